What follows belongs to an exercise in optimizing a design on an open flow for small area and a short achievable clock period; a production flow would make more cautious choices. Where RTL was checked, it was by simulation tests only, not by an equivalence proof against the original. The runs stand in the order in which they began. Some may have run side by side, so a run need not build on the results above it, and the first need not be the original design. Some runs may be left out. An edit can pass the tests and still lose a function that they never use. The RTL of runs 4 to 7 was laid out without a check of its function.

==> design/flow/design.v <==
module EntryBox(Ai, Bi, Pi, Gi);
  input Ai, Bi;
  output Pi, Gi;
  wire Pi, Gi;
  xor(Pi, Ai, Bi);
  and(Gi, Ai, Bi);
endmodule
module GenerateBox(Pi, Gi, Gki, G);
  input Pi, Gi, Gki;
  output G;
  wire G;
  wire w1, w2;
  and(w1, Pi, Gki);
  or(G, w1, Gi);
endmodule
module PropagateBox(Pi, Gi, Pki, Gki, P, G);
  input Pi, Gi, Pki, Gki;
  output P, G;
  wire P, G;
  and(P, Pi, Pki);  
  GenerateBox gbox(.Pi(Pi), .Gi(Gi), .Gki(Gki), .G(G));
endmodule
module SumBlock(Pi, Gki, Si);
  input Pi, Gki;
  output Si;
  wire Si;
  xor(Si, Pi, Gki);
endmodule
`timescale 1ns / 1ns
module KoggeStoneAdder8bit(A, B, Ci, S, Co);
  input Ci;
  input [7:0] A, B;
  output [7:0] S;
  output Co;
  wire [7:0] S;
  wire Co;
  wire P00, P01, P02, P03, P04, P05, P06, P07;
  wire G00, G01, G02, G03, G04, G05, G06, G07;
  wire P11, P12, P13, P14, P15, P16, P17;
  wire G10, G11, G12, G13, G14, G15, G16, G17;
  wire P23, P24, P25, P26, P27;
  wire G21, G22, G23, G24, G25, G26, G27;
  wire P37;
  wire G33, G34, G35, G36;
  EntryBox E0(.Ai(A[0]), .Bi(B[0]), .Pi(P00), .Gi(G00));
  EntryBox E1(.Ai(A[1]), .Bi(B[1]), .Pi(P01), .Gi(G01));
  EntryBox E2(.Ai(A[2]), .Bi(B[2]), .Pi(P02), .Gi(G02));
  EntryBox E3(.Ai(A[3]), .Bi(B[3]), .Pi(P03), .Gi(G03));
  EntryBox E4(.Ai(A[4]), .Bi(B[4]), .Pi(P04), .Gi(G04));
  EntryBox E5(.Ai(A[5]), .Bi(B[5]), .Pi(P05), .Gi(G05));
  EntryBox E6(.Ai(A[6]), .Bi(B[6]), .Pi(P06), .Gi(G06));
  EntryBox E7(.Ai(A[7]), .Bi(B[7]), .Pi(P07), .Gi(G07));
  GenerateBox  GB10 (.Pi(P00), .Gi(G00), .Gki(Ci),  .G(G10));
  PropagateBox PB11 (.Pi(P01), .Gi(G01), .Pki(P00), .Gki(G00), .P(P11), .G(G11));
  PropagateBox PB12 (.Pi(P02), .Gi(G02), .Pki(P01), .Gki(G01), .P(P12), .G(G12));
  PropagateBox PB13 (.Pi(P03), .Gi(G03), .Pki(P02), .Gki(G02), .P(P13), .G(G13));
  PropagateBox PB14 (.Pi(P04), .Gi(G04), .Pki(P03), .Gki(G03), .P(P14), .G(G14));
  PropagateBox PB15 (.Pi(P05), .Gi(G05), .Pki(P04), .Gki(G04), .P(P15), .G(G15));
  PropagateBox PB16 (.Pi(P06), .Gi(G06), .Pki(P05), .Gki(G05), .P(P16), .G(G16));
  PropagateBox PB17 (.Pi(P07), .Gi(G07), .Pki(P06), .Gki(G06), .P(P17), .G(G17));
  GenerateBox  GB21 (.Pi(P11), .Gi(G11), .Gki(Ci),  .G(G21));
  GenerateBox  GB22 (.Pi(P12), .Gi(G12), .Gki(G10), .G(G22));
  PropagateBox PB23 (.Pi(P13), .Gi(G13), .Pki(P11), .Gki(G11), .P(P23), .G(G23));
  PropagateBox PB24 (.Pi(P14), .Gi(G14), .Pki(P12), .Gki(G12), .P(P24), .G(G24));
  PropagateBox PB25 (.Pi(P15), .Gi(G15), .Pki(P13), .Gki(G13), .P(P25), .G(G25));
  PropagateBox PB26 (.Pi(P16), .Gi(G16), .Pki(P14), .Gki(G14), .P(P26), .G(G26));
  PropagateBox PB27 (.Pi(P17), .Gi(G17), .Pki(P15), .Gki(G15), .P(P27), .G(G27));
  GenerateBox  GB33 (.Pi(P23), .Gi(G23), .Gki(Ci),  .G(G33));
  GenerateBox  GB34 (.Pi(P24), .Gi(G24), .Gki(G10), .G(G34));
  GenerateBox  GB35 (.Pi(P25), .Gi(G25), .Gki(G21), .G(G35));
  GenerateBox  GB36 (.Pi(P26), .Gi(G26), .Gki(G22), .G(G36));
  PropagateBox PB37 (.Pi(P27), .Gi(G27), .Pki(P23), .Gki(G23), .P(P37), .G(G37));
  GenerateBox  GB47 (.Pi(P37), .Gi(G37), .Gki(Ci), .G(Co)); 
  SumBlock S0(.Pi(P00), .Gki(Ci),  .Si(S[0]));
  SumBlock S1(.Pi(P01), .Gki(G10), .Si(S[1]));
  SumBlock S2(.Pi(P02), .Gki(G21), .Si(S[2]));
  SumBlock S3(.Pi(P03), .Gki(G22), .Si(S[3]));
  SumBlock S4(.Pi(P04), .Gki(G33), .Si(S[4]));
  SumBlock S5(.Pi(P05), .Gki(G34), .Si(S[5]));
  SumBlock S6(.Pi(P06), .Gki(G35), .Si(S[6]));
  SumBlock S7(.Pi(P07), .Gki(G36), .Si(S[7]));
endmodule
`timescale 1ns / 1ns
module KSA_24bit(Ci, A, B, S, Co);
	input Ci;						 
	input [23:0] A, B;			 
	output wire [23:0] S;		 
	output wire Co;				 
	wire W1, W2;
	KoggeStoneAdder8bit KSA0(.A(A[7:0]),   .B(B[7:0]),   .Ci(Ci), .S(S[7:0]),   .Co(W1));
	KoggeStoneAdder8bit KSA1(.A(A[15:8]),  .B(B[15:8]),  .Ci(W1), .S(S[15:8]),  .Co(W2));
	KoggeStoneAdder8bit KSA2(.A(A[23:16]), .B(B[23:16]), .Ci(W2), .S(S[23:16]), .Co(Co));
endmodule
`timescale 1ns / 1ns
module KSA_48bit(Ci, A, B, S, Co);
	input Ci;						 
	input [47:0] A, B;			 
	output wire [47:0] S;		 
	output wire Co;				 
	wire W1, W2, W3, W4, W5;
	KoggeStoneAdder8bit KSA0(.A(A[7:0]),   .B(B[7:0]),   .Ci(Ci), .S(S[7:0]),   .Co(W1));
	KoggeStoneAdder8bit KSA1(.A(A[15:8]),  .B(B[15:8]),  .Ci(W1), .S(S[15:8]),  .Co(W2));
	KoggeStoneAdder8bit KSA2(.A(A[23:16]), .B(B[23:16]), .Ci(W2), .S(S[23:16]), .Co(W3));
	KoggeStoneAdder8bit KSA3(.A(A[31:24]), .B(B[31:24]), .Ci(W3), .S(S[31:24]), .Co(W4));
	KoggeStoneAdder8bit KSA4(.A(A[39:32]), .B(B[39:32]), .Ci(W4), .S(S[39:32]), .Co(W5));
	KoggeStoneAdder8bit KSA5(.A(A[47:40]), .B(B[47:40]), .Ci(W5), .S(S[47:40]), .Co(Co));
endmodule
module Mux(sel,in0,in1,out);
input wire sel;
input wire [23:0] in0,in1;
output wire [23:0] out;
assign out=(sel)? in1:in0;
endmodule
`timescale 1ns / 1ps
module FSA_24bit_u(Multiplicand, Multiplier, Result);
	input wire [23:0] Multiplicand;
	input wire [23:0] Multiplier;
	output wire [47:0] Result;
	wire [47:0] W0,	 W1,  W2,  W3,  W4,  W5,  W6,  W7,  W8,  W9,  W10, W11;
	wire [47:0] W12, W13, W14, W15, W16, W17, W18, W19, W20, W21;
	wire [23:0] WAND0,	WAND1,	WAND2,	WAND3,	WAND4,	WAND5,	WAND6,	WAND7; 
	wire [23:0] WAND8,	WAND9,	WAND10, WAND11, WAND12, WAND13, WAND14, WAND15; 
	wire [23:0] WAND16, WAND17, WAND18, WAND19, WAND20, WAND21, WAND22, WAND23;
	and(WAND0[0], Multiplicand[0], Multiplier[0]);
	and(WAND0[1], Multiplicand[1], Multiplier[0]);
	and(WAND0[2], Multiplicand[2], Multiplier[0]);
	and(WAND0[3], Multiplicand[3], Multiplier[0]);
	and(WAND0[4], Multiplicand[4], Multiplier[0]);
	and(WAND0[5], Multiplicand[5], Multiplier[0]);
	and(WAND0[6], Multiplicand[6], Multiplier[0]);
	and(WAND0[7], Multiplicand[7], Multiplier[0]);
	and(WAND0[8], Multiplicand[8], Multiplier[0]);
	and(WAND0[9], Multiplicand[9], Multiplier[0]);
	and(WAND0[10], Multiplicand[10], Multiplier[0]);
	and(WAND0[11], Multiplicand[11], Multiplier[0]);
	and(WAND0[12], Multiplicand[12], Multiplier[0]);
	and(WAND0[13], Multiplicand[13], Multiplier[0]);
	and(WAND0[14], Multiplicand[14], Multiplier[0]);
	and(WAND0[15], Multiplicand[15], Multiplier[0]);
	and(WAND0[16], Multiplicand[16], Multiplier[0]);
	and(WAND0[17], Multiplicand[17], Multiplier[0]);
	and(WAND0[18], Multiplicand[18], Multiplier[0]);
	and(WAND0[19], Multiplicand[19], Multiplier[0]);
	and(WAND0[20], Multiplicand[20], Multiplier[0]);
	and(WAND0[21], Multiplicand[21], Multiplier[0]);
	and(WAND0[22], Multiplicand[22], Multiplier[0]);
	and(WAND0[23], Multiplicand[23], Multiplier[0]);
	and(WAND1[0], Multiplicand[0], Multiplier[1]);
	and(WAND1[1], Multiplicand[1], Multiplier[1]);
	and(WAND1[2], Multiplicand[2], Multiplier[1]);
	and(WAND1[3], Multiplicand[3], Multiplier[1]);
	and(WAND1[4], Multiplicand[4], Multiplier[1]);
	and(WAND1[5], Multiplicand[5], Multiplier[1]);
	and(WAND1[6], Multiplicand[6], Multiplier[1]);
	and(WAND1[7], Multiplicand[7], Multiplier[1]);
	and(WAND1[8], Multiplicand[8], Multiplier[1]);
	and(WAND1[9], Multiplicand[9], Multiplier[1]);
	and(WAND1[10], Multiplicand[10], Multiplier[1]);
	and(WAND1[11], Multiplicand[11], Multiplier[1]);
	and(WAND1[12], Multiplicand[12], Multiplier[1]);
	and(WAND1[13], Multiplicand[13], Multiplier[1]);
	and(WAND1[14], Multiplicand[14], Multiplier[1]);
	and(WAND1[15], Multiplicand[15], Multiplier[1]);
	and(WAND1[16], Multiplicand[16], Multiplier[1]);
	and(WAND1[17], Multiplicand[17], Multiplier[1]);
	and(WAND1[18], Multiplicand[18], Multiplier[1]);
	and(WAND1[19], Multiplicand[19], Multiplier[1]);
	and(WAND1[20], Multiplicand[20], Multiplier[1]);
	and(WAND1[21], Multiplicand[21], Multiplier[1]);
	and(WAND1[22], Multiplicand[22], Multiplier[1]);
	and(WAND1[23], Multiplicand[23], Multiplier[1]);
	and(WAND2[0], Multiplicand[0], Multiplier[2]);
	and(WAND2[1], Multiplicand[1], Multiplier[2]);
	and(WAND2[2], Multiplicand[2], Multiplier[2]);
	and(WAND2[3], Multiplicand[3], Multiplier[2]);
	and(WAND2[4], Multiplicand[4], Multiplier[2]);
	and(WAND2[5], Multiplicand[5], Multiplier[2]);
	and(WAND2[6], Multiplicand[6], Multiplier[2]);
	and(WAND2[7], Multiplicand[7], Multiplier[2]);
	and(WAND2[8], Multiplicand[8], Multiplier[2]);
	and(WAND2[9], Multiplicand[9], Multiplier[2]);
	and(WAND2[10], Multiplicand[10], Multiplier[2]);
	and(WAND2[11], Multiplicand[11], Multiplier[2]);
	and(WAND2[12], Multiplicand[12], Multiplier[2]);
	and(WAND2[13], Multiplicand[13], Multiplier[2]);
	and(WAND2[14], Multiplicand[14], Multiplier[2]);
	and(WAND2[15], Multiplicand[15], Multiplier[2]);
	and(WAND2[16], Multiplicand[16], Multiplier[2]);
	and(WAND2[17], Multiplicand[17], Multiplier[2]);
	and(WAND2[18], Multiplicand[18], Multiplier[2]);
	and(WAND2[19], Multiplicand[19], Multiplier[2]);
	and(WAND2[20], Multiplicand[20], Multiplier[2]);
	and(WAND2[21], Multiplicand[21], Multiplier[2]);
	and(WAND2[22], Multiplicand[22], Multiplier[2]);
	and(WAND2[23], Multiplicand[23], Multiplier[2]);
	and(WAND3[0], Multiplicand[0], Multiplier[3]);
	and(WAND3[1], Multiplicand[1], Multiplier[3]);
	and(WAND3[2], Multiplicand[2], Multiplier[3]);
	and(WAND3[3], Multiplicand[3], Multiplier[3]);
	and(WAND3[4], Multiplicand[4], Multiplier[3]);
	and(WAND3[5], Multiplicand[5], Multiplier[3]);
	and(WAND3[6], Multiplicand[6], Multiplier[3]);
	and(WAND3[7], Multiplicand[7], Multiplier[3]);
	and(WAND3[8], Multiplicand[8], Multiplier[3]);
	and(WAND3[9], Multiplicand[9], Multiplier[3]);
	and(WAND3[10], Multiplicand[10], Multiplier[3]);
	and(WAND3[11], Multiplicand[11], Multiplier[3]);
	and(WAND3[12], Multiplicand[12], Multiplier[3]);
	and(WAND3[13], Multiplicand[13], Multiplier[3]);
	and(WAND3[14], Multiplicand[14], Multiplier[3]);
	and(WAND3[15], Multiplicand[15], Multiplier[3]);
	and(WAND3[16], Multiplicand[16], Multiplier[3]);
	and(WAND3[17], Multiplicand[17], Multiplier[3]);
	and(WAND3[18], Multiplicand[18], Multiplier[3]);
	and(WAND3[19], Multiplicand[19], Multiplier[3]);
	and(WAND3[20], Multiplicand[20], Multiplier[3]);
	and(WAND3[21], Multiplicand[21], Multiplier[3]);
	and(WAND3[22], Multiplicand[22], Multiplier[3]);
	and(WAND3[23], Multiplicand[23], Multiplier[3]);
	and(WAND4[0], Multiplicand[0], Multiplier[4]);
	and(WAND4[1], Multiplicand[1], Multiplier[4]);
	and(WAND4[2], Multiplicand[2], Multiplier[4]);
	and(WAND4[3], Multiplicand[3], Multiplier[4]);
	and(WAND4[4], Multiplicand[4], Multiplier[4]);
	and(WAND4[5], Multiplicand[5], Multiplier[4]);
	and(WAND4[6], Multiplicand[6], Multiplier[4]);
	and(WAND4[7], Multiplicand[7], Multiplier[4]);
	and(WAND4[8], Multiplicand[8], Multiplier[4]);
	and(WAND4[9], Multiplicand[9], Multiplier[4]);
	and(WAND4[10], Multiplicand[10], Multiplier[4]);
	and(WAND4[11], Multiplicand[11], Multiplier[4]);
	and(WAND4[12], Multiplicand[12], Multiplier[4]);
	and(WAND4[13], Multiplicand[13], Multiplier[4]);
	and(WAND4[14], Multiplicand[14], Multiplier[4]);
	and(WAND4[15], Multiplicand[15], Multiplier[4]);
	and(WAND4[16], Multiplicand[16], Multiplier[4]);
	and(WAND4[17], Multiplicand[17], Multiplier[4]);
	and(WAND4[18], Multiplicand[18], Multiplier[4]);
	and(WAND4[19], Multiplicand[19], Multiplier[4]);
	and(WAND4[20], Multiplicand[20], Multiplier[4]);
	and(WAND4[21], Multiplicand[21], Multiplier[4]);
	and(WAND4[22], Multiplicand[22], Multiplier[4]);
	and(WAND4[23], Multiplicand[23], Multiplier[4]);
	and(WAND5[0], Multiplicand[0], Multiplier[5]);
	and(WAND5[1], Multiplicand[1], Multiplier[5]);
	and(WAND5[2], Multiplicand[2], Multiplier[5]);
	and(WAND5[3], Multiplicand[3], Multiplier[5]);
	and(WAND5[4], Multiplicand[4], Multiplier[5]);
	and(WAND5[5], Multiplicand[5], Multiplier[5]);
	and(WAND5[6], Multiplicand[6], Multiplier[5]);
	and(WAND5[7], Multiplicand[7], Multiplier[5]);
	and(WAND5[8], Multiplicand[8], Multiplier[5]);
	and(WAND5[9], Multiplicand[9], Multiplier[5]);
	and(WAND5[10], Multiplicand[10], Multiplier[5]);
	and(WAND5[11], Multiplicand[11], Multiplier[5]);
	and(WAND5[12], Multiplicand[12], Multiplier[5]);
	and(WAND5[13], Multiplicand[13], Multiplier[5]);
	and(WAND5[14], Multiplicand[14], Multiplier[5]);
	and(WAND5[15], Multiplicand[15], Multiplier[5]);
	and(WAND5[16], Multiplicand[16], Multiplier[5]);
	and(WAND5[17], Multiplicand[17], Multiplier[5]);
	and(WAND5[18], Multiplicand[18], Multiplier[5]);
	and(WAND5[19], Multiplicand[19], Multiplier[5]);
	and(WAND5[20], Multiplicand[20], Multiplier[5]);
	and(WAND5[21], Multiplicand[21], Multiplier[5]);
	and(WAND5[22], Multiplicand[22], Multiplier[5]);
	and(WAND5[23], Multiplicand[23], Multiplier[5]);
	and(WAND6[0], Multiplicand[0], Multiplier[6]);
	and(WAND6[1], Multiplicand[1], Multiplier[6]);
	and(WAND6[2], Multiplicand[2], Multiplier[6]);
	and(WAND6[3], Multiplicand[3], Multiplier[6]);
	and(WAND6[4], Multiplicand[4], Multiplier[6]);
	and(WAND6[5], Multiplicand[5], Multiplier[6]);
	and(WAND6[6], Multiplicand[6], Multiplier[6]);
	and(WAND6[7], Multiplicand[7], Multiplier[6]);
	and(WAND6[8], Multiplicand[8], Multiplier[6]);
	and(WAND6[9], Multiplicand[9], Multiplier[6]);
	and(WAND6[10], Multiplicand[10], Multiplier[6]);
	and(WAND6[11], Multiplicand[11], Multiplier[6]);
	and(WAND6[12], Multiplicand[12], Multiplier[6]);
	and(WAND6[13], Multiplicand[13], Multiplier[6]);
	and(WAND6[14], Multiplicand[14], Multiplier[6]);
	and(WAND6[15], Multiplicand[15], Multiplier[6]);
	and(WAND6[16], Multiplicand[16], Multiplier[6]);
	and(WAND6[17], Multiplicand[17], Multiplier[6]);
	and(WAND6[18], Multiplicand[18], Multiplier[6]);
	and(WAND6[19], Multiplicand[19], Multiplier[6]);
	and(WAND6[20], Multiplicand[20], Multiplier[6]);
	and(WAND6[21], Multiplicand[21], Multiplier[6]);
	and(WAND6[22], Multiplicand[22], Multiplier[6]);
	and(WAND6[23], Multiplicand[23], Multiplier[6]);
	and(WAND7[0], Multiplicand[0], Multiplier[7]);
	and(WAND7[1], Multiplicand[1], Multiplier[7]);
	and(WAND7[2], Multiplicand[2], Multiplier[7]);
	and(WAND7[3], Multiplicand[3], Multiplier[7]);
	and(WAND7[4], Multiplicand[4], Multiplier[7]);
	and(WAND7[5], Multiplicand[5], Multiplier[7]);
	and(WAND7[6], Multiplicand[6], Multiplier[7]);
	and(WAND7[7], Multiplicand[7], Multiplier[7]);
	and(WAND7[8], Multiplicand[8], Multiplier[7]);
	and(WAND7[9], Multiplicand[9], Multiplier[7]);
	and(WAND7[10], Multiplicand[10], Multiplier[7]);
	and(WAND7[11], Multiplicand[11], Multiplier[7]);
	and(WAND7[12], Multiplicand[12], Multiplier[7]);
	and(WAND7[13], Multiplicand[13], Multiplier[7]);
	and(WAND7[14], Multiplicand[14], Multiplier[7]);
	and(WAND7[15], Multiplicand[15], Multiplier[7]);
	and(WAND7[16], Multiplicand[16], Multiplier[7]);
	and(WAND7[17], Multiplicand[17], Multiplier[7]);
	and(WAND7[18], Multiplicand[18], Multiplier[7]);
	and(WAND7[19], Multiplicand[19], Multiplier[7]);
	and(WAND7[20], Multiplicand[20], Multiplier[7]);
	and(WAND7[21], Multiplicand[21], Multiplier[7]);
	and(WAND7[22], Multiplicand[22], Multiplier[7]);
	and(WAND7[23], Multiplicand[23], Multiplier[7]);
	and(WAND8[0], Multiplicand[0], Multiplier[8]);
	and(WAND8[1], Multiplicand[1], Multiplier[8]);
	and(WAND8[2], Multiplicand[2], Multiplier[8]);
	and(WAND8[3], Multiplicand[3], Multiplier[8]);
	and(WAND8[4], Multiplicand[4], Multiplier[8]);
	and(WAND8[5], Multiplicand[5], Multiplier[8]);
	and(WAND8[6], Multiplicand[6], Multiplier[8]);
	and(WAND8[7], Multiplicand[7], Multiplier[8]);
	and(WAND8[8], Multiplicand[8], Multiplier[8]);
	and(WAND8[9], Multiplicand[9], Multiplier[8]);
	and(WAND8[10], Multiplicand[10], Multiplier[8]);
	and(WAND8[11], Multiplicand[11], Multiplier[8]);
	and(WAND8[12], Multiplicand[12], Multiplier[8]);
	and(WAND8[13], Multiplicand[13], Multiplier[8]);
	and(WAND8[14], Multiplicand[14], Multiplier[8]);
	and(WAND8[15], Multiplicand[15], Multiplier[8]);
	and(WAND8[16], Multiplicand[16], Multiplier[8]);
	and(WAND8[17], Multiplicand[17], Multiplier[8]);
	and(WAND8[18], Multiplicand[18], Multiplier[8]);
	and(WAND8[19], Multiplicand[19], Multiplier[8]);
	and(WAND8[20], Multiplicand[20], Multiplier[8]);
	and(WAND8[21], Multiplicand[21], Multiplier[8]);
	and(WAND8[22], Multiplicand[22], Multiplier[8]);
	and(WAND8[23], Multiplicand[23], Multiplier[8]);
	and(WAND9[0], Multiplicand[0], Multiplier[9]);
	and(WAND9[1], Multiplicand[1], Multiplier[9]);
	and(WAND9[2], Multiplicand[2], Multiplier[9]);
	and(WAND9[3], Multiplicand[3], Multiplier[9]);
	and(WAND9[4], Multiplicand[4], Multiplier[9]);
	and(WAND9[5], Multiplicand[5], Multiplier[9]);
	and(WAND9[6], Multiplicand[6], Multiplier[9]);
	and(WAND9[7], Multiplicand[7], Multiplier[9]);
	and(WAND9[8], Multiplicand[8], Multiplier[9]);
	and(WAND9[9], Multiplicand[9], Multiplier[9]);
	and(WAND9[10], Multiplicand[10], Multiplier[9]);
	and(WAND9[11], Multiplicand[11], Multiplier[9]);
	and(WAND9[12], Multiplicand[12], Multiplier[9]);
	and(WAND9[13], Multiplicand[13], Multiplier[9]);
	and(WAND9[14], Multiplicand[14], Multiplier[9]);
	and(WAND9[15], Multiplicand[15], Multiplier[9]);
	and(WAND9[16], Multiplicand[16], Multiplier[9]);
	and(WAND9[17], Multiplicand[17], Multiplier[9]);
	and(WAND9[18], Multiplicand[18], Multiplier[9]);
	and(WAND9[19], Multiplicand[19], Multiplier[9]);
	and(WAND9[20], Multiplicand[20], Multiplier[9]);
	and(WAND9[21], Multiplicand[21], Multiplier[9]);
	and(WAND9[22], Multiplicand[22], Multiplier[9]);
	and(WAND9[23], Multiplicand[23], Multiplier[9]);
	and(WAND10[0], Multiplicand[0], Multiplier[10]);
	and(WAND10[1], Multiplicand[1], Multiplier[10]);
	and(WAND10[2], Multiplicand[2], Multiplier[10]);
	and(WAND10[3], Multiplicand[3], Multiplier[10]);
	and(WAND10[4], Multiplicand[4], Multiplier[10]);
	and(WAND10[5], Multiplicand[5], Multiplier[10]);
	and(WAND10[6], Multiplicand[6], Multiplier[10]);
	and(WAND10[7], Multiplicand[7], Multiplier[10]);
	and(WAND10[8], Multiplicand[8], Multiplier[10]);
	and(WAND10[9], Multiplicand[9], Multiplier[10]);
	and(WAND10[10], Multiplicand[10], Multiplier[10]);
	and(WAND10[11], Multiplicand[11], Multiplier[10]);
	and(WAND10[12], Multiplicand[12], Multiplier[10]);
	and(WAND10[13], Multiplicand[13], Multiplier[10]);
	and(WAND10[14], Multiplicand[14], Multiplier[10]);
	and(WAND10[15], Multiplicand[15], Multiplier[10]);
	and(WAND10[16], Multiplicand[16], Multiplier[10]);
	and(WAND10[17], Multiplicand[17], Multiplier[10]);
	and(WAND10[18], Multiplicand[18], Multiplier[10]);
	and(WAND10[19], Multiplicand[19], Multiplier[10]);
	and(WAND10[20], Multiplicand[20], Multiplier[10]);
	and(WAND10[21], Multiplicand[21], Multiplier[10]);
	and(WAND10[22], Multiplicand[22], Multiplier[10]);
	and(WAND10[23], Multiplicand[23], Multiplier[10]);
	and(WAND11[0], Multiplicand[0], Multiplier[11]);
	and(WAND11[1], Multiplicand[1], Multiplier[11]);
	and(WAND11[2], Multiplicand[2], Multiplier[11]);
	and(WAND11[3], Multiplicand[3], Multiplier[11]);
	and(WAND11[4], Multiplicand[4], Multiplier[11]);
	and(WAND11[5], Multiplicand[5], Multiplier[11]);
	and(WAND11[6], Multiplicand[6], Multiplier[11]);
	and(WAND11[7], Multiplicand[7], Multiplier[11]);
	and(WAND11[8], Multiplicand[8], Multiplier[11]);
	and(WAND11[9], Multiplicand[9], Multiplier[11]);
	and(WAND11[10], Multiplicand[10], Multiplier[11]);
	and(WAND11[11], Multiplicand[11], Multiplier[11]);
	and(WAND11[12], Multiplicand[12], Multiplier[11]);
	and(WAND11[13], Multiplicand[13], Multiplier[11]);
	and(WAND11[14], Multiplicand[14], Multiplier[11]);
	and(WAND11[15], Multiplicand[15], Multiplier[11]);
	and(WAND11[16], Multiplicand[16], Multiplier[11]);
	and(WAND11[17], Multiplicand[17], Multiplier[11]);
	and(WAND11[18], Multiplicand[18], Multiplier[11]);
	and(WAND11[19], Multiplicand[19], Multiplier[11]);
	and(WAND11[20], Multiplicand[20], Multiplier[11]);
	and(WAND11[21], Multiplicand[21], Multiplier[11]);
	and(WAND11[22], Multiplicand[22], Multiplier[11]);
	and(WAND11[23], Multiplicand[23], Multiplier[11]);
	and(WAND12[0], Multiplicand[0], Multiplier[12]);
	and(WAND12[1], Multiplicand[1], Multiplier[12]);
	and(WAND12[2], Multiplicand[2], Multiplier[12]);
	and(WAND12[3], Multiplicand[3], Multiplier[12]);
	and(WAND12[4], Multiplicand[4], Multiplier[12]);
	and(WAND12[5], Multiplicand[5], Multiplier[12]);
	and(WAND12[6], Multiplicand[6], Multiplier[12]);
	and(WAND12[7], Multiplicand[7], Multiplier[12]);
	and(WAND12[8], Multiplicand[8], Multiplier[12]);
	and(WAND12[9], Multiplicand[9], Multiplier[12]);
	and(WAND12[10], Multiplicand[10], Multiplier[12]);
	and(WAND12[11], Multiplicand[11], Multiplier[12]);
	and(WAND12[12], Multiplicand[12], Multiplier[12]);
	and(WAND12[13], Multiplicand[13], Multiplier[12]);
	and(WAND12[14], Multiplicand[14], Multiplier[12]);
	and(WAND12[15], Multiplicand[15], Multiplier[12]);
	and(WAND12[16], Multiplicand[16], Multiplier[12]);
	and(WAND12[17], Multiplicand[17], Multiplier[12]);
	and(WAND12[18], Multiplicand[18], Multiplier[12]);
	and(WAND12[19], Multiplicand[19], Multiplier[12]);
	and(WAND12[20], Multiplicand[20], Multiplier[12]);
	and(WAND12[21], Multiplicand[21], Multiplier[12]);
	and(WAND12[22], Multiplicand[22], Multiplier[12]);
	and(WAND12[23], Multiplicand[23], Multiplier[12]);
	and(WAND13[0], Multiplicand[0], Multiplier[13]);
	and(WAND13[1], Multiplicand[1], Multiplier[13]);
	and(WAND13[2], Multiplicand[2], Multiplier[13]);
	and(WAND13[3], Multiplicand[3], Multiplier[13]);
	and(WAND13[4], Multiplicand[4], Multiplier[13]);
	and(WAND13[5], Multiplicand[5], Multiplier[13]);
	and(WAND13[6], Multiplicand[6], Multiplier[13]);
	and(WAND13[7], Multiplicand[7], Multiplier[13]);
	and(WAND13[8], Multiplicand[8], Multiplier[13]);
	and(WAND13[9], Multiplicand[9], Multiplier[13]);
	and(WAND13[10], Multiplicand[10], Multiplier[13]);
	and(WAND13[11], Multiplicand[11], Multiplier[13]);
	and(WAND13[12], Multiplicand[12], Multiplier[13]);
	and(WAND13[13], Multiplicand[13], Multiplier[13]);
	and(WAND13[14], Multiplicand[14], Multiplier[13]);
	and(WAND13[15], Multiplicand[15], Multiplier[13]);
	and(WAND13[16], Multiplicand[16], Multiplier[13]);
	and(WAND13[17], Multiplicand[17], Multiplier[13]);
	and(WAND13[18], Multiplicand[18], Multiplier[13]);
	and(WAND13[19], Multiplicand[19], Multiplier[13]);
	and(WAND13[20], Multiplicand[20], Multiplier[13]);
	and(WAND13[21], Multiplicand[21], Multiplier[13]);
	and(WAND13[22], Multiplicand[22], Multiplier[13]);
	and(WAND13[23], Multiplicand[23], Multiplier[13]);
	and(WAND14[0], Multiplicand[0], Multiplier[14]);
	and(WAND14[1], Multiplicand[1], Multiplier[14]);
	and(WAND14[2], Multiplicand[2], Multiplier[14]);
	and(WAND14[3], Multiplicand[3], Multiplier[14]);
	and(WAND14[4], Multiplicand[4], Multiplier[14]);
	and(WAND14[5], Multiplicand[5], Multiplier[14]);
	and(WAND14[6], Multiplicand[6], Multiplier[14]);
	and(WAND14[7], Multiplicand[7], Multiplier[14]);
	and(WAND14[8], Multiplicand[8], Multiplier[14]);
	and(WAND14[9], Multiplicand[9], Multiplier[14]);
	and(WAND14[10], Multiplicand[10], Multiplier[14]);
	and(WAND14[11], Multiplicand[11], Multiplier[14]);
	and(WAND14[12], Multiplicand[12], Multiplier[14]);
	and(WAND14[13], Multiplicand[13], Multiplier[14]);
	and(WAND14[14], Multiplicand[14], Multiplier[14]);
	and(WAND14[15], Multiplicand[15], Multiplier[14]);
	and(WAND14[16], Multiplicand[16], Multiplier[14]);
	and(WAND14[17], Multiplicand[17], Multiplier[14]);
	and(WAND14[18], Multiplicand[18], Multiplier[14]);
	and(WAND14[19], Multiplicand[19], Multiplier[14]);
	and(WAND14[20], Multiplicand[20], Multiplier[14]);
	and(WAND14[21], Multiplicand[21], Multiplier[14]);
	and(WAND14[22], Multiplicand[22], Multiplier[14]);
	and(WAND14[23], Multiplicand[23], Multiplier[14]);
	and(WAND15[0], Multiplicand[0], Multiplier[15]);
	and(WAND15[1], Multiplicand[1], Multiplier[15]);
	and(WAND15[2], Multiplicand[2], Multiplier[15]);
	and(WAND15[3], Multiplicand[3], Multiplier[15]);
	and(WAND15[4], Multiplicand[4], Multiplier[15]);
	and(WAND15[5], Multiplicand[5], Multiplier[15]);
	and(WAND15[6], Multiplicand[6], Multiplier[15]);
	and(WAND15[7], Multiplicand[7], Multiplier[15]);
	and(WAND15[8], Multiplicand[8], Multiplier[15]);
	and(WAND15[9], Multiplicand[9], Multiplier[15]);
	and(WAND15[10], Multiplicand[10], Multiplier[15]);
	and(WAND15[11], Multiplicand[11], Multiplier[15]);
	and(WAND15[12], Multiplicand[12], Multiplier[15]);
	and(WAND15[13], Multiplicand[13], Multiplier[15]);
	and(WAND15[14], Multiplicand[14], Multiplier[15]);
	and(WAND15[15], Multiplicand[15], Multiplier[15]);
	and(WAND15[16], Multiplicand[16], Multiplier[15]);
	and(WAND15[17], Multiplicand[17], Multiplier[15]);
	and(WAND15[18], Multiplicand[18], Multiplier[15]);
	and(WAND15[19], Multiplicand[19], Multiplier[15]);
	and(WAND15[20], Multiplicand[20], Multiplier[15]);
	and(WAND15[21], Multiplicand[21], Multiplier[15]);
	and(WAND15[22], Multiplicand[22], Multiplier[15]);
	and(WAND15[23], Multiplicand[23], Multiplier[15]);
	and(WAND16[0], Multiplicand[0], Multiplier[16]);
	and(WAND16[1], Multiplicand[1], Multiplier[16]);
	and(WAND16[2], Multiplicand[2], Multiplier[16]);
	and(WAND16[3], Multiplicand[3], Multiplier[16]);
	and(WAND16[4], Multiplicand[4], Multiplier[16]);
	and(WAND16[5], Multiplicand[5], Multiplier[16]);
	and(WAND16[6], Multiplicand[6], Multiplier[16]);
	and(WAND16[7], Multiplicand[7], Multiplier[16]);
	and(WAND16[8], Multiplicand[8], Multiplier[16]);
	and(WAND16[9], Multiplicand[9], Multiplier[16]);
	and(WAND16[10], Multiplicand[10], Multiplier[16]);
	and(WAND16[11], Multiplicand[11], Multiplier[16]);
	and(WAND16[12], Multiplicand[12], Multiplier[16]);
	and(WAND16[13], Multiplicand[13], Multiplier[16]);
	and(WAND16[14], Multiplicand[14], Multiplier[16]);
	and(WAND16[15], Multiplicand[15], Multiplier[16]);
	and(WAND16[16], Multiplicand[16], Multiplier[16]);
	and(WAND16[17], Multiplicand[17], Multiplier[16]);
	and(WAND16[18], Multiplicand[18], Multiplier[16]);
	and(WAND16[19], Multiplicand[19], Multiplier[16]);
	and(WAND16[20], Multiplicand[20], Multiplier[16]);
	and(WAND16[21], Multiplicand[21], Multiplier[16]);
	and(WAND16[22], Multiplicand[22], Multiplier[16]);
	and(WAND16[23], Multiplicand[23], Multiplier[16]);
	and(WAND17[0], Multiplicand[0], Multiplier[17]);
	and(WAND17[1], Multiplicand[1], Multiplier[17]);
	and(WAND17[2], Multiplicand[2], Multiplier[17]);
	and(WAND17[3], Multiplicand[3], Multiplier[17]);
	and(WAND17[4], Multiplicand[4], Multiplier[17]);
	and(WAND17[5], Multiplicand[5], Multiplier[17]);
	and(WAND17[6], Multiplicand[6], Multiplier[17]);
	and(WAND17[7], Multiplicand[7], Multiplier[17]);
	and(WAND17[8], Multiplicand[8], Multiplier[17]);
	and(WAND17[9], Multiplicand[9], Multiplier[17]);
	and(WAND17[10], Multiplicand[10], Multiplier[17]);
	and(WAND17[11], Multiplicand[11], Multiplier[17]);
	and(WAND17[12], Multiplicand[12], Multiplier[17]);
	and(WAND17[13], Multiplicand[13], Multiplier[17]);
	and(WAND17[14], Multiplicand[14], Multiplier[17]);
	and(WAND17[15], Multiplicand[15], Multiplier[17]);
	and(WAND17[16], Multiplicand[16], Multiplier[17]);
	and(WAND17[17], Multiplicand[17], Multiplier[17]);
	and(WAND17[18], Multiplicand[18], Multiplier[17]);
	and(WAND17[19], Multiplicand[19], Multiplier[17]);
	and(WAND17[20], Multiplicand[20], Multiplier[17]);
	and(WAND17[21], Multiplicand[21], Multiplier[17]);
	and(WAND17[22], Multiplicand[22], Multiplier[17]);
	and(WAND17[23], Multiplicand[23], Multiplier[17]);
	and(WAND18[0], Multiplicand[0], Multiplier[18]);
	and(WAND18[1], Multiplicand[1], Multiplier[18]);
	and(WAND18[2], Multiplicand[2], Multiplier[18]);
	and(WAND18[3], Multiplicand[3], Multiplier[18]);
	and(WAND18[4], Multiplicand[4], Multiplier[18]);
	and(WAND18[5], Multiplicand[5], Multiplier[18]);
	and(WAND18[6], Multiplicand[6], Multiplier[18]);
	and(WAND18[7], Multiplicand[7], Multiplier[18]);
	and(WAND18[8], Multiplicand[8], Multiplier[18]);
	and(WAND18[9], Multiplicand[9], Multiplier[18]);
	and(WAND18[10], Multiplicand[10], Multiplier[18]);
	and(WAND18[11], Multiplicand[11], Multiplier[18]);
	and(WAND18[12], Multiplicand[12], Multiplier[18]);
	and(WAND18[13], Multiplicand[13], Multiplier[18]);
	and(WAND18[14], Multiplicand[14], Multiplier[18]);
	and(WAND18[15], Multiplicand[15], Multiplier[18]);
	and(WAND18[16], Multiplicand[16], Multiplier[18]);
	and(WAND18[17], Multiplicand[17], Multiplier[18]);
	and(WAND18[18], Multiplicand[18], Multiplier[18]);
	and(WAND18[19], Multiplicand[19], Multiplier[18]);
	and(WAND18[20], Multiplicand[20], Multiplier[18]);
	and(WAND18[21], Multiplicand[21], Multiplier[18]);
	and(WAND18[22], Multiplicand[22], Multiplier[18]);
	and(WAND18[23], Multiplicand[23], Multiplier[18]);
	and(WAND19[0], Multiplicand[0], Multiplier[19]);
	and(WAND19[1], Multiplicand[1], Multiplier[19]);
	and(WAND19[2], Multiplicand[2], Multiplier[19]);
	and(WAND19[3], Multiplicand[3], Multiplier[19]);
	and(WAND19[4], Multiplicand[4], Multiplier[19]);
	and(WAND19[5], Multiplicand[5], Multiplier[19]);
	and(WAND19[6], Multiplicand[6], Multiplier[19]);
	and(WAND19[7], Multiplicand[7], Multiplier[19]);
	and(WAND19[8], Multiplicand[8], Multiplier[19]);
	and(WAND19[9], Multiplicand[9], Multiplier[19]);
	and(WAND19[10], Multiplicand[10], Multiplier[19]);
	and(WAND19[11], Multiplicand[11], Multiplier[19]);
	and(WAND19[12], Multiplicand[12], Multiplier[19]);
	and(WAND19[13], Multiplicand[13], Multiplier[19]);
	and(WAND19[14], Multiplicand[14], Multiplier[19]);
	and(WAND19[15], Multiplicand[15], Multiplier[19]);
	and(WAND19[16], Multiplicand[16], Multiplier[19]);
	and(WAND19[17], Multiplicand[17], Multiplier[19]);
	and(WAND19[18], Multiplicand[18], Multiplier[19]);
	and(WAND19[19], Multiplicand[19], Multiplier[19]);
	and(WAND19[20], Multiplicand[20], Multiplier[19]);
	and(WAND19[21], Multiplicand[21], Multiplier[19]);
	and(WAND19[22], Multiplicand[22], Multiplier[19]);
	and(WAND19[23], Multiplicand[23], Multiplier[19]);
	and(WAND20[0], Multiplicand[0], Multiplier[20]);
	and(WAND20[1], Multiplicand[1], Multiplier[20]);
	and(WAND20[2], Multiplicand[2], Multiplier[20]);
	and(WAND20[3], Multiplicand[3], Multiplier[20]);
	and(WAND20[4], Multiplicand[4], Multiplier[20]);
	and(WAND20[5], Multiplicand[5], Multiplier[20]);
	and(WAND20[6], Multiplicand[6], Multiplier[20]);
	and(WAND20[7], Multiplicand[7], Multiplier[20]);
	and(WAND20[8], Multiplicand[8], Multiplier[20]);
	and(WAND20[9], Multiplicand[9], Multiplier[20]);
	and(WAND20[10], Multiplicand[10], Multiplier[20]);
	and(WAND20[11], Multiplicand[11], Multiplier[20]);
	and(WAND20[12], Multiplicand[12], Multiplier[20]);
	and(WAND20[13], Multiplicand[13], Multiplier[20]);
	and(WAND20[14], Multiplicand[14], Multiplier[20]);
	and(WAND20[15], Multiplicand[15], Multiplier[20]);
	and(WAND20[16], Multiplicand[16], Multiplier[20]);
	and(WAND20[17], Multiplicand[17], Multiplier[20]);
	and(WAND20[18], Multiplicand[18], Multiplier[20]);
	and(WAND20[19], Multiplicand[19], Multiplier[20]);
	and(WAND20[20], Multiplicand[20], Multiplier[20]);
	and(WAND20[21], Multiplicand[21], Multiplier[20]);
	and(WAND20[22], Multiplicand[22], Multiplier[20]);
	and(WAND20[23], Multiplicand[23], Multiplier[20]);
	and(WAND21[0], Multiplicand[0], Multiplier[21]);
	and(WAND21[1], Multiplicand[1], Multiplier[21]);
	and(WAND21[2], Multiplicand[2], Multiplier[21]);
	and(WAND21[3], Multiplicand[3], Multiplier[21]);
	and(WAND21[4], Multiplicand[4], Multiplier[21]);
	and(WAND21[5], Multiplicand[5], Multiplier[21]);
	and(WAND21[6], Multiplicand[6], Multiplier[21]);
	and(WAND21[7], Multiplicand[7], Multiplier[21]);
	and(WAND21[8], Multiplicand[8], Multiplier[21]);
	and(WAND21[9], Multiplicand[9], Multiplier[21]);
	and(WAND21[10], Multiplicand[10], Multiplier[21]);
	and(WAND21[11], Multiplicand[11], Multiplier[21]);
	and(WAND21[12], Multiplicand[12], Multiplier[21]);
	and(WAND21[13], Multiplicand[13], Multiplier[21]);
	and(WAND21[14], Multiplicand[14], Multiplier[21]);
	and(WAND21[15], Multiplicand[15], Multiplier[21]);
	and(WAND21[16], Multiplicand[16], Multiplier[21]);
	and(WAND21[17], Multiplicand[17], Multiplier[21]);
	and(WAND21[18], Multiplicand[18], Multiplier[21]);
	and(WAND21[19], Multiplicand[19], Multiplier[21]);
	and(WAND21[20], Multiplicand[20], Multiplier[21]);
	and(WAND21[21], Multiplicand[21], Multiplier[21]);
	and(WAND21[22], Multiplicand[22], Multiplier[21]);
	and(WAND21[23], Multiplicand[23], Multiplier[21]);
	and(WAND22[0], Multiplicand[0], Multiplier[22]);
	and(WAND22[1], Multiplicand[1], Multiplier[22]);
	and(WAND22[2], Multiplicand[2], Multiplier[22]);
	and(WAND22[3], Multiplicand[3], Multiplier[22]);
	and(WAND22[4], Multiplicand[4], Multiplier[22]);
	and(WAND22[5], Multiplicand[5], Multiplier[22]);
	and(WAND22[6], Multiplicand[6], Multiplier[22]);
	and(WAND22[7], Multiplicand[7], Multiplier[22]);
	and(WAND22[8], Multiplicand[8], Multiplier[22]);
	and(WAND22[9], Multiplicand[9], Multiplier[22]);
	and(WAND22[10], Multiplicand[10], Multiplier[22]);
	and(WAND22[11], Multiplicand[11], Multiplier[22]);
	and(WAND22[12], Multiplicand[12], Multiplier[22]);
	and(WAND22[13], Multiplicand[13], Multiplier[22]);
	and(WAND22[14], Multiplicand[14], Multiplier[22]);
	and(WAND22[15], Multiplicand[15], Multiplier[22]);
	and(WAND22[16], Multiplicand[16], Multiplier[22]);
	and(WAND22[17], Multiplicand[17], Multiplier[22]);
	and(WAND22[18], Multiplicand[18], Multiplier[22]);
	and(WAND22[19], Multiplicand[19], Multiplier[22]);
	and(WAND22[20], Multiplicand[20], Multiplier[22]);
	and(WAND22[21], Multiplicand[21], Multiplier[22]);
	and(WAND22[22], Multiplicand[22], Multiplier[22]);
	and(WAND22[23], Multiplicand[23], Multiplier[22]);
	and(WAND23[0], Multiplicand[0], Multiplier[23]);
	and(WAND23[1], Multiplicand[1], Multiplier[23]);
	and(WAND23[2], Multiplicand[2], Multiplier[23]);
	and(WAND23[3], Multiplicand[3], Multiplier[23]);
	and(WAND23[4], Multiplicand[4], Multiplier[23]);
	and(WAND23[5], Multiplicand[5], Multiplier[23]);
	and(WAND23[6], Multiplicand[6], Multiplier[23]);
	and(WAND23[7], Multiplicand[7], Multiplier[23]);
	and(WAND23[8], Multiplicand[8], Multiplier[23]);
	and(WAND23[9], Multiplicand[9], Multiplier[23]);
	and(WAND23[10], Multiplicand[10], Multiplier[23]);
	and(WAND23[11], Multiplicand[11], Multiplier[23]);
	and(WAND23[12], Multiplicand[12], Multiplier[23]);
	and(WAND23[13], Multiplicand[13], Multiplier[23]);
	and(WAND23[14], Multiplicand[14], Multiplier[23]);
	and(WAND23[15], Multiplicand[15], Multiplier[23]);
	and(WAND23[16], Multiplicand[16], Multiplier[23]);
	and(WAND23[17], Multiplicand[17], Multiplier[23]);
	and(WAND23[18], Multiplicand[18], Multiplier[23]);
	and(WAND23[19], Multiplicand[19], Multiplier[23]);
	and(WAND23[20], Multiplicand[20], Multiplier[23]);
	and(WAND23[21], Multiplicand[21], Multiplier[23]);
	and(WAND23[22], Multiplicand[22], Multiplier[23]);
	and(WAND23[23], Multiplicand[23], Multiplier[23]);
	KSA_48bit KSA0  (.Ci(1'b0), .A({24'b0, WAND0}),         .B({23'b0, WAND1, 1'b0}),   .S(W0),  .Co());
	KSA_48bit KSA1  (.Ci(1'b0), .A({22'b0, WAND2, 2'b0}),   .B({21'b0, WAND3, 3'b0}),   .S(W1),  .Co());
	KSA_48bit KSA2  (.Ci(1'b0), .A({20'b0, WAND4, 4'b0}),   .B({19'b0, WAND5, 5'b0}),   .S(W2),  .Co());
	KSA_48bit KSA3  (.Ci(1'b0), .A({18'b0, WAND6, 6'b0}),   .B({17'b0, WAND7, 7'b0}),   .S(W3),  .Co());
	KSA_48bit KSA4  (.Ci(1'b0), .A({16'b0, WAND8, 8'b0}),   .B({15'b0, WAND9, 9'b0}),   .S(W4),  .Co());
	KSA_48bit KSA5  (.Ci(1'b0), .A({14'b0, WAND10, 10'b0}), .B({13'b0, WAND11, 11'b0}), .S(W5),  .Co());
	KSA_48bit KSA6  (.Ci(1'b0), .A({12'b0, WAND12, 12'b0}), .B({11'b0, WAND13, 13'b0}), .S(W6),  .Co());
	KSA_48bit KSA7  (.Ci(1'b0), .A({10'b0, WAND14, 14'b0}), .B({9'b0, WAND15, 15'b0}),  .S(W7),  .Co());
	KSA_48bit KSA8  (.Ci(1'b0), .A({8'b0, WAND16, 16'b0}),  .B({7'b0, WAND17, 17'b0}),  .S(W8),  .Co());
	KSA_48bit KSA9  (.Ci(1'b0), .A({6'b0, WAND18, 18'b0}),  .B({5'b0, WAND19, 19'b0}),  .S(W9),  .Co());
	KSA_48bit KSA10 (.Ci(1'b0), .A({4'b0, WAND20, 20'b0}),  .B({3'b0, WAND21, 21'b0}),  .S(W10), .Co());
	KSA_48bit KSA11 (.Ci(1'b0), .A({2'b0, WAND22, 22'b0}),  .B({1'b0, WAND23, 23'b0}),  .S(W11), .Co());
	KSA_48bit KSA12 (.Ci(1'b0), .A(W0),    .B(W1),    .S(W12),   .Co());
	KSA_48bit KSA13 (.Ci(1'b0), .A(W2),    .B(W3),    .S(W13),   .Co());
	KSA_48bit KSA14 (.Ci(1'b0), .A(W4),    .B(W5),    .S(W14),   .Co());
	KSA_48bit KSA15 (.Ci(1'b0), .A(W6),    .B(W7),    .S(W15),   .Co());
	KSA_48bit KSA16 (.Ci(1'b0), .A(W8),    .B(W9),    .S(W16),   .Co());
	KSA_48bit KSA17 (.Ci(1'b0), .A(W10),   .B(W11),   .S(W17),   .Co());
	KSA_48bit KSA18 (.Ci(1'b0), .A(W12),   .B(W13),   .S(W18),   .Co());
	KSA_48bit KSA19 (.Ci(1'b0), .A(W14),   .B(W15),   .S(W19),   .Co());
	KSA_48bit KSA20 (.Ci(1'b0), .A(W16),   .B(W17),   .S(W20),   .Co());
	KSA_48bit KSA21 (.Ci(1'b0), .A(W18),   .B(W19),   .S(W21),   .Co());
	KSA_48bit KSA22 (.Ci(1'b0), .A(W20),   .B(W21),   .S(Result),   .Co());
endmodule
`timescale 1ns / 1ps
module FloatMultiplier_rounding(Multiplicand, Multiplier, Result);
	input wire [31:0] Multiplicand;
	input wire [31:0] Multiplier;
	output wire [31:0] Result;
	wire [47:0] Wmult;
	wire [23:0] Wmux, Wround;
	wire [7:0] WE1;
	FSA_24bit_u Mult( .Multiplicand({1'b1,Multiplicand[22:0]}), .Multiplier({1'b1,Multiplier[22:0]}), .Result(Wmult));
	Mux m2to1( .sel(Wmult[47]), .in0(Wmult[45:22]), .in1(Wmult[46:23]), .out(Wmux));
	KSA_24bit addr( .Ci(Wmux[0]), .A({1'b0,Wmux[23:1]}), .B(24'b0), .S(Wround), .Co());
	assign Result[22:0] = Wround[22:0];
	KoggeStoneAdder8bit Add1( .A(Multiplicand[30:23]), .B(8'b10000001), .Ci(Wmult[47]), .S(WE1), .Co());
	KoggeStoneAdder8bit Add2( .A(WE1), .B(Multiplier[30:23]), .Ci(Wround[23]), .S(Result[30:23]), .Co());
	xor x1(Result[31],Multiplicand[31],Multiplier[31]);
endmodule
module Circle_Area_Calculator(clk, rst, radius, area);
  input wire clk, rst;
  input wire [31:0] radius;
  output reg [31:0] area;
  wire [31:0] Square_radius, Result;
  parameter Pi = 32'b01000000010010010000111111010000;
  FloatMultiplier_rounding FM0(.Multiplicand(radius), .Multiplier(radius), .Result(Square_radius));
  FloatMultiplier_rounding FM1(.Multiplicand(Square_radius), .Multiplier(Pi), .Result(Result));
  always @(posedge clk) begin
	if(rst) begin
		area[31:0] <= 1'b0;
	end else begin
		area[31:0] <= Result[31:0];
	end
  end
endmodule
==> design/flow/run.sh <==
#!/bin/bash
# synth_recipe.tcl (not shown) runs the flow's synth.tcl, then flattens the netlist and writes it again
# the make line also repeats each setting of config.mk as NAME=value (left out here)
make -C /OpenROAD-flow-scripts/flow DESIGN_CONFIG=/design/flow/config.mk WORK_HOME=/design/flow/orfs CLKGATE_MAP_FILE= SYNTH_SCRIPT=/design/flow/synth_recipe.tcl finish
==> design/flow/config.mk <==
export PLATFORM = sky130hd
export DESIGN_NAME = Circle_Area_Calculator
export DESIGN_NICKNAME = Circle_Area_Calculator
export VERILOG_FILES = /design/flow/design.v
export SDC_FILE = /design/flow/constraint.sdc
export NUM_CORES = 4
export LEC_CHECK = 0
export CAP_MARGIN = 20
export CORE_MARGIN = 2
export CORE_UTILIZATION = 40
export SLEW_MARGIN = 20
==> design/flow/constraint.sdc <==
create_clock -name core_clock -period 30.0 [get_ports {clk}]
set_input_delay 6.0000 -clock core_clock [delete_from_list [all_inputs] [get_ports {clk}]]
set_output_delay 6.0000 -clock core_clock [all_outputs]
set_load 0.01 [all_outputs]
==> results of run 1 <==
layer usage:
layer / vias up / part of all wire / wire [um] / track usage
li1: 15700 / - / - / -
met4: 0 / 0.019 / 1640 / 0.0407
met1: 14100 / 0.48 / 41600 / 0.273
met3: 73 / 0.019 / 1650 / 0.00285
met5: - / 0 / 0 / 0
met2: 330 / 0.48 / 41500 / 0.372
cells by family after synthesis:
kind of cell | Yosys count
flops | 31
buf+inv | 448
simple gates | 1194
mux | 18
xor+xnor | 601
fa+ha+maj | 738
compound gates | 1265
other cells | 2
critical path: cells and delay by family:
kind	cells	cell delay, ns
xor+xnor	6	0.82
compound gates	53	8.41
buf+inv	12	1.46
simple gates	39	5.02
fa+ha+maj	23	7.18
cells in the mapped netlist (16+ instances only):
| cell | n | share of area |
|---|---|---|
| a31o_2 | 21 | 0.0057 |
| clkbuf_1 | 79 | 0.0092 |
| nand4_1 | 19 | 0.0037 |
| inv_1 | 339 | 0.039 |
| a211oi_1 | 22 | 0.0051 |
| or3_1 | 19 | 0.0037 |
| ha_1 | 630 | 0.24 |
| nand2_1 | 179 | 0.021 |
| o21bai_1 | 110 | 0.026 |
| nand2b_1 | 98 | 0.019 |
| a31oi_1 | 18 | 0.0035 |
| o21a_1 | 117 | 0.027 |
| nand3_1 | 53 | 0.0082 |
| nor2_1 | 310 | 0.036 |
| xnor2_1 | 416 | 0.11 |
| o211ai_1 | 21 | 0.0049 |
| a21oi_1 | 406 | 0.063 |
| xor2_1 | 181 | 0.049 |
| or2_2 | 16 | 0.0031 |
| fa_1 | 104 | 0.065 |
| dfxtp_1 | 31 | 0.019 |
| and2_1 | 198 | 0.038 |
| o21ai_0 | 224 | 0.035 |
| nor2b_1 | 124 | 0.024 |
| and3_1 | 30 | 0.0058 |
| a21o_1 | 185 | 0.043 |
| nor3_1 | 93 | 0.014 |
per-stage QoR:
| stage | setup slack, ns | setup TNS, ns | hold WS (ns) | cell area (um2) |
|---|---|---|---|---|
| finish | 1.31 | 0 | 6.52 | 36800 |
| global route | -0.115 | -0.213 | 6.59 | 36800 |
| CTS | 0.0150 | 0 | 6.53 | 36300 |
| detailed placement | -0.651 | -1.89 | 6.73 | 36100 |
| global placement | -0.460 | -0.920 | 6.73 | 36100 |
| floorplan | 0.421 | 0 | 6.20 | 32300 |
repair_timing:
item                       CTS  global route
buffers inserted             2            12
setup endpoints to repair    3            31
cloned                       0             1
resized for setup            7           113
pin swaps                    1            32
path summary, 6_finish.rpt:
path,start,end,slack (ns),cells after the start
hold / removal,rst,area[30],6.52,3
setup / recovery,radius[2],area[28],1.31,133
cell type report:
cell class	instances	area, um2	area share
Sequential cell	31	621	0.0169
Inverter	352	1320	0.0359
Tap cell	1060	1330	0.0361
Multi-Input combinational cell	3820	30200	0.822
Clock buffer	8	156	0.00425
Timing Repair Buffer	382	3120	0.0848
==> impl_metrics.toml, run 1 <==
[run_status]
status = "no timing/DRC/antenna violations"

[synthesis]
synth_flop_cell = "dfxtp_1"
ys_seq_area_frac = 0.0192
synth-adder-area-share = 0.310
synth.distinct_cells = 106
yosys.area_share.simple = 0.192
synth_xor_area_frac = 0.164
yosysWarnings = 2
syn_area_per_cell_um2 = 7.51
ys_ff_latch = 31
synthCells = 4297
synth_top_family_by_area = "adder cells"
synthMuxAreaShare = 0.00609
synth_edf_count = 0
ys_async_sr_fraction = 0
syn_area_um2 = 32300
synth_compound_gate_area_share = 0.255

[worst_setup_path]
path_class = "in2reg"
cp.arrival_ns = 28.89
required_ns = 30.20
cp-start-kind = "input port"
crit_slowest_cell = "fa_1"
crit_fanout = 6
end_kind = "flop"
slowest_delay_ns = 0.51

[sta]
fmax_ghz = 0.0349
setup_viol = 0
finalHoldViolCount = 0
worst_slew_pin_slew_ns = 0.982
period_needed_ns = 28.69
slew_headroom = 0.346
period_share = 0.956
finalMaxSlewViolations = 0

[floorplan]
coreArea_um2 = 80200
rows = 104
die_h_um = 288
pin_count = 66
die-area_um2 = 82900
start_util = 0.402
die_width_um = 288

[global_route]
grt_pass1_wl_um = 143000
grt_max_degree = 34
grt_usage = 0.205
grt_pass1_vias = 29600
antenna_found_initial = 0
grt_overflow = 0

[job]
drv_cap = 0

[final_layout]
final_cell_mix = "ha_1, xnor2_1, a21oi_1, inv_1, buf_4"
area_growth_pct = 14.1
fin_nets = 5360
fin_cells = 5653
largest_register_ffs = 31
reg.largest.list = "area x31"
drive_above_1_share = 0.105
top_register = "area"
postLayoutCoreUtil = 0.459
final_common_cell = "ha_1"
n_antenna_cell = 0
fillers = 8254

[drt]
drc = 0
detail-route-antenna-nets = 0
drtPass1Iterations = 5
num_vias = 30200
drt_first_iter_violations = 1288
vias_per_cell = 5.34
routed_wl_um = 86400
wire_per_inst_um = 15.3

[clocking]
cts_sinks = 31
htree_levels = 2
clockRootBuffer = "clkbuf_16"
path_clk_slew_ns = 0.05
clock_path_buffers = 2
cts_tree = "yes"
cts_buffers = 5
hold_buffers = 0

[placement]
dp_cells = 5630
gp_congestion = 0.885
dp_hpwl_um = 75100
portBuffers = 62

[hold_path]
hold_class = "in2reg"
Power of run 1 is not shown: default switching activity piles up to over one toggle a cycle in this logic, so the estimate is an artifact.
==> inputs of run 2 (changes only) <==
==> design/flow/design.v (replaced) <==
module Circle_Area_Calculator(clk, rst, radius, area);
  input wire clk, rst;
  input wire [31:0] radius;
  output reg [31:0] area;
  wire [22:0] r = radius[22:0];
  wire p47 = r >= 23'h3504f4;
  wire np47 = ~p47;
  wire ge_a = r >= 23'h106ebf;
  wire ge_b = r >= 23'h4c422f;
  wire ge_c = r >= 23'h4c4230;
  wire q47 = (ge_a & ~p47) | ge_c;
  wire nq47 = ~q47;
  wire [7:0] expo = {radius[29:23], 1'b0} + 8'd130 + {7'd0, ge_a} + {7'd0, ge_b};
  wire [22:0] nm1;
  wire pp1 = r[0] & r[1];
  wire pp2 = r[0] & r[2];
  wire pp3 = r[0] & r[3];
  wire pp4 = r[0] & r[4];
  wire pp5 = r[0] & r[5];
  wire pp6 = r[0] & r[6];
  wire pp7 = r[0] & r[7];
  wire pp8 = r[0] & r[8];
  wire pp9 = r[0] & r[9];
  wire pp10 = r[0] & r[10];
  wire pp11 = r[0] & r[11];
  wire pp12 = r[0] & r[12];
  wire pp13 = r[0] & r[13];
  wire pp14 = r[0] & r[14];
  wire pp15 = r[0] & r[15];
  wire pp16 = r[0] & r[16];
  wire pp17 = r[0] & r[17];
  wire pp18 = r[0] & r[18];
  wire pp19 = r[0] & r[19];
  wire pp20 = r[0] & r[20];
  wire pp21 = r[0] & r[21];
  wire pp22 = r[0] & r[22];
  wire pp23 = r[1] & r[2];
  wire pp24 = r[1] & r[3];
  wire pp25 = r[1] & r[4];
  wire pp26 = r[1] & r[5];
  wire pp27 = r[1] & r[6];
  wire pp28 = r[1] & r[7];
  wire pp29 = r[1] & r[8];
  wire pp30 = r[1] & r[9];
  wire pp31 = r[1] & r[10];
  wire pp32 = r[1] & r[11];
  wire pp33 = r[1] & r[12];
  wire pp34 = r[1] & r[13];
  wire pp35 = r[1] & r[14];
  wire pp36 = r[1] & r[15];
  wire pp37 = r[1] & r[16];
  wire pp38 = r[1] & r[17];
  wire pp39 = r[1] & r[18];
  wire pp40 = r[1] & r[19];
  wire pp41 = r[1] & r[20];
  wire pp42 = r[1] & r[21];
  wire pp43 = r[1] & r[22];
  wire pp44 = r[2] & r[3];
  wire pp45 = r[2] & r[4];
  wire pp46 = r[2] & r[5];
  wire pp47 = r[2] & r[6];
  wire pp48 = r[2] & r[7];
  wire pp49 = r[2] & r[8];
  wire pp50 = r[2] & r[9];
  wire pp51 = r[2] & r[10];
  wire pp52 = r[2] & r[11];
  wire pp53 = r[2] & r[12];
  wire pp54 = r[2] & r[13];
  wire pp55 = r[2] & r[14];
  wire pp56 = r[2] & r[15];
  wire pp57 = r[2] & r[16];
  wire pp58 = r[2] & r[17];
  wire pp59 = r[2] & r[18];
  wire pp60 = r[2] & r[19];
  wire pp61 = r[2] & r[20];
  wire pp62 = r[2] & r[21];
  wire pp63 = r[2] & r[22];
  wire pp64 = r[3] & r[4];
  wire pp65 = r[3] & r[5];
  wire pp66 = r[3] & r[6];
  wire pp67 = r[3] & r[7];
  wire pp68 = r[3] & r[8];
  wire pp69 = r[3] & r[9];
  wire pp70 = r[3] & r[10];
  wire pp71 = r[3] & r[11];
  wire pp72 = r[3] & r[12];
  wire pp73 = r[3] & r[13];
  wire pp74 = r[3] & r[14];
  wire pp75 = r[3] & r[15];
  wire pp76 = r[3] & r[16];
  wire pp77 = r[3] & r[17];
  wire pp78 = r[3] & r[18];
  wire pp79 = r[3] & r[19];
  wire pp80 = r[3] & r[20];
  wire pp81 = r[3] & r[21];
  wire pp82 = r[3] & r[22];
  wire pp83 = r[4] & r[5];
  wire pp84 = r[4] & r[6];
  wire pp85 = r[4] & r[7];
  wire pp86 = r[4] & r[8];
  wire pp87 = r[4] & r[9];
  wire pp88 = r[4] & r[10];
  wire pp89 = r[4] & r[11];
  wire pp90 = r[4] & r[12];
  wire pp91 = r[4] & r[13];
  wire pp92 = r[4] & r[14];
  wire pp93 = r[4] & r[15];
  wire pp94 = r[4] & r[16];
  wire pp95 = r[4] & r[17];
  wire pp96 = r[4] & r[18];
  wire pp97 = r[4] & r[19];
  wire pp98 = r[4] & r[20];
  wire pp99 = r[4] & r[21];
  wire pp100 = r[4] & r[22];
  wire pp101 = r[5] & r[6];
  wire pp102 = r[5] & r[7];
  wire pp103 = r[5] & r[8];
  wire pp104 = r[5] & r[9];
  wire pp105 = r[5] & r[10];
  wire pp106 = r[5] & r[11];
  wire pp107 = r[5] & r[12];
  wire pp108 = r[5] & r[13];
  wire pp109 = r[5] & r[14];
  wire pp110 = r[5] & r[15];
  wire pp111 = r[5] & r[16];
  wire pp112 = r[5] & r[17];
  wire pp113 = r[5] & r[18];
  wire pp114 = r[5] & r[19];
  wire pp115 = r[5] & r[20];
  wire pp116 = r[5] & r[21];
  wire pp117 = r[5] & r[22];
  wire pp118 = r[6] & r[7];
  wire pp119 = r[6] & r[8];
  wire pp120 = r[6] & r[9];
  wire pp121 = r[6] & r[10];
  wire pp122 = r[6] & r[11];
  wire pp123 = r[6] & r[12];
  wire pp124 = r[6] & r[13];
  wire pp125 = r[6] & r[14];
  wire pp126 = r[6] & r[15];
  wire pp127 = r[6] & r[16];
  wire pp128 = r[6] & r[17];
  wire pp129 = r[6] & r[18];
  wire pp130 = r[6] & r[19];
  wire pp131 = r[6] & r[20];
  wire pp132 = r[6] & r[21];
  wire pp133 = r[6] & r[22];
  wire pp134 = r[7] & r[8];
  wire pp135 = r[7] & r[9];
  wire pp136 = r[7] & r[10];
  wire pp137 = r[7] & r[11];
  wire pp138 = r[7] & r[12];
  wire pp139 = r[7] & r[13];
  wire pp140 = r[7] & r[14];
  wire pp141 = r[7] & r[15];
  wire pp142 = r[7] & r[16];
  wire pp143 = r[7] & r[17];
  wire pp144 = r[7] & r[18];
  wire pp145 = r[7] & r[19];
  wire pp146 = r[7] & r[20];
  wire pp147 = r[7] & r[21];
  wire pp148 = r[7] & r[22];
  wire pp149 = r[8] & r[9];
  wire pp150 = r[8] & r[10];
  wire pp151 = r[8] & r[11];
  wire pp152 = r[8] & r[12];
  wire pp153 = r[8] & r[13];
  wire pp154 = r[8] & r[14];
  wire pp155 = r[8] & r[15];
  wire pp156 = r[8] & r[16];
  wire pp157 = r[8] & r[17];
  wire pp158 = r[8] & r[18];
  wire pp159 = r[8] & r[19];
  wire pp160 = r[8] & r[20];
  wire pp161 = r[8] & r[21];
  wire pp162 = r[8] & r[22];
  wire pp163 = r[9] & r[10];
  wire pp164 = r[9] & r[11];
  wire pp165 = r[9] & r[12];
  wire pp166 = r[9] & r[13];
  wire pp167 = r[9] & r[14];
  wire pp168 = r[9] & r[15];
  wire pp169 = r[9] & r[16];
  wire pp170 = r[9] & r[17];
  wire pp171 = r[9] & r[18];
  wire pp172 = r[9] & r[19];
  wire pp173 = r[9] & r[20];
  wire pp174 = r[9] & r[21];
  wire pp175 = r[9] & r[22];
  wire pp176 = r[10] & r[11];
  wire pp177 = r[10] & r[12];
  wire pp178 = r[10] & r[13];
  wire pp179 = r[10] & r[14];
  wire pp180 = r[10] & r[15];
  wire pp181 = r[10] & r[16];
  wire pp182 = r[10] & r[17];
  wire pp183 = r[10] & r[18];
  wire pp184 = r[10] & r[19];
  wire pp185 = r[10] & r[20];
  wire pp186 = r[10] & r[21];
  wire pp187 = r[10] & r[22];
  wire pp188 = r[11] & r[12];
  wire pp189 = r[11] & r[13];
  wire pp190 = r[11] & r[14];
  wire pp191 = r[11] & r[15];
  wire pp192 = r[11] & r[16];
  wire pp193 = r[11] & r[17];
  wire pp194 = r[11] & r[18];
  wire pp195 = r[11] & r[19];
  wire pp196 = r[11] & r[20];
  wire pp197 = r[11] & r[21];
  wire pp198 = r[11] & r[22];
  wire pp199 = r[12] & r[13];
  wire pp200 = r[12] & r[14];
  wire pp201 = r[12] & r[15];
  wire pp202 = r[12] & r[16];
  wire pp203 = r[12] & r[17];
  wire pp204 = r[12] & r[18];
  wire pp205 = r[12] & r[19];
  wire pp206 = r[12] & r[20];
  wire pp207 = r[12] & r[21];
  wire pp208 = r[12] & r[22];
  wire pp209 = r[13] & r[14];
  wire pp210 = r[13] & r[15];
  wire pp211 = r[13] & r[16];
  wire pp212 = r[13] & r[17];
  wire pp213 = r[13] & r[18];
  wire pp214 = r[13] & r[19];
  wire pp215 = r[13] & r[20];
  wire pp216 = r[13] & r[21];
  wire pp217 = r[13] & r[22];
  wire pp218 = r[14] & r[15];
  wire pp219 = r[14] & r[16];
  wire pp220 = r[14] & r[17];
  wire pp221 = r[14] & r[18];
  wire pp222 = r[14] & r[19];
  wire pp223 = r[14] & r[20];
  wire pp224 = r[14] & r[21];
  wire pp225 = r[14] & r[22];
  wire pp226 = r[15] & r[16];
  wire pp227 = r[15] & r[17];
  wire pp228 = r[15] & r[18];
  wire pp229 = r[15] & r[19];
  wire pp230 = r[15] & r[20];
  wire pp231 = r[15] & r[21];
  wire pp232 = r[15] & r[22];
  wire pp233 = r[16] & r[17];
  wire pp234 = r[16] & r[18];
  wire pp235 = r[16] & r[19];
  wire pp236 = r[16] & r[20];
  wire pp237 = r[16] & r[21];
  wire pp238 = r[16] & r[22];
  wire pp239 = r[17] & r[18];
  wire pp240 = r[17] & r[19];
  wire pp241 = r[17] & r[20];
  wire pp242 = r[17] & r[21];
  wire pp243 = r[17] & r[22];
  wire pp244 = r[18] & r[19];
  wire pp245 = r[18] & r[20];
  wire pp246 = r[18] & r[21];
  wire pp247 = r[18] & r[22];
  wire pp248 = r[19] & r[20];
  wire pp249 = r[19] & r[21];
  wire pp250 = r[19] & r[22];
  wire pp251 = r[20] & r[21];
  wire pp252 = r[20] & r[22];
  wire pp253 = r[21] & r[22];
  wire fs254, fc254;
  assign {fc254, fs254} = r[2] + pp3 + pp23;
  wire fs255, fc255;
  assign {fc255, fs255} = pp4 + pp24;
  wire fs256, fc256;
  assign {fc256, fs256} = r[3] + pp5 + pp25;
  wire fs257, fc257;
  assign {fc257, fs257} = pp44 + fc255;
  wire fs258, fc258;
  assign {fc258, fs258} = pp6 + pp26 + pp45;
  wire fs259, fc259;
  assign {fc259, fs259} = fc256 + fs258;
  wire fs260, fc260;
  assign {fc260, fs260} = r[4] + pp7 + pp27;
  wire fs261, fc261;
  assign {fc261, fs261} = pp46 + pp64 + fc258;
  wire fs262, fc262;
  assign {fc262, fs262} = fs260 + fc259;
  wire fs263, fc263;
  assign {fc263, fs263} = pp8 + pp28 + pp47;
  wire fs264, fc264;
  assign {fc264, fs264} = pp65 + fc260 + fs263;
  wire fs265, fc265;
  assign {fc265, fs265} = fc261 + fs264;
  wire fs266, fc266;
  assign {fc266, fs266} = r[5] + pp9 + pp29;
  wire fs267, fc267;
  assign {fc267, fs267} = pp48 + pp66 + pp83;
  wire fs268, fc268;
  assign {fc268, fs268} = fc263 + fs266 + fs267;
  wire fs269, fc269;
  assign {fc269, fs269} = fc264 + fs268;
  wire fs270, fc270;
  assign {fc270, fs270} = pp10 + pp30 + pp49;
  wire fs271, fc271;
  assign {fc271, fs271} = pp67 + pp84 + fc266;
  wire fs272, fc272;
  assign {fc272, fs272} = fc267 + fs270 + fc268;
  wire fs273, fc273;
  assign {fc273, fs273} = fs271 + fc269 + fs272;
  wire fs274, fc274;
  assign {fc274, fs274} = r[6] + pp11 + pp31;
  wire fs275, fc275;
  assign {fc275, fs275} = pp50 + pp68 + pp85;
  wire fs276, fc276;
  assign {fc276, fs276} = pp101 + fc270 + fs274;
  wire fs277, fc277;
  assign {fc277, fs277} = fs275 + fc271 + fs276;
  wire fs278, fc278;
  assign {fc278, fs278} = fc272 + fs277;
  wire fs279, fc279;
  assign {fc279, fs279} = pp12 + pp32 + pp51;
  wire fs280, fc280;
  assign {fc280, fs280} = pp69 + pp86 + pp102;
  wire fs281, fc281;
  assign {fc281, fs281} = fc274 + fc275 + fs279;
  wire fs282, fc282;
  assign {fc282, fs282} = fs280 + fc276 + fs281;
  wire fs283, fc283;
  assign {fc283, fs283} = fc277 + fs282;
  wire fs284, fc284;
  assign {fc284, fs284} = r[7] + pp13 + pp33;
  wire fs285, fc285;
  assign {fc285, fs285} = pp52 + pp70 + pp87;
  wire fs286, fc286;
  assign {fc286, fs286} = pp103 + pp118 + fc279;
  wire fs287, fc287;
  assign {fc287, fs287} = fc280 + fs284 + fs285;
  wire fs288, fc288;
  assign {fc288, fs288} = fc281 + fs286 + fs287;
  wire fs289, fc289;
  assign {fc289, fs289} = fc282 + fs288;
  wire fs290, fc290;
  assign {fc290, fs290} = pp14 + pp34 + pp53;
  wire fs291, fc291;
  assign {fc291, fs291} = pp71 + pp88 + pp104;
  wire fs292, fc292;
  assign {fc292, fs292} = pp119 + fc284 + fc285;
  wire fs293, fc293;
  assign {fc293, fs293} = fs290 + fs291 + fc286;
  wire fs294, fc294;
  assign {fc294, fs294} = fc287 + fs292 + fs293;
  wire fs295, fc295;
  assign {fc295, fs295} = fc288 + fc289 + fs294;
  wire fs296, fc296;
  assign {fc296, fs296} = r[8] + pp15 + pp35;
  wire fs297, fc297;
  assign {fc297, fs297} = pp54 + pp72 + pp89;
  wire fs298, fc298;
  assign {fc298, fs298} = pp105 + pp120 + pp134;
  wire fs299, fc299;
  assign {fc299, fs299} = fc290 + fc291 + fs296;
  wire fs300, fc300;
  assign {fc300, fs300} = fs297 + fs298 + fc292;
  wire fs301, fc301;
  assign {fc301, fs301} = fs299 + fc293 + fs300;
  wire fs302, fc302;
  assign {fc302, fs302} = fc294 + fs301;
  wire fs303, fc303;
  assign {fc303, fs303} = pp16 + pp36 + pp55;
  wire fs304, fc304;
  assign {fc304, fs304} = pp73 + pp90 + pp106;
  wire fs305, fc305;
  assign {fc305, fs305} = pp121 + pp135 + fc296;
  wire fs306, fc306;
  assign {fc306, fs306} = fc297 + fc298 + fs303;
  wire fs307, fc307;
  assign {fc307, fs307} = fs304 + fc299 + fs305;
  wire fs308, fc308;
  assign {fc308, fs308} = fs306 + fc300 + fs307;
  wire fs309, fc309;
  assign {fc309, fs309} = fc301 + fs308;
  wire fs310, fc310;
  assign {fc310, fs310} = r[9] + pp17 + pp37;
  wire fs311, fc311;
  assign {fc311, fs311} = pp56 + pp74 + pp91;
  wire fs312, fc312;
  assign {fc312, fs312} = pp107 + pp122 + pp136;
  wire fs313, fc313;
  assign {fc313, fs313} = pp149 + fc303 + fc304;
  wire fs314, fc314;
  assign {fc314, fs314} = fs310 + fs311 + fs312;
  wire fs315, fc315;
  assign {fc315, fs315} = fc305 + fc306 + fs313;
  wire fs316, fc316;
  assign {fc316, fs316} = fs314 + fc307 + fs315;
  wire fs317, fc317;
  assign {fc317, fs317} = fc308 + fs316;
  wire fs318, fc318;
  assign {fc318, fs318} = pp18 + pp38 + pp57;
  wire fs319, fc319;
  assign {fc319, fs319} = pp75 + pp92 + pp108;
  wire fs320, fc320;
  assign {fc320, fs320} = pp123 + pp137 + pp150;
  wire fs321, fc321;
  assign {fc321, fs321} = fc310 + fc311 + fc312;
  wire fs322, fc322;
  assign {fc322, fs322} = fs318 + fs319 + fs320;
  wire fs323, fc323;
  assign {fc323, fs323} = fc313 + fc314 + fs321;
  wire fs324, fc324;
  assign {fc324, fs324} = fs322 + fc315 + fs323;
  wire fs325, fc325;
  assign {fc325, fs325} = fc316 + fs324;
  wire fs326, fc326;
  assign {fc326, fs326} = r[10] + pp19 + pp39;
  wire fs327, fc327;
  assign {fc327, fs327} = pp58 + pp76 + pp93;
  wire fs328, fc328;
  assign {fc328, fs328} = pp109 + pp124 + pp138;
  wire fs329, fc329;
  assign {fc329, fs329} = pp151 + pp163 + fc318;
  wire fs330, fc330;
  assign {fc330, fs330} = fc319 + fc320 + fs326;
  wire fs331, fc331;
  assign {fc331, fs331} = fs327 + fs328 + fc321;
  wire fs332, fc332;
  assign {fc332, fs332} = fc322 + fs329 + fs330;
  wire fs333, fc333;
  assign {fc333, fs333} = fc323 + fs331 + fs332;
  wire fs334, fc334;
  assign {fc334, fs334} = fc324 + fs333;
  wire fs335, fc335;
  assign {fc335, fs335} = pp20 + pp40 + pp59;
  wire fs336, fc336;
  assign {fc336, fs336} = pp77 + pp94 + pp110;
  wire fs337, fc337;
  assign {fc337, fs337} = pp125 + pp139 + pp152;
  wire fs338, fc338;
  assign {fc338, fs338} = pp164 + fc326 + fc327;
  wire fs339, fc339;
  assign {fc339, fs339} = fc328 + fs335 + fs336;
  wire fs340, fc340;
  assign {fc340, fs340} = fs337 + fc329 + fc330;
  wire fs341, fc341;
  assign {fc341, fs341} = fs338 + fs339 + fc331;
  wire fs342, fc342;
  assign {fc342, fs342} = fs340 + fc332 + fs341;
  wire fs343, fc343;
  assign {fc343, fs343} = fc333 + fc334 + fs342;
  wire fs344, fc344;
  assign {fc344, fs344} = r[11] + pp21 + pp41;
  wire fs345, fc345;
  assign {fc345, fs345} = pp60 + pp78 + pp95;
  wire fs346, fc346;
  assign {fc346, fs346} = pp111 + pp126 + pp140;
  wire fs347, fc347;
  assign {fc347, fs347} = pp153 + pp165 + pp176;
  wire fs348, fc348;
  assign {fc348, fs348} = fc335 + fc336 + fc337;
  wire fs349, fc349;
  assign {fc349, fs349} = np47 + fs344 + fs345;
  wire fs350, fc350;
  assign {fc350, fs350} = fs346 + fs347 + fc338;
  wire fs351, fc351;
  assign {fc351, fs351} = fc339 + fs348 + fs349;
  wire fs352, fc352;
  assign {fc352, fs352} = fc340 + fs350 + fs351;
  wire fs353, fc353;
  assign {fc353, fs353} = fc341 + fs352 + fc342;
  wire fs354, fc354;
  assign {fc354, fs354} = pp22 + pp42 + pp61;
  wire fs355, fc355;
  assign {fc355, fs355} = pp79 + pp96 + pp112;
  wire fs356, fc356;
  assign {fc356, fs356} = pp127 + pp141 + pp154;
  wire fs357, fc357;
  assign {fc357, fs357} = pp166 + pp177 + fc344;
  wire fs358, fc358;
  assign {fc358, fs358} = fc345 + fc346 + fc347;
  wire fs359, fc359;
  assign {fc359, fs359} = p47 + fs354 + fs355;
  wire fs360, fc360;
  assign {fc360, fs360} = fs356 + fc348 + fc349;
  wire fs361, fc361;
  assign {fc361, fs361} = fs357 + fs358 + fs359;
  wire fs362, fc362;
  assign {fc362, fs362} = fc350 + fs360 + fc351;
  wire fs363, fc363;
  assign {fc363, fs363} = fs361 + fc352 + fs362;
  wire fs364, fc364;
  assign {fc364, fs364} = r[0] + r[12] + pp43;
  wire fs365, fc365;
  assign {fc365, fs365} = pp62 + pp80 + pp97;
  wire fs366, fc366;
  assign {fc366, fs366} = pp113 + pp128 + pp142;
  wire fs367, fc367;
  assign {fc367, fs367} = pp155 + pp167 + pp178;
  wire fs368, fc368;
  assign {fc368, fs368} = pp188 + fc354 + fc355;
  wire fs369, fc369;
  assign {fc369, fs369} = fc356 + fs364 + fs365;
  wire fs370, fc370;
  assign {fc370, fs370} = fs366 + fs367 + fc357;
  wire fs371, fc371;
  assign {fc371, fs371} = fc358 + fc359 + fs368;
  wire fs372, fc372;
  assign {fc372, fs372} = fs369 + fc360 + fs370;
  wire fs373, fc373;
  assign {fc373, fs373} = fs371 + fc361 + fc362;
  wire fs374, fc374;
  assign {fc374, fs374} = fs372 + fc363 + fs373;
  wire fs375, fc375;
  assign {fc375, fs375} = r[1] + pp63 + pp81;
  wire fs376, fc376;
  assign {fc376, fs376} = pp98 + pp114 + pp129;
  wire fs377, fc377;
  assign {fc377, fs377} = pp143 + pp156 + pp168;
  wire fs378, fc378;
  assign {fc378, fs378} = pp179 + pp189 + fc364;
  wire fs379, fc379;
  assign {fc379, fs379} = fc365 + fc366 + fc367;
  wire fs380, fc380;
  assign {fc380, fs380} = fs375 + fs376 + fs377;
  wire fs381, fc381;
  assign {fc381, fs381} = fc368 + fc369 + fs378;
  wire fs382, fc382;
  assign {fc382, fs382} = fs379 + fs380 + fc370;
  wire fs383, fc383;
  assign {fc383, fs383} = fc371 + fs381 + fs382;
  wire fs384, fc384;
  assign {fc384, fs384} = fc372 + fc373 + fs383;
  wire fs385, fc385;
  assign {fc385, fs385} = r[2] + r[13] + pp82;
  wire fs386, fc386;
  assign {fc386, fs386} = pp99 + pp115 + pp130;
  wire fs387, fc387;
  assign {fc387, fs387} = pp144 + pp157 + pp169;
  wire fs388, fc388;
  assign {fc388, fs388} = pp180 + pp190 + pp199;
  wire fs389, fc389;
  assign {fc389, fs389} = fc375 + fc376 + fc377;
  wire fs390, fc390;
  assign {fc390, fs390} = fs385 + fs386 + fs387;
  wire fs391, fc391;
  assign {fc391, fs391} = fs388 + fc378 + fc379;
  wire fs392, fc392;
  assign {fc392, fs392} = fc380 + fs389 + fs390;
  wire fs393, fc393;
  assign {fc393, fs393} = fc381 + fs391 + fs392;
  wire fs394, fc394;
  assign {fc394, fs394} = fc382 + fs393 + fc383;
  wire fs395, fc395;
  assign {fc395, fs395} = r[3] + pp100 + pp116;
  wire fs396, fc396;
  assign {fc396, fs396} = pp131 + pp145 + pp158;
  wire fs397, fc397;
  assign {fc397, fs397} = pp170 + pp181 + pp191;
  wire fs398, fc398;
  assign {fc398, fs398} = pp200 + fc385 + fc386;
  wire fs399, fc399;
  assign {fc399, fs399} = fc387 + fc388 + fs395;
  wire fs400, fc400;
  assign {fc400, fs400} = fs396 + fs397 + fc389;
  wire fs401, fc401;
  assign {fc401, fs401} = fc390 + fs398 + fs399;
  wire fs402, fc402;
  assign {fc402, fs402} = fc391 + fs400 + fc392;
  wire fs403, fc403;
  assign {fc403, fs403} = fs401 + fc393 + fs402;
  wire fs404, fc404;
  assign {fc404, fs404} = r[4] + r[14] + pp117;
  wire fs405, fc405;
  assign {fc405, fs405} = pp132 + pp146 + pp159;
  wire fs406, fc406;
  assign {fc406, fs406} = pp171 + pp182 + pp192;
  wire fs407, fc407;
  assign {fc407, fs407} = pp201 + pp209 + fc395;
  wire fs408, fc408;
  assign {fc408, fs408} = fc396 + fc397 + fs404;
  wire fs409, fc409;
  assign {fc409, fs409} = fs405 + fs406 + fc398;
  wire fs410, fc410;
  assign {fc410, fs410} = fc399 + fs407 + fs408;
  wire fs411, fc411;
  assign {fc411, fs411} = fc400 + fs409 + fc401;
  wire fs412, fc412;
  assign {fc412, fs412} = fs410 + fc402 + fs411;
  wire fs413, fc413;
  assign {fc413, fs413} = r[5] + pp133 + pp147;
  wire fs414, fc414;
  assign {fc414, fs414} = pp160 + pp172 + pp183;
  wire fs415, fc415;
  assign {fc415, fs415} = pp193 + pp202 + pp210;
  wire fs416, fc416;
  assign {fc416, fs416} = fc404 + fc405 + fc406;
  wire fs417, fc417;
  assign {fc417, fs417} = fs413 + fs414 + fs415;
  wire fs418, fc418;
  assign {fc418, fs418} = fc407 + fc408 + fs416;
  wire fs419, fc419;
  assign {fc419, fs419} = fs417 + fc409 + fs418;
  wire fs420, fc420;
  assign {fc420, fs420} = fc410 + fc411 + fs419;
  wire fs421, fc421;
  assign {fc421, fs421} = r[6] + r[15] + pp148;
  wire fs422, fc422;
  assign {fc422, fs422} = pp161 + pp173 + pp184;
  wire fs423, fc423;
  assign {fc423, fs423} = pp194 + pp203 + pp211;
  wire fs424, fc424;
  assign {fc424, fs424} = pp218 + fc413 + fc414;
  wire fs425, fc425;
  assign {fc425, fs425} = fc415 + fs421 + fs422;
  wire fs426, fc426;
  assign {fc426, fs426} = fs423 + fc416 + fc417;
  wire fs427, fc427;
  assign {fc427, fs427} = fs424 + fs425 + fc418;
  wire fs428, fc428;
  assign {fc428, fs428} = fs426 + fs427 + fc419;
  wire fs429, fc429;
  assign {fc429, fs429} = r[7] + pp162 + pp174;
  wire fs430, fc430;
  assign {fc430, fs430} = pp185 + pp195 + pp204;
  wire fs431, fc431;
  assign {fc431, fs431} = pp212 + pp219 + fc421;
  wire fs432, fc432;
  assign {fc432, fs432} = fc422 + fc423 + fs429;
  wire fs433, fc433;
  assign {fc433, fs433} = fs430 + fc424 + fc425;
  wire fs434, fc434;
  assign {fc434, fs434} = fs431 + fs432 + fc426;
  wire fs435, fc435;
  assign {fc435, fs435} = fs433 + fc427 + fs434;
  wire fs436, fc436;
  assign {fc436, fs436} = r[8] + r[16] + pp175;
  wire fs437, fc437;
  assign {fc437, fs437} = pp186 + pp196 + pp205;
  wire fs438, fc438;
  assign {fc438, fs438} = pp213 + pp220 + pp226;
  wire fs439, fc439;
  assign {fc439, fs439} = fc429 + fc430 + fs436;
  wire fs440, fc440;
  assign {fc440, fs440} = fs437 + fs438 + fc431;
  wire fs441, fc441;
  assign {fc441, fs441} = fc432 + fs439 + fc433;
  wire fs442, fc442;
  assign {fc442, fs442} = fs440 + fc434 + fs441;
  wire fs443, fc443;
  assign {fc443, fs443} = r[9] + pp187 + pp197;
  wire fs444, fc444;
  assign {fc444, fs444} = pp206 + pp214 + pp221;
  wire fs445, fc445;
  assign {fc445, fs445} = pp227 + fc436 + fc437;
  wire fs446, fc446;
  assign {fc446, fs446} = fc438 + fs443 + fs444;
  wire fs447, fc447;
  assign {fc447, fs447} = fc439 + fs445 + fs446;
  wire fs448, fc448;
  assign {fc448, fs448} = fc440 + fs447 + fc441;
  wire fs449, fc449;
  assign {fc449, fs449} = r[10] + r[17] + pp198;
  wire fs450, fc450;
  assign {fc450, fs450} = pp207 + pp215 + pp222;
  wire fs451, fc451;
  assign {fc451, fs451} = pp228 + pp233 + fc443;
  wire fs452, fc452;
  assign {fc452, fs452} = fc444 + fs449 + fs450;
  wire fs453, fc453;
  assign {fc453, fs453} = fc445 + fc446 + fs451;
  wire fs454, fc454;
  assign {fc454, fs454} = fs452 + fs453 + fc447;
  wire fs455, fc455;
  assign {fc455, fs455} = r[11] + pp208 + pp216;
  wire fs456, fc456;
  assign {fc456, fs456} = pp223 + pp229 + pp234;
  wire fs457, fc457;
  assign {fc457, fs457} = fc449 + fc450 + fs455;
  wire fs458, fc458;
  assign {fc458, fs458} = fs456 + fc451 + fc452;
  wire fs459, fc459;
  assign {fc459, fs459} = fs457 + fc453 + fs458;
  wire fs460, fc460;
  assign {fc460, fs460} = r[12] + r[18] + pp217;
  wire fs461, fc461;
  assign {fc461, fs461} = pp224 + pp230 + pp235;
  wire fs462, fc462;
  assign {fc462, fs462} = pp239 + fc455 + fc456;
  wire fs463, fc463;
  assign {fc463, fs463} = fs460 + fs461 + fc457;
  wire fs464, fc464;
  assign {fc464, fs464} = fs462 + fc458 + fs463;
  wire fs465, fc465;
  assign {fc465, fs465} = r[13] + pp225 + pp231;
  wire fs466, fc466;
  assign {fc466, fs466} = pp236 + pp240 + fc460;
  wire fs467, fc467;
  assign {fc467, fs467} = fc461 + fs465 + fc462;
  wire fs468, fc468;
  assign {fc468, fs468} = fs466 + fc463 + fs467;
  wire fs469, fc469;
  assign {fc469, fs469} = r[14] + r[19] + pp232;
  wire fs470, fc470;
  assign {fc470, fs470} = pp237 + pp241 + pp244;
  wire fs471, fc471;
  assign {fc471, fs471} = fc465 + fs469 + fs470;
  wire fs472, fc472;
  assign {fc472, fs472} = fc466 + fs471 + fc467;
  wire fs473, fc473;
  assign {fc473, fs473} = r[15] + pp238 + pp242;
  wire fs474, fc474;
  assign {fc474, fs474} = pp245 + fc469 + fc470;
  wire fs475, fc475;
  assign {fc475, fs475} = fs473 + fc471 + fs474;
  wire fs476, fc476;
  assign {fc476, fs476} = r[16] + r[20] + pp243;
  wire fs477, fc477;
  assign {fc477, fs477} = pp246 + pp248 + fc473;
  wire fs478, fc478;
  assign {fc478, fs478} = fs476 + fc474 + fs477;
  wire fs479, fc479;
  assign {fc479, fs479} = r[17] + pp247 + pp249;
  wire fs480, fc480;
  assign {fc480, fs480} = fc476 + fs479 + fc477;
  wire fs481, fc481;
  assign {fc481, fs481} = r[18] + r[21] + pp250;
  wire fs482, fc482;
  assign {fc482, fs482} = pp251 + fc479 + fs481;
  wire fs483, fc483;
  assign {fc483, fs483} = r[19] + pp252 + fc481;
  wire fs484, fc484;
  assign {fc484, fs484} = r[20] + r[22] + pp253;
  wire [47:0] s1a = {1'b0, r[22], r[21], fc483, fc482, fc480, fc478, fc475, fc472, fc468, fc464, fc459, fc454, fc448, fc442, fc435, fc428, fc420, fc412, fc403, fc394, fc384, fc374, fs374, fc353, fc343, fs343, fc325, fc317, fc309, fc302, fc295, fs295, fc283, fc278, fc273, fs273, fc265, fc262, fs261, fc257, fs256, fc254, fs254, pp2, pp1, 1'b0, r[0]};
  wire [47:0] s1b = {1'b0, 1'b1, fc484, fs484, fs483, fs482, fs480, fs478, fs475, fs472, fs468, fs464, fs459, fs454, fs448, fs442, fs435, fs428, fs420, fs412, fs403, fs394, fs384, 1'b0, fs363, fs353, 1'b0, fs334, fs325, fs317, fs309, fs302, 1'b0, fs289, fs283, fs278, 1'b0, fs269, fs265, fs262, fs259, fs257, fs255, 1'b0, 1'b0, r[1], 1'b0, 1'b0};
  wire [47:0] p1 = s1a + s1b;
  wire [22:0] m1 = p47 ? p1[46:24] : p1[45:23];
  wire fs485, fc485;
  assign {fc485, fs485} = 1'b1 + m1[2] + nm1[0];
  wire fs486, fc486;
  assign {fc486, fs486} = m1[3] + nm1[1];
  wire fs487, fc487;
  assign {fc487, fs487} = m1[4] + nm1[2];
  wire fs488, fc488;
  assign {fc488, fs488} = m1[5] + nm1[3];
  wire fs489, fc489;
  assign {fc489, fs489} = m1[6] + nm1[4];
  wire fs490, fc490;
  assign {fc490, fs490} = m1[7] + nm1[5];
  wire fs491, fc491;
  assign {fc491, fs491} = m1[0] + m1[8] + nm1[6];
  wire fs492, fc492;
  assign {fc492, fs492} = m1[1] + m1[9] + nm1[7];
  wire fs493, fc493;
  assign {fc493, fs493} = m1[2] + m1[10] + nm1[8];
  wire fs494, fc494;
  assign {fc494, fs494} = m1[3] + m1[11] + nm1[9];
  wire fs495, fc495;
  assign {fc495, fs495} = m1[0] + m1[4] + m1[12];
  wire fs496, fc496;
  assign {fc496, fs496} = nm1[10] + fc494 + fs495;
  wire fs497, fc497;
  assign {fc497, fs497} = m1[1] + m1[5] + m1[13];
  wire fs498, fc498;
  assign {fc498, fs498} = nm1[11] + fc495 + fs497;
  wire fs499, fc499;
  assign {fc499, fs499} = m1[2] + m1[6] + m1[14];
  wire fs500, fc500;
  assign {fc500, fs500} = nm1[12] + fc497 + fs499;
  wire fs501, fc501;
  assign {fc501, fs501} = m1[0] + m1[3] + m1[7];
  wire fs502, fc502;
  assign {fc502, fs502} = m1[15] + nm1[13] + fc499;
  wire fs503, fc503;
  assign {fc503, fs503} = fs501 + fc500 + fs502;
  wire fs504, fc504;
  assign {fc504, fs504} = m1[1] + m1[4] + m1[8];
  wire fs505, fc505;
  assign {fc505, fs505} = m1[16] + nm1[14] + fc501;
  wire fs506, fc506;
  assign {fc506, fs506} = fs504 + fc502 + fs505;
  wire fs507, fc507;
  assign {fc507, fs507} = m1[2] + m1[5] + m1[9];
  wire fs508, fc508;
  assign {fc508, fs508} = m1[17] + nm1[15] + fc504;
  wire fs509, fc509;
  assign {fc509, fs509} = fs507 + fc505 + fs508;
  wire fs510, fc510;
  assign {fc510, fs510} = 1'b1 + m1[3] + m1[6];
  wire fs511, fc511;
  assign {fc511, fs511} = m1[10] + m1[18] + nq47;
  wire fs512, fc512;
  assign {fc512, fs512} = nm1[0] + nm1[16] + fc507;
  wire fs513, fc513;
  assign {fc513, fs513} = fs510 + fs511 + fc508;
  wire fs514, fc514;
  assign {fc514, fs514} = fs512 + fc509 + fs513;
  wire fs515, fc515;
  assign {fc515, fs515} = m1[4] + m1[7] + m1[11];
  wire fs516, fc516;
  assign {fc516, fs516} = m1[19] + q47 + nm1[1];
  wire fs517, fc517;
  assign {fc517, fs517} = nm1[17] + fc510 + fc511;
  wire fs518, fc518;
  assign {fc518, fs518} = fs515 + fs516 + fc512;
  wire fs519, fc519;
  assign {fc519, fs519} = fs517 + fc513 + fs518;
  wire fs520, fc520;
  assign {fc520, fs520} = m1[0] + m1[5] + m1[8];
  wire fs521, fc521;
  assign {fc521, fs521} = m1[12] + m1[20] + nm1[2];
  wire fs522, fc522;
  assign {fc522, fs522} = nm1[18] + fc515 + fc516;
  wire fs523, fc523;
  assign {fc523, fs523} = fs520 + fs521 + fc517;
  wire fs524, fc524;
  assign {fc524, fs524} = fs522 + fc518 + fs523;
  wire fs525, fc525;
  assign {fc525, fs525} = m1[1] + m1[6] + m1[9];
  wire fs526, fc526;
  assign {fc526, fs526} = m1[13] + m1[21] + nm1[3];
  wire fs527, fc527;
  assign {fc527, fs527} = nm1[19] + fc520 + fc521;
  wire fs528, fc528;
  assign {fc528, fs528} = fs525 + fs526 + fc522;
  wire fs529, fc529;
  assign {fc529, fs529} = fs527 + fc523 + fs528;
  wire fs530, fc530;
  assign {fc530, fs530} = m1[2] + m1[7] + m1[10];
  wire fs531, fc531;
  assign {fc531, fs531} = m1[14] + m1[22] + nm1[4];
  wire fs532, fc532;
  assign {fc532, fs532} = nm1[20] + fc525 + fc526;
  wire fs533, fc533;
  assign {fc533, fs533} = fs530 + fs531 + fc527;
  wire fs534, fc534;
  assign {fc534, fs534} = fs532 + fc528 + fs533;
  wire fs535, fc535;
  assign {fc535, fs535} = 1'b1 + m1[3] + m1[8];
  wire fs536, fc536;
  assign {fc536, fs536} = m1[11] + m1[15] + nm1[5];
  wire fs537, fc537;
  assign {fc537, fs537} = nm1[21] + fc530 + fc531;
  wire fs538, fc538;
  assign {fc538, fs538} = fs535 + fs536 + fc532;
  wire fs539, fc539;
  assign {fc539, fs539} = fs537 + fc533 + fs538;
  wire fs540, fc540;
  assign {fc540, fs540} = m1[4] + m1[9] + m1[12];
  wire fs541, fc541;
  assign {fc541, fs541} = m1[16] + nm1[6] + nm1[22];
  wire fs542, fc542;
  assign {fc542, fs542} = fc535 + fc536 + fs540;
  wire fs543, fc543;
  assign {fc543, fs543} = fs541 + fc537 + fs542;
  wire fs544, fc544;
  assign {fc544, fs544} = fc538 + fs543;
  wire fs545, fc545;
  assign {fc545, fs545} = m1[5] + m1[10] + m1[13];
  wire fs546, fc546;
  assign {fc546, fs546} = m1[17] + nm1[7] + fc540;
  wire fs547, fc547;
  assign {fc547, fs547} = fc541 + fs545 + fc542;
  wire fs548, fc548;
  assign {fc548, fs548} = fs546 + fc543 + fs547;
  wire fs549, fc549;
  assign {fc549, fs549} = 1'b1 + m1[6] + m1[11];
  wire fs550, fc550;
  assign {fc550, fs550} = m1[14] + m1[18] + nm1[8];
  wire fs551, fc551;
  assign {fc551, fs551} = fc545 + fs549 + fs550;
  wire fs552, fc552;
  assign {fc552, fs552} = fc546 + fs551 + fc547;
  wire fs553, fc553;
  assign {fc553, fs553} = 1'b1 + m1[7] + m1[12];
  wire fs554, fc554;
  assign {fc554, fs554} = m1[15] + m1[19] + nm1[9];
  wire fs555, fc555;
  assign {fc555, fs555} = fc549 + fc550 + fs553;
  wire fs556, fc556;
  assign {fc556, fs556} = fs554 + fc551 + fs555;
  wire fs557, fc557;
  assign {fc557, fs557} = 1'b1 + m1[8] + m1[13];
  wire fs558, fc558;
  assign {fc558, fs558} = m1[16] + m1[20] + nm1[10];
  wire fs559, fc559;
  assign {fc559, fs559} = fc553 + fc554 + fs557;
  wire fs560, fc560;
  assign {fc560, fs560} = fs558 + fc555 + fs559;
  wire fs561, fc561;
  assign {fc561, fs561} = 1'b1 + m1[9] + m1[14];
  wire fs562, fc562;
  assign {fc562, fs562} = m1[17] + m1[21] + nm1[11];
  wire fs563, fc563;
  assign {fc563, fs563} = fc557 + fc558 + fs561;
  wire fs564, fc564;
  assign {fc564, fs564} = fs562 + fc559 + fs563;
  wire fs565, fc565;
  assign {fc565, fs565} = 1'b1 + m1[10] + m1[15];
  wire fs566, fc566;
  assign {fc566, fs566} = m1[18] + m1[22] + nm1[12];
  wire fs567, fc567;
  assign {fc567, fs567} = fc561 + fc562 + fs565;
  wire fs568, fc568;
  assign {fc568, fs568} = fs566 + fc563 + fs567;
  wire fs569, fc569;
  assign {fc569, fs569} = m1[11] + m1[16] + m1[19];
  wire fs570, fc570;
  assign {fc570, fs570} = nm1[13] + fc565 + fc566;
  wire fs571, fc571;
  assign {fc571, fs571} = fs569 + fc567 + fs570;
  wire fs572, fc572;
  assign {fc572, fs572} = m1[12] + m1[17] + m1[20];
  wire fs573, fc573;
  assign {fc573, fs573} = nm1[14] + fc569 + fs572;
  wire fs574, fc574;
  assign {fc574, fs574} = fc570 + fs573;
  wire fs575, fc575;
  assign {fc575, fs575} = m1[13] + m1[18] + m1[21];
  wire fs576, fc576;
  assign {fc576, fs576} = nm1[15] + fc572 + fs575;
  wire fs577, fc577;
  assign {fc577, fs577} = fc573 + fs576;
  wire fs578, fc578;
  assign {fc578, fs578} = m1[14] + m1[19] + m1[22];
  wire fs579, fc579;
  assign {fc579, fs579} = nm1[16] + fc575 + fs578;
  wire fs580, fc580;
  assign {fc580, fs580} = fc576 + fs579;
  wire fs581, fc581;
  assign {fc581, fs581} = 1'b1 + m1[15] + m1[20];
  wire fs582, fc582;
  assign {fc582, fs582} = nm1[17] + fc578 + fs581;
  wire fs583, fc583;
  assign {fc583, fs583} = fc579 + fs582;
  wire fs584, fc584;
  assign {fc584, fs584} = m1[16] + m1[21] + nm1[18];
  wire fs585, fc585;
  assign {fc585, fs585} = fc581 + fs584 + fc582;
  wire fs586, fc586;
  assign {fc586, fs586} = m1[17] + m1[22] + nm1[19];
  wire fs587, fc587;
  assign {fc587, fs587} = fc584 + fs586;
  wire fs588, fc588;
  assign {fc588, fs588} = 1'b1 + m1[18] + nm1[20];
  wire fs589, fc589;
  assign {fc589, fs589} = fc586 + fs588;
  wire fs590, fc590;
  assign {fc590, fs590} = m1[19] + nm1[21] + fc588;
  wire fs591, fc591;
  assign {fc591, fs591} = m1[20] + nm1[22];
  wire [47:0] s2a = {1'b0, m1[22], m1[21], fc590, fc589, fc587, fc585, fc583, fc580, fc577, fc574, fc571, fc568, fc564, fc560, fc556, fc552, fc548, fc544, fc539, fc534, fc529, fc524, fc519, fc514, fs514, fc506, fc503, fs503, fc498, fc496, fs496, fc493, fc492, fc491, fc490, fc489, fc488, fc487, fc486, fc485, fs485, m1[1], m1[0], 1'b0, 1'b0, 1'b0, 1'b0};
  wire [47:0] s2b = {1'b0, 1'b1, fc591, fs591, fs590, fs589, fs587, fs585, fs583, fs580, fs577, fs574, fs571, fs568, fs564, fs560, fs556, fs552, fs548, fs544, fs539, fs534, fs529, fs524, fs519, 1'b0, fs509, fs506, 1'b0, fs500, fs498, 1'b0, fs494, fs493, fs492, fs491, fs490, fs489, fs488, fs487, fs486, 1'b0, 1'b0, 1'b0, 1'b0, 1'b0, 1'b0, 1'b0};
  wire [47:0] q1 = s2a + s2b;
  wire [22:0] mant = q47 ? q1[46:24] : q1[45:23];
  assign nm1 = ~m1;
  always @(posedge clk) begin
    if (rst)
      area <= 32'd0;
    else
      area <= {1'b0, expo, mant};
  end
endmodule
==> run 2 against run 1 <==
Net effect: still clean; sequential share of layout area grew 2.2 points; final cell count shrank 62%; utilization shrank 1.5 points; clock-buffer cell count shrank 2.
==> impl_metrics.toml, run 2 <==
[run_status]
status = "no timing/DRC/antenna violations"

[final_layout]
reg.largest.list = "area x31"
drive_above_1_share = 0.0406
largest_register_ffs = 31
design_area_um2 = 15800
n_antenna_cell = 0
fin_cells = 2159
fin_nets = 2143
final_common_cell = "inv_1"
top_register = "area"
area_growth_pct = 9.08
final_cell_mix = "inv_1, fa_1, and2_1, ha_1, nand2_1"

[hold_path]
hold_class = "in2reg"
whs_endpoint = "area[30]"
min_path_cells = 3
hp-start = "radius[29]"

[synthesis]
synth_common_cells = "inv_1, fa_1, and2_1"
yosysWarnings = 1
yosysMostFrequentCell = "inv_1"
synth_top_area_cell = "fa_1"
synth.distinct_cells = 79
ys_async_sr_fraction = 0
ys_ff_latch = 31
synth.area.top_cells = "fa_1, ha_1, inv_1, and2_1, dfxtp_1"
syn_area_um2 = 14500
synth_edf_count = 0
syn_area_per_cell_um2 = 8.71
ys_seq_area_frac = 0.0428
synthCells = 1665
synth_top_area_share = 0.414
synth_flop_cell = "dfxtp_1"

[floorplan]
coreArea_um2 = 35700
pin_count = 66
start_util = 0.407
die-area_um2 = 37800
die_h_um = 194
rows = 69
die_width_um = 194

[worst_setup_path]
crit_fanout = 39
worst-path-buf-inv = 7
end_kind = "flop"
cp_common_cell = "fa_1"
crit_family = "compound AO/OA/AOI/OAI gates"
cp-start-kind = "input port"
required_ns = 30.18
slowest_delay_ns = 0.85
crit_slowest_cell = "a221oi_1"
path_class = "in2reg"
cp.arrival_ns = 19.59

[drt]
wl_met3_um = 1360
drtPass1Iterations = 17
drt-met1-wl_um = 17400
detail-route-antenna-nets = 0
drc = 0
wl_met2_um = 17400
num_vias = 11000
vias_per_cell = 5.12
routed_wl_um = 36600
dr.max_layer_used = "met4"
wire_per_inst_um = 17.0
drt_first_iter_violations = 574

[sta]
rsz0062_at_grt = "false"
period_needed_ns = 19.41
tns_ns = 0
setup_viol = 0
fmax_ghz = 0.0515
finalMaxSlewViolations = 0
worst_slew_pin_slew_ns = 1.08
finalHoldViolCount = 0
slew_headroom = 0.281
period_share = 0.647
setup_slack_ns = 10.59

[placement]
portBuffers = 62
dp_hpwl_um = 28500
gp_congestion = 0.866
dpl_cell_area_um2 = 15700
dp_cells = 2152
place_ws_ns = 10.31

[clocking]
clock_path_buffers = 2
path_clk_slew_ns = 0.05
htree_levels = 2
cts_tree = "yes"
postCtsSetupBuffers = 0
clockRootBuffer = "clkbuf_16"
cts_sinks = 31
cts_resized = 0
cts_buffers = 5
hold_buffers = 0

[global_route]
grt_usage = 0.202
grt_pass1_vias = 11900
antenna_found_initial = 0
grt_max_degree = 40
grt_overflow = 0
grt_pass1_wl_um = 61500

[job]
drv_cap = 0
## run 2: kinds of logic (layout without fill, tap and decap cells)
kind of cell,Yosys count,count (layout),synth area share
compound gates,231,231,0.113
xor+xnor,36,36,0.0217
fa+ha+maj,411,411,0.510
buf+inv,427,460,0.111
flops,31,31,0.0428
mux,14,14,0.00992
other cells,1,1,0.000259
simple gates,514,514,0.191
## run 2: worst max-delay path by stage
stage / from / endpoint / cells after the start
finish: radius[4] / area[22] / 47
CTS: radius[4] / area[22] / 45
floorplan: radius[7] / area[22] / 44
global route: radius[4] / area[22] / 45
detailed placement: radius[4] / area[22] / 45
global placement: radius[4] / area[22] / 47
## run 2: area by class of cell
| type | instances | area (um2) |
|---|---|---|
| clock buffers | 6 | 139 |
| repair buffers | 94 | 861 |
| inverters | 359 | 1350 |
| fillers | 3570 | 19800 |
| clock inverters | 1 | 5.00 |
| flip-flops and latches | 31 | 621 |
| multi-input cells | 1207 | 12300 |
| well taps | 461 | 577 |
## run 2: routing by layer
layer	up-vias	GRT usage
li1	5239	-
met1	5551	0.283
met2	220	0.344
met3	37	0.0201
met4	0	0.0339
met5	-	0
## run 2: metrics by stage
| step | util | hold slack, ns |
|---|---|---|
| after floorplan | - | 6.14 |
| after global placement | 0.440 | 6.65 |
| after detailed placement | 0.440 | 6.66 |
| after CTS | 0.444 | 6.37 |
| after global routing | 0.444 | 6.38 |
| final | 0.444 | 6.37 |
## run 2: worst min-delay path: stages
cell and delay [ns]:
clkdlybuf4s50_1 0.41, xnor2_1 0.15, nor2_1 0.04
Power of run 2 is left out for the same reason.
==> inputs of run 3 (changes only) <==
==> design/flow/design.v (replaced) <==
module Circle_Area_Calculator(clk, rst, radius, area);
  input wire clk, rst;
  input wire [31:0] radius;
  output reg [31:0] area;
  wire [22:0] r = radius[22:0];
  wire p47 = r >= 23'h3504f4;
  wire np47 = ~p47;
  wire ge_a = r >= 23'h106ebf;
  wire ge_b = r >= 23'h4c422f;
  wire ge_c = r >= 23'h4c4230;
  wire q47 = (ge_a & ~p47) | ge_c;
  wire nq47 = ~q47;
  wire [7:0] expo = {radius[29:23], 1'b0} + 8'd130 + {7'd0, ge_a} + {7'd0, ge_b};
  wire [22:0] nm1;
  wire pp1 = r[0] & r[1];
  wire pp2 = r[0] & r[2];
  wire pp3 = r[0] & r[3];
  wire pp4 = r[0] & r[4];
  wire pp5 = r[0] & r[5];
  wire pp6 = r[0] & r[6];
  wire pp7 = r[0] & r[7];
  wire pp8 = r[0] & r[8];
  wire pp9 = r[0] & r[9];
  wire pp10 = r[0] & r[10];
  wire pp11 = r[0] & r[11];
  wire pp12 = r[0] & r[12];
  wire pp13 = r[0] & r[13];
  wire pp14 = r[0] & r[14];
  wire pp15 = r[0] & r[15];
  wire pp16 = r[0] & r[16];
  wire pp17 = r[0] & r[17];
  wire pp18 = r[0] & r[18];
  wire pp19 = r[0] & r[19];
  wire pp20 = r[0] & r[20];
  wire pp21 = r[0] & r[21];
  wire pp22 = r[0] & r[22];
  wire pp23 = r[1] & r[2];
  wire pp24 = r[1] & r[3];
  wire pp25 = r[1] & r[4];
  wire pp26 = r[1] & r[5];
  wire pp27 = r[1] & r[6];
  wire pp28 = r[1] & r[7];
  wire pp29 = r[1] & r[8];
  wire pp30 = r[1] & r[9];
  wire pp31 = r[1] & r[10];
  wire pp32 = r[1] & r[11];
  wire pp33 = r[1] & r[12];
  wire pp34 = r[1] & r[13];
  wire pp35 = r[1] & r[14];
  wire pp36 = r[1] & r[15];
  wire pp37 = r[1] & r[16];
  wire pp38 = r[1] & r[17];
  wire pp39 = r[1] & r[18];
  wire pp40 = r[1] & r[19];
  wire pp41 = r[1] & r[20];
  wire pp42 = r[1] & r[21];
  wire pp43 = r[1] & r[22];
  wire pp44 = r[2] & r[3];
  wire pp45 = r[2] & r[4];
  wire pp46 = r[2] & r[5];
  wire pp47 = r[2] & r[6];
  wire pp48 = r[2] & r[7];
  wire pp49 = r[2] & r[8];
  wire pp50 = r[2] & r[9];
  wire pp51 = r[2] & r[10];
  wire pp52 = r[2] & r[11];
  wire pp53 = r[2] & r[12];
  wire pp54 = r[2] & r[13];
  wire pp55 = r[2] & r[14];
  wire pp56 = r[2] & r[15];
  wire pp57 = r[2] & r[16];
  wire pp58 = r[2] & r[17];
  wire pp59 = r[2] & r[18];
  wire pp60 = r[2] & r[19];
  wire pp61 = r[2] & r[20];
  wire pp62 = r[2] & r[21];
  wire pp63 = r[2] & r[22];
  wire pp64 = r[3] & r[4];
  wire pp65 = r[3] & r[5];
  wire pp66 = r[3] & r[6];
  wire pp67 = r[3] & r[7];
  wire pp68 = r[3] & r[8];
  wire pp69 = r[3] & r[9];
  wire pp70 = r[3] & r[10];
  wire pp71 = r[3] & r[11];
  wire pp72 = r[3] & r[12];
  wire pp73 = r[3] & r[13];
  wire pp74 = r[3] & r[14];
  wire pp75 = r[3] & r[15];
  wire pp76 = r[3] & r[16];
  wire pp77 = r[3] & r[17];
  wire pp78 = r[3] & r[18];
  wire pp79 = r[3] & r[19];
  wire pp80 = r[3] & r[20];
  wire pp81 = r[3] & r[21];
  wire pp82 = r[3] & r[22];
  wire pp83 = r[4] & r[5];
  wire pp84 = r[4] & r[6];
  wire pp85 = r[4] & r[7];
  wire pp86 = r[4] & r[8];
  wire pp87 = r[4] & r[9];
  wire pp88 = r[4] & r[10];
  wire pp89 = r[4] & r[11];
  wire pp90 = r[4] & r[12];
  wire pp91 = r[4] & r[13];
  wire pp92 = r[4] & r[14];
  wire pp93 = r[4] & r[15];
  wire pp94 = r[4] & r[16];
  wire pp95 = r[4] & r[17];
  wire pp96 = r[4] & r[18];
  wire pp97 = r[4] & r[19];
  wire pp98 = r[4] & r[20];
  wire pp99 = r[4] & r[21];
  wire pp100 = r[4] & r[22];
  wire pp101 = r[5] & r[6];
  wire pp102 = r[5] & r[7];
  wire pp103 = r[5] & r[8];
  wire pp104 = r[5] & r[9];
  wire pp105 = r[5] & r[10];
  wire pp106 = r[5] & r[11];
  wire pp107 = r[5] & r[12];
  wire pp108 = r[5] & r[13];
  wire pp109 = r[5] & r[14];
  wire pp110 = r[5] & r[15];
  wire pp111 = r[5] & r[16];
  wire pp112 = r[5] & r[17];
  wire pp113 = r[5] & r[18];
  wire pp114 = r[5] & r[19];
  wire pp115 = r[5] & r[20];
  wire pp116 = r[5] & r[21];
  wire pp117 = r[5] & r[22];
  wire pp118 = r[6] & r[7];
  wire pp119 = r[6] & r[8];
  wire pp120 = r[6] & r[9];
  wire pp121 = r[6] & r[10];
  wire pp122 = r[6] & r[11];
  wire pp123 = r[6] & r[12];
  wire pp124 = r[6] & r[13];
  wire pp125 = r[6] & r[14];
  wire pp126 = r[6] & r[15];
  wire pp127 = r[6] & r[16];
  wire pp128 = r[6] & r[17];
  wire pp129 = r[6] & r[18];
  wire pp130 = r[6] & r[19];
  wire pp131 = r[6] & r[20];
  wire pp132 = r[6] & r[21];
  wire pp133 = r[6] & r[22];
  wire pp134 = r[7] & r[8];
  wire pp135 = r[7] & r[9];
  wire pp136 = r[7] & r[10];
  wire pp137 = r[7] & r[11];
  wire pp138 = r[7] & r[12];
  wire pp139 = r[7] & r[13];
  wire pp140 = r[7] & r[14];
  wire pp141 = r[7] & r[15];
  wire pp142 = r[7] & r[16];
  wire pp143 = r[7] & r[17];
  wire pp144 = r[7] & r[18];
  wire pp145 = r[7] & r[19];
  wire pp146 = r[7] & r[20];
  wire pp147 = r[7] & r[21];
  wire pp148 = r[7] & r[22];
  wire pp149 = r[8] & r[9];
  wire pp150 = r[8] & r[10];
  wire pp151 = r[8] & r[11];
  wire pp152 = r[8] & r[12];
  wire pp153 = r[8] & r[13];
  wire pp154 = r[8] & r[14];
  wire pp155 = r[8] & r[15];
  wire pp156 = r[8] & r[16];
  wire pp157 = r[8] & r[17];
  wire pp158 = r[8] & r[18];
  wire pp159 = r[8] & r[19];
  wire pp160 = r[8] & r[20];
  wire pp161 = r[8] & r[21];
  wire pp162 = r[8] & r[22];
  wire pp163 = r[9] & r[10];
  wire pp164 = r[9] & r[11];
  wire pp165 = r[9] & r[12];
  wire pp166 = r[9] & r[13];
  wire pp167 = r[9] & r[14];
  wire pp168 = r[9] & r[15];
  wire pp169 = r[9] & r[16];
  wire pp170 = r[9] & r[17];
  wire pp171 = r[9] & r[18];
  wire pp172 = r[9] & r[19];
  wire pp173 = r[9] & r[20];
  wire pp174 = r[9] & r[21];
  wire pp175 = r[9] & r[22];
  wire pp176 = r[10] & r[11];
  wire pp177 = r[10] & r[12];
  wire pp178 = r[10] & r[13];
  wire pp179 = r[10] & r[14];
  wire pp180 = r[10] & r[15];
  wire pp181 = r[10] & r[16];
  wire pp182 = r[10] & r[17];
  wire pp183 = r[10] & r[18];
  wire pp184 = r[10] & r[19];
  wire pp185 = r[10] & r[20];
  wire pp186 = r[10] & r[21];
  wire pp187 = r[10] & r[22];
  wire pp188 = r[11] & r[12];
  wire pp189 = r[11] & r[13];
  wire pp190 = r[11] & r[14];
  wire pp191 = r[11] & r[15];
  wire pp192 = r[11] & r[16];
  wire pp193 = r[11] & r[17];
  wire pp194 = r[11] & r[18];
  wire pp195 = r[11] & r[19];
  wire pp196 = r[11] & r[20];
  wire pp197 = r[11] & r[21];
  wire pp198 = r[11] & r[22];
  wire pp199 = r[12] & r[13];
  wire pp200 = r[12] & r[14];
  wire pp201 = r[12] & r[15];
  wire pp202 = r[12] & r[16];
  wire pp203 = r[12] & r[17];
  wire pp204 = r[12] & r[18];
  wire pp205 = r[12] & r[19];
  wire pp206 = r[12] & r[20];
  wire pp207 = r[12] & r[21];
  wire pp208 = r[12] & r[22];
  wire pp209 = r[13] & r[14];
  wire pp210 = r[13] & r[15];
  wire pp211 = r[13] & r[16];
  wire pp212 = r[13] & r[17];
  wire pp213 = r[13] & r[18];
  wire pp214 = r[13] & r[19];
  wire pp215 = r[13] & r[20];
  wire pp216 = r[13] & r[21];
  wire pp217 = r[13] & r[22];
  wire pp218 = r[14] & r[15];
  wire pp219 = r[14] & r[16];
  wire pp220 = r[14] & r[17];
  wire pp221 = r[14] & r[18];
  wire pp222 = r[14] & r[19];
  wire pp223 = r[14] & r[20];
  wire pp224 = r[14] & r[21];
  wire pp225 = r[14] & r[22];
  wire pp226 = r[15] & r[16];
  wire pp227 = r[15] & r[17];
  wire pp228 = r[15] & r[18];
  wire pp229 = r[15] & r[19];
  wire pp230 = r[15] & r[20];
  wire pp231 = r[15] & r[21];
  wire pp232 = r[15] & r[22];
  wire pp233 = r[16] & r[17];
  wire pp234 = r[16] & r[18];
  wire pp235 = r[16] & r[19];
  wire pp236 = r[16] & r[20];
  wire pp237 = r[16] & r[21];
  wire pp238 = r[16] & r[22];
  wire pp239 = r[17] & r[18];
  wire pp240 = r[17] & r[19];
  wire pp241 = r[17] & r[20];
  wire pp242 = r[17] & r[21];
  wire pp243 = r[17] & r[22];
  wire pp244 = r[18] & r[19];
  wire pp245 = r[18] & r[20];
  wire pp246 = r[18] & r[21];
  wire pp247 = r[18] & r[22];
  wire pp248 = r[19] & r[20];
  wire pp249 = r[19] & r[21];
  wire pp250 = r[19] & r[22];
  wire pp251 = r[20] & r[21];
  wire pp252 = r[20] & r[22];
  wire pp253 = r[21] & r[22];
  wire fs254, fc254;
  FA u254 (r[2], pp3, pp23, fs254, fc254);
  wire fs255, fc255;
  HA u255 (pp4, pp24, fs255, fc255);
  wire fs256, fc256;
  FA u256 (r[3], pp5, pp25, fs256, fc256);
  wire fs257, fc257;
  HA u257 (pp44, fc255, fs257, fc257);
  wire fs258, fc258;
  FA u258 (pp6, pp26, pp45, fs258, fc258);
  wire fs259, fc259;
  HA u259 (fc256, fs258, fs259, fc259);
  wire fs260, fc260;
  FA u260 (r[4], pp7, pp27, fs260, fc260);
  wire fs261, fc261;
  FA u261 (pp46, pp64, fc258, fs261, fc261);
  wire fs262, fc262;
  HA u262 (fs260, fc259, fs262, fc262);
  wire fs263, fc263;
  FA u263 (pp8, pp28, pp47, fs263, fc263);
  wire fs264, fc264;
  FA u264 (pp65, fc260, fs263, fs264, fc264);
  wire fs265, fc265;
  HA u265 (fc261, fs264, fs265, fc265);
  wire fs266, fc266;
  FA u266 (r[5], pp9, pp29, fs266, fc266);
  wire fs267, fc267;
  FA u267 (pp48, pp66, pp83, fs267, fc267);
  wire fs268, fc268;
  FA u268 (fc263, fs266, fs267, fs268, fc268);
  wire fs269, fc269;
  HA u269 (fc264, fs268, fs269, fc269);
  wire fs270, fc270;
  FA u270 (pp10, pp30, pp49, fs270, fc270);
  wire fs271, fc271;
  FA u271 (pp67, pp84, fc266, fs271, fc271);
  wire fs272, fc272;
  FA u272 (fc267, fs270, fc268, fs272, fc272);
  wire fs273, fc273;
  FA u273 (fs271, fc269, fs272, fs273, fc273);
  wire fs274, fc274;
  FA u274 (r[6], pp11, pp31, fs274, fc274);
  wire fs275, fc275;
  FA u275 (pp50, pp68, pp85, fs275, fc275);
  wire fs276, fc276;
  FA u276 (pp101, fc270, fs274, fs276, fc276);
  wire fs277, fc277;
  FA u277 (fs275, fc271, fs276, fs277, fc277);
  wire fs278, fc278;
  HA u278 (fc272, fs277, fs278, fc278);
  wire fs279, fc279;
  FA u279 (pp12, pp32, pp51, fs279, fc279);
  wire fs280, fc280;
  FA u280 (pp69, pp86, pp102, fs280, fc280);
  wire fs281, fc281;
  FA u281 (fc274, fc275, fs279, fs281, fc281);
  wire fs282, fc282;
  FA u282 (fs280, fc276, fs281, fs282, fc282);
  wire fs283, fc283;
  HA u283 (fc277, fs282, fs283, fc283);
  wire fs284, fc284;
  FA u284 (r[7], pp13, pp33, fs284, fc284);
  wire fs285, fc285;
  FA u285 (pp52, pp70, pp87, fs285, fc285);
  wire fs286, fc286;
  FA u286 (pp103, pp118, fc279, fs286, fc286);
  wire fs287, fc287;
  FA u287 (fc280, fs284, fs285, fs287, fc287);
  wire fs288, fc288;
  FA u288 (fc281, fs286, fs287, fs288, fc288);
  wire fs289, fc289;
  HA u289 (fc282, fs288, fs289, fc289);
  wire fs290, fc290;
  FA u290 (pp14, pp34, pp53, fs290, fc290);
  wire fs291, fc291;
  FA u291 (pp71, pp88, pp104, fs291, fc291);
  wire fs292, fc292;
  FA u292 (pp119, fc284, fc285, fs292, fc292);
  wire fs293, fc293;
  FA u293 (fs290, fs291, fc286, fs293, fc293);
  wire fs294, fc294;
  FA u294 (fc287, fs292, fs293, fs294, fc294);
  wire fs295, fc295;
  FA u295 (fc288, fc289, fs294, fs295, fc295);
  wire fs296, fc296;
  FA u296 (r[8], pp15, pp35, fs296, fc296);
  wire fs297, fc297;
  FA u297 (pp54, pp72, pp89, fs297, fc297);
  wire fs298, fc298;
  FA u298 (pp105, pp120, pp134, fs298, fc298);
  wire fs299, fc299;
  FA u299 (fc290, fc291, fs296, fs299, fc299);
  wire fs300, fc300;
  FA u300 (fs297, fs298, fc292, fs300, fc300);
  wire fs301, fc301;
  FA u301 (fs299, fc293, fs300, fs301, fc301);
  wire fs302, fc302;
  HA u302 (fc294, fs301, fs302, fc302);
  wire fs303, fc303;
  FA u303 (pp16, pp36, pp55, fs303, fc303);
  wire fs304, fc304;
  FA u304 (pp73, pp90, pp106, fs304, fc304);
  wire fs305, fc305;
  FA u305 (pp121, pp135, fc296, fs305, fc305);
  wire fs306, fc306;
  FA u306 (fc297, fc298, fs303, fs306, fc306);
  wire fs307, fc307;
  FA u307 (fs304, fc299, fs305, fs307, fc307);
  wire fs308, fc308;
  FA u308 (fs306, fc300, fs307, fs308, fc308);
  wire fs309, fc309;
  HA u309 (fc301, fs308, fs309, fc309);
  wire fs310, fc310;
  FA u310 (r[9], pp17, pp37, fs310, fc310);
  wire fs311, fc311;
  FA u311 (pp56, pp74, pp91, fs311, fc311);
  wire fs312, fc312;
  FA u312 (pp107, pp122, pp136, fs312, fc312);
  wire fs313, fc313;
  FA u313 (pp149, fc303, fc304, fs313, fc313);
  wire fs314, fc314;
  FA u314 (fs310, fs311, fs312, fs314, fc314);
  wire fs315, fc315;
  FA u315 (fc305, fc306, fs313, fs315, fc315);
  wire fs316, fc316;
  FA u316 (fs314, fc307, fs315, fs316, fc316);
  wire fs317, fc317;
  HA u317 (fc308, fs316, fs317, fc317);
  wire fs318, fc318;
  FA u318 (pp18, pp38, pp57, fs318, fc318);
  wire fs319, fc319;
  FA u319 (pp75, pp92, pp108, fs319, fc319);
  wire fs320, fc320;
  FA u320 (pp123, pp137, pp150, fs320, fc320);
  wire fs321, fc321;
  FA u321 (fc310, fc311, fc312, fs321, fc321);
  wire fs322, fc322;
  FA u322 (fs318, fs319, fs320, fs322, fc322);
  wire fs323, fc323;
  FA u323 (fc313, fc314, fs321, fs323, fc323);
  wire fs324, fc324;
  FA u324 (fs322, fc315, fs323, fs324, fc324);
  wire fs325, fc325;
  HA u325 (fc316, fs324, fs325, fc325);
  wire fs326, fc326;
  FA u326 (r[10], pp19, pp39, fs326, fc326);
  wire fs327, fc327;
  FA u327 (pp58, pp76, pp93, fs327, fc327);
  wire fs328, fc328;
  FA u328 (pp109, pp124, pp138, fs328, fc328);
  wire fs329, fc329;
  FA u329 (pp151, pp163, fc318, fs329, fc329);
  wire fs330, fc330;
  FA u330 (fc319, fc320, fs326, fs330, fc330);
  wire fs331, fc331;
  FA u331 (fs327, fs328, fc321, fs331, fc331);
  wire fs332, fc332;
  FA u332 (fc322, fs329, fs330, fs332, fc332);
  wire fs333, fc333;
  FA u333 (fc323, fs331, fs332, fs333, fc333);
  wire fs334, fc334;
  HA u334 (fc324, fs333, fs334, fc334);
  wire fs335, fc335;
  FA u335 (pp20, pp40, pp59, fs335, fc335);
  wire fs336, fc336;
  FA u336 (pp77, pp94, pp110, fs336, fc336);
  wire fs337, fc337;
  FA u337 (pp125, pp139, pp152, fs337, fc337);
  wire fs338, fc338;
  FA u338 (pp164, fc326, fc327, fs338, fc338);
  wire fs339, fc339;
  FA u339 (fc328, fs335, fs336, fs339, fc339);
  wire fs340, fc340;
  FA u340 (fs337, fc329, fc330, fs340, fc340);
  wire fs341, fc341;
  FA u341 (fs338, fs339, fc331, fs341, fc341);
  wire fs342, fc342;
  FA u342 (fs340, fc332, fs341, fs342, fc342);
  wire fs343, fc343;
  FA u343 (fc333, fc334, fs342, fs343, fc343);
  wire fs344 = ~(r[11] ^ pp21);
  wire fc344 = r[11] | pp21;
  wire fs345, fc345;
  FA u345 (pp41, pp60, pp78, fs345, fc345);
  wire fs346, fc346;
  FA u346 (pp95, pp111, pp126, fs346, fc346);
  wire fs347, fc347;
  FA u347 (pp140, pp153, pp165, fs347, fc347);
  wire fs348, fc348;
  FA u348 (pp176, fs344, fc335, fs348, fc348);
  wire fs349, fc349;
  FA u349 (fc336, fc337, fs345, fs349, fc349);
  wire fs350, fc350;
  FA u350 (fs346, fs347, fc338, fs350, fc350);
  wire fs351, fc351;
  FA u351 (fc339, fs348, fs349, fs351, fc351);
  wire fs352, fc352;
  FA u352 (fc340, fs350, p47, fs352, fc352);
  wire fs353, fc353;
  FA u353 (fs351, fc341, fs352, fs353, fc353);
  wire fs354, fc354;
  HA u354 (fc342, fs353, fs354, fc354);
  wire fs355, fc355;
  FA u355 (pp22, pp42, pp61, fs355, fc355);
  wire fs356, fc356;
  FA u356 (pp79, pp96, pp112, fs356, fc356);
  wire fs357, fc357;
  FA u357 (pp127, pp141, pp154, fs357, fc357);
  wire fs358, fc358;
  FA u358 (pp166, pp177, fc344, fs358, fc358);
  wire fs359, fc359;
  FA u359 (fc345, fc346, fc347, fs359, fc359);
  wire fs360, fc360;
  FA u360 (fs355, fs356, fs357, fs360, fc360);
  wire fs361, fc361;
  FA u361 (fs358, fc348, fc349, fs361, fc361);
  wire fs362, fc362;
  FA u362 (fs359, fs360, fc350, fs362, fc362);
  wire fs363, fc363;
  FA u363 (fs361, fc351, fs362, fs363, fc363);
  wire fs364, fc364;
  FA u364 (fc352, fs363, fc353, fs364, fc364);
  wire fs365, fc365;
  FA u365 (r[0], r[12], pp43, fs365, fc365);
  wire fs366, fc366;
  FA u366 (pp62, pp80, pp97, fs366, fc366);
  wire fs367, fc367;
  FA u367 (pp113, pp128, pp142, fs367, fc367);
  wire fs368, fc368;
  FA u368 (pp155, pp167, pp178, fs368, fc368);
  wire fs369, fc369;
  FA u369 (pp188, fc355, fc356, fs369, fc369);
  wire fs370, fc370;
  FA u370 (fc357, fs365, fs366, fs370, fc370);
  wire fs371, fc371;
  FA u371 (fs367, fs368, fc358, fs371, fc371);
  wire fs372, fc372;
  FA u372 (fc359, fc360, fs369, fs372, fc372);
  wire fs373, fc373;
  FA u373 (fs370, fs371, fc361, fs373, fc373);
  wire fs374, fc374;
  FA u374 (fs372, fc362, fs373, fs374, fc374);
  wire fs375, fc375;
  HA u375 (fc363, fs374, fs375, fc375);
  wire fs376, fc376;
  FA u376 (r[1], pp63, pp81, fs376, fc376);
  wire fs377, fc377;
  FA u377 (pp98, pp114, pp129, fs377, fc377);
  wire fs378, fc378;
  FA u378 (pp143, pp156, pp168, fs378, fc378);
  wire fs379, fc379;
  FA u379 (pp179, pp189, fc365, fs379, fc379);
  wire fs380, fc380;
  FA u380 (fc366, fc367, fc368, fs380, fc380);
  wire fs381, fc381;
  FA u381 (fs376, fs377, fs378, fs381, fc381);
  wire fs382, fc382;
  FA u382 (fc369, fc370, fs379, fs382, fc382);
  wire fs383, fc383;
  FA u383 (fs380, fs381, fc371, fs383, fc383);
  wire fs384, fc384;
  FA u384 (fc372, fs382, fs383, fs384, fc384);
  wire fs385, fc385;
  FA u385 (fc373, fs384, fc374, fs385, fc385);
  wire fs386, fc386;
  FA u386 (r[2], r[13], pp82, fs386, fc386);
  wire fs387, fc387;
  FA u387 (pp99, pp115, pp130, fs387, fc387);
  wire fs388, fc388;
  FA u388 (pp144, pp157, pp169, fs388, fc388);
  wire fs389, fc389;
  FA u389 (pp180, pp190, pp199, fs389, fc389);
  wire fs390, fc390;
  FA u390 (fc376, fc377, fc378, fs390, fc390);
  wire fs391, fc391;
  FA u391 (fs386, fs387, fs388, fs391, fc391);
  wire fs392, fc392;
  FA u392 (fs389, fc379, fc380, fs392, fc392);
  wire fs393, fc393;
  FA u393 (fc381, fs390, fs391, fs393, fc393);
  wire fs394, fc394;
  FA u394 (fc382, fs392, fs393, fs394, fc394);
  wire fs395, fc395;
  FA u395 (fc383, fs394, fc384, fs395, fc395);
  wire fs396, fc396;
  FA u396 (r[3], pp100, pp116, fs396, fc396);
  wire fs397, fc397;
  FA u397 (pp131, pp145, pp158, fs397, fc397);
  wire fs398, fc398;
  FA u398 (pp170, pp181, pp191, fs398, fc398);
  wire fs399, fc399;
  FA u399 (pp200, fc386, fc387, fs399, fc399);
  wire fs400, fc400;
  FA u400 (fc388, fc389, fs396, fs400, fc400);
  wire fs401, fc401;
  FA u401 (fs397, fs398, fc390, fs401, fc401);
  wire fs402, fc402;
  FA u402 (fc391, fs399, fs400, fs402, fc402);
  wire fs403, fc403;
  FA u403 (fc392, fs401, fc393, fs403, fc403);
  wire fs404, fc404;
  FA u404 (fs402, fc394, fs403, fs404, fc404);
  wire fs405, fc405;
  FA u405 (r[4], r[14], pp117, fs405, fc405);
  wire fs406, fc406;
  FA u406 (pp132, pp146, pp159, fs406, fc406);
  wire fs407, fc407;
  FA u407 (pp171, pp182, pp192, fs407, fc407);
  wire fs408, fc408;
  FA u408 (pp201, pp209, fc396, fs408, fc408);
  wire fs409, fc409;
  FA u409 (fc397, fc398, fs405, fs409, fc409);
  wire fs410, fc410;
  FA u410 (fs406, fs407, fc399, fs410, fc410);
  wire fs411, fc411;
  FA u411 (fc400, fs408, fs409, fs411, fc411);
  wire fs412, fc412;
  FA u412 (fc401, fs410, fc402, fs412, fc412);
  wire fs413, fc413;
  FA u413 (fs411, fc403, fs412, fs413, fc413);
  wire fs414, fc414;
  FA u414 (r[5], pp133, pp147, fs414, fc414);
  wire fs415, fc415;
  FA u415 (pp160, pp172, pp183, fs415, fc415);
  wire fs416, fc416;
  FA u416 (pp193, pp202, pp210, fs416, fc416);
  wire fs417, fc417;
  FA u417 (fc405, fc406, fc407, fs417, fc417);
  wire fs418, fc418;
  FA u418 (fs414, fs415, fs416, fs418, fc418);
  wire fs419, fc419;
  FA u419 (fc408, fc409, fs417, fs419, fc419);
  wire fs420, fc420;
  FA u420 (fs418, fc410, fs419, fs420, fc420);
  wire fs421, fc421;
  FA u421 (fc411, fc412, fs420, fs421, fc421);
  wire fs422, fc422;
  FA u422 (r[6], r[15], pp148, fs422, fc422);
  wire fs423, fc423;
  FA u423 (pp161, pp173, pp184, fs423, fc423);
  wire fs424, fc424;
  FA u424 (pp194, pp203, pp211, fs424, fc424);
  wire fs425, fc425;
  FA u425 (pp218, fc414, fc415, fs425, fc425);
  wire fs426, fc426;
  FA u426 (fc416, fs422, fs423, fs426, fc426);
  wire fs427, fc427;
  FA u427 (fs424, fc417, fc418, fs427, fc427);
  wire fs428, fc428;
  FA u428 (fs425, fs426, fc419, fs428, fc428);
  wire fs429, fc429;
  FA u429 (fs427, fs428, fc420, fs429, fc429);
  wire fs430, fc430;
  FA u430 (r[7], pp162, pp174, fs430, fc430);
  wire fs431, fc431;
  FA u431 (pp185, pp195, pp204, fs431, fc431);
  wire fs432, fc432;
  FA u432 (pp212, pp219, fc422, fs432, fc432);
  wire fs433, fc433;
  FA u433 (fc423, fc424, fs430, fs433, fc433);
  wire fs434, fc434;
  FA u434 (fs431, fc425, fc426, fs434, fc434);
  wire fs435, fc435;
  FA u435 (fs432, fs433, fc427, fs435, fc435);
  wire fs436, fc436;
  FA u436 (fs434, fc428, fs435, fs436, fc436);
  wire fs437, fc437;
  FA u437 (r[8], r[16], pp175, fs437, fc437);
  wire fs438, fc438;
  FA u438 (pp186, pp196, pp205, fs438, fc438);
  wire fs439, fc439;
  FA u439 (pp213, pp220, pp226, fs439, fc439);
  wire fs440, fc440;
  FA u440 (fc430, fc431, fs437, fs440, fc440);
  wire fs441, fc441;
  FA u441 (fs438, fs439, fc432, fs441, fc441);
  wire fs442, fc442;
  FA u442 (fc433, fs440, fc434, fs442, fc442);
  wire fs443, fc443;
  FA u443 (fs441, fc435, fs442, fs443, fc443);
  wire fs444, fc444;
  FA u444 (r[9], pp187, pp197, fs444, fc444);
  wire fs445, fc445;
  FA u445 (pp206, pp214, pp221, fs445, fc445);
  wire fs446, fc446;
  FA u446 (pp227, fc437, fc438, fs446, fc446);
  wire fs447, fc447;
  FA u447 (fc439, fs444, fs445, fs447, fc447);
  wire fs448, fc448;
  FA u448 (fc440, fs446, fs447, fs448, fc448);
  wire fs449, fc449;
  FA u449 (fc441, fs448, fc442, fs449, fc449);
  wire fs450, fc450;
  FA u450 (r[10], r[17], pp198, fs450, fc450);
  wire fs451, fc451;
  FA u451 (pp207, pp215, pp222, fs451, fc451);
  wire fs452, fc452;
  FA u452 (pp228, pp233, fc444, fs452, fc452);
  wire fs453, fc453;
  FA u453 (fc445, fs450, fs451, fs453, fc453);
  wire fs454, fc454;
  FA u454 (fc446, fc447, fs452, fs454, fc454);
  wire fs455, fc455;
  FA u455 (fs453, fs454, fc448, fs455, fc455);
  wire fs456, fc456;
  FA u456 (r[11], pp208, pp216, fs456, fc456);
  wire fs457, fc457;
  FA u457 (pp223, pp229, pp234, fs457, fc457);
  wire fs458, fc458;
  FA u458 (fc450, fc451, fs456, fs458, fc458);
  wire fs459, fc459;
  FA u459 (fs457, fc452, fc453, fs459, fc459);
  wire fs460, fc460;
  FA u460 (fs458, fc454, fs459, fs460, fc460);
  wire fs461, fc461;
  FA u461 (r[12], r[18], pp217, fs461, fc461);
  wire fs462, fc462;
  FA u462 (pp224, pp230, pp235, fs462, fc462);
  wire fs463, fc463;
  FA u463 (pp239, fc456, fc457, fs463, fc463);
  wire fs464, fc464;
  FA u464 (fs461, fs462, fc458, fs464, fc464);
  wire fs465, fc465;
  FA u465 (fs463, fc459, fs464, fs465, fc465);
  wire fs466, fc466;
  FA u466 (r[13], pp225, pp231, fs466, fc466);
  wire fs467, fc467;
  FA u467 (pp236, pp240, fc461, fs467, fc467);
  wire fs468, fc468;
  FA u468 (fc462, fs466, fc463, fs468, fc468);
  wire fs469, fc469;
  FA u469 (fs467, fc464, fs468, fs469, fc469);
  wire fs470, fc470;
  FA u470 (r[14], r[19], pp232, fs470, fc470);
  wire fs471, fc471;
  FA u471 (pp237, pp241, pp244, fs471, fc471);
  wire fs472, fc472;
  FA u472 (fc466, fs470, fs471, fs472, fc472);
  wire fs473, fc473;
  FA u473 (fc467, fs472, fc468, fs473, fc473);
  wire fs474, fc474;
  FA u474 (r[15], pp238, pp242, fs474, fc474);
  wire fs475, fc475;
  FA u475 (pp245, fc470, fc471, fs475, fc475);
  wire fs476, fc476;
  FA u476 (fs474, fc472, fs475, fs476, fc476);
  wire fs477, fc477;
  FA u477 (r[16], r[20], pp243, fs477, fc477);
  wire fs478, fc478;
  FA u478 (pp246, pp248, fc474, fs478, fc478);
  wire fs479, fc479;
  FA u479 (fs477, fc475, fs478, fs479, fc479);
  wire fs480, fc480;
  FA u480 (r[17], pp247, pp249, fs480, fc480);
  wire fs481, fc481;
  FA u481 (fc477, fs480, fc478, fs481, fc481);
  wire fs482, fc482;
  FA u482 (r[18], r[21], pp250, fs482, fc482);
  wire fs483, fc483;
  FA u483 (pp251, fc480, fs482, fs483, fc483);
  wire fs484, fc484;
  FA u484 (r[19], pp252, fc482, fs484, fc484);
  wire fs485, fc485;
  FA u485 (r[20], r[22], pp253, fs485, fc485);
  wire [47:0] s1a = {1'b0, r[22], r[21], fc484, fc483, fc481, fc479, fc476, fc473, fc469, fc465, fc460, fc455, fc449, fc443, fc436, fc429, fc421, fc413, fc404, fc395, fc385, fc375, fc364, fc354, fc343, fs343, fc325, fc317, fc309, fc302, fc295, fs295, fc283, fc278, fc273, fs273, fc265, fc262, fs261, fc257, fs256, fc254, fs254, pp2, pp1, 1'b0, r[0]};
  wire [47:0] s1b = {1'b0, 1'b1, fc485, fs485, fs484, fs483, fs481, fs479, fs476, fs473, fs469, fs465, fs460, fs455, fs449, fs443, fs436, fs429, fs421, fs413, fs404, fs395, fs385, fs375, fs364, fs354, 1'b0, fs334, fs325, fs317, fs309, fs302, 1'b0, fs289, fs283, fs278, 1'b0, fs269, fs265, fs262, fs259, fs257, fs255, 1'b0, 1'b0, r[1], 1'b0, 1'b0};
  wire [47:0] p1 = s1a + s1b;
  wire [22:0] m1 = p47 ? p1[46:24] : p1[45:23];
  wire fs486 = ~(m1[2] ^ nm1[0]);
  wire fc486 = m1[2] | nm1[0];
  wire fs487, fc487;
  HA u487 (m1[3], nm1[1], fs487, fc487);
  wire fs488, fc488;
  HA u488 (m1[4], nm1[2], fs488, fc488);
  wire fs489, fc489;
  HA u489 (m1[5], nm1[3], fs489, fc489);
  wire fs490, fc490;
  HA u490 (m1[6], nm1[4], fs490, fc490);
  wire fs491, fc491;
  HA u491 (m1[7], nm1[5], fs491, fc491);
  wire fs492, fc492;
  FA u492 (m1[0], m1[8], nm1[6], fs492, fc492);
  wire fs493, fc493;
  FA u493 (m1[1], m1[9], nm1[7], fs493, fc493);
  wire fs494, fc494;
  FA u494 (m1[2], m1[10], nm1[8], fs494, fc494);
  wire fs495, fc495;
  FA u495 (m1[3], m1[11], nm1[9], fs495, fc495);
  wire fs496, fc496;
  FA u496 (m1[0], m1[4], m1[12], fs496, fc496);
  wire fs497, fc497;
  FA u497 (nm1[10], fc495, fs496, fs497, fc497);
  wire fs498, fc498;
  FA u498 (m1[1], m1[5], m1[13], fs498, fc498);
  wire fs499, fc499;
  FA u499 (nm1[11], fc496, fs498, fs499, fc499);
  wire fs500, fc500;
  FA u500 (m1[2], m1[6], m1[14], fs500, fc500);
  wire fs501, fc501;
  FA u501 (nm1[12], fc498, fs500, fs501, fc501);
  wire fs502, fc502;
  FA u502 (m1[0], m1[3], m1[7], fs502, fc502);
  wire fs503, fc503;
  FA u503 (m1[15], nm1[13], fc500, fs503, fc503);
  wire fs504, fc504;
  FA u504 (fs502, fc501, fs503, fs504, fc504);
  wire fs505, fc505;
  FA u505 (m1[1], m1[4], m1[8], fs505, fc505);
  wire fs506, fc506;
  FA u506 (m1[16], nm1[14], fc502, fs506, fc506);
  wire fs507, fc507;
  FA u507 (fs505, fc503, fs506, fs507, fc507);
  wire fs508, fc508;
  FA u508 (m1[2], m1[5], m1[9], fs508, fc508);
  wire fs509, fc509;
  FA u509 (m1[17], nm1[15], fc505, fs509, fc509);
  wire fs510, fc510;
  FA u510 (fs508, fc506, fs509, fs510, fc510);
  wire fs511, fc511;
  FA u511 (m1[3], m1[6], m1[10], fs511, fc511);
  wire fs512, fc512;
  FA u512 (m1[18], q47, nm1[0], fs512, fc512);
  wire fs513, fc513;
  FA u513 (nm1[16], fc508, fs511, fs513, fc513);
  wire fs514, fc514;
  FA u514 (fs512, fc509, fs513, fs514, fc514);
  wire fs515 = ~(m1[4] ^ m1[7]);
  wire fc515 = m1[4] | m1[7];
  wire fs516, fc516;
  FA u516 (m1[11], m1[19], nm1[1], fs516, fc516);
  wire fs517, fc517;
  FA u517 (nm1[17], fs515, fc511, fs517, fc517);
  wire fs518, fc518;
  FA u518 (fc512, fs516, fc513, fs518, fc518);
  wire fs519, fc519;
  FA u519 (fs517, fc514, fs518, fs519, fc519);
  wire fs520, fc520;
  FA u520 (m1[0], m1[5], m1[8], fs520, fc520);
  wire fs521, fc521;
  FA u521 (m1[12], m1[20], nm1[2], fs521, fc521);
  wire fs522, fc522;
  FA u522 (nm1[18], fc515, fc516, fs522, fc522);
  wire fs523, fc523;
  FA u523 (fs520, fs521, fc517, fs523, fc523);
  wire fs524, fc524;
  FA u524 (fs522, fc518, fs523, fs524, fc524);
  wire fs525, fc525;
  FA u525 (m1[1], m1[6], m1[9], fs525, fc525);
  wire fs526, fc526;
  FA u526 (m1[13], m1[21], nm1[3], fs526, fc526);
  wire fs527, fc527;
  FA u527 (nm1[19], fc520, fc521, fs527, fc527);
  wire fs528, fc528;
  FA u528 (fs525, fs526, fc522, fs528, fc528);
  wire fs529, fc529;
  FA u529 (fs527, fc523, fs528, fs529, fc529);
  wire fs530, fc530;
  FA u530 (m1[2], m1[7], m1[10], fs530, fc530);
  wire fs531, fc531;
  FA u531 (m1[14], m1[22], nm1[4], fs531, fc531);
  wire fs532, fc532;
  FA u532 (nm1[20], fc525, fc526, fs532, fc532);
  wire fs533, fc533;
  FA u533 (fs530, fs531, fc527, fs533, fc533);
  wire fs534, fc534;
  FA u534 (fs532, fc528, fs533, fs534, fc534);
  wire fs535 = ~(m1[3] ^ m1[8]);
  wire fc535 = m1[3] | m1[8];
  wire fs536, fc536;
  FA u536 (m1[11], m1[15], nm1[5], fs536, fc536);
  wire fs537, fc537;
  FA u537 (nm1[21], fs535, fc530, fs537, fc537);
  wire fs538, fc538;
  FA u538 (fc531, fs536, fc532, fs538, fc538);
  wire fs539, fc539;
  FA u539 (fs537, fc533, fs538, fs539, fc539);
  wire fs540, fc540;
  FA u540 (m1[4], m1[9], m1[12], fs540, fc540);
  wire fs541, fc541;
  FA u541 (m1[16], nm1[6], nm1[22], fs541, fc541);
  wire fs542, fc542;
  FA u542 (fc535, fc536, fs540, fs542, fc542);
  wire fs543, fc543;
  FA u543 (fs541, fc537, fs542, fs543, fc543);
  wire fs544, fc544;
  HA u544 (fc538, fs543, fs544, fc544);
  wire fs545, fc545;
  FA u545 (m1[5], m1[10], m1[13], fs545, fc545);
  wire fs546, fc546;
  FA u546 (m1[17], nm1[7], fc540, fs546, fc546);
  wire fs547, fc547;
  FA u547 (fc541, fs545, fc542, fs547, fc547);
  wire fs548, fc548;
  FA u548 (fs546, fc543, fs547, fs548, fc548);
  wire fs549 = ~(m1[6] ^ m1[11]);
  wire fc549 = m1[6] | m1[11];
  wire fs550, fc550;
  FA u550 (m1[14], m1[18], nm1[8], fs550, fc550);
  wire fs551, fc551;
  FA u551 (fs549, fc545, fs550, fs551, fc551);
  wire fs552, fc552;
  FA u552 (fc546, fs551, fc547, fs552, fc552);
  wire fs553 = ~(m1[7] ^ m1[12]);
  wire fc553 = m1[7] | m1[12];
  wire fs554, fc554;
  FA u554 (m1[15], m1[19], nm1[9], fs554, fc554);
  wire fs555, fc555;
  FA u555 (fc549, fs553, fc550, fs555, fc555);
  wire fs556, fc556;
  FA u556 (fs554, fc551, fs555, fs556, fc556);
  wire fs557 = ~(m1[8] ^ m1[13]);
  wire fc557 = m1[8] | m1[13];
  wire fs558, fc558;
  FA u558 (m1[16], m1[20], nm1[10], fs558, fc558);
  wire fs559, fc559;
  FA u559 (fc553, fs557, fc554, fs559, fc559);
  wire fs560, fc560;
  FA u560 (fs558, fc555, fs559, fs560, fc560);
  wire fs561 = ~(m1[9] ^ m1[14]);
  wire fc561 = m1[9] | m1[14];
  wire fs562, fc562;
  FA u562 (m1[17], m1[21], nm1[11], fs562, fc562);
  wire fs563, fc563;
  FA u563 (fc557, fs561, fc558, fs563, fc563);
  wire fs564, fc564;
  FA u564 (fs562, fc559, fs563, fs564, fc564);
  wire fs565 = ~(m1[10] ^ m1[15]);
  wire fc565 = m1[10] | m1[15];
  wire fs566, fc566;
  FA u566 (m1[18], m1[22], nm1[12], fs566, fc566);
  wire fs567, fc567;
  FA u567 (fc561, fs565, fc562, fs567, fc567);
  wire fs568, fc568;
  FA u568 (fs566, fc563, fs567, fs568, fc568);
  wire fs569, fc569;
  FA u569 (m1[11], m1[16], m1[19], fs569, fc569);
  wire fs570, fc570;
  FA u570 (nm1[13], fc565, fc566, fs570, fc570);
  wire fs571, fc571;
  FA u571 (fs569, fc567, fs570, fs571, fc571);
  wire fs572, fc572;
  FA u572 (m1[12], m1[17], m1[20], fs572, fc572);
  wire fs573, fc573;
  FA u573 (nm1[14], fc569, fs572, fs573, fc573);
  wire fs574, fc574;
  HA u574 (fc570, fs573, fs574, fc574);
  wire fs575, fc575;
  FA u575 (m1[13], m1[18], m1[21], fs575, fc575);
  wire fs576, fc576;
  FA u576 (nm1[15], fc572, fs575, fs576, fc576);
  wire fs577, fc577;
  HA u577 (fc573, fs576, fs577, fc577);
  wire fs578, fc578;
  FA u578 (m1[14], m1[19], m1[22], fs578, fc578);
  wire fs579, fc579;
  FA u579 (nm1[16], fc575, fs578, fs579, fc579);
  wire fs580, fc580;
  HA u580 (fc576, fs579, fs580, fc580);
  wire fs581 = ~(m1[15] ^ m1[20]);
  wire fc581 = m1[15] | m1[20];
  wire fs582, fc582;
  FA u582 (nm1[17], fs581, fc578, fs582, fc582);
  wire fs583, fc583;
  HA u583 (fc579, fs582, fs583, fc583);
  wire fs584, fc584;
  FA u584 (m1[16], m1[21], nm1[18], fs584, fc584);
  wire fs585, fc585;
  FA u585 (fc581, fs584, fc582, fs585, fc585);
  wire fs586, fc586;
  FA u586 (m1[17], m1[22], nm1[19], fs586, fc586);
  wire fs587, fc587;
  HA u587 (fc584, fs586, fs587, fc587);
  wire fs588 = ~(m1[18] ^ nm1[20]);
  wire fc588 = m1[18] | nm1[20];
  wire fs589, fc589;
  HA u589 (fs588, fc586, fs589, fc589);
  wire fs590, fc590;
  FA u590 (m1[19], nm1[21], fc588, fs590, fc590);
  wire fs591, fc591;
  HA u591 (m1[20], nm1[22], fs591, fc591);
  wire [47:0] s2a = {1'b0, m1[22], m1[21], fc590, fc589, fc587, fc585, fc583, fc580, fc577, fc574, fc571, fc568, fc564, fc560, fc556, fc552, fc548, fc544, fc539, fc534, fc529, fc524, fc519, fs519, fc510, fc507, fc504, fs504, fc499, fc497, fs497, fc494, fc493, fc492, fc491, fc490, fc489, fc488, fc487, fc486, fs486, m1[1], m1[0], 1'b0, 1'b0, 1'b0, 1'b0};
  wire [47:0] s2b = {1'b0, 1'b1, fc591, fs591, fs590, fs589, fs587, fs585, fs583, fs580, fs577, fs574, fs571, fs568, fs564, fs560, fs556, fs552, fs548, fs544, fs539, fs534, fs529, fs524, 1'b0, fs514, fs510, fs507, 1'b0, fs501, fs499, 1'b0, fs495, fs494, fs493, fs492, fs491, fs490, fs489, fs488, fs487, 1'b0, 1'b0, 1'b0, 1'b0, 1'b0, 1'b0, 1'b0};
  wire [47:0] q1 = s2a + s2b;
  wire [22:0] mant = q47 ? q1[46:24] : q1[45:23];
  assign nm1 = ~m1;
  always @(posedge clk) begin
    if (rst)
      area <= 32'd0;
    else
      area <= {1'b0, expo, mant};
  end
endmodule
module FA(a, b, c, s, co);
  input wire a, b, c;
  output wire s, co;
  assign s = a ^ b ^ c;
  assign co = (a & b) | (a & c) | (b & c);
endmodule
module HA(a, b, s, co);
  input wire a, b;
  output wire s, co;
  assign s = a ^ b;
  assign co = a & b;
endmodule
--- a/design/flow/config.mk
+++ b/design/flow/config.mk
@@ -9,3 +9,5 @@
 export CORE_MARGIN = 2
 export CORE_UTILIZATION = 40
 export SLEW_MARGIN = 20
+export SYNTH_HIERARCHICAL = 1
+export SYNTH_MINIMUM_KEEP_SIZE = 0
==> run 3 against run 2 <==
Net effect: sequential cell count unchanged; synthesized cell count is 15% lower; first-iteration DRC count grew 11%; clock-buffer cell count unchanged; final cell count decreased by 13%; global-route usage rose by 1.3 points; hold slack improved by 0.00062 ns; setup slack improved by 1.2 ns; maximum frequency increased by 6.6%; die area shrank 4.9%; largest cell class unchanged; non-clock buffer count down 3; critical path type unchanged; cell area shrank 4.7%.
==> impl_metrics.toml, run 3 <==
[run_status]
status = "no timing/DRC/antenna violations"

[sta]
setup_viol = 0
finalHoldViolCount = 0
slew_headroom = 0.304
worst_slew_pin_slew_ns = 1.04
period_share = 0.607
fmax_ghz = 0.0549
setup_slack_ns = 11.79
finalMaxSlewViolations = 0
period_needed_ns = 18.21
tns_ns = 0
rsz0062_at_grt = "false"

[clocking]
path_clk_slew_ns = 0.05
cts_buffers = 5
clockRootBuffer = "clkbuf_16"
cts_tree = "yes"
postCtsSetupBuffers = 0
hold_buffers = 0
clock_path_buffers = 2
cts_resized = 0
htree_levels = 2
cts_sinks = 31

[floorplan]
start_util = 0.409
die_width_um = 190
die_h_um = 190
coreArea_um2 = 33700
die-area_um2 = 36000
rows = 67
pin_count = 66

[drt]
detail-route-antenna-nets = 0
wl_met3_um = 1690
wire_per_inst_um = 19.6
dr.max_layer_used = "met4"
routed_wl_um = 37000
drt_first_iter_violations = 640
vias_per_cell = 5.60
drt-met1-wl_um = 17600
drtPass1Iterations = 5
num_vias = 10600
wl_met2_um = 17200
drc = 0

[worst_setup_path]
required_ns = 30.22
path_class = "in2reg"
end_kind = "flop"
cp.arrival_ns = 18.43
crit_path_end = "area[22]"
crit_slowest_cell = "clkdlybuf4s50_1"
crit_fanout = 22
slowest_delay_ns = 0.91
worstSetupStartpoint = "radius[0]"
cp-start-kind = "input port"
cp_common_cell = "fa_1"

[final_layout]
drive_above_1_share = 0.0487
area_growth_pct = 9.33
largest_register_ffs = 31
top_register = "area"
final_common_cell = "fa_1"
reg.largest.list = "area x31"
n_antenna_cell = 0
postLayoutCoreUtil = 0.447
final_cell_mix = "fa_1, and2_1, ha_1, nand2_1, a21oi_1"
fin_nets = 1882
design_area_um2 = 15100

[synthesis]
synthCells = 1414
synth.area.top_cells = "fa_1, and2_1, ha_1, dfxtp_1, a21oi_1"
synth_common_cells = "fa_1, and2_1, ha_1"
syn_area_per_cell_um2 = 9.75
synth_edf_count = 0
synth.distinct_cells = 78
yosysWarnings = 7
synth_flop_cell = "dfxtp_1"
synth_top_area_share = 0.433
ys_async_sr_fraction = 0
syn_area_um2 = 13800
yosysMostFrequentCell = "fa_1"
synth_top_area_cell = "fa_1"
ys_ff_latch = 31
ys_seq_area_frac = 0.0450

[placement]
dp_hpwl_um = 28700
dpl_cell_area_um2 = 14900
portBuffers = 62
place_ws_ns = 11.84
gp_congestion = 0.891

[hold_path]
hp-start = "radius[29]"
hold_class = "in2reg"

[global_route]
grt_overflow = 0
grt_usage = 0.215
grt_pass1_wl_um = 61300
grt_pass1_vias = 11400
antenna_found_initial = 1
grt_max_degree = 48

[job]
drv_cap = 0
-- run 3: cell types whose count changed after synthesis, moves of 6 or more --
cell,before,now
inv_1,358,57
o21bai_1,4,13
a21oi_1,60,69
o21ai_0,30,49
and2_1,213,256
o221a_2,0,6
nand2_1,109,70
nor2_1,81,65
clkbuf_1,60,72
-- run 3: worst min-delay path by stage --
| stage | cells past startpoint | end |
|---|---|---|
| finish | 3 | area[30] |
| global route | 3 | area[25] |
| CTS | 3 | area[30] |
| detailed placement | 3 | area[30] |
| global placement | 3 | area[30] |
| floorplan | 2 | area[27] |
-- run 3: logic make-up after synthesis --
family	after synthesis	synth area share
other	1	0.000272
AOI/OAI and AO/OA	289	0.148
buffers and inverters	134	0.0369
adders and majority gates	412	0.536
muxes	8	0.00590
xor gates and xnor gates	34	0.0216
and+or+nand+nor	505	0.206
DFF	31	0.0450
-- run 3: critical path: cells and delay by family --
kind / cells / cell delay (ns)
fa+ha+maj: 12 / 5.30
compound gates: 12 / 3.97
simple gates: 7 / 2.15
buf+inv: 1 / 0.91
xor+xnor: 1 / 0.09
-- run 3: Yosys stat by module (local to each module, per instance) --
| module | cells inside | area, um2 | flip-flops and latches |
|---|---|---|---|
| FA | 1 | 20.0 | 0 |
| HA | 1 | 12.5 | 0 |
| Circle_Area_Calculator | 1087 | 7450 | 31 |
-- run 3: layout make-up --
cell class | count | area, um2
Clock buffer | 6 | 139
Inverter | 58 | 218
Tap cell | 448 | 561
Clock inverter | 2 | 35.0
Timing Repair Buffer | 91 | 838
Sequential cell | 31 | 621
Fill cell | 3305 | 18600
Multi-Input combinational cell | 1249 | 12700
-- run 3: routing by layer --
metal  global-route usage  vias up
li1                     -     4855
met1                0.311     5400
met3               0.0273       34
met4               0.0355        0
met2                0.353      274
met5                    0        -
-- run 3: metrics by stage --
step	std cells	hold WS, ns
floorplan	1414	6.14
global placement	1877	6.65
detailed placement	1877	6.66
CTS	1885	6.37
global route	1885	6.39
finish	1885	6.37
Power of run 3 is left out for the same reason.
==> inputs of run 4 (changes only) <==
==> design/flow/design.v (replaced) <==
module Circle_Area_Calculator(clk, rst, radius, area);
  input wire clk, rst;
  input wire [31:0] radius;
  output reg [31:0] area;
  wire [22:0] r = radius[22:0];
  wire [22:0] rn = ~r;
  wire p47 = r >= 23'h3504f4;
  wire p47n = ~p47;
  wire ge_a = r >= 23'h106ebf;
  wire ge_b = r >= 23'h4c422f;
  wire ge_c = r >= 23'h4c4230;
  wire q47 = (ge_a & ~p47) | ge_c;
  wire q47n = ~q47;
  wire [7:0] expo = {radius[29:23], 1'b0} + 8'd130 + {7'd0, ge_a} + {7'd0, ge_b};
  wire [22:0] mant;
  wire n1;
  ND2 u1 (r[0], r[1], n1);
  wire n2;
  ND2 u2 (r[0], r[2], n2);
  wire n3;
  ND2 u3 (r[0], r[3], n3);
  wire n4;
  ND2 u4 (r[0], r[4], n4);
  wire n5;
  ND2 u5 (r[0], r[5], n5);
  wire n6;
  ND2 u6 (r[0], r[6], n6);
  wire n7;
  ND2 u7 (r[0], r[7], n7);
  wire n8;
  ND2 u8 (r[0], r[8], n8);
  wire n9;
  ND2 u9 (r[0], r[9], n9);
  wire n10;
  ND2 u10 (r[0], r[10], n10);
  wire n11;
  ND2 u11 (r[0], r[11], n11);
  wire n12;
  ND2 u12 (r[0], r[12], n12);
  wire n13;
  ND2 u13 (r[0], r[13], n13);
  wire n14;
  ND2 u14 (r[0], r[14], n14);
  wire n15;
  ND2 u15 (r[0], r[15], n15);
  wire n16;
  ND2 u16 (r[0], r[16], n16);
  wire n17;
  ND2 u17 (r[0], r[17], n17);
  wire n18;
  ND2 u18 (r[0], r[18], n18);
  wire n19;
  ND2 u19 (r[0], r[19], n19);
  wire n20;
  ND2 u20 (r[0], r[20], n20);
  wire n21;
  ND2 u21 (r[0], r[21], n21);
  wire n22;
  ND2 u22 (r[0], r[22], n22);
  wire n23;
  ND2 u23 (r[1], r[2], n23);
  wire n24;
  ND2 u24 (r[1], r[3], n24);
  wire n25;
  ND2 u25 (r[1], r[4], n25);
  wire n26;
  ND2 u26 (r[1], r[5], n26);
  wire n27;
  ND2 u27 (r[1], r[6], n27);
  wire n28;
  ND2 u28 (r[1], r[7], n28);
  wire n29;
  ND2 u29 (r[1], r[8], n29);
  wire n30;
  ND2 u30 (r[1], r[9], n30);
  wire n31;
  ND2 u31 (r[1], r[10], n31);
  wire n32;
  ND2 u32 (r[1], r[11], n32);
  wire n33;
  ND2 u33 (r[1], r[12], n33);
  wire n34;
  ND2 u34 (r[1], r[13], n34);
  wire n35;
  ND2 u35 (r[1], r[14], n35);
  wire n36;
  ND2 u36 (r[1], r[15], n36);
  wire n37;
  ND2 u37 (r[1], r[16], n37);
  wire n38;
  ND2 u38 (r[1], r[17], n38);
  wire n39;
  ND2 u39 (r[1], r[18], n39);
  wire n40;
  ND2 u40 (r[1], r[19], n40);
  wire n41;
  ND2 u41 (r[1], r[20], n41);
  wire n42;
  ND2 u42 (r[1], r[21], n42);
  wire n43;
  ND2 u43 (r[1], r[22], n43);
  wire n44;
  ND2 u44 (r[2], r[3], n44);
  wire n45;
  ND2 u45 (r[2], r[4], n45);
  wire n46;
  ND2 u46 (r[2], r[5], n46);
  wire n47;
  ND2 u47 (r[2], r[6], n47);
  wire n48;
  ND2 u48 (r[2], r[7], n48);
  wire n49;
  ND2 u49 (r[2], r[8], n49);
  wire n50;
  ND2 u50 (r[2], r[9], n50);
  wire n51;
  ND2 u51 (r[2], r[10], n51);
  wire n52;
  ND2 u52 (r[2], r[11], n52);
  wire n53;
  ND2 u53 (r[2], r[12], n53);
  wire n54;
  ND2 u54 (r[2], r[13], n54);
  wire n55;
  ND2 u55 (r[2], r[14], n55);
  wire n56;
  ND2 u56 (r[2], r[15], n56);
  wire n57;
  ND2 u57 (r[2], r[16], n57);
  wire n58;
  ND2 u58 (r[2], r[17], n58);
  wire n59;
  ND2 u59 (r[2], r[18], n59);
  wire n60;
  ND2 u60 (r[2], r[19], n60);
  wire n61;
  ND2 u61 (r[2], r[20], n61);
  wire n62;
  ND2 u62 (r[2], r[21], n62);
  wire n63;
  ND2 u63 (r[2], r[22], n63);
  wire n64;
  ND2 u64 (r[3], r[4], n64);
  wire n65;
  ND2 u65 (r[3], r[5], n65);
  wire n66;
  ND2 u66 (r[3], r[6], n66);
  wire n67;
  ND2 u67 (r[3], r[7], n67);
  wire n68;
  ND2 u68 (r[3], r[8], n68);
  wire n69;
  ND2 u69 (r[3], r[9], n69);
  wire n70;
  ND2 u70 (r[3], r[10], n70);
  wire n71;
  ND2 u71 (r[3], r[11], n71);
  wire n72;
  ND2 u72 (r[3], r[12], n72);
  wire n73;
  ND2 u73 (r[3], r[13], n73);
  wire n74;
  ND2 u74 (r[3], r[14], n74);
  wire n75;
  ND2 u75 (r[3], r[15], n75);
  wire n76;
  ND2 u76 (r[3], r[16], n76);
  wire n77;
  ND2 u77 (r[3], r[17], n77);
  wire n78;
  ND2 u78 (r[3], r[18], n78);
  wire n79;
  ND2 u79 (r[3], r[19], n79);
  wire n80;
  ND2 u80 (r[3], r[20], n80);
  wire n81;
  ND2 u81 (r[3], r[21], n81);
  wire n82;
  ND2 u82 (r[3], r[22], n82);
  wire n83;
  ND2 u83 (r[4], r[5], n83);
  wire n84;
  ND2 u84 (r[4], r[6], n84);
  wire n85;
  ND2 u85 (r[4], r[7], n85);
  wire n86;
  ND2 u86 (r[4], r[8], n86);
  wire n87;
  ND2 u87 (r[4], r[9], n87);
  wire n88;
  ND2 u88 (r[4], r[10], n88);
  wire n89;
  ND2 u89 (r[4], r[11], n89);
  wire n90;
  ND2 u90 (r[4], r[12], n90);
  wire n91;
  ND2 u91 (r[4], r[13], n91);
  wire n92;
  ND2 u92 (r[4], r[14], n92);
  wire n93;
  ND2 u93 (r[4], r[15], n93);
  wire n94;
  ND2 u94 (r[4], r[16], n94);
  wire n95;
  ND2 u95 (r[4], r[17], n95);
  wire n96;
  ND2 u96 (r[4], r[18], n96);
  wire n97;
  ND2 u97 (r[4], r[19], n97);
  wire n98;
  ND2 u98 (r[4], r[20], n98);
  wire n99;
  ND2 u99 (r[4], r[21], n99);
  wire n100;
  ND2 u100 (r[4], r[22], n100);
  wire n101;
  ND2 u101 (r[5], r[6], n101);
  wire n102;
  ND2 u102 (r[5], r[7], n102);
  wire n103;
  ND2 u103 (r[5], r[8], n103);
  wire n104;
  ND2 u104 (r[5], r[9], n104);
  wire n105;
  ND2 u105 (r[5], r[10], n105);
  wire n106;
  ND2 u106 (r[5], r[11], n106);
  wire n107;
  ND2 u107 (r[5], r[12], n107);
  wire n108;
  ND2 u108 (r[5], r[13], n108);
  wire n109;
  ND2 u109 (r[5], r[14], n109);
  wire n110;
  ND2 u110 (r[5], r[15], n110);
  wire n111;
  ND2 u111 (r[5], r[16], n111);
  wire n112;
  ND2 u112 (r[5], r[17], n112);
  wire n113;
  ND2 u113 (r[5], r[18], n113);
  wire n114;
  ND2 u114 (r[5], r[19], n114);
  wire n115;
  ND2 u115 (r[5], r[20], n115);
  wire n116;
  ND2 u116 (r[5], r[21], n116);
  wire n117;
  ND2 u117 (r[5], r[22], n117);
  wire n118;
  ND2 u118 (r[6], r[7], n118);
  wire n119;
  ND2 u119 (r[6], r[8], n119);
  wire n120;
  ND2 u120 (r[6], r[9], n120);
  wire n121;
  ND2 u121 (r[6], r[10], n121);
  wire n122;
  ND2 u122 (r[6], r[11], n122);
  wire n123;
  ND2 u123 (r[6], r[12], n123);
  wire n124;
  ND2 u124 (r[6], r[13], n124);
  wire n125;
  ND2 u125 (r[6], r[14], n125);
  wire n126;
  ND2 u126 (r[6], r[15], n126);
  wire n127;
  ND2 u127 (r[6], r[16], n127);
  wire n128;
  ND2 u128 (r[6], r[17], n128);
  wire n129;
  ND2 u129 (r[6], r[18], n129);
  wire n130;
  ND2 u130 (r[6], r[19], n130);
  wire n131;
  ND2 u131 (r[6], r[20], n131);
  wire n132;
  ND2 u132 (r[6], r[21], n132);
  wire n133;
  ND2 u133 (r[6], r[22], n133);
  wire n134;
  ND2 u134 (r[7], r[8], n134);
  wire n135;
  ND2 u135 (r[7], r[9], n135);
  wire n136;
  ND2 u136 (r[7], r[10], n136);
  wire n137;
  ND2 u137 (r[7], r[11], n137);
  wire n138;
  ND2 u138 (r[7], r[12], n138);
  wire n139;
  ND2 u139 (r[7], r[13], n139);
  wire n140;
  ND2 u140 (r[7], r[14], n140);
  wire n141;
  ND2 u141 (r[7], r[15], n141);
  wire n142;
  ND2 u142 (r[7], r[16], n142);
  wire n143;
  ND2 u143 (r[7], r[17], n143);
  wire n144;
  ND2 u144 (r[7], r[18], n144);
  wire n145;
  ND2 u145 (r[7], r[19], n145);
  wire n146;
  ND2 u146 (r[7], r[20], n146);
  wire n147;
  ND2 u147 (r[7], r[21], n147);
  wire n148;
  ND2 u148 (r[7], r[22], n148);
  wire n149;
  ND2 u149 (r[8], r[9], n149);
  wire n150;
  ND2 u150 (r[8], r[10], n150);
  wire n151;
  ND2 u151 (r[8], r[11], n151);
  wire n152;
  ND2 u152 (r[8], r[12], n152);
  wire n153;
  ND2 u153 (r[8], r[13], n153);
  wire n154;
  ND2 u154 (r[8], r[14], n154);
  wire n155;
  ND2 u155 (r[8], r[15], n155);
  wire n156;
  ND2 u156 (r[8], r[16], n156);
  wire n157;
  ND2 u157 (r[8], r[17], n157);
  wire n158;
  ND2 u158 (r[8], r[18], n158);
  wire n159;
  ND2 u159 (r[8], r[19], n159);
  wire n160;
  ND2 u160 (r[8], r[20], n160);
  wire n161;
  ND2 u161 (r[8], r[21], n161);
  wire n162;
  ND2 u162 (r[8], r[22], n162);
  wire n163;
  ND2 u163 (r[9], r[10], n163);
  wire n164;
  ND2 u164 (r[9], r[11], n164);
  wire n165;
  ND2 u165 (r[9], r[12], n165);
  wire n166;
  ND2 u166 (r[9], r[13], n166);
  wire n167;
  ND2 u167 (r[9], r[14], n167);
  wire n168;
  ND2 u168 (r[9], r[15], n168);
  wire n169;
  ND2 u169 (r[9], r[16], n169);
  wire n170;
  ND2 u170 (r[9], r[17], n170);
  wire n171;
  ND2 u171 (r[9], r[18], n171);
  wire n172;
  ND2 u172 (r[9], r[19], n172);
  wire n173;
  ND2 u173 (r[9], r[20], n173);
  wire n174;
  ND2 u174 (r[9], r[21], n174);
  wire n175;
  ND2 u175 (r[9], r[22], n175);
  wire n176;
  ND2 u176 (r[10], r[11], n176);
  wire n177;
  ND2 u177 (r[10], r[12], n177);
  wire n178;
  ND2 u178 (r[10], r[13], n178);
  wire n179;
  ND2 u179 (r[10], r[14], n179);
  wire n180;
  ND2 u180 (r[10], r[15], n180);
  wire n181;
  ND2 u181 (r[10], r[16], n181);
  wire n182;
  ND2 u182 (r[10], r[17], n182);
  wire n183;
  ND2 u183 (r[10], r[18], n183);
  wire n184;
  ND2 u184 (r[10], r[19], n184);
  wire n185;
  ND2 u185 (r[10], r[20], n185);
  wire n186;
  ND2 u186 (r[10], r[21], n186);
  wire n187;
  ND2 u187 (r[10], r[22], n187);
  wire n188;
  ND2 u188 (r[11], r[12], n188);
  wire n189;
  ND2 u189 (r[11], r[13], n189);
  wire n190;
  ND2 u190 (r[11], r[14], n190);
  wire n191;
  ND2 u191 (r[11], r[15], n191);
  wire n192;
  ND2 u192 (r[11], r[16], n192);
  wire n193;
  ND2 u193 (r[11], r[17], n193);
  wire n194;
  ND2 u194 (r[11], r[18], n194);
  wire n195;
  ND2 u195 (r[11], r[19], n195);
  wire n196;
  ND2 u196 (r[11], r[20], n196);
  wire n197;
  ND2 u197 (r[11], r[21], n197);
  wire n198;
  ND2 u198 (r[11], r[22], n198);
  wire n199;
  ND2 u199 (r[12], r[13], n199);
  wire n200;
  ND2 u200 (r[12], r[14], n200);
  wire n201;
  ND2 u201 (r[12], r[15], n201);
  wire n202;
  ND2 u202 (r[12], r[16], n202);
  wire n203;
  ND2 u203 (r[12], r[17], n203);
  wire n204;
  ND2 u204 (r[12], r[18], n204);
  wire n205;
  ND2 u205 (r[12], r[19], n205);
  wire n206;
  ND2 u206 (r[12], r[20], n206);
  wire n207;
  ND2 u207 (r[12], r[21], n207);
  wire n208;
  ND2 u208 (r[12], r[22], n208);
  wire n209;
  ND2 u209 (r[13], r[14], n209);
  wire n210;
  ND2 u210 (r[13], r[15], n210);
  wire n211;
  ND2 u211 (r[13], r[16], n211);
  wire n212;
  ND2 u212 (r[13], r[17], n212);
  wire n213;
  ND2 u213 (r[13], r[18], n213);
  wire n214;
  ND2 u214 (r[13], r[19], n214);
  wire n215;
  ND2 u215 (r[13], r[20], n215);
  wire n216;
  ND2 u216 (r[13], r[21], n216);
  wire n217;
  ND2 u217 (r[13], r[22], n217);
  wire n218;
  ND2 u218 (r[14], r[15], n218);
  wire n219;
  ND2 u219 (r[14], r[16], n219);
  wire n220;
  ND2 u220 (r[14], r[17], n220);
  wire n221;
  ND2 u221 (r[14], r[18], n221);
  wire n222;
  ND2 u222 (r[14], r[19], n222);
  wire n223;
  ND2 u223 (r[14], r[20], n223);
  wire n224;
  ND2 u224 (r[14], r[21], n224);
  wire n225;
  ND2 u225 (r[14], r[22], n225);
  wire n226;
  ND2 u226 (r[15], r[16], n226);
  wire n227;
  ND2 u227 (r[15], r[17], n227);
  wire n228;
  ND2 u228 (r[15], r[18], n228);
  wire n229;
  ND2 u229 (r[15], r[19], n229);
  wire n230;
  ND2 u230 (r[15], r[20], n230);
  wire n231;
  ND2 u231 (r[15], r[21], n231);
  wire n232;
  ND2 u232 (r[15], r[22], n232);
  wire n233;
  ND2 u233 (r[16], r[17], n233);
  wire n234;
  ND2 u234 (r[16], r[18], n234);
  wire n235;
  ND2 u235 (r[16], r[19], n235);
  wire n236;
  ND2 u236 (r[16], r[20], n236);
  wire n237;
  ND2 u237 (r[16], r[21], n237);
  wire n238;
  ND2 u238 (r[16], r[22], n238);
  wire n239;
  ND2 u239 (r[17], r[18], n239);
  wire n240;
  ND2 u240 (r[17], r[19], n240);
  wire n241;
  ND2 u241 (r[17], r[20], n241);
  wire n242;
  ND2 u242 (r[17], r[21], n242);
  wire n243;
  ND2 u243 (r[17], r[22], n243);
  wire n244;
  ND2 u244 (r[18], r[19], n244);
  wire n245;
  ND2 u245 (r[18], r[20], n245);
  wire n246;
  ND2 u246 (r[18], r[21], n246);
  wire n247;
  ND2 u247 (r[18], r[22], n247);
  wire n248;
  ND2 u248 (r[19], r[20], n248);
  wire n249;
  ND2 u249 (r[19], r[21], n249);
  wire n250;
  ND2 u250 (r[19], r[22], n250);
  wire n251;
  ND2 u251 (r[20], r[21], n251);
  wire n252;
  ND2 u252 (r[20], r[22], n252);
  wire n253;
  ND2 u253 (r[21], r[22], n253);
  wire n254, n255;
  FA u255 (rn[2], n3, n23, n254, n255);
  wire n256;
  XN2 u256 (n4, n24, n256);
  wire n257;
  OR2 u257 (n4, n24, n257);
  wire n258, n259;
  FA u259 (rn[3], n5, n25, n258, n259);
  wire n260;
  XN2 u260 (n44, n257, n260);
  wire n261;
  OR2 u261 (n44, n257, n261);
  wire n262, n263;
  FA u263 (n6, n26, n45, n262, n263);
  wire n264;
  XN2 u264 (n259, n262, n264);
  wire n265;
  OR2 u265 (n259, n262, n265);
  wire n266, n267;
  FA u267 (rn[4], n7, n27, n266, n267);
  wire n268, n269;
  FA u269 (n46, n64, n263, n268, n269);
  wire n270, n271;
  FA u271 (n266, n265, n268, n270, n271);
  wire n272, n273;
  FA u273 (n8, n28, n47, n272, n273);
  wire n274, n275;
  FA u275 (n65, n267, n272, n274, n275);
  wire n276;
  XN2 u276 (n269, n274, n276);
  wire n277;
  OR2 u277 (n269, n274, n277);
  wire n278, n279;
  FA u279 (rn[5], n9, n29, n278, n279);
  wire n280, n281;
  FA u281 (n48, n66, n83, n280, n281);
  wire n282, n283;
  FA u283 (n273, n278, n280, n282, n283);
  wire n284;
  XN2 u284 (n275, n282, n284);
  wire n285;
  OR2 u285 (n275, n282, n285);
  wire n286, n287;
  FA u287 (n10, n30, n49, n286, n287);
  wire n288, n289;
  FA u289 (n67, n84, n279, n288, n289);
  wire n290, n291;
  FA u291 (n281, n286, n288, n290, n291);
  wire n292, n293;
  FA u293 (n283, n285, n290, n292, n293);
  wire n294, n295;
  FA u295 (rn[6], n11, n31, n294, n295);
  wire n296, n297;
  FA u297 (n50, n68, n85, n296, n297);
  wire n298, n299;
  FA u299 (n101, n287, n294, n298, n299);
  wire n300, n301;
  FA u301 (n296, n289, n298, n300, n301);
  wire n302;
  XN2 u302 (n291, n300, n302);
  wire n303;
  OR2 u303 (n291, n300, n303);
  wire n304, n305;
  FA u305 (n12, n32, n51, n304, n305);
  wire n306, n307;
  FA u307 (n69, n86, n102, n306, n307);
  wire n308, n309;
  FA u309 (n295, n297, n304, n308, n309);
  wire n310, n311;
  FA u311 (n306, n299, n308, n310, n311);
  wire n312;
  XN2 u312 (n301, n310, n312);
  wire n313;
  OR2 u313 (n301, n310, n313);
  wire n314, n315;
  FA u315 (rn[7], n13, n33, n314, n315);
  wire n316, n317;
  FA u317 (n52, n70, n87, n316, n317);
  wire n318, n319;
  FA u319 (n103, n118, n305, n318, n319);
  wire n320, n321;
  FA u321 (n307, n314, n316, n320, n321);
  wire n322, n323;
  FA u323 (n318, n309, n320, n322, n323);
  wire n324;
  XN2 u324 (n311, n322, n324);
  wire n325;
  OR2 u325 (n311, n322, n325);
  wire n326, n327;
  FA u327 (n14, n34, n53, n326, n327);
  wire n328, n329;
  FA u329 (n71, n88, n104, n328, n329);
  wire n330, n331;
  FA u331 (n119, n315, n317, n330, n331);
  wire n332, n333;
  FA u333 (n326, n328, n319, n332, n333);
  wire n334, n335;
  FA u335 (n330, n321, n332, n334, n335);
  wire n336, n337;
  FA u337 (n323, n325, n334, n336, n337);
  wire n338, n339;
  FA u339 (rn[8], n15, n35, n338, n339);
  wire n340, n341;
  FA u341 (n54, n72, n89, n340, n341);
  wire n342, n343;
  FA u343 (n105, n120, n134, n342, n343);
  wire n344, n345;
  FA u345 (n327, n329, n338, n344, n345);
  wire n346, n347;
  FA u347 (n340, n342, n331, n346, n347);
  wire n348, n349;
  FA u349 (n344, n333, n346, n348, n349);
  wire n350;
  XN2 u350 (n335, n348, n350);
  wire n351;
  OR2 u351 (n335, n348, n351);
  wire n352, n353;
  FA u353 (n16, n36, n55, n352, n353);
  wire n354, n355;
  FA u355 (n73, n90, n106, n354, n355);
  wire n356, n357;
  FA u357 (n121, n135, n339, n356, n357);
  wire n358, n359;
  FA u359 (n341, n343, n352, n358, n359);
  wire n360, n361;
  FA u361 (n354, n356, n345, n360, n361);
  wire n362, n363;
  FA u363 (n358, n347, n360, n362, n363);
  wire n364;
  XN2 u364 (n349, n362, n364);
  wire n365;
  OR2 u365 (n349, n362, n365);
  wire n366, n367;
  FA u367 (rn[9], n17, n37, n366, n367);
  wire n368, n369;
  FA u369 (n56, n74, n91, n368, n369);
  wire n370, n371;
  FA u371 (n107, n122, n136, n370, n371);
  wire n372, n373;
  FA u373 (n149, n353, n355, n372, n373);
  wire n374, n375;
  FA u375 (n366, n368, n370, n374, n375);
  wire n376, n377;
  FA u377 (n357, n372, n359, n376, n377);
  wire n378, n379;
  FA u379 (n374, n361, n376, n378, n379);
  wire n380;
  XN2 u380 (n363, n378, n380);
  wire n381;
  OR2 u381 (n363, n378, n381);
  wire n382, n383;
  FA u383 (n18, n38, n57, n382, n383);
  wire n384, n385;
  FA u385 (n75, n92, n108, n384, n385);
  wire n386, n387;
  FA u387 (n123, n137, n150, n386, n387);
  wire n388, n389;
  FA u389 (n367, n369, n371, n388, n389);
  wire n390, n391;
  FA u391 (n382, n384, n386, n390, n391);
  wire n392, n393;
  FA u393 (n373, n388, n375, n392, n393);
  wire n394, n395;
  FA u395 (n390, n377, n392, n394, n395);
  wire n396;
  XN2 u396 (n379, n394, n396);
  wire n397;
  OR2 u397 (n379, n394, n397);
  wire n398, n399;
  FA u399 (rn[10], n19, n39, n398, n399);
  wire n400, n401;
  FA u401 (n58, n76, n93, n400, n401);
  wire n402, n403;
  FA u403 (n109, n124, n138, n402, n403);
  wire n404, n405;
  FA u405 (n151, n163, n383, n404, n405);
  wire n406, n407;
  FA u407 (n385, n387, n398, n406, n407);
  wire n408, n409;
  FA u409 (n400, n402, n389, n408, n409);
  wire n410, n411;
  FA u411 (n404, n391, n406, n410, n411);
  wire n412, n413;
  FA u413 (n393, n408, n410, n412, n413);
  wire n414;
  XN2 u414 (n395, n412, n414);
  wire n415;
  OR2 u415 (n395, n412, n415);
  wire n416, n417;
  FA u417 (n20, n40, n59, n416, n417);
  wire n418, n419;
  FA u419 (n77, n94, n110, n418, n419);
  wire n420, n421;
  FA u421 (n125, n139, n152, n420, n421);
  wire n422, n423;
  FA u423 (n164, n399, n401, n422, n423);
  wire n424, n425;
  FA u425 (n403, n416, n418, n424, n425);
  wire n426, n427;
  FA u427 (n420, n405, n422, n426, n427);
  wire n428, n429;
  FA u429 (n407, n424, n409, n428, n429);
  wire n430, n431;
  FA u431 (n411, n426, n428, n430, n431);
  wire n432, n433;
  FA u433 (n413, n415, n430, n432, n433);
  wire n434, n435;
  HA u435 (rn[11], n21, n434, n435);
  wire n436, n437;
  FA u437 (n41, n60, n78, n436, n437);
  wire n438, n439;
  FA u439 (n95, n111, n126, n438, n439);
  wire n440, n441;
  FA u441 (n140, n153, n165, n440, n441);
  wire n442, n443;
  FA u443 (n176, n434, n417, n442, n443);
  wire n444, n445;
  FA u445 (n419, n421, n436, n444, n445);
  wire n446, n447;
  FA u447 (n438, n440, n423, n446, n447);
  wire n448, n449;
  FA u449 (n442, n425, n444, n448, n449);
  wire n450, n451;
  FA u451 (n427, n446, n448, n450, n451);
  wire n452, n453;
  FA u453 (p47n, n429, n450, n452, n453);
  wire n454;
  XN2 u454 (n431, n452, n454);
  wire n455;
  OR2 u455 (n431, n452, n455);
  wire n456, n457;
  FA u457 (n22, n42, n61, n456, n457);
  wire n458, n459;
  FA u459 (n79, n96, n112, n458, n459);
  wire n460, n461;
  FA u461 (n127, n141, n154, n460, n461);
  wire n462, n463;
  FA u463 (n166, n177, n435, n462, n463);
  wire n464, n465;
  FA u465 (n437, n439, n441, n464, n465);
  wire n466, n467;
  FA u467 (n456, n458, n460, n466, n467);
  wire n468, n469;
  FA u469 (n462, n443, n464, n468, n469);
  wire n470, n471;
  FA u471 (n445, n466, n447, n470, n471);
  wire n472, n473;
  FA u473 (n449, n468, n470, n472, n473);
  wire n474, n475;
  FA u475 (n451, n472, n453, n474, n475);
  wire n476, n477;
  FA u477 (rn[0], rn[12], n43, n476, n477);
  wire n478, n479;
  FA u479 (n62, n80, n97, n478, n479);
  wire n480, n481;
  FA u481 (n113, n128, n142, n480, n481);
  wire n482, n483;
  FA u483 (n155, n167, n178, n482, n483);
  wire n484, n485;
  FA u485 (n188, n457, n459, n484, n485);
  wire n486, n487;
  FA u487 (n461, n476, n478, n486, n487);
  wire n488, n489;
  FA u489 (n480, n482, n463, n488, n489);
  wire n490, n491;
  FA u491 (n465, n484, n467, n490, n491);
  wire n492, n493;
  FA u493 (n486, n488, n469, n492, n493);
  wire n494, n495;
  FA u495 (n490, n471, n492, n494, n495);
  wire n496;
  XN2 u496 (n473, n494, n496);
  wire n497;
  OR2 u497 (n473, n494, n497);
  wire n498, n499;
  FA u499 (rn[1], n63, n81, n498, n499);
  wire n500, n501;
  FA u501 (n98, n114, n129, n500, n501);
  wire n502, n503;
  FA u503 (n143, n156, n168, n502, n503);
  wire n504, n505;
  FA u505 (n179, n189, n477, n504, n505);
  wire n506, n507;
  FA u507 (n479, n481, n483, n506, n507);
  wire n508, n509;
  FA u509 (n498, n500, n502, n508, n509);
  wire n510, n511;
  FA u511 (n485, n504, n506, n510, n511);
  wire n512, n513;
  FA u513 (n487, n508, n489, n512, n513);
  wire n514, n515;
  FA u515 (n491, n510, n512, n514, n515);
  wire n516, n517;
  FA u517 (n493, n514, n495, n516, n517);
  wire n518, n519;
  FA u519 (rn[2], rn[13], n82, n518, n519);
  wire n520, n521;
  FA u521 (n99, n115, n130, n520, n521);
  wire n522, n523;
  FA u523 (n144, n157, n169, n522, n523);
  wire n524, n525;
  FA u525 (n180, n190, n199, n524, n525);
  wire n526, n527;
  FA u527 (n499, n501, n503, n526, n527);
  wire n528, n529;
  FA u529 (n518, n520, n522, n528, n529);
  wire n530, n531;
  FA u531 (n524, n505, n507, n530, n531);
  wire n532, n533;
  FA u533 (n526, n509, n528, n532, n533);
  wire n534, n535;
  FA u535 (n511, n530, n532, n534, n535);
  wire n536, n537;
  FA u537 (n513, n534, n515, n536, n537);
  wire n538, n539;
  FA u539 (rn[3], n100, n116, n538, n539);
  wire n540, n541;
  FA u541 (n131, n145, n158, n540, n541);
  wire n542, n543;
  FA u543 (n170, n181, n191, n542, n543);
  wire n544, n545;
  FA u545 (n200, n519, n521, n544, n545);
  wire n546, n547;
  FA u547 (n523, n525, n538, n546, n547);
  wire n548, n549;
  FA u549 (n540, n542, n527, n548, n549);
  wire n550, n551;
  FA u551 (n544, n529, n546, n550, n551);
  wire n552, n553;
  FA u553 (n531, n548, n533, n552, n553);
  wire n554, n555;
  FA u555 (n550, n552, n535, n554, n555);
  wire n556, n557;
  FA u557 (rn[4], rn[14], n117, n556, n557);
  wire n558, n559;
  FA u559 (n132, n146, n159, n558, n559);
  wire n560, n561;
  FA u561 (n171, n182, n192, n560, n561);
  wire n562, n563;
  FA u563 (n201, n209, n539, n562, n563);
  wire n564, n565;
  FA u565 (n541, n543, n556, n564, n565);
  wire n566, n567;
  FA u567 (n558, n560, n545, n566, n567);
  wire n568, n569;
  FA u569 (n562, n547, n564, n568, n569);
  wire n570, n571;
  FA u571 (n549, n566, n551, n570, n571);
  wire n572, n573;
  FA u573 (n568, n553, n570, n572, n573);
  wire n574, n575;
  FA u575 (rn[5], n133, n147, n574, n575);
  wire n576, n577;
  FA u577 (n160, n172, n183, n576, n577);
  wire n578, n579;
  FA u579 (n193, n202, n210, n578, n579);
  wire n580, n581;
  FA u581 (n557, n559, n561, n580, n581);
  wire n582, n583;
  FA u583 (n574, n576, n578, n582, n583);
  wire n584, n585;
  FA u585 (n563, n580, n565, n584, n585);
  wire n586, n587;
  FA u587 (n582, n567, n569, n586, n587);
  wire n588, n589;
  FA u589 (n584, n571, n586, n588, n589);
  wire n590, n591;
  FA u591 (rn[6], rn[15], n148, n590, n591);
  wire n592, n593;
  FA u593 (n161, n173, n184, n592, n593);
  wire n594, n595;
  FA u595 (n194, n203, n211, n594, n595);
  wire n596, n597;
  FA u597 (n218, n575, n577, n596, n597);
  wire n598, n599;
  FA u599 (n579, n590, n592, n598, n599);
  wire n600, n601;
  FA u601 (n594, n581, n596, n600, n601);
  wire n602, n603;
  FA u603 (n583, n598, n585, n602, n603);
  wire n604, n605;
  FA u605 (n600, n587, n602, n604, n605);
  wire n606, n607;
  FA u607 (rn[7], n162, n174, n606, n607);
  wire n608, n609;
  FA u609 (n185, n195, n204, n608, n609);
  wire n610, n611;
  FA u611 (n212, n219, n591, n610, n611);
  wire n612, n613;
  FA u613 (n593, n595, n606, n612, n613);
  wire n614, n615;
  FA u615 (n608, n597, n610, n614, n615);
  wire n616, n617;
  FA u617 (n599, n612, n601, n616, n617);
  wire n618, n619;
  FA u619 (n614, n603, n616, n618, n619);
  wire n620, n621;
  FA u621 (rn[8], rn[16], n175, n620, n621);
  wire n622, n623;
  FA u623 (n186, n196, n205, n622, n623);
  wire n624, n625;
  FA u625 (n213, n220, n226, n624, n625);
  wire n626, n627;
  FA u627 (n607, n609, n620, n626, n627);
  wire n628, n629;
  FA u629 (n622, n624, n611, n628, n629);
  wire n630, n631;
  FA u631 (n613, n626, n615, n630, n631);
  wire n632, n633;
  FA u633 (n628, n617, n630, n632, n633);
  wire n634, n635;
  FA u635 (rn[9], n187, n197, n634, n635);
  wire n636, n637;
  FA u637 (n206, n214, n221, n636, n637);
  wire n638, n639;
  FA u639 (n227, n621, n623, n638, n639);
  wire n640, n641;
  FA u641 (n625, n634, n636, n640, n641);
  wire n642, n643;
  FA u643 (n638, n627, n640, n642, n643);
  wire n644, n645;
  FA u645 (n629, n642, n631, n644, n645);
  wire n646, n647;
  FA u647 (rn[10], rn[17], n198, n646, n647);
  wire n648, n649;
  FA u649 (n207, n215, n222, n648, n649);
  wire n650, n651;
  FA u651 (n228, n233, n635, n650, n651);
  wire n652, n653;
  FA u653 (n637, n646, n648, n652, n653);
  wire n654, n655;
  FA u655 (n639, n650, n641, n654, n655);
  wire n656, n657;
  FA u657 (n652, n643, n654, n656, n657);
  wire n658, n659;
  FA u659 (rn[11], n208, n216, n658, n659);
  wire n660, n661;
  FA u661 (n223, n229, n234, n660, n661);
  wire n662, n663;
  FA u663 (n647, n649, n658, n662, n663);
  wire n664, n665;
  FA u665 (n660, n651, n653, n664, n665);
  wire n666, n667;
  FA u667 (n662, n655, n664, n666, n667);
  wire n668, n669;
  FA u669 (rn[12], rn[18], n217, n668, n669);
  wire n670, n671;
  FA u671 (n224, n230, n235, n670, n671);
  wire n672, n673;
  FA u673 (n239, n659, n661, n672, n673);
  wire n674, n675;
  FA u675 (n668, n670, n672, n674, n675);
  wire n676, n677;
  FA u677 (n663, n665, n674, n676, n677);
  wire n678, n679;
  FA u679 (rn[13], n225, n231, n678, n679);
  wire n680, n681;
  FA u681 (n236, n240, n669, n680, n681);
  wire n682, n683;
  FA u683 (n671, n678, n673, n682, n683);
  wire n684, n685;
  FA u685 (n680, n675, n682, n684, n685);
  wire n686, n687;
  FA u687 (rn[14], rn[19], n232, n686, n687);
  wire n688, n689;
  FA u689 (n237, n241, n244, n688, n689);
  wire n690, n691;
  FA u691 (n679, n686, n688, n690, n691);
  wire n692, n693;
  FA u693 (n681, n690, n683, n692, n693);
  wire n694, n695;
  FA u695 (rn[15], n238, n242, n694, n695);
  wire n696, n697;
  FA u697 (n245, n687, n689, n696, n697);
  wire n698, n699;
  FA u699 (n694, n696, n691, n698, n699);
  wire n700, n701;
  FA u701 (rn[16], rn[20], n243, n700, n701);
  wire n702, n703;
  FA u703 (n246, n248, n695, n702, n703);
  wire n704, n705;
  FA u705 (n700, n697, n702, n704, n705);
  wire n706, n707;
  FA u707 (rn[17], n247, n249, n706, n707);
  wire n708, n709;
  FA u709 (n701, n706, n703, n708, n709);
  wire n710, n711;
  FA u711 (rn[18], rn[21], n250, n710, n711);
  wire n712, n713;
  FA u713 (n251, n707, n710, n712, n713);
  wire n714, n715;
  FA u715 (rn[19], n252, n711, n714, n715);
  wire n716, n717;
  FA u717 (rn[20], rn[22], n253, n716, n717);
  wire n718;
  NR2 u718 (n433, n454, n718);
  wire n719;
  XR2 u719 (n433, n454, n719);
  wire n720;
  NR2 u720 (n397, n414, n720);
  wire n721;
  INV u721 (n432, n721);
  wire n722;
  ND2 u722 (n721, n720, n722);
  wire n723;
  XR2 u723 (n397, n414, n723);
  wire n724;
  ND2 u724 (n721, n723, n724);
  wire n725;
  NR2 u725 (n381, n396, n725);
  wire n726;
  XR2 u726 (n381, n396, n726);
  wire n727;
  NR2 u727 (n365, n380, n727);
  wire n728;
  AOI21 u728 (n726, n727, n725, n728);
  wire n729;
  XR2 u729 (n365, n380, n729);
  wire n730;
  ND2 u730 (n726, n729, n730);
  wire n731;
  NR2 u731 (n351, n364, n731);
  wire n732;
  XR2 u732 (n351, n364, n732);
  wire n733;
  NR2 u733 (n337, n350, n733);
  wire n734;
  AOI21 u734 (n732, n733, n731, n734);
  wire n735;
  OAI21 u735 (n730, n734, n728, n735);
  wire n736;
  XR2 u736 (n337, n350, n736);
  wire n737;
  ND2 u737 (n732, n736, n737);
  wire n738;
  NR2 u738 (n730, n737, n738);
  wire n739;
  NR2 u739 (n313, n324, n739);
  wire n740;
  INV u740 (n336, n740);
  wire n741;
  ND2 u741 (n740, n739, n741);
  wire n742;
  XR2 u742 (n313, n324, n742);
  wire n743;
  ND2 u743 (n740, n742, n743);
  wire n744;
  NR2 u744 (n303, n312, n744);
  wire n745;
  XR2 u745 (n303, n312, n745);
  wire n746;
  NR2 u746 (n293, n302, n746);
  wire n747;
  AOI21 u747 (n745, n746, n744, n747);
  wire n748;
  OAI21 u748 (n743, n747, n741, n748);
  wire n749;
  XR2 u749 (n293, n302, n749);
  wire n750;
  ND2 u750 (n745, n749, n750);
  wire n751;
  NR2 u751 (n743, n750, n751);
  wire n752;
  NR2 u752 (n277, n284, n752);
  wire n753;
  INV u753 (n292, n753);
  wire n754;
  ND2 u754 (n753, n752, n754);
  wire n755;
  XR2 u755 (n277, n284, n755);
  wire n756;
  ND2 u756 (n753, n755, n756);
  wire n757;
  NR2 u757 (n271, n276, n757);
  wire n758;
  XR2 u758 (n271, n276, n758);
  wire n759;
  INV u759 (n757, n759);
  wire n760;
  OAI21 u760 (n756, n759, n754, n760);
  wire n761;
  AOI21 u761 (n751, n760, n748, n761);
  wire n762;
  INV u762 (n270, n762);
  wire n763;
  ND2 u763 (n758, n762, n763);
  wire n764;
  NR2 u764 (n756, n763, n764);
  wire n765;
  ND2 u765 (n751, n764, n765);
  wire n766;
  NR2 u766 (n261, n264, n766);
  wire n767;
  XR2 u767 (n261, n264, n767);
  wire n768;
  NR2 u768 (n258, n260, n768);
  wire n769;
  AOI21 u769 (n767, n768, n766, n769);
  wire n770;
  XR2 u770 (n258, n260, n770);
  wire n771;
  ND2 u771 (n767, n770, n771);
  wire n772;
  NR2 u772 (n255, n256, n772);
  wire n773;
  XR2 u773 (n255, n256, n773);
  wire n774;
  INV u774 (n772, n774);
  wire n775;
  OAI21 u775 (n771, n774, n769, n775);
  wire n776;
  INV u776 (n254, n776);
  wire n777;
  ND2 u777 (n773, n776, n777);
  wire n778;
  NR2 u778 (n771, n777, n778);
  wire n779;
  NR2 u779 (n1, rn[1], n779);
  wire n780;
  INV u780 (n2, n780);
  wire n781;
  ND2 u781 (n780, n779, n781);
  wire n782;
  XR2 u782 (n1, rn[1], n782);
  wire n783;
  ND2 u783 (n780, n782, n783);
  wire n784;
  INV u784 (n781, n784);
  wire n785;
  AOI21 u785 (n778, n784, n775, n785);
  wire n786;
  OAI21 u786 (n765, n785, n761, n786);
  wire n787;
  AOI21 u787 (n738, n786, n735, n787);
  wire n788;
  OAI21 u788 (n724, n787, n722, n788);
  wire n789;
  AOI21 u789 (n719, n788, n718, n789);
  wire n790;
  XR2 u790 (n455, n474, n790);
  wire n791;
  XR2 u791 (n790, n789, n791);
  wire n792;
  NR2 u792 (n455, n474, n792);
  wire n793;
  AOI21 u793 (n790, n718, n792, n793);
  wire n794;
  ND2 u794 (n790, n719, n794);
  wire n795;
  OAI21 u795 (n794, n722, n793, n795);
  wire n796;
  NR2 u796 (n794, n724, n796);
  wire n797;
  AOI21 u797 (n796, n735, n795, n797);
  wire n798;
  ND2 u798 (n796, n738, n798);
  wire n799;
  INV u799 (n786, n799);
  wire n800;
  OAI21 u800 (n798, n799, n797, n800);
  wire n801;
  XR2 u801 (n475, n496, n801);
  wire n802;
  XR2 u802 (n801, n800, n802);
  wire n803;
  NR2 u803 (n475, n496, n803);
  wire n804;
  AOI21 u804 (n801, n800, n803, n804);
  wire n805;
  XR2 u805 (n497, n516, n805);
  wire n806;
  XR2 u806 (n805, n804, n806);
  wire n807;
  NR2 u807 (n497, n516, n807);
  wire n808;
  AOI21 u808 (n805, n803, n807, n808);
  wire n809;
  ND2 u809 (n805, n801, n809);
  wire n810;
  INV u810 (n800, n810);
  wire n811;
  OAI21 u811 (n809, n810, n808, n811);
  wire n812;
  XR2 u812 (n517, n536, n812);
  wire n813;
  XR2 u813 (n812, n811, n813);
  wire n814;
  NR2 u814 (n517, n536, n814);
  wire n815;
  AOI21 u815 (n812, n811, n814, n815);
  wire n816;
  XR2 u816 (n537, n554, n816);
  wire n817;
  XR2 u817 (n816, n815, n817);
  wire n818;
  NR2 u818 (n537, n554, n818);
  wire n819;
  AOI21 u819 (n816, n814, n818, n819);
  wire n820;
  ND2 u820 (n816, n812, n820);
  wire n821;
  OAI21 u821 (n820, n808, n819, n821);
  wire n822;
  NR2 u822 (n820, n809, n822);
  wire n823;
  AOI21 u823 (n822, n800, n821, n823);
  wire n824;
  XR2 u824 (n555, n572, n824);
  wire n825;
  XR2 u825 (n824, n823, n825);
  wire n826;
  NR2 u826 (n555, n572, n826);
  wire n827;
  INV u827 (n823, n827);
  wire n828;
  AOI21 u828 (n824, n827, n826, n828);
  wire n829;
  XR2 u829 (n573, n588, n829);
  wire n830;
  XR2 u830 (n829, n828, n830);
  wire n831;
  NR2 u831 (n573, n588, n831);
  wire n832;
  AOI21 u832 (n829, n826, n831, n832);
  wire n833;
  ND2 u833 (n829, n824, n833);
  wire n834;
  OAI21 u834 (n833, n823, n832, n834);
  wire n835;
  XR2 u835 (n589, n604, n835);
  wire n836;
  XR2 u836 (n835, n834, n836);
  wire n837;
  NR2 u837 (n589, n604, n837);
  wire n838;
  AOI21 u838 (n835, n834, n837, n838);
  wire n839;
  XR2 u839 (n605, n618, n839);
  wire n840;
  XR2 u840 (n839, n838, n840);
  wire n841;
  NR2 u841 (n605, n618, n841);
  wire n842;
  AOI21 u842 (n839, n837, n841, n842);
  wire n843;
  ND2 u843 (n839, n835, n843);
  wire n844;
  OAI21 u844 (n843, n832, n842, n844);
  wire n845;
  NR2 u845 (n843, n833, n845);
  wire n846;
  AOI21 u846 (n845, n821, n844, n846);
  wire n847;
  ND2 u847 (n845, n822, n847);
  wire n848;
  OAI21 u848 (n847, n797, n846, n848);
  wire n849;
  NR2 u849 (n847, n798, n849);
  wire n850;
  AOI21 u850 (n849, n786, n848, n850);
  wire n851;
  XR2 u851 (n619, n632, n851);
  wire n852;
  XR2 u852 (n851, n850, n852);
  wire n853;
  NR2 u853 (n619, n632, n853);
  wire n854;
  INV u854 (n850, n854);
  wire n855;
  AOI21 u855 (n851, n854, n853, n855);
  wire n856;
  XR2 u856 (n633, n644, n856);
  wire n857;
  XR2 u857 (n856, n855, n857);
  wire n858;
  NR2 u858 (n633, n644, n858);
  wire n859;
  AOI21 u859 (n856, n853, n858, n859);
  wire n860;
  ND2 u860 (n856, n851, n860);
  wire n861;
  OAI21 u861 (n860, n850, n859, n861);
  wire n862;
  XR2 u862 (n645, n656, n862);
  wire n863;
  XR2 u863 (n862, n861, n863);
  wire n864;
  NR2 u864 (n645, n656, n864);
  wire n865;
  AOI21 u865 (n862, n861, n864, n865);
  wire n866;
  XR2 u866 (n657, n666, n866);
  wire n867;
  XR2 u867 (n866, n865, n867);
  wire n868;
  NR2 u868 (n657, n666, n868);
  wire n869;
  AOI21 u869 (n866, n864, n868, n869);
  wire n870;
  ND2 u870 (n866, n862, n870);
  wire n871;
  OAI21 u871 (n870, n859, n869, n871);
  wire n872;
  NR2 u872 (n870, n860, n872);
  wire n873;
  AOI21 u873 (n872, n854, n871, n873);
  wire n874;
  XR2 u874 (n667, n676, n874);
  wire n875;
  XR2 u875 (n874, n873, n875);
  wire n876;
  NR2 u876 (n667, n676, n876);
  wire n877;
  INV u877 (n873, n877);
  wire n878;
  AOI21 u878 (n874, n877, n876, n878);
  wire n879;
  XR2 u879 (n677, n684, n879);
  wire n880;
  XR2 u880 (n879, n878, n880);
  wire n881;
  NR2 u881 (n677, n684, n881);
  wire n882;
  AOI21 u882 (n879, n876, n881, n882);
  wire n883;
  ND2 u883 (n879, n874, n883);
  wire n884;
  OAI21 u884 (n883, n873, n882, n884);
  wire n885;
  XR2 u885 (n685, n692, n885);
  wire n886;
  XR2 u886 (n885, n884, n886);
  wire n887;
  NR2 u887 (n685, n692, n887);
  wire n888;
  AOI21 u888 (n885, n884, n887, n888);
  wire n889;
  XR2 u889 (n693, n698, n889);
  wire n890;
  XR2 u890 (n889, n888, n890);
  wire n891;
  NR2 u891 (n693, n698, n891);
  wire n892;
  AOI21 u892 (n889, n887, n891, n892);
  wire n893;
  ND2 u893 (n889, n885, n893);
  wire n894;
  OAI21 u894 (n893, n882, n892, n894);
  wire n895;
  NR2 u895 (n893, n883, n895);
  wire n896;
  AOI21 u896 (n895, n871, n894, n896);
  wire n897;
  ND2 u897 (n895, n872, n897);
  wire n898;
  OAI21 u898 (n897, n850, n896, n898);
  wire n899;
  XR2 u899 (n699, n704, n899);
  wire n900;
  XR2 u900 (n899, n898, n900);
  wire n901;
  NR2 u901 (n699, n704, n901);
  wire n902;
  AOI21 u902 (n899, n898, n901, n902);
  wire n903;
  XR2 u903 (n705, n708, n903);
  wire n904;
  XR2 u904 (n903, n902, n904);
  wire n905;
  NR2 u905 (n705, n708, n905);
  wire n906;
  AOI21 u906 (n903, n901, n905, n906);
  wire n907;
  ND2 u907 (n903, n899, n907);
  wire n908;
  INV u908 (n898, n908);
  wire n909;
  OAI21 u909 (n907, n908, n906, n909);
  wire n910;
  XR2 u910 (n709, n712, n910);
  wire n911;
  XR2 u911 (n910, n909, n911);
  wire n912;
  NR2 u912 (n709, n712, n912);
  wire n913;
  AOI21 u913 (n910, n909, n912, n913);
  wire n914;
  XR2 u914 (n713, n714, n914);
  wire n915;
  XR2 u915 (n914, n913, n915);
  wire n916;
  NR2 u916 (n713, n714, n916);
  wire n917;
  AOI21 u917 (n914, n912, n916, n917);
  wire n918;
  ND2 u918 (n914, n910, n918);
  wire n919;
  OAI21 u919 (n918, n906, n917, n919);
  wire n920;
  NR2 u920 (n918, n907, n920);
  wire n921;
  AOI21 u921 (n920, n898, n919, n921);
  wire n922;
  XR2 u922 (n715, n716, n922);
  wire n923;
  XR2 u923 (n922, n921, n923);
  wire n924;
  NR2 u924 (n715, n716, n924);
  wire n925;
  INV u925 (n921, n925);
  wire n926;
  AOI21 u926 (n922, n925, n924, n926);
  wire n927;
  XR2 u927 (rn[21], n717, n927);
  wire n928;
  XR2 u928 (n927, n926, n928);
  wire n929;
  NR2 u929 (rn[21], n717, n929);
  wire n930;
  AOI21 u930 (n927, n924, n929, n930);
  wire n931;
  ND2 u931 (n927, n922, n931);
  wire n932;
  OAI21 u932 (n931, n921, n930, n932);
  wire n933;
  XR2 u933 (rn[22], n932, n933);
  wire n934;
  INV u934 (n791, n934);
  wire n935;
  MX2I u935 (n934, n802, p47, n935);
  wire n936;
  INV u936 (n806, n936);
  wire n937;
  MX2I u937 (n802, n936, p47, n937);
  wire n938;
  MX2I u938 (n936, n813, p47, n938);
  wire n939;
  INV u939 (n817, n939);
  wire n940;
  MX2I u940 (n813, n939, p47, n940);
  wire n941;
  MX2I u941 (n817, n825, p47, n941);
  wire n942;
  MX2I u942 (n825, n830, p47, n942);
  wire n943;
  INV u943 (n830, n943);
  wire n944;
  MX2I u944 (n943, n836, p47, n944);
  wire n945;
  INV u945 (n840, n945);
  wire n946;
  MX2I u946 (n836, n945, p47, n946);
  wire n947;
  MX2I u947 (n840, n852, p47, n947);
  wire n948;
  MX2I u948 (n852, n857, p47, n948);
  wire n949;
  INV u949 (n857, n949);
  wire n950;
  MX2I u950 (n949, n863, p47, n950);
  wire n951;
  INV u951 (n867, n951);
  wire n952;
  MX2I u952 (n863, n951, p47, n952);
  wire n953;
  MX2I u953 (n867, n875, p47, n953);
  wire n954;
  MX2I u954 (n875, n880, p47, n954);
  wire n955;
  INV u955 (n880, n955);
  wire n956;
  MX2I u956 (n955, n886, p47, n956);
  wire n957;
  INV u957 (n890, n957);
  wire n958;
  MX2I u958 (n886, n957, p47, n958);
  wire n959;
  MX2I u959 (n957, n900, p47, n959);
  wire n960;
  INV u960 (n904, n960);
  wire n961;
  MX2I u961 (n900, n960, p47, n961);
  wire n962;
  MX2I u962 (n960, n911, p47, n962);
  wire n963;
  INV u963 (n915, n963);
  wire n964;
  MX2I u964 (n911, n963, p47, n964);
  wire n965;
  MX2I u965 (n915, n923, p47, n965);
  wire n966;
  MX2I u966 (n923, n928, p47, n966);
  wire n967;
  INV u967 (n928, n967);
  wire n968;
  MX2I u968 (n967, n933, p47, n968);
  wire n969;
  INV u969 (n941, n969);
  wire n970;
  INV u970 (n942, n970);
  wire n971;
  INV u971 (n947, n971);
  wire n972;
  INV u972 (n948, n972);
  wire n973;
  INV u973 (n953, n973);
  wire n974;
  INV u974 (n954, n974);
  wire n975;
  INV u975 (n965, n975);
  wire n976;
  INV u976 (n966, n976);
  wire n977;
  INV u977 (n935, n977);
  wire n978;
  INV u978 (n937, n978);
  wire n979;
  INV u979 (n938, n979);
  wire n980;
  INV u980 (n940, n980);
  wire n981;
  INV u981 (n944, n981);
  wire n982;
  INV u982 (n946, n982);
  wire n983;
  INV u983 (n950, n983);
  wire n984;
  INV u984 (n952, n984);
  wire n985;
  INV u985 (n956, n985);
  wire n986;
  INV u986 (n958, n986);
  wire n987;
  INV u987 (n959, n987);
  wire n988;
  INV u988 (n961, n988);
  wire n989;
  INV u989 (n962, n989);
  wire n990;
  INV u990 (n964, n990);
  wire n991;
  INV u991 (n968, n991);
  wire n992, n993;
  HA u993 (n977, n938, n992, n993);
  wire n994;
  XN2 u994 (n978, n940, n994);
  wire n995;
  OR2 u995 (n978, n940, n995);
  wire n996;
  XN2 u996 (n979, n969, n996);
  wire n997;
  OR2 u997 (n979, n969, n997);
  wire n998;
  XN2 u998 (n980, n970, n998);
  wire n999;
  OR2 u999 (n980, n970, n999);
  wire n1000;
  XN2 u1000 (n941, n944, n1000);
  wire n1001;
  OR2 u1001 (n941, n944, n1001);
  wire n1002;
  XN2 u1002 (n942, n946, n1002);
  wire n1003;
  OR2 u1003 (n942, n946, n1003);
  wire n1004, n1005;
  FA u1005 (n935, n981, n971, n1004, n1005);
  wire n1006, n1007;
  FA u1007 (n937, n972, n982, n1006, n1007);
  wire n1008, n1009;
  FA u1009 (n938, n950, n947, n1008, n1009);
  wire n1010, n1011;
  FA u1011 (n940, n948, n952, n1010, n1011);
  wire n1012, n1013;
  FA u1013 (n935, n969, n983, n1012, n1013);
  wire n1014;
  XN2 u1014 (n973, n1012, n1014);
  wire n1015;
  OR2 u1015 (n973, n1012, n1015);
  wire n1016, n1017;
  FA u1017 (n937, n970, n984, n1016, n1017);
  wire n1018, n1019;
  FA u1019 (n974, n1013, n1016, n1018, n1019);
  wire n1020, n1021;
  FA u1021 (n938, n944, n953, n1020, n1021);
  wire n1022, n1023;
  FA u1023 (n956, n1017, n1020, n1022, n1023);
  wire n1024, n1025;
  FA u1025 (n935, n940, n946, n1024, n1025);
  wire n1026, n1027;
  FA u1027 (n954, n958, n1021, n1026, n1027);
  wire n1028, n1029;
  FA u1029 (n1024, n1023, n1026, n1028, n1029);
  wire n1030, n1031;
  FA u1031 (n937, n969, n971, n1030, n1031);
  wire n1032, n1033;
  FA u1033 (n985, n959, n1025, n1032, n1033);
  wire n1034, n1035;
  FA u1035 (n1030, n1027, n1032, n1034, n1035);
  wire n1036, n1037;
  FA u1037 (n938, n970, n972, n1036, n1037);
  wire n1038, n1039;
  FA u1039 (n961, n986, n1036, n1038, n1039);
  wire n1040, n1041;
  FA u1041 (n1031, n1038, n1033, n1040, n1041);
  wire n1042, n1043;
  FA u1043 (q47n, n977, n940, n1042, n1043);
  wire n1044, n1045;
  FA u1045 (n944, n950, n962, n1044, n1045);
  wire n1046, n1047;
  FA u1047 (n987, n1037, n1042, n1046, n1047);
  wire n1048, n1049;
  FA u1049 (n1044, n1039, n1046, n1048, n1049);
  wire n1050, n1051;
  HA u1051 (n978, n969, n1050, n1051);
  wire n1052, n1053;
  FA u1053 (n946, n952, n988, n1052, n1053);
  wire n1054, n1055;
  FA u1055 (n1050, n964, n1043, n1054, n1055);
  wire n1056, n1057;
  FA u1057 (n1045, n1052, n1047, n1056, n1057);
  wire n1058, n1059;
  FA u1059 (n1054, n1049, n1056, n1058, n1059);
  wire n1060, n1061;
  FA u1061 (n935, n979, n970, n1060, n1061);
  wire n1062, n1063;
  FA u1063 (n971, n973, n989, n1062, n1063);
  wire n1064, n1065;
  FA u1065 (n1051, n975, n1060, n1064, n1065);
  wire n1066, n1067;
  FA u1067 (n1053, n1062, n1055, n1066, n1067);
  wire n1068, n1069;
  FA u1069 (n1064, n1057, n1066, n1068, n1069);
  wire n1070, n1071;
  FA u1071 (n937, n980, n944, n1070, n1071);
  wire n1072, n1073;
  FA u1073 (n972, n974, n990, n1072, n1073);
  wire n1074, n1075;
  FA u1075 (n976, n1061, n1070, n1074, n1075);
  wire n1076, n1077;
  FA u1077 (n1063, n1072, n1065, n1076, n1077);
  wire n1078, n1079;
  FA u1079 (n1074, n1067, n1076, n1078, n1079);
  wire n1080, n1081;
  FA u1081 (n938, n941, n950, n1080, n1081);
  wire n1082, n1083;
  FA u1083 (n946, n956, n965, n1082, n1083);
  wire n1084, n1085;
  FA u1085 (n968, n1071, n1080, n1084, n1085);
  wire n1086, n1087;
  FA u1087 (n1073, n1082, n1075, n1086, n1087);
  wire n1088, n1089;
  FA u1089 (n1084, n1077, n1086, n1088, n1089);
  wire n1090, n1091;
  HA u1091 (n940, n942, n1090, n1091);
  wire n1092, n1093;
  FA u1093 (n971, n952, n1090, n1092, n1093);
  wire n1094, n1095;
  FA u1095 (n958, n966, n1081, n1094, n1095);
  wire n1096, n1097;
  FA u1097 (n1083, n1092, n1085, n1096, n1097);
  wire n1098, n1099;
  FA u1099 (n1094, n1087, n1096, n1098, n1099);
  wire n1100, n1101;
  FA u1101 (n969, n981, n972, n1100, n1101);
  wire n1102, n1103;
  FA u1103 (n973, n1091, n959, n1102, n1103);
  wire n1104, n1105;
  FA u1105 (n991, n1100, n1093, n1104, n1105);
  wire n1106, n1107;
  FA u1107 (n1102, n1095, n1104, n1106, n1107);
  wire n1108;
  XN2 u1108 (n1097, n1106, n1108);
  wire n1109;
  OR2 u1109 (n1097, n1106, n1109);
  wire n1110, n1111;
  FA u1111 (n970, n950, n982, n1110, n1111);
  wire n1112, n1113;
  FA u1113 (n974, n961, n1101, n1112, n1113);
  wire n1114, n1115;
  FA u1115 (n1110, n1103, n1112, n1114, n1115);
  wire n1116, n1117;
  FA u1117 (n1105, n1114, n1107, n1116, n1117);
  wire n1118, n1119;
  HA u1119 (n944, n947, n1118, n1119);
  wire n1120, n1121;
  FA u1121 (n952, n956, n962, n1120, n1121);
  wire n1122, n1123;
  FA u1123 (n1118, n1111, n1120, n1122, n1123);
  wire n1124, n1125;
  FA u1125 (n1113, n1122, n1115, n1124, n1125);
  wire n1126, n1127;
  HA u1127 (n948, n946, n1126, n1127);
  wire n1128, n1129;
  FA u1129 (n973, n958, n964, n1128, n1129);
  wire n1130, n1131;
  FA u1131 (n1119, n1126, n1121, n1130, n1131);
  wire n1132, n1133;
  FA u1133 (n1128, n1123, n1130, n1132, n1133);
  wire n1134, n1135;
  HA u1135 (n983, n971, n1134, n1135);
  wire n1136, n1137;
  FA u1137 (n974, n959, n975, n1136, n1137);
  wire n1138, n1139;
  FA u1139 (n1127, n1134, n1129, n1138, n1139);
  wire n1140, n1141;
  FA u1141 (n1136, n1131, n1138, n1140, n1141);
  wire n1142, n1143;
  HA u1143 (n972, n984, n1142, n1143);
  wire n1144, n1145;
  FA u1145 (n956, n961, n976, n1144, n1145);
  wire n1146, n1147;
  FA u1147 (n1135, n1142, n1137, n1146, n1147);
  wire n1148, n1149;
  FA u1149 (n1144, n1139, n1146, n1148, n1149);
  wire n1150, n1151;
  HA u1151 (n950, n953, n1150, n1151);
  wire n1152, n1153;
  FA u1153 (n962, n958, n968, n1152, n1153);
  wire n1154, n1155;
  FA u1155 (n1143, n1150, n1145, n1154, n1155);
  wire n1156, n1157;
  FA u1157 (n1152, n1147, n1154, n1156, n1157);
  wire n1158, n1159;
  FA u1159 (n952, n954, n959, n1158, n1159);
  wire n1160, n1161;
  FA u1161 (n964, n1151, n1153, n1160, n1161);
  wire n1162, n1163;
  FA u1163 (n1158, n1155, n1160, n1162, n1163);
  wire n1164, n1165;
  FA u1165 (n973, n985, n961, n1164, n1165);
  wire n1166, n1167;
  FA u1167 (n975, n1164, n1159, n1166, n1167);
  wire n1168;
  XN2 u1168 (n1161, n1166, n1168);
  wire n1169;
  OR2 u1169 (n1161, n1166, n1169);
  wire n1170, n1171;
  FA u1171 (n974, n962, n986, n1170, n1171);
  wire n1172, n1173;
  FA u1173 (n976, n1165, n1170, n1172, n1173);
  wire n1174;
  XN2 u1174 (n1167, n1172, n1174);
  wire n1175;
  OR2 u1175 (n1167, n1172, n1175);
  wire n1176, n1177;
  FA u1177 (n956, n987, n964, n1176, n1177);
  wire n1178, n1179;
  FA u1179 (n968, n1171, n1176, n1178, n1179);
  wire n1180;
  XN2 u1180 (n1173, n1178, n1180);
  wire n1181;
  OR2 u1181 (n1173, n1178, n1181);
  wire n1182, n1183;
  HA u1183 (n988, n958, n1182, n1183);
  wire n1184, n1185;
  FA u1185 (n975, n1182, n1177, n1184, n1185);
  wire n1186;
  XN2 u1186 (n1179, n1184, n1186);
  wire n1187;
  OR2 u1187 (n1179, n1184, n1187);
  wire n1188, n1189;
  FA u1189 (n989, n959, n976, n1188, n1189);
  wire n1190, n1191;
  FA u1191 (n1183, n1188, n1185, n1190, n1191);
  wire n1192, n1193;
  FA u1193 (n961, n990, n968, n1192, n1193);
  wire n1194;
  XN2 u1194 (n1189, n1192, n1194);
  wire n1195;
  OR2 u1195 (n1189, n1192, n1195);
  wire n1196, n1197;
  HA u1197 (n962, n965, n1196, n1197);
  wire n1198;
  XN2 u1198 (n1196, n1193, n1198);
  wire n1199;
  OR2 u1199 (n1196, n1193, n1199);
  wire n1200, n1201;
  FA u1201 (n964, n966, n1197, n1200, n1201);
  wire n1202;
  XN2 u1202 (n975, n991, n1202);
  wire n1203;
  OR2 u1203 (n975, n991, n1203);
  wire n1204;
  NR2 u1204 (n1041, n1048, n1204);
  wire n1205;
  XR2 u1205 (n1041, n1048, n1205);
  wire n1206;
  NR2 u1206 (n1035, n1040, n1206);
  wire n1207;
  XR2 u1207 (n1035, n1040, n1207);
  wire n1208;
  NR2 u1208 (n1029, n1034, n1208);
  wire n1209;
  AOI21 u1209 (n1207, n1208, n1206, n1209);
  wire n1210;
  XR2 u1210 (n1029, n1034, n1210);
  wire n1211;
  ND2 u1211 (n1207, n1210, n1211);
  wire n1212;
  NR2 u1212 (n1019, n1022, n1212);
  wire n1213;
  INV u1213 (n1028, n1213);
  wire n1214;
  ND2 u1214 (n1213, n1212, n1214);
  wire n1215;
  XR2 u1215 (n1019, n1022, n1215);
  wire n1216;
  ND2 u1216 (n1213, n1215, n1216);
  wire n1217;
  NR2 u1217 (n1015, n1018, n1217);
  wire n1218;
  XR2 u1218 (n1015, n1018, n1218);
  wire n1219;
  NR2 u1219 (n1011, n1014, n1219);
  wire n1220;
  AOI21 u1220 (n1218, n1219, n1217, n1220);
  wire n1221;
  OAI21 u1221 (n1216, n1220, n1214, n1221);
  wire n1222;
  XR2 u1222 (n1011, n1014, n1222);
  wire n1223;
  ND2 u1223 (n1218, n1222, n1223);
  wire n1224;
  NR2 u1224 (n1216, n1223, n1224);
  wire n1225;
  NR2 u1225 (n1009, n1010, n1225);
  wire n1226;
  XR2 u1226 (n1009, n1010, n1226);
  wire n1227;
  NR2 u1227 (n1007, n1008, n1227);
  wire n1228;
  AOI21 u1228 (n1226, n1227, n1225, n1228);
  wire n1229;
  XR2 u1229 (n1007, n1008, n1229);
  wire n1230;
  ND2 u1230 (n1226, n1229, n1230);
  wire n1231;
  NR2 u1231 (n1005, n1006, n1231);
  wire n1232;
  XR2 u1232 (n1005, n1006, n1232);
  wire n1233;
  NR2 u1233 (n1003, n1004, n1233);
  wire n1234;
  AOI21 u1234 (n1232, n1233, n1231, n1234);
  wire n1235;
  OAI21 u1235 (n1230, n1234, n1228, n1235);
  wire n1236;
  XR2 u1236 (n1003, n1004, n1236);
  wire n1237;
  ND2 u1237 (n1232, n1236, n1237);
  wire n1238;
  NR2 u1238 (n1230, n1237, n1238);
  wire n1239;
  NR2 u1239 (n1001, n1002, n1239);
  wire n1240;
  XR2 u1240 (n1001, n1002, n1240);
  wire n1241;
  NR2 u1241 (n999, n1000, n1241);
  wire n1242;
  AOI21 u1242 (n1240, n1241, n1239, n1242);
  wire n1243;
  XR2 u1243 (n999, n1000, n1243);
  wire n1244;
  ND2 u1244 (n1240, n1243, n1244);
  wire n1245;
  NR2 u1245 (n997, n998, n1245);
  wire n1246;
  XR2 u1246 (n997, n998, n1246);
  wire n1247;
  NR2 u1247 (n995, n996, n1247);
  wire n1248;
  AOI21 u1248 (n1246, n1247, n1245, n1248);
  wire n1249;
  OAI21 u1249 (n1244, n1248, n1242, n1249);
  wire n1250;
  AOI21 u1250 (n1238, n1249, n1235, n1250);
  wire n1251;
  XR2 u1251 (n995, n996, n1251);
  wire n1252;
  ND2 u1252 (n1246, n1251, n1252);
  wire n1253;
  NR2 u1253 (n1244, n1252, n1253);
  wire n1254;
  ND2 u1254 (n1238, n1253, n1254);
  wire n1255;
  NR2 u1255 (n993, n994, n1255);
  wire n1256;
  XR2 u1256 (n993, n994, n1256);
  wire n1257;
  INV u1257 (n992, n1257);
  wire n1258;
  ND2 u1258 (n1256, n1257, n1258);
  wire n1259;
  NR2 u1259 (n937, n935, n1259);
  wire n1260;
  INV u1260 (n1258, n1260);
  wire n1261;
  ND2 u1261 (n1260, n1259, n1261);
  wire n1262;
  INV u1262 (n1255, n1262);
  wire n1263;
  OAI21 u1263 (n1254, n1262, n1250, n1263);
  wire n1264;
  AOI21 u1264 (n1224, n1263, n1221, n1264);
  wire n1265;
  OAI21 u1265 (n1211, n1264, n1209, n1265);
  wire n1266;
  AOI21 u1266 (n1205, n1265, n1204, n1266);
  wire n1267;
  XR2 u1267 (n1058, n1266, n1267);
  wire n1268;
  INV u1268 (n1058, n1268);
  wire n1269;
  ND2 u1269 (n1268, n1204, n1269);
  wire n1270;
  ND2 u1270 (n1268, n1205, n1270);
  wire n1271;
  OAI21 u1271 (n1270, n1209, n1269, n1271);
  wire n1272;
  NR2 u1272 (n1270, n1211, n1272);
  wire n1273;
  AOI21 u1273 (n1272, n1221, n1271, n1273);
  wire n1274;
  ND2 u1274 (n1272, n1224, n1274);
  wire n1275;
  INV u1275 (n1263, n1275);
  wire n1276;
  OAI21 u1276 (n1274, n1275, n1273, n1276);
  wire n1277;
  XR2 u1277 (n1059, n1068, n1277);
  wire n1278;
  XR2 u1278 (n1277, n1276, n1278);
  wire n1279;
  NR2 u1279 (n1059, n1068, n1279);
  wire n1280;
  AOI21 u1280 (n1277, n1276, n1279, n1280);
  wire n1281;
  XR2 u1281 (n1069, n1078, n1281);
  wire n1282;
  XR2 u1282 (n1281, n1280, n1282);
  wire n1283;
  NR2 u1283 (n1069, n1078, n1283);
  wire n1284;
  AOI21 u1284 (n1281, n1279, n1283, n1284);
  wire n1285;
  ND2 u1285 (n1281, n1277, n1285);
  wire n1286;
  INV u1286 (n1276, n1286);
  wire n1287;
  OAI21 u1287 (n1285, n1286, n1284, n1287);
  wire n1288;
  XR2 u1288 (n1079, n1088, n1288);
  wire n1289;
  XR2 u1289 (n1288, n1287, n1289);
  wire n1290;
  NR2 u1290 (n1079, n1088, n1290);
  wire n1291;
  AOI21 u1291 (n1288, n1287, n1290, n1291);
  wire n1292;
  XR2 u1292 (n1089, n1098, n1292);
  wire n1293;
  XR2 u1293 (n1292, n1291, n1293);
  wire n1294;
  NR2 u1294 (n1089, n1098, n1294);
  wire n1295;
  AOI21 u1295 (n1292, n1290, n1294, n1295);
  wire n1296;
  ND2 u1296 (n1292, n1288, n1296);
  wire n1297;
  OAI21 u1297 (n1296, n1284, n1295, n1297);
  wire n1298;
  NR2 u1298 (n1296, n1285, n1298);
  wire n1299;
  AOI21 u1299 (n1298, n1276, n1297, n1299);
  wire n1300;
  XR2 u1300 (n1099, n1108, n1300);
  wire n1301;
  XR2 u1301 (n1300, n1299, n1301);
  wire n1302;
  NR2 u1302 (n1099, n1108, n1302);
  wire n1303;
  INV u1303 (n1299, n1303);
  wire n1304;
  AOI21 u1304 (n1300, n1303, n1302, n1304);
  wire n1305;
  XR2 u1305 (n1109, n1116, n1305);
  wire n1306;
  XR2 u1306 (n1305, n1304, n1306);
  wire n1307;
  NR2 u1307 (n1109, n1116, n1307);
  wire n1308;
  AOI21 u1308 (n1305, n1302, n1307, n1308);
  wire n1309;
  ND2 u1309 (n1305, n1300, n1309);
  wire n1310;
  OAI21 u1310 (n1309, n1299, n1308, n1310);
  wire n1311;
  XR2 u1311 (n1117, n1124, n1311);
  wire n1312;
  XR2 u1312 (n1311, n1310, n1312);
  wire n1313;
  NR2 u1313 (n1117, n1124, n1313);
  wire n1314;
  AOI21 u1314 (n1311, n1310, n1313, n1314);
  wire n1315;
  XR2 u1315 (n1125, n1132, n1315);
  wire n1316;
  XR2 u1316 (n1315, n1314, n1316);
  wire n1317;
  NR2 u1317 (n1125, n1132, n1317);
  wire n1318;
  AOI21 u1318 (n1315, n1313, n1317, n1318);
  wire n1319;
  ND2 u1319 (n1315, n1311, n1319);
  wire n1320;
  OAI21 u1320 (n1319, n1308, n1318, n1320);
  wire n1321;
  NR2 u1321 (n1319, n1309, n1321);
  wire n1322;
  AOI21 u1322 (n1321, n1297, n1320, n1322);
  wire n1323;
  ND2 u1323 (n1321, n1298, n1323);
  wire n1324;
  OAI21 u1324 (n1323, n1273, n1322, n1324);
  wire n1325;
  NR2 u1325 (n1323, n1274, n1325);
  wire n1326;
  AOI21 u1326 (n1325, n1263, n1324, n1326);
  wire n1327;
  XR2 u1327 (n1133, n1140, n1327);
  wire n1328;
  XR2 u1328 (n1327, n1326, n1328);
  wire n1329;
  NR2 u1329 (n1133, n1140, n1329);
  wire n1330;
  INV u1330 (n1326, n1330);
  wire n1331;
  AOI21 u1331 (n1327, n1330, n1329, n1331);
  wire n1332;
  XR2 u1332 (n1141, n1148, n1332);
  wire n1333;
  XR2 u1333 (n1332, n1331, n1333);
  wire n1334;
  NR2 u1334 (n1141, n1148, n1334);
  wire n1335;
  AOI21 u1335 (n1332, n1329, n1334, n1335);
  wire n1336;
  ND2 u1336 (n1332, n1327, n1336);
  wire n1337;
  OAI21 u1337 (n1336, n1326, n1335, n1337);
  wire n1338;
  XR2 u1338 (n1149, n1156, n1338);
  wire n1339;
  XR2 u1339 (n1338, n1337, n1339);
  wire n1340;
  NR2 u1340 (n1149, n1156, n1340);
  wire n1341;
  AOI21 u1341 (n1338, n1337, n1340, n1341);
  wire n1342;
  XR2 u1342 (n1157, n1162, n1342);
  wire n1343;
  XR2 u1343 (n1342, n1341, n1343);
  wire n1344;
  NR2 u1344 (n1157, n1162, n1344);
  wire n1345;
  AOI21 u1345 (n1342, n1340, n1344, n1345);
  wire n1346;
  ND2 u1346 (n1342, n1338, n1346);
  wire n1347;
  OAI21 u1347 (n1346, n1335, n1345, n1347);
  wire n1348;
  NR2 u1348 (n1346, n1336, n1348);
  wire n1349;
  AOI21 u1349 (n1348, n1330, n1347, n1349);
  wire n1350;
  XR2 u1350 (n1163, n1168, n1350);
  wire n1351;
  XR2 u1351 (n1350, n1349, n1351);
  wire n1352;
  NR2 u1352 (n1163, n1168, n1352);
  wire n1353;
  INV u1353 (n1349, n1353);
  wire n1354;
  AOI21 u1354 (n1350, n1353, n1352, n1354);
  wire n1355;
  XR2 u1355 (n1169, n1174, n1355);
  wire n1356;
  XR2 u1356 (n1355, n1354, n1356);
  wire n1357;
  NR2 u1357 (n1169, n1174, n1357);
  wire n1358;
  AOI21 u1358 (n1355, n1352, n1357, n1358);
  wire n1359;
  ND2 u1359 (n1355, n1350, n1359);
  wire n1360;
  OAI21 u1360 (n1359, n1349, n1358, n1360);
  wire n1361;
  XR2 u1361 (n1175, n1180, n1361);
  wire n1362;
  XR2 u1362 (n1361, n1360, n1362);
  wire n1363;
  NR2 u1363 (n1175, n1180, n1363);
  wire n1364;
  AOI21 u1364 (n1361, n1360, n1363, n1364);
  wire n1365;
  XR2 u1365 (n1181, n1186, n1365);
  wire n1366;
  XR2 u1366 (n1365, n1364, n1366);
  wire n1367;
  NR2 u1367 (n1181, n1186, n1367);
  wire n1368;
  AOI21 u1368 (n1365, n1363, n1367, n1368);
  wire n1369;
  ND2 u1369 (n1365, n1361, n1369);
  wire n1370;
  OAI21 u1370 (n1369, n1358, n1368, n1370);
  wire n1371;
  NR2 u1371 (n1369, n1359, n1371);
  wire n1372;
  AOI21 u1372 (n1371, n1347, n1370, n1372);
  wire n1373;
  ND2 u1373 (n1371, n1348, n1373);
  wire n1374;
  OAI21 u1374 (n1373, n1326, n1372, n1374);
  wire n1375;
  XR2 u1375 (n1187, n1190, n1375);
  wire n1376;
  XR2 u1376 (n1375, n1374, n1376);
  wire n1377;
  NR2 u1377 (n1187, n1190, n1377);
  wire n1378;
  AOI21 u1378 (n1375, n1374, n1377, n1378);
  wire n1379;
  XR2 u1379 (n1191, n1194, n1379);
  wire n1380;
  XR2 u1380 (n1379, n1378, n1380);
  wire n1381;
  NR2 u1381 (n1191, n1194, n1381);
  wire n1382;
  AOI21 u1382 (n1379, n1377, n1381, n1382);
  wire n1383;
  ND2 u1383 (n1379, n1375, n1383);
  wire n1384;
  INV u1384 (n1374, n1384);
  wire n1385;
  OAI21 u1385 (n1383, n1384, n1382, n1385);
  wire n1386;
  XR2 u1386 (n1195, n1198, n1386);
  wire n1387;
  XR2 u1387 (n1386, n1385, n1387);
  wire n1388;
  NR2 u1388 (n1195, n1198, n1388);
  wire n1389;
  AOI21 u1389 (n1386, n1385, n1388, n1389);
  wire n1390;
  XR2 u1390 (n1199, n1200, n1390);
  wire n1391;
  XR2 u1391 (n1390, n1389, n1391);
  wire n1392;
  NR2 u1392 (n1199, n1200, n1392);
  wire n1393;
  AOI21 u1393 (n1390, n1388, n1392, n1393);
  wire n1394;
  ND2 u1394 (n1390, n1386, n1394);
  wire n1395;
  OAI21 u1395 (n1394, n1382, n1393, n1395);
  wire n1396;
  NR2 u1396 (n1394, n1383, n1396);
  wire n1397;
  AOI21 u1397 (n1396, n1374, n1395, n1397);
  wire n1398;
  XR2 u1398 (n1201, n1202, n1398);
  wire n1399;
  XR2 u1399 (n1398, n1397, n1399);
  wire n1400;
  NR2 u1400 (n1201, n1202, n1400);
  wire n1401;
  INV u1401 (n1397, n1401);
  wire n1402;
  AOI21 u1402 (n1398, n1401, n1400, n1402);
  wire n1403;
  XR2 u1403 (n976, n1203, n1403);
  wire n1404;
  XR2 u1404 (n1403, n1402, n1404);
  wire n1405;
  NR2 u1405 (n976, n1203, n1405);
  wire n1406;
  AOI21 u1406 (n1403, n1400, n1405, n1406);
  wire n1407;
  ND2 u1407 (n1403, n1398, n1407);
  wire n1408;
  OAI21 u1408 (n1407, n1397, n1406, n1408);
  wire n1409;
  XR2 u1409 (n968, n1408, n1409);
  wire n1410;
  MX2I u1410 (n1267, n1278, q47, n1410);
  wire n1411;
  INV u1411 (n1282, n1411);
  wire n1412;
  MX2I u1412 (n1278, n1411, q47, n1412);
  wire n1413;
  MX2I u1413 (n1411, n1289, q47, n1413);
  wire n1414;
  INV u1414 (n1293, n1414);
  wire n1415;
  MX2I u1415 (n1289, n1414, q47, n1415);
  wire n1416;
  MX2I u1416 (n1293, n1301, q47, n1416);
  wire n1417;
  MX2I u1417 (n1301, n1306, q47, n1417);
  wire n1418;
  INV u1418 (n1306, n1418);
  wire n1419;
  MX2I u1419 (n1418, n1312, q47, n1419);
  wire n1420;
  INV u1420 (n1316, n1420);
  wire n1421;
  MX2I u1421 (n1312, n1420, q47, n1421);
  wire n1422;
  MX2I u1422 (n1316, n1328, q47, n1422);
  wire n1423;
  MX2I u1423 (n1328, n1333, q47, n1423);
  wire n1424;
  INV u1424 (n1333, n1424);
  wire n1425;
  MX2I u1425 (n1424, n1339, q47, n1425);
  wire n1426;
  INV u1426 (n1343, n1426);
  wire n1427;
  MX2I u1427 (n1339, n1426, q47, n1427);
  wire n1428;
  MX2I u1428 (n1343, n1351, q47, n1428);
  wire n1429;
  MX2I u1429 (n1351, n1356, q47, n1429);
  wire n1430;
  INV u1430 (n1356, n1430);
  wire n1431;
  MX2I u1431 (n1430, n1362, q47, n1431);
  wire n1432;
  INV u1432 (n1366, n1432);
  wire n1433;
  MX2I u1433 (n1362, n1432, q47, n1433);
  wire n1434;
  MX2I u1434 (n1432, n1376, q47, n1434);
  wire n1435;
  INV u1435 (n1380, n1435);
  wire n1436;
  MX2I u1436 (n1376, n1435, q47, n1436);
  wire n1437;
  MX2I u1437 (n1435, n1387, q47, n1437);
  wire n1438;
  INV u1438 (n1391, n1438);
  wire n1439;
  MX2I u1439 (n1387, n1438, q47, n1439);
  wire n1440;
  MX2I u1440 (n1391, n1399, q47, n1440);
  wire n1441;
  MX2I u1441 (n1399, n1404, q47, n1441);
  wire n1442;
  INV u1442 (n1404, n1442);
  wire n1443;
  MX2I u1443 (n1442, n1409, q47, n1443);
  assign mant = {~n1443, n1441, n1440, ~n1439, ~n1437, ~n1436, ~n1434, ~n1433, ~n1431, n1429, n1428, ~n1427, ~n1425, n1423, n1422, ~n1421, ~n1419, n1417, n1416, ~n1415, ~n1413, ~n1412, ~n1410};
  always @(posedge clk) begin
    if (rst)
      area <= 32'd0;
    else
      area <= {1'b0, expo, mant};
  end
endmodule
module AOI21(a, b, c, y);
  input wire a, b, c;
  output wire y;
  assign y = ~((a & b) | c);
endmodule
module FA(a, b, c, s, co);
  input wire a, b, c;
  output wire s, co;
  assign s = a ^ b ^ c;
  assign co = (a & b) | (a & c) | (b & c);
endmodule
module HA(a, b, s, co);
  input wire a, b;
  output wire s, co;
  assign s = a ^ b;
  assign co = a & b;
endmodule
module INV(a, y);
  input wire a;
  output wire y;
  assign y = ~a;
endmodule
module MX2I(a0, a1, s, y);
  input wire a0, a1, s;
  output wire y;
  assign y = ~(s ? a1 : a0);
endmodule
module ND2(a, b, y);
  input wire a, b;
  output wire y;
  assign y = ~(a & b);
endmodule
module NR2(a, b, y);
  input wire a, b;
  output wire y;
  assign y = ~(a | b);
endmodule
module OAI21(a, b, c, y);
  input wire a, b, c;
  output wire y;
  assign y = ~((a | b) & c);
endmodule
module OR2(a, b, y);
  input wire a, b;
  output wire y;
  assign y = a | b;
endmodule
module XN2(a, b, y);
  input wire a, b;
  output wire y;
  assign y = ~(a ^ b);
endmodule
module XR2(a, b, y);
  input wire a, b;
  output wire y;
  assign y = a ^ b;
endmodule
==> run 4 against run 3 <==
Net effect: non-clock buffer count did not move; sequential share of layout area rose by 0.50 points; first-iteration DRC count is 28% lower; hold slack lost 0.19 ns; die area fell by 13%; clock-buffer cell count is 1 higher; cell area fell by 11%; critical path depth is 5 higher; critical endpoint is now area[20].
==> impl_metrics.toml, run 4 <==
[floorplan]
coreArea_um2 = 29600
start_util = 0.405
rows = 63
die_h_um = 177
pin_count = 66
die_width_um = 177
die-area_um2 = 31400

[sta]
tns_ns = 0
rsz0062_at_grt = "false"
finalHoldViolCount = 0
setup_viol = 0
period_needed_ns = 16.77
worst_slew_pin_slew_ns = 1.00
slew_headroom = 0.312
fmax_ghz = 0.0596
period_share = 0.559
finalMaxSlewViolations = 0

[clocking]
postCtsSetupBuffers = 0
path_clk_slew_ns = 0.05
clock_path_buffers = 2
cts_sinks = 31
clockRootBuffer = "clkbuf_16"
cts_buffers = 5
htree_levels = 2
hold_buffers = 0
cts_resized = 0
cts_tree = "yes"

[drt]
wire_per_inst_um = 17.0
detail-route-antenna-nets = 0
num_vias = 9092
routed_wl_um = 29800
vias_per_cell = 5.17
drt_first_iter_violations = 458
drtPass1Iterations = 5
drc = 0

[synthesis]
synth_top_area_cell = "fa_1"
synthMuxAreaShare = 0.0384
synth.distinct_cells = 41
yosysMostFrequentCell = "nand2_1"
synthCells = 1273
synth.area.top_cells = "fa_1, nand2_1, xor2_1, a21oi_2, dfxtp_1"
synth_top_area_share = 0.498
synth_flop_cell = "dfxtp_1"
synth_top_family_by_area = "adder cells"
synth-adder-area-share = 0.511
yosys.area_share.simple = 0.167
ys_ff_latch = 31
ys_seq_area_frac = 0.0518
syn_area_per_cell_um2 = 9.41
synth_xor_area_frac = 0.113
yosysWarnings = 7
synth_compound_gate_area_share = 0.0857
syn_area_um2 = 12000
ys_async_sr_fraction = 0
synth_edf_count = 0
synth_common_cells = "nand2_1, fa_1, xor2_1"

[worst_setup_path]
worstSetupStartpoint = "radius[10]"
cp_common_cell = "fa_1"
slowest_delay_ns = 0.71
path_class = "in2reg"
cp-start-kind = "input port"
crit_fanout = 26
required_ns = 30.14
end_kind = "flop"
cp.arrival_ns = 16.91
crit_slowest_cell = "mux2i_1"

[final_layout]
multi_input_area_um2 = 11000
reg.largest.list = "area x31"
fillers = 2861
final_common_cell = "nand2_1"
final_cell_mix = "nand2_1, fa_1, xor2_1, nor2_1, inv_1"
top_register = "area"
fin_cells = 1758
largest_register_ffs = 31
area_growth_pct = 12.1
n_antenna_cell = 0
drive_above_1_share = 0.0877
register_area_um2 = 621
design_area_um2 = 13400
fin_nets = 1712

[placement]
portBuffers = 62
dp_cells = 1750
gp_congestion = 0.905
dpl_cell_area_um2 = 13300
dp_hpwl_um = 23300

[global_route]
grt_overflow = 0
antenna_found_initial = 0
grt_pass1_vias = 9893
grt_pass1_wl_um = 50900
grt_usage = 0.204
grt_max_degree = 32

[run_status]
status = "no timing/DRC/antenna violations"

[hold_path]
hp-start = "rst"
hold_class = "in2reg"

[job]
drv_cap = 0
[run 4: cell count changes after synthesis, sizes merged, moves of 39 or more]
cell	change
a21o	-42
clkbuf	-70
ha	-101
mux2i	+39
and2	-256
nor2	+55
inv	+40
xor2	+113
nand2	+242
[run 4: per-layer routing]
metal / vias to the layer above / wire, um / track usage
li1: 4163 / - / -
met1: 4592 / 13100 / 0.279
met2: 296 / 14200 / 0.343
met3: 41 / 1770 / 0.0260
met4: 0 / 788 / 0.0548
met5: - / 0 / 0
[run 4: metrics by stage]
stage	utilization	setup slack (ns)	hold slack, ns
finish	0.454	13.23	6.18
global route	0.454	12.43	6.23
CTS	0.454	13.22	6.37
detailed placement	0.450	12.94	6.66
global placement	0.450	13.06	6.65
floorplan	-	15.04	6.07
[run 4: cell families (layout without fill, tap and decap cells)]
logic type	count (synthesis)	after routing
and+or+nand+nor	491	491
DFF	31	31
adders and majority gates	311	311
AOI/OAI and AO/OA	136	136
muxes	46	46
other	1	1
xor gates and xnor gates	155	155
buffers and inverters	102	197
[run 4: Yosys stat by module, one instance, submodules excluded]
module / copies in the design / cell area (um2) / cells inside
XN2: 29 / 8.76 / 1
Circle_Area_Calculator: 1 / 1270 / 147
AOI21: 76 / 8.76 / 1
OR2: 29 / 6.26 / 1
INV: 72 / 3.75 / 1
HA: 11 / 12.5 / 1
FA: 298 / 20.0 / 1
OAI21: 41 / 5.00 / 1
NR2: 96 / 3.75 / 1
MX2I: 46 / 10.0 / 1
XR2: 121 / 8.76 / 1
ND2: 307 / 3.75 / 1
[run 4: final timing paths]
kind | end | slack [ns] | cells after the start
worst min-delay path | area[3] | 6.18 | 2
worst max-delay path | area[20] | 13.23 | 38
[run 4: cell type report]
type                    count  area share
clock inverters             1    0.000373
clock buffers               7     0.00987
well taps                 390      0.0363
multi-input cells        1140       0.818
repair buffers             91      0.0620
flip-flops and latches     31      0.0462
inverters                  98      0.0274
[run 4: worst max-delay path: cells and delay by family]
kind | cells | cell delay [ns]
XOR/XNOR | 4 | 1.01
AND/OR/NAND/NOR | 7 | 0.96
buffers and inverters | 6 | 1.29
multiplexers | 2 | 0.83
adder cells (fa/ha/maj) | 11 | 5.01
AO/OA/AOI/OAI | 8 | 1.79
Power of run 4 is left out for the same reason.
==> inputs of run 5 (changes only) <==
==> design/flow/flow/run.sh (new file) <==
#!/bin/bash
set -o pipefail
cp standard.sh standard_sh.log
export SETUP_SLACK_MARGIN=${MARGIN:-15}
bash standard.sh > standard.log 2>&1
==> design/flow/standard.sh (new file) <==
#!/bin/bash
# synth_recipe.tcl (not shown) runs the flow's synth.tcl, then flattens the netlist and writes it again
# the make line also repeats each setting of config.mk as NAME=value (left out here)
make -C /OpenROAD-flow-scripts/flow DESIGN_CONFIG=/design/flow/config.mk WORK_HOME=/design/flow/orfs CLKGATE_MAP_FILE= SYNTH_SCRIPT=/design/flow/synth_recipe.tcl "${@:-finish}"
removed: design/flow/run.sh
==> run 5 against run 4 <==
Net effect: still clean; sequential cell count stayed put; hold slack improved by 0.0048 ns; via count grew 12%; first-iteration DRC count rose by 40%; critical path type unchanged; critical endpoint unchanged; largest cell class unchanged.
==> impl_metrics.toml, run 5 <==
[run_status]
status = "no timing/DRC/antenna violations"

[final_layout]
final_common_cell = "nand2_1"
n_antenna_cell = 0
reg.largest.list = "area x31"
fin_nets = 1857
design_area_um2 = 16100
final_cell_mix = "nand2_1, fa_1, buf_4, nor2_1, xor2_1"
top_register = "area"
register_area_um2 = 621
area_growth_pct = 34.1
drive_above_1_share = 0.260
postLayoutCoreUtil = 0.544
largest_register_ffs = 31
multi_input_area_um2 = 11600
fillers = 2549

[clocking]
clockRootBuffer = "clkbuf_16"
cts_tree = "yes"
cts_sinks = 31
htree_levels = 2
clock_path_buffers = 2
path_clk_slew_ns = 0.05
cts_buffers = 5

[worst_setup_path]
required_ns = 30.14
crit_slowest_cell = "fa_2"
path_class = "in2reg"
end_kind = "flop"
cp_common_cell = "fa_1"
slowest_delay_ns = 0.68
cp-start-kind = "input port"
cp.arrival_ns = 14.90
crit_fanout = 9

[floorplan]
pin_count = 66
rows = 63
die_h_um = 177
start_util = 0.405
die-area_um2 = 31400
die_width_um = 177
coreArea_um2 = 29600

[hold_path]
hp-start = "rst"
min_path_cells = 2
hold_class = "in2reg"
whs_endpoint = "area[3]"

[placement]
gp_congestion = 0.905
dpl_cell_area_um2 = 13300
dp_hpwl_um = 23300
portBuffers = 62

[drt]
drc = 0
drtPass1Iterations = 5
num_vias = 10200
vias_per_cell = 5.35
wire_per_inst_um = 19.2
detail-route-antenna-nets = 0
routed_wl_um = 36500
drt_first_iter_violations = 640

[global_route]
grt_max_degree = 32
antenna_found_initial = 0
grt_overflow = 0
grt_pass1_wl_um = 56800
grt_pass1_vias = 10500
grt_usage = 0.234

[sta]
tns_ns = 0
rsz0062_at_grt = "true"
fmax_ghz = 0.0677
finalMaxSlewViolations = 0
finalHoldViolCount = 0
setup_viol = 0
slew_headroom = 0.585
period_share = 0.492
period_needed_ns = 14.76
worst_slew_pin_slew_ns = 0.622

[synthesis]
syn_area_um2 = 12000
synth_top_area_share = 0.498
yosysWarnings = 7
synth_common_cells = "nand2_1, fa_1, xor2_1"
synth.area.top_cells = "fa_1, nand2_1, xor2_1, a21oi_2, dfxtp_1"
syn_area_per_cell_um2 = 9.41
synth_top_area_cell = "fa_1"
ys_async_sr_fraction = 0
ys_ff_latch = 31
synthCells = 1273
yosysMostFrequentCell = "nand2_1"
synth_flop_cell = "dfxtp_1"
synth_edf_count = 0
synth.distinct_cells = 41
ys_seq_area_frac = 0.0518

[job]
drv_cap = 0
==> run 5: cell counts after synthesis <==
Identical to the previous run, type by type.
==> run 5: cells by family after synthesis <==
kind of cell	after synthesis	share of synthesized area
AO/OA/AOI/OAI	136	0.0857
XOR/XNOR	155	0.113
buffers and inverters	102	0.0323
multiplexers	46	0.0384
flip-flops	31	0.0518
other	1	0.000313
AND/OR/NAND/NOR	491	0.167
adder cells (fa/ha/maj)	311	0.511
==> run 5: worst max path at each step <==
stage | start | endpoint | slack (ns) | cells past startpoint
after floorplan | radius[1] | area[20] | 15.04 | 36
after global placement | radius[10] | area[20] | 13.06 | 38
after detailed placement | radius[10] | area[20] | 12.94 | 38
after CTS | radius[22] | area[20] | 15.00 | 39
after global routing | radius[2] | area[19] | 14.85 | 39
final | radius[11] | area[20] | 15.24 | 39
==> run 5: modules after synthesis, one instance, submodules excluded <==
module,flops+latches,cells inside,area (um2)
HA,0,1,12.5
MX2I,0,1,10.0
ND2,0,1,3.75
OAI21,0,1,5.00
FA,0,1,20.0
XR2,0,1,8.76
NR2,0,1,3.75
OR2,0,1,6.26
AOI21,0,1,8.76
Circle_Area_Calculator,31,147,1270
INV,0,1,3.75
XN2,0,1,8.76
==> run 5: routing by layer <==
layer | track usage | vias up | part of all wire
met5 | 0 | - | 0
li1 | - | 4472 | -
met3 | 0.0445 | 111 | 0.094
met4 | 0.0947 | 0 | 0.052
met2 | 0.387 | 516 | 0.47
met1 | 0.303 | 5085 | 0.39
==> run 5: final cells by class <==
class                           instances  area share
Inverter                               98      0.0236
Timing Repair Buffer                  236       0.178
Clock buffer                            7     0.00825
Tap cell                              390      0.0304
Clock inverter                          1    0.000311
Sequential cell                        31      0.0386
Multi-Input combinational cell       1140       0.721
==> run 5: critical path, delay by kind of cell <==
kind,cells,cell delay [ns]
fa+ha+maj,9,4.38
compound gates,12,1.77
buf+inv,7,0.85
xor+xnor,4,0.82
simple gates,5,0.64
mux,2,0.44
==> run 5: stage by stage <==
step / hold WS, ns / worst slack [ns] / instances
final: 6.19 / 15.24 / 1903
after global routing: 6.23 / 14.85 / 1903
after CTS: 6.37 / 15.00 / 1818
after detailed placement: 6.66 / 12.94 / 1750
after global placement: 6.65 / 13.06 / 1750
after floorplan: 6.07 / 15.04 / 1273
==> run 5: what timing repair did <==
action                                  4_1_cts  5_1_grt
hold endpoints to repair                      0        0
hold buffers                                  0        0
cloned                                       22        6
endpoints found under the setup margin       23       21
pin swaps                                     8       50
gates resized for setup                     183      135
setup buffers                                38       78
Power of run 5 is left out for the same reason.
==> inputs of run 6 (changes only) <==
==> design/flow/flow/run.sh (replaced) <==
#!/bin/bash
set -o pipefail
cp standard.sh standard_sh.log
export SETUP_SLACK_MARGIN=${MARGIN:-14}
bash standard.sh > standard.log 2>&1
==> run 6 against run 5 <==
Net effect: sequential share of layout area grew 0.61 points; non-clock buffer count decreased by 131; highest routed layer unchanged; clock-buffer cell count is the same; critical endpoint unchanged; maximum frequency down 4.9%.
==> impl_metrics.toml, run 6 <==
[drt]
drc = 0
num_vias = 9232
drtPass1Iterations = 4
wire_per_inst_um = 17.1
drt_first_iter_violations = 413
detail-route-antenna-nets = 0
routed_wl_um = 30300
vias_per_cell = 5.21

[global_route]
grt_usage = 0.205
grt_pass1_vias = 9904
grt_overflow = 0
grt_pass1_wl_um = 50900
antenna_found_initial = 0
grt_max_degree = 32

[floorplan]
die-area_um2 = 31400
die_h_um = 177
die_width_um = 177
rows = 63
pin_count = 66
coreArea_um2 = 29600
start_util = 0.405

[worst_setup_path]
worst-path-buf-inv = 6
crit_slowest_cell = "fa_1"
path_class = "in2reg"
cp.arrival_ns = 15.66
cp-start-kind = "input port"
crit_path_end = "area[20]"
crit_family = "adder cells"
cp_common_cell = "fa_1"
path_depth = 38
worstSetupStartpoint = "radius[10]"
slowest_delay_ns = 0.58
required_ns = 30.14
crit_fanout = 26
end_kind = "flop"

[clocking]
path_clk_slew_ns = 0.05
htree_levels = 2
hold_buffers = 0
clockRootBuffer = "clkbuf_16"
cts_sinks = 31
clock_path_buffers = 2
cts_tree = "yes"
cts_buffers = 5

[placement]
gp_congestion = 0.905
dp_hpwl_um = 23300
portBuffers = 62

[final_layout]
final_cell_mix = "nand2_1, fa_1, nor2_1, xor2_1, inv_1"
area_growth_pct = 16.0
drive_above_1_share = 0.124
fin_nets = 1726
largest_register_ffs = 31
final_common_cell = "nand2_1"
n_antenna_cell = 0
reg.largest.list = "area x31"
top_register = "area"

[sta]
slew_headroom = 0.387
worst_slew_pin_slew_ns = 0.894
tns_ns = 0
rsz0062_at_grt = "false"
fmax_ghz = 0.0644
setup_viol = 0
period_share = 0.517
finalHoldViolCount = 0
period_needed_ns = 15.52
finalMaxSlewViolations = 0

[synthesis]
synth_top_area_share = 0.498
syn_area_per_cell_um2 = 9.41
yosysMostFrequentCell = "nand2_1"
synth.distinct_cells = 41
ys_ff_latch = 31
synth_edf_count = 0
synth_common_cells = "nand2_1, fa_1, xor2_1"
ys_async_sr_fraction = 0
ys_seq_area_frac = 0.0518
synth_top_area_cell = "fa_1"
yosysWarnings = 7
synth.area.top_cells = "fa_1, nand2_1, xor2_1, a21oi_2, dfxtp_1"
syn_area_um2 = 12000
synthCells = 1273
synth_flop_cell = "dfxtp_1"

[hold_path]
hold_class = "in2reg"

[job]
drv_cap = 0

[run_status]
status = "no timing/DRC/antenna violations"
==> run 6: cell counts after synthesis <==
Identical to the previous run, type by type.
==> run 6: cell type report <==
| cell class | count | area (um2) |
|---|---|---|
| repair buffers | 105 | 1030 |
| flip-flops and latches | 31 | 621 |
| fillers | 2826 | 15700 |
| multi-input cells | 1140 | 11200 |
| well taps | 390 | 488 |
| clock inverters | 1 | 5.00 |
| clock buffers | 7 | 133 |
| inverters | 98 | 372 |
==> run 6: logic make-up after synthesis <==
family	count (synthesis)	synth area share
AO/OA/AOI/OAI	136	0.0857
XOR/XNOR	155	0.113
adder cells (fa/ha/maj)	311	0.511
buffers and inverters	102	0.0323
flip-flops	31	0.0518
multiplexers	46	0.0384
other	1	0.000313
AND/OR/NAND/NOR	491	0.167
==> run 6: metal layers <==
metal | share of wire | vias up | global-route usage
met4 | 0.024 | 0 | 0.0527
met2 | 0.48 | 306 | 0.345
li1 | - | 4193 | -
met5 | 0 | - | 0
met3 | 0.064 | 41 | 0.0238
met1 | 0.43 | 4692 | 0.280
==> run 6: worst min path at each step <==
stage                          start  endpoint  slack, ns  depth (start not counted)
final                            rst   area[0]       6.18                          2
after global placement    radius[24]  area[25]       6.65                          3
after detailed placement  radius[24]  area[25]       6.66                          3
after global routing             rst  area[11]       6.23                          2
after floorplan                  rst  area[23]       6.07                          1
after CTS                 radius[24]  area[25]       6.37                          3
==> run 6: per-stage QoR <==
step | hold slack, ns | instances | utilization | setup WS (ns) | cell area (um2)
floorplan | 6.07 | 1273 | - | 15.04 | 12000
global placement | 6.65 | 1750 | 0.450 | 13.06 | 13300
detailed placement | 6.66 | 1750 | 0.450 | 12.94 | 13300
CTS | 6.37 | 1760 | 0.458 | 14.01 | 13500
global route | 6.23 | 1772 | 0.470 | 13.96 | 13900
finish | 6.18 | 1772 | 0.470 | 14.48 | 13900
==> run 6: Yosys stat by module (local to each module, per instance) <==
module                  flip-flops and latches  area [um2]  times used  cells
HA                                           0        12.5          11      1
OR2                                          0        6.26          29      1
XN2                                          0        8.76          29      1
AOI21                                        0        8.76          76      1
INV                                          0        3.75          72      1
FA                                           0        20.0         298      1
ND2                                          0        3.75         307      1
Circle_Area_Calculator                      31        1270           1    147
MX2I                                         0        10.0          46      1
OAI21                                        0        5.00          41      1
XR2                                          0        8.76         121      1
NR2                                          0        3.75          96      1
==> run 6: timing repair <==
action,CTS,global route
resized for setup,20,56
buffers inserted,2,12
pin swaps,0,4
endpoints found under the setup margin,14,12
Power of run 6 is left out for the same reason.
==> inputs of run 7 (changes only) <==
==> design/flow/flow/run.sh (replaced) <==
#!/bin/bash
set -o pipefail
cp standard.sh standard_sh.log
export SETUP_SLACK_MARGIN=${MARGIN:-14}
export BUFFER_PORTS_ARGS="${BPA:--buffer_cell sky130_fd_sc_hd__buf_4}"
bash standard.sh > standard.log 2>&1
==> run 7 against run 6 <==
Net effect: cell area shrank 4.4%; synthesized cell count is the same; global-route usage shrank 0.19 points; wire length shrank 0.89%; highest routed layer unchanged; area after synthesis is the same; critical path depth shrank 1; die area is the same; final cell count shrank 1.7%; still clean; hold slack lost 0.21 ns; maximum frequency grew 1.3%; sequential share of layout area grew 0.21 points.
==> impl_metrics.toml, run 7 <==
[global_route]
grt_usage = 0.203
grt_overflow = 0
antenna_found_initial = 0
grt_pass1_wl_um = 50700
grt_max_degree = 32
grt_pass1_vias = 9811

[synthesis]
ys_ff_latch = 31
yosysMostFrequentCell = "nand2_1"
synth_flop_cell = "dfxtp_1"
ys_async_sr_fraction = 0
yosysWarnings = 7
synth_top_area_share = 0.498
ys_seq_area_frac = 0.0518
synth_common_cells = "nand2_1, fa_1, xor2_1"
synthCells = 1273
synth_edf_count = 0
synth.area.top_cells = "fa_1, nand2_1, xor2_1, a21oi_2, dfxtp_1"
syn_area_um2 = 12000
synth_top_area_cell = "fa_1"
syn_area_per_cell_um2 = 9.41
synth.distinct_cells = 41

[final_layout]
fin_nets = 1695
n_antenna_cell = 0
multi_input_area_um2 = 11100
postLayoutCoreUtil = 0.449
top_register = "area"
largest_register_ffs = 31
register_area_um2 = 621
area_growth_pct = 10.8
final_common_cell = "nand2_1"
final_cell_mix = "nand2_1, fa_1, xor2_1, nor2_1, inv_1"
drive_above_1_share = 0.135
fillers = 2904
reg.largest.list = "area x31"

[worst_setup_path]
path_class = "in2reg"
worst-path-buf-inv = 5
required_ns = 30.15
crit_fanout = 26
crit_slowest_cell = "fa_1"
cp_common_cell = "fa_1"
crit_family = "adder cells"
slowest_delay_ns = 0.59
end_kind = "flop"
cp-start-kind = "input port"
cp.arrival_ns = 15.47

[drt]
detail-route-antenna-nets = 0
drt_first_iter_violations = 434
drtPass1Iterations = 4
drc = 0
vias_per_cell = 5.21
wire_per_inst_um = 17.2
routed_wl_um = 30000
num_vias = 9067

[floorplan]
coreArea_um2 = 29600
start_util = 0.405
die_width_um = 177
pin_count = 66
rows = 63
die_h_um = 177
die-area_um2 = 31400

[clocking]
clock_path_buffers = 2
cts_buffers = 5
cts_tree = "yes"
htree_levels = 2
clockRootBuffer = "clkbuf_16"
hold_buffers = 0
cts_sinks = 31
path_clk_slew_ns = 0.05

[sta]
fmax_ghz = 0.0653
period_needed_ns = 15.32
period_share = 0.511
slew_headroom = 0.392
tns_ns = 0
setup_viol = 0
finalMaxSlewViolations = 0
finalHoldViolCount = 0
worst_slew_pin_slew_ns = 0.886
rsz0062_at_grt = "false"

[job]
drv_cap = 0

[hold_path]
hold_class = "in2reg"

[placement]
gp_congestion = 0.918
dp_hpwl_um = 23700
portBuffers = 62

[run_status]
status = "no timing/DRC/antenna violations"
==> run 7: timing repair <==
item	in CTS	in global routing
gates cloned	0	0
setup endpoints to repair	5	15
setup buffers	0	6
gates resized for setup	5	23
==> run 7: metrics by stage <==
stage                     std cells  setup slack [ns]  hold slack [ns]  cell area (um2)
after floorplan                1273             15.04             6.07            12000
after global placement         1727             13.61             6.25            13000
after detailed placement       1727             13.49             6.26            13000
after CTS                      1735             14.00             5.97            13100
after global routing           1741             14.01             5.99            13300
final                          1741             14.68             5.97            13300
==> run 7: layer usage <==
layer  GRT usage  share of wire  vias up
li1            -              -     4123
met1       0.272           0.43     4574
met2       0.344           0.47      306
met3      0.0243          0.064       64
met4      0.0603          0.035        0
met5           0              0        -
==> run 7: Yosys stat by module (local to each module, per instance) <==
module,times used,area (um2),cells inside
Circle_Area_Calculator,1,1270,147
FA,298,20.0,1
OR2,29,6.26,1
AOI21,76,8.76,1
INV,72,3.75,1
ND2,307,3.75,1
XN2,29,8.76,1
MX2I,46,10.0,1
OAI21,41,5.00,1
XR2,121,8.76,1
HA,11,12.5,1
NR2,96,3.75,1
==> run 7: logic make-up (layout without fill, tap and decap cells) <==
group	after synthesis	after routing	share of synthesized area
AOI/OAI and AO/OA	136	136	0.0857
xor gates and xnor gates	155	155	0.113
adders and majority gates	311	311	0.511
buffers and inverters	102	180	0.0323
DFF	31	31	0.0518
muxes	46	46	0.0384
other	1	1	0.000313
and+or+nand+nor	491	491	0.167
==> run 7: worst paths after layout <==
path / from / slack, ns / cells after the start / end
max: radius[10] / 14.68 / 37 / area[20]
min: radius[29] / 5.97 / 3 / area[30]
==> run 7: layout make-up <==
cell class / count / area share
timing repair buffer: 74 / 0.0424
sequential: 31 / 0.0467
inverter: 98 / 0.0277
clock buffer: 7 / 0.00998
multi-input combinational: 1140 / 0.836
tap: 390 / 0.0367
clock inverter: 1 / 0.000377
==> run 7: worst min-delay path, stage by stage <==
cell     delay (ns)
buf_4          0.08
xnor2_1        0.06
nor2_1         0.07
Power of run 7 is left out for the same reason.
==> run 8: too many edits to list; what changed since run 7 <==
design/flow/design.v: 2348 -> 2389 lines; modules unchanged: 11
  Circle_Area_Calculator: edited, 2291 -> 2327 lines, shown in part
  NB2: new, 5 lines
==> module Circle_Area_Calculator, changes in run 8, first 72 of 3613 lines <==
@@ -14,2274 +14,2310 @@
   wire [7:0] expo = {radius[29:23], 1'b0} + 8'd130 + {7'd0, ge_a} + {7'd0, ge_b};
   wire [22:0] mant;
   wire n1;
-  ND2 u1 (r[0], r[1], n1);
+  NB2 u1 (r[1], r[0], n1);
   wire n2;
-  ND2 u2 (r[0], r[2], n2);
+  ND2 u2 (r[0], r[1], n2);
   wire n3;
-  ND2 u3 (r[0], r[3], n3);
+  ND2 u3 (r[0], r[2], n3);
   wire n4;
-  ND2 u4 (r[0], r[4], n4);
+  ND2 u4 (r[0], r[3], n4);
   wire n5;
-  ND2 u5 (r[0], r[5], n5);
+  ND2 u5 (r[0], r[4], n5);
   wire n6;
-  ND2 u6 (r[0], r[6], n6);
+  ND2 u6 (r[0], r[5], n6);
   wire n7;
-  ND2 u7 (r[0], r[7], n7);
+  ND2 u7 (r[0], r[6], n7);
   wire n8;
-  ND2 u8 (r[0], r[8], n8);
+  ND2 u8 (r[0], r[7], n8);
   wire n9;
-  ND2 u9 (r[0], r[9], n9);
+  ND2 u9 (r[0], r[8], n9);
   wire n10;
-  ND2 u10 (r[0], r[10], n10);
+  ND2 u10 (r[0], r[9], n10);
   wire n11;
-  ND2 u11 (r[0], r[11], n11);
+  ND2 u11 (r[0], r[10], n11);
   wire n12;
-  ND2 u12 (r[0], r[12], n12);
+  ND2 u12 (r[0], r[11], n12);
   wire n13;
-  ND2 u13 (r[0], r[13], n13);
+  ND2 u13 (r[0], r[12], n13);
   wire n14;
-  ND2 u14 (r[0], r[14], n14);
+  ND2 u14 (r[0], r[13], n14);
   wire n15;
-  ND2 u15 (r[0], r[15], n15);
+  ND2 u15 (r[0], r[14], n15);
   wire n16;
-  ND2 u16 (r[0], r[16], n16);
+  ND2 u16 (r[0], r[15], n16);
   wire n17;
-  ND2 u17 (r[0], r[17], n17);
+  ND2 u17 (r[0], r[16], n17);
   wire n18;
-  ND2 u18 (r[0], r[18], n18);
+  ND2 u18 (r[0], r[17], n18);
   wire n19;
-  ND2 u19 (r[0], r[19], n19);
+  ND2 u19 (r[0], r[18], n19);
   wire n20;
-  ND2 u20 (r[0], r[20], n20);
+  ND2 u20 (r[0], r[19], n20);
   wire n21;
-  ND2 u21 (r[0], r[21], n21);
+  ND2 u21 (r[0], r[20], n21);
   wire n22;
-  ND2 u22 (r[0], r[22], n22);
+  ND2 u22 (r[0], r[21], n22);
   wire n23;
-  ND2 u23 (r[1], r[2], n23);
+  ND2 u23 (r[0], r[22], n23);
==> module NB2 as of run 8 <==
module NB2(a, b, y);
  input wire a, b;
  output wire y;
  assign y = ~(a & ~b);
endmodule
==> run 8 against run 7 <==
Net effect: area after synthesis is 0.84% higher; non-clock buffer count decreased by 2; clock-buffer cell count is 1 lower; via count down 0.13%; final cell count increased by 0.75%; cell area increased by 0.16%; largest cell class unchanged; setup slack is the same; still clean on timing, DRC and antenna; critical path depth is the same.
==> impl_metrics.toml, run 8 <==
[run_status]
status = "no timing/DRC/antenna violations"

[synthesis]
synth_flop_cell = "dfxtp_1"
yosys.area_share.simple = 0.177
ys_seq_area_frac = 0.0514
synthCells = 1289
syn_area_um2 = 12100
synth_common_cells = "nand2_1, fa_1, xor2_1"
synth_edf_count = 0
synth_top_area_cell = "fa_1"
syn_area_per_cell_um2 = 9.38
synth_compound_gate_area_share = 0.0843
yosysMostFrequentCell = "nand2_1"
synth_top_family_by_area = "adder cells"
synth-adder-area-share = 0.506
ys_async_sr_fraction = 0
synth_top_area_share = 0.492
synthMuxAreaShare = 0.0381
synth_xor_area_frac = 0.112
yosysWarnings = 7
synth.area.top_cells = "fa_1, nand2_1, xor2_1, a21oi_2, dfxtp_1"
ys_ff_latch = 31
synth.distinct_cells = 41

[final_layout]
final_cell_mix = "nand2_1, fa_1, xor2_1, nor2_1, inv_1"
top_register = "area"
fin_nets = 1709
reg.largest.list = "area x31"
area_growth_pct = 10.1
postLayoutCoreUtil = 0.448
final_common_cell = "nand2_1"
largest_register_ffs = 31
n_antenna_cell = 0
drive_above_1_share = 0.127

[placement]
dp_hpwl_um = 22800
gp_congestion = 0.887
place_ws_ns = 13.93
portBuffers = 62

[sta]
slew_headroom = 0.375
setup_slack_ns = 14.68
rsz0062_at_grt = "false"
period_needed_ns = 15.32
worst_slew_pin_slew_ns = 0.911
setup_viol = 0
finalHoldViolCount = 0
period_share = 0.511
tns_ns = 0
fmax_ghz = 0.0653
finalMaxSlewViolations = 0

[global_route]
antenna_found_initial = 0
grt_usage = 0.202
grt_max_degree = 32
grt_pass1_wl_um = 50500
grt_overflow = 0
grt_pass1_vias = 9902

[floorplan]
pin_count = 66
rows = 63
die-area_um2 = 31600
die_h_um = 178
coreArea_um2 = 29700
die_width_um = 178
start_util = 0.407

[worst_setup_path]
crit_slowest_cell = "fa_1"
worstSetupStartpoint = "radius[18]"
end_kind = "flop"
required_ns = 30.15
cp.arrival_ns = 15.47
crit_fanout = 28
slowest_delay_ns = 0.59
cp-start-kind = "input port"
cp_common_cell = "fa_1"
path_class = "in2reg"

[clocking]
clock_path_buffers = 2
clockRootBuffer = "clkbuf_16"
cts_buffers = 5
hold_buffers = 0
htree_levels = 2
cts_sinks = 31
cts_tree = "yes"
path_clk_slew_ns = 0.05

[drt]
vias_per_cell = 5.16
drtPass1Iterations = 5
wire_per_inst_um = 17.0
detail-route-antenna-nets = 0
drt_first_iter_violations = 405
routed_wl_um = 29800
num_vias = 9055
drc = 0

[job]
drv_cap = 0

[hold_path]
hold_class = "in2reg"
hp-start = "radius[27]"
min_path_cells = 3
whs_endpoint = "area[28]"
-- run 8: changes by cell type after synthesis --
| cell | previous run | this run |
|---|---|---|
| inv_1 | 98 | 93 |
| a21oi_2 | 76 | 75 |
| nand2_1 | 312 | 313 |
| nand2b_1 | 1 | 22 |
| fa_1 | 298 | 297 |
| ha_1 | 13 | 14 |
-- run 8: critical path: cells and delay by family --
family / cells / cell delay (ns)
adders and majority gates: 10 / 4.67
and+or+nand+nor: 10 / 1.28
AOI/OAI and AO/OA: 6 / 1.25
xor gates and xnor gates: 4 / 1.02
buffers and inverters: 5 / 0.78
muxes: 2 / 0.42
-- run 8: repair_timing --
action	4_1_cts	5_1_grt
buffers inserted	0	1
endpoints found under the setup margin	0	10
resized for setup	0	18
-- run 8: cells by family (layout without fill, tap and decap cells) --
logic type | after synthesis | after routing
flops | 31 | 31
simple gates | 513 | 513
mux | 46 | 46
compound gates | 135 | 135
xor+xnor | 155 | 155
buf+inv | 97 | 172
fa+ha+maj | 311 | 311
other cells | 1 | 1
-- run 8: per-module statistics from Yosys, one instance, submodules excluded, a selection --
module,area [um2],cells inside
FA,20.0,1
INV,3.75,1
XR2,8.76,1
NR2,3.75,1
Circle_Area_Calculator,1270,147
OR2,6.26,1
AOI21,8.76,1
HA,12.5,1
OAI21,5.00,1
NB2,6.26,1
XN2,8.76,1
ND2,3.75,1
-- run 8: routing by layer --
| metal | track usage | share of wire | up-vias |
|---|---|---|---|
| met5 | 0 | 0 | - |
| met4 | 0.0413 | 0.018 | 0 |
| met3 | 0.0249 | 0.052 | 36 |
| met2 | 0.354 | 0.50 | 247 |
| met1 | 0.268 | 0.43 | 4596 |
| li1 | - | - | 4176 |
-- run 8: how the worst max path moves through the flow --
stage | endpoint | slack [ns] | cells past startpoint
final | area[19] | 14.68 | 37
after global routing | area[19] | 14.03 | 36
after CTS | area[19] | 14.21 | 37
after detailed placement | area[19] | 13.93 | 37
after global placement | area[19] | 14.05 | 36
after floorplan | area[20] | 15.29 | 37
-- run 8: cell type report --
class,instances,area (um2)
Fill cell,2905,16400
Multi-Input combinational cell,1161,11100
Sequential cell,31,621
Timing Repair Buffer,72,559
Tap cell,390,488
Inverter,93,349
Clock buffer,6,139
Clock inverter,1,5.00
-- run 8: per-stage QoR --
step	instances	area, um2	hold slack [ns]
finish	1754	13300	5.98
global route	1754	13300	5.99
CTS	1753	13200	5.98
detailed placement	1746	13100	6.26
global placement	1746	13100	6.26
floorplan	1289	12100	6.07
Power of run 8 is left out for the same reason.
==> inputs of run 9 (changes only) <==
==> design/flow/flow/run.sh (replaced) <==
#!/bin/bash
set -o pipefail
cp standard.sh standard_sh.log
export PRE_FLOORPLAN_TCL="$(pwd)/flow/downsize.tcl"
export SETUP_SLACK_MARGIN=${MARGIN:-14.5}
export BUFFER_PORTS_ARGS="-buffer_cell sky130_fd_sc_hd__buf_2"
bash standard.sh > standard.log 2>&1
==> design/flow/flow/downsize.tcl (new file) <==
# Downsize the combinational cells that synthesis mapped to a stronger drive
# than _1 (ABC upsizes some one-gate modules) to the _1 cell of the same
# function; the timing repair steps later upsize the cells that need it.
set ds_count 0
set ds_db [ord::get_db]
foreach ds_inst [[ord::get_db_block] getInsts] {
  set ds_master [[$ds_inst getMaster] getName]
  if { ![regexp {^sky130_fd_sc_hd__(\w+)_(\d+)$} $ds_master -> ds_base ds_drive] } { continue }
  if { $ds_drive <= 1 } { continue }
  if { [regexp {^(dfxtp|dfrtp|dfstp|buf|clkbuf|clkinv|clkdlybuf4s\d+|dlygate4sd\d|dlymetal6s\d+s|tapvpwrvgnd|fill|decap|conb)$} $ds_base] } { continue }
  set ds_new "sky130_fd_sc_hd__${ds_base}_1"
  if { [$ds_db findMaster $ds_new] == "NULL" } { continue }
  replace_cell [$ds_inst getName] $ds_new
  incr ds_count
}
puts "downsize.tcl: downsized $ds_count instances"
==> run 9 against run 8 <==
Net effect: still clean on timing, DRC and antenna; final cell count rose by 0.34%; utilization rose by 0.66 points; cell area fell by 1.5%; hold slack got worse by 0.0089 ns; clock-buffer cell count fell by 1; non-clock buffer count rose by 11; critical endpoint is now area[15].
==> impl_metrics.toml, run 9 <==
[final_layout]
design_area_um2 = 13100
fillers = 2807
fin_nets = 1720
drive_above_1_share = 0.0908
final_cell_mix = "nand2_1, fa_1, nor2_1, xor2_1, inv_1"
top_register = "area"
n_antenna_cell = 0
largest_register_ffs = 31
final_common_cell = "nand2_1"
reg.largest.list = "area x31"

[clocking]
cts_tree = "yes"
htree_levels = 2
cts_buffers = 5
hold_buffers = 0
clock_path_buffers = 2
cts_sinks = 31
path_clk_slew_ns = 0.05
clockRootBuffer = "clkbuf_16"

[floorplan]
die_width_um = 176
rows = 62
die-area_um2 = 30800
pin_count = 66
coreArea_um2 = 28900
start_util = 0.408
die_h_um = 176

[worst_setup_path]
cp-start-kind = "input port"
path_class = "in2reg"
slowest_delay_ns = 0.56
end_kind = "flop"
crit_fanout = 28
cp_common_cell = "fa_1"
required_ns = 30.14
crit_slowest_cell = "fa_1"
cp.arrival_ns = 15.09

[sta]
finalMaxSlewViolations = 0
setup_slack_ns = 15.05
hold_slack_ns = 5.97
period_needed_ns = 14.95
finalHoldViolCount = 0
worst_slew_pin_slew_ns = 1.29
setup_viol = 0
fmax_ghz = 0.0669
rsz0062_at_grt = "false"
period_share = 0.498
tns_ns = 0
slew_headroom = 0.137

[synthesis]
synthCells = 1289
yosysWarnings = 7

[placement]
dpl_cell_area_um2 = 12600
portBuffers = 62
dp_hpwl_um = 22300
gp_congestion = 0.868
place_ws_ns = 13.56

[global_route]
grt_overflow = 0
grt_pass1_vias = 9738
antenna_found_initial = 0
grt_max_degree = 32
grt_usage = 0.200
grt_pass1_wl_um = 49200

[drt]
drc = 0
drtPass1Iterations = 5
drt_first_iter_violations = 444
detail-route-antenna-nets = 0
wire_per_inst_um = 16.6
num_vias = 9067
vias_per_cell = 5.15
routed_wl_um = 29300

[hold_path]
hold_class = "in2reg"
min_path_cells = 3
hp-start = "radius[29]"
whs_endpoint = "area[30]"

[job]
drv_cap = 0

[run_status]
status = "no timing/DRC/antenna violations"
## run 9: cell types whose count changed in the layout (fill, tap and decap cells not counted), sizes merged
cell	before	now
inv	93	92
clkinv	1	4
buf	72	83
clkbuf	6	5
## run 9: through the flow
step | instances | util
final | 1760 | 0.454
after detailed placement | 1741 | 0.437
after global placement | 1741 | 0.437
after floorplan | 1289 | -
after CTS | 1749 | 0.445
after global routing | 1760 | 0.454
## run 9: cell type report
type / instances / area (um2) / area share
inverter: 93 / 349 / 0.0266
clock inverter: 3 / 15.0 / 0.00115
tap: 384 / 480 / 0.0366
clock buffer: 5 / 125 / 0.00954
sequential: 31 / 621 / 0.0473
multi-input combinational: 1161 / 10900 / 0.834
timing repair buffer: 83 / 592 / 0.0451
## run 9: critical path: cells and delay by family
kind	cells	cell delay, ns
AOI/OAI and AO/OA	14	2.44
buffers and inverters	5	0.90
muxes	2	0.64
xor gates and xnor gates	4	0.75
and+or+nand+nor	2	0.20
adders and majority gates	9	4.14
## run 9: worst max path at each step
stage	from	slack (ns)	end
floorplan	radius[1]	15.57	area[21]
global placement	radius[19]	13.69	area[22]
detailed placement	radius[19]	13.56	area[22]
CTS	radius[18]	14.50	area[22]
global route	radius[1]	14.43	area[15]
finish	radius[6]	15.05	area[15]
## run 9: what timing repair did
| action | 4_1_cts | 5_1_grt |
|---|---|---|
| pin swaps | 0 | 2 |
| gates resized for setup | 29 | 49 |
| setup endpoints to repair | 16 | 20 |
| setup buffers | 0 | 11 |
## run 9: metal layers
| metal | up-vias | track usage | share of wire | wire length [um] |
|---|---|---|---|---|
| li1 | 4202 | - | - | - |
| met1 | 4562 | 0.266 | 0.44 | 12800 |
| met2 | 261 | 0.352 | 0.49 | 14300 |
| met3 | 42 | 0.0242 | 0.056 | 1640 |
| met4 | 0 | 0.0434 | 0.017 | 508 |
| met5 | - | 0 | 0 | 0 |
Power of run 9 is left out for the same reason.
==> inputs of run 10 (changes only) <==
--- a/design/flow/design.v
+++ b/design/flow/design.v
@@ -1198,7 +1198,7 @@
   wire n810;
   XR2 u810 (n457, n476, n810);
   wire n811;
-  XR2 u811 (n810, n809, n811);
+  XN2 u811 (n810, n809, n811);
   wire n812;
   NR2 u812 (n457, n476, n812);
   wire n813;
@@ -1228,7 +1228,7 @@
   wire n825;
   XR2 u825 (n497, n516, n825);
   wire n826;
-  XR2 u826 (n825, n824, n826);
+  XN2 u826 (n825, n824, n826);
   wire n827;
   NR2 u827 (n497, n516, n827);
   wire n828;
@@ -1240,7 +1240,7 @@
   wire n831;
   OAI21 u831 (n829, n830, n828, n831);
   wire n832;
-  XR2 u832 (n536, n831, n832);
+  XN2 u832 (n536, n831, n832);
   wire n833;
   INV u833 (n536, n833);
   wire n834;
@@ -1248,7 +1248,7 @@
   wire n835;
   XR2 u835 (n537, n556, n835);
   wire n836;
-  XR2 u836 (n835, n834, n836);
+  XN2 u836 (n835, n834, n836);
   wire n837;
   NR2 u837 (n537, n556, n837);
   wire n838;
@@ -1264,7 +1264,7 @@
   wire n843;
   XR2 u843 (n557, n574, n843);
   wire n844;
-  XR2 u844 (n843, n842, n844);
+  XN2 u844 (n843, n842, n844);
   wire n845;
   NR2 u845 (n557, n574, n845);
   wire n846;
@@ -1274,7 +1274,7 @@
   wire n848;
   XR2 u848 (n575, n592, n848);
   wire n849;
-  XR2 u849 (n848, n847, n849);
+  XN2 u849 (n848, n847, n849);
   wire n850;
   NR2 u850 (n575, n592, n850);
   wire n851;
@@ -1294,7 +1294,7 @@
   wire n858;
   XR2 u858 (n609, n624, n858);
   wire n859;
-  XR2 u859 (n858, n857, n859);
+  XN2 u859 (n858, n857, n859);
   wire n860;
   NR2 u860 (n609, n624, n860);
   wire n861;
@@ -1318,7 +1318,7 @@
   wire n870;
   XR2 u870 (n625, n638, n870);
   wire n871;
-  XR2 u871 (n870, n869, n871);
+  XN2 u871 (n870, n869, n871);
   wire n872;
   NR2 u872 (n625, n638, n872);
   wire n873;
@@ -1328,7 +1328,7 @@
   wire n875;
   XR2 u875 (n639, n652, n875);
   wire n876;
-  XR2 u876 (n875, n874, n876);
+  XN2 u876 (n875, n874, n876);
   wire n877;
   NR2 u877 (n639, n652, n877);
   wire n878;
@@ -1348,7 +1348,7 @@
   wire n885;
   XR2 u885 (n665, n676, n885);
   wire n886;
-  XR2 u886 (n885, n884, n886);
+  XN2 u886 (n885, n884, n886);
   wire n887;
   NR2 u887 (n665, n676, n887);
   wire n888;
@@ -1364,7 +1364,7 @@
   wire n893;
   XR2 u893 (n677, n686, n893);
   wire n894;
-  XR2 u894 (n893, n892, n894);
+  XN2 u894 (n893, n892, n894);
   wire n895;
   NR2 u895 (n677, n686, n895);
   wire n896;
@@ -1374,7 +1374,7 @@
   wire n898;
   XR2 u898 (n687, n696, n898);
   wire n899;
-  XR2 u899 (n898, n897, n899);
+  XN2 u899 (n898, n897, n899);
   wire n900;
   NR2 u900 (n687, n696, n900);
   wire n901;
@@ -1394,7 +1394,7 @@
   wire n908;
   XR2 u908 (n705, n712, n908);
   wire n909;
-  XR2 u909 (n908, n907, n909);
+  XN2 u909 (n908, n907, n909);
   wire n910;
   NR2 u910 (n705, n712, n910);
   wire n911;
@@ -1422,7 +1422,7 @@
   wire n922;
   XR2 u922 (n719, n724, n922);
   wire n923;
-  XR2 u923 (n922, n921, n923);
+  XN2 u923 (n922, n921, n923);
   wire n924;
   NR2 u924 (n719, n724, n924);
   wire n925;
@@ -1444,7 +1444,7 @@
   wire n933;
   XR2 u933 (n729, n732, n933);
   wire n934;
-  XR2 u934 (n933, n932, n934);
+  XN2 u934 (n933, n932, n934);
   wire n935;
   NR2 u935 (n729, n732, n935);
   wire n936;
@@ -1460,7 +1460,7 @@
   wire n941;
   XR2 u941 (n733, n734, n941);
   wire n942;
-  XR2 u942 (n941, n940, n942);
+  XN2 u942 (n941, n940, n942);
   wire n943;
   NR2 u943 (n733, n734, n943);
   wire n944;
@@ -1470,7 +1470,7 @@
   wire n946;
   XR2 u946 (n735, n736, n946);
   wire n947;
-  XR2 u947 (n946, n945, n947);
+  XN2 u947 (n946, n945, n947);
   wire n948;
   NR2 u948 (n735, n736, n948);
   wire n949;
@@ -1480,844 +1480,802 @@
   wire n951;
   OAI21 u951 (n950, n940, n949, n951);
   wire n952;
-  XR2 u952 (n738, n951, n952);
+  XN2 u952 (n738, n951, n952);
   wire n953;
-  INV u953 (n811, n953);
+  MX2I u953 (n811, n822, p47, n953);
   wire n954;
-  MX2I u954 (n953, n822, p47, n954);
+  MX2I u954 (n822, n826, p47, n954);
   wire n955;
-  INV u955 (n826, n955);
+  MX2I u955 (n826, n832, p47, n955);
   wire n956;
-  MX2I u956 (n822, n955, p47, n956);
+  MX2I u956 (n832, n836, p47, n956);
   wire n957;
-  MX2I u957 (n826, n832, p47, n957);
+  MX2I u957 (n836, n844, p47, n957);
   wire n958;
-  MX2I u958 (n832, n836, p47, n958);
+  MX2I u958 (n844, n849, p47, n958);
   wire n959;
-  MX2I u959 (n836, n844, p47, n959);
+  MX2I u959 (n849, n855, p47, n959);
   wire n960;
-  MX2I u960 (n844, n849, p47, n960);
+  MX2I u960 (n855, n859, p47, n960);
   wire n961;
-  INV u961 (n849, n961);
+  MX2I u961 (n859, n871, p47, n961);
   wire n962;
-  MX2I u962 (n961, n855, p47, n962);
+  MX2I u962 (n871, n876, p47, n962);
   wire n963;
-  INV u963 (n859, n963);
+  MX2I u963 (n876, n882, p47, n963);
   wire n964;
-  MX2I u964 (n855, n963, p47, n964);
+  MX2I u964 (n882, n886, p47, n964);
   wire n965;
-  MX2I u965 (n859, n871, p47, n965);
+  MX2I u965 (n886, n894, p47, n965);
   wire n966;
-  MX2I u966 (n871, n876, p47, n966);
+  MX2I u966 (n894, n899, p47, n966);
   wire n967;
-  INV u967 (n876, n967);
+  MX2I u967 (n899, n905, p47, n967);
   wire n968;
-  MX2I u968 (n967, n882, p47, n968);
+  MX2I u968 (n905, n909, p47, n968);
   wire n969;
-  INV u969 (n886, n969);
+  MX2I u969 (n909, n919, p47, n969);
   wire n970;
-  MX2I u970 (n882, n969, p47, n970);
+  MX2I u970 (n919, n923, p47, n970);
   wire n971;
-  MX2I u971 (n886, n894, p47, n971);
+  MX2I u971 (n923, n930, p47, n971);
   wire n972;
-  MX2I u972 (n894, n899, p47, n972);
+  MX2I u972 (n930, n934, p47, n972);
   wire n973;
-  INV u973 (n899, n973);
+  MX2I u973 (n934, n942, p47, n973);
   wire n974;
-  MX2I u974 (n973, n905, p47, n974);
+  MX2I u974 (n942, n947, p47, n974);
   wire n975;
-  INV u975 (n909, n975);
+  MX2I u975 (n947, n952, p47, n975);
   wire n976;
-  MX2I u976 (n905, n975, p47, n976);
+  INV u976 (n953, n976);
   wire n977;
-  MX2I u977 (n975, n919, p47, n977);
+  INV u977 (n954, n977);
   wire n978;
-  INV u978 (n923, n978);
+  INV u978 (n955, n978);
   wire n979;
-  MX2I u979 (n919, n978, p47, n979);
+  INV u979 (n956, n979);
   wire n980;
-  MX2I u980 (n978, n930, p47, n980);
+  INV u980 (n957, n980);
   wire n981;
-  INV u981 (n934, n981);
+  INV u981 (n958, n981);
   wire n982;
-  MX2I u982 (n930, n981, p47, n982);
+  INV u982 (n959, n982);
   wire n983;
-  MX2I u983 (n934, n942, p47, n983);
+  INV u983 (n960, n983);
   wire n984;
-  MX2I u984 (n942, n947, p47, n984);
+  INV u984 (n961, n984);
   wire n985;
-  MX2I u985 (n947, n952, p47, n985);
+  INV u985 (n962, n985);
   wire n986;
-  INV u986 (n957, n986);
+  INV u986 (n963, n986);
   wire n987;
-  INV u987 (n958, n987);
+  INV u987 (n964, n987);
   wire n988;
-  INV u988 (n959, n988);
+  INV u988 (n965, n988);
   wire n989;
-  INV u989 (n960, n989);
+  INV u989 (n966, n989);
   wire n990;
-  INV u990 (n965, n990);
+  INV u990 (n967, n990);
   wire n991;
-  INV u991 (n966, n991);
+  INV u991 (n968, n991);
   wire n992;
-  INV u992 (n971, n992);
+  INV u992 (n969, n992);
   wire n993;
-  INV u993 (n972, n993);
+  INV u993 (n970, n993);
   wire n994;
-  INV u994 (n983, n994);
+  INV u994 (n971, n994);
   wire n995;
-  INV u995 (n984, n995);
+  INV u995 (n972, n995);
   wire n996;
-  INV u996 (n985, n996);
+  INV u996 (n973, n996);
   wire n997;
-  INV u997 (n954, n997);
+  INV u997 (n974, n997);
   wire n998;
-  INV u998 (n956, n998);
-  wire n999;
-  INV u999 (n962, n999);
-  wire n1000;
-  INV u1000 (n964, n1000);
+  INV u998 (n975, n998);
+  wire n999, n1000;
+  HA u1000 (n955, n976, n999, n1000);
   wire n1001;
-  INV u1001 (n968, n1001);
+  XN2 u1001 (n956, n977, n1001);
   wire n1002;
-  INV u1002 (n970, n1002);
+  OR2 u1002 (n956, n977, n1002);
   wire n1003;
-  INV u1003 (n974, n1003);
+  XN2 u1003 (n957, n978, n1003);
   wire n1004;
-  INV u1004 (n976, n1004);
+  OR2 u1004 (n957, n978, n1004);
   wire n1005;
-  INV u1005 (n977, n1005);
+  XN2 u1005 (n958, n979, n1005);
   wire n1006;
-  INV u1006 (n979, n1006);
+  OR2 u1006 (n958, n979, n1006);
   wire n1007;
-  INV u1007 (n980, n1007);
+  XN2 u1007 (n959, n980, n1007);
   wire n1008;
-  INV u1008 (n982, n1008);
-  wire n1009, n1010;
-  HA u1010 (n997, n986, n1009, n1010);
-  wire n1011;
-  XN2 u1011 (n998, n987, n1011);
-  wire n1012;
-  OR2 u1012 (n998, n987, n1012);
-  wire n1013;
-  XN2 u1013 (n957, n988, n1013);
-  wire n1014;
-  OR2 u1014 (n957, n988, n1014);
-  wire n1015;
-  XN2 u1015 (n958, n989, n1015);
-  wire n1016;
-  OR2 u1016 (n958, n989, n1016);
-  wire n1017;
-  XN2 u1017 (n959, n962, n1017);
-  wire n1018;
-  OR2 u1018 (n959, n962, n1018);
-  wire n1019;
-  XN2 u1019 (n960, n964, n1019);
-  wire n1020;
-  OR2 u1020 (n960, n964, n1020);
+  OR2 u1008 (n959, n980, n1008);
+  wire n1009;
+  XN2 u1009 (n960, n981, n1009);
+  wire n1010;
+  OR2 u1010 (n960, n981, n1010);
+  wire n1011, n1012;
+  FA u1012 (n953, n961, n982, n1011, n1012);
+  wire n1013, n1014;
+  FA u1014 (n954, n962, n983, n1013, n1014);
+  wire n1015, n1016;
+  FA u1016 (n955, n963, n984, n1015, n1016);
+  wire n1017, n1018;
+  FA u1018 (n956, n964, n985, n1017, n1018);
+  wire n1019, n1020;
+  FA u1020 (n953, n957, n965, n1019, n1020);
   wire n1021, n1022;
-  FA u1022 (n954, n999, n990, n1021, n1022);
+  FA u1022 (n986, n1019, n1018, n1021, n1022);
   wire n1023, n1024;
-  FA u1024 (n956, n1000, n991, n1023, n1024);
+  FA u1024 (n954, n958, n966, n1023, n1024);
   wire n1025, n1026;
-  FA u1026 (n986, n965, n968, n1025, n1026);
+  FA u1026 (n987, n1020, n1023, n1025, n1026);
   wire n1027, n1028;
-  FA u1028 (n987, n966, n970, n1027, n1028);
+  FA u1028 (n955, n959, n967, n1027, n1028);
   wire n1029, n1030;
-  FA u1030 (n954, n988, n1001, n1029, n1030);
-  wire n1031;
-  XN2 u1031 (n992, n1029, n1031);
-  wire n1032;
-  OR2 u1032 (n992, n1029, n1032);
+  FA u1030 (n988, n1024, n1027, n1029, n1030);
+  wire n1031, n1032;
+  FA u1032 (n953, n956, n960, n1031, n1032);
   wire n1033, n1034;
-  FA u1034 (n956, n989, n1002, n1033, n1034);
-  wire n1035, n1036;
-  FA u1036 (n993, n1030, n1033, n1035, n1036);
+  FA u1034 (n968, n1031, n989, n1033, n1034);
+  wire n1035;
+  XN2 u1035 (n1028, n1033, n1035);
+  wire n1036;
+  OR2 u1036 (n1028, n1033, n1036);
   wire n1037, n1038;
-  FA u1038 (n986, n962, n971, n1037, n1038);
+  FA u1038 (n954, n957, n961, n1037, n1038);
   wire n1039, n1040;
-  FA u1040 (n974, n1034, n1037, n1039, n1040);
+  FA u1040 (n1032, n969, n1037, n1039, n1040);
   wire n1041, n1042;
-  FA u1042 (n954, n987, n964, n1041, n1042);
+  FA u1042 (n990, n1039, n1034, n1041, n1042);
   wire n1043, n1044;
-  FA u1044 (n972, n976, n1041, n1043, n1044);
-  wire n1045;
-  XN2 u1045 (n1038, n1043, n1045);
-  wire n1046;
-  OR2 u1046 (n1038, n1043, n1046);
+  FA u1044 (n955, n958, n962, n1043, n1044);
+  wire n1045, n1046;
+  FA u1046 (n970, n1038, n1043, n1045, n1046);
   wire n1047, n1048;
-  FA u1048 (n956, n988, n990, n1047, n1048);
+  FA u1048 (n991, n1040, n1045, n1047, n1048);
   wire n1049, n1050;
-  FA u1050 (n1003, n1042, n977, n1049, n1050);
+  FA u1050 (q47n, n976, n956, n1049, n1050);
   wire n1051, n1052;
-  FA u1052 (n1047, n1044, n1049, n1051, n1052);
+  FA u1052 (n959, n963, n971, n1051, n1052);
   wire n1053, n1054;
-  FA u1054 (n986, n989, n991, n1053, n1054);
+  FA u1054 (n1049, n1044, n992, n1053, n1054);
   wire n1055, n1056;
-  FA u1056 (n979, n1048, n1004, n1055, n1056);
+  FA u1056 (n1051, n1046, n1053, n1055, n1056);
   wire n1057, n1058;
-  FA u1058 (n1053, n1050, n1055, n1057, n1058);
+  HA u1058 (n957, n977, n1057, n1058);
   wire n1059, n1060;
-  FA u1060 (q47n, n997, n987, n1059, n1060);
+  FA u1060 (n960, n1050, n1057, n1059, n1060);
   wire n1061, n1062;
-  FA u1062 (n962, n968, n980, n1061, n1062);
+  FA u1062 (n964, n972, n993, n1061, n1062);
   wire n1063, n1064;
-  FA u1064 (n1059, n1005, n1054, n1063, n1064);
-  wire n1065, n1066;
-  FA u1066 (n1061, n1056, n1063, n1065, n1066);
+  FA u1064 (n1052, n1059, n1061, n1063, n1064);
+  wire n1065;
+  XN2 u1065 (n1054, n1063, n1065);
+  wire n1066;
+  OR2 u1066 (n1054, n1063, n1066);
   wire n1067, n1068;
-  HA u1068 (n998, n988, n1067, n1068);
+  FA u1068 (n953, n958, n978, n1067, n1068);
   wire n1069, n1070;
-  FA u1070 (n964, n1067, n1060, n1069, n1070);
+  FA u1070 (n961, n1058, n965, n1069, n1070);
   wire n1071, n1072;
-  FA u1072 (n970, n1006, n982, n1071, n1072);
+  FA u1072 (n1067, n973, n994, n1071, n1072);
   wire n1073, n1074;
-  FA u1074 (n1062, n1069, n1071, n1073, n1074);
+  FA u1074 (n1060, n1069, n1062, n1073, n1074);
   wire n1075, n1076;
-  FA u1076 (n1064, n1073, n1066, n1075, n1076);
+  FA u1076 (n1071, n1064, n1073, n1075, n1076);
   wire n1077, n1078;
-  FA u1078 (n954, n957, n989, n1077, n1078);
+  FA u1078 (n954, n959, n979, n1077, n1078);
   wire n1079, n1080;
-  FA u1080 (n990, n1068, n992, n1079, n1080);
+  FA u1080 (n962, n966, n1068, n1079, n1080);
   wire n1081, n1082;
-  FA u1082 (n1007, n1077, n994, n1081, n1082);
+  FA u1082 (n974, n1077, n995, n1081, n1082);
   wire n1083, n1084;
   FA u1084 (n1070, n1079, n1072, n1083, n1084);
   wire n1085, n1086;
   FA u1086 (n1081, n1074, n1083, n1085, n1086);
   wire n1087, n1088;
-  FA u1088 (n956, n958, n962, n1087, n1088);
+  FA u1088 (n955, n960, n980, n1087, n1088);
   wire n1089, n1090;
-  FA u1090 (n991, n993, n1078, n1089, n1090);
+  FA u1090 (n963, n967, n975, n1089, n1090);
   wire n1091, n1092;
-  FA u1092 (n1087, n1008, n995, n1091, n1092);
+  FA u1092 (n1078, n1087, n996, n1091, n1092);
   wire n1093, n1094;
   FA u1094 (n1080, n1089, n1082, n1093, n1094);
   wire n1095, n1096;
   FA u1096 (n1091, n1084, n1093, n1095, n1096);
   wire n1097, n1098;
-  FA u1098 (n986, n959, n964, n1097, n1098);
+  HA u1098 (n956, n961, n1097, n1098);
   wire n1099, n1100;
-  FA u1100 (n968, n974, n1088, n1099, n1100);
+  FA u1100 (n981, n964, n1097, n1099, n1100);
   wire n1101, n1102;
-  FA u1102 (n983, n996, n1097, n1101, n1102);
+  FA u1102 (n968, n1088, n997, n1101, n1102);
   wire n1103, n1104;
-  FA u1104 (n1090, n1099, n1092, n1103, n1104);
+  FA u1104 (n1099, n1090, n1092, n1103, n1104);
   wire n1105, n1106;
   FA u1106 (n1101, n1094, n1103, n1105, n1106);
   wire n1107, n1108;
-  HA u1108 (n987, n960, n1107, n1108);
+  FA u1108 (n957, n982, n962, n1107, n1108);
   wire n1109, n1110;
-  FA u1110 (n990, n1107, n970, n1109, n1110);
+  FA u1110 (n965, n1098, n969, n1109, n1110);
   wire n1111, n1112;
-  FA u1112 (n1098, n976, n984, n1111, n1112);
+  FA u1112 (n1107, n998, n1100, n1111, n1112);
   wire n1113, n1114;
-  FA u1114 (n1100, n1109, n1102, n1113, n1114);
-  wire n1115, n1116;
-  FA u1116 (n1111, n1104, n1113, n1115, n1116);
+  FA u1114 (n1109, n1102, n1111, n1113, n1114);
+  wire n1115;
+  XN2 u1115 (n1104, n1113, n1115);
+  wire n1116;
+  OR2 u1116 (n1104, n1113, n1116);
   wire n1117, n1118;
-  FA u1118 (n988, n999, n991, n1117, n1118);
+  FA u1118 (n958, n963, n983, n1117, n1118);
   wire n1119, n1120;
-  FA u1120 (n1108, n992, n977, n1119, n1120);
+  FA u1120 (n966, n970, n1108, n1119, n1120);
   wire n1121, n1122;
-  FA u1122 (n985, n1117, n1110, n1121, n1122);
+  FA u1122 (n1117, n1110, n1119, n1121, n1122);
   wire n1123, n1124;
-  FA u1124 (n1112, n1119, n1121, n1123, n1124);
-  wire n1125;
-  XN2 u1125 (n1114, n1123, n1125);
-  wire n1126;
-  OR2 u1126 (n1114, n1123, n1126);
+  FA u1124 (n1112, n1121, n1114, n1123, n1124);
+  wire n1125, n1126;
+  HA u1126 (n959, n984, n1125, n1126);
   wire n1127, n1128;
-  FA u1128 (n989, n1000, n968, n1127, n1128);
+  FA u1128 (n964, n967, n971, n1127, n1128);
   wire n1129, n1130;
-  FA u1130 (n993, n979, n1118, n1129, n1130);
+  FA u1130 (n1125, n1118, n1127, n1129, n1130);
   wire n1131, n1132;
-  FA u1132 (n1127, n1120, n1129, n1131, n1132);
+  FA u1132 (n1120, n1129, n1122, n1131, n1132);
   wire n1133, n1134;
-  FA u1134 (n1122, n1131, n1124, n1133, n1134);
+  HA u1134 (n960, n965, n1133, n1134);
   wire n1135, n1136;
-  HA u1136 (n962, n965, n1135, n1136);
+  FA u1136 (n985, n968, n972, n1135, n1136);
   wire n1137, n1138;
-  FA u1138 (n970, n974, n980, n1137, n1138);
+  FA u1138 (n1126, n1133, n1128, n1137, n1138);
   wire n1139, n1140;
-  FA u1140 (n1135, n1128, n1137, n1139, n1140);
+  FA u1140 (n1135, n1130, n1137, n1139, n1140);
   wire n1141, n1142;
-  FA u1142 (n1130, n1139, n1132, n1141, n1142);
+  HA u1142 (n961, n966, n1141, n1142);
   wire n1143, n1144;
-  HA u1144 (n964, n966, n1143, n1144);
+  FA u1144 (n986, n969, n973, n1143, n1144);
   wire n1145, n1146;
-  FA u1146 (n992, n1136, n1143, n1145, n1146);
+  FA u1146 (n1134, n1141, n1136, n1145, n1146);
   wire n1147, n1148;
-  FA u1148 (n976, n982, n1138, n1147, n1148);
+  FA u1148 (n1143, n1138, n1145, n1147, n1148);
   wire n1149, n1150;
-  FA u1150 (n1145, n1140, n1147, n1149, n1150);
+  HA u1150 (n962, n967, n1149, n1150);
   wire n1151, n1152;
-  HA u1152 (n990, n1001, n1151, n1152);
+  FA u1152 (n970, n974, n987, n1151, n1152);
   wire n1153, n1154;
-  FA u1154 (n993, n1144, n1151, n1153, n1154);
+  FA u1154 (n1142, n1149, n1144, n1153, n1154);
   wire n1155, n1156;
-  FA u1156 (n977, n994, n1146, n1155, n1156);
+  FA u1156 (n1151, n1146, n1153, n1155, n1156);
   wire n1157, n1158;
-  FA u1158 (n1153, n1148, n1155, n1157, n1158);
+  HA u1158 (n963, n971, n1157, n1158);
   wire n1159, n1160;
-  HA u1160 (n991, n1002, n1159, n1160);
+  FA u1160 (n968, n975, n988, n1159, n1160);
   wire n1161, n1162;
-  FA u1162 (n974, n979, n1152, n1161, n1162);
+  FA u1162 (n1150, n1157, n1152, n1161, n1162);
   wire n1163, n1164;
-  FA u1164 (n995, n1159, n1154, n1163, n1164);
+  FA u1164 (n1159, n1154, n1161, n1163, n1164);
   wire n1165, n1166;
-  FA u1166 (n1161, n1156, n1163, n1165, n1166);
+  FA u1166 (n964, n969, n972, n1165, n1166);
   wire n1167, n1168;
-  HA u1168 (n968, n971, n1167, n1168);
+  FA u1168 (n989, n1158, n1165, n1167, n1168);
   wire n1169, n1170;
-  FA u1170 (n980, n976, n996, n1169, n1170);
+  FA u1170 (n1160, n1162, n1167, n1169, n1170);
   wire n1171, n1172;
-  FA u1172 (n1160, n1167, n1162, n1171, n1172);
+  FA u1172 (n965, n970, n973, n1171, n1172);
   wire n1173, n1174;
-  FA u1174 (n1169, n1164, n1171, n1173, n1174);
-  wire n1175, n1176;
-  FA u1176 (n970, n972, n977, n1175, n1176);
+  FA u1174 (n990, n1166, n1171, n1173, n1174);
+  wire n1175;
+  XN2 u1175 (n1168, n1173, n1175);
+  wire n1176;
+  OR2 u1176 (n1168, n1173, n1176);
   wire n1177, n1178;
-  FA u1178 (n982, n1168, n1170, n1177, n1178);
+  FA u1178 (n966, n971, n974, n1177, n1178);
   wire n1179, n1180;
-  FA u1180 (n1175, n1172, n1177, n1179, n1180);
-  wire n1181, n1182;
-  FA u1182 (n992, n1003, n979, n1181, n1182);
+  FA u1180 (n991, n1172, n1177, n1179, n1180);
+  wire n1181;
+  XN2 u1181 (n1174, n1179, n1181);
+  wire n1182;
+  OR2 u1182 (n1174, n1179, n1182);
   wire n1183, n1184;
-  FA u1184 (n994, n1181, n1176, n1183, n1184);
-  wire n1185;
-  XN2 u1185 (n1178, n1183, n1185);
-  wire n1186;
-  OR2 u1186 (n1178, n1183, n1186);
-  wire n1187, n1188;
-  FA u1188 (n993, n980, n1004, n1187, n1188);
+  FA u1184 (n967, n972, n975, n1183, n1184);
+  wire n1185, n1186;
+  FA u1186 (n992, n1178, n1183, n1185, n1186);
+  wire n1187;
+  XN2 u1187 (n1180, n1185, n1187);
+  wire n1188;
+  OR2 u1188 (n1180, n1185, n1188);
   wire n1189, n1190;
-  FA u1190 (n995, n1182, n1187, n1189, n1190);
-  wire n1191;
-  XN2 u1191 (n1184, n1189, n1191);
-  wire n1192;
-  OR2 u1192 (n1184, n1189, n1192);
-  wire n1193, n1194;
-  FA u1194 (n974, n1005, n982, n1193, n1194);
+  HA u1190 (n968, n973, n1189, n1190);
+  wire n1191, n1192;
+  FA u1192 (n993, n1189, n1184, n1191, n1192);
+  wire n1193;
+  XN2 u1193 (n1186, n1191, n1193);
+  wire n1194;
+  OR2 u1194 (n1186, n1191, n1194);
   wire n1195, n1196;
-  FA u1196 (n996, n1188, n1193, n1195, n1196);
-  wire n1197;
-  XN2 u1197 (n1190, n1195, n1197);
-  wire n1198;
-  OR2 u1198 (n1190, n1195, n1198);
+  FA u1196 (n969, n974, n994, n1195, n1196);
+  wire n1197, n1198;
+  FA u1198 (n1190, n1195, n1192, n1197, n1198);
   wire n1199, n1200;
-  HA u1200 (n1006, n976, n1199, n1200);
-  wire n1201, n1202;
-  FA u1202 (n994, n1199, n1194, n1201, n1202);
-  wire n1203;
-  XN2 u1203 (n1196, n1201, n1203);
-  wire n1204;
-  OR2 u1204 (n1196, n1201, n1204);
-  wire n1205, n1206;
-  FA u1206 (n1007, n977, n995, n1205, n1206);
+  FA u1200 (n970, n975, n995, n1199, n1200);
+  wire n1201;
+  XN2 u1201 (n1196, n1199, n1201);
+  wire n1202;
+  OR2 u1202 (n1196, n1199, n1202);
+  wire n1203, n1204;
+  HA u1204 (n971, n996, n1203, n1204);
+  wire n1205;
+  XN2 u1205 (n1203, n1200, n1205);
+  wire n1206;
+  OR2 u1206 (n1203, n1200, n1206);
   wire n1207, n1208;
-  FA u1208 (n1200, n1205, n1202, n1207, n1208);
-  wire n1209, n1210;
-  FA u1210 (n979, n1008, n996, n1209, n1210);
+  FA u1208 (n972, n997, n1204, n1207, n1208);
+  wire n1209;
+  XN2 u1209 (n973, n998, n1209);
+  wire n1210;
+  OR2 u1210 (n973, n998, n1210);
   wire n1211;
-  XN2 u1211 (n1206, n1209, n1211);
+  NR2 u1211 (n1048, n1055, n1211);
   wire n1212;
-  OR2 u1212 (n1206, n1209, n1212);
-  wire n1213, n1214;
-  HA u1214 (n980, n983, n1213, n1214);
+  XR2 u1212 (n1048, n1055, n1212);
+  wire n1213;
+  NR2 u1213 (n1042, n1047, n1213);
+  wire n1214;
+  XR2 u1214 (n1042, n1047, n1214);
   wire n1215;
-  XN2 u1215 (n1213, n1210, n1215);
+  NR2 u1215 (n1036, n1041, n1215);
   wire n1216;
-  OR2 u1216 (n1213, n1210, n1216);
-  wire n1217, n1218;
-  FA u1218 (n982, n984, n1214, n1217, n1218);
+  AOI21 u1216 (n1214, n1215, n1213, n1216);
+  wire n1217;
+  XR2 u1217 (n1036, n1041, n1217);
+  wire n1218;
+  ND2 u1218 (n1214, n1217, n1218);
   wire n1219;
-  XN2 u1219 (n994, n985, n1219);
+  NR2 u1219 (n1030, n1035, n1219);
   wire n1220;
-  OR2 u1220 (n994, n985, n1220);
+  XR2 u1220 (n1030, n1035, n1220);
   wire n1221;
-  NR2 u1221 (n1058, n1065, n1221);
+  NR2 u1221 (n1026, n1029, n1221);
   wire n1222;
-  XR2 u1222 (n1058, n1065, n1222);
+  AOI21 u1222 (n1220, n1221, n1219, n1222);
   wire n1223;
-  NR2 u1223 (n1052, n1057, n1223);
+  XR2 u1223 (n1026, n1029, n1223);
   wire n1224;
-  XR2 u1224 (n1052, n1057, n1224);
+  ND2 u1224 (n1220, n1223, n1224);
   wire n1225;
-  NR2 u1225 (n1046, n1051, n1225);
+  NR2 u1225 (n1022, n1025, n1225);
   wire n1226;
-  AOI21 u1226 (n1224, n1225, n1223, n1226);
+  XR2 u1226 (n1022, n1025, n1226);
   wire n1227;
-  XR2 u1227 (n1046, n1051, n1227);
+  INV u1227 (n1225, n1227);
   wire n1228;
-  ND2 u1228 (n1224, n1227, n1228);
+  OAI21 u1228 (n1224, n1227, n1222, n1228);
   wire n1229;
-  NR2 u1229 (n1040, n1045, n1229);
+  INV u1229 (n1021, n1229);
   wire n1230;
-  XR2 u1230 (n1040, n1045, n1230);
+  ND2 u1230 (n1226, n1229, n1230);
   wire n1231;
-  NR2 u1231 (n1036, n1039, n1231);
+  NR2 u1231 (n1224, n1230, n1231);
   wire n1232;
-  AOI21 u1232 (n1230, n1231, n1229, n1232);
+  NR2 u1232 (n1016, n1017, n1232);
   wire n1233;
-  XR2 u1233 (n1036, n1039, n1233);
+  XR2 u1233 (n1016, n1017, n1233);
   wire n1234;
-  ND2 u1234 (n1230, n1233, n1234);
+  NR2 u1234 (n1014, n1015, n1234);
   wire n1235;
-  NR2 u1235 (n1032, n1035, n1235);
+  AOI21 u1235 (n1233, n1234, n1232, n1235);
   wire n1236;
-  XR2 u1236 (n1032, n1035, n1236);
+  XR2 u1236 (n1014, n1015, n1236);
   wire n1237;
-  NR2 u1237 (n1028, n1031, n1237);
+  ND2 u1237 (n1233, n1236, n1237);
   wire n1238;
-  AOI21 u1238 (n1236, n1237, n1235, n1238);
+  NR2 u1238 (n1012, n1013, n1238);
   wire n1239;
-  OAI21 u1239 (n1234, n1238, n1232, n1239);
+  XR2 u1239 (n1012, n1013, n1239);
   wire n1240;
-  XR2 u1240 (n1028, n1031, n1240);
+  NR2 u1240 (n1010, n1011, n1240);
   wire n1241;
-  ND2 u1241 (n1236, n1240, n1241);
+  AOI21 u1241 (n1239, n1240, n1238, n1241);
   wire n1242;
-  NR2 u1242 (n1234, n1241, n1242);
+  OAI21 u1242 (n1237, n1241, n1235, n1242);
   wire n1243;
-  NR2 u1243 (n1026, n1027, n1243);
+  XR2 u1243 (n1010, n1011, n1243);
   wire n1244;
-  XR2 u1244 (n1026, n1027, n1244);
+  ND2 u1244 (n1239, n1243, n1244);
   wire n1245;
-  NR2 u1245 (n1024, n1025, n1245);
+  NR2 u1245 (n1237, n1244, n1245);
   wire n1246;
-  AOI21 u1246 (n1244, n1245, n1243, n1246);
+  NR2 u1246 (n1008, n1009, n1246);
   wire n1247;
-  XR2 u1247 (n1024, n1025, n1247);
+  XR2 u1247 (n1008, n1009, n1247);
   wire n1248;
-  ND2 u1248 (n1244, n1247, n1248);
+  NR2 u1248 (n1006, n1007, n1248);
   wire n1249;
-  NR2 u1249 (n1022, n1023, n1249);
+  AOI21 u1249 (n1247, n1248, n1246, n1249);
   wire n1250;
-  XR2 u1250 (n1022, n1023, n1250);
+  XR2 u1250 (n1006, n1007, n1250);
   wire n1251;
-  NR2 u1251 (n1020, n1021, n1251);
+  ND2 u1251 (n1247, n1250, n1251);
   wire n1252;
-  AOI21 u1252 (n1250, n1251, n1249, n1252);
+  NR2 u1252 (n1004, n1005, n1252);
   wire n1253;
-  OAI21 u1253 (n1248, n1252, n1246, n1253);
+  XR2 u1253 (n1004, n1005, n1253);
   wire n1254;
-  XR2 u1254 (n1020, n1021, n1254);
+  NR2 u1254 (n1002, n1003, n1254);
   wire n1255;
-  ND2 u1255 (n1250, n1254, n1255);
+  AOI21 u1255 (n1253, n1254, n1252, n1255);
   wire n1256;
-  NR2 u1256 (n1248, n1255, n1256);
+  OAI21 u1256 (n1251, n1255, n1249, n1256);
   wire n1257;
-  NR2 u1257 (n1018, n1019, n1257);
+  AOI21 u1257 (n1245, n1256, n1242, n1257);
   wire n1258;
-  XR2 u1258 (n1018, n1019, n1258);
+  XR2 u1258 (n1002, n1003, n1258);
   wire n1259;
-  NR2 u1259 (n1016, n1017, n1259);
+  ND2 u1259 (n1253, n1258, n1259);
   wire n1260;
-  AOI21 u1260 (n1258, n1259, n1257, n1260);
+  NR2 u1260 (n1251, n1259, n1260);
   wire n1261;
-  XR2 u1261 (n1016, n1017, n1261);
+  ND2 u1261 (n1245, n1260, n1261);
   wire n1262;
-  ND2 u1262 (n1258, n1261, n1262);
+  NR2 u1262 (n1000, n1001, n1262);
   wire n1263;
-  NR2 u1263 (n1014, n1015, n1263);
+  XR2 u1263 (n1000, n1001, n1263);
   wire n1264;
-  XR2 u1264 (n1014, n1015, n1264);
+  INV u1264 (n999, n1264);
   wire n1265;
-  NR2 u1265 (n1012, n1013, n1265);
+  ND2 u1265 (n1263, n1264, n1265);
   wire n1266;
-  AOI21 u1266 (n1264, n1265, n1263, n1266);
+  NR2 u1266 (n954, n953, n1266);
   wire n1267;
-  OAI21 u1267 (n1262, n1266, n1260, n1267);
+  INV u1267 (n1265, n1267);
   wire n1268;
-  AOI21 u1268 (n1256, n1267, n1253, n1268);
+  ND2 u1268 (n1267, n1266, n1268);
   wire n1269;
-  XR2 u1269 (n1012, n1013, n1269);
+  INV u1269 (n1262, n1269);
   wire n1270;
-  ND2 u1270 (n1264, n1269, n1270);
+  OAI21 u1270 (n1261, n1269, n1257, n1270);
   wire n1271;
-  NR2 u1271 (n1262, n1270, n1271);
+  AOI21 u1271 (n1231, n1270, n1228, n1271);
   wire n1272;
-  ND2 u1272 (n1256, n1271, n1272);
+  OAI21 u1272 (n1218, n1271, n1216, n1272);
   wire n1273;
-  NR2 u1273 (n1010, n1011, n1273);
+  AOI21 u1273 (n1212, n1272, n1211, n1273);
   wire n1274;
-  XR2 u1274 (n1010, n1011, n1274);
+  XR2 u1274 (n1056, n1065, n1274);
   wire n1275;
-  INV u1275 (n1009, n1275);
+  XN2 u1275 (n1274, n1273, n1275);
   wire n1276;
-  ND2 u1276 (n1274, n1275, n1276);
+  NR2 u1276 (n1056, n1065, n1276);
   wire n1277;
-  NR2 u1277 (n956, n954, n1277);
+  AOI21 u1277 (n1274, n1211, n1276, n1277);
   wire n1278;
-  INV u1278 (n1276, n1278);
+  ND2 u1278 (n1274, n1212, n1278);
   wire n1279;
-  ND2 u1279 (n1278, n1277, n1279);
+  OAI21 u1279 (n1278, n1216, n1277, n1279);
   wire n1280;
-  INV u1280 (n1273, n1280);
+  NR2 u1280 (n1278, n1218, n1280);
   wire n1281;
-  OAI21 u1281 (n1272, n1280, n1268, n1281);
+  AOI21 u1281 (n1280, n1228, n1279, n1281);
   wire n1282;
-  AOI21 u1282 (n1242, n1281, n1239, n1282);
+  ND2 u1282 (n1280, n1231, n1282);
   wire n1283;
-  OAI21 u1283 (n1228, n1282, n1226, n1283);
+  INV u1283 (n1270, n1283);
   wire n1284;
-  AOI21 u1284 (n1222, n1283, n1221, n1284);
+  OAI21 u1284 (n1282, n1283, n1281, n1284);
   wire n1285;
-  XR2 u1285 (n1075, n1284, n1285);
+  XR2 u1285 (n1066, n1075, n1285);
   wire n1286;
-  INV u1286 (n1075, n1286);
+  XR2 u1286 (n1285, n1284, n1286);
   wire n1287;
-  ND2 u1287 (n1286, n1221, n1287);
+  NR2 u1287 (n1066, n1075, n1287);
   wire n1288;
-  ND2 u1288 (n1286, n1222, n1288);
+  AOI21 u1288 (n1285, n1284, n1287, n1288);
   wire n1289;
-  OAI21 u1289 (n1288, n1226, n1287, n1289);
+  XR2 u1289 (n1076, n1085, n1289);
   wire n1290;
-  NR2 u1290 (n1288, n1228, n1290);
+  XN2 u1290 (n1289, n1288, n1290);
   wire n1291;
-  AOI21 u1291 (n1290, n1239, n1289, n1291);
+  NR2 u1291 (n1076, n1085, n1291);
   wire n1292;
-  ND2 u1292 (n1290, n1242, n1292);
+  AOI21 u1292 (n1289, n1287, n1291, n1292);
   wire n1293;
-  INV u1293 (n1281, n1293);
+  ND2 u1293 (n1289, n1285, n1293);
   wire n1294;
-  OAI21 u1294 (n1292, n1293, n1291, n1294);
+  INV u1294 (n1284, n1294);
   wire n1295;
-  XR2 u1295 (n1076, n1085, n1295);
+  OAI21 u1295 (n1293, n1294, n1292, n1295);
   wire n1296;
-  XR2 u1296 (n1295, n1294, n1296);
+  XR2 u1296 (n1086, n1095, n1296);
   wire n1297;
-  NR2 u1297 (n1076, n1085, n1297);
+  XR2 u1297 (n1296, n1295, n1297);
   wire n1298;
-  AOI21 u1298 (n1295, n1294, n1297, n1298);
+  NR2 u1298 (n1086, n1095, n1298);
   wire n1299;
-  XR2 u1299 (n1086, n1095, n1299);
+  AOI21 u1299 (n1296, n1295, n1298, n1299);
   wire n1300;
-  XR2 u1300 (n1299, n1298, n1300);
+  XR2 u1300 (n1096, n1105, n1300);
   wire n1301;
-  NR2 u1301 (n1086, n1095, n1301);
+  XN2 u1301 (n1300, n1299, n1301);
   wire n1302;
-  AOI21 u1302 (n1299, n1297, n1301, n1302);
+  NR2 u1302 (n1096, n1105, n1302);
   wire n1303;
-  ND2 u1303 (n1299, n1295, n1303);
+  AOI21 u1303 (n1300, n1298, n1302, n1303);
   wire n1304;
-  INV u1304 (n1294, n1304);
+  ND2 u1304 (n1300, n1296, n1304);
   wire n1305;
-  OAI21 u1305 (n1303, n1304, n1302, n1305);
+  OAI21 u1305 (n1304, n1292, n1303, n1305);
   wire n1306;
-  XR2 u1306 (n1096, n1105, n1306);
+  NR2 u1306 (n1304, n1293, n1306);
   wire n1307;
-  XR2 u1307 (n1306, n1305, n1307);
+  AOI21 u1307 (n1306, n1284, n1305, n1307);
   wire n1308;
-  NR2 u1308 (n1096, n1105, n1308);
+  XR2 u1308 (n1106, n1115, n1308);
   wire n1309;
-  AOI21 u1309 (n1306, n1305, n1308, n1309);
+  XN2 u1309 (n1308, n1307, n1309);
   wire n1310;
-  XR2 u1310 (n1106, n1115, n1310);
+  NR2 u1310 (n1106, n1115, n1310);
   wire n1311;
-  XR2 u1311 (n1310, n1309, n1311);
+  INV u1311 (n1307, n1311);
   wire n1312;
-  NR2 u1312 (n1106, n1115, n1312);
+  AOI21 u1312 (n1308, n1311, n1310, n1312);
   wire n1313;
-  AOI21 u1313 (n1310, n1308, n1312, n1313);
+  XR2 u1313 (n1116, n1123, n1313);
   wire n1314;
-  ND2 u1314 (n1310, n1306, n1314);
+  XN2 u1314 (n1313, n1312, n1314);
   wire n1315;
-  OAI21 u1315 (n1314, n1302, n1313, n1315);
+  NR2 u1315 (n1116, n1123, n1315);
   wire n1316;
-  NR2 u1316 (n1314, n1303, n1316);
+  AOI21 u1316 (n1313, n1310, n1315, n1316);
   wire n1317;
-  AOI21 u1317 (n1316, n1294, n1315, n1317);
+  ND2 u1317 (n1313, n1308, n1317);
   wire n1318;
-  XR2 u1318 (n1116, n1125, n1318);
+  OAI21 u1318 (n1317, n1307, n1316, n1318);
   wire n1319;
-  XR2 u1319 (n1318, n1317, n1319);
+  XR2 u1319 (n1124, n1131, n1319);
   wire n1320;
-  NR2 u1320 (n1116, n1125, n1320);
+  XR2 u1320 (n1319, n1318, n1320);
   wire n1321;
-  INV u1321 (n1317, n1321);
+  NR2 u1321 (n1124, n1131, n1321);
   wire n1322;
-  AOI21 u1322 (n1318, n1321, n1320, n1322);
+  AOI21 u1322 (n1319, n1318, n1321, n1322);
   wire n1323;
-  XR2 u1323 (n1126, n1133, n1323);
+  XR2 u1323 (n1132, n1139, n1323);
   wire n1324;
-  XR2 u1324 (n1323, n1322, n1324);
+  XN2 u1324 (n1323, n1322, n1324);
   wire n1325;
-  NR2 u1325 (n1126, n1133, n1325);
+  NR2 u1325 (n1132, n1139, n1325);
   wire n1326;
-  AOI21 u1326 (n1323, n1320, n1325, n1326);
+  AOI21 u1326 (n1323, n1321, n1325, n1326);
   wire n1327;
-  ND2 u1327 (n1323, n1318, n1327);
+  ND2 u1327 (n1323, n1319, n1327);
   wire n1328;
-  OAI21 u1328 (n1327, n1317, n1326, n1328);
+  OAI21 u1328 (n1327, n1316, n1326, n1328);
   wire n1329;
-  XR2 u1329 (n1134, n1141, n1329);
+  NR2 u1329 (n1327, n1317, n1329);
   wire n1330;
-  XR2 u1330 (n1329, n1328, n1330);
+  AOI21 u1330 (n1329, n1305, n1328, n1330);
   wire n1331;
-  NR2 u1331 (n1134, n1141, n1331);
+  ND2 u1331 (n1329, n1306, n1331);
   wire n1332;
-  AOI21 u1332 (n1329, n1328, n1331, n1332);
+  OAI21 u1332 (n1331, n1281, n1330, n1332);
   wire n1333;
-  XR2 u1333 (n1142, n1149, n1333);
+  NR2 u1333 (n1331, n1282, n1333);
   wire n1334;
-  XR2 u1334 (n1333, n1332, n1334);
+  AOI21 u1334 (n1333, n1270, n1332, n1334);
   wire n1335;
-  NR2 u1335 (n1142, n1149, n1335);
+  XR2 u1335 (n1140, n1147, n1335);
   wire n1336;
-  AOI21 u1336 (n1333, n1331, n1335, n1336);
+  XN2 u1336 (n1335, n1334, n1336);
   wire n1337;
-  ND2 u1337 (n1333, n1329, n1337);
+  NR2 u1337 (n1140, n1147, n1337);
   wire n1338;
-  OAI21 u1338 (n1337, n1326, n1336, n1338);
+  INV u1338 (n1334, n1338);
   wire n1339;
-  NR2 u1339 (n1337, n1327, n1339);
+  AOI21 u1339 (n1335, n1338, n1337, n1339);
   wire n1340;
-  AOI21 u1340 (n1339, n1315, n1338, n1340);
+  XR2 u1340 (n1148, n1155, n1340);
   wire n1341;
-  ND2 u1341 (n1339, n1316, n1341);
+  XN2 u1341 (n1340, n1339, n1341);
   wire n1342;
-  OAI21 u1342 (n1341, n1291, n1340, n1342);
+  NR2 u1342 (n1148, n1155, n1342);
   wire n1343;
-  NR2 u1343 (n1341, n1292, n1343);
+  AOI21 u1343 (n1340, n1337, n1342, n1343);
   wire n1344;
-  AOI21 u1344 (n1343, n1281, n1342, n1344);
+  ND2 u1344 (n1340, n1335, n1344);
   wire n1345;
-  XR2 u1345 (n1150, n1157, n1345);
+  OAI21 u1345 (n1344, n1334, n1343, n1345);
   wire n1346;
-  XR2 u1346 (n1345, n1344, n1346);
+  XR2 u1346 (n1156, n1163, n1346);
   wire n1347;
-  NR2 u1347 (n1150, n1157, n1347);
+  XR2 u1347 (n1346, n1345, n1347);
   wire n1348;
-  INV u1348 (n1344, n1348);
+  NR2 u1348 (n1156, n1163, n1348);
   wire n1349;
-  AOI21 u1349 (n1345, n1348, n1347, n1349);
+  AOI21 u1349 (n1346, n1345, n1348, n1349);
   wire n1350;
-  XR2 u1350 (n1158, n1165, n1350);
+  XR2 u1350 (n1164, n1169, n1350);
   wire n1351;
-  XR2 u1351 (n1350, n1349, n1351);
+  XN2 u1351 (n1350, n1349, n1351);
   wire n1352;
-  NR2 u1352 (n1158, n1165, n1352);
+  NR2 u1352 (n1164, n1169, n1352);
   wire n1353;
-  AOI21 u1353 (n1350, n1347, n1352, n1353);
+  AOI21 u1353 (n1350, n1348, n1352, n1353);
   wire n1354;
-  ND2 u1354 (n1350, n1345, n1354);
+  ND2 u1354 (n1350, n1346, n1354);
   wire n1355;
-  OAI21 u1355 (n1354, n1344, n1353, n1355);
+  OAI21 u1355 (n1354, n1343, n1353, n1355);
   wire n1356;
-  XR2 u1356 (n1166, n1173, n1356);
+  NR2 u1356 (n1354, n1344, n1356);
   wire n1357;
-  XR2 u1357 (n1356, n1355, n1357);
+  AOI21 u1357 (n1356, n1338, n1355, n1357);
   wire n1358;
-  NR2 u1358 (n1166, n1173, n1358);
+  XR2 u1358 (n1170, n1175, n1358);
   wire n1359;
-  AOI21 u1359 (n1356, n1355, n1358, n1359);
+  XN2 u1359 (n1358, n1357, n1359);
   wire n1360;
-  XR2 u1360 (n1174, n1179, n1360);
+  NR2 u1360 (n1170, n1175, n1360);
   wire n1361;
-  XR2 u1361 (n1360, n1359, n1361);
+  INV u1361 (n1357, n1361);
   wire n1362;
-  NR2 u1362 (n1174, n1179, n1362);
+  AOI21 u1362 (n1358, n1361, n1360, n1362);
   wire n1363;
-  AOI21 u1363 (n1360, n1358, n1362, n1363);
+  XR2 u1363 (n1176, n1181, n1363);
   wire n1364;
-  ND2 u1364 (n1360, n1356, n1364);
+  XN2 u1364 (n1363, n1362, n1364);
   wire n1365;
-  OAI21 u1365 (n1364, n1353, n1363, n1365);
+  NR2 u1365 (n1176, n1181, n1365);
   wire n1366;
-  NR2 u1366 (n1364, n1354, n1366);
+  AOI21 u1366 (n1363, n1360, n1365, n1366);
   wire n1367;
-  AOI21 u1367 (n1366, n1348, n1365, n1367);
+  ND2 u1367 (n1363, n1358, n1367);
   wire n1368;
-  XR2 u1368 (n1180, n1185, n1368);
+  OAI21 u1368 (n1367, n1357, n1366, n1368);
   wire n1369;
-  XR2 u1369 (n1368, n1367, n1369);
+  XR2 u1369 (n1182, n1187, n1369);
   wire n1370;
-  NR2 u1370 (n1180, n1185, n1370);
+  XR2 u1370 (n1369, n1368, n1370);
   wire n1371;
-  INV u1371 (n1367, n1371);
+  NR2 u1371 (n1182, n1187, n1371);
   wire n1372;
-  AOI21 u1372 (n1368, n1371, n1370, n1372);
+  AOI21 u1372 (n1369, n1368, n1371, n1372);
   wire n1373;
-  XR2 u1373 (n1186, n1191, n1373);
+  XR2 u1373 (n1188, n1193, n1373);
   wire n1374;
-  XR2 u1374 (n1373, n1372, n1374);
+  XN2 u1374 (n1373, n1372, n1374);
   wire n1375;
-  NR2 u1375 (n1186, n1191, n1375);
+  NR2 u1375 (n1188, n1193, n1375);
   wire n1376;
-  AOI21 u1376 (n1373, n1370, n1375, n1376);
+  AOI21 u1376 (n1373, n1371, n1375, n1376);
   wire n1377;
-  ND2 u1377 (n1373, n1368, n1377);
+  ND2 u1377 (n1373, n1369, n1377);
   wire n1378;
-  OAI21 u1378 (n1377, n1367, n1376, n1378);
+  OAI21 u1378 (n1377, n1366, n1376, n1378);
   wire n1379;
-  XR2 u1379 (n1192, n1197, n1379);
+  NR2 u1379 (n1377, n1367, n1379);
   wire n1380;
-  XR2 u1380 (n1379, n1378, n1380);
+  AOI21 u1380 (n1379, n1355, n1378, n1380);
   wire n1381;
-  NR2 u1381 (n1192, n1197, n1381);
+  ND2 u1381 (n1379, n1356, n1381);
   wire n1382;
-  AOI21 u1382 (n1379, n1378, n1381, n1382);
+  OAI21 u1382 (n1381, n1334, n1380, n1382);
   wire n1383;
-  XR2 u1383 (n1198, n1203, n1383);
+  XR2 u1383 (n1194, n1197, n1383);
   wire n1384;
   XR2 u1384 (n1383, n1382, n1384);
   wire n1385;
-  NR2 u1385 (n1198, n1203, n1385);
+  NR2 u1385 (n1194, n1197, n1385);
   wire n1386;
-  AOI21 u1386 (n1383, n1381, n1385, n1386);
+  AOI21 u1386 (n1383, n1382, n1385, n1386);
   wire n1387;
-  ND2 u1387 (n1383, n1379, n1387);
+  XR2 u1387 (n1198, n1201, n1387);
   wire n1388;
-  OAI21 u1388 (n1387, n1376, n1386, n1388);
+  XN2 u1388 (n1387, n1386, n1388);
   wire n1389;
-  NR2 u1389 (n1387, n1377, n1389);
+  NR2 u1389 (n1198, n1201, n1389);
   wire n1390;
-  AOI21 u1390 (n1389, n1365, n1388, n1390);
+  AOI21 u1390 (n1387, n1385, n1389, n1390);
   wire n1391;
-  ND2 u1391 (n1389, n1366, n1391);
+  ND2 u1391 (n1387, n1383, n1391);
   wire n1392;
-  OAI21 u1392 (n1391, n1344, n1390, n1392);
+  INV u1392 (n1382, n1392);
   wire n1393;
-  XR2 u1393 (n1204, n1207, n1393);
+  OAI21 u1393 (n1391, n1392, n1390, n1393);
   wire n1394;
-  XR2 u1394 (n1393, n1392, n1394);
+  XR2 u1394 (n1202, n1205, n1394);
   wire n1395;
-  NR2 u1395 (n1204, n1207, n1395);
+  XR2 u1395 (n1394, n1393, n1395);
   wire n1396;
-  AOI21 u1396 (n1393, n1392, n1395, n1396);
+  NR2 u1396 (n1202, n1205, n1396);
   wire n1397;
-  XR2 u1397 (n1208, n1211, n1397);
+  AOI21 u1397 (n1394, n1393, n1396, n1397);
   wire n1398;
-  XR2 u1398 (n1397, n1396, n1398);
+  XR2 u1398 (n1206, n1207, n1398);
   wire n1399;
-  NR2 u1399 (n1208, n1211, n1399);
+  XN2 u1399 (n1398, n1397, n1399);
   wire n1400;
-  AOI21 u1400 (n1397, n1395, n1399, n1400);
+  NR2 u1400 (n1206, n1207, n1400);
   wire n1401;
-  ND2 u1401 (n1397, n1393, n1401);
+  AOI21 u1401 (n1398, n1396, n1400, n1401);
   wire n1402;
-  INV u1402 (n1392, n1402);
+  ND2 u1402 (n1398, n1394, n1402);
   wire n1403;
-  OAI21 u1403 (n1401, n1402, n1400, n1403);
+  OAI21 u1403 (n1402, n1390, n1401, n1403);
   wire n1404;
-  XR2 u1404 (n1212, n1215, n1404);
+  NR2 u1404 (n1402, n1391, n1404);
   wire n1405;
-  XR2 u1405 (n1404, n1403, n1405);
+  AOI21 u1405 (n1404, n1382, n1403, n1405);
   wire n1406;
-  NR2 u1406 (n1212, n1215, n1406);
+  XR2 u1406 (n1208, n1209, n1406);
   wire n1407;
-  AOI21 u1407 (n1404, n1403, n1406, n1407);
+  XN2 u1407 (n1406, n1405, n1407);
   wire n1408;
-  XR2 u1408 (n1216, n1217, n1408);
+  NR2 u1408 (n1208, n1209, n1408);
   wire n1409;
-  XR2 u1409 (n1408, n1407, n1409);
+  INV u1409 (n1405, n1409);
   wire n1410;
-  NR2 u1410 (n1216, n1217, n1410);
+  AOI21 u1410 (n1406, n1409, n1408, n1410);
   wire n1411;
-  AOI21 u1411 (n1408, n1406, n1410, n1411);
+  XR2 u1411 (n974, n1210, n1411);
   wire n1412;
-  ND2 u1412 (n1408, n1404, n1412);
+  XN2 u1412 (n1411, n1410, n1412);
   wire n1413;
-  OAI21 u1413 (n1412, n1400, n1411, n1413);
+  NR2 u1413 (n974, n1210, n1413);
   wire n1414;
-  NR2 u1414 (n1412, n1401, n1414);
+  AOI21 u1414 (n1411, n1408, n1413, n1414);
   wire n1415;
-  AOI21 u1415 (n1414, n1392, n1413, n1415);
+  ND2 u1415 (n1411, n1406, n1415);
   wire n1416;
-  XR2 u1416 (n1218, n1219, n1416);
+  OAI21 u1416 (n1415, n1405, n1414, n1416);
   wire n1417;
-  XR2 u1417 (n1416, n1415, n1417);
+  XR2 u1417 (n975, n1416, n1417);
   wire n1418;
-  NR2 u1418 (n1218, n1219, n1418);
+  MX2I u1418 (n1275, n1286, q47, n1418);
   wire n1419;
-  INV u1419 (n1415, n1419);
+  MX2I u1419 (n1286, n1290, q47, n1419);
   wire n1420;
-  AOI21 u1420 (n1416, n1419, n1418, n1420);
+  MX2I u1420 (n1290, n1297, q47, n1420);
   wire n1421;
-  XR2 u1421 (n995, n1220, n1421);
+  MX2I u1421 (n1297, n1301, q47, n1421);
   wire n1422;
-  XR2 u1422 (n1421, n1420, n1422);
+  MX2I u1422 (n1301, n1309, q47, n1422);
   wire n1423;
-  NR2 u1423 (n995, n1220, n1423);
+  MX2I u1423 (n1309, n1314, q47, n1423);
   wire n1424;
-  AOI21 u1424 (n1421, n1418, n1423, n1424);
+  MX2I u1424 (n1314, n1320, q47, n1424);
   wire n1425;
-  ND2 u1425 (n1421, n1416, n1425);
+  MX2I u1425 (n1320, n1324, q47, n1425);
   wire n1426;
-  OAI21 u1426 (n1425, n1415, n1424, n1426);
+  MX2I u1426 (n1324, n1336, q47, n1426);
   wire n1427;
-  XR2 u1427 (n996, n1426, n1427);
+  MX2I u1427 (n1336, n1341, q47, n1427);
   wire n1428;
-  MX2I u1428 (n1285, n1296, q47, n1428);
+  MX2I u1428 (n1341, n1347, q47, n1428);
   wire n1429;
-  INV u1429 (n1300, n1429);
+  MX2I u1429 (n1347, n1351, q47, n1429);
   wire n1430;
-  MX2I u1430 (n1296, n1429, q47, n1430);
+  MX2I u1430 (n1351, n1359, q47, n1430);
   wire n1431;
-  MX2I u1431 (n1429, n1307, q47, n1431);
+  MX2I u1431 (n1359, n1364, q47, n1431);
   wire n1432;
-  INV u1432 (n1311, n1432);
+  MX2I u1432 (n1364, n1370, q47, n1432);
   wire n1433;
-  MX2I u1433 (n1307, n1432, q47, n1433);
+  MX2I u1433 (n1370, n1374, q47, n1433);
   wire n1434;
-  MX2I u1434 (n1311, n1319, q47, n1434);
+  MX2I u1434 (n1374, n1384, q47, n1434);
   wire n1435;
-  MX2I u1435 (n1319, n1324, q47, n1435);
+  MX2I u1435 (n1384, n1388, q47, n1435);
   wire n1436;
-  INV u1436 (n1324, n1436);
+  MX2I u1436 (n1388, n1395, q47, n1436);
   wire n1437;
-  MX2I u1437 (n1436, n1330, q47, n1437);
+  MX2I u1437 (n1395, n1399, q47, n1437);
   wire n1438;
-  INV u1438 (n1334, n1438);
+  MX2I u1438 (n1399, n1407, q47, n1438);
   wire n1439;
-  MX2I u1439 (n1330, n1438, q47, n1439);
+  MX2I u1439 (n1407, n1412, q47, n1439);
   wire n1440;
-  MX2I u1440 (n1334, n1346, q47, n1440);
-  wire n1441;
-  MX2I u1441 (n1346, n1351, q47, n1441);
-  wire n1442;
-  INV u1442 (n1351, n1442);
-  wire n1443;
-  MX2I u1443 (n1442, n1357, q47, n1443);
-  wire n1444;
-  INV u1444 (n1361, n1444);
-  wire n1445;
-  MX2I u1445 (n1357, n1444, q47, n1445);
-  wire n1446;
-  MX2I u1446 (n1361, n1369, q47, n1446);
-  wire n1447;
-  MX2I u1447 (n1369, n1374, q47, n1447);
-  wire n1448;
-  INV u1448 (n1374, n1448);
-  wire n1449;
-  MX2I u1449 (n1448, n1380, q47, n1449);
-  wire n1450;
-  INV u1450 (n1384, n1450);
-  wire n1451;
-  MX2I u1451 (n1380, n1450, q47, n1451);
-  wire n1452;
-  MX2I u1452 (n1450, n1394, q47, n1452);
-  wire n1453;
-  INV u1453 (n1398, n1453);
-  wire n1454;
-  MX2I u1454 (n1394, n1453, q47, n1454);
-  wire n1455;
-  MX2I u1455 (n1453, n1405, q47, n1455);
-  wire n1456;
-  INV u1456 (n1409, n1456);
-  wire n1457;
-  MX2I u1457 (n1405, n1456, q47, n1457);
-  wire n1458;
-  MX2I u1458 (n1409, n1417, q47, n1458);
-  wire n1459;
-  MX2I u1459 (n1417, n1422, q47, n1459);
-  wire n1460;
-  INV u1460 (n1422, n1460);
-  wire n1461;
-  MX2I u1461 (n1460, n1427, q47, n1461);
-  assign mant = {~n1461, n1459, n1458, ~n1457, ~n1455, ~n1454, ~n1452, ~n1451, ~n1449, n1447, n1446, ~n1445, ~n1443, n1441, n1440, ~n1439, ~n1437, n1435, n1434, ~n1433, ~n1431, ~n1430, ~n1428};
+  MX2I u1440 (n1412, n1417, q47, n1440);
+  assign mant = {~n1440, ~n1439, ~n1438, ~n1437, ~n1436, ~n1435, ~n1434, ~n1433, ~n1432, ~n1431, ~n1430, ~n1429, ~n1428, ~n1427, ~n1426, ~n1425, ~n1424, ~n1423, ~n1422, ~n1421, ~n1420, ~n1419, ~n1418};
   always @(posedge clk) begin
     if (rst)
       area <= 32'd0;
==> run 10 against run 9 <==
Net effect: still clean on timing, DRC and antenna; sequential share of layout area up 0.068 points; via count down 0.44%; global-route usage down 0.20 points; sequential cell count unchanged; setup slack worse by 0.0071 ns; cell area down 1.4%; wire length down 0.99%; clock-buffer cell count up 1; critical path depth unchanged; non-clock buffer count down 1; critical endpoint is now area[20].
==> impl_metrics.toml, run 10 <==
[global_route]
grt_pass1_wl_um = 48600
antenna_found_initial = 0
grt_overflow = 0
grt_max_degree = 32
grt_pass1_vias = 9694
grt_usage = 0.198

[floorplan]
coreArea_um2 = 28700
rows = 62
die_h_um = 175
die_width_um = 175
pin_count = 66
start_util = 0.407
die-area_um2 = 30600

[worst_setup_path]
slowest_delay_ns = 0.58
path_class = "in2reg"
cp-start-kind = "input port"
cp.arrival_ns = 15.10
required_ns = 30.14
crit_slowest_cell = "fa_1"
worst-path-buf-inv = 3
crit_fanout = 26
end_kind = "flop"
crit_family = "adder cells"
cp_common_cell = "fa_1"

[clocking]
cts_tree = "yes"
path_clk_slew_ns = 0.05
cts_sinks = 31
clockRootBuffer = "clkbuf_16"
hold_buffers = 0
clock_path_buffers = 2
postCtsSetupBuffers = 0
htree_levels = 2
cts_buffers = 5

[job]
drv_cap = 0

[final_layout]
drive_above_1_share = 0.0753
top_register = "area"
n_antenna_cell = 0
final_cell_mix = "nand2_1, fa_1, nor2_1, xor2_1, a21oi_1"
largest_register_ffs = 31
fin_nets = 1698
reg.largest.list = "area x31"
final_common_cell = "nand2_1"

[sta]
fmax_ghz = 0.0669
period_needed_ns = 14.95
rsz0062_at_grt = "false"
slew_headroom = 0.389
setup_viol = 0
finalHoldViolCount = 0
tns_ns = 0
period_share = 0.498
finalMaxSlewViolations = 0
worst_slew_pin_slew_ns = 0.911

[run_status]
status = "no timing/DRC/antenna violations"

[drt]
wire_per_inst_um = 16.7
routed_wl_um = 29000
drtPass1Iterations = 5
vias_per_cell = 5.19
drt_first_iter_violations = 435
drc = 0
detail-route-antenna-nets = 0
num_vias = 9027

[hold_path]
hold_class = "in2reg"

[synthesis]
yosysWarnings = 7
synthCells = 1268

[placement]
portBuffers = 62
gp_congestion = 0.818
dp_hpwl_um = 21900
==> run 10: cell count changes in the layout (fill, tap and decap cells not counted), sizes merged <==
| cell | before | now |
|---|---|---|
| bufinv | 0 | 1 |
| xnor2 | 31 | 65 |
| clkinv | 4 | 1 |
| clkbuf | 5 | 11 |
| buf | 83 | 77 |
| nor2 | 120 | 128 |
| xor2 | 124 | 90 |
| nor2b | 11 | 3 |
| nand2 | 313 | 312 |
| inv | 92 | 73 |
==> run 10: path summary, 6_finish.rpt <==
| kind | from | end | depth (start not counted) |
|---|---|---|---|
| max | radius[17] | area[20] | 36 |
| min | radius[29] | area[30] | 3 |
==> run 10: stage by stage <==
step | cell area, um2 | setup slack, ns | util | hold WS [ns] | instances
floorplan | 11700 | 15.77 | - | 6.07 | 1268
global placement | 12600 | 13.84 | 0.439 | 6.25 | 1730
detailed placement | 12600 | 13.81 | 0.439 | 6.26 | 1730
CTS | 12800 | 14.63 | 0.447 | 5.97 | 1738
global route | 12900 | 14.53 | 0.450 | 5.98 | 1738
finish | 12900 | 15.05 | 0.450 | 5.98 | 1738
==> run 10: layout make-up <==
type	instances	area, um2
well taps	384	480
inverters	73	274
flip-flops and latches	31	621
clock inverters	2	35.0
clock buffers	6	139
repair buffers	82	537
fillers	2858	15800
multi-input cells	1160	10800
==> run 10: routing by layer <==
layer / global-route usage / up-vias / routed length (um)
met5: 0 / - / 0
met2: 0.340 / 291 / 14300
met1: 0.269 / 4545 / 12500
met4: 0.0368 / 0 / 339
li1: - / 4156 / -
met3: 0.0294 / 35 / 1850
==> run 10: repair_timing <==
item	CTS	global route
setup endpoints to repair	11	12
gates resized for setup	21	24
pin swaps	0	0
Power of run 10 is left out for the same reason.
==> inputs of run 11 (changes only) <==
==> design/flow/flow/run.sh (replaced) <==
#!/bin/bash
set -o pipefail
cp standard.sh standard_sh.log
export PRE_FLOORPLAN_TCL="$(pwd)/flow/downsize.tcl"
export SETUP_SLACK_MARGIN=${MARGIN:-14.25}
export BUFFER_PORTS_ARGS="-buffer_cell sky130_fd_sc_hd__buf_2"
bash standard.sh > standard.log 2>&1
==> run 11 against run 10 <==
Net effect: synthesized cell count unchanged; critical path depth is 1 higher; sequential share of layout area hardly changed; non-clock buffer count is the same; clock-buffer cell count did not move; critical endpoint is now area[15].
==> impl_metrics.toml, run 11 <==
[final_layout]
final_common_cell = "nand2_1"
largest_register_ffs = 31
final_cell_mix = "nand2_1, fa_1, nor2_1, xor2_1, a21oi_1"
drive_above_1_share = 0.0724
n_antenna_cell = 0
fin_nets = 1698
top_register = "area"
reg.largest.list = "area x31"

[floorplan]
rows = 62
pin_count = 66
die_h_um = 175
die_width_um = 175
die-area_um2 = 30600
start_util = 0.407
coreArea_um2 = 28700

[global_route]
grt_overflow = 0
grt_pass1_vias = 9689
grt.busiest_layer = "met2"
grt_usage = 0.198
use_met3 = 0.0298
grtUsageMet1 = 0.270
antenna_found_initial = 0
grt_pass1_wl_um = 48600
use_met2 = 0.340
grt_max_degree = 32

[sta]
slew_headroom = 0.261
worst_slew_pin_slew_ns = 1.10
setup_viol = 0
period_share = 0.501
finalMaxSlewViolations = 0
period_needed_ns = 15.04
finalHoldViolCount = 0
rsz0062_at_grt = "false"
tns_ns = 0
fmax_ghz = 0.0665

[run_status]
status = "no timing/DRC/antenna violations"

[drt]
detail-route-antenna-nets = 0
drtPass1Iterations = 5
num_vias = 9017
drt_first_iter_violations = 441
wire_per_inst_um = 16.6
drc = 0
vias_per_cell = 5.19
routed_wl_um = 28900

[worst_setup_path]
path_class = "in2reg"
crit_slowest_cell = "fa_1"
end_kind = "flop"
crit_fanout = 29
slowest_delay_ns = 0.56
cp-start-kind = "input port"
required_ns = 30.15
cp.arrival_ns = 15.19

[placement]
portBuffers = 62
dp_hpwl_um = 21900
gp_congestion = 0.818

[clocking]
htree_levels = 2
cts_sinks = 31
path_clk_slew_ns = 0.06
clock_path_buffers = 2
postCtsSetupBuffers = 0
cts_resized = 3
hold_buffers = 0
cts_tree = "yes"
clockRootBuffer = "clkbuf_16"
cts_buffers = 5

[synthesis]
synthCells = 1268
yosysWarnings = 7

[hold_path]
hold_class = "in2reg"
min_path_cells = 3

[job]
drv_cap = 0
[run 11: routing by layer]
metal,wire length [um],vias up
li1,-,4158
met1,12500,4532
met2,14100,294
met3,1960,33
met4,368,0
met5,0,-
[run 11: path summary, 6_finish.rpt]
kind | slack (ns) | to | start
max | 14.96 | area[15] | radius[22]
min | 5.97 | area[30] | radius[29]
[run 11: cell type report]
type | instances | area [um2]
inverter | 73 | 274
sequential | 31 | 621
multi-input combinational | 1160 | 10800
fill | 2862 | 15800
clock inverter | 2 | 35.0
timing repair buffer | 82 | 518
tap | 384 | 480
clock buffer | 6 | 139
[run 11: critical path, delay by kind of cell]
family | cells | cell delay [ns]
multiplexers | 2 | 0.29
buffers and inverters | 5 | 0.87
AO/OA/AOI/OAI | 15 | 2.86
adder cells (fa/ha/maj) | 9 | 4.20
AND/OR/NAND/NOR | 2 | 0.20
XOR/XNOR | 4 | 0.77
[run 11: metrics by stage]
step	std cells	util	cell area, um2	hold WS [ns]	setup WS, ns
6_report	1738	0.449	12900	5.97	14.96
3_5_place_dp	1730	0.439	12600	6.26	13.81
2_1_floorplan	1268	-	11700	6.07	15.77
4_1_cts	1738	0.445	12800	5.97	14.35
5_1_grt	1738	0.449	12900	5.98	14.28
3_3_place_gp	1730	0.439	12600	6.25	13.84
Power of run 11 is left out for the same reason.
==> inputs of run 12 (changes only) <==
==> design/flow/flow/run.sh (replaced) <==
#!/bin/bash
set -o pipefail
cp standard.sh standard_sh.log
export PRE_FLOORPLAN_TCL="$(pwd)/flow/downsize.tcl"
export SETUP_SLACK_MARGIN=${MARGIN:-14.75}
export BUFFER_PORTS_ARGS="-buffer_cell sky130_fd_sc_hd__buf_2"
bash standard.sh > standard.log 2>&1
==> run 12 against run 11 <==
Net effect: cell area grew 1.1%; setup slack improved by 0.34 ns; clock-buffer cell count did not move; sequential share of layout area shrank 0.054 points; sequential cell count is the same; critical path type unchanged; critical path depth decreased by 1; non-clock buffer count rose by 1.
==> impl_metrics.toml, run 12 <==
[run_status]
status = "no timing/DRC/antenna violations"

[worst_setup_path]
crit_slowest_cell = "fa_1"
cp_common_cell = "fa_1"
slowest_delay_ns = 0.57
crit_fanout = 26
required_ns = 30.15
cp-start-kind = "input port"
cp.arrival_ns = 14.85
path_class = "in2reg"
end_kind = "flop"

[placement]
dp_hpwl_um = 21900
portBuffers = 62
gp_congestion = 0.818

[global_route]
grt_pass1_vias = 9699
antenna_found_initial = 0
grt_usage = 0.198
grt_pass1_wl_um = 48600
grt_max_degree = 32
grt_overflow = 0

[clocking]
cts_sinks = 31
cts_buffers = 5
hold_buffers = 0
path_clk_slew_ns = 0.05
clockRootBuffer = "clkbuf_16"
clock_path_buffers = 2
cts_tree = "yes"
htree_levels = 2

[drt]
routed_wl_um = 28900
drc = 0
num_vias = 9045
detail-route-antenna-nets = 0
drtPass1Iterations = 5
vias_per_cell = 5.20
drt_first_iter_violations = 450
wire_per_inst_um = 16.6

[floorplan]
die_width_um = 175
pin_count = 66
die-area_um2 = 30600
rows = 62
die_h_um = 175
coreArea_um2 = 28700
start_util = 0.407

[sta]
tns_ns = 0
finalMaxSlewViolations = 0
rsz0062_at_grt = "false"
fmax_ghz = 0.0680
worst_slew_pin_slew_ns = 0.881
finalHoldViolCount = 0
setup_viol = 0
period_share = 0.490
slew_headroom = 0.408
period_needed_ns = 14.70

[final_layout]
final_cell_mix = "nand2_1, fa_1, nor2_1, xor2_1, inv_1"
final_common_cell = "nand2_1"
postLayoutCoreUtil = 0.454
largest_register_ffs = 31
fin_nets = 1699
top_register = "area"
n_antenna_cell = 0
reg.largest.list = "area x31"
drive_above_1_share = 0.0797

[job]
drv_cap = 0

[synthesis]
yosysWarnings = 7
synthCells = 1268

[hold_path]
hold_class = "in2reg"
run 12: path summary, 6_finish.rpt:
path	to	slack [ns]	cells past startpoint	startpoint
setup / recovery	area[20]	15.30	36	radius[17]
hold / removal	area[30]	5.97	3	radius[29]
run 12: critical path, delay by kind of cell:
| kind | cells | cell delay [ns] |
|---|---|---|
| multiplexers | 2 | 0.26 |
| XOR/XNOR | 4 | 0.76 |
| adder cells (fa/ha/maj) | 10 | 4.70 |
| AND/OR/NAND/NOR | 8 | 1.01 |
| AO/OA/AOI/OAI | 9 | 1.57 |
| buffers and inverters | 3 | 0.51 |
run 12: final cells by class:
class                           count  area [um2]
Inverter                           73         274
Sequential cell                    31         621
Multi-Input combinational cell   1160       10900
Clock buffer                        6         139
Fill cell                        2835       15700
Clock inverter                      2        35.0
Tap cell                          384         480
Timing Repair Buffer               83         608
run 12: what timing repair did:
item,4_1_cts,5_1_grt
setup buffers,0,1
resized for setup,29,37
endpoints found under the setup margin,15,14
run 12: through the flow:
stage	setup WS, ns	instances	cell area [um2]	hold slack [ns]
floorplan	15.77	1268	11700	6.07
global placement	13.84	1730	12600	6.25
detailed placement	13.81	1730	12600	6.26
CTS	14.77	1738	12900	5.97
global route	14.75	1739	13000	5.98
finish	15.30	1739	13000	5.97
run 12: layer usage:
metal	global-route usage	vias up	routed length, um
met2	0.340	299	14300
met4	0.0368	0	341
met1	0.270	4557	12400
li1	-	4156	-
met5	0	-	0
met3	0.0294	33	1930
Power of run 12 is left out for the same reason.
==> inputs of run 13 (changes only) <==
==> design/flow/flow/run.sh (replaced) <==
#!/bin/bash
set -o pipefail
cp standard.sh standard_sh.log
export PRE_FLOORPLAN_TCL="$(pwd)/flow/downsize.tcl"
export SETUP_SLACK_MARGIN=${MARGIN:-15.25}
export BUFFER_PORTS_ARGS="-buffer_cell sky130_fd_sc_hd__buf_2"
bash standard.sh > standard.log 2>&1
==> run 13 against run 12 <==
Net effect: critical endpoint unchanged; critical path depth unchanged; non-clock buffer count up 10; hold slack better by 0.0023 ns; via count up 0.52%; sequential share of layout area down 0.15 points; first-iteration DRC count up 5.3%; global-route usage up 0.077 points.
==> impl_metrics.toml, run 13 <==
[final_layout]
top_register = "area"
drive_above_1_share = 0.114
final_cell_mix = "nand2_1, fa_1, nor2_1, xor2_1, inv_1"
fin_cells = 1749
fillers = 2804
n_antenna_cell = 0
fin_nets = 1709
design_area_um2 = 13500
final_common_cell = "nand2_1"
reg.largest.list = "area x31"
largest_register_ffs = 31

[sta]
slew_headroom = 0.410
worst_slew_pin_slew_ns = 0.879
finalHoldViolCount = 0
period_needed_ns = 14.46
finalMaxSlewViolations = 0
fmax_ghz = 0.0692
hold_slack_ns = 5.98
period_share = 0.482
setup_viol = 0
tns_ns = 0
rsz0062_at_grt = "false"

[drt]
routed_wl_um = 29700
drt_first_iter_violations = 474
num_vias = 9092
detail-route-antenna-nets = 0
vias_per_cell = 5.20
drc = 0
wire_per_inst_um = 17.0
drtPass1Iterations = 6

[global_route]
grt_usage = 0.199
grt_overflow = 0
grt_pass1_wl_um = 48900
grt_max_degree = 32
grt_pass1_vias = 9760
antenna_found_initial = 0

[worst_setup_path]
cp-start-kind = "input port"
path_class = "in2reg"
slowest_delay_ns = 0.58
crit_slowest_cell = "fa_2"
cp_common_cell = "fa_1"
end_kind = "flop"
crit_path_end = "area[20]"
worstSetupStartpoint = "radius[16]"
required_ns = 30.14
cp.arrival_ns = 14.60
crit_fanout = 27

[clocking]
htree_levels = 2
hold_buffers = 0
path_clk_slew_ns = 0.06
cts_buffers = 5
cts_sinks = 31
clockRootBuffer = "clkbuf_16"
cts_tree = "yes"
clock_path_buffers = 2

[placement]
portBuffers = 62
dp_cells = 1730
gp_congestion = 0.818
dp_hpwl_um = 21900
dpl_cell_area_um2 = 12600

[floorplan]
rows = 62
die-area_um2 = 30600
die_h_um = 175
start_util = 0.407
coreArea_um2 = 28700
pin_count = 66
die_width_um = 175

[job]
drv_cap = 0

[synthesis]
yosysWarnings = 7
synthCells = 1268

[run_status]
status = "no timing/DRC/antenna violations"

[hold_path]
hold_class = "in2reg"
-- run 13: cell types whose count changed in the layout (fill, tap and decap cells not counted), moves of 9 or more --
cell	change
buf_12	+9
buf_4	+9
buf_6	-20
buf_8	+12
xor2_1	-10
xor2_2	+10
-- run 13: worst min-delay path by stage --
stage | start | end | slack, ns | cells past startpoint
after floorplan | rst | area[23] | 6.07 | 1
after global placement | radius[29] | area[30] | 6.25 | 3
after detailed placement | radius[29] | area[30] | 6.26 | 3
after CTS | radius[29] | area[30] | 5.97 | 3
after global routing | radius[27] | area[28] | 5.98 | 3
final | radius[29] | area[30] | 5.98 | 3
-- run 13: worst max-delay path: cells and delay by family --
kind | cells | cell delay [ns]
xor+xnor | 4 | 0.72
compound gates | 10 | 1.55
simple gates | 6 | 0.76
mux | 2 | 0.27
buf+inv | 4 | 0.63
fa+ha+maj | 10 | 4.62
-- run 13: repair_timing --
action / CTS / global route
buffers inserted: 0 / 11
gates resized for setup: 68 / 73
pin swaps: 0 / 13
setup endpoints to repair: 18 / 16
-- run 13: through the flow --
step | utilization | setup WS, ns
after floorplan | - | 15.77
after global placement | 0.439 | 13.84
after detailed placement | 0.439 | 13.81
after CTS | 0.454 | 15.28
after global routing | 0.469 | 15.16
final | 0.469 | 15.54
-- run 13: layout make-up --
class                   count  area, um2  share of cell area
flip-flops and latches     31        621              0.0461
inverters                  73        274              0.0204
multi-input cells        1160      11100               0.825
clock inverters             2       35.0             0.00260
repair buffers             93        811              0.0603
clock buffers               6        139              0.0103
well taps                 384        480              0.0357
-- run 13: metal layers --
metal | vias up | global-route usage | part of all wire
met5 | - | 0 | 0
met4 | 0 | 0.0396 | 0.0095
met3 | 33 | 0.0307 | 0.071
met2 | 319 | 0.341 | 0.50
met1 | 4569 | 0.269 | 0.42
li1 | 4171 | - | -
Power of run 13 is left out for the same reason.
==> inputs of run 14 (changes only) <==
==> design/flow/flow/run.sh (replaced) <==
#!/bin/bash
set -o pipefail
cp standard.sh standard_sh.log
export PRE_FLOORPLAN_TCL="$(pwd)/flow/downsize.tcl"
export SETUP_SLACK_MARGIN=${MARGIN:-15}
export BUFFER_PORTS_ARGS="-buffer_cell sky130_fd_sc_hd__buf_2"
bash standard.sh > standard.log 2>&1
==> run 14 against run 13 <==
Net effect: still clean; cell area down 1.7%; maximum frequency shrank 0.85%; clock-buffer cell count unchanged; via count down 0.52%; hold slack worse by 0.00065 ns; largest cell class unchanged; highest routed layer unchanged.
==> impl_metrics.toml, run 14 <==
[run_status]
status = "no timing/DRC/antenna violations"

[global_route]
grt_usage = 0.199
grt_pass1_wl_um = 48700
antenna_found_initial = 0
grt_pass1_vias = 9743
grt_max_degree = 32
grt_overflow = 0

[placement]
dp_hpwl_um = 21900
portBuffers = 62
dpl_cell_area_um2 = 12600
gp_congestion = 0.818

[final_layout]
register_area_um2 = 621
final_common_cell = "nand2_1"
design_area_um2 = 13200
postLayoutCoreUtil = 0.461
reg.largest.list = "area x31"
multi_input_area_um2 = 11000
fillers = 2824
largest_register_ffs = 31
top_register = "area"
fin_nets = 1704
n_antenna_cell = 0
drive_above_1_share = 0.0956
final_cell_mix = "nand2_1, fa_1, nor2_1, xor2_1, inv_1"

[worst_setup_path]
crit_fanout = 29
slowest_delay_ns = 0.57
cp.arrival_ns = 14.73
path_class = "in2reg"
end_kind = "flop"
required_ns = 30.14
cp-start-kind = "input port"
crit_slowest_cell = "fa_1"
cp_common_cell = "fa_1"

[sta]
period_share = 0.486
period_needed_ns = 14.58
hold_slack_ns = 5.97
setup_viol = 0
finalMaxSlewViolations = 0
slew_headroom = 0.413
worst_slew_pin_slew_ns = 0.875
finalHoldViolCount = 0
fmax_ghz = 0.0686
tns_ns = 0
rsz0062_at_grt = "false"

[clocking]
htree_levels = 2
hold_buffers = 0
cts_sinks = 31
cts_buffers = 5
clock_path_buffers = 2
clockRootBuffer = "clkbuf_16"
path_clk_slew_ns = 0.06
cts_tree = "yes"

[drt]
routed_wl_um = 29200
drtPass1Iterations = 7
detail-route-antenna-nets = 0
vias_per_cell = 5.19
num_vias = 9045
wire_per_inst_um = 16.7
drc = 0
drt_first_iter_violations = 434

[floorplan]
pin_count = 66
die_h_um = 175
die_width_um = 175
coreArea_um2 = 28700
die-area_um2 = 30600
start_util = 0.407
rows = 62

[hold_path]
min_path_cells = 3
hold_class = "in2reg"

[synthesis]
yosysWarnings = 7
synthCells = 1268

[job]
drv_cap = 0
run 14: final cells by class:
cell class	instances	share of cell area
Multi-Input combinational cell	1160	0.829
Sequential cell	31	0.0469
Timing Repair Buffer	88	0.0535
Clock buffer	6	0.0105
Clock inverter	2	0.00265
Tap cell	384	0.0363
Inverter	73	0.0207
run 14: final timing paths:
check / slack, ns / startpoint / to
max: 15.42 / radius[19] / area[20]
min: 5.97 / radius[29] / area[30]
run 14: critical path, delay by kind of cell:
family | cells | cell delay, ns
fa+ha+maj | 10 | 4.65
compound gates | 8 | 1.30
mux | 2 | 0.26
buf+inv | 3 | 0.48
xor+xnor | 4 | 0.82
simple gates | 9 | 1.19
run 14: timing repair:
action | 4_1_cts | 5_1_grt
setup buffers | 0 | 6
endpoints found under the setup margin | 16 | 16
gates cloned | 0 | 0
pin swaps | 0 | 1
gates resized for setup | 49 | 51
run 14: metal layers:
layer / share of wire / GRT usage / wire (um)
met1: 0.43 / 0.269 / 12600
met2: 0.50 / 0.339 / 14500
met3: 0.060 / 0.0305 / 1770
met4: 0.011 / 0.0413 / 313
met5: 0 / 0 / 0
run 14: metrics by stage:
stage,setup WS (ns),std cells
floorplan,15.77,1268
global placement,13.84,1730
detailed placement,13.81,1730
CTS,15.03,1738
global route,14.97,1744
finish,15.42,1744
Power of run 14 is left out for the same reason.
==> inputs of run 15 (changes only) <==
==> design/flow/flow/run.sh (replaced) <==
#!/bin/bash
set -o pipefail
cp standard.sh standard_sh.log
export PRE_FLOORPLAN_TCL="$(pwd)/flow/downsize.tcl"
export SETUP_SLACK_MARGIN=${MARGIN:-14.75}
export BUFFER_PORTS_ARGS="-buffer_cell sky130_fd_sc_hd__buf_2"
bash standard.sh > standard.log 2>&1
--- a/design/flow/config.mk
+++ b/design/flow/config.mk
@@ -8,6 +8,7 @@
 export CAP_MARGIN = 20
 export CORE_MARGIN = 2
 export CORE_UTILIZATION = 40
+export CTS_BUF_LIST = sky130_fd_sc_hd__clkbuf_4
 export SLEW_MARGIN = 20
 export SYNTH_HIERARCHICAL = 1
 export SYNTH_MINIMUM_KEEP_SIZE = 0
==> run 15 against run 14 <==
Net effect: still clean on timing, DRC and antenna; sequential share of layout area grew 0.12 points; maximum frequency shrank 0.81%; non-clock buffer count decreased by 6; cell area shrank 2.5%; via count decreased by 0.56%; utilization shrank 1.2 points; global-route usage shrank 0.082 points; synthesized cell count did not move; hold slack lost 0.073 ns; sequential cell count is the same; highest routed layer unchanged.
==> impl_metrics.toml, run 15 <==
[final_layout]
n_antenna_cell = 0
final_cell_mix = "nand2_1, fa_1, nor2_1, xor2_1, inv_1"
drive_above_1_share = 0.0783
largest_register_ffs = 31
fin_cells = 1738
design_area_um2 = 12900
final_common_cell = "nand2_1"
fin_nets = 1698
reg.largest.list = "area x31"
top_register = "area"

[worst_setup_path]
crit_slowest_cell = "fa_1"
crit_family = "adder cells"
worstSetupStartpoint = "radius[15]"
required_ns = 30.22
path_class = "in2reg"
cp_common_cell = "fa_1"
cp-start-kind = "input port"
cp.arrival_ns = 14.92
worst-path-buf-inv = 3
crit_fanout = 26
end_kind = "flop"
slowest_delay_ns = 0.57

[placement]
gp_congestion = 0.818
dpl_cell_area_um2 = 12600
dp_cells = 1730
dp_hpwl_um = 21900
place_ws_ns = 13.81
portBuffers = 62

[global_route]
grt_pass1_vias = 9678
grt_overflow = 0
antenna_found_initial = 0
grt_usage = 0.198
grt_max_degree = 32
grt_pass1_wl_um = 48500

[drt]
routed_wl_um = 29000
drt_first_iter_violations = 470
wire_per_inst_um = 16.7
drtPass1Iterations = 5
vias_per_cell = 5.17
detail-route-antenna-nets = 0
drc = 0
num_vias = 8994

[floorplan]
coreArea_um2 = 28700
die_width_um = 175
start_util = 0.407
die-area_um2 = 30600
pin_count = 66
die_h_um = 175
rows = 62

[sta]
setup_slack_ns = 15.30
setup_viol = 0
fmax_ghz = 0.0680
finalHoldViolCount = 0
rsz0062_at_grt = "false"
worst_slew_pin_slew_ns = 0.880
period_needed_ns = 14.70
period_share = 0.490
finalMaxSlewViolations = 0
tns_ns = 0
slew_headroom = 0.410

[hold_path]
hold_class = "in2reg"
hp-start = "radius[29]"

[clocking]
path_clk_slew_ns = 0.11
htree_levels = 2
cts_tree = "yes"
cts_sinks = 31
clock_path_buffers = 2
clockRootBuffer = "clkbuf_4"
cts_buffers = 5
hold_buffers = 0

[synthesis]
synthCells = 1268
yosysWarnings = 7

[job]
drv_cap = 0

[run_status]
status = "no timing/DRC/antenna violations"
## run 15: cell count changes in the layout (fill, tap and decap cells not counted), moves of 3 or more
cell,previous run,this run
a21oi_2,10,4
buf_8,13,0
buf_4,26,31
clkbuf_16,5,0
clkbuf_4,0,5
buf_6,9,12
xor2_1,82,88
a21oi_1,65,71
xor2_2,8,2
## run 15: worst paths after layout
kind	to	slack, ns	cells after the start
worst min-delay path	area[30]	5.90	3
worst max-delay path	area[15]	15.30	36
## run 15: layout make-up
type,instances,area (um2)
multi-input cells,1160,10900
clock inverters,3,38.8
fillers,2861,15800
well taps,384,480
flip-flops and latches,31,621
inverters,73,274
clock buffers,5,37.5
repair buffers,82,563
## run 15: layer usage
metal | global-route usage | wire (um) | vias up | part of all wire
li1 | - | - | 4156 | -
met1 | 0.269 | 12700 | 4527 | 0.44
met2 | 0.339 | 14200 | 277 | 0.49
met3 | 0.0296 | 1830 | 34 | 0.063
met4 | 0.0368 | 338 | 0 | 0.012
met5 | 0 | 0 | - | 0
## run 15: stage by stage
step | hold slack, ns | util
2_1_floorplan | 6.07 | -
3_3_place_gp | 6.25 | 0.439
3_5_place_dp | 6.26 | 0.439
4_1_cts | 5.89 | 0.444
5_1_grt | 5.90 | 0.449
6_report | 5.90 | 0.449
## run 15: repair_timing
action,CTS,global route
buffers inserted,0,0
endpoints found under the setup margin,14,16
resized for setup,24,36
pin swaps,0,0
Power of run 15 is left out for the same reason.
==> inputs of run 16 (changes only) <==
--- a/design/flow/design.v
+++ b/design/flow/design.v
@@ -11,6 +11,12 @@
   wire ge_c = r >= 23'h4c4230;
   wire q47 = (ge_a & ~p47) | ge_c;
   wire q47n = ~q47;
+  wire sh0 = ~q47 & ~p47;
+  wire sh1 = q47 ^ p47;
+  wire sh2 = q47 & p47;
+  wire sh0n = ~sh0;
+  wire sh1n = ~sh1;
+  wire sh2n = ~sh2;
   wire [7:0] expo = {radius[29:23], 1'b0} + 8'd130 + {7'd0, ge_a} + {7'd0, ge_b};
   wire [22:0] mant;
   wire n1;
@@ -1058,29 +1064,29 @@
   wire n740;
   NR2 u740 (n437, n456, n740);
   wire n741;
-  XR2 u741 (n437, n456, n741);
+  ND2 u741 (n437, n456, n741);
   wire n742;
   NR2 u742 (n419, n436, n742);
   wire n743;
-  XR2 u743 (n419, n436, n743);
+  ND2 u743 (n419, n436, n743);
   wire n744;
   NR2 u744 (n403, n418, n744);
   wire n745;
   AOI21 u745 (n743, n744, n742, n745);
   wire n746;
-  XR2 u746 (n403, n418, n746);
+  ND2 u746 (n403, n418, n746);
   wire n747;
   ND2 u747 (n743, n746, n747);
   wire n748;
   NR2 u748 (n387, n402, n748);
   wire n749;
-  XR2 u749 (n387, n402, n749);
+  ND2 u749 (n387, n402, n749);
   wire n750;
   NR2 u750 (n373, n386, n750);
   wire n751;
   AOI21 u751 (n749, n750, n748, n751);
   wire n752;
-  XR2 u752 (n373, n386, n752);
+  ND2 u752 (n373, n386, n752);
   wire n753;
   ND2 u753 (n749, n752, n753);
   wire n754;
@@ -1092,7 +1098,7 @@
   wire n757;
   OAI21 u757 (n753, n756, n751, n757);
   wire n758;
-  XR2 u758 (n347, n358, n758);
+  ND2 u758 (n347, n358, n758);
   wire n759;
   ND2 u759 (n755, n758, n759);
   wire n760;
@@ -1100,13 +1106,13 @@
   wire n761;
   NR2 u761 (n335, n346, n761);
   wire n762;
-  XR2 u762 (n335, n346, n762);
+  ND2 u762 (n335, n346, n762);
   wire n763;
   NR2 u763 (n325, n334, n763);
   wire n764;
   AOI21 u764 (n762, n763, n761, n764);
   wire n765;
-  XR2 u765 (n325, n334, n765);
+  ND2 u765 (n325, n334, n765);
   wire n766;
   ND2 u766 (n762, n765, n766);
   wire n767;
@@ -1118,7 +1124,7 @@
   wire n770;
   OAI21 u770 (n766, n769, n764, n770);
   wire n771;
-  XR2 u771 (n307, n314, n771);
+  ND2 u771 (n307, n314, n771);
   wire n772;
   ND2 u772 (n768, n771, n772);
   wire n773;
@@ -1126,13 +1132,13 @@
   wire n774;
   NR2 u774 (n299, n306, n774);
   wire n775;
-  XR2 u775 (n299, n306, n775);
+  ND2 u775 (n299, n306, n775);
   wire n776;
   NR2 u776 (n293, n298, n776);
   wire n777;
   AOI21 u777 (n775, n776, n774, n777);
   wire n778;
-  XR2 u778 (n293, n298, n778);
+  ND2 u778 (n293, n298, n778);
   wire n779;
   ND2 u779 (n775, n778, n779);
   wire n780;
@@ -1146,7 +1152,7 @@
   wire n784;
   AOI21 u784 (n773, n783, n770, n784);
   wire n785;
-  XR2 u785 (n283, n286, n785);
+  ND2 u785 (n283, n286, n785);
   wire n786;
   ND2 u786 (n781, n785, n786);
   wire n787;
@@ -1160,7 +1166,7 @@
   wire n791;
   ND2 u791 (n790, n789, n791);
   wire n792;
-  XR2 u792 (n277, n278, n792);
+  ND2 u792 (n277, n278, n792);
   wire n793;
   ND2 u793 (n790, n792, n793);
   wire n794;
@@ -1172,7 +1178,7 @@
   wire n797;
   OAI21 u797 (n793, n796, n791, n797);
   wire n798;
-  XR2 u798 (n4, n24, n798);
+  ND2 u798 (n4, n24, n798);
   wire n799;
   ND2 u799 (n795, n798, n799);
   wire n800;
@@ -1180,7 +1186,7 @@
   wire n801;
   NR2 u801 (n2, n3, n801);
   wire n802;
-  XR2 u802 (n2, n3, n802);
+  ND2 u802 (n2, n3, n802);
   wire n803;
   INV u803 (n1, n803);
   wire n804;
@@ -1818,35 +1824,35 @@
   wire n1211;
   NR2 u1211 (n1048, n1055, n1211);
   wire n1212;
-  XR2 u1212 (n1048, n1055, n1212);
+  ND2 u1212 (n1048, n1055, n1212);
   wire n1213;
   NR2 u1213 (n1042, n1047, n1213);
   wire n1214;
-  XR2 u1214 (n1042, n1047, n1214);
+  ND2 u1214 (n1042, n1047, n1214);
   wire n1215;
   NR2 u1215 (n1036, n1041, n1215);
   wire n1216;
   AOI21 u1216 (n1214, n1215, n1213, n1216);
   wire n1217;
-  XR2 u1217 (n1036, n1041, n1217);
+  ND2 u1217 (n1036, n1041, n1217);
   wire n1218;
   ND2 u1218 (n1214, n1217, n1218);
   wire n1219;
   NR2 u1219 (n1030, n1035, n1219);
   wire n1220;
-  XR2 u1220 (n1030, n1035, n1220);
+  ND2 u1220 (n1030, n1035, n1220);
   wire n1221;
   NR2 u1221 (n1026, n1029, n1221);
   wire n1222;
   AOI21 u1222 (n1220, n1221, n1219, n1222);
   wire n1223;
-  XR2 u1223 (n1026, n1029, n1223);
+  ND2 u1223 (n1026, n1029, n1223);
   wire n1224;
   ND2 u1224 (n1220, n1223, n1224);
   wire n1225;
   NR2 u1225 (n1022, n1025, n1225);
   wire n1226;
-  XR2 u1226 (n1022, n1025, n1226);
+  ND2 u1226 (n1022, n1025, n1226);
   wire n1227;
   INV u1227 (n1225, n1227);
   wire n1228;
@@ -1860,19 +1866,19 @@
   wire n1232;
   NR2 u1232 (n1016, n1017, n1232);
   wire n1233;
-  XR2 u1233 (n1016, n1017, n1233);
+  ND2 u1233 (n1016, n1017, n1233);
   wire n1234;
   NR2 u1234 (n1014, n1015, n1234);
   wire n1235;
   AOI21 u1235 (n1233, n1234, n1232, n1235);
   wire n1236;
-  XR2 u1236 (n1014, n1015, n1236);
+  ND2 u1236 (n1014, n1015, n1236);
   wire n1237;
   ND2 u1237 (n1233, n1236, n1237);
   wire n1238;
   NR2 u1238 (n1012, n1013, n1238);
   wire n1239;
-  XR2 u1239 (n1012, n1013, n1239);
+  ND2 u1239 (n1012, n1013, n1239);
   wire n1240;
   NR2 u1240 (n1010, n1011, n1240);
   wire n1241;
@@ -1880,7 +1886,7 @@
   wire n1242;
   OAI21 u1242 (n1237, n1241, n1235, n1242);
   wire n1243;
-  XR2 u1243 (n1010, n1011, n1243);
+  ND2 u1243 (n1010, n1011, n1243);
   wire n1244;
   ND2 u1244 (n1239, n1243, n1244);
   wire n1245;
@@ -1888,19 +1894,19 @@
   wire n1246;
   NR2 u1246 (n1008, n1009, n1246);
   wire n1247;
-  XR2 u1247 (n1008, n1009, n1247);
+  ND2 u1247 (n1008, n1009, n1247);
   wire n1248;
   NR2 u1248 (n1006, n1007, n1248);
   wire n1249;
   AOI21 u1249 (n1247, n1248, n1246, n1249);
   wire n1250;
-  XR2 u1250 (n1006, n1007, n1250);
+  ND2 u1250 (n1006, n1007, n1250);
   wire n1251;
   ND2 u1251 (n1247, n1250, n1251);
   wire n1252;
   NR2 u1252 (n1004, n1005, n1252);
   wire n1253;
-  XR2 u1253 (n1004, n1005, n1253);
+  ND2 u1253 (n1004, n1005, n1253);
   wire n1254;
   NR2 u1254 (n1002, n1003, n1254);
   wire n1255;
@@ -1910,7 +1916,7 @@
   wire n1257;
   AOI21 u1257 (n1245, n1256, n1242, n1257);
   wire n1258;
-  XR2 u1258 (n1002, n1003, n1258);
+  ND2 u1258 (n1002, n1003, n1258);
   wire n1259;
   ND2 u1259 (n1253, n1258, n1259);
   wire n1260;
@@ -1920,7 +1926,7 @@
   wire n1262;
   NR2 u1262 (n1000, n1001, n1262);
   wire n1263;
-  XR2 u1263 (n1000, n1001, n1263);
+  ND2 u1263 (n1000, n1001, n1263);
   wire n1264;
   INV u1264 (n999, n1264);
   wire n1265;
==> run 16 against run 15 <==
Net effect: critical endpoint is now area[21]; hold slack improved by 0.027 ns; critical path type unchanged; synthesized cell count did not move; wire length rose by 0.45%; critical path depth did not move.
==> impl_metrics.toml, run 16 <==
[run_status]
status = "no timing/DRC/antenna violations"

[drt]
drt-met1-wl_um = 13200
detail-route-antenna-nets = 0
wl_met3_um = 1780
dr.max_layer_used = "met4"
drc = 0
num_vias = 9043
routed_wl_um = 29100
drtPass1Iterations = 5
wire_per_inst_um = 16.7
vias_per_cell = 5.19
wl_met2_um = 13900
drt_first_iter_violations = 634

[final_layout]
multi_input_area_um2 = 10800
largest_register_ffs = 31
fillers = 2871
fin_cells = 1743
fin_nets = 1703
reg.largest.list = "area x31"
n_antenna_cell = 0
design_area_um2 = 12800
top_register = "area"
register_area_um2 = 621
final_common_cell = "nand2_1"
drive_above_1_share = 0.0831
final_cell_mix = "nand2_1, fa_1, nor2_1, inv_1, a21oi_1"

[worst_setup_path]
crit_family = "adder cells"
cp-start-kind = "input port"
end_kind = "flop"
required_ns = 30.22
cp.arrival_ns = 15.00
crit_fanout = 28
path_class = "in2reg"
slowest_delay_ns = 0.60
worstSetupStartpoint = "radius[10]"
crit_slowest_cell = "fa_1"
cp_common_cell = "fa_1"
worst-path-buf-inv = 3

[placement]
dpl_cell_area_um2 = 12400
dp_hpwl_um = 22000
dp_cells = 1727
portBuffers = 62
gp_congestion = 0.825

[floorplan]
die_width_um = 174
rows = 62
coreArea_um2 = 28500
pin_count = 66
die-area_um2 = 30200
die_h_um = 174
start_util = 0.404

[sta]
worst_slew_pin_slew_ns = 0.943
finalHoldViolCount = 0
period_share = 0.493
setup_viol = 0
slew_headroom = 0.367
tns_ns = 0
rsz0062_at_grt = "false"
period_needed_ns = 14.78
fmax_ghz = 0.0677
finalMaxSlewViolations = 0

[clocking]
clockRootBuffer = "clkbuf_4"
htree_levels = 2
clock_path_buffers = 2
path_clk_slew_ns = 0.11
cts_buffers = 5
cts_tree = "yes"
cts_sinks = 31

[global_route]
grt_pass1_wl_um = 49400
grt_max_degree = 32
antenna_found_initial = 0
grt_overflow = 0
grt_usage = 0.202
grt_pass1_vias = 9844

[synthesis]
synthCells = 1268
yosysWarnings = 7

[job]
drv_cap = 0

[hold_path]
hp-start = "radius[28]"
hold_class = "in2reg"
==> run 16: routing by layer <==
metal	GRT usage	up-vias
met5	0	-
met4	0.0252	0
met3	0.0261	26
met2	0.349	279
met1	0.281	4572
li1	-	4166
==> run 16: what timing repair did <==
| action | CTS | global route |
|---|---|---|
| pin swaps | 0 | 2 |
| buffers inserted | 0 | 7 |
| resized for setup | 30 | 40 |
| gates cloned | 0 | 0 |
| hold buffers | 0 | 0 |
| setup endpoints to repair | 15 | 15 |
==> run 16: per-stage QoR <==
step | hold slack, ns | setup WS (ns) | utilization
finish | 5.93 | 15.22 | 0.450
global route | 5.92 | 14.73 | 0.450
CTS | 5.91 | 14.77 | 0.441
detailed placement | 6.27 | 13.60 | 0.435
global placement | 6.25 | 13.70 | 0.435
floorplan | 6.07 | 15.77 | -
==> run 16: cell type report <==
class,count,share of cell area
clock inverters,3,0.00302
repair buffers,87,0.0497
multi-input cells,1160,0.837
clock buffers,5,0.00292
inverters,73,0.0213
well taps,384,0.0374
flip-flops and latches,31,0.0483
==> run 16: path summary, 6_finish.rpt <==
path | end | cells after the start
setup / recovery | area[21] | 36
hold / removal | area[29] | 3
Power of run 16 is left out for the same reason.
==> inputs of run 17 (changes only) <==
==> design/flow/flow/run.sh (replaced) <==
#!/bin/bash
set -o pipefail
cp standard.sh standard_sh.log
export PRE_FLOORPLAN_TCL="$(pwd)/flow/downsize.tcl"
export PRE_RESIZE_TCL="$(pwd)/flow/outports.tcl"
export SETUP_SLACK_MARGIN=${MARGIN:-14.75}
export BUFFER_PORTS_ARGS="-inputs -buffer_cell sky130_fd_sc_hd__buf_2"
bash standard.sh > standard.log 2>&1
==> design/flow/flow/outports.tcl (new file) <==
buffer_ports -outputs -buffer_cell sky130_fd_sc_hd__buf_1
==> run 17 against run 16 <==
Net effect: non-clock buffer count is 1 lower; die area stayed put; hold slack worse by 0.014 ns; still clean on timing, DRC and antenna; first-iteration DRC count is 20% lower; utilization is 0.20 points lower; global-route usage is 0.21 points lower; sequential cell count stayed put; setup slack better by 0.084 ns; critical path depth stayed put; maximum frequency is 0.57% higher; cell area is 0.45% lower; via count is 0.14% higher.
==> impl_metrics.toml, run 17 <==
[drt]
num_vias = 9056
routed_wl_um = 28800
drt_first_iter_violations = 506
wire_per_inst_um = 16.6
detail-route-antenna-nets = 0
drc = 0
drtPass1Iterations = 7
vias_per_cell = 5.20

[sta]
period_share = 0.490
slew_headroom = 0.377
tns_ns = 0
fmax_ghz = 0.0681
period_needed_ns = 14.69
finalMaxSlewViolations = 0
finalHoldViolCount = 0
worst_slew_pin_slew_ns = 0.929
rsz0062_at_grt = "false"
setup_viol = 0

[placement]
portBuffers = 31
gp_congestion = 0.839
dp_hpwl_um = 21600
dpl_cell_area_um2 = 12400

[worst_setup_path]
end_kind = "flop"
cp-start-kind = "input port"
cp_common_cell = "fa_1"
slowest_delay_ns = 0.58
cp.arrival_ns = 14.92
path_class = "in2reg"
required_ns = 30.23
crit_slowest_cell = "fa_1"
crit_fanout = 28

[clocking]
cts_tree = "yes"
cts_buffers = 5
clockRootBuffer = "clkbuf_4"
clock_path_buffers = 2
path_clk_slew_ns = 0.12
htree_levels = 2
cts_sinks = 31

[global_route]
grt_max_degree = 32
grt_pass1_wl_um = 48900
grt_pass1_vias = 9679
grt_usage = 0.200
antenna_found_initial = 0
grt_overflow = 0

[run_status]
status = "no timing/DRC/antenna violations"

[final_layout]
design_area_um2 = 12800
register_area_um2 = 621
final_common_cell = "nand2_1"
top_register = "area"
reg.largest.list = "area x31"
multi_input_area_um2 = 10800
fillers = 2827
postLayoutCoreUtil = 0.448
drive_above_1_share = 0.0619
fin_nets = 1702
largest_register_ffs = 31
n_antenna_cell = 0
final_cell_mix = "nand2_1, fa_1, nor2_1, inv_1, a21oi_1"

[floorplan]
pin_count = 66
die-area_um2 = 30200
start_util = 0.404
rows = 62
die_width_um = 174
die_h_um = 174
coreArea_um2 = 28500

[synthesis]
synthCells = 1268
yosysWarnings = 7

[job]
drv_cap = 0

[hold_path]
whs_endpoint = "area[30]"
min_path_cells = 3
hp-start = "radius[29]"
hold_class = "in2reg"
==> run 17: changes by cell type in the layout (fill, tap and decap cells not counted), moves of 3 or more <==
cell	delta
buf_1	+31
buf_2	-31
buf_6	-4
clkbuf_4	+3
==> run 17: routing by layer <==
metal	vias to the layer above	track usage	part of all wire	wire length, um
li1	4166	-	-	-
met4	0	0.0305	0.0074	213
met2	268	0.341	0.48	13800
met1	4598	0.286	0.46	13300
met3	24	0.0169	0.051	1470
met5	-	0	0	0
==> run 17: cell type report <==
class | instances | area share
clock buffers | 5 | 0.00294
clock inverters | 3 | 0.00303
inverters | 73 | 0.0214
multi-input cells | 1160 | 0.843
flip-flops and latches | 31 | 0.0485
well taps | 384 | 0.0376
repair buffers | 86 | 0.0439
==> run 17: how the worst max path moves through the flow <==
stage                     cells past startpoint  slack, ns        from        to
final                                        36      15.31  radius[10]  area[21]
after CTS                                    36      14.79  radius[11]  area[21]
after floorplan                              36      15.77   radius[1]  area[21]
after global routing                         36      14.76   radius[1]  area[15]
after detailed placement                     37      13.51  radius[19]  area[21]
after global placement                       36      13.59  radius[19]  area[22]
==> run 17: repair_timing <==
| item | 4_1_cts | 5_1_grt |
|---|---|---|
| gates cloned | 0 | 0 |
| pin swaps | 0 | 1 |
| setup endpoints to repair | 15 | 19 |
| gates resized for setup | 28 | 38 |
| setup buffers | 0 | 7 |
| hold buffers | 0 | 0 |
==> run 17: worst max-delay path, delay by kind of cell <==
| kind | cells | cell delay [ns] |
|---|---|---|
| muxes | 2 | 0.25 |
| adders and majority gates | 10 | 4.53 |
| xor gates and xnor gates | 4 | 0.77 |
| buffers and inverters | 3 | 0.58 |
| and+or+nand+nor | 5 | 0.70 |
| AOI/OAI and AO/OA | 12 | 2.06 |
==> run 17: stage by stage <==
stage,instances,setup WS [ns],hold slack (ns)
after global routing,1742,14.76,5.94
after detailed placement,1727,13.51,6.26
after global placement,1696,13.59,6.25
final,1742,15.31,5.91
after floorplan,1268,15.77,6.07
after CTS,1735,14.79,5.90
Power of run 17 is left out for the same reason.
==> inputs of run 18 (changes only) <==
--- a/design/flow/config.mk
+++ b/design/flow/config.mk
@@ -8,7 +8,7 @@
 export CAP_MARGIN = 20
 export CORE_MARGIN = 2
 export CORE_UTILIZATION = 40
-export CTS_BUF_LIST = sky130_fd_sc_hd__clkbuf_4
+export CTS_BUF_LIST = sky130_fd_sc_hd__clkbuf_8
 export SLEW_MARGIN = 20
 export SYNTH_HIERARCHICAL = 1
 export SYNTH_MINIMUM_KEEP_SIZE = 0
==> run 18 against run 17 <==
Net effect: cell area increased by 0.88%; clock-buffer cell count rose by 1; non-clock buffer count did not move; critical path depth stayed put; global-route usage about the same; hold slack gained 0.056 ns; die area stayed put; sequential cell count did not move; final cell count did not move; setup slack improved by 0.036 ns; largest cell class unchanged.
==> impl_metrics.toml, run 18 <==
[run_status]
status = "no timing/DRC/antenna violations"

[global_route]
grt_pass1_vias = 9669
grt_usage = 0.200
grt_max_degree = 32
antenna_found_initial = 0
grt_overflow = 0
grt_pass1_wl_um = 48900

[final_layout]
top_register = "area"
final_common_cell = "nand2_1"
n_antenna_cell = 0
final_cell_mix = "nand2_1, fa_1, nor2_1, inv_1, a21oi_1"
largest_register_ffs = 31
drive_above_1_share = 0.0663
reg.largest.list = "area x31"
postLayoutCoreUtil = 0.452
fin_nets = 1702

[clocking]
hold_buffers = 0
cts_sinks = 31
clock_path_buffers = 2
htree_levels = 2
clockRootBuffer = "clkbuf_8"
cts_buffers = 5
cts_tree = "yes"
path_clk_slew_ns = 0.07

[placement]
dp_hpwl_um = 21600
gp_congestion = 0.839
portBuffers = 31

[floorplan]
start_util = 0.404
die_h_um = 174
die_width_um = 174
die-area_um2 = 30200
coreArea_um2 = 28500
rows = 62
pin_count = 66

[drt]
num_vias = 9002
vias_per_cell = 5.17
detail-route-antenna-nets = 0
drtPass1Iterations = 7
routed_wl_um = 28900
drt_first_iter_violations = 531
drc = 0
wire_per_inst_um = 16.6

[hold_path]
whs_endpoint = "area[28]"
min_path_cells = 3
hp-start = "radius[27]"
hold_class = "in2reg"

[sta]
period_needed_ns = 14.66
rsz0062_at_grt = "false"
worst_slew_pin_slew_ns = 0.916
slew_headroom = 0.385
tns_ns = 0
period_share = 0.489
finalMaxSlewViolations = 0
fmax_ghz = 0.0682
finalHoldViolCount = 0
setup_viol = 0

[worst_setup_path]
required_ns = 30.22
crit_slowest_cell = "fa_1"
cp.arrival_ns = 14.87
crit_fanout = 23
end_kind = "flop"
path_class = "in2reg"
cp_common_cell = "fa_1"
slowest_delay_ns = 0.58
cp-start-kind = "input port"

[synthesis]
synthCells = 1268
yosysWarnings = 7

[job]
drv_cap = 0
[run 18: changes by cell type in the layout (fill, tap and decap cells not counted), moves of 2 or more]
cell	before	now
clkbuf_8	0	6
buf_4	30	27
buf_6	14	20
a21oi_1	71	69
clkbuf_4	8	0
o21ai_4	1	3
[run 18: worst max-delay path, delay by kind of cell]
family	cells	cell delay, ns
adder cells (fa/ha/maj)	10	4.65
AO/OA/AOI/OAI	9	1.53
AND/OR/NAND/NOR	8	1.02
XOR/XNOR	4	0.93
buffers and inverters	3	0.54
multiplexers	2	0.21
[run 18: metal layers]
| layer | GRT usage | share of wire | routed length, um | vias to the layer above |
|---|---|---|---|---|
| met5 | 0 | 0 | 0 | - |
| met4 | 0.0284 | 0.0070 | 201 | 0 |
| met3 | 0.0171 | 0.055 | 1590 | 18 |
| met2 | 0.341 | 0.49 | 14000 | 249 |
| met1 | 0.286 | 0.45 | 13100 | 4574 |
| li1 | - | - | - | 4161 |
[run 18: through the flow]
stage	area [um2]	hold WS, ns	worst slack (ns)	instances
after floorplan	11500	6.07	15.77	1268
after global placement	12300	6.25	13.59	1696
after detailed placement	12400	6.26	13.51	1727
after CTS	12600	5.96	14.76	1735
after global routing	12900	6.00	14.80	1742
final	12900	5.97	15.34	1742
[run 18: how the worst max path moves through the flow]
stage / cells after the start / to / startpoint
final: 36 / area[20] / radius[0]
after global routing: 36 / area[20] / radius[22]
after CTS: 36 / area[21] / radius[0]
after detailed placement: 37 / area[21] / radius[19]
after global placement: 36 / area[22] / radius[19]
after floorplan: 36 / area[21] / radius[1]
[run 18: area by class of cell]
class	count	area, um2
Clock buffer	6	82.6
Clock inverter	2	35.0
Fill cell	2814	15600
Inverter	73	274
Multi-Input combinational cell	1160	10800
Sequential cell	31	621
Tap cell	384	480
Timing Repair Buffer	86	584
[run 18: timing repair]
item / 4_1_cts / 5_1_grt
resized for setup: 29 / 53
pin swaps: 0 / 2
setup endpoints to repair: 15 / 20
buffers inserted: 0 / 7
Power of run 18 is left out for the same reason.
==> inputs of run 19 (changes only) <==
==> design/flow/flow/run.sh (replaced) <==
#!/bin/bash
set -o pipefail
cp standard.sh standard_sh.log
export PRE_FLOORPLAN_TCL="$(pwd)/flow/downsize.tcl"
export PRE_RESIZE_TCL="$(pwd)/flow/outports.tcl"
export SETUP_SLACK_MARGIN=${MARGIN:-15}
export BUFFER_PORTS_ARGS="-inputs -buffer_cell sky130_fd_sc_hd__buf_2"
bash standard.sh > standard.log 2>&1
--- a/design/flow/config.mk
+++ b/design/flow/config.mk
@@ -8,7 +8,7 @@
 export CAP_MARGIN = 20
 export CORE_MARGIN = 2
 export CORE_UTILIZATION = 40
-export CTS_BUF_LIST = sky130_fd_sc_hd__clkbuf_8
+export CTS_BUF_LIST = sky130_fd_sc_hd__clkbuf_4
 export SLEW_MARGIN = 20
 export SYNTH_HIERARCHICAL = 1
 export SYNTH_MINIMUM_KEEP_SIZE = 0
==> run 19 against run 18 <==
Net effect: still clean on timing, DRC and antenna; global-route usage hardly changed; final cell count is 0.29% higher; via count up 1.2%; sequential share of layout area fell by 0.052 points; wire length grew 0.61%; maximum frequency increased by 1.1%; synthesized cell count unchanged; clock-buffer cell count down 1; hold slack worse by 0.057 ns; critical path type unchanged; largest cell class unchanged.
==> impl_metrics.toml, run 19 <==
[floorplan]
die_h_um = 174
die_width_um = 174
rows = 62
pin_count = 66
coreArea_um2 = 28500
die-area_um2 = 30200
start_util = 0.404

[clocking]
htree_levels = 2
cts_sinks = 31
hold_buffers = 0
clockRootBuffer = "clkbuf_4"
path_clk_slew_ns = 0.12
cts_buffers = 5
clock_path_buffers = 2
cts_tree = "yes"

[worst_setup_path]
crit_slowest_cell = "fa_1"
crit_fanout = 23
end_kind = "flop"
path_class = "in2reg"
slowest_delay_ns = 0.57
cp.arrival_ns = 14.72
cp_common_cell = "fa_1"
required_ns = 30.23
worstSetupStartpoint = "radius[0]"
cp-start-kind = "input port"

[global_route]
grt_overflow = 0
grt_max_degree = 32
grt_pass1_wl_um = 48900
grt_usage = 0.200
antenna_found_initial = 0
grt_pass1_vias = 9709

[final_layout]
n_antenna_cell = 0
top_register = "area"
drive_above_1_share = 0.0748
final_cell_mix = "nand2_1, fa_1, nor2_1, inv_1, a21oi_1"
fin_nets = 1707
largest_register_ffs = 31
reg.largest.list = "area x31"
final_common_cell = "nand2_1"

[hold_path]
hold_class = "in2reg"
hp-start = "radius[29]"

[drt]
detail-route-antenna-nets = 0
drc = 0
wire_per_inst_um = 16.6
vias_per_cell = 5.21
num_vias = 9110
routed_wl_um = 29100
drt_first_iter_violations = 474
drtPass1Iterations = 5

[synthesis]
yosysWarnings = 7
synthCells = 1268

[placement]
place_ws_ns = 13.51
dp_hpwl_um = 21600
gp_congestion = 0.839
portBuffers = 31

[sta]
setup_viol = 0
tns_ns = 0
fmax_ghz = 0.0690
worst_slew_pin_slew_ns = 0.940
rsz0062_at_grt = "false"
period_needed_ns = 14.49
finalMaxSlewViolations = 0
finalHoldViolCount = 0
setup_slack_ns = 15.51
period_share = 0.483
slew_headroom = 0.369

[run_status]
status = "no timing/DRC/antenna violations"

[job]
drv_cap = 0
-- run 19: timing repair --
item / in CTS / in global routing
setup buffers: 0 / 12
setup endpoints to repair: 16 / 21
gates resized for setup: 37 / 78
pin swaps: 0 / 7
cloned: 0 / 0
-- run 19: stage by stage --
stage / instance area (um2) / hold WS (ns) / std cells / utilization
2_1_floorplan: 11500 / 6.07 / 1268 / -
3_3_place_gp: 12300 / 6.25 / 1696 / 0.430
3_5_place_dp: 12400 / 6.26 / 1727 / 0.434
4_1_cts: 12600 / 5.90 / 1735 / 0.441
5_1_grt: 13000 / 5.94 / 1747 / 0.457
6_report: 13000 / 5.91 / 1747 / 0.457
-- run 19: worst paths after layout --
check | cells after the start | endpoint | slack [ns]
max | 36 | area[21] | 15.51
min | 3 | area[30] | 5.91
-- run 19: final cells by class --
cell class	count	area, um2
fill	2775	15500
clock buffer	5	37.5
tap	384	480
timing repair buffer	91	743
clock inverter	3	38.8
sequential	31	621
multi-input combinational	1160	10800
inverter	73	274
-- run 19: routing by layer --
| metal | GRT usage | part of all wire |
|---|---|---|
| met5 | 0 | 0 |
| met2 | 0.341 | 0.49 |
| met4 | 0.0308 | 0.0078 |
| met1 | 0.283 | 0.45 |
| met3 | 0.0206 | 0.053 |
-- run 19: critical path: cells and delay by family --
family / cells / cell delay [ns]
adders and majority gates: 10 / 4.59
AOI/OAI and AO/OA: 12 / 2.05
xor gates and xnor gates: 4 / 0.75
muxes: 2 / 0.25
buffers and inverters: 3 / 0.49
and+or+nand+nor: 5 / 0.58
Power of run 19 is left out for the same reason.

## what the ideal ports hide
How much do the figures lean on ideal ports? The routed layouts below were timed once more, with nothing changed but the port constraints.
Step 1 assumes that a clkbuf_16 drives the clock port and a buf_2 every other input.
Step 2, shift: input delay + t, output delay - t, t = (earliest + latest rising clock arrival at the registers) / 2. This alone moves slack from input paths to output paths.
Three values: ideal, step 1, step 2; two values: the first two.
run	t, ns	setup WS [ns]	worst setup path at the end	latest minus earliest clock arrival (ns)
run 1	0.312	1.309 / 1.313 / 1.001	input to register	0.004 / 0.004
run 2	0.315	10.587 / 10.603 / 10.288	input to register	0.005 / 0.005
run 3	0.310	11.791 / 11.804 / 11.494	input to register	0.003 / 0.003
run 4	0.312	13.230 / 13.239 / 12.927	input to register	0.003 / 0.003
run 5	0.314	15.239 / 15.236 / 14.922	input to register	0.003 / 0.003
run 6	0.309	14.477 / 14.484 / 14.175	input to register	0.004 / 0.003
run 7	0.304	14.680 / 14.673 / 14.369	input to register	0.004 / 0.004
run 8	0.298	14.680 / 14.687 / 14.388	input to register	0.005 / 0.005
run 9	0.309	15.055 / 15.057 / 14.748	input to register	0.006 / 0.006
run 10	0.309	15.047 / 15.061 / 14.752	input to register	0.002 / 0.002
run 11	0.311	14.959 / 14.970 / 14.658	input to register	0.005 / 0.005
run 12	0.310	15.296 / 15.296 / 14.985	input to register	0.003 / 0.003
run 13	0.310	15.541 / 15.527 / 15.217	input to register	0.005 / 0.004
run 14	0.310	15.418 / 15.405 / 15.095	input to register	0.005 / 0.004
run 15	0.366	15.299 / 15.306 / 14.940	input to register	0.008 / 0.008
run 16	0.354	15.225 / 15.219 / 14.865	input to register	0.019 / 0.018
run 17	0.360	15.309 / 15.312 / 14.952	input to register	0.017 / 0.017
run 18	0.311	15.345 / 15.348 / 15.037	input to register	0.006 / 0.006
run 19	0.361	15.506 / 15.495 / 15.134	input to register	0.017 / 0.018
After both steps setup and hold are still met in every run listed. The setup slack of run 19, which loses most, moves by -0.011 ns with the drivers and by -0.372 ns with both steps.
